From an optimization exercise on the open Yosys and OpenROAD flow, aimed at small area and a short achievable clock period; shortcuts taken in it are not production practice. RTL that was checked went through simulation tests only; none was proved equivalent to the original. Order is by start time. A run may have started before the one above it ended, and the first run may already hold edits. The series may have gaps, and a smaller design here may also do less where the tests do not look. No functional check of the RTL was part of runs 3 to 16, 19, 25, 27 and 38. The clock cells of runs 16 to 40 come from the design's own scripts or RTL, not from TritonCTS. The clock port is modelled as an ideal driver, which makes a skipped or thinned clock tree look cheaper than it is; a real chip needs a root buffer or a tree. Power is estimated from default activity; no workload was simulated.

==> design.v <==
module xspi_top (
    input  wire        clk,       
    input  wire        rst_n,     
    input  wire        start,     
    input  wire [7:0]  command,   
    input  wire [47:0] address,   
    input  wire [63:0] wr_data,   
    output wire [63:0] rd_data,   
    output wire        done,      
    output wire        ready,     
    output wire        xspi_cs_n,  
    output wire [7:0]  xspi_io     
);
    wire        cs_n;            
    wire        sck;             
    wire [7:0]  master_io_out;   
    wire [7:0]  slave_io_out;    
    wire        master_io_oe;    
    wire        slave_io_oe;     
    wire [7:0]  io_bus;          
    assign io_bus = master_io_oe ? master_io_out : 
                    slave_io_oe  ? slave_io_out  : 8'h00;
    assign xspi_cs_n = cs_n;
    assign xspi_io   = io_bus;
    xspi_sopi_controller master (
        .clk(clk),
        .rst_n(rst_n),
        .cs_n(cs_n),
        .sck(sck),
        .io_out(master_io_out),
        .io_in(io_bus),
        .io_oe(master_io_oe),
        .start(start),
        .command(command),
        .address(address),
        .wr_data(wr_data),
        .rd_data(rd_data),
        .done(done)
    );
    xspi_sopi_slave slave (
        .clk(clk),
        .rst_n(rst_n),
        .cs_n(cs_n),
        .sck(sck),
        .io_out(slave_io_out),
        .io_in(io_bus),
        .io_oe(slave_io_oe),
        .ready(ready)
    );
endmodule
module xspi_sopi_controller (
    input  wire        clk,       
    input  wire        rst_n,     
    output reg         cs_n,      
    output reg         sck,       
    output reg [7:0]   io_out,    
    input  wire [7:0]  io_in,     
    output reg         io_oe,     
    input  wire        start,     
    input  wire [7:0]  command,   
    input  wire [47:0] address,   
    input  wire [63:0] wr_data,   
    output reg [63:0]  rd_data,   
    output reg         done       
);
    reg [2:0] state;          
    reg [2:0] next_state;     
    localparam STATE_IDLE      = 3'd0;  
    localparam STATE_CMD       = 3'd1;  
    localparam STATE_ADDR      = 3'd2;  
    localparam STATE_WR_DATA   = 3'd3;  
    localparam STATE_RD_DATA   = 3'd4;  
    localparam STATE_FINISH    = 3'd5;  
    reg [3:0] byte_cnt;       
    reg [63:0] rdata_buf;     
    always @(posedge clk or negedge rst_n) begin
        if (!rst_n)
            state <= STATE_IDLE;
        else
            state <= next_state;
    end
    always @(*) begin
        next_state = state;
        case (state)
            STATE_IDLE:
                if (start)
                    next_state = STATE_CMD;
            STATE_CMD:
                    next_state = STATE_ADDR;
            STATE_ADDR:
              if (byte_cnt == 6) 
                next_state = (command == 8'hFF) ? STATE_RD_DATA : (command == 8'hA5) ? STATE_WR_DATA : STATE_FINISH; 
            STATE_WR_DATA:
              if (byte_cnt == 14)
                    next_state = STATE_FINISH;
            STATE_RD_DATA:
              if (byte_cnt == 15)
                    next_state = STATE_FINISH;
            STATE_FINISH:
                next_state = STATE_IDLE;
            default:
                next_state = STATE_IDLE;
        endcase
    end
    always @(posedge clk or negedge rst_n) begin
        if (!rst_n) begin
            cs_n     <= 1'b1;
            sck      <= 1'b0;
            io_out   <= 8'h00;
            io_oe    <= 1'b0;
            done     <= 1'b0;
            rd_data  <= 64'h0;
            rdata_buf <= 64'h0;
            byte_cnt <= 4'd0;
        end else begin
            case (state)
                STATE_IDLE: begin
                    cs_n     <= 1'b1;
                    sck      <= 1'b0;
                    io_oe    <= 1'b0;
                    done     <= 1'b0;
                    byte_cnt <= 4'd0;
                end
                STATE_CMD: begin
                    cs_n     <= 1'b0;
                    io_oe    <= 1'b1;
                    io_out   <= command;
                    byte_cnt <= byte_cnt + 1;
                end
                STATE_ADDR: begin
                  io_oe    <= 1'b1;
                  case (byte_cnt)
                        1: io_out <= address[47:40];
                        2: io_out <= address[39:32];
                        3: io_out <= address[31:24];
                        4: io_out <= address[23:16];
                        5: io_out <= address[15:8];
                        6: io_out <= address[7:0];
                  endcase
                    byte_cnt <= byte_cnt + 1;
                end
                STATE_WR_DATA: begin
                  io_oe    <= 1'b1;
                  case (byte_cnt)
                    7: io_out <= wr_data[63:56];
                        8: io_out <= wr_data[55:48];
                        9: io_out <= wr_data[47:40];
                        10: io_out <= wr_data[39:32];
                       11: io_out <= wr_data[31:24];
                       12: io_out <= wr_data[23:16];
                       13: io_out <= wr_data[15:8];
                       14: io_out <= wr_data[7:0];
                  endcase
                    byte_cnt <= byte_cnt + 1;
                end
                STATE_RD_DATA: begin
                    io_oe <= 1'b0;
                  case (byte_cnt)
                        8: rdata_buf[63:56] <= io_in;
                        9: rdata_buf[55:48] <= io_in;
                        10: rdata_buf[47:40] <= io_in;
                        11: rdata_buf[39:32] <= io_in;
                        12: rdata_buf[31:24] <= io_in;
                        13: rdata_buf[23:16] <= io_in;
                        14: rdata_buf[15:8]  <= io_in;
                        15: rdata_buf[7:0]   <= io_in;
                  endcase
                    byte_cnt <= byte_cnt + 1;
                end
                STATE_FINISH: begin
                    cs_n    <= 1'b1;
                    io_oe   <= 1'b0;
                    done    <= 1'b1;
                    rd_data <= rdata_buf;
                end
            endcase
        end
    end
endmodule
module xspi_sopi_slave (
    input  wire        clk,       
    input  wire        rst_n,     
    input  wire        cs_n,      
    input  wire        sck,       
    output reg [7:0]   io_out,    
    input  wire [7:0]  io_in,     
    output reg         io_oe,     
    output reg         ready      
);
    reg [2:0] state;          
    localparam STATE_IDLE      = 3'd0;  
    localparam STATE_CMD       = 3'd1;  
    localparam STATE_ADDR      = 3'd2;  
    localparam STATE_WR_DATA   = 3'd3;  
    localparam STATE_RD_DATA   = 3'd4;  
    localparam STATE_DONE      = 3'd5;  
    reg [3:0] byte_cnt;       
    reg [7:0]  command_reg;   
    reg [47:0] addr_reg;      
    reg [63:0] data_reg;      
    reg [63:0] mem ;    
  always @(negedge clk or negedge rst_n) begin
        if (!rst_n) begin
            state      <= STATE_IDLE;
            io_out     <= 8'h00;
            io_oe      <= 1'b0;
            byte_cnt   <= 4'd0;
            ready      <= 1'b0;
            command_reg <= 8'h00;
            addr_reg   <= 48'h0;
            data_reg   <= 64'h0;
        end else begin
            if (cs_n) begin
                state    <= STATE_CMD;
                io_oe    <= 1'b0;
                byte_cnt <= 0;
                ready    <= 1'b0;
            end else begin
                case (state)
                    STATE_IDLE: begin
                        byte_cnt <= 0;
                        state    <= STATE_CMD;
                    end
                    STATE_CMD: begin
                        command_reg <= io_in;
                        byte_cnt    <= 1;
                        state       <= STATE_ADDR;
                    end
                    STATE_ADDR: begin
                        case (byte_cnt)
                            1: addr_reg[47:40] <= io_in;
                            2: addr_reg[39:32] <= io_in;
                            3: addr_reg[31:24] <= io_in;
                            4: addr_reg[23:16] <= io_in;
                            5: addr_reg[15:8]  <= io_in;
                            6: addr_reg[7:0]   <= io_in;
                        endcase
                        byte_cnt <= byte_cnt + 1;
                        if (byte_cnt == 6)
                            state <= (command_reg == 8'hFF) ? STATE_RD_DATA :
                                     (command_reg == 8'hA5) ? STATE_WR_DATA : STATE_DONE;
                    end
                    STATE_WR_DATA: begin
                        case (byte_cnt)
                            7: data_reg[63:56] <= io_in;
                            8: data_reg[55:48] <= io_in;
                            9: data_reg[47:40] <= io_in;
                           10: data_reg[39:32] <= io_in;
                           11: data_reg[31:24] <= io_in;
                           12: data_reg[23:16] <= io_in;
                           13: data_reg[15:8]  <= io_in;
                           14: data_reg[7:0]   <= io_in;
                        endcase
                        byte_cnt <= byte_cnt + 1;
                      if (byte_cnt == 14) begin
                            mem <= {io_in, data_reg[55:0]};  
                            state <= STATE_DONE;
                        end
                    end
                    STATE_RD_DATA: begin
                      if (byte_cnt == 6)
                        data_reg <= mem;
                        io_oe  <= 1'b1;
                        case (byte_cnt)
                            7: io_out <= data_reg[63:56];
                            8: io_out <= data_reg[55:48];
                            9: io_out <= data_reg[47:40];
                           10: io_out <= data_reg[39:32];
                           11: io_out <= data_reg[31:24];
                           12: io_out <= data_reg[23:16];
                           13: io_out <= data_reg[15:8];
                           14: io_out <= data_reg[7:0];
                        endcase
                        byte_cnt <= byte_cnt + 1;
                      if (byte_cnt == 14)
                            state <= STATE_DONE;
                    end
                    STATE_DONE: begin
                        io_oe <= 1'b0;
                        ready <= 1'b1;
                    end
                    default: state <= STATE_IDLE;
                endcase
            end
        end
    end
endmodule
==> run.sh <==
#!/bin/bash
# synth_recipe.tcl (not shown) runs the flow's synth.tcl, then flattens the netlist and writes it again
# the make line also repeats each setting of config.mk as NAME=value (left out here)
make -C /OpenROAD-flow-scripts/flow DESIGN_CONFIG=/design/flow/config.mk WORK_HOME=/design/flow/orfs CLKGATE_MAP_FILE= SYNTH_SCRIPT=/design/flow/synth_recipe.tcl finish
==> config.mk <==
export PLATFORM = sky130hd
export DESIGN_NAME = xspi_top
export DESIGN_NICKNAME = xspi_top
export VERILOG_FILES = /design/flow/design.v
export SDC_FILE = /design/flow/constraint.sdc
export NUM_CORES = 4
export LEC_CHECK = 0
export CAP_MARGIN = 20
export CORE_MARGIN = 2
export CORE_UTILIZATION = 40
export SLEW_MARGIN = 20
==> constraint.sdc <==
create_clock -name core_clock -period 7.0 [get_ports {clk}]
set_input_delay 1.4000 -clock core_clock [delete_from_list [all_inputs] [get_ports {clk}]]
set_output_delay 1.4000 -clock core_clock [all_outputs]
set_load 0.01 [all_outputs]
==> reports/metrics.cfg, run 1 <==
[status]
status=no timing/DRC/antenna violations

[logic_synthesis]
synth.area.mux_share_pct=8.85
synth_adder_area_share_pct=0.872
yosysWarnings=2
yosysSeqAreaShare_pct=60.4
synth_top_area_share_pct=28.1
synthArstFlopShare_pct=78.6
synth_simple_gate_area_share_pct=9.16
ys_ff_latch=299
synth-edff-count=64
avgSynthCellArea_um2=11.1
synthTopCellsByArea=dfrtp_1 (28%), dfrtn_1 (17%), edfxtp_1 (15%)
synth_compound_area_share_pct=16.9
synth_top_family_by_area=compound AO/OA/AOI/OAI gates
yosys.area.top_type=dfrtp_1
synth_area_mm2=0.0129
synth.distinct_cells=58
synth_xor_area_share_pct=0.136
syn_nets=1300
netlist_instances=1168
synth_flop_cell=dfrtp_1

[sta]
setup_viol=0
clock_skew_ns=0.0705
relSlewSlack_pct=36.4
worst_pin_slew_ns=0.954
hold_violations=0
rsz0062_at_grt=false
slew_violations=0
setup-tns-final_ns=0

[grt]
antenna_found_initial=0
grt_pass1_wl_mm=57.3
grt_max_degree=168
grtUsageTotal_pct=22.0
grt_overflow_total=0
grt_pass1_vias=9815

[worst_setup_path]
crit_cells=5
cp_num_buf_inv=3
cp_slowest_cell=clkdlybuf4s50_1
crit_type=register to output port
worstPathArrival_ns=5.51
crit_required_ns=5.60
crit_path_max_incr_delay_ns=0.53
crit_path_start_kind=register
rr_startpoint=master.io_oe$_DFFE_PN0P_
cp-end-kind=output port
path_max_fanout=3
critical-path-top-delay-family=buffers and inverters
crit_chain=nor2b_2, buf_4, a22oi_2, inv_2, clkdlybuf4s50_1
reg2regPathDepth=7
timing.critical_path.from=slave.io_oe$_DFFE_NN0P_

[cells_and_area]
utilization_pct=52.1
diodes=0
stdcell_count=1831
final_cell_area_mm2=0.0165
layout.cells.most_common=clkdlybuf4s50_1
areaGrowthSynthToFinish_pct=28.0
nNetsFinal=1539
final_cell_mix=clkdlybuf4s50_1 (190), nand2_1 (169), dfrtp_1 (145), o21ai_1 (106), inv_1 (103)
layout-drive-gt1-share_pct=9.31

[clocking]
htree_levels=1
clock_sinks=299
numCtsBuffers=30
cts_tree=yes
clk_pin_slew_ns=0.05
cts_root_buffer=clkbuf_16
worstSkewPairLatency_ns=0.61
ctsLongestPathBuffers=3

[die]
ios=198
die_w_um=184
core_area_mm2=0.0317
initial_core_util_pct=40.7
dieArea_mm2=0.0337
die_y_um=184
num_rows=65

[place]
io_buffers=197
gp_congestion=0.808
place_area_mm2=0.0153
placedCellCount=1714
dpl.hpwl_mm=24.3

[worst_hold_path]
hp-start=slave.io_out[7]$_DFFE_NN0P_
holdPathStages=2
hold_class=register to register

[flow_run]
cap_violations=0

[route]
drt_iter0_drc=757
num_vias=10042
wirelength_mm=37.3
dr.pass1.iters=5
routed_via_density=5.48
drc=0
wl_per_cell_um=20.4
antenna_left=0

[power]
powerDensity_mw_per_mm2=350
ir_worst_vdd_uv=237
p_leak_uw=0.00727

final cells by class:
type                            count  area, um2
Clock buffer                       38        842
Fill cell                        2895      15200
Multi-Input combinational cell    751       4660
Timing Repair Buffer              221       2210
Inverter                           40        150
Sequential cell                   299       7800
Clock inverter                     80        367
Tap cell                          402        503
layer usage:
| metal | part of all wire, % | wire length (um) | GRT usage [%] |
|---|---|---|---|
| met5 | 0 | 0 | 0 |
| met4 | 2.7 | 1010 | 7.04 |
| met3 | 5.8 | 2160 | 3.03 |
| met2 | 46 | 17000 | 34.6 |
| met1 | 46 | 17100 | 31.5 |
cells by family (layout without fill, tap and decap cells):
group | count (synthesis) | in the layout
AOI/OAI and AO/OA | 360 | 360
DFF | 299 | 299
and+or+nand+nor | 275 | 275
buffers and inverters | 118 | 379
muxes | 105 | 105
adders and majority gates | 9 | 9
xor gates and xnor gates | 2 | 2
final timing paths:
| kind | to | slack, ns |
|---|---|---|
| min in group asynchronous | master.io_out[0]$_DFFE_PN0P_ | 1.08 |
| max in group asynchronous | slave.data_reg[60]$_DFFE_NN0P_ | 1.90 |
| worst max register to register | slave.data_reg[9]$_DFFE_NN0P_ | 1.35 |
| worst min-delay path | slave.io_out[7]$_DFFE_NN0P_ | 0.44 |
| worst max-delay path | xspi_io[2] | 0.09 |
| worst min register to register | slave.io_out[7]$_DFFE_NN0P_ | 0.44 |
worst reg2reg max path, delay by kind of cell, from the launching register on:
family | cells | cell delay [ns]
and+or+nand+nor | 2 | 0.38
buffers and inverters | 2 | 0.47
AOI/OAI and AO/OA | 3 | 0.45
DFF | 1 | 0.68
through the flow:
step | hold WS, ns | setup slack (ns) | power [uW]
floorplan | 0.403 | 0.126 | 3440
detailed placement | 0.414 | 0.521 | 4150
global placement | 0.406 | 0.551 | 4120
global route | 0.463 | 0.0141 | 6140
finish | 0.441 | 0.0882 | 5790
CTS | 0.444 | 0.00139 | 5830
cells in the mapped netlist (all sizes together), types with 7 or more instances:
| cell | count |
|---|---|
| buf | 21 |
| nand3 | 9 |
| mux2 | 74 |
| a222oi | 13 |
| a22oi | 39 |
| edfxtp | 64 |
| ha | 9 |
| clkbuf | 56 |
| a311oi | 7 |
| nor3 | 13 |
| nor2 | 43 |
| mux2i | 31 |
| a221oi | 13 |
| a21oi | 58 |
| dfrtn | 89 |
| nand2 | 171 |
| inv | 41 |
| nor2b | 9 |
| dfrtp | 145 |
| a22o | 7 |
| o21ai | 190 |
repair_timing:
item,CTS,global route
hold buffers,0,0
endpoints found under the setup margin,4,6
setup buffers,0,0
gates resized for setup,3,6
power by group:
| part | total [uW] | internal, uW | switching (uW) |
|---|---|---|---|
| Sequential | 2350 | 2070 | 273 |
| Combinational | 1730 | 665 | 1070 |
| Clock | 1710 | 950 | 762 |
==> inputs of run 2 (changes only) <==
==> design.v (replaced) <==
module xspi_top (
    input  wire        clk,
    input  wire        rst_n,
    input  wire        start,
    input  wire [7:0]  command,
    input  wire [47:0] address,
    input  wire [63:0] wr_data,
    output reg  [63:0] rd_data,
    output reg         done,
    output reg         ready,
    output reg         xspi_cs_n,
    output reg  [7:0]  xspi_io
);
    reg  [4:0]  cyc;
    reg         is_wr;       
    reg         is_rd;       
    reg         clr_pend;    
    reg  [63:0] mem;         
    wire is_oth = ~is_wr & ~is_rd;
    wire c0  = (cyc == 5'd0);
    wire c1  = (cyc == 5'd1);
    wire c8  = (cyc == 5'd8);
    wire c16 = (cyc == 5'd16);
    wire c17 = (cyc == 5'd17);
    wire c1_7  = (cyc >= 5'd1) & (cyc <= 5'd7);
    wire c9_15 = (cyc >= 5'd9) & (cyc <= 5'd15);
    reg [4:0] cyc_nx;
    always @(*) begin
        if (c0)
            cyc_nx = start ? 5'd1 : 5'd0;
        else if ((c8 & is_oth) | (c16 & is_wr) | c17)
            cyc_nx = 5'd0;
        else
            cyc_nx = cyc + 5'd1;
    end
    always @(posedge clk or negedge rst_n) begin
        if (!rst_n)
            cyc <= 5'd0;
        else
            cyc <= cyc_nx;
    end
    always @(posedge clk or negedge rst_n) begin
        if (!rst_n)
            clr_pend <= 1'b1;
        else if (c8)
            clr_pend <= 1'b0;
    end
    always @(posedge clk) begin
        if (c1) begin
            is_wr <= (command == 8'hA5);
            is_rd <= (command == 8'hFF);
        end
    end
    wire data_nx = (c8 & ~is_oth) | c9_15;
    wire [7:0] data_byte =
          ({8{is_wr & (cyc == 5'd8)}}  & wr_data[63:56])
        | ({8{is_wr & (cyc == 5'd9)}}  & wr_data[55:48])
        | ({8{is_wr & (cyc == 5'd10)}} & wr_data[47:40])
        | ({8{is_wr & (cyc == 5'd11)}} & wr_data[39:32])
        | ({8{is_wr & (cyc == 5'd12)}} & wr_data[31:24])
        | ({8{is_wr & (cyc == 5'd13)}} & wr_data[23:16])
        | ({8{is_wr & (cyc == 5'd14)}} & wr_data[15:8])
        | ({8{is_wr & (cyc == 5'd15)}} & wr_data[7:0])
        | ({8{is_rd & data_nx}}        & mem[63:56]);
    wire [7:0] io_nx =
          ({8{c1}}              & command)
        | ({8{cyc == 5'd2}}     & address[47:40])
        | ({8{cyc == 5'd3}}     & address[39:32])
        | ({8{cyc == 5'd4}}     & address[31:24])
        | ({8{cyc == 5'd5}}     & address[23:16])
        | ({8{cyc == 5'd6}}     & address[15:8])
        | ({8{cyc == 5'd7}}     & address[7:0])
        | data_byte;
    always @(posedge clk) begin
        xspi_io   <= io_nx;
        xspi_cs_n <= ~(c1_7 | (c8 & ~is_oth) | c9_15 | (c16 & is_rd));
        done      <= (c8 & is_oth) | (c16 & is_wr) | c17;
        ready     <= c16 & is_rd;
    end
    wire mem_wr  = is_wr & ((cyc >= 5'd9) & (cyc <= 5'd16));
    wire mem_rot = is_rd & (c8 | c9_15);
    wire [7:0] mem_in = (is_wr ? xspi_io : mem[63:56]) & {8{~clr_pend}};
    always @(posedge clk) begin
        if (clr_pend | mem_wr | mem_rot)
            mem <= {mem[55:0], mem_in};
    end
    wire rd_sh = is_rd & ((cyc >= 5'd9) & (cyc <= 5'd16));
    always @(posedge clk) begin
        if (clr_pend | rd_sh)
            rd_data <= {rd_data[55:0], xspi_io & {8{~clr_pend}}};
    end
endmodule
==> run 2 against run 1 <==
  * Hold slack worse by 0.025 ns
  * Design area fell by 47%
  * Flip-flop and latch count decreased by 152
  * Die area decreased by 53%
==> reports/metrics.cfg, run 2 <==
[clocking]
htree_levels=4  ; +3
worstSkewPairLatency_ns=0.40  ; -0.21 ns
cts_root_buffer=clkbuf_16
ctsLongestPathBuffers=2  ; -1
postCtsResizedCells=0  ; -3
numCtsBuffers=17  ; -43%
clock_sinks=147  ; -51%
clk_pin_slew_ns=0.06  ; about the same
post_cts_buffers=0  ; unchanged
cts_hold_buf=0  ; unchanged
cts_tree=yes

[logic_synthesis]
synth_top_area_share_pct=65.4  ; +37 points
synth-edff-count=130  ; +100%
synth.distinct_cells=61  ; +5.2%
synthArstFlopShare_pct=4.08  ; -75 points
synth_flop_cell=edfxtp_1
synthTopCellsByCount=edfxtp_1 (130), nor2_1 (29), mux2i_1 (25)
yosys.area.top_type=edfxtp_1
yosysSeqAreaShare_pct=71.6  ; +11 points
synth_most_common_cell=edfxtp_1
netlist_instances=384  ; -67%
synthTopCellsByArea=edfxtp_1 (65%), mux2i_1 (4.2%), dfxtp_1 (3.7%)
synth_area_mm2=0.00597  ; -54%
ys_ff_latch=147  ; -51%
yosysWarnings=1  ; -1
avgSynthCellArea_um2=15.6  ; +41%
syn_nets=512  ; -61%

[cells_and_area]
diodes=0  ; unchanged
layout.cells.most_common=clkdlybuf4s50_1
reg_top3=mem x64, rd_data x64, xspi_io x8
layout-drive-gt1-share_pct=8.11  ; -1.2 points
final_cell_mix=clkdlybuf4s50_1 (197), edfxtp_1 (130), nor2_1 (29), mux2i_1 (25), clkbuf_16 (19)
areaGrowthSynthToFinish_pct=45.9
stdcell_count=776  ; -58%
nNetsFinal=707  ; -54%

[power]
clockPowerShare_pct=24.9  ; -4.7 points
netSwitchingPower_uw=1180  ; -44%
ir_worst_vdd_uv=274  ; +16%
combPwrFrac_pct=31.2  ; +1.3 points
p_seq_share_pct=43.9  ; +3.4 points
powerDensity_mw_per_mm2=438  ; +25%
internal_power_uw=2640  ; -29%
p_leak_uw=0.00305  ; -58%
switching_share_pct=31.0  ; -5.3 points
total_power_uw=3820  ; -34%

[sta]
setup-tns-final_ns=0  ; unchanged
fin_crit_ns=3.15
fmax_mhz=318
rsz0062_at_grt=false
slew_violations=0  ; unchanged
hold_violations=0  ; unchanged
worst_pin_slew_ns=0.970  ; +0.0160 ns
setup_viol=0  ; unchanged
hold_ws_ns=0.416  ; -0.0250 ns
relSlewSlack_pct=35.3  ; -1.1 points
clock_skew_ns=0.00613  ; -0.0644 ns
fin_crit_sh_pct=45.0

[worst_setup_path]
crit_path_max_incr_delay_ns=0.73  ; +0.20 ns
path_max_fanout=64  ; +61
crit_chain=inv_1, ha_1, nand2_1, o32ai_1, a21oi_1, o21ai_4, buf_4
rr_startpoint=cyc[0]$_DFF_PN0_
cp_slowest_cell=ha_1
reg2regPathDepth=7  ; unchanged
r2r_slack_ns=3.85  ; +2.50 ns
crit_required_ns=7.03  ; +1.43 ns
timing.rr.end=mem[55]$_DFFE_PP_
cp-end-kind=register
crit_path_start_kind=register
crit_type=register to register
worstPathArrival_ns=3.18  ; -2.33 ns

[route]
wl_per_cell_um=21.1  ; +3.6%
antenna_left=0  ; unchanged
dr.pass1.iters=6  ; +1
drt_iter0_drc=330  ; -56%
drc=0  ; unchanged
wirelength_mm=16.4  ; -56%
routed_via_density=5.38  ; -1.9%
num_vias=4174  ; -58%

[grt]
antenna_found_initial=0  ; unchanged
grtUsageMet2_pct=33.0  ; -1.6 points
grtUsageTotal_pct=20.7  ; -1.3 points
grt_pass1_vias=4317  ; -56%
grtUsageMet3_pct=4.63  ; +1.6 points
grt_max_degree=65  ; -61%
met1_usage_pct=28.1  ; -3.4 points
grt_overflow_total=0  ; unchanged
grt_pass1_wl_mm=24.9  ; -56%
grt-busiest-layer=met2

[worst_hold_path]
hold_class=register to register
holdPathStages=0  ; -2
hp-start=mem[46]$_DFFE_PP_
hold_end=mem[54]$_DFFE_PP_

[place]
placedCellCount=744  ; -57%
io_buffers=197  ; unchanged
gp_congestion=0.886  ; +9.7%
dpl.hpwl_mm=12.0  ; -51%

[die]
dieArea_mm2=0.0159  ; -53%
die_y_um=126  ; -31%
core_area_mm2=0.0145  ; -54%
initial_core_util_pct=41.1  ; +0.36 points
ios=198  ; unchanged
die_w_um=126  ; -31%
num_rows=44  ; -32%

[flow_run]
cap_violations=0  ; unchanged

[status]
status=no timing/DRC/antenna violations

## run 2: changes by cell type after synthesis, moves of 55 or more
cell / delta
dfrtp_1: -140
nand2_1: -156
edfxtp_1: +66
a21oi_1: -55
dfrtn_1: -89
o21ai_1: -106
o21ai_0: -81
## run 2: layout make-up
type	count	area, um2
Tap cell	184	230
Clock buffer	24	524
Multi-Input combinational cell	206	1540
Fill cell	1169	5820
Inverter	7	26.3
Clock inverter	8	120
Timing Repair Buffer	200	1990
Sequential cell	147	4280
## run 2: worst max path at each step
stage                          start            endpoint  cells after the start
floorplan           cyc[0]$_DFF_PN0_    mem[0]$_DFFE_PP_                      7
global placement         wr_data[26]  xspi_io[2]$_DFF_P_                      5
detailed placement       wr_data[26]  xspi_io[2]$_DFF_P_                      5
CTS                 cyc[0]$_DFF_PN0_   mem[53]$_DFFE_PP_                      7
global route        cyc[0]$_DFF_PN0_   mem[55]$_DFFE_PP_                      7
finish              cyc[0]$_DFF_PN0_   mem[55]$_DFFE_PP_                      7
## run 2: cells by family (layout without fill, tap and decap cells)
group | after synthesis | after routing | synth area share (%)
muxes | 28 | 28 | 4.82
adders and majority gates | 5 | 5 | 1.05
AOI/OAI and AO/OA | 75 | 75 | 10.2
DFF | 147 | 147 | 71.6
buffers and inverters | 31 | 239 | 2.83
and+or+nand+nor | 96 | 96 | 9.20
xor gates and xnor gates | 2 | 2 | 0.293
## run 2: through the flow
step                      instance area (um2)  utilization (%)  worst slack [ns]
after floorplan                          5970                -             0.397
after global placement                   8070             55.5              3.75
after detailed placement                 8070             55.5              3.77
after CTS                                8710             59.9              3.88
after global routing                     8710             59.9              3.68
final                                    8710             59.9              3.85
## run 2: power groups by stage
stage | Clock, uW | Combinational, uW | Sequential [uW]
finish | 952 | 1190 | 1680
global route | 1010 | 1290 | 1720
CTS | 971 | 1200 | 1680
detailed placement | 0 | 1190 | 1690
global placement | 0 | 1180 | 1670
floorplan | 0 | 669 | 1710
## run 2: worst max-delay path: cells and delay by family, from the launching register on
family	cells	cell delay, ns
compound gates	3	0.61
fa+ha+maj	1	0.73
buf+inv	2	0.75
flops	1	0.44
simple gates	1	0.20
## run 2: routing by layer
layer,vias to the layer above,share of wire [%]
met1,2076,44
met5,-,0
met2,156,49
met4,0,2.0
li1,1915,-
met3,27,5.3
==> inputs of run 3 (changes only) <==
--- a/design.v
+++ b/design.v
@@ -77,14 +77,19 @@
         done      <= (c8 & is_oth) | (c16 & is_wr) | c17;
         ready     <= c16 & is_rd;
     end
-    wire mem_wr  = is_wr & ((cyc >= 5'd9) & (cyc <= 5'd16));
-    wire mem_rot = is_rd & (c8 | c9_15);
+    reg mem_wr;      
+    reg mem_rot;     
+    reg rd_sh;       
+    always @(posedge clk) begin
+        mem_wr  <= is_wr & (cyc >= 5'd8) & (cyc <= 5'd15);
+        mem_rot <= is_rd & (cyc >= 5'd7) & (cyc <= 5'd14);
+        rd_sh   <= is_rd & (cyc >= 5'd8) & (cyc <= 5'd15);
+    end
     wire [7:0] mem_in = (is_wr ? xspi_io : mem[63:56]) & {8{~clr_pend}};
     always @(posedge clk) begin
         if (clr_pend | mem_wr | mem_rot)
             mem <= {mem[55:0], mem_in};
     end
-    wire rd_sh = is_rd & ((cyc >= 5'd9) & (cyc <= 5'd16));
     always @(posedge clk) begin
         if (clr_pend | rd_sh)
             rd_data <= {rd_data[55:0], xspi_io & {8{~clr_pend}}};
--- a/config.mk
+++ b/config.mk
@@ -5,7 +5,9 @@
 export SDC_FILE = /design/flow/constraint.sdc
 export NUM_CORES = 4
 export LEC_CHECK = 0
+export ABC_CLOCK_PERIOD_IN_PS = 2300
 export CAP_MARGIN = 20
 export CORE_MARGIN = 2
 export CORE_UTILIZATION = 40
+export SETUP_SLACK_MARGIN = 4.6
 export SLEW_MARGIN = 20
==> run 3 against run 2 <==
  * Flip-flop and latch count up 3
  * Via count up 1.6%
  * Sequential share of layout area up 0.68 points
  * Power down 14%
  * Highest routed layer is now met5
  * Clock skew up 0.0015 ns
  * Die area down 0.70%
  * Sequential power down 13%
  * Final cell count up 5.7%
==> reports/metrics.cfg, run 3 <==
[status]
status=no timing/DRC/antenna violations

[cells_and_area]
final_cell_area_mm2=0.00874  ; +0.39%
final_cell_mix=edfxtp_1 (130), clkdlybuf4s50_1 (122), buf_2 (70), buf_4 (47), mux2i_1 (30)
diodes=0  ; unchanged
stdcell_count=820  ; +5.7%
nNetsFinal=751  ; +6.2%
layout.cells.most_common=edfxtp_1
areaGrowthSynthToFinish_pct=47.5
layout-drive-gt1-share_pct=29.9  ; +22 points
utilization_pct=60.2  ; +0.23 points
reg_top3=mem x64, rd_data x64, xspi_io x8

[sta]
hold_violations=0  ; unchanged
fin_crit_ns=2.39  ; -0.755 ns
clock_skew_ns=0.00763  ; +0.00150 ns
rsz0062_at_grt=true
fin_crit_sh_pct=34.2  ; -11 points
fmax_mhz=418  ; +32%
worst_pin_slew_ns=0.800  ; -0.171 ns
setup-tns-final_ns=0  ; unchanged
setup_viol=0  ; unchanged
slew_violations=0  ; unchanged
relSlewSlack_pct=46.7  ; +11 points

[power]
combPwrFrac_pct=28.0  ; -3.2 points
switching_share_pct=29.9  ; -1.1 points
p_seq_share_pct=44.7  ; +0.8 points
clockPowerShare_pct=27.3  ; +2.4 points
ir_worst_vdd_uv=231  ; -16%
netSwitchingPower_uw=979  ; -17%
internal_power_uw=2290  ; -13%
powerDensity_mw_per_mm2=374  ; -15%
p_leak_uw=0.00328  ; +7.8%
total_power_uw=3270  ; -14%

[clocking]
htree_levels=4  ; unchanged
ctsLongestPathBuffers=2  ; unchanged
cts_hold_buf=0  ; unchanged
clock_sinks=150  ; +2.0%
numCtsBuffers=17  ; unchanged
worstSkewPairLatency_ns=0.41  ; about the same
cts_tree=yes
cts_root_buffer=clkbuf_16
clk_pin_slew_ns=0.06  ; about the same

[logic_synthesis]
syn_nets=510  ; -0.39%
synthTopCellsByCount=edfxtp_1 (130), mux2i_1 (30), nor2_1 (27)
netlist_instances=382  ; -0.52%
synth.distinct_cells=56  ; -8.2%
synth-edff-count=130  ; unchanged
ys_ff_latch=150  ; +2.0%
synthTopCellsByArea=edfxtp_1 (66%), mux2i_1 (5.1%), dfxtp_1 (4.7%)
synth_area_mm2=0.00593  ; -0.71%
yosys.area.top_type=edfxtp_1
synthArstFlopShare_pct=4.00  ; -0.082 points
synth_most_common_cell=edfxtp_1
synth_flop_cell=edfxtp_1
yosysWarnings=1  ; unchanged
avgSynthCellArea_um2=15.5  ; -0.19%
yosysSeqAreaShare_pct=73.1  ; +1.5 points
synth_top_area_share_pct=65.8  ; +0.47 points

[die]
die_w_um=126  ; -0.35%
die_y_um=126  ; -0.35%
num_rows=44  ; unchanged
core_area_mm2=0.0145  ; unchanged
dieArea_mm2=0.0158  ; -0.70%
ios=198  ; unchanged
initial_core_util_pct=40.8  ; -0.29 points

[route]
dr.pass1.iters=4  ; -2
drt_iter0_drc=278  ; -16%
antenna_left=0  ; unchanged
drc=0  ; unchanged
wirelength_mm=16.2  ; -1.2%
wl_per_cell_um=19.7  ; -6.5%
routed_via_density=5.17  ; -3.8%
num_vias=4242  ; +1.6%

[grt]
grt_pass1_vias=4301  ; -0.37%
grt_max_degree=65  ; unchanged
grt_pass1_wl_mm=24.7  ; -1.0%
antenna_found_initial=1  ; +1
grt_overflow_total=0  ; unchanged
grtUsageTotal_pct=20.7  ; about the same

[worst_setup_path]
crit_path_start_kind=input port
reg2regPathDepth=7  ; unchanged
crit_type=input port to register
worstPathArrival_ns=2.66  ; -0.52 ns
cp-end-kind=register
crit_required_ns=7.27  ; +0.24 ns
path_max_fanout=1  ; -98%

[place]
placedCellCount=744  ; unchanged
gp_congestion=0.871  ; -1.8%
dpl.hpwl_mm=11.4  ; -4.8%
io_buffers=197  ; unchanged
place_area_mm2=0.00807  ; about the same

[worst_hold_path]
hold_class=register to register
holdPathStages=0  ; unchanged

[flow_run]
cap_violations=0  ; unchanged

run 3: cell types whose count changed in the layout (fill, tap and decap cells not counted), moves of 5 or more:
cell	change
nand2_1	-5
a311oi_1	-6
buf_4	+44
clkdlybuf4s50_1	-75
dfxtp_2	+6
buf_6	+6
a222oi_1	-7
a221oi_1	+7
o211ai_1	-8
dfxtp_1	-5
buf_2	+70
mux2i_1	+5
run 3: worst max-delay path, cell delays in order:
cell and delay (ns):
clkdlybuf4s50_1 0.41, a221oi_1 0.27, a211oi_1 0.11, nor3_1 0.36, nand3_1 0.12
run 3: cells by family after synthesis:
| group | Yosys count | synth area share [%] |
|---|---|---|
| buffers and inverters | 30 | 2.11 |
| flip-flops | 150 | 73.1 |
| AND/OR/NAND/NOR | 97 | 9.12 |
| AO/OA/AOI/OAI | 66 | 8.86 |
| XOR/XNOR | 2 | 0.295 |
| adder cells (fa/ha/maj) | 5 | 1.06 |
| multiplexers | 32 | 5.44 |
run 3: final timing paths:
| path | startpoint | end | slack [ns] |
|---|---|---|---|
| hold / removal | mem[17]$_DFFE_PP_ | mem[25]$_DFFE_PP_ | 0.42 |
| max in group asynchronous | rst_n | clr_pend$_DFFE_PN1N_ | 5.47 |
| setup / recovery | wr_data[42] | xspi_io[2]$_DFF_P_ | 4.61 |
| setup reg to reg | cyc[0]$_DFF_PN0_ | xspi_io[7]$_DFF_P_ | 4.74 |
| min in group asynchronous | rst_n | cyc[3]$_DFF_PN0_ | 1.24 |
| hold reg to reg | mem[17]$_DFFE_PP_ | mem[25]$_DFFE_PP_ | 0.42 |
run 3: metal layers:
metal,routed length (um),up-vias,GRT usage (%)
met5,13,-,0
met4,195,2,5.49
met3,1050,15,7.05
met2,8040,158,33.9
met1,6880,2088,26.7
li1,-,1979,-
run 3: area by class of cell:
type	instances	area (um2)
clock buffers	22	507
clock inverters	10	90.1
fillers	1203	5790
inverters	7	26.3
multi-input cells	202	1550
flip-flops and latches	150	4350
well taps	184	230
repair buffers	245	1990
run 3: timing repair:
item,in CTS,in global routing
hold endpoints to repair,0,0
pin swaps,2,1
gates resized for setup,311,22
endpoints found under the setup margin,83,48
buffers inserted,30,14
run 3: per-stage QoR:
step / hold WS (ns) / setup WS, ns
final: 0.416 / 4.61
after global routing: 0.429 / 4.55
after CTS: 0.419 / 4.55
after detailed placement: 0.405 / 4.03
after global placement: 0.406 / 4.02
after floorplan: 0.400 / 4.61
run 3: power groups by stage:
| stage | logic [uW] | clock network [uW] | registers [uW] |
|---|---|---|---|
| final | 915 | 893 | 1460 |
| after detailed placement | 877 | 0 | 1490 |
| after global routing | 994 | 955 | 1490 |
| after global placement | 863 | 0 | 1480 |
| after floorplan | 475 | 0 | 1460 |
| after CTS | 873 | 910 | 1480 |
==> inputs of run 4 (changes only) <==
--- a/config.mk
+++ b/config.mk
@@ -5,9 +5,7 @@
 export SDC_FILE = /design/flow/constraint.sdc
 export NUM_CORES = 4
 export LEC_CHECK = 0
-export ABC_CLOCK_PERIOD_IN_PS = 2300
 export CAP_MARGIN = 20
 export CORE_MARGIN = 2
 export CORE_UTILIZATION = 40
-export SETUP_SLACK_MARGIN = 4.6
 export SLEW_MARGIN = 20
==> run 4 against run 3 <==
  * Sequential share of layout area rose by 0.36 points
  * Combinational power decreased by 4.3%
  * Largest cell class unchanged
  * Core utilization fell by 0.64 points
  * Via count shrank 3.7%
  * Critical endpoint is now xspi_io[5]
  * Largest power group unchanged
  * Final cell count down 5.4%
==> reports/metrics.cfg, run 4 <==
[worst_hold_path]
hp-start=mem[41]$_DFFE_PP_
holdPathStages=0  ; unchanged
hold_class=register to register

[clocking]
numCtsBuffers=17  ; unchanged
ctsLongestPathBuffers=2  ; unchanged
cts_hold_buf=0  ; unchanged
clock_sinks=150  ; unchanged
postCtsResizedCells=0  ; -100%
post_cts_buffers=0  ; -100%
htree_levels=4  ; unchanged
clk_pin_slew_ns=0.06  ; about the same
cts_tree=yes
worstSkewPairLatency_ns=0.41  ; about the same
cts_root_buffer=clkbuf_16

[sta]
relSlewSlack_pct=45.1  ; -1.6 points
rsz0062_at_grt=false
fin_crit_ns=2.84  ; +0.442 ns
setup_viol=0  ; unchanged
hold_violations=0  ; unchanged
fin_crit_sh_pct=40.5  ; +6.3 points
fmax_mhz=353  ; -16%
clock_skew_ns=0.00776  ; +0.000128 ns
fin_ws_ns=4.16  ; -0.442 ns
slew_violations=0  ; unchanged
worst_pin_slew_ns=0.824  ; +0.0247 ns
setup-tns-final_ns=0  ; unchanged

[grt]
grt_pass1_wl_mm=23.6  ; -4.4%
grt_overflow_total=0  ; unchanged
grt_max_degree=65  ; unchanged
grt_pass1_vias=4136  ; -3.8%
grtUsageTotal_pct=19.8  ; -0.96 points
antenna_found_initial=1  ; unchanged

[place]
dpl.hpwl_mm=11.3  ; -0.73%
pre_cts_slack_ns=4.04  ; +0.0105 ns
place_area_mm2=0.00807  ; unchanged
io_buffers=197  ; unchanged
gp_congestion=0.869  ; -0.21%

[route]
drt_iter0_drc=348  ; +25%
num_vias=4087  ; -3.7%
antenna_left=0  ; unchanged
wirelength_mm=15.5  ; -4.1%
wl_per_cell_um=20.0  ; +1.3%
drc=0  ; unchanged
dr.pass1.iters=5  ; +1
routed_via_density=5.27  ; +1.8%

[worst_setup_path]
cp_slowest_cell=clkdlybuf4s50_1
worstPathArrival_ns=1.44  ; -1.22 ns
path_max_fanout=3  ; +2
crit_chain=clkdlybuf4s50_1
crit_type=register to output port
critical-path-top-delay-family=buffers and inverters
r2r_slack_ns=4.31  ; -0.43 ns
crit_required_ns=5.60  ; -1.67 ns
crit_end=xspi_io[5]
cp-end-kind=output port
cp_num_buf_inv=1  ; unchanged
timing.rr.end=xspi_io[7]$_DFF_P_
reg2regPathDepth=7  ; unchanged
crit_path_start_kind=register
crit_cells=1  ; -4
rr_startpoint=cyc[1]$_DFF_PN0_
crit_path_max_incr_delay_ns=0.60  ; +0.19 ns
timing.critical_path.from=xspi_io[5]$_DFF_P_

[logic_synthesis]
syn_nets=510  ; unchanged
synthArstFlopShare_pct=4.00  ; unchanged
synth_most_common_cell=edfxtp_1
synth-edff-count=130  ; unchanged
synthTopCellsByCount=edfxtp_1 (130), mux2i_1 (30), nor2_1 (27)
yosysWarnings=1  ; unchanged
yosysSeqAreaShare_pct=73.1  ; unchanged
synthTopCellsByArea=edfxtp_1 (66%), mux2i_1 (5.1%), dfxtp_1 (4.7%)
synth_flop_cell=edfxtp_1
synth_area_mm2=0.00593  ; unchanged
netlist_instances=382  ; unchanged
synth.distinct_cells=56  ; unchanged
synth_top_area_share_pct=65.8  ; unchanged
avgSynthCellArea_um2=15.5  ; unchanged
ys_ff_latch=150  ; unchanged
yosys.area.top_type=edfxtp_1

[cells_and_area]
nNetsFinal=707  ; -5.9%
final_cell_mix=clkdlybuf4s50_1 (197), edfxtp_1 (130), mux2i_1 (30), nor2_1 (27), clkbuf_16 (17)
reg_top3=mem x64, rd_data x64, xspi_io x8
areaGrowthSynthToFinish_pct=45.9
layout.cells.most_common=clkdlybuf4s50_1
layout-drive-gt1-share_pct=8.45  ; -21 points
fill_cells=1184  ; -1.6%
diodes=0  ; unchanged
final_cell_area_mm2=0.00865  ; -1.1%

[die]
dieArea_mm2=0.0158  ; unchanged
core_area_mm2=0.0145  ; unchanged
initial_core_util_pct=40.8  ; unchanged
die_w_um=126  ; unchanged
die_y_um=126  ; unchanged
ios=198  ; unchanged
num_rows=44  ; unchanged

[flow_run]
cap_violations=0  ; unchanged

[power]
ir_worst_vdd_uv=268  ; +16%
p_leak_uw=0.00302  ; -7.9%
total_power_uw=3240  ; -0.88%
powerDensity_mw_per_mm2=375  ; +0.18%

[status]
status=no timing/DRC/antenna violations

run 4: report_power, final:
part,switching [uW],internal [uW],total [uW],leakage [uW]
registers,142,1330,1470,0.00138
logic,464,412,876,0.00135
clock network,341,558,899,0.000291
run 4: logic make-up after synthesis:
logic type / after synthesis / share of synthesized area (%)
compound gates: 66 / 8.86
fa+ha+maj: 5 / 1.06
xor+xnor: 2 / 0.295
simple gates: 97 / 9.12
mux: 32 / 5.44
flops: 150 / 73.1
buf+inv: 30 / 2.11
run 4: cell type report:
class | count | area [um2] | area share [%]
well taps | 184 | 230 | 2.66
clock buffers | 18 | 429 | 4.96
multi-input cells | 202 | 1470 | 17.0
repair buffers | 201 | 2000 | 23.1
flip-flops and latches | 150 | 4340 | 50.1
inverters | 7 | 26.3 | 0.304
clock inverters | 14 | 158 | 1.82
run 4: how the worst min path moves through the flow:
stage,endpoint,slack (ns)
finish,mem[49]$_DFFE_PP_,0.42
global route,mem[44]$_DFFE_PP_,0.43
detailed placement,mem[50]$_DFFE_PP_,0.40
CTS,mem[31]$_DFFE_PP_,0.42
floorplan,mem[10]$_DFFE_PP_,0.40
global placement,mem[11]$_DFFE_PP_,0.40
run 4: metal layers:
layer	global-route usage, %	vias up	part of all wire (%)
met2	32.3	168	49
met1	25.6	2010	43
li1	-	1894	-
met3	6.24	15	7.2
met5	0	-	0
met4	5.62	0	0.94
run 4: per-stage QoR:
| stage | hold slack (ns) | util [%] | cells |
|---|---|---|---|
| floorplan | 0.400 | - | 382 |
| global placement | 0.404 | 55.5 | 744 |
| detailed placement | 0.405 | 55.5 | 744 |
| CTS | 0.417 | 59.5 | 776 |
| global route | 0.430 | 59.5 | 776 |
| finish | 0.415 | 59.5 | 776 |
==> inputs of run 5 (changes only) <==
==> flow/run.sh (new file) <==
#!/bin/bash
# Standard ORFS layout, with plain buf_1 cells as the port buffers.
set -euo pipefail
export BUFFER_PORTS_ARGS="-buffer_cell sky130_fd_sc_hd__buf_1"
bash standard.sh "BUFFER_PORTS_ARGS=$BUFFER_PORTS_ARGS" finish > standard_flow.log 2>&1
==> standard.sh (new file) <==
#!/bin/bash
# synth_recipe.tcl (not shown) runs the flow's synth.tcl, then flattens the netlist and writes it again
# the make line also repeats each setting of config.mk as NAME=value (left out here)
make -C /OpenROAD-flow-scripts/flow DESIGN_CONFIG=/design/flow/config.mk WORK_HOME=/design/flow/orfs CLKGATE_MAP_FILE= SYNTH_SCRIPT=/design/flow/synth_recipe.tcl "${@:-finish}"
--- a/config.mk
+++ b/config.mk
@@ -5,7 +5,11 @@
 export SDC_FILE = /design/flow/constraint.sdc
 export NUM_CORES = 4
 export LEC_CHECK = 0
+export ABC_CLOCK_PERIOD_IN_PS = 2200
 export CAP_MARGIN = 20
 export CORE_MARGIN = 2
 export CORE_UTILIZATION = 40
+export CTS_BUF_LIST = sky130_fd_sc_hd__clkbuf_8
+export CTS_CLUSTER_SIZE = 30
+export SETUP_SLACK_MARGIN = 4.8
 export SLEW_MARGIN = 20
removed: run.sh
==> run 5 against run 4 <==
  * Critical endpoint is now rd_data[25]
  * Clock power fell by 31%
  * Synthesized area did not move
  * Die area did not move
  * First-iteration DRC count is 4.9% higher
  * Flip-flop and latch count did not move
  * Non-clock buffer count rose by 62
  * Highest routed layer unchanged
  * Setup slack better by 0.43 ns
  * Fmax up 18%
  * Hold slack about the same
  * Still clean on timing, DRC and antenna
  * Clock-buffer cell count is 1 lower
==> reports/metrics.cfg, run 5 <==
[worst_hold_path]
hold_class=register to register
holdPathStages=0  ; unchanged

[sta]
slew_violations=0  ; unchanged
relSlewSlack_pct=42.4  ; -2.7 points
hold_violations=0  ; unchanged
fmax_mhz=416  ; +18%
setup_viol=0  ; unchanged
fin_crit_sh_pct=34.3  ; -6.2 points
worst_pin_slew_ns=0.864  ; +0.0402 ns
clock_skew_ns=0.00945  ; +0.00169 ns
setup-tns-final_ns=0  ; unchanged
fin_crit_ns=2.40  ; -0.434 ns
rsz0062_at_grt=true

[logic_synthesis]
synth_flop_cell=edfxtp_1
avgSynthCellArea_um2=15.5  ; unchanged
synthTopCellsByCount=edfxtp_1 (130), mux2i_1 (30), nor2_1 (27)
yosys.area.top_type=edfxtp_1
yosysSeqAreaShare_pct=73.1  ; unchanged
synthArstFlopShare_pct=4.00  ; unchanged
synth_top_area_share_pct=65.8  ; unchanged
syn_nets=510  ; unchanged
synth-edff-count=130  ; unchanged
yosysWarnings=1  ; unchanged
synth_area_mm2=0.00593  ; unchanged
synth_most_common_cell=edfxtp_1
netlist_instances=382  ; unchanged
synthTopCellsByArea=edfxtp_1 (66%), mux2i_1 (5.1%), dfxtp_1 (4.7%)
synth.distinct_cells=56  ; unchanged
ys_ff_latch=150  ; unchanged

[route]
dr.pass1.iters=4  ; -1
wl_per_cell_um=18.8  ; -5.8%
num_vias=4320  ; +5.7%
drc=0  ; unchanged
antenna_left=0  ; unchanged
routed_via_density=5.16  ; -2.1%
drt_iter0_drc=365  ; +4.9%
wirelength_mm=15.8  ; +1.7%

[cells_and_area]
final_cell_mix=buf_1 (132), edfxtp_1 (130), buf_4 (64), clkbuf_2 (46), mux2i_1 (30)
areaGrowthSynthToFinish_pct=34.0
layout.cells.most_common=buf_1
nNetsFinal=769  ; +8.8%
reg_top3=mem x64, rd_data x64, xspi_io x8
diodes=0  ; unchanged
utilization_pct=54.7  ; -4.9 points
layout-drive-gt1-share_pct=30.6  ; +22 points

[power]
netSwitchingPower_uw=971  ; +2.5%
ir_worst_vdd_uv=169  ; -37%
p_leak_uw=0.00290  ; -4.0%
p_seq_share_pct=48.0  ; +2.7 points
combPwrFrac_pct=31.6  ; +4.6 points
clockPowerShare_pct=20.4  ; -7.3 points
powerDensity_mw_per_mm2=384  ; +2.5%
switching_share_pct=31.8  ; +2.6 points
internal_power_uw=2080  ; -9.3%

[clocking]
clock_sinks=150  ; unchanged
clk_pin_slew_ns=0.08  ; +0.02 ns
numCtsBuffers=17  ; unchanged
ctsLongestPathBuffers=2  ; unchanged
cts_root_buffer=clkbuf_8
htree_levels=4  ; unchanged
cts_tree=yes
worstSkewPairLatency_ns=0.43  ; +0.02 ns

[place]
gp_congestion=0.984  ; +13%
io_buffers=197  ; unchanged
dpl.hpwl_mm=11.0  ; -3.1%

[flow_run]
cap_violations=0  ; unchanged

[worst_setup_path]
crit_cells=1  ; unchanged
cp_slowest_cell=edfxtp_1
reg2regPathDepth=6  ; -1
critical-path-top-delay-family=flip-flops
worstPathArrival_ns=1.00  ; -0.44 ns
crit_path_max_incr_delay_ns=0.42  ; -0.18 ns
crit_chain=clkbuf_2
crit_path_start_kind=register
cp-end-kind=output port
cp_num_buf_inv=1  ; unchanged
path_max_fanout=2  ; -1
crit_type=register to output port
crit_required_ns=5.60  ; about the same

[die]
initial_core_util_pct=40.8  ; unchanged
num_rows=44  ; unchanged
core_area_mm2=0.0145  ; unchanged
ios=198  ; unchanged
die_y_um=126  ; unchanged
dieArea_mm2=0.0158  ; unchanged
die_w_um=126  ; unchanged

[grt]
grt_pass1_vias=4296  ; +3.9%
grt_overflow_total=0  ; unchanged
grtUsageTotal_pct=19.8  ; +0.028 points
grt_pass1_wl_mm=23.8  ; +0.70%
grt_max_degree=65  ; unchanged
antenna_found_initial=0  ; -1

[status]
status=no timing/DRC/antenna violations

run 5: cell counts after synthesis:
No cell type changed its count.
run 5: cells by family after synthesis:
| group | after synthesis | share of synthesized area, % |
|---|---|---|
| AOI/OAI and AO/OA | 66 | 8.86 |
| buffers and inverters | 30 | 2.11 |
| DFF | 150 | 73.1 |
| adders and majority gates | 5 | 1.06 |
| and+or+nand+nor | 97 | 9.12 |
| muxes | 32 | 5.44 |
| xor gates and xnor gates | 2 | 0.295 |
run 5: final cells by class:
class                   count  area (um2)
clock buffers              17         234
clock inverters            15         139
fillers                  1239        6590
inverters                   7        26.3
multi-input cells         202        1550
flip-flops and latches    150        4370
well taps                 184         230
repair buffers            263        1400
run 5: final timing paths:
path / to / from / slack, ns
worst max-delay path: rd_data[25] / rd_data[25]$_DFFE_PP_ / 4.60
worst min-delay path: mem[25]$_DFFE_PP_ / mem[17]$_DFFE_PP_ / 0.42
worst max register to register: xspi_io[1]$_DFF_P_ / cyc[1]$_DFF_PN0_ / 4.89
worst min register to register: mem[25]$_DFFE_PP_ / mem[17]$_DFFE_PP_ / 0.42
max in group asynchronous: clr_pend$_DFFE_PN1N_ / rst_n / 5.86
min in group asynchronous: cyc[1]$_DFF_PN0_ / rst_n / 0.84
run 5: power by group through the flow:
stage	Combinational, uW	Sequential (uW)	Clock [uW]
after floorplan	485	1460	0
after global placement	732	1480	0
after detailed placement	743	1490	0
after CTS	880	1470	639
after global routing	1050	1490	675
final	964	1470	623
run 5: timing repair:
action | in CTS | in global routing
pin swaps | 0 | 3
setup endpoints to repair | 83 | 83
hold endpoints to repair | 0 | 0
setup buffers | 36 | 27
gates cloned | 0 | 0
gates resized for setup | 46 | 68
hold buffers | 0 | 0
run 5: through the flow:
stage / worst slack [ns] / cell area [um2] / cells / total power (uW) / hold slack [ns]
2_1_floorplan: 4.75 / 5950 / 382 / 1940 / 0.400
3_3_place_gp: 4.39 / 6840 / 743 / 2210 / 0.401
3_5_place_dp: 4.40 / 6840 / 743 / 2230 / 0.405
4_1_cts: 4.56 / 7620 / 811 / 2990 / 0.419
5_1_grt: 4.53 / 7950 / 838 / 3210 / 0.422
6_report: 4.60 / 7950 / 838 / 3050 / 0.416
run 5: metal layers:
metal	global-route usage (%)	up-vias	part of all wire [%]
met4	5.82	0	1.6
met5	0	-	0
met2	31.2	161	47
met3	5.27	22	5.9
li1	-	2016	-
met1	27.2	2121	45
==> inputs of run 6 (changes only) <==
--- a/config.mk
+++ b/config.mk
@@ -9,7 +9,5 @@
 export CAP_MARGIN = 20
 export CORE_MARGIN = 2
 export CORE_UTILIZATION = 40
-export CTS_BUF_LIST = sky130_fd_sc_hd__clkbuf_8
-export CTS_CLUSTER_SIZE = 30
 export SETUP_SLACK_MARGIN = 4.8
 export SLEW_MARGIN = 20
==> run 6 against run 5 <==
  * Still clean
  * Final cell count is 0.60% lower
  * Hold slack worse by 0.0071 ns
  * Die area stayed put
  * Clock-buffer cell count stayed put
  * Fmax is 0.59% higher
==> reports/metrics.cfg, run 6 <==
[status]
status=no timing/DRC/antenna violations

[clocking]
cts_root_buffer=clkbuf_16
cts_tree=yes
ctsLongestPathBuffers=2  ; unchanged
clock_sinks=150  ; unchanged
cts_hold_buf=0  ; unchanged
htree_levels=4  ; unchanged
numCtsBuffers=17  ; unchanged
clk_pin_slew_ns=0.06  ; -0.02 ns
worstSkewPairLatency_ns=0.41  ; -0.02 ns

[die]
die_y_um=126  ; unchanged
core_area_mm2=0.0145  ; unchanged
initial_core_util_pct=40.8  ; unchanged
dieArea_mm2=0.0158  ; unchanged
num_rows=44  ; unchanged
die_w_um=126  ; unchanged
ios=198  ; unchanged

[place]
gp_congestion=0.984  ; unchanged
place_area_mm2=0.00684  ; unchanged
dpl.hpwl_mm=11.0  ; unchanged
io_buffers=197  ; unchanged

[route]
num_vias=4338  ; +0.42%
antenna_left=0  ; unchanged
drt_iter0_drc=363  ; -0.55%
routed_via_density=5.21  ; +1.0%
drc=0  ; unchanged
dr.pass1.iters=4  ; unchanged
wirelength_mm=15.9  ; +0.70%
wl_per_cell_um=19.1  ; +1.3%

[sta]
relSlewSlack_pct=43.3  ; +0.94 points
setup_viol=0  ; unchanged
setup-tns-final_ns=0  ; unchanged
slew_violations=0  ; unchanged
hold_ws_ns=0.409  ; -0.00712 ns
rsz0062_at_grt=true
worst_pin_slew_ns=0.850  ; -0.0141 ns
fmax_mhz=419  ; +0.59%
fin_crit_ns=2.39  ; -0.0141 ns
fin_crit_sh_pct=34.1  ; -0.20 points
hold_violations=0  ; unchanged
clock_skew_ns=0.0123  ; +0.00288 ns

[logic_synthesis]
synthTopCellsByArea=edfxtp_1 (66%), mux2i_1 (5.1%), dfxtp_1 (4.7%)
synth.distinct_cells=56  ; unchanged
synthArstFlopShare_pct=4.00  ; unchanged
yosys.area.top_type=edfxtp_1
yosysSeqAreaShare_pct=73.1  ; unchanged
syn_nets=510  ; unchanged
yosysWarnings=1  ; unchanged
ys_ff_latch=150  ; unchanged
synth_area_mm2=0.00593  ; unchanged
synth_most_common_cell=edfxtp_1
synth-edff-count=130  ; unchanged
avgSynthCellArea_um2=15.5  ; unchanged
netlist_instances=382  ; unchanged
synth_flop_cell=edfxtp_1
synthTopCellsByCount=edfxtp_1 (130), mux2i_1 (30), nor2_1 (27)
synth_top_area_share_pct=65.8  ; unchanged

[worst_hold_path]
hp-start=mem[21]$_DFFE_PP_
hold_class=register to register
holdPathStages=0  ; unchanged

[cells_and_area]
final_cell_area_mm2=0.00811  ; +2.1%
layout-drive-gt1-share_pct=30.0  ; -0.53 points
areaGrowthSynthToFinish_pct=36.8
fill_cells=1220  ; -1.5%
layout.cells.most_common=buf_1
final_cell_mix=buf_1 (132), edfxtp_1 (130), buf_4 (59), clkbuf_2 (39), mux2i_1 (30)
multi_input_area_mm2=0.00155  ; +0.16%
diodes=0  ; unchanged
ff_latch_area_mm2=0.00437  ; about the same
nNetsFinal=764  ; -0.65%
reg_top3=mem x64, rd_data x64, xspi_io x8

[worst_setup_path]
crit_path_max_incr_delay_ns=0.43  ; about the same
timing.critical_path.from=rd_data[18]$_DFFE_PP_
rr_startpoint=cyc[1]$_DFF_PN0_
worstPathArrival_ns=0.99  ; about the same
cp_slowest_cell=edfxtp_1
cp-end-kind=output port
crit_chain=buf_6
crit_type=register to output port
crit_path_start_kind=register
cp_num_buf_inv=1  ; unchanged
crit_cells=1  ; unchanged
path_max_fanout=2  ; unchanged
r2r_slack_ns=4.88  ; about the same
critical-path-top-delay-family=flip-flops
reg2regPathDepth=6  ; unchanged
crit_required_ns=5.60  ; about the same

[grt]
grt_overflow_total=0  ; unchanged
antenna_found_initial=0  ; unchanged
grt_pass1_wl_mm=24.0  ; +0.87%
grt_max_degree=65  ; unchanged
grt_pass1_vias=4241  ; -1.3%
grtUsageTotal_pct=19.9  ; +0.14 points

[power]
powerDensity_mw_per_mm2=404  ; +5.2%
ir_worst_vdd_uv=227  ; +34%
p_leak_uw=0.00297  ; +2.3%

[flow_run]
cap_violations=0  ; unchanged

## run 6: power by group
part           leakage [uW]  switching (uW)  internal, uW
Combinational       0.00132             521           422
Sequential          0.00138             138          1340
Clock              0.000270             342           519
## run 6: layout make-up
cell class                 count  area share [%]
clock buffer                  17            5.24
sequential                   150            53.8
tap                          184            2.84
clock inverter                15            1.71
multi-input combinational    202            19.1
timing repair buffer         258            17.0
inverter                       7           0.324
## run 6: final timing paths
kind                                   endpoint
max                                 rd_data[18]
min                           mem[29]$_DFFE_PP_
max reg2reg                  xspi_io[7]$_DFF_P_
min reg2reg                   mem[29]$_DFFE_PP_
max in group asynchronous  clr_pend$_DFFE_PN1N_
min in group asynchronous      cyc[1]$_DFF_PN0_
## run 6: stage by stage
| step | total power (uW) | std cells | utilization [%] | setup WS, ns |
|---|---|---|---|---|
| 2_1_floorplan | 1940 | 382 | - | 4.75 |
| 3_3_place_gp | 2210 | 743 | 47.1 | 4.39 |
| 3_5_place_dp | 2230 | 743 | 47.1 | 4.40 |
| 4_1_cts | 3220 | 809 | 53.6 | 4.58 |
| 5_1_grt | 3450 | 833 | 55.8 | 4.57 |
| 6_report | 3280 | 833 | 55.8 | 4.61 |
## run 6: metal layers
metal | GRT usage [%] | part of all wire, % | routed length, um | vias to the layer above
met5 | 0 | 0 | 0 | -
met4 | 5.17 | 0.82 | 131 | 0
met3 | 5.48 | 5.3 | 839 | 10
met2 | 31.3 | 48 | 7640 | 163
met1 | 27.7 | 46 | 7280 | 2154
li1 | - | - | - | 2011
## run 6: what timing repair did
| action | in CTS | in global routing |
|---|---|---|
| gates resized for setup | 52 | 63 |
| setup endpoints to repair | 83 | 83 |
| buffers inserted | 34 | 24 |
| pin swaps | 0 | 2 |
## run 6: logic make-up (layout without fill, tap and decap cells)
group / Yosys count / after routing / share of synthesized area (%)
DFF: 150 / 150 / 73.1
and+or+nand+nor: 97 / 97 / 9.12
AOI/OAI and AO/OA: 66 / 66 / 8.86
muxes: 32 / 32 / 5.44
buffers and inverters: 30 / 297 / 2.11
adders and majority gates: 5 / 5 / 1.06
xor gates and xnor gates: 2 / 2 / 0.295
## run 6: worst reg2reg max path, stage by stage, from the launching register on
cell,delay [ns]
dfrtp_2,0.48
inv_1,0.11
ha_2,0.34
or3b_2,0.62
o22ai_1,0.30
a2111oi_4,0.09
nand4_1,0.11
==> inputs of run 7 (changes only) <==
==> flow/run.sh (replaced) <==
#!/bin/bash
# Standard ORFS layout, with plain buf_1 cells as the port buffers and a
# shallow clock tree.
set -euo pipefail
export BUFFER_PORTS_ARGS="-buffer_cell sky130_fd_sc_hd__buf_1"
export CTS_ARGS="-sink_clustering_enable -repair_clock_nets -buf_list sky130_fd_sc_hd__clkbuf_8 -root_buf sky130_fd_sc_hd__clkbuf_16 -sink_clustering_size 40 -sink_clustering_max_diameter 150 -dont_use_dummy_load"
bash standard.sh "BUFFER_PORTS_ARGS=$BUFFER_PORTS_ARGS" "CTS_ARGS=$CTS_ARGS" finish > standard_flow.log 2>&1
==> run 7 against run 6 <==
  * Non-clock buffer count rose by 4
  * Hold slack got worse by 0.0026 ns
  * Sequential share of layout area rose by 2.0 points
  * Wire length fell by 0.34%
  * Die area did not move
  * Clock power fell by 44%
  * Synthesized cell count did not move
  * Largest cell class unchanged
==> reports/metrics.cfg, run 7 <==
[sta]
fin_crit_ns=2.32  ; -0.0638 ns
fmax_mhz=430  ; +2.7%
worst_pin_slew_ns=0.856  ; +0.00597 ns
fin_ws_ns=4.68  ; +0.0638 ns
relSlewSlack_pct=42.9  ; -0.40 points
setup-tns-final_ns=0  ; unchanged
fin_crit_sh_pct=33.2  ; -0.91 points
hold_violations=0  ; unchanged
slew_violations=0  ; unchanged
rsz0062_at_grt=true
setup_viol=0  ; unchanged
clock_skew_ns=0.0218  ; +0.00950 ns

[power]
ir_worst_vdd_uv=181  ; -20%
p_leak_uw=0.00284  ; -4.2%
total_power_uw=2920  ; -11%
powerDensity_mw_per_mm2=373  ; -7.7%

[worst_setup_path]
cp-end-kind=output port
crit_type=register to output port
path_max_fanout=2  ; unchanged
cp_slowest_cell=edfxtp_1
worstPathArrival_ns=0.92  ; -0.07 ns
crit_path_max_incr_delay_ns=0.42  ; about the same
crit_required_ns=5.60  ; about the same
cp_num_buf_inv=1  ; unchanged
critical-path-top-delay-family=flip-flops
rr_startpoint=cyc[1]$_DFF_PN0_
crit_chain=clkbuf_2
timing.critical_path.from=rd_data[43]$_DFFE_PP_
crit_path_start_kind=register

[cells_and_area]
stdcell_count=822  ; -1.3%
final_cell_mix=buf_1 (133), edfxtp_1 (130), buf_4 (64), clkbuf_2 (43), mux2i_1 (30)
layout-drive-gt1-share_pct=29.9  ; -0.11 points
diodes=0  ; unchanged
layout.cells.most_common=buf_1
reg_top3=mem x64, rd_data x64, xspi_io x8
areaGrowthSynthToFinish_pct=31.9
utilization_pct=53.8  ; -2.0 points
nNetsFinal=768  ; +0.52%

[logic_synthesis]
synth_flop_cell=edfxtp_1
ys_ff_latch=150  ; unchanged
avgSynthCellArea_um2=15.5  ; unchanged
synth-edff-count=130  ; unchanged
synthTopCellsByArea=edfxtp_1 (66%), mux2i_1 (5.1%), dfxtp_1 (4.7%)
yosys.area.top_type=edfxtp_1
synth_top_area_share_pct=65.8  ; unchanged
synth_most_common_cell=edfxtp_1
yosysSeqAreaShare_pct=73.1  ; unchanged
synth.distinct_cells=56  ; unchanged
synthArstFlopShare_pct=4.00  ; unchanged
syn_nets=510  ; unchanged
synthTopCellsByCount=edfxtp_1 (130), mux2i_1 (30), nor2_1 (27)
yosysWarnings=1  ; unchanged
netlist_instances=382  ; unchanged
synth_area_mm2=0.00593  ; unchanged

[place]
pre_cts_slack_ns=4.40  ; unchanged
dpl.hpwl_mm=11.0  ; unchanged
gp_congestion=0.984  ; unchanged
placedCellCount=743  ; unchanged
io_buffers=197  ; unchanged

[route]
drc=0  ; unchanged
highest_layer=met4
antenna_left=0  ; unchanged
routed_via_density=5.23  ; +0.50%
dr.pass1.iters=4  ; unchanged
wl_per_cell_um=19.3  ; +0.99%
drt-met1-wl_mm=7.10  ; -2.6%
wl_met3_um=903  ; +7.6%
dr_wl_met2_mm=7.64  ; about the same
drt_iter0_drc=358  ; -1.4%
num_vias=4302  ; -0.83%
wirelength_mm=15.8  ; -0.34%

[die]
dieArea_mm2=0.0158  ; unchanged
die_y_um=126  ; unchanged
num_rows=44  ; unchanged
ios=198  ; unchanged
core_area_mm2=0.0145  ; unchanged
initial_core_util_pct=40.8  ; unchanged
die_w_um=126  ; unchanged

[clocking]
numCtsBuffers=17  ; unchanged
worstSkewPairLatency_ns=0.36  ; -0.05 ns
clock_sinks=150  ; unchanged
clk_pin_slew_ns=0.08  ; +0.02 ns
cts_tree=yes
htree_levels=4  ; unchanged
cts_root_buffer=clkbuf_16
ctsLongestPathBuffers=2  ; unchanged

[grt]
grt_pass1_wl_mm=23.6  ; -1.4%
antenna_found_initial=0  ; unchanged
grt_pass1_vias=4273  ; +0.75%
grtUsageTotal_pct=19.7  ; -0.18 points
grt_overflow_total=0  ; unchanged
grt_max_degree=65  ; unchanged

[worst_hold_path]
hp-start=mem[21]$_DFFE_PP_
hold_class=register to register

[status]
status=no timing/DRC/antenna violations

[flow_run]
cap_violations=0  ; unchanged

-- run 7: logic make-up after synthesis --
| logic type | synth area share (%) |
|---|---|
| flops | 73.1 |
| simple gates | 9.12 |
| compound gates | 8.86 |
| mux | 5.44 |
| buf+inv | 2.11 |
| fa+ha+maj | 1.06 |
| xor+xnor | 0.295 |
-- run 7: area by class of cell --
cell class / count / area, um2
clock buffers: 17 / 245
fillers: 1253 / 6710
inverters: 7 / 26.3
multi-input cells: 202 / 1560
flip-flops and latches: 150 / 4360
well taps: 184 / 230
repair buffers: 262 / 1400
-- run 7: per-stage QoR --
stage	hold slack (ns)	instance area [um2]
2_1_floorplan	0.400	5950
6_report	0.406	7820
4_1_cts	0.404	7520
3_3_place_gp	0.401	6840
3_5_place_dp	0.405	6840
5_1_grt	0.408	7820
-- run 7: repair_timing --
action | in CTS | in global routing
resized for setup | 53 | 64
setup endpoints to repair | 83 | 83
pin swaps | 1 | 2
hold buffers | 0 | 0
buffers inserted | 37 | 25
-- run 7: final timing paths --
kind | to | slack [ns] | depth (start not counted)
setup / recovery | rd_data[43] | 4.68 | 1
hold / removal | mem[29]$_DFFE_PP_ | 0.41 | 0
setup reg to reg | xspi_io[7]$_DFF_P_ | 4.91 | 6
hold reg to reg | mem[29]$_DFFE_PP_ | 0.41 | 0
max in group asynchronous | clr_pend$_DFFE_PN1N_ | 5.77 | 1
min in group asynchronous | cyc[0]$_DFF_PN0_ | 0.92 | 1
-- run 7: metal layers --
| metal | track usage, % | up-vias |
|---|---|---|
| met5 | 0 | - |
| met4 | 6.21 | 0 |
| met3 | 5.14 | 16 |
| met2 | 31.2 | 161 |
| met1 | 27.0 | 2125 |
| li1 | - | 2000 |
-- run 7: report_power, final --
part	internal, uW	leakage (uW)	switching (uW)
sequential	1340	0.00137	130
clock	229	0.000127	257
combinational	432	0.00134	532
total	2000	0.00284	920
==> inputs of run 8 (changes only) <==
==> flow/run.sh (replaced) <==
#!/bin/bash
# Standard ORFS layout, with plain buf_1 cells as the port buffers and a
# shallow clock tree.
set -euo pipefail
export BUFFER_PORTS_ARGS="-buffer_cell sky130_fd_sc_hd__buf_1"
export CTS_ARGS="-sink_clustering_enable -repair_clock_nets -buf_list sky130_fd_sc_hd__clkbuf_16 -root_buf sky130_fd_sc_hd__clkbuf_16 -sink_clustering_size 80 -sink_clustering_max_diameter 200 -dont_use_dummy_load"
bash standard.sh "BUFFER_PORTS_ARGS=$BUFFER_PORTS_ARGS" "CTS_ARGS=$CTS_ARGS" finish > standard_flow.log 2>&1
==> run 8 against run 7 <==
  * Core utilization grew 0.94 points
  * Die area did not move
  * Via count increased by 0.21%
  * Non-clock buffer count down 6
  * Largest power group unchanged
  * Still clean on timing, DRC and antenna
  * Flip-flop and latch count stayed put
  * Sequential power barely moved
  * Fmax decreased by 1.9%
  * Power is 7.0% higher
  * Design area grew 1.7%
==> reports/metrics.cfg, run 8 <==
[route]
antenna_left=0  ; unchanged
routed_via_density=5.28  ; +0.95%
drc=0  ; unchanged
dr.pass1.iters=4  ; unchanged
num_vias=4311  ; +0.21%
wirelength_mm=15.8  ; -0.50%
wl_per_cell_um=19.3  ; +0.23%
drt_iter0_drc=351  ; -2.0%

[clocking]
ctsLongestPathBuffers=2  ; unchanged
cts_root_buffer=clkbuf_16
cts_tree=yes
numCtsBuffers=17  ; unchanged
clock_sinks=150  ; unchanged
htree_levels=4  ; unchanged
cts_hold_buf=0  ; unchanged
clk_pin_slew_ns=0.06  ; -0.02 ns
worstSkewPairLatency_ns=0.40  ; +0.04 ns

[logic_synthesis]
synth_flop_cell=edfxtp_1
synth_area_mm2=0.00593  ; unchanged
synth-edff-count=130  ; unchanged
avgSynthCellArea_um2=15.5  ; unchanged
synth_adder_area_share_pct=1.06  ; unchanged
synth_top_family_by_area=simple AND/OR/NAND/NOR gates
yosysWarnings=1  ; unchanged
synthArstFlopShare_pct=4.00  ; unchanged
synth_top_area_share_pct=65.8  ; unchanged
synth_simple_gate_area_share_pct=9.12  ; unchanged
synthTopCellsByArea=edfxtp_1 (66%), mux2i_1 (5.1%), dfxtp_1 (4.7%)
synth.distinct_cells=56  ; unchanged
yosys.area.top_type=edfxtp_1
netlist_instances=382  ; unchanged
syn_nets=510  ; unchanged
yosysSeqAreaShare_pct=73.1  ; unchanged
synth_compound_area_share_pct=8.86  ; unchanged
synth.area.mux_share_pct=5.44  ; unchanged
synth_xor_area_share_pct=0.295  ; unchanged
ys_ff_latch=150  ; unchanged
synth_most_common_cell=edfxtp_1
synthTopCellsByCount=edfxtp_1 (130), mux2i_1 (30), nor2_1 (27)

[worst_setup_path]
path_max_fanout=2  ; unchanged
crit_path_max_incr_delay_ns=0.41  ; about the same
crit_chain=clkbuf_2
cp-end-kind=output port
cp_num_buf_inv=1  ; unchanged
worstPathArrival_ns=0.97  ; +0.05 ns
cp_slowest_cell=edfxtp_1
critical-path-top-delay-family=flip-flops
rr_startpoint=cyc[0]$_DFF_PN0_
timing.critical_path.from=rd_data[43]$_DFFE_PP_
crit_type=register to output port
crit_path_start_kind=register
crit_required_ns=5.60  ; about the same

[grt]
antenna_found_initial=0  ; unchanged
grt_overflow_total=0  ; unchanged
grt_max_degree=65  ; unchanged
grt_pass1_vias=4210  ; -1.5%
grtUsageTotal_pct=19.8  ; +0.068 points
grt_pass1_wl_mm=23.7  ; +0.41%

[sta]
setup-tns-final_ns=0  ; unchanged
relSlewSlack_pct=43.3  ; +0.41 points
worst_pin_slew_ns=0.850  ; -0.00614 ns
fin_ws_ns=4.63  ; -0.0452 ns
slew_violations=0  ; unchanged
fmax_mhz=422  ; -1.9%
fin_crit_sh_pct=33.8  ; +0.65 points
setup_viol=0  ; unchanged
hold_violations=0  ; unchanged
rsz0062_at_grt=true
clock_skew_ns=0.0154  ; -0.00644 ns
fin_crit_ns=2.37  ; +0.0452 ns

[die]
die_w_um=126  ; unchanged
core_area_mm2=0.0145  ; unchanged
ios=198  ; unchanged
dieArea_mm2=0.0158  ; unchanged
die_y_um=126  ; unchanged
initial_core_util_pct=40.8  ; unchanged
num_rows=44  ; unchanged

[cells_and_area]
multi_input_area_mm2=0.00155  ; -0.96%
areaGrowthSynthToFinish_pct=34.2
nNetsFinal=762  ; -0.78%
layout-drive-gt1-share_pct=29.0  ; -0.98 points
layout.cells.most_common=buf_1
fill_cells=1232  ; -1.7%
ff_latch_area_mm2=0.00437  ; about the same
final_cell_mix=buf_1 (132), edfxtp_1 (130), buf_4 (57), clkbuf_2 (38), mux2i_1 (30)
reg_top3=mem x64, rd_data x64, xspi_io x8
diodes=0  ; unchanged

[power]
ir_worst_vdd_uv=224  ; +23%
internal_power_uw=2180  ; +9.0%
powerDensity_mw_per_mm2=392  ; +5.2%
clockPowerShare_pct=22.7  ; +6.0 points
p_seq_share_pct=47.3  ; -3.0 points
combPwrFrac_pct=30.0  ; -3.0 points
netSwitchingPower_uw=945  ; +2.8%
switching_share_pct=30.3  ; -1.2 points
p_leak_uw=0.00290  ; +1.9%

[place]
dpl.hpwl_mm=11.0  ; unchanged
io_buffers=197  ; unchanged
pre_cts_slack_ns=4.40  ; unchanged
gp_congestion=0.984  ; unchanged

[status]
status=no timing/DRC/antenna violations

[worst_hold_path]
hp-start=mem[17]$_DFFE_PP_
hold_class=register to register

[flow_run]
cap_violations=0  ; unchanged

==> run 8: cell counts after synthesis <==
No cell type changed its count.
==> run 8: power by group through the flow <==
| stage | clock (uW) | combinational (uW) | sequential (uW) |
|---|---|---|---|
| global route | 762 | 1020 | 1510 |
| finish | 709 | 936 | 1480 |
| CTS | 725 | 866 | 1470 |
| global placement | 0 | 732 | 1480 |
| detailed placement | 0 | 743 | 1490 |
| floorplan | 0 | 485 | 1460 |
==> run 8: layout make-up <==
| cell class | count | area share [%] |
|---|---|---|
| Clock buffer | 17 | 5.34 |
| Sequential cell | 150 | 54.8 |
| Multi-Input combinational cell | 202 | 19.4 |
| Tap cell | 184 | 2.89 |
| Inverter | 7 | 0.330 |
| Timing Repair Buffer | 256 | 17.1 |
==> run 8: per-stage QoR <==
step | std cells | power, uW | cell area (um2) | util [%] | hold slack (ns)
floorplan | 382 | 1940 | 5950 | - | 0.400
detailed placement | 743 | 2230 | 6840 | 47.1 | 0.405
CTS | 794 | 3060 | 7650 | 52.6 | 0.406
global placement | 743 | 2210 | 6840 | 47.1 | 0.401
finish | 816 | 3120 | 7960 | 54.8 | 0.407
global route | 816 | 3280 | 7960 | 54.8 | 0.410
==> run 8: path summary, 6_finish.rpt <==
kind,endpoint,depth (start not counted),slack (ns)
worst max-delay path,rd_data[43],1,4.63
worst min-delay path,mem[25]$_DFFE_PP_,0,0.41
worst max register to register,xspi_io[1]$_DFF_P_,6,4.89
worst min register to register,mem[25]$_DFFE_PP_,0,0.41
max in group asynchronous,clr_pend$_DFFE_PN1N_,1,5.82
min in group asynchronous,cyc[0]$_DFF_PN0_,1,0.87
==> run 8: layer usage <==
metal,global-route usage (%),wire length (um),up-vias
li1,-,-,1988
met1,27.1,7010,2117
met2,31.4,7580,191
met3,5.73,1010,15
met4,5.17,173,0
met5,0,0,-
==> run 8: cell families (layout without fill, tap and decap cells) <==
logic type,after synthesis,after routing
xor+xnor,2,2
buf+inv,30,280
fa+ha+maj,5,5
mux,32,32
flops,150,150
compound gates,66,66
simple gates,97,97
==> run 8: worst register-to-register path, cell delays in order, from the launching register on <==
cell	delay, ns
dfrtp_2	0.45
inv_1	0.11
ha_2	0.30
and4b_2	0.37
and3_1	0.29
a2111oi_2	0.33
nand4_1	0.13
==> run 8: what timing repair did <==
item,4_1_cts,5_1_grt
setup buffers,34,22
endpoints found under the hold margin,0,0
pin swaps,0,2
gates resized for setup,50,66
setup endpoints to repair,83,83
cloned,0,0
==> inputs of run 9 (changes only) <==
--- a/design.v
+++ b/design.v
@@ -77,21 +77,20 @@
         done      <= (c8 & is_oth) | (c16 & is_wr) | c17;
         ready     <= c16 & is_rd;
     end
-    reg mem_wr;      
-    reg mem_rot;     
-    reg rd_sh;       
+    reg mem_sh;      
+    reg rd_ld;       
     always @(posedge clk) begin
-        mem_wr  <= is_wr & (cyc >= 5'd8) & (cyc <= 5'd15);
-        mem_rot <= is_rd & (cyc >= 5'd7) & (cyc <= 5'd14);
-        rd_sh   <= is_rd & (cyc >= 5'd8) & (cyc <= 5'd15);
+        mem_sh <= (is_wr & (cyc >= 5'd8) & (cyc <= 5'd15))
+                | (is_rd & (cyc >= 5'd7) & (cyc <= 5'd14));
+        rd_ld  <= is_rd & (cyc == 5'd15);
     end
     wire [7:0] mem_in = (is_wr ? xspi_io : mem[63:56]) & {8{~clr_pend}};
     always @(posedge clk) begin
-        if (clr_pend | mem_wr | mem_rot)
+        if (clr_pend | mem_sh)
             mem <= {mem[55:0], mem_in};
     end
     always @(posedge clk) begin
-        if (clr_pend | rd_sh)
-            rd_data <= {rd_data[55:0], xspi_io & {8{~clr_pend}}};
+        if (clr_pend | rd_ld)
+            rd_data <= mem;
     end
 endmodule
==> flow/run.sh (replaced) <==
#!/bin/bash
# Standard ORFS layout, with plain buf_1 cells as the port buffers and a
# shallow clock tree.
set -euo pipefail
export BUFFER_PORTS_ARGS="-buffer_cell sky130_fd_sc_hd__buf_1"
export CTS_ARGS="-sink_clustering_enable -repair_clock_nets -buf_list sky130_fd_sc_hd__clkbuf_8 -root_buf sky130_fd_sc_hd__clkbuf_16 -sink_clustering_size 40 -sink_clustering_max_diameter 150 -dont_use_dummy_load"
export RECOVER_POWER=100
bash standard.sh "BUFFER_PORTS_ARGS=$BUFFER_PORTS_ARGS" "CTS_ARGS=$CTS_ARGS" finish > standard_flow.log 2>&1
--- a/config.mk
+++ b/config.mk
@@ -9,5 +9,5 @@
 export CAP_MARGIN = 20
 export CORE_MARGIN = 2
 export CORE_UTILIZATION = 40
-export SETUP_SLACK_MARGIN = 4.8
+export SETUP_SLACK_MARGIN = 4.6
 export SLEW_MARGIN = 20
==> run 9 against run 8 <==
  * Now fails the layout checks on capacitance limit, slew limit
  * Largest power group unchanged
  * Register-to-register slack lost 1.8 ns
  * Critical endpoint is now rd_data[4]$_DFFE_PP_
  * Sequential power is essentially flat
  * Largest cell class unchanged
  * Setup slack lost 1.5 ns
==> reports/metrics.cfg, run 9 <==
[logic_synthesis]
synthTopCellsByArea=edfxtp_1 (64%), mux2i_1 (5.4%), dfxtp_1 (4.3%)
netlist_instances=398  ; +4.2%
synth-edff-count=130  ; unchanged
synthTopCellsByCount=edfxtp_1 (130), mux2i_1 (33), nor2_1 (22)
synth.distinct_cells=58  ; +3.6%
synthArstFlopShare_pct=4.03  ; +0.027 points
synth_most_common_cell=edfxtp_1
syn_nets=526  ; +3.1%
yosysWarnings=1  ; unchanged
synth_top_area_share_pct=64.1  ; -1.8 points
ys_ff_latch=149  ; -0.67%
synth_flop_cell=edfxtp_1
avgSynthCellArea_um2=15.3  ; -1.4%
yosysSeqAreaShare_pct=70.8  ; -2.3 points
synth_area_mm2=0.00609  ; +2.8%
yosys.area.top_type=edfxtp_1

[die]
initial_core_util_pct=40.5  ; -0.26 points
core_area_mm2=0.0150  ; +3.4%
die_y_um=127  ; +1.3%
die_w_um=127  ; +1.3%
ios=198  ; unchanged
num_rows=45  ; +2.3%
dieArea_mm2=0.0162  ; +2.7%

[cells_and_area]
diodes=0  ; unchanged
nNetsFinal=722  ; -5.2%
final_cell_mix=buf_1 (196), edfxtp_1 (130), mux2i_1 (33), nor2_1 (23), nand2_1 (20)
layout.cells.most_common=buf_1
fill_cells=1414  ; +15%
reg_top3=mem x64, rd_data x64, xspi_io x8
layout-drive-gt1-share_pct=6.08  ; -23 points
areaGrowthSynthToFinish_pct=17.2

[route]
num_vias=4112  ; -4.6%
drt_iter0_drc=308  ; -12%
wirelength_mm=15.7  ; -0.27%
routed_via_density=5.27  ; -0.21%
dr.pass1.iters=4  ; unchanged
wl_per_cell_um=20.2  ; +4.3%
drc=0  ; unchanged
antenna_left=0  ; unchanged

[grt]
grt_pass1_wl_mm=23.1  ; -2.5%
grtUsageMet2_pct=33.4  ; +2.1 points
grtUsageTotal_pct=19.4  ; -0.40 points
grt_overflow_total=0  ; unchanged
met1_usage_pct=23.4  ; -3.7 points
antenna_found_initial=0  ; unchanged
grt-busiest-layer=met2
grt_pass1_vias=4164  ; -1.1%
grt_max_degree=65  ; unchanged
grtUsageMet3_pct=5.32  ; -0.42 points

[clocking]
ctsLongestPathBuffers=2  ; unchanged
worstSkewPairLatency_ns=0.36  ; -0.04 ns
htree_levels=4  ; unchanged
cts_tree=yes
clock_sinks=149  ; -0.67%
post_cts_buffers=0  ; -100%
clk_pin_slew_ns=0.06  ; about the same
cts_root_buffer=clkbuf_16
numCtsBuffers=17  ; unchanged

[sta]
fin_crit_sh_pct=55.3  ; +21 points
rsz0062_at_grt=false
hold_violations=0  ; unchanged
setup-tns-final_ns=0  ; unchanged
worst_pin_slew_ns=3.52  ; +2.67 ns
setup_viol=0  ; unchanged
slew_violations=65  ; +65
fin_crit_ns=3.87  ; +1.50 ns
relSlewSlack_pct=-135  ; -180 points
clock_skew_ns=0.0217  ; +0.00631 ns
fmax_mhz=258  ; -39%

[worst_hold_path]
hold_class=register to register

[power]
p_leak_uw=0.00233  ; -19%
total_power_uw=2720  ; -13%
powerDensity_mw_per_mm2=381  ; -2.9%
ir_worst_vdd_uv=133  ; -40%

[place]
dpl.hpwl_mm=11.7  ; +7.0%
gp_congestion=0.876  ; -11%
io_buffers=197  ; unchanged

[flow_run]
cap_violations=1  ; +1

[status]
status=complete, but fails checks
failed_checks=capacitance limit, slew limit

[worst_setup_path]
crit_path_start_kind=register
crit_required_ns=6.88  ; +1.28 ns
crit_type=register to register
cp-end-kind=register
path_max_fanout=64  ; +62
worstPathArrival_ns=3.75  ; +2.78 ns

-- run 9: cell count changes in the layout (fill, tap and decap cells not counted), moves of 10 or more --
cell | before | now
buf_1 | 132 | 196
buf_2 | 14 | 0
buf_4 | 57 | 1
buf_6 | 13 | 0
clkbuf_16 | 17 | 1
clkbuf_2 | 38 | 0
clkbuf_8 | 0 | 16
nand2_1 | 10 | 20
-- run 9: worst max-delay path, cell delays in order (launching register included) --
cell and delay [ns]:
dfstp_1 0.72, or2_2 0.18, clkbuf_1 2.46
-- run 9: through the flow --
stage,hold WS (ns),std cells,cell area [um2],util (%),worst slack [ns]
finish,0.429,780,7140,47.5,3.13
global route,0.448,780,7140,47.5,2.71
CTS,0.434,780,7190,47.8,4.67
detailed placement,0.430,763,6940,46.1,4.46
global placement,0.425,763,6940,46.1,4.48
floorplan,0.421,398,6090,-,4.82
-- run 9: area by class of cell --
class / count / area [um2] / share of cell area, %
flip-flops and latches: 149 / 4320 / 60.5
inverters: 16 / 60.1 / 0.841
clock buffers: 17 / 245 / 3.43
well taps: 188 / 235 / 3.29
repair buffers: 200 / 754 / 10.6
multi-input cells: 210 / 1530 / 21.4
-- run 9: repair_timing --
item | in CTS | in global routing
setup endpoints to repair | 8 | 8
resized for setup | 2 | 3
pin swaps | 0 | 0
hold buffers | 0 | 0
-- run 9: path summary, 6_finish.rpt --
kind,from,end,slack [ns],cells after the start
setup / recovery,clr_pend$_DFFE_PN1N_,rd_data[4]$_DFFE_PP_,3.13,2
hold / removal,mem[18]$_DFFE_PP_,rd_data[18]$_DFFE_PP_,0.43,0
min in group asynchronous,rst_n,cyc[1]$_DFF_PN0_,0.93,1
setup reg to reg,clr_pend$_DFFE_PN1N_,rd_data[4]$_DFFE_PP_,3.13,2
max in group asynchronous,rst_n,clr_pend$_DFFE_PN1N_,5.73,1
hold reg to reg,mem[18]$_DFFE_PP_,rd_data[18]$_DFFE_PP_,0.43,0
-- run 9: cell families (layout without fill, tap and decap cells) --
group / Yosys count / after routing / synth area share [%]
flip-flops: 149 / 149 / 70.8
AND/OR/NAND/NOR: 96 / 96 / 8.89
multiplexers: 33 / 33 / 5.42
buffers and inverters: 39 / 233 / 3.57
AO/OA/AOI/OAI: 73 / 73 / 9.84
adder cells (fa/ha/maj): 5 / 5 / 1.03
XOR/XNOR: 3 / 3 / 0.431
-- run 9: layer usage --
metal	up-vias	routed length [um]
met5	-	0
met4	0	369
met3	22	1240
met2	220	7850
met1	1951	6270
li1	1919	-
-- run 9: where the power goes --
| part | total, uW | internal (uW) | leakage (uW) | switching (uW) |
|---|---|---|---|---|
| registers | 1500 | 1300 | 0.00138 | 204 |
| logic | 731 | 292 | 0.000825 | 440 |
| clock network | 483 | 229 | 0.000127 | 255 |
| total | 2720 | 1820 | 0.00233 | 898 |
==> inputs of run 10 (changes only) <==
--- a/flow/run.sh
+++ b/flow/run.sh
@@ -4,5 +4,5 @@
 set -euo pipefail
 export BUFFER_PORTS_ARGS="-buffer_cell sky130_fd_sc_hd__buf_1"
 export CTS_ARGS="-sink_clustering_enable -repair_clock_nets -buf_list sky130_fd_sc_hd__clkbuf_8 -root_buf sky130_fd_sc_hd__clkbuf_16 -sink_clustering_size 40 -sink_clustering_max_diameter 150 -dont_use_dummy_load"
-export RECOVER_POWER=100
+
 bash standard.sh "BUFFER_PORTS_ARGS=$BUFFER_PORTS_ARGS" "CTS_ARGS=$CTS_ARGS" finish > standard_flow.log 2>&1
--- a/config.mk
+++ b/config.mk
@@ -9,5 +9,5 @@
 export CAP_MARGIN = 20
 export CORE_MARGIN = 2
 export CORE_UTILIZATION = 40
-export SETUP_SLACK_MARGIN = 4.6
+export SETUP_SLACK_MARGIN = 4.8
 export SLEW_MARGIN = 20
==> run 10 against run 9 <==
  * The run now finishes clean
  * Critical path depth fell by 1
  * Core utilization rose by 1.8 points
  * Via count rose by 0.75%
  * Clock skew fell by 0.0024 ns
  * Die area did not move
  * Wire length rose by 0.95%
  * Power rose by 4.2%
  * Critical endpoint is now rd_data[7]
  * Highest routed layer unchanged
==> reports/metrics.cfg, run 10 <==
[cells_and_area]
reg_top3=mem x64, rd_data x64, xspi_io x8
layout.cells.most_common=buf_1
diodes=0  ; unchanged
final_cell_mix=buf_1 (133), edfxtp_1 (130), clkbuf_2 (53), mux2i_1 (33), nor2_1 (22)
nNetsFinal=723  ; +0.14%
layout-drive-gt1-share_pct=21.2  ; +15 points
areaGrowthSynthToFinish_pct=21.6

[route]
num_vias=4143  ; +0.75%
wl_per_cell_um=20.3  ; +0.82%
wirelength_mm=15.9  ; +0.95%
drt_iter0_drc=312  ; +1.3%
routed_via_density=5.30  ; +0.62%
antenna_left=0  ; unchanged
dr.pass1.iters=4  ; unchanged
drc=0  ; unchanged

[worst_setup_path]
cp-end-kind=output port
rr_startpoint=cyc[1]$_DFF_PN0_
critical-path-top-delay-family=flip-flops
crit_path_max_incr_delay_ns=0.41  ; -2.05 ns
cp_slowest_cell=edfxtp_1
cp_num_buf_inv=1  ; unchanged
crit_path_start_kind=register
crit_chain=clkbuf_2
path_max_fanout=1  ; -98%
crit_type=register to output port
crit_required_ns=5.60  ; -1.28 ns
r2r_slack_ns=4.89  ; +1.76 ns
worstPathArrival_ns=0.90  ; -2.85 ns
reg2regPathDepth=6  ; +4
timing.rr.end=xspi_io[1]$_DFF_P_

[flow_run]
cap_violations=0  ; -1

[logic_synthesis]
synth_xor_area_share_pct=0.431  ; unchanged
synth_area_mm2=0.00609  ; unchanged
synth_most_common_cell=edfxtp_1
yosysWarnings=1  ; unchanged
synth_simple_gate_area_share_pct=8.89  ; unchanged
synth.distinct_cells=58  ; unchanged
synth_adder_area_share_pct=1.03  ; unchanged
synth_top_area_share_pct=64.1  ; unchanged
ys_ff_latch=149  ; unchanged
yosys.area.top_type=edfxtp_1
synthArstFlopShare_pct=4.03  ; unchanged
yosysSeqAreaShare_pct=70.8  ; unchanged
synth_compound_area_share_pct=9.84  ; unchanged
synth_top_family_by_area=compound AO/OA/AOI/OAI gates
avgSynthCellArea_um2=15.3  ; unchanged
synthTopCellsByArea=edfxtp_1 (64%), mux2i_1 (5.4%), dfxtp_1 (4.3%)
synthTopCellsByCount=edfxtp_1 (130), mux2i_1 (33), nor2_1 (22)
synth.area.mux_share_pct=5.42  ; unchanged
synth_flop_cell=edfxtp_1
syn_nets=526  ; unchanged
synth-edff-count=130  ; unchanged
netlist_instances=398  ; unchanged

[grt]
grtUsageTotal_pct=19.4  ; -0.027 points
grt_overflow_total=0  ; unchanged
grt_pass1_vias=4172  ; +0.19%
grt_pass1_wl_mm=23.1  ; about the same
grt_max_degree=65  ; unchanged
antenna_found_initial=0  ; unchanged

[sta]
clock_skew_ns=0.0193  ; -0.00242 ns
fin_crit_sh_pct=32.8  ; -23 points
worst_pin_slew_ns=0.903  ; -2.62 ns
fin_ws_ns=4.70  ; +1.58 ns
hold_violations=0  ; unchanged
relSlewSlack_pct=39.8  ; +170 points
setup-tns-final_ns=0  ; unchanged
fin_crit_ns=2.30  ; -1.58 ns
fmax_mhz=436  ; +69%
rsz0062_at_grt=true
slew_violations=0  ; -100%
hold_ws_ns=0.434  ; +0.00441 ns
setup_viol=0  ; unchanged

[clocking]
cts_tree=yes
clk_pin_slew_ns=0.06  ; about the same
worstSkewPairLatency_ns=0.36  ; about the same
clock_sinks=149  ; unchanged
cts_root_buffer=clkbuf_16
htree_levels=4  ; unchanged
numCtsBuffers=17  ; unchanged
ctsLongestPathBuffers=2  ; unchanged

[place]
gp_congestion=0.876  ; unchanged
dpl.hpwl_mm=11.7  ; unchanged
io_buffers=197  ; unchanged
pre_cts_slack_ns=4.46  ; unchanged

[die]
die_y_um=127  ; unchanged
num_rows=45  ; unchanged
ios=198  ; unchanged
initial_core_util_pct=40.5  ; unchanged
core_area_mm2=0.0150  ; unchanged
dieArea_mm2=0.0162  ; unchanged
die_w_um=127  ; unchanged

[power]
p_leak_uw=0.00258  ; +11%
ir_worst_vdd_uv=137  ; +2.9%
powerDensity_mw_per_mm2=382  ; +0.43%

[status]
status=no timing/DRC/antenna violations

[worst_hold_path]
hp-start=mem[18]$_DFFE_PP_
hold_class=register to register
holdPathStages=0  ; unchanged
hold_end=rd_data[18]$_DFFE_PP_

[run 10: timing repair]
action | 4_1_cts | 5_1_grt
gates resized for setup | 37 | 60
hold buffers | 0 | 0
setup buffers | 0 | 1
endpoints found under the setup margin | 84 | 84
[run 10: kinds of logic (layout without fill, tap and decap cells)]
group,after synthesis,count (layout)
AO/OA/AOI/OAI,73,73
XOR/XNOR,3,3
adder cells (fa/ha/maj),5,5
buffers and inverters,39,234
flip-flops,149,149
multiplexers,33,33
AND/OR/NAND/NOR,96,96
[run 10: cell type report]
| class | count | area [um2] |
|---|---|---|
| flip-flops and latches | 149 | 4340 |
| repair buffers | 201 | 926 |
| clock buffers | 17 | 245 |
| multi-input cells | 210 | 1610 |
| inverters | 16 | 60.1 |
| fillers | 1369 | 7630 |
| well taps | 188 | 235 |
[run 10: where the power goes]
part	switching (uW)	total, uW	internal (uW)
Sequential	196	1500	1310
Clock	256	484	229
Combinational	478	846	368
Total	930	2830	1900
[run 10: metal layers]
layer	wire (um)	GRT usage (%)	up-vias
li1	-	-	1925
met1	6380	23.3	1974
met2	7900	33.4	219
met3	1210	5.32	25
met4	378	7.11	0
met5	0	0	-
[run 10: worst max path at each step]
stage	slack (ns)	cells after the start	from	to
after detailed placement	4.46	5	wr_data[47]	xspi_io[7]$_DFF_P_
after floorplan	4.82	4	address[15]	xspi_io[7]$_DFF_P_
after global routing	4.67	1	rd_data[12]$_DFFE_PP_	rd_data[12]
after global placement	4.48	5	wr_data[47]	xspi_io[7]$_DFF_P_
after CTS	4.69	1	rd_data[23]$_DFFE_PP_	rd_data[23]
final	4.70	1	rd_data[7]$_DFFE_PP_	rd_data[7]
[run 10: through the flow]
| stage | power [uW] | util (%) | std cells | instance area [um2] |
|---|---|---|---|---|
| detailed placement | 2280 | 46.1 | 763 | 6940 |
| global route | 2980 | 49.3 | 781 | 7410 |
| floorplan | 2030 | - | 398 | 6090 |
| global placement | 2250 | 46.1 | 763 | 6940 |
| finish | 2830 | 49.3 | 781 | 7410 |
| CTS | 2820 | 48.5 | 780 | 7290 |
==> inputs of run 11 (changes only) <==
==> flow/run.sh (replaced) <==
#!/bin/bash
# Standard ORFS layout, with plain buf_1 cells as the port buffers and a
# shallow clock tree.
set -euo pipefail
export BUFFER_PORTS_ARGS="-buffer_cell sky130_fd_sc_hd__buf_1"
export CTS_ARGS="-sink_clustering_enable -repair_clock_nets -buf_list sky130_fd_sc_hd__clkbuf_16 -root_buf sky130_fd_sc_hd__clkbuf_16 -sink_clustering_size 80 -sink_clustering_max_diameter 500 -sink_clustering_levels 1 -dont_use_dummy_load"

bash standard.sh "BUFFER_PORTS_ARGS=$BUFFER_PORTS_ARGS" "CTS_ARGS=$CTS_ARGS" finish > standard_flow.log 2>&1
==> run 11 against run 10 <==
  * Still clean on timing, DRC and antenna
  * Non-clock buffer count unchanged
  * Synthesized area is the same
  * Setup slack lost 0.048 ns
  * Hold slack worse by 0.0039 ns
  * Fmax decreased by 2.1%
  * Sequential power about the same
  * Sequential share of layout area decreased by 1.3 points
  * Clock-buffer cell count unchanged
  * Flip-flop and latch count is the same
  * Via count grew 0.36%
  * Clock power grew 45%
  * Critical path type unchanged
  * Largest cell class unchanged
==> reports/metrics.cfg, run 11 <==
[route]
routed_via_density=5.32  ; +0.36%
wl_per_cell_um=20.4  ; +0.21%
num_vias=4158  ; +0.36%
drt_iter0_drc=349  ; +12%
dr.pass1.iters=5  ; +1
antenna_left=0  ; unchanged
wirelength_mm=15.9  ; +0.21%
drc=0  ; unchanged

[sta]
fin_crit_sh_pct=33.5  ; +0.69 points
relSlewSlack_pct=39.4  ; -0.36 points
fin_crit_ns=2.34  ; +0.0483 ns
rsz0062_at_grt=true
fmax_mhz=427  ; -2.1%
worst_pin_slew_ns=0.908  ; +0.00534 ns
slew_violations=0  ; unchanged
clock_skew_ns=0.0172  ; -0.00208 ns
setup_viol=0  ; unchanged
hold_ws_ns=0.430  ; -0.00389 ns
setup-tns-final_ns=0  ; unchanged
hold_violations=0  ; unchanged

[cells_and_area]
layout-drive-gt1-share_pct=21.2  ; unchanged
diodes=0  ; unchanged
areaGrowthSynthToFinish_pct=24.3
layout.cells.most_common=buf_1
final_cell_mix=buf_1 (133), edfxtp_1 (130), clkbuf_2 (53), mux2i_1 (33), nor2_1 (22)
reg_top3=mem x64, rd_data x64, xspi_io x8
utilization_pct=50.4  ; +1.1 points
nNetsFinal=723  ; unchanged

[worst_setup_path]
crit_chain=clkbuf_2
crit_type=register to output port
crit_path_start_kind=register
path_max_fanout=1  ; unchanged
cp_num_buf_inv=1  ; unchanged
crit_required_ns=5.60  ; about the same
critical-path-top-delay-family=flip-flops
worstPathArrival_ns=0.94  ; +0.04 ns
crit_path_max_incr_delay_ns=0.40  ; about the same
cp-end-kind=output port
cp_slowest_cell=edfxtp_1

[power]
p_leak_uw=0.00266  ; +3.1%
ir_worst_vdd_uv=208  ; +52%
powerDensity_mw_per_mm2=402  ; +5.3%
total_power_uw=3050  ; +7.6%

[clocking]
htree_levels=4  ; unchanged
ctsLongestPathBuffers=2  ; unchanged
cts_root_buffer=clkbuf_16
numCtsBuffers=17  ; unchanged
worstSkewPairLatency_ns=0.41  ; +0.05 ns
clk_pin_slew_ns=0.05  ; about the same
cts_tree=yes
clock_sinks=149  ; unchanged

[grt]
antenna_found_initial=0  ; unchanged
grtUsageTotal_pct=19.5  ; +0.14 points
grt_pass1_wl_mm=23.2  ; +0.33%
grt_overflow_total=0  ; unchanged
grt_max_degree=65  ; unchanged
grt_pass1_vias=4201  ; +0.70%

[logic_synthesis]
synth-edff-count=130  ; unchanged
syn_nets=526  ; unchanged
synthArstFlopShare_pct=4.03  ; unchanged
synthTopCellsByArea=edfxtp_1 (64%), mux2i_1 (5.4%), dfxtp_1 (4.3%)
synth.distinct_cells=58  ; unchanged
yosysWarnings=1  ; unchanged
ys_ff_latch=149  ; unchanged
synthTopCellsByCount=edfxtp_1 (130), mux2i_1 (33), nor2_1 (22)
netlist_instances=398  ; unchanged
synth_flop_cell=edfxtp_1
synth_area_mm2=0.00609  ; unchanged
yosysSeqAreaShare_pct=70.8  ; unchanged
avgSynthCellArea_um2=15.3  ; unchanged
yosys.area.top_type=edfxtp_1
synth_top_area_share_pct=64.1  ; unchanged
synth_most_common_cell=edfxtp_1

[status]
status=no timing/DRC/antenna violations

[die]
initial_core_util_pct=40.5  ; unchanged
core_area_mm2=0.0150  ; unchanged
ios=198  ; unchanged
die_y_um=127  ; unchanged
die_w_um=127  ; unchanged
num_rows=45  ; unchanged
dieArea_mm2=0.0162  ; unchanged

[place]
dpl.hpwl_mm=11.7  ; unchanged
io_buffers=197  ; unchanged
gp_congestion=0.876  ; unchanged

[worst_hold_path]
hold_class=register to register

[flow_run]
cap_violations=0  ; unchanged

## run 11: cell counts after synthesis
Identical to the previous run, type by type.
## run 11: worst paths after layout
kind / from / to / slack, ns / depth (start not counted)
setup reg to reg: cyc[1]$_DFF_PN0_ / xspi_io[1]$_DFF_P_ / 4.90 / 6
max in group asynchronous: rst_n / clr_pend$_DFFE_PN1N_ / 5.77 / 1
setup / recovery: rd_data[7]$_DFFE_PP_ / rd_data[7] / 4.66 / 1
min in group asynchronous: rst_n / cyc[3]$_DFF_PN0_ / 0.89 / 1
hold / removal: mem[18]$_DFFE_PP_ / rd_data[18]$_DFFE_PP_ / 0.43 / 0
hold reg to reg: mem[18]$_DFFE_PP_ / rd_data[18]$_DFFE_PP_ / 0.43 / 0
## run 11: through the flow
| stage | std cells | worst slack, ns | instance area [um2] |
|---|---|---|---|
| after floorplan | 398 | 4.82 | 6090 |
| after global placement | 763 | 4.48 | 6940 |
| after detailed placement | 763 | 4.46 | 6940 |
| after CTS | 780 | 4.64 | 7470 |
| after global routing | 781 | 4.62 | 7570 |
| final | 781 | 4.66 | 7570 |
## run 11: final cells by class
cell class                 instances  area (um2)
fill                            1350        7460
tap                              188         235
sequential                       149        4340
timing repair buffer             201         926
clock buffer                      17         425
inverter                          16        60.1
multi-input combinational        210        1590
## run 11: worst reg2reg max path, delay by kind of cell, from the launching register on
family          cells  cell delay [ns]
simple gates        1             0.49
fa+ha+maj           1             0.48
compound gates      3             0.47
flops               1             0.46
buf+inv             1             0.11
## run 11: metal layers
layer / global-route usage (%) / up-vias / routed length, um
met2: 33.4 / 234 / 8040
met4: 7.89 / 0 / 292
li1: - / 1926 / -
met5: 0 / - / 0
met3: 5.32 / 21 / 1250
met1: 23.4 / 1977 / 6330
## run 11: cell families (layout without fill, tap and decap cells)
kind of cell	after synthesis	after routing	share of synthesized area, %
DFF	149	149	70.8
and+or+nand+nor	96	96	8.89
AOI/OAI and AO/OA	73	73	9.84
buffers and inverters	39	234	3.57
muxes	33	33	5.42
adders and majority gates	5	5	1.03
xor gates and xnor gates	3	3	0.431
## run 11: power breakdown
part           internal (uW)  total [uW]  switching (uW)
combinational            364         840             475
sequential              1310        1500             197
clock                    419         704             285
total                   2090        3050             957
## run 11: what timing repair did
action,CTS,global route
hold buffers,0,0
gates cloned,0,0
setup buffers,0,1
endpoints found under the setup margin,84,84
resized for setup,37,59
pin swaps,0,1
==> inputs of run 12 (changes only) <==
==> flow/run.sh (replaced) <==
#!/bin/bash
# Standard ORFS layout, with plain buf_1 cells as the port buffers and a
# shallow clock tree.
set -euo pipefail
export BUFFER_PORTS_ARGS="-buffer_cell sky130_fd_sc_hd__buf_1"
export CTS_ARGS="-sink_clustering_enable -repair_clock_nets -buf_list sky130_fd_sc_hd__clkbuf_16 -root_buf sky130_fd_sc_hd__clkbuf_16 -sink_clustering_size 50 -sink_clustering_max_diameter 500 -dont_use_dummy_load"

bash standard.sh "BUFFER_PORTS_ARGS=$BUFFER_PORTS_ARGS" "CTS_ARGS=$CTS_ARGS" finish > standard_flow.log 2>&1
==> run 12 against run 11 <==
  * Clock-buffer cell count unchanged
  * Via count unchanged
  * Design area unchanged
  * Flip-flop and latch count unchanged
  * Power unchanged
  * Fmax unchanged
  * Core utilization unchanged
  * Critical endpoint unchanged
  * Sequential share of layout area unchanged
==> reports/metrics.cfg, run 12 <==
[sta]
fmax_mhz=427  ; unchanged
relSlewSlack_pct=39.4  ; unchanged
rsz0062_at_grt=true
setup_viol=0  ; unchanged
hold_violations=0  ; unchanged
worst_pin_slew_ns=0.908  ; unchanged
setup-tns-final_ns=0  ; unchanged
fin_crit_ns=2.34  ; unchanged
fin_crit_sh_pct=33.5  ; unchanged
slew_violations=0  ; unchanged
clock_skew_ns=0.0172  ; unchanged

[logic_synthesis]
yosysSeqAreaShare_pct=70.8  ; unchanged
yosysWarnings=1  ; unchanged
synth_top_area_share_pct=64.1  ; unchanged
syn_nets=526  ; unchanged
yosys.area.top_type=edfxtp_1
synth_most_common_cell=edfxtp_1
synthArstFlopShare_pct=4.03  ; unchanged
synth_area_mm2=0.00609  ; unchanged
synthTopCellsByArea=edfxtp_1 (64%), mux2i_1 (5.4%), dfxtp_1 (4.3%)
synth-edff-count=130  ; unchanged
netlist_instances=398  ; unchanged
avgSynthCellArea_um2=15.3  ; unchanged
synth.distinct_cells=58  ; unchanged
synthTopCellsByCount=edfxtp_1 (130), mux2i_1 (33), nor2_1 (22)
ys_ff_latch=149  ; unchanged
synth_flop_cell=edfxtp_1

[die]
num_rows=45  ; unchanged
dieArea_mm2=0.0162  ; unchanged
die_y_um=127  ; unchanged
initial_core_util_pct=40.5  ; unchanged
ios=198  ; unchanged
core_area_mm2=0.0150  ; unchanged
die_w_um=127  ; unchanged

[route]
antenna_left=0  ; unchanged
drt_iter0_drc=349  ; unchanged
wirelength_mm=15.9  ; unchanged
dr.pass1.iters=5  ; unchanged
num_vias=4158  ; unchanged
drc=0  ; unchanged
wl_per_cell_um=20.4  ; unchanged
routed_via_density=5.32  ; unchanged

[cells_and_area]
layout.cells.most_common=buf_1
fill_cells=1350  ; unchanged
multi_input_area_mm2=0.00159  ; unchanged
areaGrowthSynthToFinish_pct=24.3  ; unchanged
stdcell_count=781  ; unchanged
diodes=0  ; unchanged
layout-drive-gt1-share_pct=21.2  ; unchanged
final_cell_mix=buf_1 (133), edfxtp_1 (130), clkbuf_2 (53), mux2i_1 (33), nor2_1 (22)
ff_latch_area_mm2=0.00434  ; unchanged
reg_top3=mem x64, rd_data x64, xspi_io x8
nNetsFinal=723  ; unchanged

[status]
status=no timing/DRC/antenna violations

[clocking]
numCtsBuffers=17  ; unchanged
clock_sinks=149  ; unchanged
cts_tree=yes
htree_levels=4  ; unchanged
clk_pin_slew_ns=0.05  ; about the same
worstSkewPairLatency_ns=0.41  ; about the same
cts_root_buffer=clkbuf_16
ctsLongestPathBuffers=2  ; unchanged

[worst_setup_path]
path_max_fanout=1  ; unchanged
cp_slowest_cell=edfxtp_1
worstPathArrival_ns=0.94  ; about the same
crit_chain=clkbuf_2
cp-end-kind=output port
crit_type=register to output port
crit_path_start_kind=register
cp_num_buf_inv=1  ; unchanged
critical-path-top-delay-family=flip-flops
crit_path_max_incr_delay_ns=0.40  ; about the same
crit_required_ns=5.60  ; about the same

[place]
placedCellCount=763  ; unchanged
io_buffers=197  ; unchanged
gp_congestion=0.876  ; unchanged
dpl.hpwl_mm=11.7  ; unchanged

[grt]
grtUsageTotal_pct=19.5  ; unchanged
grt_pass1_vias=4201  ; unchanged
antenna_found_initial=0  ; unchanged
grt_max_degree=65  ; unchanged
grt_pass1_wl_mm=23.2  ; unchanged
grt_overflow_total=0  ; unchanged

[worst_hold_path]
hold_class=register to register

[power]
total_power_uw=3050  ; unchanged
clockPowerShare_pct=23.1  ; about the same
ir_worst_vdd_uv=208  ; unchanged
switching_share_pct=31.4  ; unchanged
netSwitchingPower_uw=957  ; unchanged
p_leak_uw=0.00266  ; unchanged
p_seq_share_pct=49.4  ; about the same
combPwrFrac_pct=27.6  ; about the same
powerDensity_mw_per_mm2=402  ; unchanged
internal_power_uw=2090  ; unchanged

[flow_run]
cap_violations=0  ; unchanged

run 12: final cells by class:
| cell class | instances | share of cell area (%) |
|---|---|---|
| Multi-Input combinational cell | 210 | 21.0 |
| Sequential cell | 149 | 57.2 |
| Inverter | 16 | 0.793 |
| Timing Repair Buffer | 201 | 12.2 |
| Tap cell | 188 | 3.11 |
| Clock buffer | 17 | 5.62 |
run 12: logic make-up (layout without fill, tap and decap cells):
group                    after synthesis  after routing  synth area share [%]
multiplexers                          33             33                  5.42
AND/OR/NAND/NOR                       96             96                  8.89
buffers and inverters                 39            234                  3.57
AO/OA/AOI/OAI                         73             73                  9.84
adder cells (fa/ha/maj)                5              5                  1.03
XOR/XNOR                               3              3                 0.431
flip-flops                           149            149                  70.8
run 12: power by group through the flow:
stage / Clock (uW) / Sequential, uW / Combinational (uW)
finish: 704 / 1500 / 840
global route: 757 / 1540 / 909
CTS: 728 / 1520 / 800
detailed placement: 0 / 1520 / 755
global placement: 0 / 1500 / 743
floorplan: 0 / 1410 / 620
run 12: worst paths after layout:
check,start,endpoint,slack (ns),cells past startpoint
setup / recovery,rd_data[7]$_DFFE_PP_,rd_data[7],4.66,1
hold / removal,mem[18]$_DFFE_PP_,rd_data[18]$_DFFE_PP_,0.43,0
setup reg to reg,cyc[1]$_DFF_PN0_,xspi_io[1]$_DFF_P_,4.90,6
hold reg to reg,mem[18]$_DFFE_PP_,rd_data[18]$_DFFE_PP_,0.43,0
max in group asynchronous,rst_n,clr_pend$_DFFE_PN1N_,5.77,1
min in group asynchronous,rst_n,cyc[3]$_DFF_PN0_,0.89,1
run 12: worst reg2reg max path, delay by kind of cell (launching register included):
family / cells / cell delay, ns
buffers and inverters: 1 / 0.11
flip-flops: 1 / 0.46
adder cells (fa/ha/maj): 1 / 0.48
AO/OA/AOI/OAI: 3 / 0.47
AND/OR/NAND/NOR: 1 / 0.49
run 12: through the flow:
stage	hold slack, ns	utilization [%]	worst slack (ns)	cell area (um2)
floorplan	0.421	-	4.82	6090
global placement	0.425	46.1	4.48	6940
detailed placement	0.430	46.1	4.46	6940
CTS	0.433	49.7	4.64	7470
global route	0.448	50.4	4.62	7570
finish	0.430	50.4	4.66	7570
run 12: metal layers:
metal / up-vias / GRT usage, % / wire length (um)
li1: 1926 / - / -
met3: 21 / 5.32 / 1250
met4: 0 / 7.89 / 292
met5: - / 0 / 0
met1: 1977 / 23.4 / 6330
met2: 234 / 33.4 / 8040
run 12: what timing repair did:
item                                    CTS  global route
hold buffers                              0             0
pin swaps                                 0             1
endpoints found under the setup margin   84            84
setup buffers                             0             1
gates resized for setup                  37            59
cloned                                    0             0
==> inputs of run 13 (changes only) <==
==> flow/run.sh (replaced) <==
#!/bin/bash
# Standard ORFS layout, with plain buf_1 cells as the port buffers and a
# shallow clock tree.
set -euo pipefail
export BUFFER_PORTS_ARGS="-buffer_cell sky130_fd_sc_hd__buf_1"
export CTS_ARGS="-sink_clustering_enable -repair_clock_nets -buf_list sky130_fd_sc_hd__clkbuf_8 -root_buf sky130_fd_sc_hd__clkbuf_16 -sink_clustering_size 40 -sink_clustering_max_diameter 150 -dont_use_dummy_load"

bash standard.sh "BUFFER_PORTS_ARGS=$BUFFER_PORTS_ARGS" "CTS_ARGS=$CTS_ARGS" finish > standard_flow.log 2>&1
--- a/config.mk
+++ b/config.mk
@@ -5,9 +5,9 @@
 export SDC_FILE = /design/flow/constraint.sdc
 export NUM_CORES = 4
 export LEC_CHECK = 0
-export ABC_CLOCK_PERIOD_IN_PS = 2200
+export ABC_AREA = 1
 export CAP_MARGIN = 20
 export CORE_MARGIN = 2
 export CORE_UTILIZATION = 40
-export SETUP_SLACK_MARGIN = 4.8
+export SETUP_SLACK_MARGIN = 4.7
 export SLEW_MARGIN = 20
==> run 13 against run 12 <==
  * Still clean on timing, DRC and antenna
  * Die area increased by 1.2%
  * Core utilization down 1.3 points
  * Combinational power decreased by 13%
  * Flip-flop and latch count unchanged
  * Setup slack improved by 0.028 ns
  * Critical endpoint is now rd_data[2]
  * Largest cell class unchanged
  * Largest power group unchanged
  * Highest routed layer unchanged
==> reports/metrics.cfg, run 13 <==
[status]
status=no timing/DRC/antenna violations

[worst_setup_path]
crit_path_start_kind=register
crit_required_ns=5.60  ; about the same
crit_chain=buf_1
cp_num_buf_inv=1  ; unchanged
critical-path-top-delay-family=flip-flops
worstPathArrival_ns=0.92  ; -0.02 ns
path_max_fanout=1  ; unchanged
cp-end-kind=output port
cp_slowest_cell=edfxtp_1
crit_path_max_incr_delay_ns=0.41  ; about the same
crit_type=register to output port

[place]
gp_congestion=0.898  ; +2.5%
pre_cts_slack_ns=4.71  ; +0.249 ns
dpl.hpwl_mm=12.5  ; +6.8%
io_buffers=197  ; unchanged
place_area_mm2=0.00707  ; +1.9%

[logic_synthesis]
synth-edff-count=130  ; unchanged
synthTopCellsByArea=edfxtp_1 (63%), nand2_1 (7.7%), nor2_1 (5.4%)
avgSynthCellArea_um2=11.0  ; -28%
syn_nets=687  ; +31%
synth_area_mm2=0.00617  ; +1.2%
synth.distinct_cells=33  ; -43%
synth_flop_cell=edfxtp_1
yosys.area.top_type=edfxtp_1
ys_ff_latch=149  ; unchanged
synth_top_area_share_pct=63.3  ; -0.78 points
synthArstFlopShare_pct=4.03  ; unchanged
yosysSeqAreaShare_pct=70.0  ; -0.86 points
netlist_instances=559  ; +40%
yosysWarnings=1  ; unchanged
synthTopCellsByCount=edfxtp_1 (130), nand2_1 (126), nor2_1 (89)
synth_most_common_cell=edfxtp_1

[die]
ios=198  ; unchanged
initial_core_util_pct=40.7  ; +0.19 points
dieArea_mm2=0.0164  ; +1.2%
die_w_um=128  ; +0.59%
num_rows=45  ; unchanged
core_area_mm2=0.0151  ; +0.75%
die_y_um=128  ; +0.59%

[power]
combPwrFrac_pct=27.4  ; -0.2 points
netSwitchingPower_uw=923  ; -3.6%
internal_power_uw=1740  ; -17%
ir_worst_vdd_uv=156  ; -25%
switching_share_pct=34.6  ; +3.2 points
powerDensity_mw_per_mm2=359  ; -11%
p_seq_share_pct=54.6  ; +5.2 points
clockPowerShare_pct=18.0  ; -5.1 points
p_leak_uw=0.00302  ; +14%

[route]
wl_per_cell_um=17.3  ; -15%
wirelength_mm=16.6  ; +4.2%
antenna_left=0  ; unchanged
routed_via_density=4.99  ; -6.3%
drc=0  ; unchanged
drt_iter0_drc=374  ; +7.2%
dr.pass1.iters=5  ; unchanged
num_vias=4763  ; +15%

[clocking]
numCtsBuffers=17  ; unchanged
cts_root_buffer=clkbuf_16
clk_pin_slew_ns=0.07  ; +0.02 ns
clock_sinks=149  ; unchanged
ctsLongestPathBuffers=2  ; unchanged
htree_levels=4  ; unchanged
cts_hold_buf=0  ; unchanged
worstSkewPairLatency_ns=0.36  ; -0.05 ns
cts_tree=yes

[cells_and_area]
layout.cells.most_common=buf_1
reg_top3=mem x64, rd_data x64, xspi_io x8
nNetsFinal=897  ; +24%
diodes=0  ; unchanged
fill_cells=1441  ; +6.7%
areaGrowthSynthToFinish_pct=20.5
final_cell_area_mm2=0.00743  ; -1.9%
final_cell_mix=buf_1 (146), edfxtp_1 (130), nand2_1 (126), nor2_1 (89), nand3_1 (58)
layout-drive-gt1-share_pct=12.6  ; -8.6 points

[sta]
slew_violations=0  ; unchanged
fin_crit_ns=2.32  ; -0.0282 ns
fmax_mhz=432  ; +1.2%
rsz0062_at_grt=true
relSlewSlack_pct=39.8  ; +0.41 points
setup-tns-final_ns=0  ; unchanged
setup_viol=0  ; unchanged
worst_pin_slew_ns=0.899  ; -0.00948 ns
fin_ws_ns=4.68  ; +0.0282 ns
hold_violations=0  ; unchanged
clock_skew_ns=0.0129  ; -0.00427 ns
fin_crit_sh_pct=33.1  ; -0.40 points

[grt]
grt_pass1_vias=4830  ; +15%
grt_pass1_wl_mm=25.0  ; +7.6%
grtUsageTotal_pct=20.7  ; +1.2 points
grt_max_degree=65  ; unchanged
antenna_found_initial=0  ; unchanged
grt_overflow_total=0  ; unchanged

[flow_run]
cap_violations=0  ; unchanged

[worst_hold_path]
hold_class=register to register

run 13: changes by cell type after synthesis, sizes merged, moves of 8 or more:
cell / before / now
nand2: 21 / 132
nor2: 25 / 96
nand3: 9 / 59
inv: 16 / 55
mux2i: 33 / 0
a2111oi: 9 / 0
buf: 19 / 10
a22oi: 8 / 0
run 13: final timing paths:
check                           cells past startpoint                 start                   end  slack (ns)
worst min-delay path                                0      mem[8]$_DFFE_PP_  rd_data[8]$_DFFE_PP_        0.43
min in group asynchronous                           1                 rst_n      cyc[1]$_DFF_PN0_        0.97
max in group asynchronous                           1                 rst_n  clr_pend$_DFFE_PN1N_        5.70
worst max register to register                     12      cyc[0]$_DFF_PN0_    xspi_io[6]$_DFF_P_        4.86
worst max-delay path                                1  rd_data[2]$_DFFE_PP_            rd_data[2]        4.68
worst min register to register                      0      mem[8]$_DFFE_PP_  rd_data[8]$_DFFE_PP_        0.43
run 13: power by group through the flow:
| stage | registers (uW) | logic [uW] | clock network (uW) |
|---|---|---|---|
| floorplan | 1410 | 488 | 0 |
| global placement | 1460 | 694 | 0 |
| detailed placement | 1470 | 708 | 0 |
| CTS | 1460 | 712 | 501 |
| global route | 1480 | 819 | 535 |
| finish | 1460 | 729 | 481 |
run 13: area by class of cell:
type / count / area (um2) / area share (%)
sequential: 149 / 4320 / 58.1
multi-input combinational: 343 / 1570 / 21.1
timing repair buffer: 203 / 853 / 11.5
clock buffer: 17 / 245 / 3.30
tap: 188 / 235 / 3.16
inverter: 55 / 214 / 2.88
run 13: worst register-to-register path: cells and delay by family (launching register included):
kind                     cells  cell delay (ns)
adder cells (fa/ha/maj)      2             0.50
buffers and inverters        2             0.26
AND/OR/NAND/NOR              8             0.82
flip-flops                   1             0.45
run 13: kinds of logic (layout without fill, tap and decap cells):
family | Yosys count | after routing | share of synthesized area [%]
buffers and inverters | 67 | 275 | 4.87
AND/OR/NAND/NOR | 312 | 312 | 21.7
adder cells (fa/ha/maj) | 5 | 5 | 1.01
AO/OA/AOI/OAI | 26 | 26 | 2.43
flip-flops | 149 | 149 | 70.0
run 13: per-stage QoR:
step,util (%),hold WS [ns],power (uW),instances
6_report,49.1,0.427,2670,955
5_1_grt,49.1,0.451,2840,955
4_1_cts,48.3,0.430,2670,950
3_5_place_dp,46.7,0.429,2180,933
3_3_place_gp,46.7,0.424,2150,933
2_1_floorplan,-,0.421,1900,559
run 13: what timing repair did:
item                                   CTS  global route
setup endpoints to repair               23            63
pin swaps                                0             0
resized for setup                        5            52
endpoints found under the hold margin    0             0
buffers inserted                         0             5
run 13: routing by layer:
metal	up-vias	part of all wire [%]	track usage [%]
met1	2181	41	24.8
met2	246	47	34.0
met4	0	4.3	11.8
met3	48	7.3	5.13
met5	-	0	0
li1	2288	-	-
==> inputs of run 14 (changes only) <==
--- a/config.mk
+++ b/config.mk
@@ -9,5 +9,5 @@
 export CAP_MARGIN = 20
 export CORE_MARGIN = 2
 export CORE_UTILIZATION = 40
-export SETUP_SLACK_MARGIN = 4.7
+export SETUP_SLACK_MARGIN = 4.8
 export SLEW_MARGIN = 20
==> run 14 against run 13 <==
  * Flip-flop and latch count unchanged
  * Sequential power about the same
  * Power up 1.6%
  * Critical path depth did not move
  * Clock skew about the same
  * Largest power group unchanged
  * Via count is 0.17% higher
  * Synthesized cell count did not move
  * Fmax barely moved
  * Hold slack improved by 0.0028 ns
  * Non-clock buffer count down 1
  * Still clean on timing, DRC and antenna
  * Wire length grew 1.0%
==> reports/metrics.cfg, run 14 <==
[power]
switching_share_pct=34.5  ; -0.091 points
internal_power_uw=1770  ; +1.8%
clockPowerShare_pct=17.8  ; -0.2 points
p_seq_share_pct=54.0  ; -0.6 points
powerDensity_mw_per_mm2=360  ; +0.50%
combPwrFrac_pct=28.2  ; +0.8 points
netSwitchingPower_uw=935  ; +1.4%
p_leak_uw=0.00309  ; +2.1%
ir_worst_vdd_uv=158  ; +0.72%

[cells_and_area]
nNetsFinal=896  ; -0.11%
reg_top3=mem x64, rd_data x64, xspi_io x8
layout.cells.most_common=edfxtp_1
multi_input_area_mm2=0.00158  ; +0.48%
utilization_pct=49.6  ; +0.55 points
diodes=0  ; unchanged
stdcell_count=954  ; -0.10%
ff_latch_area_mm2=0.00433  ; +0.23%
final_cell_mix=edfxtp_1 (130), buf_1 (128), nand2_1 (126), nor2_1 (88), nand3_1 (58)
areaGrowthSynthToFinish_pct=21.9
layout-drive-gt1-share_pct=16.2  ; +3.5 points
fill_cells=1435  ; -0.42%

[logic_synthesis]
synth_area_mm2=0.00617  ; unchanged
ys_ff_latch=149  ; unchanged
synth-edff-count=130  ; unchanged
yosysSeqAreaShare_pct=70.0  ; unchanged
syn_nets=687  ; unchanged
synth.distinct_cells=33  ; unchanged
synthTopCellsByCount=edfxtp_1 (130), nand2_1 (126), nor2_1 (89)
avgSynthCellArea_um2=11.0  ; unchanged
synthTopCellsByArea=edfxtp_1 (63%), nand2_1 (7.7%), nor2_1 (5.4%)
yosys.area.top_type=edfxtp_1
synth_top_area_share_pct=63.3  ; unchanged
synth_flop_cell=edfxtp_1
synthArstFlopShare_pct=4.03  ; unchanged
synth_most_common_cell=edfxtp_1
netlist_instances=559  ; unchanged
yosysWarnings=1  ; unchanged

[die]
die_w_um=128  ; unchanged
num_rows=45  ; unchanged
ios=198  ; unchanged
die_y_um=128  ; unchanged
core_area_mm2=0.0151  ; unchanged
dieArea_mm2=0.0164  ; unchanged
initial_core_util_pct=40.7  ; unchanged

[place]
gp_congestion=0.898  ; unchanged
dpl.hpwl_mm=12.5  ; unchanged
io_buffers=197  ; unchanged
placedCellCount=933  ; unchanged

[worst_setup_path]
reg2regPathDepth=10  ; -2
crit_cells=1  ; unchanged
crit_chain=buf_1
cp-end-kind=output port
timing.critical_path.from=rd_data[2]$_DFFE_PP_
timing.rr.end=xspi_io[5]$_DFF_P_
worstPathArrival_ns=0.92  ; about the same
path_max_fanout=1  ; unchanged
critical-path-top-delay-family=flip-flops
crit_path_start_kind=register
cp_num_buf_inv=1  ; unchanged
crit_end=rd_data[2]
crit_type=register to output port
crit_path_max_incr_delay_ns=0.41  ; about the same
crit_required_ns=5.60  ; about the same
r2r_slack_ns=4.94  ; +0.08 ns
rr_startpoint=cyc[0]$_DFF_PN0_
cp_slowest_cell=edfxtp_1

[sta]
hold_ws_ns=0.430  ; +0.00283 ns
rsz0062_at_grt=true
setup_viol=0  ; unchanged
hold_violations=0  ; unchanged
clock_skew_ns=0.0126  ; -0.000327 ns
fin_crit_sh_pct=33.1  ; about the same
setup-tns-final_ns=0  ; unchanged
slew_violations=0  ; unchanged
worst_pin_slew_ns=0.889  ; -0.00968 ns
fmax_mhz=431  ; about the same
fin_crit_ns=2.32  ; +0.00197 ns
relSlewSlack_pct=40.5  ; +0.65 points

[clocking]
clock_sinks=149  ; unchanged
cts_root_buffer=clkbuf_16
clk_pin_slew_ns=0.07  ; about the same
ctsLongestPathBuffers=2  ; unchanged
cts_hold_buf=0  ; unchanged
cts_tree=yes
htree_levels=4  ; unchanged
worstSkewPairLatency_ns=0.36  ; about the same
numCtsBuffers=17  ; unchanged

[grt]
antenna_found_initial=0  ; unchanged
grt_pass1_wl_mm=25.2  ; +0.77%
grtUsageTotal_pct=20.8  ; +0.17 points
grt_pass1_vias=4897  ; +1.4%
grt_overflow_total=0  ; unchanged
grt_max_degree=65  ; unchanged

[route]
num_vias=4771  ; +0.17%
wirelength_mm=16.7  ; +1.0%
antenna_left=0  ; unchanged
drc=0  ; unchanged
wl_per_cell_um=17.5  ; +1.1%
drt_iter0_drc=372  ; -0.53%
dr.pass1.iters=5  ; unchanged
routed_via_density=5.00  ; +0.27%

[flow_run]
cap_violations=0  ; unchanged

[status]
status=no timing/DRC/antenna violations

[worst_hold_path]
hold_class=register to register

-- run 14: cell counts after synthesis --
Identical to the previous run, type by type.
-- run 14: power by group through the flow --
| stage | logic [uW] | clock network, uW | registers (uW) |
|---|---|---|---|
| 2_1_floorplan | 488 | 0 | 1410 |
| 5_1_grt | 852 | 535 | 1490 |
| 6_report | 763 | 483 | 1460 |
| 3_5_place_dp | 708 | 0 | 1470 |
| 4_1_cts | 756 | 501 | 1460 |
| 3_3_place_gp | 694 | 0 | 1460 |
-- run 14: per-stage QoR --
step | total power, uW | setup slack (ns) | cell area (um2)
6_report | 2710 | 4.68 | 7520
5_1_grt | 2880 | 4.65 | 7520
4_1_cts | 2720 | 4.66 | 7420
3_5_place_dp | 2180 | 4.71 | 7070
3_3_place_gp | 2150 | 4.74 | 7070
2_1_floorplan | 1900 | 5.10 | 6170
-- run 14: worst min-delay path by stage --
stage | start | endpoint | slack, ns | cells after the start
finish | mem[8]$_DFFE_PP_ | rd_data[8]$_DFFE_PP_ | 0.43 | 0
global route | mem[8]$_DFFE_PP_ | rd_data[8]$_DFFE_PP_ | 0.45 | 0
CTS | mem[8]$_DFFE_PP_ | rd_data[8]$_DFFE_PP_ | 0.43 | 0
detailed placement | mem[8]$_DFFE_PP_ | rd_data[8]$_DFFE_PP_ | 0.43 | 0
global placement | mem[54]$_DFFE_PP_ | rd_data[54]$_DFFE_PP_ | 0.42 | 0
floorplan | mem[2]$_DFFE_PP_ | mem[10]$_DFFE_PP_ | 0.42 | 0
-- run 14: area by class of cell --
cell class                 count  share of cell area (%)
clock buffer                  17                    3.26
multi-input combinational    343                    21.0
timing repair buffer         202                    12.2
sequential                   149                    57.6
inverter                      55                    2.85
tap                          188                    3.13
-- run 14: repair_timing --
| action | in CTS | in global routing |
|---|---|---|
| setup endpoints to repair | 80 | 81 |
| buffers inserted | 4 | 0 |
| gates resized for setup | 30 | 66 |
| gates cloned | 0 | 0 |
-- run 14: cells by family (layout without fill, tap and decap cells) --
| kind of cell | after synthesis | after routing | share of synthesized area [%] |
|---|---|---|---|
| flip-flops | 149 | 149 | 70.0 |
| AND/OR/NAND/NOR | 312 | 312 | 21.7 |
| buffers and inverters | 67 | 274 | 4.87 |
| AO/OA/AOI/OAI | 26 | 26 | 2.43 |
| adder cells (fa/ha/maj) | 5 | 5 | 1.01 |
-- run 14: per-layer routing --
layer | vias to the layer above | share of wire [%] | track usage (%)
li1 | 2285 | - | -
met1 | 2172 | 40 | 24.8
met2 | 263 | 47 | 34.1
met3 | 51 | 8.0 | 5.18
met4 | 0 | 4.9 | 12.9
met5 | - | 0 | 0
==> inputs of run 15 (changes only) <==
--- a/design.v
+++ b/design.v
@@ -52,25 +52,29 @@
         end
     end
     wire data_nx = (c8 & ~is_oth) | c9_15;
-    wire [7:0] data_byte =
-          ({8{is_wr & (cyc == 5'd8)}}  & wr_data[63:56])
-        | ({8{is_wr & (cyc == 5'd9)}}  & wr_data[55:48])
-        | ({8{is_wr & (cyc == 5'd10)}} & wr_data[47:40])
-        | ({8{is_wr & (cyc == 5'd11)}} & wr_data[39:32])
-        | ({8{is_wr & (cyc == 5'd12)}} & wr_data[31:24])
-        | ({8{is_wr & (cyc == 5'd13)}} & wr_data[23:16])
-        | ({8{is_wr & (cyc == 5'd14)}} & wr_data[15:8])
-        | ({8{is_wr & (cyc == 5'd15)}} & wr_data[7:0])
-        | ({8{is_rd & data_nx}}        & mem[63:56]);
-    wire [7:0] io_nx =
-          ({8{c1}}              & command)
-        | ({8{cyc == 5'd2}}     & address[47:40])
-        | ({8{cyc == 5'd3}}     & address[39:32])
-        | ({8{cyc == 5'd4}}     & address[31:24])
-        | ({8{cyc == 5'd5}}     & address[23:16])
-        | ({8{cyc == 5'd6}}     & address[15:8])
-        | ({8{cyc == 5'd7}}     & address[7:0])
-        | data_byte;
+    wire [15:0] io_sel;
+    assign io_sel[0]  = c1;                         
+    assign io_sel[1]  = (cyc == 5'd7);             
+    assign io_sel[2]  = (cyc == 5'd6);             
+    assign io_sel[3]  = (cyc == 5'd5);             
+    assign io_sel[4]  = (cyc == 5'd4);             
+    assign io_sel[5]  = (cyc == 5'd3);             
+    assign io_sel[6]  = (cyc == 5'd2);             
+    assign io_sel[7]  = is_wr & (cyc == 5'd15);    
+    assign io_sel[8]  = is_wr & (cyc == 5'd14);    
+    assign io_sel[9]  = is_wr & (cyc == 5'd13);    
+    assign io_sel[10] = is_wr & (cyc == 5'd12);    
+    assign io_sel[11] = is_wr & (cyc == 5'd11);    
+    assign io_sel[12] = is_wr & (cyc == 5'd10);    
+    assign io_sel[13] = is_wr & (cyc == 5'd9);     
+    assign io_sel[14] = is_wr & (cyc == 5'd8);     
+    assign io_sel[15] = is_rd & data_nx;            
+    wire [7:0] io_nx;
+    xspi_bytesel io_mux (
+        .sel(io_sel),
+        .src({mem[63:56], wr_data, address, command}),
+        .y(io_nx)
+    );
     always @(posedge clk) begin
         xspi_io   <= io_nx;
         xspi_cs_n <= ~(c1_7 | (c8 & ~is_oth) | c9_15 | (c16 & is_rd));
@@ -94,3 +98,20 @@
             rd_data <= mem;
     end
 endmodule
+module xspi_bytesel (
+    input  wire [15:0]  sel,
+    input  wire [127:0] src,
+    output wire [7:0]   y
+);
+    genvar b;
+    generate
+        for (b = 0; b < 8; b = b + 1) begin : g_bit
+            wire [15:0] bits;
+            genvar k;
+            for (k = 0; k < 16; k = k + 1) begin : g_src
+                assign bits[k] = sel[k] & src[8 * k + b];
+            end
+            assign y[b] = |bits;
+        end
+    endgenerate
+endmodule
--- a/config.mk
+++ b/config.mk
@@ -5,9 +5,11 @@
 export SDC_FILE = /design/flow/constraint.sdc
 export NUM_CORES = 4
 export LEC_CHECK = 0
-export ABC_AREA = 1
+export ABC_CLOCK_PERIOD_IN_PS = 2200
 export CAP_MARGIN = 20
 export CORE_MARGIN = 2
 export CORE_UTILIZATION = 40
 export SETUP_SLACK_MARGIN = 4.8
 export SLEW_MARGIN = 20
+export SYNTH_HIERARCHICAL = 1
+export SYNTH_MINIMUM_KEEP_SIZE = 0
==> run 15 against run 14 <==
  * Register-to-register slack worse by 0.21 ns
  * Fmax down 0.24%
  * Global-route usage down 0.56 points
  * Non-clock buffer count up 20
  * Combinational power up 0.8%
  * Largest power group unchanged
  * Highest routed layer unchanged
==> reports/metrics.cfg, run 15 <==
[grt]
grt_overflow_total=0  ; unchanged
grt_pass1_vias=3980  ; -19%
grtUsageTotal_pct=20.3  ; -0.56 points
grt_max_degree=65  ; unchanged
grt_pass1_wl_mm=21.9  ; -13%
antenna_found_initial=0  ; unchanged

[cells_and_area]
areaGrowthSynthToFinish_pct=27.6
multi_input_area_mm2=0.00138  ; -13%
fill_cells=1205  ; -16%
nNetsFinal=687  ; -23%
ff_latch_area_mm2=0.00434  ; +0.23%
layout-drive-gt1-share_pct=29.3  ; +13 points
diodes=0  ; unchanged
final_cell_mix=edfxtp_1 (130), buf_1 (124), clkbuf_2 (59), a22o_1 (31), buf_4 (24)
final_cell_area_mm2=0.00729  ; -3.0%
layout.cells.most_common=edfxtp_1
reg_top3=mem x64, rd_data x64, xspi_io x8

[logic_synthesis]
yosys.area.top_type=edfxtp_1
avgSynthCellArea_um2=16.8  ; +52%
yosysWarnings=7  ; +6
synthTopCellsByCount=edfxtp_1 (130), a22o_1 (31), a221oi_1 (27)
synthTopCellsByArea=edfxtp_1 (68%), a22o_1 (4.8%), dfxtp_1 (4.6%)
synthArstFlopShare_pct=4.03  ; unchanged
synth.distinct_cells=43  ; +30%
syn_nets=469  ; -32%
synth-edff-count=130  ; unchanged
netlist_instances=341  ; -39%
synth_flop_cell=edfxtp_1
synth_top_area_share_pct=68.3  ; +5.0 points
yosysSeqAreaShare_pct=75.5  ; +5.6 points
synth_area_mm2=0.00571  ; -7.4%
ys_ff_latch=149  ; unchanged
synth_most_common_cell=edfxtp_1

[route]
routed_via_density=5.34  ; +6.7%
num_vias=3933  ; -18%
dr.pass1.iters=4  ; -1
wirelength_mm=15.2  ; -9.0%
drc=0  ; unchanged
wl_per_cell_um=20.7  ; +18%
antenna_left=0  ; unchanged
drt_iter0_drc=256  ; -31%

[power]
ir_worst_vdd_uv=181  ; +15%
p_leak_uw=0.00260  ; -16%
powerDensity_mw_per_mm2=371  ; +2.9%

[sta]
worst_pin_slew_ns=0.887  ; -0.00239 ns
setup-tns-final_ns=0  ; unchanged
setup_viol=0  ; unchanged
hold_violations=0  ; unchanged
slew_violations=0  ; unchanged
relSlewSlack_pct=40.9  ; +0.38 points
fmax_mhz=430  ; -0.24%
clock_skew_ns=0.0175  ; +0.00494 ns
fin_crit_sh_pct=33.2  ; +0.080 points
fin_crit_ns=2.32  ; +0.00560 ns
rsz0062_at_grt=true

[worst_setup_path]
path_max_fanout=1  ; unchanged
worstPathArrival_ns=0.92  ; about the same
crit_path_start_kind=register
crit_type=register to output port
r2r_slack_ns=4.73  ; -0.21 ns
cp-end-kind=output port
cp_num_buf_inv=1  ; unchanged
critical-path-top-delay-family=flip-flops
crit_path_max_incr_delay_ns=0.42  ; about the same
cp_slowest_cell=edfxtp_1
crit_chain=clkbuf_2
crit_required_ns=5.60  ; about the same

[place]
io_buffers=197  ; unchanged
gp_congestion=0.916  ; +1.9%
dpl.hpwl_mm=11.3  ; -9.8%
place_area_mm2=0.00658  ; -6.9%

[die]
core_area_mm2=0.0139  ; -8.0%
die_y_um=124  ; -3.6%
dieArea_mm2=0.0153  ; -7.2%
die_w_um=124  ; -3.6%
initial_core_util_pct=41.0  ; +0.27 points
ios=198  ; unchanged
num_rows=43  ; -4.4%

[clocking]
cts_tree=yes
numCtsBuffers=17  ; unchanged
worstSkewPairLatency_ns=0.36  ; about the same
clk_pin_slew_ns=0.06  ; about the same
ctsLongestPathBuffers=2  ; unchanged
htree_levels=4  ; unchanged
cts_hold_buf=0  ; unchanged
clock_sinks=149  ; unchanged
cts_root_buffer=clkbuf_16

[worst_hold_path]
hold_class=register to register

[flow_run]
cap_violations=0  ; unchanged

[status]
status=no timing/DRC/antenna violations

-- run 15: power by group --
| part | internal, uW | leakage [uW] | switching, uW | total, uW |
|---|---|---|---|---|
| combinational | 339 | 0.00109 | 430 | 769 |
| clock | 229 | 0.000127 | 248 | 477 |
| sequential | 1310 | 0.00138 | 152 | 1460 |
-- run 15: stage by stage --
step / power (uW) / setup slack [ns] / utilization [%] / cells / hold WS, ns
finish: 2710 / 4.68 / 52.3 / 737 / 0.433
global route: 2850 / 4.63 / 52.3 / 737 / 0.441
CTS: 2640 / 4.64 / 50.5 / 726 / 0.437
detailed placement: 2060 / 4.51 / 47.2 / 700 / 0.430
global placement: 2030 / 4.46 / 47.1 / 700 / 0.425
floorplan: 1840 / 4.83 / - / 341 / 0.421
-- run 15: cell type report --
| cell class | count | share of cell area [%] |
|---|---|---|
| tap | 180 | 3.09 |
| clock buffer | 17 | 3.36 |
| timing repair buffer | 222 | 14.9 |
| multi-input combinational | 164 | 18.9 |
| inverter | 5 | 0.292 |
| sequential | 149 | 59.5 |
-- run 15: logic make-up (layout without fill, tap and decap cells) --
logic type	after synthesis	in the layout	share of synthesized area, %
adder cells (fa/ha/maj)	5	5	1.10
AND/OR/NAND/NOR	70	70	6.46
AO/OA/AOI/OAI	79	79	12.0
buffers and inverters	28	244	3.15
multiplexers	8	8	1.40
flip-flops	149	149	75.5
XOR/XNOR	2	2	0.307
-- run 15: timing repair --
| action | CTS | global route |
|---|---|---|
| setup endpoints to repair | 83 | 83 |
| setup buffers | 9 | 11 |
| gates resized for setup | 48 | 79 |
| pin swaps | 7 | 12 |
-- run 15: final timing paths --
path                                      start                    end  cells after the start
min reg2reg                   mem[13]$_DFFE_PP_  rd_data[13]$_DFFE_PP_                      0
max                        rd_data[0]$_DFFE_PP_             rd_data[0]                      1
min                           mem[13]$_DFFE_PP_  rd_data[13]$_DFFE_PP_                      0
max reg2reg                    cyc[0]$_DFF_PN0_     xspi_io[2]$_DFF_P_                      8
max in group asynchronous                 rst_n   clr_pend$_DFFE_PN1N_                      1
min in group asynchronous                 rst_n       cyc[4]$_DFF_PN0_                      1
-- run 15: Yosys stat by module, one instance, submodules excluded --
module | flip-flops and latches | cells
xspi_top | 149 | 253
xspi_bytesel | 0 | 88
-- run 15: routing by layer --
layer | share of wire (%) | up-vias | track usage (%) | wire length, um
li1 | - | 1812 | - | -
met1 | 41 | 1898 | 24.5 | 6200
met2 | 50 | 195 | 33.2 | 7600
met3 | 6.4 | 28 | 7.15 | 976
met4 | 3.0 | 0 | 8.10 | 456
met5 | 0 | - | 0 | 0
==> inputs of run 16 (changes only) <==
==> design.v (replaced) <==
module xspi_top (
    input  wire        clk,
    input  wire        rst_n,
    input  wire        start,
    input  wire [7:0]  command,
    input  wire [47:0] address,
    input  wire [63:0] wr_data,
    output reg  [63:0] rd_data,
    output reg         done,
    output reg         ready,
    output reg         xspi_cs_n,
    output reg  [7:0]  xspi_io
);
    reg  [8:0]  jc;
    reg         is_wr;       
    reg         is_rd;       
    reg         clr_pend;    
    reg  [63:0] mem;         
    wire is_oth = ~is_wr & ~is_rd;
    wire [17:0] st;          
    assign st[0] = ~jc[0] & ~jc[8];
    genvar n;
    generate
        for (n = 1; n <= 8; n = n + 1) begin : g_up
            assign st[n] = jc[n - 1] & ~jc[n];
        end
        for (n = 10; n <= 17; n = n + 1) begin : g_down
            assign st[n] = ~jc[n - 10] & jc[n - 9];
        end
    endgenerate
    assign st[9] = jc[0] & jc[8];
    wire up_1_8  = jc[0] & ~jc[8];   
    wire st_9_15 = jc[8] & jc[6];    
    wire fin = (st[8] & is_oth) | (st[16] & is_wr) | st[17];
    always @(posedge clk or negedge rst_n) begin
        if (!rst_n)
            jc <= 9'd0;
        else if (fin)
            jc <= 9'd0;
        else
            jc <= {jc[7:0], ~jc[8] & (jc[0] | start)};
    end
    always @(posedge clk or negedge rst_n) begin
        if (!rst_n)
            clr_pend <= 1'b1;
        else if (st[8])
            clr_pend <= 1'b0;
    end
    always @(posedge clk) begin
        if (st[1]) begin
            is_wr <= (command == 8'hA5);
            is_rd <= (command == 8'hFF);
        end
    end
    wire [15:0] io_sel;
    assign io_sel[0]  = st[1];                      
    assign io_sel[1]  = st[7];                      
    assign io_sel[2]  = st[6];                      
    assign io_sel[3]  = st[5];                      
    assign io_sel[4]  = st[4];                      
    assign io_sel[5]  = st[3];                      
    assign io_sel[6]  = st[2];                      
    assign io_sel[7]  = is_wr & st[15];             
    assign io_sel[8]  = is_wr & st[14];             
    assign io_sel[9]  = is_wr & st[13];             
    assign io_sel[10] = is_wr & st[12];             
    assign io_sel[11] = is_wr & st[11];             
    assign io_sel[12] = is_wr & st[10];             
    assign io_sel[13] = is_wr & st[9];              
    assign io_sel[14] = is_wr & st[8];              
    assign io_sel[15] = is_rd & (st[8] | st_9_15);  
    wire [7:0] io_nx;
    xspi_bytesel io_mux (
        .sel(io_sel),
        .src({mem[63:56], wr_data, address, command}),
        .y(io_nx)
    );
    always @(posedge clk) begin
        xspi_io   <= io_nx;
        xspi_cs_n <= ~((up_1_8 & ~(st[8] & is_oth)) | st_9_15
                       | (st[16] & is_rd));
        done      <= fin;
        ready     <= st[16] & is_rd;
    end
    reg mem_sh;      
    reg rd_ld;       
    always @(posedge clk) begin
        mem_sh <= (is_wr & (st[8] | st_9_15))
                | (is_rd & (st[7] | st[8] | st[9] | st[10] | st[11]
                            | st[12] | st[13] | st[14]));
        rd_ld  <= is_rd & st[15];
    end
    wire [7:0] mem_in = (is_wr ? xspi_io : mem[63:56]) & {8{~clr_pend}};
    always @(posedge clk) begin
        if (clr_pend | mem_sh)
            mem <= {mem[55:0], mem_in};
    end
    always @(posedge clk) begin
        if (clr_pend | rd_ld)
            rd_data <= mem;
    end
endmodule
module xspi_bytesel (
    input  wire [15:0]  sel,
    input  wire [127:0] src,
    output wire [7:0]   y
);
    genvar b, p;
    generate
        for (b = 0; b < 8; b = b + 1) begin : g_bit
            wire [7:0] pair_n;   
            for (p = 0; p < 8; p = p + 1) begin : g_pair
                xspi_aoi22 u_aoi (
                    .a1(sel[2 * p]),     .a2(src[16 * p + b]),
                    .b1(sel[2 * p + 1]), .b2(src[16 * p + 8 + b]),
                    .y(pair_n[p])
                );
            end
            wire lo, hi;
            xspi_nand4 u_lo (.a(pair_n[3:0]), .y(lo));
            xspi_nand4 u_hi (.a(pair_n[7:4]), .y(hi));
            xspi_or2 u_or (.a(lo), .b(hi), .y(y[b]));
        end
    endgenerate
endmodule
module xspi_aoi22 (
    input  wire a1, a2, b1, b2,
    output wire y
);
    assign y = ~((a1 & a2) | (b1 & b2));
endmodule
module xspi_nand4 (
    input  wire [3:0] a,
    output wire       y
);
    assign y = ~&a;
endmodule
module xspi_or2 (
    input  wire a, b,
    output wire y
);
    assign y = a | b;
endmodule
==> flow/run.sh (replaced) <==
#!/bin/bash
# Layout flow: the standard ORFS flow (standard.sh), with these changes.
#  - The port buffers are plain buf_1 cells.
#  - flow/mycts.tcl replaces ORFS's CTS step. The clock port drives one
#    clock inverter, which drives CTS_NBUF clock inverters, each driving one
#    cluster of flip-flops. Then timing repair aims at CTS_MARGIN ns of setup
#    slack, and an area recovery pass gives each cell the smallest size that
#    keeps the worst slack that repair reached.
set -euo pipefail
export BUFFER_PORTS_ARGS="-buffer_cell sky130_fd_sc_hd__buf_1"
RES=$PWD/orfs/results/$FLOW_PLATFORM/xspi_top/base

bash standard.sh "BUFFER_PORTS_ARGS=$BUFFER_PORTS_ARGS" place > flow_1_to_3_place.log 2>&1

PLATFORM_DIR=$FLOW_HOME/platforms/$FLOW_PLATFORM RES=$RES CLK_PORT=clk \
  CTS_ROOT=sky130_fd_sc_hd__clkinv_16 CTS_NBUF=6 CTS_BUFCELL=sky130_fd_sc_hd__clkinv_8 \
  SETUP_SLACK_MARGIN=4.85 AREA_RECOVER=1 AR_MAX_SLEW=0.4 AR_EPS=0.003 \
  openroad -no_init -exit flow/mycts.tcl > flow_4_cts.log 2>&1
cp $RES/4_1_cts.odb $RES/4_cts.odb
touch $RES/4_cts.sdc

bash standard.sh "BUFFER_PORTS_ARGS=$BUFFER_PORTS_ARGS" finish > flow_5_to_6_finish.log 2>&1
==> flow/mycts.tcl (new file) <==
# Clock tree by hand: the clock port drives NBUF clock buffers, each of which
# drives one cluster of the clock sinks (k-means on their placed positions).
# Then timing repair and legal placement as ORFS's CTS step does.
set plat $::env(PLATFORM_DIR)
set res $::env(RES)
set nbuf $::env(CTS_NBUF)
set bufcell $::env(CTS_BUFCELL)
read_liberty $plat/lib/sky130_fd_sc_hd__tt_025C_1v80.lib
read_db $res/3_place.odb
read_sdc $res/3_place.sdc
source $plat/setRC.tcl
set_dont_use [concat [get_lib_cells *probe*] [get_lib_cells *lpflow*]]

set db [ord::get_db]
set block [ord::get_db_block]
# Move each flip-flop that drives an output port buffer next to that buffer,
# so that the flip-flop's output net is short.
proc driver_of {net} {
  if {$net eq "NULL"} { return "" }
  foreach it [$net getITerms] {
    if {[$it isOutputSignal]} { return [$it getInst] }
  }
  return ""
}
set moved 0
if {[info exists ::env(PULL_OUT_FLOPS)] && $::env(PULL_OUT_FLOPS)} {
  foreach bt [$block getBTerms] {
    if {[$bt getIoType] ne "OUTPUT"} continue
    set buf [driver_of [$bt getNet]]
    if {$buf eq ""} continue
    set bin ""
    foreach it [$buf getITerms] { if {[$it isInputSignal]} { set bin $it } }
    if {$bin eq ""} continue
    set ff [driver_of [$bin getNet]]
    if {$ff eq "" || ![string match "*df*" [[$ff getMaster] getName]]} continue
    lassign [$buf getLocation] bx by
    $ff setLocation $bx $by
    incr moved
  }
  puts "moved $moved flip-flops next to their output buffers"
  detailed_placement
}
set clknet [$block findNet $::env(CLK_PORT)]
set sinks {}
foreach it [$clknet getITerms] {
  lappend sinks $it
}
puts "clock sinks: [llength $sinks]"
# positions
set px {}; set py {}
foreach it $sinks {
  set b [[$it getInst] getBBox]
  lappend px [expr {([$b xMin] + [$b xMax]) / 2.0}]
  lappend py [expr {([$b yMin] + [$b yMax]) / 2.0}]
}
set n [llength $sinks]
# k-means, seeded by sorting on angle around the centroid
set cx 0; set cy 0
foreach x $px y $py { set cx [expr {$cx + $x}]; set cy [expr {$cy + $y}] }
set cx [expr {$cx / $n}]; set cy [expr {$cy / $n}]
set cent {}
for {set k 0} {$k < $nbuf} {incr k} {
  set a [expr {2 * 3.14159265 * ($k + 0.5) / $nbuf}]
  lappend cent [list [expr {$cx + 20000 * cos($a)}] [expr {$cy + 20000 * sin($a)}]]
}
set cap [expr {int(ceil(double($n) / $nbuf)) + 2}]
for {set iter 0} {$iter < 50} {incr iter} {
  # balanced assignment: greedy by distance with a size cap
  set pairs {}
  for {set i 0} {$i < $n} {incr i} {
    for {set k 0} {$k < $nbuf} {incr k} {
      lassign [lindex $cent $k] ux uy
      set d [expr {abs([lindex $px $i] - $ux) + abs([lindex $py $i] - $uy)}]
      lappend pairs [list $d $i $k]
    }
  }
  set pairs [lsort -real -index 0 $pairs]
  set asg [lrepeat $n -1]
  set cnt [lrepeat $nbuf 0]
  foreach p $pairs {
    lassign $p d i k
    if {[lindex $asg $i] >= 0} continue
    if {[lindex $cnt $k] >= $cap} continue
    lset asg $i $k
    lset cnt $k [expr {[lindex $cnt $k] + 1}]
  }
  set newc {}
  for {set k 0} {$k < $nbuf} {incr k} {
    set sx 0; set sy 0; set m 0
    for {set i 0} {$i < $n} {incr i} {
      if {[lindex $asg $i] == $k} {
        set sx [expr {$sx + [lindex $px $i]}]; set sy [expr {$sy + [lindex $py $i]}]; incr m
      }
    }
    if {$m > 0} { lappend newc [list [expr {$sx / $m}] [expr {$sy / $m}]] } else { lappend newc [lindex $cent $k] }
  }
  set cent $newc
}
puts "cluster sizes: $cnt"
proc out_iterm {inst} {
  foreach it [$inst getITerms] {
    if {[$it isOutputSignal]} { return $it }
  }
  error "no output on [$inst getName]"
}
proc in_iterm {inst} {
  foreach it [$inst getITerms] {
    if {[$it isInputSignal]} { return $it }
  }
  error "no input on [$inst getName]"
}
# Optional root cell between the clock port and the cluster drivers.
set leafsrc $clknet
if {[info exists ::env(CTS_ROOT)] && $::env(CTS_ROOT) ne ""} {
  set rm [$db findMaster $::env(CTS_ROOT)]
  set root [odb::dbInst_create $block $rm "cts_root"]
  set leafsrc [odb::dbNet_create $block "cts_root_net"]
  $leafsrc setSigType CLOCK
  [in_iterm $root] connect $clknet
  [out_iterm $root] connect $leafsrc
  set sx 0; set sy 0
  foreach c $cent { set sx [expr {$sx + [lindex $c 0]}]; set sy [expr {$sy + [lindex $c 1]}] }
  $root setLocation [expr {int($sx / $nbuf)}] [expr {int($sy / $nbuf)}]
  $root setPlacementStatus PLACED
}
set master [$db findMaster $bufcell]
for {set k 0} {$k < $nbuf} {incr k} {
  set inst [odb::dbInst_create $block $master "cts_buf_$k"]
  set net [odb::dbNet_create $block "cts_net_$k"]
  $net setSigType CLOCK
  [in_iterm $inst] connect $leafsrc
  [out_iterm $inst] connect $net
  lassign [lindex $cent $k] ux uy
  $inst setLocation [expr {int($ux) - [$master getWidth] / 2}] [expr {int($uy)}]
  $inst setPlacementStatus PLACED
  for {set i 0} {$i < $n} {incr i} {
    if {[lindex $asg $i] == $k} {
      set it [lindex $sinks $i]
      $it disconnect
      $it connect $net
    }
  }
}
$clknet setSigType CLOCK
detailed_placement
set_propagated_clock [all_clocks]
estimate_parasitics -placement
report_clock_min_period
report_clock_latency
report_check_types -max_slew -max_capacitance -violators
foreach p [get_pins -of_objects [get_nets cts_net_*] -filter "direction==input"] { set sl [get_property $p slew_max] ; if {$sl > 0.09} { puts "slew $sl [get_full_name $p]" } }
report_checks -path_delay max -format end -group_path_count 3
set rt_args {-verbose}
if {[info exists ::env(SETUP_SLACK_MARGIN)]} { lappend rt_args -setup_margin $::env(SETUP_SLACK_MARGIN) }
repair_timing {*}$rt_args
detailed_placement
estimate_parasitics -placement

# Area recovery: give each cell the smallest size of its kind that keeps the
# worst setup slack (as repair_timing left it), keeps the slew on the cell's
# outputs under AR_MAX_SLEW ns and adds no slew or capacitance violation.
proc cell_kind {name} {
  if {[regexp {^(.*)_([0-9]+)$} $name -> base size]} { return [list $base $size] }
  return [list $name -1]
}
proc out_slew {inst} {
  set w 0
  foreach p [get_pins -of_objects $inst -filter "direction==output"] {
    set s [get_property $p slew_max]
    if {$s > $w} { set w $s }
  }
  return $w
}
if {[info exists ::env(AREA_RECOVER)] && $::env(AREA_RECOVER)} {
  set maxslew $::env(AR_MAX_SLEW)
  set floor [expr {[sta::worst_slack_cmd max] - $::env(AR_EPS) * 1e-9}]
  set nslew [sta::max_slew_violation_count]
  set ncap [sta::max_capacitance_violation_count]
  puts "area recovery: slack floor $floor"
  set todo {}
  foreach inst [get_cells *] {
    set iname [get_full_name $inst]
    if {[string match "cts_*" $iname]} continue
    set ref [get_property $inst ref_name]
    if {[string match "*tap*" $ref] || [string match "*fill*" $ref] || [string match "*decap*" $ref]} continue
    lassign [cell_kind $ref] base size
    if {$size < 0} continue
    set kinds [list $base]
    if {$base eq "sky130_fd_sc_hd__clkbuf" || $base eq "sky130_fd_sc_hd__buf"} {
      set kinds {sky130_fd_sc_hd__buf sky130_fd_sc_hd__clkbuf}
    }
    set area [get_property [get_lib_cells */$ref] area]
    set cands {}
    foreach k $kinds {
      foreach lc [get_lib_cells */${k}_*] {
        set ln [get_name $lc]
        lassign [cell_kind $ln] b2 s2
        if {$b2 ne $k} continue
        if {[get_property $lc is_buffer] != [get_property [get_lib_cells */$ref] is_buffer]} continue
        if {[get_property $lc dont_use]} continue
        set a2 [get_property $lc area]
        if {$a2 < $area - 0.01} { lappend cands [list $a2 $ln] }
      }
    }
    if {[llength $cands] == 0} continue
    set cands [lsort -real -index 0 $cands]
    lappend todo [list [expr {$area - [lindex $cands 0 0]}] $iname $ref $cands]
  }
  set todo [lsort -real -decreasing -index 0 $todo]
  set saved 0.0
  foreach t $todo {
    lassign $t gain iname ref cands
    set inst [get_cells $iname]
    set oldarea [get_property [get_lib_cells */$ref] area]
    foreach c $cands {
      lassign $c a2 ln
      replace_cell $inst [get_lib_cells */$ln]
      estimate_parasitics -placement
      set ok 1
      if {[sta::worst_slack_cmd max] < $floor} { set ok 0 }
      if {$ok && [out_slew $inst] > $maxslew} { set ok 0 }
      if {$ok && [sta::max_slew_violation_count] > $nslew} { set ok 0 }
      if {$ok && [sta::max_capacitance_violation_count] > $ncap} { set ok 0 }
      if {$ok} {
        set saved [expr {$saved + $oldarea - $a2}]
        break
      }
      replace_cell $inst [get_lib_cells */$ref]
      estimate_parasitics -placement
    }
  }
  puts "area recovery: saved $saved um2, worst slack [sta::worst_slack_cmd max]"
  detailed_placement
  estimate_parasitics -placement
}
check_placement -verbose
report_checks -path_delay max -format end -group_path_count 5
report_checks -path_delay max
write_db $res/4_1_cts.odb
write_sdc -no_timestamp $res/4_cts.sdc
--- a/config.mk
+++ b/config.mk
@@ -5,11 +5,10 @@
 export SDC_FILE = /design/flow/constraint.sdc
 export NUM_CORES = 4
 export LEC_CHECK = 0
-export ABC_CLOCK_PERIOD_IN_PS = 2200
+export ABC_CLOCK_PERIOD_IN_PS = 2100
 export CAP_MARGIN = 20
 export CORE_MARGIN = 2
 export CORE_UTILIZATION = 40
-export SETUP_SLACK_MARGIN = 4.8
 export SLEW_MARGIN = 20
 export SYNTH_HIERARCHICAL = 1
 export SYNTH_MINIMUM_KEEP_SIZE = 0
==> run 16 against run 15 <==
  * Still clean on timing, DRC and antenna
  * Global-route usage is 3.5 points lower
  * Hold slack better by 0.014 ns
  * Flip-flop and latch count is 4 higher
  * Core utilization is 6.3 points lower
  * Design area is 8.9% lower
  * Sequential power is 13% higher
  * Synthesized area is 3.0% higher
  * Combinational power is 15% lower
  * Die area is 2.9% higher
  * Critical path type unchanged
  * Critical endpoint is now rd_data[6]
  * Largest cell class unchanged
==> reports/metrics.cfg, run 16 <==
[status]
status=no timing/DRC/antenna violations

[grt]
grt_pass1_vias=3657  ; -8.1%
grt_overflow_total=0  ; unchanged
grt_pass1_wl_mm=20.8  ; -4.8%
grtUsageTotal_pct=16.8  ; -3.5 points
antenna_found_initial=0  ; unchanged
grt_max_degree=65  ; unchanged

[sta]
setup-tns-final_ns=0  ; unchanged
setup_viol=0  ; unchanged
fmax_mhz=455  ; +5.8%
hold_violations=0  ; unchanged
slew_violations=0  ; unchanged
clock_skew_ns=0.0143  ; -0.00321 ns
fin_crit_sh_pct=31.4  ; -1.8 points
fin_crit_ns=2.20  ; -0.126 ns
rsz0062_at_grt=false
worst_pin_slew_ns=0.939  ; +0.0525 ns
relSlewSlack_pct=37.4  ; -3.5 points

[worst_hold_path]
hold_class=register to register
holdPathStages=0  ; unchanged

[die]
initial_core_util_pct=40.8  ; -0.21 points
dieArea_mm2=0.0157  ; +2.9%
die_y_um=125  ; +1.4%
die_w_um=125  ; +1.4%
core_area_mm2=0.0144  ; +3.5%
num_rows=44  ; +2.3%
ios=198  ; unchanged

[logic_synthesis]
synth.distinct_cells=32  ; -26%
synthArstFlopShare_pct=6.54  ; +2.5 points
yosys.area.top_type=edfxtp_1
synth_compound_area_share_pct=14.9  ; +2.8 points
synth-edff-count=130  ; unchanged
syn_nets=442  ; -5.8%
synth_simple_gate_area_share_pct=8.32  ; +1.9 points
synth_area_mm2=0.00588  ; +3.0%
avgSynthCellArea_um2=18.4  ; +10%
synth_most_common_cell=edfxtp_1
synthTopCellsByCount=edfxtp_1 (130), a22oi_2 (64), nand4_1 (18)
yosysSeqAreaShare_pct=75.1  ; -0.48 points
synth.area.mux_share_pct=1.36  ; -0.041 points
synth_xor_area_share_pct=0  ; -0.31 points
synth_adder_area_share_pct=0  ; -1.1 points
synth_top_area_share_pct=66.4  ; -2.0 points
yosysWarnings=7  ; unchanged
synth_top_family_by_area=compound AO/OA/AOI/OAI gates
netlist_instances=319  ; -6.5%
ys_ff_latch=153  ; +2.7%
synth_flop_cell=edfxtp_1
synthTopCellsByArea=edfxtp_1 (66%), a22oi_2 (14%), dfxtp_1 (4.4%)

[route]
routed_via_density=5.17  ; -3.2%
wl_per_cell_um=19.5  ; -5.8%
drc=0  ; unchanged
num_vias=3653  ; -7.1%
drt_iter0_drc=258  ; +0.78%
antenna_left=0  ; unchanged
dr.pass1.iters=5  ; +1
wirelength_mm=13.8  ; -9.7%

[power]
ir_worst_vdd_uv=152  ; -16%
internal_power_uw=1740  ; -7.2%
netSwitchingPower_uw=900  ; +8.3%
switching_share_pct=34.1  ; +3.4 points
powerDensity_mw_per_mm2=397  ; +7.1%
combPwrFrac_pct=24.9  ; -3.5 points
p_leak_uw=0.00211  ; -19%
p_seq_share_pct=62.4  ; +8.5 points
clockPowerShare_pct=12.7  ; -4.9 points

[place]
io_buffers=197  ; unchanged
placedCellCount=698  ; -0.29%
dpl.hpwl_mm=9.94  ; -12%
gp_congestion=0.815  ; -11%

[worst_setup_path]
crit_required_ns=5.60  ; about the same
path_max_fanout=1  ; unchanged
critical-path-top-delay-family=flip-flops
crit_type=register to output port
cp_slowest_cell=edfxtp_1
crit_chain=buf_1
worstPathArrival_ns=0.80  ; -0.12 ns
cp_num_buf_inv=1  ; unchanged
cp-end-kind=output port
crit_path_max_incr_delay_ns=0.43  ; about the same
crit_cells=1  ; unchanged
reg2regPathDepth=6  ; -2
crit_path_start_kind=register

[cells_and_area]
nNetsFinal=648  ; -5.7%
diodes=0  ; unchanged
layout.cells.most_common=buf_1
layout-drive-gt1-share_pct=3.82  ; -25 points
areaGrowthSynthToFinish_pct=13.0
stdcell_count=707  ; -4.1%
reg_top3=mem x64, rd_data x64, jc x9
final_cell_mix=buf_1 (197), edfxtp_1 (130), a22oi_1 (64), nor2b_1 (19), nand4_1 (18)

[clocking]
worstSkewPairLatency_ns=0.21  ; -0.15 ns
clk_pin_slew_ns=0.10  ; +0.04 ns

[flow_run]
cap_violations=0  ; unchanged

==> run 16: cell types whose count changed after synthesis, sizes merged, moves of 9 or more <==
cell	before	now
a221oi	32	1
or2	2	11
nor2b	2	20
a22oi	0	64
a22o	32	0
buf	16	1
==> run 16: modules after synthesis (local to each module, per instance), excerpt <==
module      cell area [um2]  cells inside  flip-flops and latches
xspi_or2               6.26             1                       0
xspi_top               4930           231                     153
xspi_nand4             6.26             1                       0
xspi_aoi22             12.5             1                       0
==> run 16: power groups by stage <==
stage	sequential, uW	clock, uW	combinational (uW)
global route	1690	378	729
finish	1650	335	657
floorplan	1640	0	477
detailed placement	1680	0	763
global placement	1670	0	755
==> run 16: kinds of logic (layout without fill, tap and decap cells) <==
kind of cell,count (synthesis),count (layout)
and+or+nand+nor,82,82
DFF,153,153
buffers and inverters,4,208
muxes,8,8
AOI/OAI and AO/OA,72,72
==> run 16: per-layer routing <==
layer | global-route usage, % | part of all wire [%] | up-vias | wire, um
met5 | 0 | 0 | - | 0
met4 | 2.09 | 1.5 | 0 | 212
met3 | 2.35 | 6.6 | 17 | 902
met2 | 29.8 | 50 | 144 | 6840
met1 | 22.7 | 42 | 1794 | 5800
li1 | - | - | 1698 | -
==> run 16: final cells by class <==
class,count,area (um2)
multi-input cells,162,1110
flip-flops and latches,153,4420
inverters,8,131
fillers,1391,7780
well taps,184,230
repair buffers,200,754
==> run 16: per-stage QoR <==
step,setup slack [ns],hold slack (ns),power (uW),area [um2],utilization [%]
after floorplan,4.88,0.421,2120,5880,-
after global placement,4.60,0.427,2420,6850,47.5
after detailed placement,4.53,0.430,2440,6850,47.5
after global routing,4.74,0.458,2800,6650,46.1
final,4.80,0.447,2640,6650,46.1
==> run 16: path summary, 6_finish.rpt <==
check	startpoint	end	slack, ns
setup / recovery	rd_data[6]$_DFFE_PP_	rd_data[6]	4.80
hold / removal	mem[11]$_DFFE_PP_	mem[19]$_DFFE_PP_	0.45
setup reg to reg	jc[7]$_DFF_PN0_	xspi_io[0]$_DFF_P_	5.06
hold reg to reg	mem[11]$_DFFE_PP_	mem[19]$_DFFE_PP_	0.45
max in group asynchronous	rst_n	jc[5]$_DFF_PN0_	5.44
min in group asynchronous	rst_n	jc[2]$_DFF_PN0_	1.16
==> inputs of run 17 (changes only) <==
--- a/design.v
+++ b/design.v
@@ -105,39 +105,15 @@
     input  wire [127:0] src,
     output wire [7:0]   y
 );
-    genvar b, p;
+    genvar b;
     generate
         for (b = 0; b < 8; b = b + 1) begin : g_bit
-            wire [7:0] pair_n;   
-            for (p = 0; p < 8; p = p + 1) begin : g_pair
-                xspi_aoi22 u_aoi (
-                    .a1(sel[2 * p]),     .a2(src[16 * p + b]),
-                    .b1(sel[2 * p + 1]), .b2(src[16 * p + 8 + b]),
-                    .y(pair_n[p])
-                );
+            wire [15:0] bits;
+            genvar k;
+            for (k = 0; k < 16; k = k + 1) begin : g_src
+                assign bits[k] = sel[k] & src[8 * k + b];
             end
-            wire lo, hi;
-            xspi_nand4 u_lo (.a(pair_n[3:0]), .y(lo));
-            xspi_nand4 u_hi (.a(pair_n[7:4]), .y(hi));
-            xspi_or2 u_or (.a(lo), .b(hi), .y(y[b]));
+            assign y[b] = |bits;
         end
     endgenerate
 endmodule
-module xspi_aoi22 (
-    input  wire a1, a2, b1, b2,
-    output wire y
-);
-    assign y = ~((a1 & a2) | (b1 & b2));
-endmodule
-module xspi_nand4 (
-    input  wire [3:0] a,
-    output wire       y
-);
-    assign y = ~&a;
-endmodule
-module xspi_or2 (
-    input  wire a, b,
-    output wire y
-);
-    assign y = a | b;
-endmodule
--- a/config.mk
+++ b/config.mk
@@ -8,7 +8,7 @@
 export ABC_CLOCK_PERIOD_IN_PS = 2100
 export CAP_MARGIN = 20
 export CORE_MARGIN = 2
-export CORE_UTILIZATION = 40
+export CORE_UTILIZATION = 60
 export SLEW_MARGIN = 20
 export SYNTH_HIERARCHICAL = 1
 export SYNTH_MINIMUM_KEEP_SIZE = 0
==> run 17 against run 16 <==
  * Global-route usage up 8.1 points
  * Synthesized cell count unchanged
  * Hold slack got worse by 0.0097 ns
  * Sequential share of layout area up 0.97 points
  * Die area decreased by 34%
  * Largest power group unchanged
==> reports/metrics.cfg, run 17 <==
[logic_synthesis]
yosysWarnings=7  ; unchanged
synth_flop_cell=edfxtp_1
yosysSeqAreaShare_pct=77.4  ; +2.4 points
avgSynthCellArea_um2=17.9  ; -3.1%
synthTopCellsByArea=edfxtp_1 (68%), a22o_1 (4.8%), dfxtp_1 (4.6%)
synth_xor_area_share_pct=0  ; unchanged
synth_adder_area_share_pct=0  ; unchanged
synth_top_area_share_pct=68.5  ; +2.1 points
synth.distinct_cells=37  ; +16%
ys_ff_latch=153  ; unchanged
synth-edff-count=130  ; unchanged
synth.area.mux_share_pct=1.40  ; +0.043 points
synth_compound_area_share_pct=11.7  ; -3.2 points
yosys.area.top_type=edfxtp_1
synthArstFlopShare_pct=6.54  ; unchanged
synth_area_mm2=0.00570  ; -3.1%
synthTopCellsByCount=edfxtp_1 (130), a22o_1 (31), a221oi_1 (28)
synth_top_family_by_area=compound AO/OA/AOI/OAI gates
synth_most_common_cell=edfxtp_1
syn_nets=442  ; unchanged
synth_simple_gate_area_share_pct=6.82  ; -1.5 points
netlist_instances=319  ; unchanged

[sta]
worst_pin_slew_ns=0.842  ; -0.0979 ns
setup_viol=0  ; unchanged
fmax_mhz=459  ; +0.78%
setup-tns-final_ns=0  ; unchanged
rsz0062_at_grt=false
clock_skew_ns=0.0205  ; +0.00615 ns
fin_crit_sh_pct=31.1  ; -0.24 points
fin_crit_ns=2.18  ; -0.0170 ns
slew_violations=0  ; unchanged
hold_violations=0  ; unchanged
relSlewSlack_pct=43.9  ; +6.5 points

[flow_run]
cap_violations=0  ; unchanged

[die]
initial_core_util_pct=61.7  ; +21 points
die_y_um=101  ; -19%
die_w_um=101  ; -19%
ios=198  ; unchanged
core_area_mm2=0.00924  ; -36%
dieArea_mm2=0.0103  ; -34%
num_rows=35  ; -20%

[worst_setup_path]
worstPathArrival_ns=2.26  ; +1.46 ns
path_max_fanout=3  ; +2
crit_required_ns=7.08  ; +1.48 ns
crit_path_max_incr_delay_ns=0.33  ; -0.10 ns
cp_num_buf_inv=1  ; unchanged
crit_chain=buf_1, a22o_1, a221oi_1, nand4_1
crit_type=input port to register
critical-path-top-delay-family=compound AO/OA/AOI/OAI gates
cp_slowest_cell=a221oi_1
crit_path_start_kind=input port
cp-end-kind=register

[grt]
grtUsageMet3_pct=5.24  ; +2.9 points
grt_pass1_vias=3529  ; -3.5%
grtUsageTotal_pct=24.8  ; +8.1 points
grt_pass1_wl_mm=19.1  ; -8.0%
grt_max_degree=65  ; unchanged
grt-busiest-layer=met2
antenna_found_initial=0  ; unchanged
grt_overflow_total=0  ; unchanged
grtUsageMet2_pct=42.4  ; +13 points
met1_usage_pct=31.7  ; +9.1 points

[route]
routed_via_density=5.74  ; +11%
drt_iter0_drc=199  ; -23%
antenna_left=0  ; unchanged
dr.pass1.iters=4  ; -1
num_vias=3645  ; -0.22%
drc=0  ; unchanged
wirelength_mm=13.1  ; -5.0%
wl_per_cell_um=20.6  ; +5.8%

[cells_and_area]
final_cell_area_mm2=0.00655  ; -1.5%
reg_top3=mem x64, rd_data x64, jc x9
utilization_pct=70.9  ; +25 points
final_cell_mix=buf_1 (195), edfxtp_1 (130), a221oi_1 (33), a22o_1 (32), nor2b_1 (20)
layout-drive-gt1-share_pct=3.36  ; -0.46 points
areaGrowthSynthToFinish_pct=14.8
layout.cells.most_common=buf_1
nNetsFinal=631  ; -2.6%
diodes=0  ; unchanged

[worst_hold_path]
hold_class=register to register

[place]
gp_congestion=0.968  ; +19%
dpl.hpwl_mm=9.84  ; -0.97%
io_buffers=197  ; unchanged
place_area_mm2=0.00647  ; -5.5%

[clocking]
worstSkewPairLatency_ns=0.21  ; about the same
clk_pin_slew_ns=0.10  ; about the same

[status]
status=no timing/DRC/antenna violations

[power]
ir_worst_vdd_uv=167  ; +9.8%
powerDensity_mw_per_mm2=401  ; +0.97%
p_leak_uw=0.00213  ; +1.2%

run 17: cell types whose count changed after synthesis:
cell | previous run | this run
a221oi_1 | 1 | 28
a221oi_2 | 0 | 5
a22o_1 | 0 | 31
a22o_2 | 0 | 1
a22oi_2 | 64 | 0
buf_1 | 0 | 1
buf_2 | 0 | 1
buf_4 | 0 | 1
buf_6 | 1 | 9
clkbuf_1 | 2 | 6
clkbuf_2 | 0 | 1
nand4_1 | 18 | 10
or2_1 | 8 | 0
run 17: through the flow:
stage / std cells / power, uW / setup slack, ns / hold slack (ns)
2_1_floorplan: 319 / 2100 / 4.88 / 0.421
5_1_grt: 635 / 2770 / 4.78 / 0.434
3_5_place_dp: 628 / 2350 / 4.61 / 0.429
6_report: 635 / 2630 / 4.82 / 0.437
3_3_place_gp: 628 / 2320 / 4.66 / 0.422
run 17: final timing paths:
kind	start	end	slack, ns	cells past startpoint
max in group asynchronous	rst_n	clr_pend$_DFFE_PN1P_	5.48	1
hold reg to reg	mem[7]$_DFFE_PP_	mem[15]$_DFFE_PP_	0.44	0
setup reg to reg	is_wr$_DFFE_PP_	xspi_io[0]$_DFF_P_	4.97	5
setup / recovery	command[4]	xspi_io[4]$_DFF_P_	4.82	4
hold / removal	mem[7]$_DFFE_PP_	mem[15]$_DFFE_PP_	0.44	0
min in group asynchronous	rst_n	jc[4]$_DFF_PN0_	1.14	1
run 17: kinds of logic (layout without fill, tap and decap cells):
| logic type | count (synthesis) | in the layout |
|---|---|---|
| muxes | 8 | 8 |
| DFF | 153 | 153 |
| buffers and inverters | 20 | 207 |
| AOI/OAI and AO/OA | 72 | 72 |
| and+or+nand+nor | 66 | 66 |
run 17: power by group:
group	leakage, uW	switching, uW	total [uW]	internal (uW)
combinational	0.000627	402	646	244
clock	0.0000528	277	325	48.5
sequential	0.00145	194	1650	1460
run 17: per-layer routing:
metal	part of all wire (%)	vias to the layer above
li1	-	1660
met1	38	1762
met2	50	182
met3	7.9	41
met4	4.4	0
met5	0	-
run 17: Yosys stat by module (local to each module, per instance):
| module | copies in the design | cells inside | area (um2) |
|---|---|---|---|
| xspi_bytesel | 1 | 88 | 769 |
| xspi_top | 1 | 231 | 4930 |
run 17: cell type report:
type	count	area, um2
fillers	659	2690
inverters	8	131
multi-input cells	146	1080
flip-flops and latches	153	4420
well taps	129	161
repair buffers	199	757
==> inputs of run 18 (changes only) <==
--- a/config.mk
+++ b/config.mk
@@ -8,7 +8,7 @@
 export ABC_CLOCK_PERIOD_IN_PS = 2100
 export CAP_MARGIN = 20
 export CORE_MARGIN = 2
-export CORE_UTILIZATION = 60
+export CORE_UTILIZATION = 75
 export SLEW_MARGIN = 20
 export SYNTH_HIERARCHICAL = 1
 export SYNTH_MINIMUM_KEEP_SIZE = 0
==> run 18 against run 17 <==
  * Design area is essentially flat
  * Die area down 19%
  * Critical path depth stayed put
  * Synthesized area unchanged
  * Global-route usage up 22 points
  * Still clean on timing, DRC and antenna
  * Combinational power is 22% higher
  * First-iteration DRC count rose to 4.0 times the previous value
  * Via count rose by 24%
==> reports/metrics.cfg, run 18 <==
[status]
status=no timing/DRC/antenna violations

[worst_setup_path]
crit_required_ns=7.05  ; -0.03 ns
r2r_slack_ns=4.76  ; -0.21 ns
crit_type=input port to register
reg2regPathDepth=6  ; +1
cp-end-kind=register
rr_startpoint=jc[7]$_DFF_PN0_
worstPathArrival_ns=2.40  ; +0.14 ns
crit_path_start_kind=input port
path_max_fanout=3  ; unchanged
timing.rr.end=xspi_io[6]$_DFF_P_

[route]
wirelength_mm=19.1  ; +46%
drt_iter0_drc=800  ; +300%
drc=0  ; unchanged
dr.pass1.iters=9  ; +5
routed_via_density=7.42  ; +29%
antenna_left=0  ; unchanged
num_vias=4526  ; +24%
wl_per_cell_um=31.2  ; +52%

[place]
gp_congestion=0.999  ; +3.2%
pre_cts_slack_ns=4.39  ; -0.223 ns
dpl.hpwl_mm=11.1  ; +13%
io_buffers=197  ; unchanged
placedCellCount=598  ; -4.8%
place_area_mm2=0.00643  ; -0.58%

[sta]
worst_pin_slew_ns=1.03  ; +0.188 ns
slew_violations=0  ; unchanged
clock_skew_ns=0.0208  ; +0.000339 ns
fin_ws_ns=4.65  ; -0.171 ns
fin_crit_ns=2.35  ; +0.171 ns
relSlewSlack_pct=31.2  ; -13 points
fin_crit_sh_pct=33.6  ; +2.4 points
rsz0062_at_grt=false
fmax_mhz=425  ; -7.3%
setup_viol=0  ; unchanged
setup-tns-final_ns=0  ; unchanged
hold_violations=0  ; unchanged

[worst_hold_path]
holdPathStages=0  ; unchanged
hp-start=mem[7]$_DFFE_PP_
hold_end=mem[15]$_DFFE_PP_
hold_class=register to register

[logic_synthesis]
yosys.area.top_type=edfxtp_1
synth.distinct_cells=37  ; unchanged
synthTopCellsByCount=edfxtp_1 (130), a22o_1 (31), a221oi_1 (28)
ys_ff_latch=153  ; unchanged
synthArstFlopShare_pct=6.54  ; unchanged
synthTopCellsByArea=edfxtp_1 (68%), a22o_1 (4.8%), dfxtp_1 (4.6%)
synth_flop_cell=edfxtp_1
syn_nets=442  ; unchanged
avgSynthCellArea_um2=17.9  ; unchanged
synth-edff-count=130  ; unchanged
netlist_instances=319  ; unchanged
yosysWarnings=7  ; unchanged
synth_most_common_cell=edfxtp_1
yosysSeqAreaShare_pct=77.4  ; unchanged
synth_top_area_share_pct=68.5  ; unchanged
synth_area_mm2=0.00570  ; unchanged

[cells_and_area]
final_cell_area_mm2=0.00654  ; about the same
layout.cells.most_common=buf_1
areaGrowthSynthToFinish_pct=14.8  ; about the same
reg_top3=mem x64, rd_data x64, jc x9
fill_cells=273  ; -59%
ff_latch_area_mm2=0.00442  ; unchanged
final_cell_mix=buf_1 (199), edfxtp_1 (130), a22o_1 (32), a221oi_1 (31), nor2b_1 (19)
layout-drive-gt1-share_pct=3.73  ; +0.37 points
stdcell_count=610  ; -3.9%
utilization_pct=89.7  ; +19 points
multi_input_area_mm2=0.00110  ; +1.4%
nNetsFinal=634  ; +0.48%

[die]
core_area_mm2=0.00729  ; -21%
ios=198  ; unchanged
dieArea_mm2=0.00832  ; -19%
die_y_um=91.2  ; -10%
die_w_um=91.2  ; -10%
initial_core_util_pct=78.2  ; +16 points
num_rows=31  ; -11%

[flow_run]
cap_violations=0  ; unchanged

[grt]
antenna_found_initial=2  ; +2
grt_overflow_total=0  ; unchanged
grt_pass1_vias=4503  ; +28%
grtUsageTotal_pct=46.4  ; +22 points
grt_max_degree=65  ; unchanged
grt_pass1_wl_mm=27.8  ; +45%

[clocking]
clk_pin_slew_ns=0.10  ; about the same
worstSkewPairLatency_ns=0.22  ; about the same

[power]
powerDensity_mw_per_mm2=435  ; +8.5%
ir_worst_vdd_uv=296  ; +78%
p_leak_uw=0.00214  ; +0.36%

run 18: how the worst max path moves through the flow:
stage / slack, ns / cells after the start / to / from
after floorplan: 4.88 / 2 / is_wr$_DFFE_PP_ / command[1]
after global placement: 4.67 / 4 / xspi_io[2]$_DFF_P_ / address[26]
after detailed placement: 4.39 / 4 / xspi_io[6]$_DFF_P_ / is_wr$_DFFE_PP_
after global routing: 4.62 / 4 / xspi_io[6]$_DFF_P_ / command[6]
final: 4.65 / 4 / xspi_io[6]$_DFF_P_ / command[6]
run 18: stage by stage:
stage	power [uW]	hold WS, ns
after floorplan	2100	0.421
after global placement	2290	0.425
after detailed placement	2380	0.431
after global routing	2910	0.473
final	2850	0.456
run 18: modules after synthesis (local to each module, per instance):
module,flip-flops and latches,times used
xspi_top,153,1
xspi_bytesel,0,1
run 18: area by class of cell:
| type | instances | area share [%] |
|---|---|---|
| diodes | 2 | 0.0765 |
| flip-flops and latches | 153 | 67.5 |
| well taps | 99 | 1.89 |
| inverters | 8 | 2.01 |
| repair buffers | 202 | 11.8 |
| multi-input cells | 146 | 16.8 |
run 18: kinds of logic after synthesis:
| logic type | count (synthesis) | share of synthesized area, % |
|---|---|---|
| flops | 153 | 77.4 |
| compound gates | 72 | 11.7 |
| simple gates | 66 | 6.82 |
| buf+inv | 20 | 2.61 |
| mux | 8 | 1.40 |
run 18: power by group:
group	total (uW)	internal, uW	switching, uW	leakage [uW]
clock	337	48.5	288	0.0000528
sequential	1720	1460	258	0.00145
combinational	788	251	536	0.000635
run 18: layer usage:
metal	share of wire, %	track usage [%]	vias up	routed length (um)
met2	45	74.5	666	8640
met1	28	52.3	1973	5270
li1	-	-	1676	-
met3	16	15.6	211	3020
met5	0	0	-	0
met4	11	32.8	0	2110
run 18: critical path, stage by stage:
cell	delay (ns)
buf_1	0.11
a22o_1	0.26
a221oi_1	0.41
nand4_1	0.22
==> inputs of run 19 (changes only) <==
--- a/design.v
+++ b/design.v
@@ -82,17 +82,18 @@
         done      <= fin;
         ready     <= st[16] & is_rd;
     end
-    reg mem_sh;      
+    reg mem_wsh;     
+    reg mem_rot;     
     reg rd_ld;       
     always @(posedge clk) begin
-        mem_sh <= (is_wr & (st[8] | st_9_15))
-                | (is_rd & (st[7] | st[8] | st[9] | st[10] | st[11]
-                            | st[12] | st[13] | st[14]));
-        rd_ld  <= is_rd & st[15];
+        mem_wsh <= is_wr & (st[8] | st_9_15);
+        mem_rot <= is_rd & (st[7] | st[8] | st[9] | st[10] | st[11]
+                            | st[12] | st[13] | st[14]);
+        rd_ld   <= is_rd & st[15];
     end
-    wire [7:0] mem_in = (is_wr ? xspi_io : mem[63:56]) & {8{~clr_pend}};
+    wire [7:0] mem_in = (mem_wsh ? xspi_io : mem[63:56]) & {8{~clr_pend}};
     always @(posedge clk) begin
-        if (clr_pend | mem_sh)
+        if (clr_pend | mem_wsh | mem_rot)
             mem <= {mem[55:0], mem_in};
     end
     always @(posedge clk) begin
--- a/config.mk
+++ b/config.mk
@@ -8,7 +8,7 @@
 export ABC_CLOCK_PERIOD_IN_PS = 2100
 export CAP_MARGIN = 20
 export CORE_MARGIN = 2
-export CORE_UTILIZATION = 75
+export CORE_UTILIZATION = 40
 export SLEW_MARGIN = 20
 export SYNTH_HIERARCHICAL = 1
 export SYNTH_MINIMUM_KEEP_SIZE = 0
==> run 19 against run 18 <==
  * Synthesized area increased by 0.46%
  * Largest power group unchanged
  * Critical path type is now register to output port
  * Via count decreased by 20%
  * Flip-flop and latch count increased by 1
  * Final cell count increased by 13%
  * Design area increased by 1.4%
  * Register-to-register slack improved by 0.20 ns
  * Hold slack got worse by 0.015 ns
  * Clock power about the same
  * Fmax increased by 8.3%
  * Synthesized cell count increased by 0.63%
  * Die area increased by 84%
  * Sequential power about the same
==> reports/metrics.cfg, run 19 <==
[worst_setup_path]
crit_path_max_incr_delay_ns=0.39  ; -0.02 ns
worstPathArrival_ns=0.77  ; -1.63 ns
crit_chain=buf_1
cp_slowest_cell=dfxtp_1
reg2regPathDepth=6  ; unchanged
crit_type=register to output port
r2r_slack_ns=4.96  ; +0.20 ns
crit_cells=1  ; -3
cp_num_buf_inv=1  ; unchanged
timing.rr.end=xspi_io[7]$_DFF_P_
cp-end-kind=output port
crit_path_start_kind=register
rr_startpoint=jc[7]$_DFF_PN0_
critical-path-top-delay-family=flip-flops
crit_required_ns=5.60  ; -1.45 ns
path_max_fanout=2  ; -1

[logic_synthesis]
synth_most_common_cell=edfxtp_1
yosysWarnings=7  ; unchanged
yosysSeqAreaShare_pct=77.4  ; about the same
synth.distinct_cells=39  ; +5.4%
synthTopCellsByCount=edfxtp_1 (130), a22o_1 (31), a221oi_1 (27)
synth_top_area_share_pct=68.2  ; -0.31 points
yosys.area.top_type=edfxtp_1
ys_ff_latch=154  ; +0.65%
synthTopCellsByArea=edfxtp_1 (68%), dfxtp_1 (4.9%), a22o_1 (4.7%)
synth_area_mm2=0.00573  ; +0.46%
synth_flop_cell=edfxtp_1
synth-edff-count=130  ; unchanged
syn_nets=444  ; +0.45%
avgSynthCellArea_um2=17.8  ; -0.17%
netlist_instances=321  ; +0.63%
synthArstFlopShare_pct=6.49  ; -0.042 points

[cells_and_area]
final_cell_area_mm2=0.00663  ; +1.4%
final_cell_mix=buf_1 (195), edfxtp_1 (130), a22o_1 (32), a221oi_1 (32), nor2b_1 (19)
reg_top3=mem x64, rd_data x64, jc x9
diodes=0  ; -2
layout-drive-gt1-share_pct=3.73  ; unchanged
areaGrowthSynthToFinish_pct=15.8
stdcell_count=689  ; +13%
nNetsFinal=634  ; unchanged
layout.cells.most_common=buf_1
fill_cells=1319  ; +380%

[die]
die_y_um=124  ; +36%
num_rows=43  ; +39%
die_w_um=124  ; +36%
dieArea_mm2=0.0153  ; +84%
ios=198  ; unchanged
initial_core_util_pct=41.1  ; -37 points
core_area_mm2=0.0139  ; +91%

[sta]
fmax_mhz=461  ; +8.3%
slew_violations=0  ; unchanged
setup-tns-final_ns=0  ; unchanged
fin_crit_sh_pct=31.0  ; -2.6 points
setup_viol=0  ; unchanged
clock_skew_ns=0.0168  ; -0.00405 ns
rsz0062_at_grt=false
fin_crit_ns=2.17  ; -0.180 ns
relSlewSlack_pct=41.1  ; +9.8 points
hold_violations=0  ; unchanged
worst_pin_slew_ns=0.882  ; -0.147 ns

[clocking]
clk_pin_slew_ns=0.10  ; about the same
worstSkewPairLatency_ns=0.22  ; about the same

[grt]
grt_pass1_vias=3771  ; -16%
grt_pass1_wl_mm=20.8  ; -25%
antenna_found_initial=0  ; -2
grtUsageTotal_pct=18.0  ; -28 points
grt_max_degree=65  ; unchanged
grt_overflow_total=0  ; unchanged

[route]
dr.pass1.iters=4  ; -5
drt_iter0_drc=240  ; -70%
num_vias=3623  ; -20%
drc=0  ; unchanged
routed_via_density=5.26  ; -29%
wl_per_cell_um=20.6  ; -34%
antenna_left=0  ; unchanged
wirelength_mm=14.2  ; -25%

[power]
switching_share_pct=33.9  ; -4.1 points
combPwrFrac_pct=24.7  ; -3.0 points
powerDensity_mw_per_mm2=412  ; -5.4%
ir_worst_vdd_uv=202  ; -32%
total_power_uw=2730  ; -4.1%
internal_power_uw=1800  ; +2.2%
netSwitchingPower_uw=926  ; -14%
clockPowerShare_pct=12.3  ; +0.5 points
p_leak_uw=0.00213  ; -0.55%
p_seq_share_pct=63.0  ; +2.5 points

[place]
place_area_mm2=0.00657  ; +2.1%
io_buffers=197  ; unchanged
gp_congestion=0.859  ; -14%
dpl.hpwl_mm=10.8  ; -2.9%
placedCellCount=682  ; +14%

[worst_hold_path]
hp-start=mem[2]$_DFFE_PP_
holdPathStages=0  ; unchanged
hold_end=rd_data[2]$_DFFE_PP_
hold_class=register to register

[status]
status=no timing/DRC/antenna violations

[flow_run]
cap_violations=0  ; unchanged

## run 19: cells by family after synthesis
family | after synthesis | share of synthesized area (%)
AO/OA/AOI/OAI | 73 | 11.6
buffers and inverters | 20 | 2.62
flip-flops | 154 | 77.4
multiplexers | 8 | 1.40
AND/OR/NAND/NOR | 66 | 6.92
## run 19: how the worst max path moves through the flow
stage	from	end	slack [ns]
6_report	xspi_io[7]$_DFF_P_	xspi_io[7]	4.83
5_1_grt	xspi_io[7]$_DFF_P_	xspi_io[7]	4.77
3_5_place_dp	address[30]	xspi_io[6]$_DFF_P_	4.62
3_3_place_gp	address[30]	xspi_io[6]$_DFF_P_	4.63
2_1_floorplan	mem_wsh$_DFF_P_	mem[0]$_DFFE_PP_	4.61
## run 19: power groups by stage
| stage | sequential, uW | combinational, uW | clock [uW] |
|---|---|---|---|
| global route | 1770 | 749 | 382 |
| finish | 1720 | 674 | 335 |
| detailed placement | 1740 | 711 | 0 |
| floorplan | 1700 | 477 | 0 |
| global placement | 1730 | 696 | 0 |
## run 19: metrics by stage
stage / hold WS (ns) / utilization, % / setup WS, ns
after floorplan: 0.421 / - / 4.61
after global placement: 0.425 / 47.1 / 4.63
after detailed placement: 0.430 / 47.1 / 4.62
after global routing: 0.453 / 47.6 / 4.77
final: 0.442 / 47.6 / 4.83
## run 19: modules after synthesis (local to each module, per instance)
module        copies in the design  flip-flops and latches  cells
xspi_top                         1                     154    233
xspi_bytesel                     1                       0     88
## run 19: routing by layer
metal / vias up / share of wire (%) / track usage (%)
met5: - / 0 / 0
met4: 0 / 3.4 / 5.68
met3: 28 / 7.2 / 2.20
met2: 201 / 49 / 30.9
met1: 1721 / 40 / 23.8
li1: 1673 / - / -
## run 19: cell type report
class	instances	area, um2	share of cell area (%)
inverters	8	131	1.98
multi-input cells	147	1080	16.3
flip-flops and latches	154	4440	66.9
well taps	180	225	3.39
repair buffers	200	762	11.5
==> inputs of run 20 (changes only) <==
--- a/design.v
+++ b/design.v
@@ -82,18 +82,17 @@
         done      <= fin;
         ready     <= st[16] & is_rd;
     end
-    reg mem_wsh;     
-    reg mem_rot;     
+    reg mem_sh;      
     reg rd_ld;       
     always @(posedge clk) begin
-        mem_wsh <= is_wr & (st[8] | st_9_15);
-        mem_rot <= is_rd & (st[7] | st[8] | st[9] | st[10] | st[11]
-                            | st[12] | st[13] | st[14]);
-        rd_ld   <= is_rd & st[15];
+        mem_sh <= (is_wr & (st[8] | st_9_15))
+                | (is_rd & (st[7] | st[8] | st[9] | st[10] | st[11]
+                            | st[12] | st[13] | st[14]));
+        rd_ld  <= is_rd & st[15];
     end
-    wire [7:0] mem_in = (mem_wsh ? xspi_io : mem[63:56]) & {8{~clr_pend}};
+    wire [7:0] mem_in = (is_wr ? xspi_io : mem[63:56]) & {8{~clr_pend}};
     always @(posedge clk) begin
-        if (clr_pend | mem_wsh | mem_rot)
+        if (clr_pend | mem_sh)
             mem <= {mem[55:0], mem_in};
     end
     always @(posedge clk) begin
==> run 20 against run 19 <==
  * Clock skew fell by 0.0019 ns
  * Flip-flop and latch count down 1
  * Clock power increased by 1%
  * Setup slack got worse by 0.00095 ns
  * Highest routed layer unchanged
  * Largest power group unchanged
  * Die area is 0.44% lower
  * Hold slack barely moved
  * Wire length grew 3.0%
  * Sequential power decreased by 3%
  * Still clean on timing, DRC and antenna
  * Sequential share of layout area about the same
==> reports/metrics.cfg, run 20 <==
[status]
status=no timing/DRC/antenna violations

[die]
core_area_mm2=0.0139  ; -0.39%
dieArea_mm2=0.0152  ; -0.44%
die_w_um=123  ; -0.22%
die_y_um=123  ; -0.22%
ios=198  ; unchanged
initial_core_util_pct=41.1  ; about the same
num_rows=43  ; unchanged

[place]
gp_congestion=0.908  ; +5.7%
place_area_mm2=0.00653  ; -0.59%
dpl.hpwl_mm=11.2  ; +3.7%
placedCellCount=678  ; -0.59%
io_buffers=197  ; unchanged

[worst_setup_path]
path_max_fanout=2  ; unchanged
cp_num_buf_inv=1  ; unchanged
cp-end-kind=output port
cp_slowest_cell=dfxtp_1
worstPathArrival_ns=0.77  ; about the same
rr_startpoint=is_wr$_DFFE_PP_
crit_path_max_incr_delay_ns=0.38  ; about the same
crit_type=register to output port
crit_chain=clkbuf_2
timing.critical_path.from=xspi_io[1]$_DFF_P_
critical-path-top-delay-family=flip-flops
crit_path_start_kind=register
crit_required_ns=5.60  ; about the same

[cells_and_area]
final_cell_area_mm2=0.00661  ; -0.43%
final_cell_mix=buf_1 (194), edfxtp_1 (130), a221oi_1 (33), a22o_1 (32), nor2b_1 (20)
layout-drive-gt1-share_pct=3.17  ; -0.56 points
nNetsFinal=630  ; -0.63%
stdcell_count=686  ; -0.44%
layout.cells.most_common=buf_1
fill_cells=1301  ; -1.4%
reg_top3=mem x64, rd_data x64, jc x9
areaGrowthSynthToFinish_pct=15.8  ; about the same

[sta]
clock_skew_ns=0.0148  ; -0.00193 ns
rsz0062_at_grt=false
relSlewSlack_pct=39.6  ; -1.5 points
slew_violations=0  ; unchanged
setup_viol=0  ; unchanged
fin_crit_sh_pct=31.0  ; about the same
setup-tns-final_ns=0  ; unchanged
hold_violations=0  ; unchanged
fin_crit_ns=2.17  ; +0.000950 ns
fmax_mhz=460  ; about the same
worst_pin_slew_ns=0.907  ; +0.0244 ns

[worst_hold_path]
hp-start=mem[28]$_DFFE_PP_
hold_class=register to register

[logic_synthesis]
synth_most_common_cell=edfxtp_1
netlist_instances=319  ; -0.62%
synth_area_mm2=0.00570  ; -0.46%
synth_flop_cell=edfxtp_1
synthArstFlopShare_pct=6.54  ; +0.042 points
synth-edff-count=130  ; unchanged
yosysSeqAreaShare_pct=77.4  ; about the same
syn_nets=442  ; -0.45%
synthTopCellsByCount=edfxtp_1 (130), a22o_1 (31), a221oi_1 (28)
ys_ff_latch=153  ; -0.65%
synthTopCellsByArea=edfxtp_1 (68%), a22o_1 (4.8%), dfxtp_1 (4.6%)
synth_top_area_share_pct=68.5  ; +0.31 points
avgSynthCellArea_um2=17.9  ; +0.17%
yosys.area.top_type=edfxtp_1
yosysWarnings=7  ; unchanged
synth.distinct_cells=37  ; -5.1%

[route]
routed_via_density=5.34  ; +1.5%
wirelength_mm=14.7  ; +3.0%
wl_per_cell_um=21.4  ; +3.5%
drc=0  ; unchanged
dr.pass1.iters=4  ; unchanged
drt_iter0_drc=421  ; +75%
antenna_left=0  ; unchanged
num_vias=3662  ; +1.1%

[grt]
grt_overflow_total=0  ; unchanged
grt_pass1_vias=3702  ; -1.8%
antenna_found_initial=0  ; unchanged
grtUsageTotal_pct=18.5  ; +0.57 points
grt_pass1_wl_mm=21.0  ; +0.66%
grt_max_degree=65  ; unchanged

[power]
p_leak_uw=0.00212  ; -0.11%
ir_worst_vdd_uv=144  ; -29%
powerDensity_mw_per_mm2=401  ; -2.5%

[clocking]
clk_pin_slew_ns=0.10  ; about the same
worstSkewPairLatency_ns=0.22  ; about the same

[flow_run]
cap_violations=0  ; unchanged

[run 20: cell count changes after synthesis, moves of 2 or more]
cell and delta:
and2_1 +3, and2_2 -3, a21oi_1 -2, and3_1 +2
and3_2 -2
[run 20: layer usage]
| layer | share of wire, % | routed length [um] | vias to the layer above | global-route usage [%] |
|---|---|---|---|---|
| met5 | 0 | 0 | - | 0 |
| met4 | 2.6 | 380 | 0 | 4.26 |
| met3 | 7.1 | 1040 | 24 | 2.58 |
| met2 | 49 | 7230 | 200 | 32.2 |
| met1 | 41 | 6000 | 1771 | 24.7 |
| li1 | - | - | 1667 | - |
[run 20: power by group]
| group | internal, uW | total, uW | leakage (uW) | switching, uW |
|---|---|---|---|---|
| registers | 1460 | 1660 | 0.00145 | 202 |
| logic | 243 | 645 | 0.000621 | 402 |
| clock network | 48.7 | 340 | 0.0000528 | 292 |
| total | 1750 | 2650 | 0.00212 | 896 |
[run 20: kinds of logic after synthesis]
| logic type | count (synthesis) | synth area share, % |
|---|---|---|
| AO/OA/AOI/OAI | 72 | 11.7 |
| buffers and inverters | 20 | 2.61 |
| flip-flops | 153 | 77.4 |
| multiplexers | 8 | 1.40 |
| AND/OR/NAND/NOR | 66 | 6.82 |
[run 20: worst paths after layout]
kind / slack [ns] / cells past startpoint / to
setup / recovery: 4.83 / 1 / xspi_io[1]
hold / removal: 0.44 / 0 / rd_data[28]$_DFFE_PP_
setup reg to reg: 4.87 / 5 / xspi_io[7]$_DFF_P_
hold reg to reg: 0.44 / 0 / rd_data[28]$_DFFE_PP_
max in group asynchronous: 5.47 / 1 / jc[7]$_DFF_PN0_
min in group asynchronous: 1.15 / 1 / jc[2]$_DFF_PN0_
[run 20: area by class of cell]
class                      instances  area, um2  area share (%)
inverter                           8        131            1.99
multi-input combinational        146       1080            16.4
timing repair buffer             198        748            11.3
sequential                       153       4420            66.8
antenna                            1       2.50          0.0379
tap                              180        225            3.41
[run 20: stage by stage]
stage          hold slack, ns  util [%]  worst slack [ns]  power, uW
3_5_place_dp            0.430      47.1              4.68       2360
6_report                0.442      47.6              4.83       2650
2_1_floorplan           0.421         -              4.88       2100
5_1_grt                 0.448      47.6              4.67       2800
3_3_place_gp            0.425      47.0              4.64       2340
[run 20: modules after synthesis (local to each module, per instance)]
module,cells inside,flops+latches,times used
xspi_top,231,153,1
xspi_bytesel,88,0,1
==> inputs of run 21 (changes only) <==
--- a/flow/run.sh
+++ b/flow/run.sh
@@ -12,7 +12,7 @@
 
 bash standard.sh "BUFFER_PORTS_ARGS=$BUFFER_PORTS_ARGS" place > flow_1_to_3_place.log 2>&1
 
-PLATFORM_DIR=$FLOW_HOME/platforms/$FLOW_PLATFORM RES=$RES CLK_PORT=clk \
+PLATFORM_DIR=$FLOW_HOME/platforms/$FLOW_PLATFORM RES=$RES CLK_PORT=clk PULL_OUT_FLOPS=1 PULL_OUT_BUFS=1 \
   CTS_ROOT=sky130_fd_sc_hd__clkinv_16 CTS_NBUF=6 CTS_BUFCELL=sky130_fd_sc_hd__clkinv_8 \
   SETUP_SLACK_MARGIN=4.85 AREA_RECOVER=1 AR_MAX_SLEW=0.4 AR_EPS=0.003 \
   openroad -no_init -exit flow/mycts.tcl > flow_4_cts.log 2>&1
--- a/flow/mycts.tcl
+++ b/flow/mycts.tcl
@@ -33,8 +33,13 @@
     if {$bin eq ""} continue
     set ff [driver_of [$bin getNet]]
     if {$ff eq "" || ![string match "*df*" [[$ff getMaster] getName]]} continue
-    lassign [$buf getLocation] bx by
-    $ff setLocation $bx $by
+    if {[info exists ::env(PULL_OUT_BUFS)] && $::env(PULL_OUT_BUFS)} {
+      lassign [$ff getLocation] fx fy
+      $buf setLocation [expr {$fx + [[$ff getMaster] getWidth]}] $fy
+    } else {
+      lassign [$buf getLocation] bx by
+      $ff setLocation $bx $by
+    }
     incr moved
   }
   puts "moved $moved flip-flops next to their output buffers"
==> run 21 against run 20 <==
  * Largest power group unchanged
  * Clock skew up 0.0030 ns
  * Clock power about the same
  * Still clean
  * Hold slack worse by 0.0026 ns
  * Sequential share of layout area about the same
  * Highest routed layer unchanged
==> reports/metrics.cfg, run 21 <==
[worst_hold_path]
hp-start=mem[28]$_DFFE_PP_
hold_class=register to register
hold_end=rd_data[28]$_DFFE_PP_
holdPathStages=0  ; unchanged

[sta]
fin_crit_sh_pct=31.1  ; +0.050 points
rsz0062_at_grt=false
slew_violations=0  ; unchanged
fin_crit_ns=2.18  ; +0.00348 ns
worst_pin_slew_ns=0.893  ; -0.0136 ns
fmax_mhz=460  ; -0.16%
relSlewSlack_pct=40.5  ; +0.91 points
setup-tns-final_ns=0  ; unchanged
clock_skew_ns=0.0178  ; +0.00295 ns
fin_ws_ns=4.82  ; -0.00348 ns
hold_violations=0  ; unchanged
setup_viol=0  ; unchanged

[logic_synthesis]
synth_top_area_share_pct=68.5  ; unchanged
synth_area_mm2=0.00570  ; unchanged
ys_ff_latch=153  ; unchanged
avgSynthCellArea_um2=17.9  ; unchanged
synth-edff-count=130  ; unchanged
synthTopCellsByArea=edfxtp_1 (68%), a22o_1 (4.8%), dfxtp_1 (4.6%)
synth.distinct_cells=37  ; unchanged
synth_most_common_cell=edfxtp_1
syn_nets=442  ; unchanged
yosysSeqAreaShare_pct=77.4  ; unchanged
netlist_instances=319  ; unchanged
synthArstFlopShare_pct=6.54  ; unchanged
synth_flop_cell=edfxtp_1
synthTopCellsByCount=edfxtp_1 (130), a22o_1 (31), a221oi_1 (28)
yosys.area.top_type=edfxtp_1
yosysWarnings=7  ; unchanged

[worst_setup_path]
cp-end-kind=output port
crit_path_start_kind=register
crit_path_max_incr_delay_ns=0.37  ; about the same
crit_chain=buf_2
worstPathArrival_ns=0.78  ; about the same
path_max_fanout=2  ; unchanged
crit_required_ns=5.60  ; about the same
reg2regPathDepth=5  ; unchanged
timing.rr.end=xspi_io[7]$_DFF_P_
critical-path-top-delay-family=flip-flops
crit_type=register to output port
r2r_slack_ns=4.87  ; about the same
rr_startpoint=is_wr$_DFFE_PP_
cp_num_buf_inv=1  ; unchanged
cp_slowest_cell=dfxtp_1

[power]
combPwrFrac_pct=24.9  ; +0.5 points
internal_power_uw=1750  ; about the same
p_leak_uw=0.00212  ; about the same
clockPowerShare_pct=12.8  ; about the same
netSwitchingPower_uw=901  ; +0.51%
powerDensity_mw_per_mm2=402  ; +0.15%
switching_share_pct=33.9  ; +0.11 points
total_power_uw=2650  ; +0.17%
ir_worst_vdd_uv=148  ; +2.7%
p_seq_share_pct=62.2  ; -0.6 points

[place]
io_buffers=197  ; unchanged
dpl.hpwl_mm=11.2  ; unchanged
pre_cts_slack_ns=4.68  ; unchanged
gp_congestion=0.908  ; unchanged

[route]
routed_via_density=5.19  ; -2.9%
dr.pass1.iters=4  ; unchanged
drt_iter0_drc=434  ; +3.1%
antenna_left=0  ; unchanged
wl_per_cell_um=21.6  ; +1.3%
drc=0  ; unchanged
wirelength_mm=14.9  ; +1.3%
num_vias=3557  ; -2.9%

[die]
dieArea_mm2=0.0152  ; unchanged
initial_core_util_pct=41.1  ; unchanged
die_w_um=123  ; unchanged
core_area_mm2=0.0139  ; unchanged
num_rows=43  ; unchanged
ios=198  ; unchanged
die_y_um=123  ; unchanged

[cells_and_area]
final_cell_mix=buf_1 (193), edfxtp_1 (130), a221oi_1 (33), a22o_1 (32), nor2b_1 (20)
nNetsFinal=630  ; unchanged
fill_cells=1236  ; -5.0%
areaGrowthSynthToFinish_pct=15.9  ; about the same
reg_top3=mem x64, rd_data x64, jc x9
utilization_pct=47.6  ; about the same
multi_input_area_mm2=0.00108  ; unchanged
ff_latch_area_mm2=0.00442  ; unchanged
layout-drive-gt1-share_pct=3.37  ; +0.20 points
layout.cells.most_common=buf_1

[clocking]
worstSkewPairLatency_ns=0.22  ; about the same
clk_pin_slew_ns=0.11  ; about the same

[status]
status=no timing/DRC/antenna violations

[grt]
grt_pass1_wl_mm=21.4  ; +2.2%
grtUsageTotal_pct=19.0  ; +0.46 points
grt_pass1_vias=3592  ; -3.0%
grt_overflow_total=0  ; unchanged
antenna_found_initial=0  ; unchanged
grt_max_degree=65  ; unchanged

[flow_run]
cap_violations=0  ; unchanged

[run 21: kinds of logic (layout without fill, tap and decap cells)]
family / Yosys count / count (layout) / share of synthesized area, %
AO/OA/AOI/OAI: 72 / 72 / 11.7
buffers and inverters: 20 / 206 / 2.61
flip-flops: 153 / 153 / 77.4
multiplexers: 8 / 8 / 1.40
other: 0 / 1 / 0
AND/OR/NAND/NOR: 66 / 66 / 6.82
[run 21: worst max path at each step]
stage / cells after the start / endpoint / from
after floorplan: 2 / is_wr$_DFFE_PP_ / command[1]
after global placement: 4 / xspi_io[1]$_DFF_P_ / is_wr$_DFFE_PP_
after detailed placement: 4 / xspi_io[7]$_DFF_P_ / command[7]
after global routing: 5 / xspi_io[7]$_DFF_P_ / is_wr$_DFFE_PP_
final: 1 / xspi_io[1] / xspi_io[1]$_DFF_P_
[run 21: Yosys stat by module, one instance, submodules excluded]
module / cells inside / area (um2)
xspi_bytesel: 88 / 769
xspi_top: 231 / 4930
[run 21: power groups by stage]
stage / Sequential, uW / Combinational (uW) / Clock (uW)
finish: 1650 / 662 / 341
global placement: 1670 / 670 / 0
global route: 1690 / 736 / 379
floorplan: 1630 / 465 / 0
detailed placement: 1690 / 677 / 0
[run 21: per-layer routing]
metal  share of wire (%)  wire length, um  global-route usage, %  up-vias
met3                 8.3             1230                   3.14       23
met5                   0                0                      0        -
met4                 2.5              371                   4.62        0
met2                  49             7290                   32.6      192
met1                  40             5960                   25.3     1679
li1                    -                -                      -     1663
[run 21: final cells by class]
cell class,count,area share [%]
sequential,153,66.8
inverter,8,1.99
timing repair buffer,198,11.3
tap,180,3.41
multi-input combinational,146,16.4
antenna,1,0.0379
[run 21: per-stage QoR]
stage	hold slack, ns	cells	instance area, um2
final	0.440	686	6610
after global routing	0.445	685	6600
after detailed placement	0.430	678	6530
after global placement	0.425	677	6530
after floorplan	0.421	319	5700
==> inputs of run 22 (changes only) <==
--- a/flow/run.sh
+++ b/flow/run.sh
@@ -12,9 +12,9 @@
 
 bash standard.sh "BUFFER_PORTS_ARGS=$BUFFER_PORTS_ARGS" place > flow_1_to_3_place.log 2>&1
 
-PLATFORM_DIR=$FLOW_HOME/platforms/$FLOW_PLATFORM RES=$RES CLK_PORT=clk PULL_OUT_FLOPS=1 PULL_OUT_BUFS=1 \
+PLATFORM_DIR=$FLOW_HOME/platforms/$FLOW_PLATFORM RES=$RES CLK_PORT=clk \
   CTS_ROOT=sky130_fd_sc_hd__clkinv_16 CTS_NBUF=6 CTS_BUFCELL=sky130_fd_sc_hd__clkinv_8 \
-  SETUP_SLACK_MARGIN=4.85 AREA_RECOVER=1 AR_MAX_SLEW=0.4 AR_EPS=0.003 \
+  SETUP_SLACK_MARGIN=4.95 AREA_RECOVER=1 AR_MAX_SLEW=0.4 AR_EPS=0.003 AR_GUARD=0.03 \
   openroad -no_init -exit flow/mycts.tcl > flow_4_cts.log 2>&1
 cp $RES/4_1_cts.odb $RES/4_cts.odb
 touch $RES/4_cts.sdc
--- a/flow/mycts.tcl
+++ b/flow/mycts.tcl
@@ -181,7 +181,10 @@
   set floor [expr {[sta::worst_slack_cmd max] - $::env(AR_EPS) * 1e-9}]
   set nslew [sta::max_slew_violation_count]
   set ncap [sta::max_capacitance_violation_count]
-  puts "area recovery: slack floor $floor"
+  set guard 0
+  if {[info exists ::env(AR_GUARD)]} { set guard $::env(AR_GUARD) }
+  set gfloor [expr {$floor * 1e9 + $guard}]
+  puts "area recovery: slack floor $floor, guard floor $gfloor ns"
   set todo {}
   foreach inst [get_cells *] {
     set iname [get_full_name $inst]
@@ -224,6 +227,12 @@
       set ok 1
       if {[sta::worst_slack_cmd max] < $floor} { set ok 0 }
       if {$ok && [out_slew $inst] > $maxslew} { set ok 0 }
+      if {$ok && $guard > 0} {
+        foreach p [get_pins -of_objects $inst -filter "direction==output"] {
+          set ps [get_property $p slack_max]
+          if {$ps ne "INF" && $ps < $gfloor} { set ok 0 }
+        }
+      }
       if {$ok && [sta::max_slew_violation_count] > $nslew} { set ok 0 }
       if {$ok && [sta::max_capacitance_violation_count] > $ncap} { set ok 0 }
       if {$ok} {
==> run 22 against run 21 <==
  * Combinational power about the same
  * Via count grew 3.4%
  * Synthesized area unchanged
  * Design area up 0.45%
  * Core utilization grew 0.22 points
  * Largest power group unchanged
  * Wire length about the same
  * Still clean on timing, DRC and antenna
  * Power is 0.37% higher
  * Register-to-register slack improved by 0.21 ns
==> reports/metrics.cfg, run 22 <==
[worst_setup_path]
crit_chain=clkbuf_2
crit_path_max_incr_delay_ns=0.41  ; +0.04 ns
path_max_fanout=1  ; -1
cp_slowest_cell=edfxtp_1
worstPathArrival_ns=0.77  ; about the same
cp_num_buf_inv=1  ; unchanged
cp-end-kind=output port
crit_path_start_kind=register
crit_type=register to output port
critical-path-top-delay-family=flip-flops
crit_required_ns=5.60  ; about the same

[power]
ir_worst_vdd_uv=142  ; -3.7%
p_leak_uw=0.00215  ; +1.2%
switching_share_pct=33.9  ; -0.066 points
p_seq_share_pct=62.3  ; about the same
powerDensity_mw_per_mm2=401  ; about the same
internal_power_uw=1760  ; +0.47%
netSwitchingPower_uw=902  ; +0.18%
combPwrFrac_pct=25.0  ; about the same
clockPowerShare_pct=12.8  ; about the same

[cells_and_area]
multi_input_area_mm2=0.00108  ; unchanged
layout.cells.most_common=buf_1
final_cell_area_mm2=0.00664  ; +0.45%
areaGrowthSynthToFinish_pct=16.4
reg_top3=mem x64, rd_data x64, jc x9
ff_latch_area_mm2=0.00442  ; +0.14%
fill_cells=1306  ; +5.7%
nNetsFinal=634  ; +0.63%
final_cell_mix=buf_1 (190), edfxtp_1 (130), a221oi_1 (33), a22o_1 (32), nor2b_1 (20)
stdcell_count=690  ; +0.58%
layout-drive-gt1-share_pct=5.70  ; +2.3 points

[logic_synthesis]
synth_area_mm2=0.00570  ; unchanged
synth_flop_cell=edfxtp_1
synth_top_area_share_pct=68.5  ; unchanged
avgSynthCellArea_um2=17.9  ; unchanged
synth-edff-count=130  ; unchanged
yosys.area.top_type=edfxtp_1
synthTopCellsByCount=edfxtp_1 (130), a22o_1 (31), a221oi_1 (28)
syn_nets=442  ; unchanged
synthArstFlopShare_pct=6.54  ; unchanged
synth.distinct_cells=37  ; unchanged
yosysSeqAreaShare_pct=77.4  ; unchanged
synthTopCellsByArea=edfxtp_1 (68%), a22o_1 (4.8%), dfxtp_1 (4.6%)
yosysWarnings=7  ; unchanged
ys_ff_latch=153  ; unchanged
synth_most_common_cell=edfxtp_1
netlist_instances=319  ; unchanged

[sta]
fin_crit_ns=2.17  ; -0.00159 ns
worst_pin_slew_ns=0.898  ; +0.00482 ns
clock_skew_ns=0.0164  ; -0.00140 ns
hold_violations=0  ; unchanged
fin_ws_ns=4.83  ; +0.00159 ns
fin_crit_sh_pct=31.1  ; about the same
relSlewSlack_pct=40.1  ; -0.32 points
setup_viol=0  ; unchanged
hold_ws_ns=0.442  ; +0.00212 ns
fmax_mhz=460  ; about the same
rsz0062_at_grt=false
setup-tns-final_ns=0  ; unchanged
slew_violations=0  ; unchanged

[flow_run]
cap_violations=0  ; unchanged

[route]
wirelength_mm=14.9  ; about the same
drt_iter0_drc=424  ; -2.3%
routed_via_density=5.33  ; +2.8%
antenna_left=0  ; unchanged
drc=0  ; unchanged
wl_per_cell_um=21.5  ; -0.53%
dr.pass1.iters=5  ; +1
num_vias=3679  ; +3.4%

[grt]
grtUsageTotal_pct=18.8  ; -0.23 points
grt_overflow_total=0  ; unchanged
grt_pass1_wl_mm=21.2  ; -0.93%
grt_max_degree=65  ; unchanged
antenna_found_initial=0  ; unchanged
grt_pass1_vias=3741  ; +4.1%

[place]
pre_cts_slack_ns=4.68  ; unchanged
place_area_mm2=0.00653  ; unchanged
placedCellCount=678  ; unchanged
dpl.hpwl_mm=11.2  ; unchanged
gp_congestion=0.908  ; unchanged
io_buffers=197  ; unchanged

[die]
core_area_mm2=0.0139  ; unchanged
num_rows=43  ; unchanged
die_w_um=123  ; unchanged
dieArea_mm2=0.0152  ; unchanged
ios=198  ; unchanged
die_y_um=123  ; unchanged
initial_core_util_pct=41.1  ; unchanged

[worst_hold_path]
hold_class=register to register

[clocking]
worstSkewPairLatency_ns=0.22  ; about the same
clk_pin_slew_ns=0.10  ; about the same

[status]
status=no timing/DRC/antenna violations

==> run 22: cell counts after synthesis <==
No cell type changed its count.
==> run 22: final timing paths <==
kind | from | endpoint | slack [ns] | cells after the start
max in group asynchronous | rst_n | jc[7]$_DFF_PN0_ | 5.47 | 1
min in group asynchronous | rst_n | jc[2]$_DFF_PN0_ | 1.15 | 1
worst min-delay path | mem[28]$_DFFE_PP_ | mem[36]$_DFFE_PP_ | 0.44 | 0
worst max-delay path | rd_data[0]$_DFFE_PP_ | rd_data[0] | 4.83 | 1
worst max register to register | jc[7]$_DFF_PN0_ | xspi_io[2]$_DFF_P_ | 5.08 | 6
worst min register to register | mem[28]$_DFFE_PP_ | mem[36]$_DFFE_PP_ | 0.44 | 0
==> run 22: area by class of cell <==
class / count / area share (%)
diodes: 1 / 0.0377
inverters: 8 / 1.98
multi-input cells: 146 / 16.3
flip-flops and latches: 153 / 66.6
well taps: 180 / 3.39
repair buffers: 202 / 11.7
==> run 22: metrics by stage <==
| stage | util, % | power [uW] |
|---|---|---|
| 2_1_floorplan | - | 2100 |
| 3_3_place_gp | 47.0 | 2340 |
| 3_5_place_dp | 47.1 | 2360 |
| 5_1_grt | 47.8 | 2820 |
| 6_report | 47.8 | 2660 |
==> run 22: power by group through the flow <==
| stage | sequential [uW] | combinational, uW | clock (uW) |
|---|---|---|---|
| floorplan | 1630 | 465 | 0 |
| global placement | 1670 | 670 | 0 |
| detailed placement | 1690 | 677 | 0 |
| global route | 1700 | 739 | 379 |
| finish | 1660 | 665 | 340 |
==> run 22: logic make-up (layout without fill, tap and decap cells) <==
family | count (synthesis) | count (layout) | share of synthesized area (%)
flip-flops | 153 | 153 | 77.4
buffers and inverters | 20 | 210 | 2.61
multiplexers | 8 | 8 | 1.40
AO/OA/AOI/OAI | 72 | 72 | 11.7
other | 0 | 1 | 0
AND/OR/NAND/NOR | 66 | 66 | 6.82
==> run 22: metal layers <==
layer	track usage, %	wire length, um	share of wire [%]
met1	24.7	6110	41
met2	32.6	7310	49
met3	2.72	1020	6.8
met4	4.90	418	2.8
met5	0	0	0
==> run 22: modules after synthesis (local to each module, per instance) <==
| module | flip-flops and latches | cells inside |
|---|---|---|
| xspi_top | 153 | 231 |
| xspi_bytesel | 0 | 88 |
==> inputs of run 23 (changes only) <==
--- a/flow/run.sh
+++ b/flow/run.sh
@@ -14,7 +14,7 @@
 
 PLATFORM_DIR=$FLOW_HOME/platforms/$FLOW_PLATFORM RES=$RES CLK_PORT=clk \
   CTS_ROOT=sky130_fd_sc_hd__clkinv_16 CTS_NBUF=6 CTS_BUFCELL=sky130_fd_sc_hd__clkinv_8 \
-  SETUP_SLACK_MARGIN=4.95 AREA_RECOVER=1 AR_MAX_SLEW=0.4 AR_EPS=0.003 AR_GUARD=0.03 \
+  SETUP_SLACK_MARGIN=4.85 AREA_RECOVER=1 AR_MAX_SLEW=0.4 AR_EPS=0.003 AR_GUARD=0.03 \
   openroad -no_init -exit flow/mycts.tcl > flow_4_cts.log 2>&1
 cp $RES/4_1_cts.odb $RES/4_cts.odb
 touch $RES/4_cts.sdc
==> run 23 against run 22 <==
  * Die area is the same
  * Combinational power shrank 2%
  * Power shrank 0.34%
  * Largest cell class unchanged
  * Clock skew shrank 0.0013 ns
  * Register-to-register slack lost 0.21 ns
  * Global-route usage shrank 0.22 points
  * Critical path depth is the same
  * Clock power is essentially flat
  * Largest power group unchanged
  * Sequential share of layout area grew 0.094 points
  * Via count shrank 0.41%
  * Flip-flop and latch count is the same
  * Hold slack is essentially flat
==> reports/metrics.cfg, run 23 <==
[status]
status=no timing/DRC/antenna violations

[die]
initial_core_util_pct=41.1  ; unchanged
dieArea_mm2=0.0152  ; unchanged
die_w_um=123  ; unchanged
die_y_um=123  ; unchanged
ios=198  ; unchanged
num_rows=43  ; unchanged
core_area_mm2=0.0139  ; unchanged

[logic_synthesis]
synthArstFlopShare_pct=6.54  ; unchanged
synth_top_area_share_pct=68.5  ; unchanged
ys_ff_latch=153  ; unchanged
netlist_instances=319  ; unchanged
avgSynthCellArea_um2=17.9  ; unchanged
synthTopCellsByCount=edfxtp_1 (130), a22o_1 (31), a221oi_1 (28)
synthTopCellsByArea=edfxtp_1 (68%), a22o_1 (4.8%), dfxtp_1 (4.6%)
syn_nets=442  ; unchanged
synth_compound_area_share_pct=11.7  ; unchanged
yosysSeqAreaShare_pct=77.4  ; unchanged
yosysWarnings=7  ; unchanged
synth_simple_gate_area_share_pct=6.82  ; unchanged
synth-edff-count=130  ; unchanged
synth_area_mm2=0.00570  ; unchanged
synth.area.mux_share_pct=1.40  ; unchanged
synth_adder_area_share_pct=0  ; unchanged
synth.distinct_cells=37  ; unchanged
synth_top_family_by_area=compound AO/OA/AOI/OAI gates
synth_most_common_cell=edfxtp_1
synth_flop_cell=edfxtp_1
synth_xor_area_share_pct=0  ; unchanged
yosys.area.top_type=edfxtp_1

[cells_and_area]
multi_input_area_mm2=0.00108  ; unchanged
layout.cells.most_common=buf_1
fill_cells=1297  ; -0.69%
final_cell_mix=buf_1 (183), edfxtp_1 (130), a221oi_1 (33), a22o_1 (32), nor2b_1 (20)
areaGrowthSynthToFinish_pct=16.1
nNetsFinal=630  ; -0.63%
layout-drive-gt1-share_pct=5.74  ; +0.045 points
ff_latch_area_mm2=0.00442  ; about the same
reg_top3=mem x64, rd_data x64, jc x9
final_cell_area_mm2=0.00662  ; -0.23%

[sta]
setup_viol=0  ; unchanged
slew_violations=0  ; unchanged
fmax_mhz=460  ; about the same
setup-tns-final_ns=0  ; unchanged
hold_violations=0  ; unchanged
fin_ws_ns=4.83  ; -0.0000700 ns
fin_crit_ns=2.17  ; +0.0000700 ns
hold_ws_ns=0.442  ; -0.0000380 ns
relSlewSlack_pct=40.0  ; -0.16 points
clock_skew_ns=0.0151  ; -0.00127 ns
rsz0062_at_grt=false
fin_crit_sh_pct=31.1  ; about the same
worst_pin_slew_ns=0.900  ; +0.00236 ns

[place]
dpl.hpwl_mm=11.2  ; unchanged
place_area_mm2=0.00653  ; unchanged
gp_congestion=0.908  ; unchanged
pre_cts_slack_ns=4.68  ; unchanged
io_buffers=197  ; unchanged

[power]
total_power_uw=2660  ; -0.34%
powerDensity_mw_per_mm2=401  ; -0.11%
p_leak_uw=0.00216  ; +0.28%
ir_worst_vdd_uv=142  ; about the same

[grt]
grtUsageTotal_pct=18.5  ; -0.22 points
grt_overflow_total=0  ; unchanged
antenna_found_initial=0  ; unchanged
grt_pass1_vias=3701  ; -1.1%
grt_max_degree=65  ; unchanged
grt_pass1_wl_mm=21.0  ; -1.2%

[worst_setup_path]
cp_slowest_cell=edfxtp_1
critical-path-top-delay-family=flip-flops
crit_required_ns=5.60  ; about the same
cp-end-kind=output port
crit_path_max_incr_delay_ns=0.41  ; about the same
crit_chain=clkbuf_2
cp_num_buf_inv=1  ; unchanged
path_max_fanout=1  ; unchanged
crit_path_start_kind=register
rr_startpoint=is_wr$_DFFE_PP_
worstPathArrival_ns=0.77  ; about the same
timing.critical_path.from=rd_data[0]$_DFFE_PP_
crit_type=register to output port

[route]
antenna_left=0  ; unchanged
wirelength_mm=14.7  ; -1.3%
drt_iter0_drc=423  ; -0.24%
drc=0  ; unchanged
num_vias=3664  ; -0.41%
dr.pass1.iters=4  ; -1
wl_per_cell_um=21.4  ; -0.71%
routed_via_density=5.34  ; +0.17%

[flow_run]
cap_violations=0  ; unchanged

[worst_hold_path]
hp-start=mem[28]$_DFFE_PP_
hold_class=register to register

[clocking]
clk_pin_slew_ns=0.10  ; about the same
worstSkewPairLatency_ns=0.22  ; about the same

-- run 23: cell count changes in the layout (fill, tap and decap cells not counted), sizes merged --
| cell | previous run | this run |
|---|---|---|
| buf | 195 | 184 |
| clkbuf | 7 | 14 |
-- run 23: cells by family after synthesis --
| kind of cell | after synthesis |
|---|---|
| DFF | 153 |
| buffers and inverters | 20 |
| and+or+nand+nor | 66 |
| AOI/OAI and AO/OA | 72 |
| muxes | 8 |
-- run 23: stage by stage --
stage               cells  utilization (%)
floorplan             319                -
global placement      677             47.0
detailed placement    678             47.1
global route          685             47.7
finish                686             47.7
-- run 23: final cells by class --
type	count	area share, %
antenna	1	0.0378
inverter	8	1.98
multi-input combinational	146	16.3
sequential	153	66.7
tap	180	3.40
timing repair buffer	198	11.5
-- run 23: final timing paths --
kind                                       to  slack (ns)  cells after the start
max                                rd_data[0]        4.83                      1
min                         mem[36]$_DFFE_PP_        0.44                      0
max reg2reg                xspi_io[7]$_DFF_P_        4.87                      5
min reg2reg                 mem[36]$_DFFE_PP_        0.44                      0
max in group asynchronous     jc[7]$_DFF_PN0_        5.47                      1
min in group asynchronous     jc[2]$_DFF_PN0_        1.16                      1
-- run 23: layer usage --
layer / share of wire (%) / vias to the layer above / track usage, %
li1: - / 1667 / -
met1: 41 / 1781 / 24.7
met2: 50 / 196 / 32.2
met3: 6.9 / 20 / 2.58
met4: 2.3 / 0 / 4.26
met5: 0 / - / 0
-- run 23: per-module statistics from Yosys (local to each module, per instance) --
| module | area (um2) | cells inside | flip-flops and latches | times used |
|---|---|---|---|---|
| xspi_top | 4930 | 231 | 153 | 1 |
| xspi_bytesel | 769 | 88 | 0 | 1 |
-- run 23: power breakdown --
group          internal, uW  leakage (uW)  switching [uW]
registers              1460       0.00145             203
clock network          48.8     0.0000528             291
logic                   247      0.000653             402
total                  1760       0.00216             896
==> inputs of run 24 (changes only) <==
--- a/flow/run.sh
+++ b/flow/run.sh
@@ -12,9 +12,9 @@
 
 bash standard.sh "BUFFER_PORTS_ARGS=$BUFFER_PORTS_ARGS" place > flow_1_to_3_place.log 2>&1
 
-PLATFORM_DIR=$FLOW_HOME/platforms/$FLOW_PLATFORM RES=$RES CLK_PORT=clk \
+PLATFORM_DIR=$FLOW_HOME/platforms/$FLOW_PLATFORM RES=$RES CLK_PORT=clk PULL_OUT_FLOPS=1 PULL_OUT_BUFS=1 PULL_MATCH=*edfxtp* \
   CTS_ROOT=sky130_fd_sc_hd__clkinv_16 CTS_NBUF=6 CTS_BUFCELL=sky130_fd_sc_hd__clkinv_8 \
-  SETUP_SLACK_MARGIN=4.85 AREA_RECOVER=1 AR_MAX_SLEW=0.4 AR_EPS=0.003 AR_GUARD=0.03 \
+  SETUP_SLACK_MARGIN=4.95 AREA_RECOVER=1 AR_MAX_SLEW=0.4 AR_EPS=0.003 AR_GUARD=0.03 \
   openroad -no_init -exit flow/mycts.tcl > flow_4_cts.log 2>&1
 cp $RES/4_1_cts.odb $RES/4_cts.odb
 touch $RES/4_cts.sdc
--- a/flow/mycts.tcl
+++ b/flow/mycts.tcl
@@ -32,7 +32,9 @@
     foreach it [$buf getITerms] { if {[$it isInputSignal]} { set bin $it } }
     if {$bin eq ""} continue
     set ff [driver_of [$bin getNet]]
-    if {$ff eq "" || ![string match "*df*" [[$ff getMaster] getName]]} continue
+    set pm "*df*"
+    if {[info exists ::env(PULL_MATCH)]} { set pm $::env(PULL_MATCH) }
+    if {$ff eq "" || ![string match $pm [[$ff getMaster] getName]]} continue
     if {[info exists ::env(PULL_OUT_BUFS)] && $::env(PULL_OUT_BUFS)} {
       lassign [$ff getLocation] fx fy
       $buf setLocation [expr {$fx + [[$ff getMaster] getWidth]}] $fy
==> run 24 against run 23 <==
  * Sequential power about the same
  * Die area unchanged
  * Still clean
  * Setup slack improved by 0.035 ns
  * Wire length increased by 0.84%
  * Sequential share of layout area decreased by 0.64 points
  * Power increased by 0.88%
  * First-iteration DRC count decreased by 6.1%
  * Synthesized cell count unchanged
  * Largest cell class unchanged
  * Design area increased by 1.1%
  * Core utilization increased by 0.54 points
  * Fmax increased by 1.6%
  * Clock power about the same
==> reports/metrics.cfg, run 24 <==
[die]
num_rows=43  ; unchanged
dieArea_mm2=0.0152  ; unchanged
core_area_mm2=0.0139  ; unchanged
ios=198  ; unchanged
initial_core_util_pct=41.1  ; unchanged
die_y_um=123  ; unchanged
die_w_um=123  ; unchanged

[grt]
grt_max_degree=65  ; unchanged
antenna_found_initial=0  ; unchanged
grt_pass1_wl_mm=21.4  ; +2.2%
grt_overflow_total=0  ; unchanged
grt_pass1_vias=3636  ; -1.8%
grtUsageTotal_pct=18.9  ; +0.37 points

[logic_synthesis]
synthArstFlopShare_pct=6.54  ; unchanged
yosysWarnings=7  ; unchanged
synth-edff-count=130  ; unchanged
synthTopCellsByCount=edfxtp_1 (130), a22o_1 (31), a221oi_1 (28)
synth.distinct_cells=37  ; unchanged
syn_nets=442  ; unchanged
synth_flop_cell=edfxtp_1
yosys.area.top_type=edfxtp_1
synth_area_mm2=0.00570  ; unchanged
synth_top_area_share_pct=68.5  ; unchanged
avgSynthCellArea_um2=17.9  ; unchanged
ys_ff_latch=153  ; unchanged
synthTopCellsByArea=edfxtp_1 (68%), a22o_1 (4.8%), dfxtp_1 (4.6%)
synth_most_common_cell=edfxtp_1
netlist_instances=319  ; unchanged
yosysSeqAreaShare_pct=77.4  ; unchanged

[cells_and_area]
reg_top3=mem x64, rd_data x64, jc x9
layout.cells.most_common=buf_1
nNetsFinal=634  ; +0.63%
layout-drive-gt1-share_pct=13.0  ; +7.2 points
fill_cells=1243  ; -4.2%
areaGrowthSynthToFinish_pct=17.4
final_cell_mix=buf_1 (156), edfxtp_1 (130), clkbuf_2 (35), a221oi_1 (33), a22o_1 (32)

[worst_setup_path]
path_max_fanout=1  ; unchanged
cp-end-kind=output port
crit_end=rd_data[35]
crit_path_max_incr_delay_ns=0.38  ; -0.03 ns
worstPathArrival_ns=0.74  ; -0.03 ns
crit_required_ns=5.60  ; about the same
reg2regPathDepth=6  ; +1
r2r_slack_ns=5.09  ; +0.22 ns
crit_type=register to output port
timing.critical_path.from=rd_data[35]$_DFFE_PP_
rr_startpoint=jc[7]$_DFF_PN0_
crit_cells=1  ; unchanged
cp_slowest_cell=edfxtp_1
crit_chain=buf_1
critical-path-top-delay-family=flip-flops
cp_num_buf_inv=1  ; unchanged
timing.rr.end=xspi_io[2]$_DFF_P_
crit_path_start_kind=register

[place]
dpl.hpwl_mm=11.2  ; unchanged
io_buffers=197  ; unchanged
gp_congestion=0.908  ; unchanged

[sta]
fmax_mhz=467  ; +1.6%
relSlewSlack_pct=40.4  ; +0.44 points
fin_crit_sh_pct=30.6  ; -0.50 points
rsz0062_at_grt=false
hold_violations=0  ; unchanged
fin_crit_ns=2.14  ; -0.0350 ns
setup_viol=0  ; unchanged
clock_skew_ns=0.0169  ; +0.00178 ns
setup-tns-final_ns=0  ; unchanged
slew_violations=0  ; unchanged
worst_pin_slew_ns=0.893  ; -0.00667 ns

[power]
ir_worst_vdd_uv=143  ; +0.54%
p_leak_uw=0.00225  ; +4.5%
powerDensity_mw_per_mm2=400  ; -0.25%
total_power_uw=2680  ; +0.88%

[clocking]
worstSkewPairLatency_ns=0.22  ; about the same
clk_pin_slew_ns=0.11  ; about the same

[route]
dr.pass1.iters=4  ; unchanged
routed_via_density=5.17  ; -3.2%
drt_iter0_drc=397  ; -6.1%
num_vias=3566  ; -2.7%
antenna_left=0  ; unchanged
wl_per_cell_um=21.4  ; +0.25%
wirelength_mm=14.8  ; +0.84%
drc=0  ; unchanged

[status]
status=no timing/DRC/antenna violations

[flow_run]
cap_violations=0  ; unchanged

[worst_hold_path]
hold_class=register to register

run 24: cell counts after synthesis:
Identical to the previous run, type by type.
run 24: Yosys stat by module, one instance, submodules excluded:
module / times used / area [um2]
xspi_top: 1 / 4930
xspi_bytesel: 1 / 769
run 24: power by group:
part	switching (uW)	internal, uW
combinational	421	265
clock	292	48.7
sequential	187	1470
total	900	1780
run 24: cells by family after synthesis:
family	synth area share, %
compound gates	11.7
buf+inv	2.61
flops	77.4
mux	1.40
simple gates	6.82
run 24: worst min-delay path by stage:
stage                            from                    end  slack, ns  depth (start not counted)
floorplan            mem[2]$_DFFE_PP_      mem[10]$_DFFE_PP_       0.42                          0
finish              mem[28]$_DFFE_PP_  rd_data[28]$_DFFE_PP_       0.44                          0
global placement     mem[1]$_DFFE_PP_       mem[9]$_DFFE_PP_       0.42                          0
global route        mem[28]$_DFFE_PP_      mem[36]$_DFFE_PP_       0.44                          0
detailed placement  mem[33]$_DFFE_PP_  rd_data[33]$_DFFE_PP_       0.43                          0
run 24: final cells by class:
cell class,count,area (um2),share of cell area [%]
multi-input combinational,146,1080,16.2
antenna,1,2.50,0.0374
sequential,153,4430,66.1
inverter,8,131,1.96
tap,180,225,3.36
timing repair buffer,202,830,12.4
run 24: metal layers:
layer / up-vias / global-route usage, % / share of wire (%)
li1: 1670 / - / -
met1: 1690 / 24.7 / 40
met2: 181 / 32.8 / 49
met3: 25 / 3.18 / 7.9
met4: 0 / 4.76 / 3.1
met5: - / 0 / 0
run 24: stage by stage:
stage,instances,area (um2),setup slack [ns],utilization [%],hold WS (ns)
3_5_place_dp,678,6530,4.68,47.1,0.430
2_1_floorplan,319,5700,4.88,-,0.421
5_1_grt,689,6690,4.82,48.2,0.445
6_report,690,6700,4.86,48.2,0.439
3_3_place_gp,677,6530,4.64,47.0,0.425
==> inputs of run 25 (changes only) <==
--- a/design.v
+++ b/design.v
@@ -15,6 +15,7 @@
     reg         is_wr;       
     reg         is_rd;       
     reg         clr_pend;    
+    reg  [2:0]  ph;          
     reg  [63:0] mem;         
     wire is_oth = ~is_wr & ~is_rd;
     wire [17:0] st;          
@@ -30,7 +31,9 @@
     endgenerate
     assign st[9] = jc[0] & jc[8];
     wire up_1_8  = jc[0] & ~jc[8];   
+    wire up_1_7  = jc[0] & ~jc[7];   
     wire st_9_15 = jc[8] & jc[6];    
+    wire go = st[0] & start;         
     wire fin = (st[8] & is_oth) | (st[16] & is_wr) | st[17];
     always @(posedge clk or negedge rst_n) begin
         if (!rst_n)
@@ -47,12 +50,21 @@
             clr_pend <= 1'b0;
     end
     always @(posedge clk) begin
-        if (st[1]) begin
+        if (go) begin
             is_wr <= (command == 8'hA5);
             is_rd <= (command == 8'hFF);
         end
     end
-    wire [15:0] io_sel;
+    always @(posedge clk or negedge rst_n) begin
+        if (!rst_n)
+            ph <= 3'd0;
+        else if (st[8] & is_wr)
+            ph <= 3'd0;
+        else
+            ph <= ph + 3'd1;
+    end
+    wire ph0 = (ph == 3'd0);
+    wire [23:0] io_sel;
     assign io_sel[0]  = st[1];                      
     assign io_sel[1]  = st[7];                      
     assign io_sel[2]  = st[6];                      
@@ -68,11 +80,19 @@
     assign io_sel[12] = is_wr & st[10];             
     assign io_sel[13] = is_wr & st[9];              
     assign io_sel[14] = is_wr & st[8];              
-    assign io_sel[15] = is_rd & (st[8] | st_9_15);  
+    assign io_sel[15] = is_rd & st[15];             
+    assign io_sel[16] = is_rd & st[14];             
+    assign io_sel[17] = is_rd & st[13];             
+    assign io_sel[18] = is_rd & st[12];             
+    assign io_sel[19] = is_rd & st[11];             
+    assign io_sel[20] = is_rd & st[10];             
+    assign io_sel[21] = is_rd & st[9];              
+    assign io_sel[22] = is_rd & st[8] & ~ph0;       
+    assign io_sel[23] = is_rd & st[8] & ph0;        
     wire [7:0] io_nx;
     xspi_bytesel io_mux (
         .sel(io_sel),
-        .src({mem[63:56], wr_data, address, command}),
+        .src({mem[63:56], rd_data, wr_data, address, command}),
         .y(io_nx)
     );
     always @(posedge clk) begin
@@ -82,35 +102,32 @@
         done      <= fin;
         ready     <= st[16] & is_rd;
     end
-    reg mem_sh;      
+    reg mem_wsh;     
     reg rd_ld;       
     always @(posedge clk) begin
-        mem_sh <= (is_wr & (st[8] | st_9_15))
-                | (is_rd & (st[7] | st[8] | st[9] | st[10] | st[11]
-                            | st[12] | st[13] | st[14]));
-        rd_ld  <= is_rd & st[15];
+        mem_wsh <= is_wr & (st[8] | st_9_15);
+        rd_ld   <= (ph == 3'd7)
+                 & ((go & (command == 8'hFF)) | (is_rd & up_1_7));
     end
-    wire [7:0] mem_in = (is_wr ? xspi_io : mem[63:56]) & {8{~clr_pend}};
-    always @(posedge clk) begin
-        if (clr_pend | mem_sh)
-            mem <= {mem[55:0], mem_in};
-    end
+    wire [7:0] mem_in = (mem_wsh ? xspi_io : mem[63:56]) & {8{~clr_pend}};
+    always @(posedge clk)
+        mem <= {mem[55:0], mem_in};
     always @(posedge clk) begin
         if (clr_pend | rd_ld)
             rd_data <= mem;
     end
 endmodule
 module xspi_bytesel (
-    input  wire [15:0]  sel,
-    input  wire [127:0] src,
+    input  wire [23:0]  sel,
+    input  wire [191:0] src,
     output wire [7:0]   y
 );
     genvar b;
     generate
         for (b = 0; b < 8; b = b + 1) begin : g_bit
-            wire [15:0] bits;
+            wire [23:0] bits;
             genvar k;
-            for (k = 0; k < 16; k = k + 1) begin : g_src
+            for (k = 0; k < 24; k = k + 1) begin : g_src
                 assign bits[k] = sel[k] & src[8 * k + b];
             end
             assign y[b] = |bits;
--- a/flow/run.sh
+++ b/flow/run.sh
@@ -12,9 +12,9 @@
 
 bash standard.sh "BUFFER_PORTS_ARGS=$BUFFER_PORTS_ARGS" place > flow_1_to_3_place.log 2>&1
 
-PLATFORM_DIR=$FLOW_HOME/platforms/$FLOW_PLATFORM RES=$RES CLK_PORT=clk PULL_OUT_FLOPS=1 PULL_OUT_BUFS=1 PULL_MATCH=*edfxtp* \
+PLATFORM_DIR=$FLOW_HOME/platforms/$FLOW_PLATFORM RES=$RES CLK_PORT=clk \
   CTS_ROOT=sky130_fd_sc_hd__clkinv_16 CTS_NBUF=6 CTS_BUFCELL=sky130_fd_sc_hd__clkinv_8 \
-  SETUP_SLACK_MARGIN=4.95 AREA_RECOVER=1 AR_MAX_SLEW=0.4 AR_EPS=0.003 AR_GUARD=0.03 \
+  SETUP_SLACK_MARGIN=4.85 AREA_RECOVER=1 AR_MAX_SLEW=0.4 AR_EPS=0.003 \
   openroad -no_init -exit flow/mycts.tcl > flow_4_cts.log 2>&1
 cp $RES/4_1_cts.odb $RES/4_cts.odb
 touch $RES/4_cts.sdc
--- a/flow/mycts.tcl
+++ b/flow/mycts.tcl
@@ -32,16 +32,9 @@
     foreach it [$buf getITerms] { if {[$it isInputSignal]} { set bin $it } }
     if {$bin eq ""} continue
     set ff [driver_of [$bin getNet]]
-    set pm "*df*"
-    if {[info exists ::env(PULL_MATCH)]} { set pm $::env(PULL_MATCH) }
-    if {$ff eq "" || ![string match $pm [[$ff getMaster] getName]]} continue
-    if {[info exists ::env(PULL_OUT_BUFS)] && $::env(PULL_OUT_BUFS)} {
-      lassign [$ff getLocation] fx fy
-      $buf setLocation [expr {$fx + [[$ff getMaster] getWidth]}] $fy
-    } else {
-      lassign [$buf getLocation] bx by
-      $ff setLocation $bx $by
-    }
+    if {$ff eq "" || ![string match "*df*" [[$ff getMaster] getName]]} continue
+    lassign [$buf getLocation] bx by
+    $ff setLocation $bx $by
     incr moved
   }
   puts "moved $moved flip-flops next to their output buffers"
@@ -183,10 +176,7 @@
   set floor [expr {[sta::worst_slack_cmd max] - $::env(AR_EPS) * 1e-9}]
   set nslew [sta::max_slew_violation_count]
   set ncap [sta::max_capacitance_violation_count]
-  set guard 0
-  if {[info exists ::env(AR_GUARD)]} { set guard $::env(AR_GUARD) }
-  set gfloor [expr {$floor * 1e9 + $guard}]
-  puts "area recovery: slack floor $floor, guard floor $gfloor ns"
+  puts "area recovery: slack floor $floor"
   set todo {}
   foreach inst [get_cells *] {
     set iname [get_full_name $inst]
@@ -229,12 +219,6 @@
       set ok 1
       if {[sta::worst_slack_cmd max] < $floor} { set ok 0 }
       if {$ok && [out_slew $inst] > $maxslew} { set ok 0 }
-      if {$ok && $guard > 0} {
-        foreach p [get_pins -of_objects $inst -filter "direction==output"] {
-          set ps [get_property $p slack_max]
-          if {$ps ne "INF" && $ps < $gfloor} { set ok 0 }
-        }
-      }
       if {$ok && [sta::max_slew_violation_count] > $nslew} { set ok 0 }
       if {$ok && [sta::max_capacitance_violation_count] > $ncap} { set ok 0 }
       if {$ok} {
==> run 25 against run 24 <==
  * Register-to-register slack worse by 0.24 ns
  * Critical path type unchanged
  * Largest power group unchanged
  * Flip-flop and latch count increased by 3
  * Still clean on timing, DRC and antenna
  * Fmax decreased by 4.0%
  * Largest cell class unchanged
  * Global-route usage is 6.3 points higher
==> reports/metrics.cfg, run 25 <==
[die]
die_y_um=123  ; -0.51%
dieArea_mm2=0.0151  ; -1.0%
initial_core_util_pct=40.8  ; -0.27 points
core_area_mm2=0.0138  ; -0.39%
num_rows=43  ; unchanged
die_w_um=123  ; -0.51%
ios=198  ; unchanged

[logic_synthesis]
synthArstFlopShare_pct=8.33  ; +1.8 points
synth.distinct_cells=38  ; +2.7%
synth_area_mm2=0.00564  ; -1.1%
syn_nets=524  ; +19%
yosysWarnings=7  ; unchanged
synthTopCellsByCount=a22oi_1 (91), dfxtp_1 (77), edfxtp_1 (66)
synth_most_common_cell=a22oi_1
synth-edff-count=66  ; -49%
netlist_instances=398  ; +25%
avgSynthCellArea_um2=14.2  ; -21%
synthTopCellsByArea=edfxtp_1 (35%), dfxtp_1 (27%), a22oi_1 (12%)
yosys.area.top_type=edfxtp_1
yosysSeqAreaShare_pct=68.2  ; -9.2 points
ys_ff_latch=156  ; +2.0%
synth_flop_cell=dfxtp_1
synth_top_area_share_pct=35.1  ; -33 points

[sta]
worst_pin_slew_ns=1.32  ; +0.428 ns
relSlewSlack_pct=11.7  ; -29 points
fmax_mhz=449  ; -4.0%
slew_violations=0  ; unchanged
rsz0062_at_grt=false
clock_skew_ns=0.0109  ; -0.00595 ns
fin_crit_ns=2.23  ; +0.0881 ns
fin_crit_sh_pct=31.8  ; +1.3 points
setup-tns-final_ns=0  ; unchanged
hold_violations=0  ; unchanged
fin_ws_ns=4.77  ; -0.0881 ns
setup_viol=0  ; unchanged

[cells_and_area]
diodes=0  ; -1
areaGrowthSynthToFinish_pct=16.7
stdcell_count=784  ; +14%
final_cell_mix=buf_1 (224), a22oi_1 (96), dfxtp_1 (77), edfxtp_1 (66), nand4_1 (26)
layout.cells.most_common=buf_1
reg_top3=mem x64, rd_data x64, jc x9
layout-drive-gt1-share_pct=3.15  ; -9.8 points
nNetsFinal=732  ; +15%

[clocking]
worstSkewPairLatency_ns=0.22  ; about the same
clk_pin_slew_ns=0.10  ; about the same

[power]
p_leak_uw=0.00225  ; -0.12%
switching_share_pct=36.3  ; +2.7 points
powerDensity_mw_per_mm2=372  ; -7.0%
netSwitchingPower_uw=891  ; -1.0%
combPwrFrac_pct=27.2  ; +1.6 points
clockPowerShare_pct=13.8  ; +1.1 points
internal_power_uw=1560  ; -12%
p_seq_share_pct=59.0  ; -2.7 points
ir_worst_vdd_uv=152  ; +6.0%

[grt]
grt_max_degree=38  ; -42%
grt_overflow_total=0  ; unchanged
grt_pass1_wl_mm=27.3  ; +27%
antenna_found_initial=0  ; unchanged
grtUsageTotal_pct=25.2  ; +6.3 points
grt_pass1_vias=4371  ; +20%

[worst_setup_path]
crit_path_start_kind=register
crit_path_max_incr_delay_ns=0.45  ; +0.07 ns
crit_chain=buf_1
worstPathArrival_ns=0.83  ; +0.09 ns
path_max_fanout=2  ; +1
crit_required_ns=5.60  ; about the same
cp-end-kind=output port
critical-path-top-delay-family=flip-flops
cp_slowest_cell=edfxtp_1
crit_cells=1  ; unchanged
cp_num_buf_inv=1  ; unchanged
crit_type=register to output port
reg2regPathDepth=7  ; +1

[route]
drt_iter0_drc=435  ; +9.6%
num_vias=4434  ; +24%
routed_via_density=5.66  ; +9.4%
wirelength_mm=19.6  ; +33%
dr.pass1.iters=5  ; +1
wl_per_cell_um=25.0  ; +17%
antenna_left=0  ; unchanged
drc=0  ; unchanged

[place]
dpl.hpwl_mm=14.0  ; +25%
pre_cts_slack_ns=4.53  ; -0.155 ns
io_buffers=197  ; unchanged
gp_congestion=0.926  ; +2.0%
placedCellCount=752  ; +11%

[worst_hold_path]
hold_class=register to register
holdPathStages=0  ; unchanged

[flow_run]
cap_violations=0  ; unchanged

[status]
status=no timing/DRC/antenna violations

==> run 25: cell count changes after synthesis, moves of 4 or more <==
cell,change
a22oi_2,+5
a221oi_2,-5
and3b_1,+11
edfxtp_1,-64
nand4_1,+16
dfxtp_1,+64
buf_2,+10
or3_1,+8
a22oi_1,+91
a221oi_1,-28
buf_6,+4
a22o_1,-31
nor2b_1,-4
==> run 25: area by class of cell <==
type	instances	area [um2]
Multi-Input combinational cell	208	1500
Timing Repair Buffer	229	868
Fill cell	1374	7240
Inverter	11	143
Sequential cell	156	3850
Tap cell	180	225
==> run 25: cells by family after synthesis <==
family,after synthesis,synth area share (%)
flip-flops,156,68.2
AO/OA/AOI/OAI,103,14.3
AND/OR/NAND/NOR,94,11.0
buffers and inverters,34,4.37
multiplexers,8,1.42
adder cells (fa/ha/maj),3,0.665
==> run 25: power by group through the flow <==
stage / registers [uW] / clock network [uW] / logic [uW]
after detailed placement: 1460 / 0 / 671
after floorplan: 1410 / 0 / 450
after global placement: 1450 / 0 / 662
after global routing: 1480 / 380 / 711
final: 1440 / 339 / 667
==> run 25: per-module statistics from Yosys, one instance, submodules excluded <==
module,area (um2),cells inside,copies in the design
xspi_bytesel,1150,152,1
xspi_top,4500,246,1
==> run 25: worst paths after layout <==
path	startpoint	endpoint	slack, ns
worst min-delay path	mem[42]$_DFF_P_	mem[50]$_DFF_P_	0.35
max in group asynchronous	rst_n	jc[0]$_DFF_PN0_	5.25
worst max register to register	jc[8]$_DFF_PN0_	xspi_io[4]$_DFF_P_	4.85
worst min register to register	mem[42]$_DFF_P_	mem[50]$_DFF_P_	0.35
min in group asynchronous	rst_n	ph[1]$_DFF_PN0_	1.24
worst max-delay path	rd_data[52]$_DFFE_PP_	rd_data[52]	4.77
==> run 25: per-stage QoR <==
step	utilization, %	hold WS (ns)	total power (uW)	instance area, um2
2_1_floorplan	-	0.327	1860	5640
3_3_place_gp	46.5	0.329	2110	6430
3_5_place_dp	46.5	0.333	2130	6430
5_1_grt	47.6	0.356	2570	6590
6_report	47.6	0.350	2450	6590
==> run 25: routing by layer <==
metal	share of wire (%)	vias up	track usage, %
met1	39	2107	35.9
met3	13	46	4.32
li1	-	1949	-
met4	2.9	0	6.82
met2	44	332	39.8
met5	0	-	0
==> inputs of run 26 (changes only) <==
==> design.v: back to that of run 17 <==
--- a/flow/run.sh
+++ b/flow/run.sh
@@ -12,9 +12,9 @@
 
 bash standard.sh "BUFFER_PORTS_ARGS=$BUFFER_PORTS_ARGS" place > flow_1_to_3_place.log 2>&1
 
-PLATFORM_DIR=$FLOW_HOME/platforms/$FLOW_PLATFORM RES=$RES CLK_PORT=clk \
+PLATFORM_DIR=$FLOW_HOME/platforms/$FLOW_PLATFORM RES=$RES CLK_PORT=clk PULL_OUT_FLOPS=1 PULL_OUT_BUFS=1 PULL_MATCH=*edfxtp* \
   CTS_ROOT=sky130_fd_sc_hd__clkinv_16 CTS_NBUF=6 CTS_BUFCELL=sky130_fd_sc_hd__clkinv_8 \
-  SETUP_SLACK_MARGIN=4.85 AREA_RECOVER=1 AR_MAX_SLEW=0.4 AR_EPS=0.003 \
+  SETUP_SLACK_MARGIN=5.0 AREA_RECOVER=1 AR_MAX_SLEW=0.4 AR_EPS=0.003 AR_GUARD=0.03 \
   openroad -no_init -exit flow/mycts.tcl > flow_4_cts.log 2>&1
 cp $RES/4_1_cts.odb $RES/4_cts.odb
 touch $RES/4_cts.sdc
--- a/flow/mycts.tcl
+++ b/flow/mycts.tcl
@@ -32,9 +32,16 @@
     foreach it [$buf getITerms] { if {[$it isInputSignal]} { set bin $it } }
     if {$bin eq ""} continue
     set ff [driver_of [$bin getNet]]
-    if {$ff eq "" || ![string match "*df*" [[$ff getMaster] getName]]} continue
-    lassign [$buf getLocation] bx by
-    $ff setLocation $bx $by
+    set pm "*df*"
+    if {[info exists ::env(PULL_MATCH)]} { set pm $::env(PULL_MATCH) }
+    if {$ff eq "" || ![string match $pm [[$ff getMaster] getName]]} continue
+    if {[info exists ::env(PULL_OUT_BUFS)] && $::env(PULL_OUT_BUFS)} {
+      lassign [$ff getLocation] fx fy
+      $buf setLocation [expr {$fx + [[$ff getMaster] getWidth]}] $fy
+    } else {
+      lassign [$buf getLocation] bx by
+      $ff setLocation $bx $by
+    }
     incr moved
   }
   puts "moved $moved flip-flops next to their output buffers"
@@ -176,7 +183,10 @@
   set floor [expr {[sta::worst_slack_cmd max] - $::env(AR_EPS) * 1e-9}]
   set nslew [sta::max_slew_violation_count]
   set ncap [sta::max_capacitance_violation_count]
-  puts "area recovery: slack floor $floor"
+  set guard 0
+  if {[info exists ::env(AR_GUARD)]} { set guard $::env(AR_GUARD) }
+  set gfloor [expr {$floor * 1e9 + $guard}]
+  puts "area recovery: slack floor $floor, guard floor $gfloor ns"
   set todo {}
   foreach inst [get_cells *] {
     set iname [get_full_name $inst]
@@ -219,6 +229,12 @@
       set ok 1
       if {[sta::worst_slack_cmd max] < $floor} { set ok 0 }
       if {$ok && [out_slew $inst] > $maxslew} { set ok 0 }
+      if {$ok && $guard > 0} {
+        foreach p [get_pins -of_objects $inst -filter "direction==output"] {
+          set ps [get_property $p slack_max]
+          if {$ps ne "INF" && $ps < $gfloor} { set ok 0 }
+        }
+      }
       if {$ok && [sta::max_slew_violation_count] > $nslew} { set ok 0 }
       if {$ok && [sta::max_capacitance_violation_count] > $ncap} { set ok 0 }
       if {$ok} {
==> run 26 against run 25 <==
  * Still clean on timing, DRC and antenna
  * Critical path depth unchanged
  * Clock skew is 0.0019 ns higher
  * Die area rose by 1.0%
  * Fmax is 4.3% higher
  * Sequential power increased by 15%
  * Hold slack better by 0.089 ns
  * Wire length shrank 24%
  * Setup slack better by 0.093 ns
  * Critical endpoint is now rd_data[35]
  * Largest cell class unchanged
==> reports/metrics.cfg, run 26 <==
[status]
status=no timing/DRC/antenna violations

[place]
gp_congestion=0.908  ; -2.0%
place_area_mm2=0.00653  ; +1.6%
dpl.hpwl_mm=11.2  ; -20%
placedCellCount=678  ; -9.8%
pre_cts_slack_ns=4.68  ; +0.155 ns
io_buffers=197  ; unchanged

[sta]
rsz0062_at_grt=false
clock_skew_ns=0.0128  ; +0.00186 ns
relSlewSlack_pct=39.5  ; +28 points
hold_ws_ns=0.439  ; +0.0892 ns
fin_ws_ns=4.87  ; +0.0926 ns
hold_violations=0  ; unchanged
setup_viol=0  ; unchanged
setup-tns-final_ns=0  ; unchanged
slew_violations=0  ; unchanged
fin_crit_ns=2.13  ; -0.0926 ns
fmax_mhz=468  ; +4.3%
fin_crit_sh_pct=30.5  ; -1.3 points
worst_pin_slew_ns=0.907  ; -0.414 ns

[die]
initial_core_util_pct=41.1  ; +0.27 points
core_area_mm2=0.0139  ; +0.39%
num_rows=43  ; unchanged
ios=198  ; unchanged
dieArea_mm2=0.0152  ; +1.0%
die_y_um=123  ; +0.51%
die_w_um=123  ; +0.51%

[logic_synthesis]
synth_top_family_by_area=compound AO/OA/AOI/OAI gates
ys_ff_latch=153  ; -1.9%
synthArstFlopShare_pct=6.54  ; -1.8 points
synth.area.mux_share_pct=1.40  ; -0.015 points
synthTopCellsByCount=edfxtp_1 (130), a22o_1 (31), a221oi_1 (28)
synth_simple_gate_area_share_pct=6.82  ; -4.1 points
synth_compound_area_share_pct=11.7  ; -2.6 points
synth_flop_cell=edfxtp_1
synth_most_common_cell=edfxtp_1
synthTopCellsByArea=edfxtp_1 (68%), a22o_1 (4.8%), dfxtp_1 (4.6%)
synth-edff-count=130  ; +97%
synth.distinct_cells=37  ; -2.6%
syn_nets=442  ; -16%
yosys.area.top_type=edfxtp_1
avgSynthCellArea_um2=17.9  ; +26%
yosysWarnings=7  ; unchanged
synth_xor_area_share_pct=0  ; unchanged
synth_top_area_share_pct=68.5  ; +33 points
synth_adder_area_share_pct=0  ; -0.67 points
netlist_instances=319  ; -20%
synth_area_mm2=0.00570  ; +1.1%
yosysSeqAreaShare_pct=77.4  ; +9.2 points

[power]
powerDensity_mw_per_mm2=400  ; +7.6%
ir_worst_vdd_uv=144  ; -4.9%
p_leak_uw=0.00225  ; +0.12%

[route]
drt_iter0_drc=424  ; -2.5%
wl_per_cell_um=21.6  ; -14%
dr.pass1.iters=4  ; -1
antenna_left=0  ; unchanged
wirelength_mm=14.9  ; -24%
num_vias=3591  ; -19%
drc=0  ; unchanged
routed_via_density=5.20  ; -8.0%

[grt]
grt_pass1_vias=3625  ; -17%
grt_max_degree=65  ; +71%
grt_pass1_wl_mm=21.5  ; -21%
grtUsageTotal_pct=19.0  ; -6.2 points
antenna_found_initial=0  ; unchanged
grt_overflow_total=0  ; unchanged

[clocking]
clk_pin_slew_ns=0.10  ; about the same
worstSkewPairLatency_ns=0.21  ; about the same

[cells_and_area]
layout.cells.most_common=buf_1
stdcell_count=690  ; -12%
nNetsFinal=634  ; -13%
final_cell_mix=buf_1 (156), edfxtp_1 (130), clkbuf_2 (35), a221oi_1 (33), a22o_1 (32)
areaGrowthSynthToFinish_pct=17.4
reg_top3=mem x64, rd_data x64, jc x9
final_cell_area_mm2=0.00670  ; +1.7%
layout-drive-gt1-share_pct=13.0  ; +9.8 points

[worst_setup_path]
cp-end-kind=output port
crit_required_ns=5.60  ; about the same
critical-path-top-delay-family=flip-flops
crit_chain=buf_1
crit_type=register to output port
worstPathArrival_ns=0.73  ; -0.10 ns
crit_path_start_kind=register
crit_path_max_incr_delay_ns=0.38  ; -0.07 ns
path_max_fanout=1  ; -1
cp_num_buf_inv=1  ; unchanged
cp_slowest_cell=edfxtp_1

[worst_hold_path]
hold_class=register to register

[flow_run]
cap_violations=0  ; unchanged

[run 26: final timing paths]
path	startpoint	endpoint	slack, ns	cells after the start
worst max register to register	jc[7]$_DFF_PN0_	xspi_io[6]$_DFF_P_	5.10	6
worst min-delay path	mem[28]$_DFFE_PP_	rd_data[28]$_DFFE_PP_	0.44	0
worst min register to register	mem[28]$_DFFE_PP_	rd_data[28]$_DFFE_PP_	0.44	0
max in group asynchronous	rst_n	jc[7]$_DFF_PN0_	5.47	1
min in group asynchronous	rst_n	jc[2]$_DFF_PN0_	1.15	1
worst max-delay path	rd_data[35]$_DFFE_PP_	rd_data[35]	4.87	1
[run 26: Yosys stat by module (local to each module, per instance)]
module / cells / copies in the design / flops+latches
xspi_top: 231 / 1 / 153
xspi_bytesel: 88 / 1 / 0
[run 26: cells by family after synthesis]
| group | after synthesis |
|---|---|
| compound gates | 72 |
| buf+inv | 20 |
| flops | 153 |
| mux | 8 |
| simple gates | 66 |
[run 26: layout make-up]
class	count	area, um2
fill	1243	7180
inverter	8	131
timing repair buffer	202	830
antenna	1	2.50
tap	180	225
sequential	153	4430
multi-input combinational	146	1080
[run 26: metal layers]
layer	routed length, um	vias up	global-route usage [%]
li1	-	1672	-
met1	5880	1704	24.9
met2	7380	194	33.1
met3	1270	21	3.14
met4	380	0	4.33
met5	0	-	0
[run 26: power by group]
part | internal, uW | leakage (uW) | total [uW] | switching (uW)
sequential | 1470 | 0.00145 | 1650 | 188
clock | 48.7 | 0.0000528 | 339 | 291
combinational | 265 | 0.000751 | 689 | 424
[run 26: stage by stage]
stage / utilization (%) / total power [uW]
2_1_floorplan: - / 2100
3_3_place_gp: 47.0 / 2340
3_5_place_dp: 47.1 / 2360
5_1_grt: 48.2 / 2840
6_report: 48.2 / 2680
==> inputs of run 27 (changes only) <==
--- a/design.v
+++ b/design.v
@@ -82,17 +82,18 @@
         done      <= fin;
         ready     <= st[16] & is_rd;
     end
-    reg mem_sh;      
+    reg mem_wsh;     
+    reg mem_rot;     
     reg rd_ld;       
     always @(posedge clk) begin
-        mem_sh <= (is_wr & (st[8] | st_9_15))
-                | (is_rd & (st[7] | st[8] | st[9] | st[10] | st[11]
-                            | st[12] | st[13] | st[14]));
-        rd_ld  <= is_rd & st[15];
+        mem_wsh <= is_wr & (st[8] | st_9_15);
+        mem_rot <= is_rd & (st[7] | st[8] | st[9] | st[10] | st[11]
+                            | st[12] | st[13] | st[14]);
+        rd_ld   <= is_rd & st[15];
     end
-    wire [7:0] mem_in = (is_wr ? xspi_io : mem[63:56]) & {8{~clr_pend}};
+    wire [7:0] mem_in = (mem_wsh ? xspi_io : mem[63:56]) & {8{~clr_pend}};
     always @(posedge clk) begin
-        if (clr_pend | mem_sh)
+        if (clr_pend | mem_wsh | mem_rot)
             mem <= {mem[55:0], mem_in};
     end
     always @(posedge clk) begin
--- a/flow/run.sh
+++ b/flow/run.sh
@@ -14,7 +14,7 @@
 
 PLATFORM_DIR=$FLOW_HOME/platforms/$FLOW_PLATFORM RES=$RES CLK_PORT=clk PULL_OUT_FLOPS=1 PULL_OUT_BUFS=1 PULL_MATCH=*edfxtp* \
   CTS_ROOT=sky130_fd_sc_hd__clkinv_16 CTS_NBUF=6 CTS_BUFCELL=sky130_fd_sc_hd__clkinv_8 \
-  SETUP_SLACK_MARGIN=5.0 AREA_RECOVER=1 AR_MAX_SLEW=0.4 AR_EPS=0.003 AR_GUARD=0.03 \
+  SETUP_SLACK_MARGIN=4.95 AREA_RECOVER=1 AR_MAX_SLEW=0.4 AR_EPS=0.003 AR_GUARD=0.03 \
   openroad -no_init -exit flow/mycts.tcl > flow_4_cts.log 2>&1
 cp $RES/4_1_cts.odb $RES/4_cts.odb
 touch $RES/4_cts.sdc
==> run 27 against run 26 <==
  * Fmax decreased by 0.37%
  * Largest power group unchanged
  * Final cell count increased by 0.29%
  * Sequential share of layout area decreased by 0.059 points
  * Synthesized area increased by 0.46%
  * Register-to-register slack about the same
  * Power increased by 2.9%
  * Synthesized cell count increased by 0.63%
  * Design area increased by 0.54%
==> reports/metrics.cfg, run 27 <==
[flow_run]
cap_violations=0  ; unchanged

[power]
ir_worst_vdd_uv=182  ; +26%
p_leak_uw=0.00226  ; +0.31%
powerDensity_mw_per_mm2=410  ; +2.3%

[grt]
grt_max_degree=65  ; unchanged
grt_overflow_total=0  ; unchanged
grt_pass1_vias=3698  ; +2.0%
grt_pass1_wl_mm=21.0  ; -2.3%
antenna_found_initial=0  ; unchanged
grtUsageTotal_pct=18.2  ; -0.84 points

[worst_setup_path]
crit_type=input port to register
cp-end-kind=register
worstPathArrival_ns=2.23  ; +1.50 ns
crit_required_ns=7.09  ; +1.49 ns
path_max_fanout=2  ; +1
crit_path_start_kind=input port

[sta]
hold_violations=0  ; unchanged
setup-tns-final_ns=0  ; unchanged
fmax_mhz=467  ; -0.37%
worst_pin_slew_ns=0.876  ; -0.0315 ns
clock_skew_ns=0.0290  ; +0.0162 ns
relSlewSlack_pct=41.5  ; +2.0 points
fin_crit_ns=2.14  ; +0.00787 ns
rsz0062_at_grt=false
hold_ws_ns=0.422  ; -0.0167 ns
slew_violations=0  ; unchanged
fin_crit_sh_pct=30.6  ; +0.11 points
setup_viol=0  ; unchanged

[status]
status=no timing/DRC/antenna violations

[place]
gp_congestion=0.859  ; -5.4%
io_buffers=197  ; unchanged
placedCellCount=682  ; +0.59%
place_area_mm2=0.00657  ; +0.59%
dpl.hpwl_mm=10.8  ; -3.5%

[cells_and_area]
final_cell_mix=buf_1 (155), edfxtp_1 (130), clkbuf_2 (36), a22o_1 (32), a221oi_1 (30)
reg_top3=mem x64, rd_data x64, jc x9
multi_input_area_mm2=0.00109  ; +1.2%
areaGrowthSynthToFinish_pct=17.5  ; about the same
layout-drive-gt1-share_pct=14.3  ; +1.3 points
ff_latch_area_mm2=0.00445  ; +0.45%
final_cell_area_mm2=0.00673  ; +0.54%
nNetsFinal=637  ; +0.47%
diodes=0  ; -1
fill_cells=1252  ; +0.72%
stdcell_count=692  ; +0.29%
layout.cells.most_common=buf_1

[die]
initial_core_util_pct=41.1  ; about the same
num_rows=43  ; unchanged
dieArea_mm2=0.0153  ; +0.45%
ios=198  ; unchanged
die_y_um=124  ; +0.22%
core_area_mm2=0.0139  ; +0.39%
die_w_um=124  ; +0.22%

[logic_synthesis]
synth.distinct_cells=39  ; +5.4%
synth_top_area_share_pct=68.2  ; -0.31 points
yosysWarnings=7  ; unchanged
synthTopCellsByArea=edfxtp_1 (68%), dfxtp_1 (4.9%), a22o_1 (4.7%)
yosys.area.top_type=edfxtp_1
ys_ff_latch=154  ; +0.65%
synthArstFlopShare_pct=6.49  ; -0.042 points
avgSynthCellArea_um2=17.8  ; -0.17%
syn_nets=444  ; +0.45%
netlist_instances=321  ; +0.63%
synth_area_mm2=0.00573  ; +0.46%
synthTopCellsByCount=edfxtp_1 (130), a22o_1 (31), a221oi_1 (27)
synth_most_common_cell=edfxtp_1
yosysSeqAreaShare_pct=77.4  ; about the same
synth-edff-count=130  ; unchanged
synth_flop_cell=edfxtp_1

[route]
antenna_left=0  ; unchanged
wirelength_mm=14.3  ; -4.1%
drc=0  ; unchanged
routed_via_density=5.15  ; -1.1%
wl_per_cell_um=20.7  ; -4.3%
dr.pass1.iters=4  ; unchanged
num_vias=3561  ; -0.84%
drt_iter0_drc=306  ; -28%

[clocking]
worstSkewPairLatency_ns=0.22  ; about the same
clk_pin_slew_ns=0.10  ; about the same

[worst_hold_path]
hold_class=register to register

==> run 27: modules after synthesis (local to each module, per instance) <==
module / flip-flops and latches / cells
xspi_top: 154 / 233
xspi_bytesel: 0 / 88
==> run 27: kinds of logic after synthesis <==
| logic type | Yosys count | synth area share [%] |
|---|---|---|
| buffers and inverters | 20 | 2.62 |
| multiplexers | 8 | 1.40 |
| AO/OA/AOI/OAI | 73 | 11.6 |
| AND/OR/NAND/NOR | 66 | 6.92 |
| flip-flops | 154 | 77.4 |
==> run 27: worst max-delay path: stages <==
cell and delay, ns:
buf_1 0.12, a22o_1 0.26, a221oi_1 0.31, nand4_1 0.14
==> run 27: power by group <==
group          internal (uW)  switching (uW)  leakage, uW
registers               1520             202      0.00146
logic                    266             445     0.000747
clock network           48.6             282    0.0000528
==> run 27: area by class of cell <==
class                   instances  share of cell area [%]
repair buffers                203                    12.4
flip-flops and latches        154                    66.0
inverters                       8                    1.95
multi-input cells             147                    16.3
well taps                     180                    3.35
==> run 27: worst paths after layout <==
kind,start,endpoint,slack [ns],cells after the start
min reg2reg,mem[20]$_DFFE_PP_,rd_data[20]$_DFFE_PP_,0.42,0
max reg2reg,mem_wsh$_DFF_P_,mem[6]$_DFFE_PP_,5.09,2
max in group asynchronous,rst_n,jc[6]$_DFF_PN0_,5.43,1
min,mem[20]$_DFFE_PP_,rd_data[20]$_DFFE_PP_,0.42,0
max,command[7],xspi_io[7]$_DFF_P_,4.86,4
min in group asynchronous,rst_n,jc[7]$_DFF_PN0_,1.16,1
==> run 27: through the flow <==
step	setup slack (ns)	power, uW	util [%]
2_1_floorplan	4.61	2180	-
3_3_place_gp	4.63	2420	47.1
3_5_place_dp	4.62	2460	47.1
5_1_grt	4.80	2920	48.3
6_report	4.86	2760	48.3
==> run 27: layer usage <==
metal	global-route usage [%]	share of wire [%]	up-vias
met2	30.8	49	194
li1	-	-	1677
met1	24.2	39	1661
met5	0	0	-
met3	2.52	8.3	29
met4	5.89	3.6	0
==> inputs of run 28 (changes only) <==
--- a/design.v
+++ b/design.v
@@ -82,18 +82,17 @@
         done      <= fin;
         ready     <= st[16] & is_rd;
     end
-    reg mem_wsh;     
-    reg mem_rot;     
+    reg mem_sh;      
     reg rd_ld;       
     always @(posedge clk) begin
-        mem_wsh <= is_wr & (st[8] | st_9_15);
-        mem_rot <= is_rd & (st[7] | st[8] | st[9] | st[10] | st[11]
-                            | st[12] | st[13] | st[14]);
-        rd_ld   <= is_rd & st[15];
+        mem_sh <= (is_wr & (st[8] | st_9_15))
+                | (is_rd & (st[7] | st[8] | st[9] | st[10] | st[11]
+                            | st[12] | st[13] | st[14]));
+        rd_ld  <= is_rd & st[15];
     end
-    wire [7:0] mem_in = (mem_wsh ? xspi_io : mem[63:56]) & {8{~clr_pend}};
+    wire [7:0] mem_in = (is_wr ? xspi_io : mem[63:56]) & {8{~clr_pend}};
     always @(posedge clk) begin
-        if (clr_pend | mem_wsh | mem_rot)
+        if (clr_pend | mem_sh)
             mem <= {mem[55:0], mem_in};
     end
     always @(posedge clk) begin
==> flow/run.sh (replaced) <==
#!/bin/bash
# Layout flow: the standard ORFS flow (standard.sh), with these changes.
#  - The port buffers are plain buf_1 cells.
#  - flow/mycts.tcl replaces ORFS's CTS step. It first moves each output
#    port buffer that an enable flip-flop drives next to that flip-flop.
#    Then it builds the clock tree: the clock port drives one clock
#    inverter, which drives CTS_NBUF clock inverters, each driving one
#    cluster of flip-flops. Then timing repair aims at SETUP_SLACK_MARGIN ns
#    of setup slack, and an area recovery pass gives each cell the smallest
#    size that keeps the worst slack that repair reached (and keeps AR_GUARD
#    ns more on the paths through the cell).
set -euo pipefail
export BUFFER_PORTS_ARGS="-buffer_cell sky130_fd_sc_hd__buf_1"
RES=$PWD/orfs/results/$FLOW_PLATFORM/xspi_top/base

bash standard.sh "BUFFER_PORTS_ARGS=$BUFFER_PORTS_ARGS" place > flow_1_to_3_place.log 2>&1

PLATFORM_DIR=$FLOW_HOME/platforms/$FLOW_PLATFORM RES=$RES CLK_PORT=clk \
  PULL_OUT_FLOPS=1 PULL_OUT_BUFS=1 PULL_MATCH='*edfxtp*' \
  CTS_ROOT=sky130_fd_sc_hd__clkinv_16 CTS_NBUF=6 CTS_BUFCELL=sky130_fd_sc_hd__clkinv_8 \
  SETUP_SLACK_MARGIN=4.95 AREA_RECOVER=1 AR_MAX_SLEW=0.4 AR_EPS=0.003 AR_GUARD=0.03 \
  openroad -no_init -exit flow/mycts.tcl > flow_4_cts.log 2>&1
cp $RES/4_1_cts.odb $RES/4_cts.odb
touch $RES/4_cts.sdc

bash standard.sh "BUFFER_PORTS_ARGS=$BUFFER_PORTS_ARGS" finish > flow_5_to_6_finish.log 2>&1
--- a/flow/mycts.tcl
+++ b/flow/mycts.tcl
@@ -1,6 +1,16 @@
-# Clock tree by hand: the clock port drives NBUF clock buffers, each of which
-# drives one cluster of the clock sinks (k-means on their placed positions).
-# Then timing repair and legal placement as ORFS's CTS step does.
+# Clock tree step, run in place of ORFS's CTS step on 3_place.odb; writes
+# 4_1_cts.odb and 4_cts.sdc.
+#  1. PULL_OUT_FLOPS: each output port buffer driven by a flip-flop whose cell
+#     matches PULL_MATCH is moved next to that flip-flop (PULL_OUT_BUFS), or
+#     the flip-flop next to the buffer; then legal placement.
+#  2. Clock tree by hand: the clock port drives CTS_ROOT (if set), which
+#     drives CTS_NBUF cells CTS_BUFCELL, each driving one cluster of the clock
+#     sinks (balanced k-means on their placed positions).
+#  3. repair_timing towards SETUP_SLACK_MARGIN, then (AREA_RECOVER) area
+#     recovery: each cell gets the smallest size of its kind that keeps the
+#     worst setup slack, keeps AR_GUARD ns more on the paths through the
+#     cell, keeps its output slew under AR_MAX_SLEW and adds no slew or
+#     capacitance violation.
 set plat $::env(PLATFORM_DIR)
 set res $::env(RES)
 set nbuf $::env(CTS_NBUF)
==> run 28 against run 27 <==
  * Clock skew fell by 0.012 ns
  * Wire length rose by 3.4%
  * Critical endpoint is now rd_data[35]
  * Final cell count fell by 0.29%
  * Global-route usage rose by 0.76 points
  * First-iteration DRC count rose by 30%
  * Register-to-register slack barely moved
  * Largest power group unchanged
  * Clock power rose by 3%
  * Still clean
  * Die area fell by 0.44%
  * Core utilization fell by 0.074 points
==> reports/metrics.cfg, run 28 <==
[sta]
hold_ws_ns=0.439  ; +0.0162 ns
worst_pin_slew_ns=0.893  ; +0.0175 ns
rsz0062_at_grt=false
slew_violations=0  ; unchanged
setup-tns-final_ns=0  ; unchanged
fin_crit_sh_pct=30.6  ; -0.049 points
relSlewSlack_pct=40.4  ; -1.0 points
fin_crit_ns=2.14  ; -0.00340 ns
clock_skew_ns=0.0169  ; -0.0121 ns
setup_viol=0  ; unchanged
hold_violations=0  ; unchanged
fmax_mhz=467  ; +0.16%
fin_ws_ns=4.86  ; +0.00340 ns

[grt]
grtUsageTotal_pct=18.9  ; +0.76 points
antenna_found_initial=0  ; unchanged
grt_overflow_total=0  ; unchanged
grt_max_degree=65  ; unchanged
grt_pass1_wl_mm=21.4  ; +1.9%
grt_pass1_vias=3636  ; -1.7%

[die]
ios=198  ; unchanged
num_rows=43  ; unchanged
initial_core_util_pct=41.1  ; about the same
dieArea_mm2=0.0152  ; -0.44%
die_w_um=123  ; -0.22%
die_y_um=123  ; -0.22%
core_area_mm2=0.0139  ; -0.39%

[place]
dpl.hpwl_mm=11.2  ; +3.7%
io_buffers=197  ; unchanged
pre_cts_slack_ns=4.68  ; +0.0576 ns
placedCellCount=678  ; -0.59%
gp_congestion=0.908  ; +5.7%

[logic_synthesis]
synth.distinct_cells=37  ; -5.1%
yosysWarnings=7  ; unchanged
synth-edff-count=130  ; unchanged
synth_top_area_share_pct=68.5  ; +0.31 points
synth_most_common_cell=edfxtp_1
netlist_instances=319  ; -0.62%
ys_ff_latch=153  ; -0.65%
synth_flop_cell=edfxtp_1
yosysSeqAreaShare_pct=77.4  ; about the same
yosys.area.top_type=edfxtp_1
synth_area_mm2=0.00570  ; -0.46%
synthTopCellsByCount=edfxtp_1 (130), a22o_1 (31), a221oi_1 (28)
avgSynthCellArea_um2=17.9  ; +0.17%
synthArstFlopShare_pct=6.54  ; +0.042 points
syn_nets=442  ; -0.45%
synthTopCellsByArea=edfxtp_1 (68%), a22o_1 (4.8%), dfxtp_1 (4.6%)

[worst_setup_path]
cp_num_buf_inv=1  ; unchanged
crit_type=register to output port
cp-end-kind=output port
crit_path_start_kind=register
path_max_fanout=1  ; -1
worstPathArrival_ns=0.74  ; -1.49 ns
critical-path-top-delay-family=flip-flops
crit_chain=buf_1
crit_path_max_incr_delay_ns=0.38  ; +0.07 ns
crit_required_ns=5.60  ; -1.49 ns
cp_slowest_cell=edfxtp_1

[power]
p_leak_uw=0.00225  ; -0.31%
ir_worst_vdd_uv=143  ; -21%
powerDensity_mw_per_mm2=400  ; -2.4%

[cells_and_area]
layout-drive-gt1-share_pct=13.0  ; -1.3 points
reg_top3=mem x64, rd_data x64, jc x9
areaGrowthSynthToFinish_pct=17.4  ; about the same
nNetsFinal=634  ; -0.47%
layout.cells.most_common=buf_1
stdcell_count=690  ; -0.29%
ff_latch_area_mm2=0.00443  ; -0.45%
final_cell_mix=buf_1 (156), edfxtp_1 (130), clkbuf_2 (35), a221oi_1 (33), a22o_1 (32)
multi_input_area_mm2=0.00108  ; -1.1%
fill_cells=1243  ; -0.72%

[worst_hold_path]
hold_class=register to register

[clocking]
worstSkewPairLatency_ns=0.22  ; about the same
clk_pin_slew_ns=0.11  ; about the same

[status]
status=no timing/DRC/antenna violations

[route]
num_vias=3566  ; +0.14%
drc=0  ; unchanged
routed_via_density=5.17  ; +0.43%
wl_per_cell_um=21.4  ; +3.7%
drt_iter0_drc=397  ; +30%
dr.pass1.iters=4  ; unchanged
antenna_left=0  ; unchanged
wirelength_mm=14.8  ; +3.4%

[flow_run]
cap_violations=0  ; unchanged

run 28: cell type report:
type                            count  share of cell area (%)
Inverter                            8                    1.96
Antenna cell                        1                  0.0374
Tap cell                          180                    3.36
Multi-Input combinational cell    146                    16.2
Timing Repair Buffer              202                    12.4
Sequential cell                   153                    66.1
run 28: Yosys stat by module (local to each module, per instance):
module        times used  cells inside  flops+latches
xspi_bytesel           1            88              0
xspi_top               1           231            153
run 28: metal layers:
layer | vias up | share of wire, % | global-route usage, % | routed length (um)
li1 | 1670 | - | - | -
met1 | 1690 | 40 | 24.7 | 5900
met2 | 181 | 49 | 32.8 | 7260
met3 | 25 | 7.9 | 3.18 | 1170
met4 | 0 | 3.1 | 4.76 | 458
met5 | - | 0 | 0 | 0
run 28: kinds of logic (layout without fill, tap and decap cells):
kind of cell | after synthesis | after routing | share of synthesized area [%]
AOI/OAI and AO/OA | 72 | 72 | 11.7
buffers and inverters | 20 | 210 | 2.61
DFF | 153 | 153 | 77.4
muxes | 8 | 8 | 1.40
other | 0 | 1 | 0
and+or+nand+nor | 66 | 66 | 6.82
run 28: final timing paths:
path,startpoint,endpoint,slack [ns],cells past startpoint
worst min-delay path,mem[28]$_DFFE_PP_,rd_data[28]$_DFFE_PP_,0.44,0
min in group asynchronous,rst_n,jc[2]$_DFF_PN0_,1.15,1
worst max-delay path,rd_data[35]$_DFFE_PP_,rd_data[35],4.86,1
max in group asynchronous,rst_n,jc[7]$_DFF_PN0_,5.47,1
worst max register to register,jc[7]$_DFF_PN0_,xspi_io[2]$_DFF_P_,5.09,6
worst min register to register,mem[28]$_DFFE_PP_,rd_data[28]$_DFFE_PP_,0.44,0
run 28: through the flow:
| stage | total power, uW | util, % | instance area (um2) |
|---|---|---|---|
| global route | 2830 | 48.2 | 6690 |
| floorplan | 2100 | - | 5700 |
| finish | 2680 | 48.2 | 6700 |
| detailed placement | 2360 | 47.1 | 6530 |
| global placement | 2340 | 47.0 | 6530 |
run 28: where the power goes:
part	leakage (uW)	switching (uW)	total, uW	internal [uW]
combinational	0.000751	421	686	265
sequential	0.00145	187	1650	1470
clock	0.0000528	292	340	48.7
==> inputs of run 29 (changes only) <==
--- a/flow/run.sh
+++ b/flow/run.sh
@@ -18,7 +18,7 @@
 PLATFORM_DIR=$FLOW_HOME/platforms/$FLOW_PLATFORM RES=$RES CLK_PORT=clk \
   PULL_OUT_FLOPS=1 PULL_OUT_BUFS=1 PULL_MATCH='*edfxtp*' \
   CTS_ROOT=sky130_fd_sc_hd__clkinv_16 CTS_NBUF=6 CTS_BUFCELL=sky130_fd_sc_hd__clkinv_8 \
-  SETUP_SLACK_MARGIN=4.95 AREA_RECOVER=1 AR_MAX_SLEW=0.4 AR_EPS=0.003 AR_GUARD=0.03 \
+  SETUP_SLACK_MARGIN=4.95 AREA_RECOVER=1 AR_MAX_SLEW=0.4 AR_EPS=0.003 AR_GUARD=0.05 \
   openroad -no_init -exit flow/mycts.tcl > flow_4_cts.log 2>&1
 cp $RES/4_1_cts.odb $RES/4_cts.odb
 touch $RES/4_cts.sdc
==> run 29 against run 28 <==
  * Power grew 0.89%
  * Die area is the same
  * Register-to-register slack lost 0.02 ns
  * Critical path depth is the same
  * Setup slack gained 0.0033 ns
  * Global-route usage is essentially flat
  * Critical endpoint unchanged
  * Largest cell class unchanged
  * Largest power group unchanged
==> reports/metrics.cfg, run 29 <==
[cells_and_area]
reg_top3=mem x64, rd_data x64, jc x9
areaGrowthSynthToFinish_pct=18.3
nNetsFinal=634  ; unchanged
final_cell_mix=buf_1 (149), edfxtp_1 (130), clkbuf_2 (42), a221oi_1 (32), a22o_1 (32)
layout-drive-gt1-share_pct=14.5  ; +1.6 points
layout.cells.most_common=buf_1

[grt]
grt_max_degree=65  ; unchanged
grt_overflow_total=0  ; unchanged
grt_pass1_wl_mm=21.5  ; +0.26%
antenna_found_initial=0  ; unchanged
grt_pass1_vias=3647  ; +0.30%
grtUsageTotal_pct=19.0  ; +0.050 points

[flow_run]
cap_violations=0  ; unchanged

[power]
clockPowerShare_pct=12.6  ; about the same
p_seq_share_pct=61.3  ; -0.4 points
switching_share_pct=33.5  ; -0.067 points
netSwitchingPower_uw=906  ; +0.69%
p_leak_uw=0.00229  ; +1.6%
ir_worst_vdd_uv=143  ; -0.20%
combPwrFrac_pct=26.1  ; +0.5 points
powerDensity_mw_per_mm2=401  ; +0.18%
internal_power_uw=1800  ; +0.99%

[logic_synthesis]
yosysWarnings=7  ; unchanged
ys_ff_latch=153  ; unchanged
avgSynthCellArea_um2=17.9  ; unchanged
yosysSeqAreaShare_pct=77.4  ; unchanged
synthTopCellsByArea=edfxtp_1 (68%), a22o_1 (4.8%), dfxtp_1 (4.6%)
syn_nets=442  ; unchanged
synth_most_common_cell=edfxtp_1
netlist_instances=319  ; unchanged
synth_area_mm2=0.00570  ; unchanged
synth.distinct_cells=37  ; unchanged
synth-edff-count=130  ; unchanged
synthTopCellsByCount=edfxtp_1 (130), a22o_1 (31), a221oi_1 (28)
synth_top_area_share_pct=68.5  ; unchanged
synthArstFlopShare_pct=6.54  ; unchanged
yosys.area.top_type=edfxtp_1
synth_flop_cell=edfxtp_1

[sta]
hold_violations=0  ; unchanged
fin_crit_sh_pct=30.5  ; -0.048 points
slew_violations=0  ; unchanged
fin_ws_ns=4.86  ; +0.00334 ns
relSlewSlack_pct=40.3  ; -0.18 points
hold_ws_ns=0.438  ; -0.000482 ns
setup-tns-final_ns=0  ; unchanged
worst_pin_slew_ns=0.896  ; +0.00267 ns
rsz0062_at_grt=false
fmax_mhz=468  ; +0.16%
clock_skew_ns=0.0171  ; +0.000243 ns
fin_crit_ns=2.14  ; -0.00334 ns
setup_viol=0  ; unchanged

[place]
pre_cts_slack_ns=4.68  ; unchanged
dpl.hpwl_mm=11.2  ; unchanged
gp_congestion=0.908  ; unchanged
io_buffers=197  ; unchanged

[route]
wl_per_cell_um=21.6  ; +0.57%
dr.pass1.iters=5  ; +1
routed_via_density=5.22  ; +0.93%
antenna_left=0  ; unchanged
wirelength_mm=14.9  ; +0.57%
drt_iter0_drc=415  ; +4.5%
num_vias=3599  ; +0.93%
drc=0  ; unchanged

[worst_setup_path]
crit_path_start_kind=register
cp-end-kind=output port
path_max_fanout=1  ; unchanged
cp_num_buf_inv=1  ; unchanged
crit_chain=buf_1
reg2regPathDepth=6  ; unchanged
cp_slowest_cell=edfxtp_1
crit_type=register to output port
timing.rr.end=xspi_io[2]$_DFF_P_
worstPathArrival_ns=0.74  ; about the same
crit_required_ns=5.60  ; about the same
r2r_slack_ns=5.07  ; -0.02 ns
crit_path_max_incr_delay_ns=0.38  ; about the same
critical-path-top-delay-family=flip-flops
rr_startpoint=jc[7]$_DFF_PN0_

[worst_hold_path]
hold_end=rd_data[28]$_DFFE_PP_
hold_class=register to register
hp-start=mem[28]$_DFFE_PP_
holdPathStages=0  ; unchanged

[die]
die_y_um=123  ; unchanged
ios=198  ; unchanged
num_rows=43  ; unchanged
core_area_mm2=0.0139  ; unchanged
die_w_um=123  ; unchanged
dieArea_mm2=0.0152  ; unchanged
initial_core_util_pct=41.1  ; unchanged

[clocking]
clk_pin_slew_ns=0.11  ; about the same
worstSkewPairLatency_ns=0.22  ; about the same

[status]
status=no timing/DRC/antenna violations

-- run 29: cell counts after synthesis --
Identical to the previous run, type by type.
-- run 29: kinds of logic after synthesis --
| group | Yosys count | synth area share (%) |
|---|---|---|
| compound gates | 72 | 11.7 |
| buf+inv | 20 | 2.61 |
| flops | 153 | 77.4 |
| simple gates | 66 | 6.82 |
| mux | 8 | 1.40 |
-- run 29: how the worst max path moves through the flow --
stage,start,end,slack [ns],cells past startpoint
6_report,rd_data[35]$_DFFE_PP_,rd_data[35],4.86,1
5_1_grt,rd_data[58]$_DFFE_PP_,rd_data[58],4.82,1
3_5_place_dp,command[7],xspi_io[7]$_DFF_P_,4.68,4
3_3_place_gp,is_wr$_DFFE_PP_,xspi_io[1]$_DFF_P_,4.64,4
2_1_floorplan,command[1],is_wr$_DFFE_PP_,4.88,2
-- run 29: per-module statistics from Yosys (local to each module, per instance) --
module	times used	area, um2
xspi_top	1	4930
xspi_bytesel	1	769
-- run 29: cell type report --
| type | instances | area (um2) |
|---|---|---|
| tap | 180 | 225 |
| timing repair buffer | 202 | 871 |
| multi-input combinational | 146 | 1090 |
| fill | 1241 | 7140 |
| inverter | 8 | 131 |
| antenna | 1 | 2.50 |
| sequential | 153 | 4430 |
-- run 29: stage by stage --
step	cells	utilization, %	power [uW]	instance area, um2
finish	690	48.6	2700	6740
global placement	677	47.0	2340	6530
floorplan	319	-	2100	5700
global route	689	48.6	2860	6740
detailed placement	678	47.1	2360	6530
-- run 29: power groups by stage --
stage	Sequential, uW	Combinational, uW	Clock, uW
global route	1700	780	380
detailed placement	1690	677	0
global placement	1670	670	0
floorplan	1630	465	0
finish	1660	705	340
-- run 29: routing by layer --
| layer | GRT usage, % | vias up | part of all wire [%] |
|---|---|---|---|
| met1 | 24.8 | 1720 | 40 |
| met3 | 3.23 | 21 | 8.0 |
| met5 | 0 | - | 0 |
| li1 | - | 1670 | - |
| met2 | 33.0 | 188 | 50 |
| met4 | 4.47 | 0 | 2.5 |
==> inputs of run 30 (changes only) <==
--- a/flow/run.sh
+++ b/flow/run.sh
@@ -18,7 +18,7 @@
 PLATFORM_DIR=$FLOW_HOME/platforms/$FLOW_PLATFORM RES=$RES CLK_PORT=clk \
   PULL_OUT_FLOPS=1 PULL_OUT_BUFS=1 PULL_MATCH='*edfxtp*' \
   CTS_ROOT=sky130_fd_sc_hd__clkinv_16 CTS_NBUF=6 CTS_BUFCELL=sky130_fd_sc_hd__clkinv_8 \
-  SETUP_SLACK_MARGIN=4.95 AREA_RECOVER=1 AR_MAX_SLEW=0.4 AR_EPS=0.003 AR_GUARD=0.05 \
+  SETUP_SLACK_MARGIN=5.05 AREA_RECOVER=1 AR_MAX_SLEW=0.4 AR_EPS=0.003 AR_GUARD=0.03 \
   openroad -no_init -exit flow/mycts.tcl > flow_4_cts.log 2>&1
 cp $RES/4_1_cts.odb $RES/4_cts.odb
 touch $RES/4_cts.sdc
==> run 30 against run 29 <==
  * Largest cell class unchanged
  * Critical path depth is the same
  * Final cell count unchanged
  * Wire length down 0.47%
  * Sequential power hardly changed
  * Combinational power is 3% lower
  * Power decreased by 0.88%
  * Sequential share of layout area grew 0.47 points
==> reports/metrics.cfg, run 30 <==
[status]
status=no timing/DRC/antenna violations

[cells_and_area]
final_cell_mix=buf_1 (156), edfxtp_1 (130), clkbuf_2 (35), a221oi_1 (33), a22o_1 (32)
utilization_pct=48.2  ; -0.34 points
areaGrowthSynthToFinish_pct=17.4
fill_cells=1249  ; +0.64%
reg_top3=mem x64, rd_data x64, jc x9
nNetsFinal=634  ; unchanged
layout-drive-gt1-share_pct=13.0  ; -1.6 points
layout.cells.most_common=buf_1

[route]
num_vias=3582  ; -0.47%
routed_via_density=5.19  ; -0.47%
wirelength_mm=14.8  ; -0.47%
dr.pass1.iters=4  ; -1
wl_per_cell_um=21.5  ; -0.47%
drc=0  ; unchanged
drt_iter0_drc=427  ; +2.9%
antenna_left=0  ; unchanged

[place]
dpl.hpwl_mm=11.2  ; unchanged
io_buffers=197  ; unchanged
gp_congestion=0.908  ; unchanged

[die]
dieArea_mm2=0.0152  ; unchanged
die_w_um=123  ; unchanged
ios=198  ; unchanged
num_rows=43  ; unchanged
die_y_um=123  ; unchanged
core_area_mm2=0.0139  ; unchanged
initial_core_util_pct=41.1  ; unchanged

[worst_setup_path]
critical-path-top-delay-family=flip-flops
cp_slowest_cell=edfxtp_1
crit_path_max_incr_delay_ns=0.38  ; about the same
crit_type=register to output port
cp_num_buf_inv=1  ; unchanged
crit_required_ns=5.60  ; about the same
crit_path_start_kind=register
crit_chain=buf_1
cp-end-kind=output port
path_max_fanout=1  ; unchanged
worstPathArrival_ns=0.74  ; about the same

[clocking]
clk_pin_slew_ns=0.11  ; about the same
worstSkewPairLatency_ns=0.22  ; about the same

[sta]
fin_crit_sh_pct=30.5  ; about the same
setup-tns-final_ns=0  ; unchanged
setup_viol=0  ; unchanged
fmax_mhz=468  ; about the same
hold_violations=0  ; unchanged
worst_pin_slew_ns=0.890  ; -0.00636 ns
rsz0062_at_grt=false
clock_skew_ns=0.0178  ; +0.000650 ns
relSlewSlack_pct=40.7  ; +0.42 points
fin_crit_ns=2.14  ; +0.00179 ns
slew_violations=0  ; unchanged

[grt]
met1_usage_pct=24.7  ; -0.15 points
grtUsageMet2_pct=33.5  ; +0.52 points
grt_overflow_total=0  ; unchanged
grtUsageTotal_pct=19.0  ; unchanged
grtUsageMet3_pct=3.14  ; -0.092 points
grt_pass1_wl_mm=21.5  ; +0.13%
antenna_found_initial=0  ; unchanged
grt-busiest-layer=met2
grt_pass1_vias=3655  ; +0.22%
grt_max_degree=65  ; unchanged

[logic_synthesis]
synth_flop_cell=edfxtp_1
avgSynthCellArea_um2=17.9  ; unchanged
synthTopCellsByArea=edfxtp_1 (68%), a22o_1 (4.8%), dfxtp_1 (4.6%)
synth_top_area_share_pct=68.5  ; unchanged
yosys.area.top_type=edfxtp_1
ys_ff_latch=153  ; unchanged
netlist_instances=319  ; unchanged
synthTopCellsByCount=edfxtp_1 (130), a22o_1 (31), a221oi_1 (28)
synth_area_mm2=0.00570  ; unchanged
synth-edff-count=130  ; unchanged
synthArstFlopShare_pct=6.54  ; unchanged
yosysSeqAreaShare_pct=77.4  ; unchanged
synth.distinct_cells=37  ; unchanged
syn_nets=442  ; unchanged
yosysWarnings=7  ; unchanged
synth_most_common_cell=edfxtp_1

[power]
clockPowerShare_pct=12.6  ; about the same
p_leak_uw=0.00225  ; -1.6%
netSwitchingPower_uw=900  ; -0.69%
switching_share_pct=33.6  ; +0.063 points
combPwrFrac_pct=25.7  ; -0.4 points
powerDensity_mw_per_mm2=400  ; -0.18%
ir_worst_vdd_uv=142  ; -0.49%
p_seq_share_pct=61.7  ; +0.4 points
internal_power_uw=1780  ; -0.97%

[worst_hold_path]
hold_class=register to register

[flow_run]
cap_violations=0  ; unchanged

## run 30: worst paths after layout
check | start | endpoint | slack, ns | cells after the start
worst max-delay path | rd_data[35]$_DFFE_PP_ | rd_data[35] | 4.86 | 1
worst min register to register | mem[28]$_DFFE_PP_ | rd_data[28]$_DFFE_PP_ | 0.44 | 0
worst max register to register | jc[7]$_DFF_PN0_ | xspi_io[7]$_DFF_P_ | 5.09 | 6
min in group asynchronous | rst_n | jc[2]$_DFF_PN0_ | 1.16 | 1
worst min-delay path | mem[28]$_DFFE_PP_ | rd_data[28]$_DFFE_PP_ | 0.44 | 0
max in group asynchronous | rst_n | jc[7]$_DFF_PN0_ | 5.47 | 1
## run 30: routing by layer
metal / share of wire [%] / up-vias
li1: - / 1671
met1: 40 / 1706
met2: 50 / 186
met3: 7.9 / 19
met4: 2.3 / 0
met5: 0 / -
## run 30: cell type report
class / instances / area [um2] / area share (%)
sequential: 153 / 4430 / 66.1
multi-input combinational: 146 / 1080 / 16.2
timing repair buffer: 202 / 830 / 12.4
tap: 180 / 225 / 3.36
inverter: 8 / 131 / 1.96
antenna: 1 / 2.50 / 0.0374
## run 30: logic make-up (layout without fill, tap and decap cells)
family | count (synthesis) | count (layout) | share of synthesized area [%]
AOI/OAI and AO/OA | 72 | 72 | 11.7
buffers and inverters | 20 | 210 | 2.61
and+or+nand+nor | 66 | 66 | 6.82
DFF | 153 | 153 | 77.4
muxes | 8 | 8 | 1.40
other | 0 | 1 | 0
## run 30: per-module statistics from Yosys, one instance, submodules excluded
module	flops+latches	times used	cell area, um2	cells inside
xspi_bytesel	0	1	769	88
xspi_top	153	1	4930	231
## run 30: power groups by stage
stage | combinational, uW | sequential (uW) | clock [uW]
floorplan | 465 | 1630 | 0
global placement | 670 | 1670 | 0
detailed placement | 677 | 1690 | 0
global route | 761 | 1690 | 380
finish | 687 | 1650 | 338
## run 30: stage by stage
| step | setup slack (ns) | cells | hold slack, ns | total power [uW] | cell area [um2] |
|---|---|---|---|---|---|
| floorplan | 4.88 | 319 | 0.421 | 2100 | 5700 |
| global placement | 4.64 | 677 | 0.425 | 2340 | 6530 |
| detailed placement | 4.68 | 678 | 0.430 | 2360 | 6530 |
| global route | 4.82 | 689 | 0.445 | 2840 | 6690 |
| finish | 4.86 | 690 | 0.438 | 2680 | 6700 |
## run 30: worst register-to-register path: stages, from the launching register on
cell and delay, ns:
dfrtp_1 0.52, nor2b_1 0.34, a21oi_1 0.10, nor2b_1 0.47, a22o_1 0.22, a221oi_1 0.06, nand4_1 0.14
==> inputs of run 31 (changes only) <==
--- a/design.v
+++ b/design.v
@@ -47,10 +47,8 @@
             clr_pend <= 1'b0;
     end
     always @(posedge clk) begin
-        if (st[1]) begin
-            is_wr <= (command == 8'hA5);
-            is_rd <= (command == 8'hFF);
-        end
+        is_wr <= (command == 8'hA5);
+        is_rd <= (command == 8'hFF);
     end
     wire [15:0] io_sel;
     assign io_sel[0]  = st[1];                      
@@ -82,14 +80,9 @@
         done      <= fin;
         ready     <= st[16] & is_rd;
     end
-    reg mem_sh;      
-    reg rd_ld;       
-    always @(posedge clk) begin
-        mem_sh <= (is_wr & (st[8] | st_9_15))
-                | (is_rd & (st[7] | st[8] | st[9] | st[10] | st[11]
-                            | st[12] | st[13] | st[14]));
-        rd_ld  <= is_rd & st[15];
-    end
+    wire mem_sh = (is_wr & jc[8] & jc[7])                   
+                | (is_rd & ((jc[7] & ~jc[8]) | st_9_15));   
+    wire rd_ld  = is_rd & st[16];
     wire [7:0] mem_in = (is_wr ? xspi_io : mem[63:56]) & {8{~clr_pend}};
     always @(posedge clk) begin
         if (clr_pend | mem_sh)
--- a/flow/run.sh
+++ b/flow/run.sh
@@ -18,7 +18,7 @@
 PLATFORM_DIR=$FLOW_HOME/platforms/$FLOW_PLATFORM RES=$RES CLK_PORT=clk \
   PULL_OUT_FLOPS=1 PULL_OUT_BUFS=1 PULL_MATCH='*edfxtp*' \
   CTS_ROOT=sky130_fd_sc_hd__clkinv_16 CTS_NBUF=6 CTS_BUFCELL=sky130_fd_sc_hd__clkinv_8 \
-  SETUP_SLACK_MARGIN=5.05 AREA_RECOVER=1 AR_MAX_SLEW=0.4 AR_EPS=0.003 AR_GUARD=0.03 \
+  SETUP_SLACK_MARGIN=4.95 AREA_RECOVER=1 AR_MAX_SLEW=0.4 AR_EPS=0.003 AR_GUARD=0.03 \
   openroad -no_init -exit flow/mycts.tcl > flow_4_cts.log 2>&1
 cp $RES/4_1_cts.odb $RES/4_cts.odb
 touch $RES/4_cts.sdc
==> run 31 against run 30 <==
  * Still clean on timing, DRC and antenna
  * Wire length decreased by 5.6%
  * Register-to-register slack got worse by 0.10 ns
  * Fmax decreased by 0.42%
  * Critical path type is now input port to register
  * Critical endpoint is now xspi_io[2]$_DFF_P_
  * Largest power group unchanged
==> reports/metrics.cfg, run 31 <==
[worst_setup_path]
crit_chain=buf_1, a22o_1, a221oi_1, nand4_1
rr_startpoint=is_wr$_DFF_P_
critical-path-top-delay-family=compound AO/OA/AOI/OAI gates
crit_path_max_incr_delay_ns=0.30  ; -0.08 ns
crit_type=input port to register
r2r_slack_ns=4.99  ; -0.10 ns
crit_required_ns=7.06  ; +1.46 ns
crit_path_start_kind=input port
cp-end-kind=register
worstPathArrival_ns=2.21  ; +1.47 ns
path_max_fanout=2  ; +1
cp_slowest_cell=a221oi_1
reg2regPathDepth=5  ; -1
cp_num_buf_inv=1  ; unchanged
timing.rr.end=xspi_io[5]$_DFF_P_

[die]
core_area_mm2=0.0139  ; unchanged
dieArea_mm2=0.0151  ; -0.53%
die_w_um=123  ; -0.26%
initial_core_util_pct=40.9  ; -0.23 points
num_rows=43  ; unchanged
ios=198  ; unchanged
die_y_um=123  ; -0.26%

[cells_and_area]
layout-drive-gt1-share_pct=11.4  ; -1.5 points
reg_top3=mem x64, rd_data x64, jc x9
stdcell_count=688  ; -0.29%
fill_cells=1253  ; +0.32%
layout.cells.most_common=buf_1
nNetsFinal=632  ; -0.32%
areaGrowthSynthToFinish_pct=16.9
final_cell_area_mm2=0.00663  ; -1.0%
utilization_pct=47.8  ; -0.49 points
final_cell_mix=buf_1 (165), edfxtp_1 (128), a221oi_1 (32), a22o_1 (32), clkbuf_2 (30)

[logic_synthesis]
synth_most_common_cell=edfxtp_1
yosysSeqAreaShare_pct=76.8  ; -0.63 points
synth.distinct_cells=39  ; +5.4%
netlist_instances=318  ; -0.31%
synthTopCellsByCount=edfxtp_1 (128), a22o_1 (31), a221oi_1 (28)
synthTopCellsByArea=edfxtp_1 (68%), a22o_1 (4.8%), dfxtp_1 (4.6%)
synthArstFlopShare_pct=6.62  ; +0.087 points
syn_nets=441  ; -0.23%
synth_flop_cell=edfxtp_1
synth_area_mm2=0.00567  ; -0.55%
synth-edff-count=128  ; -1.5%
synth_top_area_share_pct=67.8  ; -0.68 points
yosysWarnings=7  ; unchanged
yosys.area.top_type=edfxtp_1
avgSynthCellArea_um2=17.8  ; -0.24%
ys_ff_latch=151  ; -1.3%

[power]
internal_power_uw=1230  ; -31%
netSwitchingPower_uw=509  ; -43%
p_seq_share_pct=61.4  ; -0.3 points
combPwrFrac_pct=20.4  ; -5.3 points
powerDensity_mw_per_mm2=263  ; -34%
p_leak_uw=0.00212  ; -5.9%
switching_share_pct=29.2  ; -4.4 points
ir_worst_vdd_uv=126  ; -11%
clockPowerShare_pct=18.3  ; +5.7 points

[flow_run]
cap_violations=0  ; unchanged

[route]
antenna_left=0  ; unchanged
wl_per_cell_um=20.3  ; -5.4%
drt_iter0_drc=258  ; -40%
drc=0  ; unchanged
num_vias=3563  ; -0.53%
routed_via_density=5.18  ; -0.24%
wirelength_mm=14.0  ; -5.6%
dr.pass1.iters=5  ; +1

[place]
dpl.hpwl_mm=10.7  ; -3.9%
pre_cts_slack_ns=4.63  ; -0.0546 ns
placedCellCount=674  ; -0.59%
io_buffers=197  ; unchanged
place_area_mm2=0.00647  ; -0.86%
gp_congestion=0.975  ; +7.3%

[worst_hold_path]
hp-start=mem[0]$_DFFE_PP_
hold_end=mem[8]$_DFFE_PP_
holdPathStages=0  ; unchanged
hold_class=register to register

[sta]
clock_skew_ns=0.0129  ; -0.00488 ns
slew_violations=0  ; unchanged
hold_violations=0  ; unchanged
fmax_mhz=466  ; -0.42%
fin_ws_ns=4.85  ; -0.00906 ns
fin_crit_sh_pct=30.7  ; +0.13 points
setup-tns-final_ns=0  ; unchanged
setup_viol=0  ; unchanged
worst_pin_slew_ns=0.927  ; +0.0371 ns
fin_crit_ns=2.15  ; +0.00906 ns
relSlewSlack_pct=38.0  ; -2.7 points
rsz0062_at_grt=false

[grt]
grt_max_degree=65  ; unchanged
grtUsageTotal_pct=17.6  ; -1.4 points
grt_pass1_wl_mm=20.1  ; -6.8%
grt_overflow_total=0  ; unchanged
antenna_found_initial=1  ; +1
grt_pass1_vias=3525  ; -3.6%

[clocking]
clk_pin_slew_ns=0.09  ; -0.02 ns
worstSkewPairLatency_ns=0.21  ; about the same

[status]
status=no timing/DRC/antenna violations

## run 31: layout make-up
cell class / instances / area, um2 / area share [%]
Sequential cell: 151 / 4360 / 65.8
Tap cell: 180 / 225 / 3.40
Antenna cell: 1 / 2.50 / 0.0378
Multi-Input combinational cell: 142 / 1070 / 16.2
Timing Repair Buffer: 205 / 827 / 12.5
Inverter: 9 / 135 / 2.04
## run 31: logic make-up (layout without fill, tap and decap cells)
| group | Yosys count | in the layout | synth area share [%] |
|---|---|---|---|
| buf+inv | 25 | 214 | 3.42 |
| mux | 9 | 9 | 1.59 |
| other cells | 0 | 1 | 0 |
| flops | 151 | 151 | 76.8 |
| simple gates | 62 | 62 | 6.82 |
| compound gates | 71 | 71 | 11.4 |
## run 31: worst max path at each step
| stage | start | end | slack [ns] | cells past startpoint |
|---|---|---|---|---|
| floorplan | jc[8]$_DFF_PN0_ | mem[0]$_DFFE_PP_ | 1.30 | 3 |
| finish | command[2] | xspi_io[2]$_DFF_P_ | 4.85 | 4 |
| global route | rd_data[14]$_DFFE_PP_ | rd_data[14] | 4.81 | 1 |
| global placement | command[2] | xspi_io[2]$_DFF_P_ | 4.65 | 4 |
| detailed placement | is_wr$_DFF_P_ | mem[48]$_DFFE_PP_ | 4.63 | 3 |
## run 31: power by group through the flow
stage / sequential, uW / combinational, uW / clock [uW]
2_1_floorplan: 1080 / 258 / 0
3_3_place_gp: 1090 / 350 / 0
3_5_place_dp: 1090 / 352 / 0
5_1_grt: 1080 / 390 / 367
6_report: 1070 / 355 / 318
## run 31: layer usage
layer	wire length, um	GRT usage, %	vias to the layer above
li1	-	-	1664
met1	5400	22.3	1664
met2	6780	31.1	197
met3	1240	3.18	38
met4	553	4.83	0
met5	0	0	-
## run 31: per-module statistics from Yosys (local to each module, per instance)
module	area, um2	times used
xspi_bytesel	769	1
xspi_top	4900	1
## run 31: per-stage QoR
stage	hold slack, ns	total power, uW
floorplan	0.421	1340
global placement	0.426	1440
detailed placement	0.430	1450
global route	0.450	1840
finish	0.437	1740
==> inputs of run 32 (changes only) <==
--- a/config.mk
+++ b/config.mk
@@ -8,7 +8,7 @@
 export ABC_CLOCK_PERIOD_IN_PS = 2100
 export CAP_MARGIN = 20
 export CORE_MARGIN = 2
-export CORE_UTILIZATION = 40
+export CORE_UTILIZATION = 50
 export SLEW_MARGIN = 20
 export SYNTH_HIERARCHICAL = 1
 export SYNTH_MINIMUM_KEEP_SIZE = 0
==> run 32 against run 31 <==
  * Critical path depth fell by 3
  * Clock power up 2%
  * Still clean on timing, DRC and antenna
  * Core utilization grew 12 points
  * Critical path type is now register to output port
  * Largest cell class unchanged
  * Hold slack better by 0.0065 ns
  * Sequential power hardly changed
  * Clock skew up 0.015 ns
  * Die area shrank 19%
  * Power grew 0.13%
  * Via count grew 2.3%
==> reports/metrics.cfg, run 32 <==
[logic_synthesis]
synth_xor_area_share_pct=0  ; unchanged
synth-edff-count=128  ; unchanged
synth_top_family_by_area=compound AO/OA/AOI/OAI gates
avgSynthCellArea_um2=17.8  ; unchanged
synth_area_mm2=0.00567  ; unchanged
yosys.area.top_type=edfxtp_1
synth.distinct_cells=39  ; unchanged
synth_compound_area_share_pct=11.4  ; unchanged
netlist_instances=318  ; unchanged
yosysSeqAreaShare_pct=76.8  ; unchanged
synthTopCellsByCount=edfxtp_1 (128), a22o_1 (31), a221oi_1 (28)
synth_flop_cell=edfxtp_1
synthArstFlopShare_pct=6.62  ; unchanged
synth_most_common_cell=edfxtp_1
synth_simple_gate_area_share_pct=6.82  ; unchanged
syn_nets=441  ; unchanged
synth_adder_area_share_pct=0  ; unchanged
yosysWarnings=7  ; unchanged
synth_top_area_share_pct=67.8  ; unchanged
synth.area.mux_share_pct=1.59  ; unchanged
ys_ff_latch=151  ; unchanged
synthTopCellsByArea=edfxtp_1 (68%), a22o_1 (4.8%), dfxtp_1 (4.6%)

[worst_hold_path]
holdPathStages=0  ; unchanged
hold_class=register to register
hold_end=mem[37]$_DFFE_PP_
hp-start=mem[29]$_DFFE_PP_

[grt]
grtUsageTotal_pct=21.5  ; +3.9 points
grt_pass1_wl_mm=20.6  ; +2.5%
grt_overflow_total=0  ; unchanged
antenna_found_initial=0  ; -1
grt_pass1_vias=3662  ; +3.9%
grt_max_degree=65  ; unchanged

[cells_and_area]
layout.cells.most_common=buf_1
areaGrowthSynthToFinish_pct=15.9
nNetsFinal=631  ; -0.16%
layout-drive-gt1-share_pct=10.1  ; -1.4 points
final_cell_mix=buf_1 (170), edfxtp_1 (128), a22o_1 (32), a221oi_1 (30), clkbuf_2 (24)
fill_cells=882  ; -30%
reg_top3=mem x64, rd_data x64, jc x9
diodes=0  ; -1

[power]
netSwitchingPower_uw=513  ; +0.80%
ir_worst_vdd_uv=153  ; +21%
p_leak_uw=0.00210  ; -0.88%
switching_share_pct=29.4  ; +0.20 points
clockPowerShare_pct=18.5  ; +0.2 points
powerDensity_mw_per_mm2=266  ; +1.0%
internal_power_uw=1230  ; -0.15%
p_seq_share_pct=61.4  ; about the same
combPwrFrac_pct=20.1  ; -0.3 points

[sta]
fin_ws_ns=4.85  ; -0.00224 ns
worst_pin_slew_ns=0.835  ; -0.0917 ns
rsz0062_at_grt=false
fin_crit_ns=2.15  ; +0.00224 ns
slew_violations=0  ; unchanged
fin_crit_sh_pct=30.7  ; +0.032 points
setup-tns-final_ns=0  ; unchanged
clock_skew_ns=0.0282  ; +0.0153 ns
relSlewSlack_pct=44.2  ; +6.2 points
hold_violations=0  ; unchanged
setup_viol=0  ; unchanged
fmax_mhz=465  ; -0.10%

[worst_setup_path]
crit_required_ns=5.60  ; -1.46 ns
cp_num_buf_inv=1  ; unchanged
crit_path_max_incr_delay_ns=0.37  ; +0.07 ns
critical-path-top-delay-family=flip-flops
path_max_fanout=1  ; -1
r2r_slack_ns=5.06  ; +0.07 ns
crit_type=register to output port
worstPathArrival_ns=0.75  ; -1.46 ns
cp-end-kind=output port
crit_path_start_kind=register
reg2regPathDepth=3  ; -2
crit_chain=buf_2
rr_startpoint=jc[7]$_DFF_PN0_
crit_cells=1  ; -3
cp_slowest_cell=edfxtp_1
timing.rr.end=rd_data[33]$_DFFE_PP_

[place]
pre_cts_slack_ns=4.58  ; -0.0501 ns
dpl.hpwl_mm=10.4  ; -3.0%
io_buffers=197  ; unchanged
gp_congestion=0.931  ; -4.5%

[die]
initial_core_util_pct=51.9  ; +11 points
dieArea_mm2=0.0122  ; -19%
die_w_um=110  ; -10%
core_area_mm2=0.0109  ; -21%
die_y_um=110  ; -10%
ios=198  ; unchanged
num_rows=38  ; -12%

[status]
status=no timing/DRC/antenna violations

[clocking]
worstSkewPairLatency_ns=0.21  ; about the same
clk_pin_slew_ns=0.10  ; about the same

[route]
routed_via_density=5.64  ; +9.0%
num_vias=3646  ; +2.3%
drc=0  ; unchanged
wl_per_cell_um=21.3  ; +4.8%
wirelength_mm=13.8  ; -1.6%
antenna_left=0  ; unchanged
drt_iter0_drc=230  ; -11%
dr.pass1.iters=5  ; unchanged

[flow_run]
cap_violations=0  ; unchanged

run 32: metal layers:
metal,global-route usage (%),up-vias,wire length (um)
li1,-,1660,-
met1,26.8,1753,5350
met2,38.8,208,6870
met3,3.79,25,1140
met4,5.25,0,402
met5,0,-,0
run 32: area by class of cell:
class,count,area [um2],share of cell area [%]
Multi-Input combinational cell,142,1090,16.5
Inverter,9,135,2.06
Tap cell,140,175,2.67
Timing Repair Buffer,204,812,12.4
Sequential cell,151,4360,66.4
run 32: through the flow:
step | cell area (um2) | hold slack, ns | utilization (%) | total power, uW | std cells
detailed placement | 6420 | 0.429 | 58.8 | 1440 | 634
floorplan | 5670 | 0.421 | - | 1340 | 318
global route | 6570 | 0.459 | 60.1 | 1820 | 646
global placement | 6420 | 0.424 | 58.8 | 1440 | 634
finish | 6570 | 0.444 | 60.1 | 1750 | 646
run 32: Yosys stat by module, one instance, submodules excluded:
module / flip-flops and latches / area [um2] / cells inside / times used
xspi_bytesel: 0 / 769 / 88 / 1
xspi_top: 151 / 4900 / 230 / 1
run 32: logic make-up after synthesis:
family / count (synthesis)
AO/OA/AOI/OAI: 71
buffers and inverters: 25
flip-flops: 151
multiplexers: 9
AND/OR/NAND/NOR: 62
run 32: worst max path at each step:
| stage | startpoint | to |
|---|---|---|
| 2_1_floorplan | jc[8]$_DFF_PN0_ | mem[0]$_DFFE_PP_ |
| 6_report | rd_data[3]$_DFFE_PP_ | rd_data[3] |
| 3_3_place_gp | command[5] | xspi_io[5]$_DFF_P_ |
| 5_1_grt | rd_data[3]$_DFFE_PP_ | rd_data[3] |
| 3_5_place_dp | command[5] | xspi_io[5]$_DFF_P_ |
run 32: power by group through the flow:
stage                     sequential (uW)  clock [uW]  combinational, uW
after floorplan                      1080           0                258
after global placement               1090           0                344
after detailed placement             1090           0                346
after global routing                 1080         366                379
final                                1070         323                350
==> inputs of run 33 (changes only) <==
--- a/flow/run.sh
+++ b/flow/run.sh
@@ -17,7 +17,7 @@
 
 PLATFORM_DIR=$FLOW_HOME/platforms/$FLOW_PLATFORM RES=$RES CLK_PORT=clk \
   PULL_OUT_FLOPS=1 PULL_OUT_BUFS=1 PULL_MATCH='*edfxtp*' \
-  CTS_ROOT=sky130_fd_sc_hd__clkinv_16 CTS_NBUF=6 CTS_BUFCELL=sky130_fd_sc_hd__clkinv_8 \
+  CTS_ROOT=sky130_fd_sc_hd__clkinv_16 CTS_NBUF=4 CTS_BUFCELL=sky130_fd_sc_hd__clkinv_16 \
   SETUP_SLACK_MARGIN=4.95 AREA_RECOVER=1 AR_MAX_SLEW=0.4 AR_EPS=0.003 AR_GUARD=0.03 \
   openroad -no_init -exit flow/mycts.tcl > flow_4_cts.log 2>&1
 cp $RES/4_1_cts.odb $RES/4_cts.odb
--- a/config.mk
+++ b/config.mk
@@ -8,7 +8,7 @@
 export ABC_CLOCK_PERIOD_IN_PS = 2100
 export CAP_MARGIN = 20
 export CORE_MARGIN = 2
-export CORE_UTILIZATION = 50
+export CORE_UTILIZATION = 40
 export SLEW_MARGIN = 20
 export SYNTH_HIERARCHICAL = 1
 export SYNTH_MINIMUM_KEEP_SIZE = 0
==> run 33 against run 32 <==
  * Setup slack gained 0.0094 ns
  * Critical path depth is the same
  * Via count shrank 3.0%
  * First-iteration DRC count grew 14%
  * Clock power grew 6.5%
==> reports/metrics.cfg, run 33 <==
[status]
status=no timing/DRC/antenna violations

[worst_hold_path]
hold_class=register to register

[worst_setup_path]
critical-path-top-delay-family=flip-flops
crit_path_start_kind=register
crit_required_ns=5.60  ; about the same
path_max_fanout=1  ; unchanged
cp-end-kind=output port
cp_slowest_cell=edfxtp_1
crit_type=register to output port
crit_path_max_incr_delay_ns=0.36  ; about the same
crit_chain=buf_2
worstPathArrival_ns=0.74  ; about the same
cp_num_buf_inv=1  ; unchanged

[logic_synthesis]
synth_flop_cell=edfxtp_1
netlist_instances=318  ; unchanged
synth_area_mm2=0.00567  ; unchanged
syn_nets=441  ; unchanged
synth-edff-count=128  ; unchanged
synthTopCellsByArea=edfxtp_1 (68%), a22o_1 (4.8%), dfxtp_1 (4.6%)
synth.distinct_cells=39  ; unchanged
yosys.area.top_type=edfxtp_1
synthArstFlopShare_pct=6.62  ; unchanged
ys_ff_latch=151  ; unchanged
yosysWarnings=7  ; unchanged
synthTopCellsByCount=edfxtp_1 (128), a22o_1 (31), a221oi_1 (28)
avgSynthCellArea_um2=17.8  ; unchanged
synth_top_area_share_pct=67.8  ; unchanged
synth_most_common_cell=edfxtp_1
yosysSeqAreaShare_pct=76.8  ; unchanged

[power]
powerDensity_mw_per_mm2=266  ; +0.15%
ir_worst_vdd_uv=132  ; -13%
p_leak_uw=0.00216  ; +2.9%
total_power_uw=1770  ; +1.6%

[cells_and_area]
fill_cells=1250  ; +42%
layout.cells.most_common=buf_1
nNetsFinal=630  ; -0.16%
reg_top3=mem x64, rd_data x64, jc x9
layout-drive-gt1-share_pct=13.9  ; +3.8 points
final_cell_mix=buf_1 (152), edfxtp_1 (128), clkbuf_2 (40), a221oi_1 (32), a22o_1 (32)
areaGrowthSynthToFinish_pct=17.6
final_cell_area_mm2=0.00667  ; +1.5%

[grt]
grt_pass1_wl_mm=20.0  ; -2.6%
grt_max_degree=65  ; unchanged
grt_overflow_total=0  ; unchanged
antenna_found_initial=1  ; +1
grt_pass1_vias=3511  ; -4.1%
grtUsageTotal_pct=17.6  ; -3.9 points

[route]
wirelength_mm=14.0  ; +2.0%
drc=0  ; unchanged
antenna_left=0  ; unchanged
dr.pass1.iters=4  ; -1
routed_via_density=5.16  ; -8.6%
wl_per_cell_um=20.4  ; -3.9%
num_vias=3538  ; -3.0%
drt_iter0_drc=263  ; +14%

[die]
ios=198  ; unchanged
die_w_um=123  ; +11%
num_rows=43  ; +13%
initial_core_util_pct=40.9  ; -11 points
dieArea_mm2=0.0151  ; +24%
core_area_mm2=0.0139  ; +27%
die_y_um=123  ; +11%

[sta]
setup-tns-final_ns=0  ; unchanged
setup_viol=0  ; unchanged
fin_ws_ns=4.86  ; +0.00935 ns
hold_ws_ns=0.446  ; +0.00197 ns
clock_skew_ns=0.00862  ; -0.0196 ns
fin_crit_ns=2.14  ; -0.00935 ns
hold_violations=0  ; unchanged
slew_violations=0  ; unchanged
relSlewSlack_pct=39.8  ; -4.4 points
fmax_mhz=467  ; +0.44%
rsz0062_at_grt=false
worst_pin_slew_ns=0.899  ; +0.0641 ns
fin_crit_sh_pct=30.6  ; -0.13 points

[clocking]
worstSkewPairLatency_ns=0.22  ; about the same
clk_pin_slew_ns=0.09  ; about the same

[flow_run]
cap_violations=0  ; unchanged

[place]
place_area_mm2=0.00647  ; +0.78%
dpl.hpwl_mm=10.7  ; +3.1%
io_buffers=197  ; unchanged
gp_congestion=0.975  ; +4.7%
pre_cts_slack_ns=4.63  ; +0.0501 ns

run 33: cell count changes in the layout (fill, tap and decap cells not counted), sizes merged:
cell,change
clkinv,-2
diode,+1
buf,-14
clkbuf,+15
run 33: worst paths after layout:
path | startpoint | end | slack [ns] | cells after the start
max in group asynchronous | rst_n | jc[0]$_DFF_PN0_ | 5.43 | 1
min in group asynchronous | rst_n | jc[6]$_DFF_PN0_ | 1.17 | 1
worst max-delay path | rd_data[14]$_DFFE_PP_ | rd_data[14] | 4.86 | 1
worst min register to register | mem[16]$_DFFE_PP_ | mem[24]$_DFFE_PP_ | 0.45 | 0
worst min-delay path | mem[16]$_DFFE_PP_ | mem[24]$_DFFE_PP_ | 0.45 | 0
worst max register to register | is_wr$_DFF_P_ | xspi_io[5]$_DFF_P_ | 5.01 | 5
run 33: where the power goes:
part / leakage [uW] / internal [uW] / switching [uW] / total (uW)
clock: 0.0000571 / 56.5 / 287 / 344
sequential: 0.00138 / 1020 / 50.9 / 1070
combinational: 0.000724 / 169 / 191 / 360
run 33: layout make-up:
| cell class | instances | area [um2] | share of cell area (%) |
|---|---|---|---|
| antenna | 1 | 2.50 | 0.0375 |
| inverter | 7 | 158 | 2.36 |
| multi-input combinational | 142 | 1070 | 16.1 |
| sequential | 151 | 4370 | 65.5 |
| tap | 180 | 225 | 3.38 |
| timing repair buffer | 205 | 843 | 12.6 |
run 33: cell families after synthesis:
group                  after synthesis  share of synthesized area, %
AOI/OAI and AO/OA                   71                          11.4
buffers and inverters               25                          3.42
muxes                                9                          1.59
and+or+nand+nor                     62                          6.82
DFF                                151                          76.8
run 33: layer usage:
layer,routed length (um),vias to the layer above,track usage (%)
li1,-,1655,-
met1,5530,1683,22.6
met2,7000,179,30.9
met3,1130,21,2.72
met4,364,0,4.97
met5,0,-,0
run 33: Yosys stat by module, one instance, submodules excluded:
module	flops+latches	area (um2)
xspi_top	151	4900
xspi_bytesel	0	769
run 33: per-stage QoR:
stage          utilization, %  instances
2_1_floorplan               -        318
3_3_place_gp             46.6        674
6_report                 48.0        686
3_5_place_dp             46.6        674
5_1_grt                  48.0        686
==> inputs of run 34 (changes only) <==
--- a/flow/run.sh
+++ b/flow/run.sh
@@ -17,7 +17,7 @@
 
 PLATFORM_DIR=$FLOW_HOME/platforms/$FLOW_PLATFORM RES=$RES CLK_PORT=clk \
   PULL_OUT_FLOPS=1 PULL_OUT_BUFS=1 PULL_MATCH='*edfxtp*' \
-  CTS_ROOT=sky130_fd_sc_hd__clkinv_16 CTS_NBUF=4 CTS_BUFCELL=sky130_fd_sc_hd__clkinv_16 \
+  CTS_ROOT=sky130_fd_sc_hd__clkinv_16 CTS_NBUF=5 CTS_BUFCELL=sky130_fd_sc_hd__clkinv_8 \
   SETUP_SLACK_MARGIN=4.95 AREA_RECOVER=1 AR_MAX_SLEW=0.4 AR_EPS=0.003 AR_GUARD=0.03 \
   openroad -no_init -exit flow/mycts.tcl > flow_4_cts.log 2>&1
 cp $RES/4_1_cts.odb $RES/4_cts.odb
==> run 34 against run 33 <==
  * Highest routed layer unchanged
  * Setup slack improved by 0.015 ns
  * Flip-flop and latch count stayed put
  * Still clean
  * Sequential power hardly changed
  * Power decreased by 1.6%
  * Critical path depth stayed put
  * Die area stayed put
  * Largest power group unchanged
  * Fmax is 0.72% higher
  * Register-to-register slack worse by 0.07 ns
  * Clock skew increased by 0.0049 ns
  * Design area fell by 0.41%
  * Global-route usage is essentially flat
  * Wire length up 0.63%
==> reports/metrics.cfg, run 34 <==
[status]
status=no timing/DRC/antenna violations

[sta]
fin_crit_ns=2.12  ; -0.0152 ns
relSlewSlack_pct=36.7  ; -3.2 points
setup-tns-final_ns=0  ; unchanged
worst_pin_slew_ns=0.946  ; +0.0471 ns
fin_ws_ns=4.88  ; +0.0152 ns
hold_violations=0  ; unchanged
setup_viol=0  ; unchanged
clock_skew_ns=0.0135  ; +0.00488 ns
hold_ws_ns=0.453  ; +0.00670 ns
fmax_mhz=471  ; +0.72%
fin_crit_sh_pct=30.3  ; -0.22 points
rsz0062_at_grt=false
slew_violations=0  ; unchanged

[logic_synthesis]
yosysSeqAreaShare_pct=76.8  ; unchanged
synth_top_area_share_pct=67.8  ; unchanged
synth_most_common_cell=edfxtp_1
synthArstFlopShare_pct=6.62  ; unchanged
synthTopCellsByCount=edfxtp_1 (128), a22o_1 (31), a221oi_1 (28)
synth-edff-count=128  ; unchanged
ys_ff_latch=151  ; unchanged
yosys.area.top_type=edfxtp_1
synthTopCellsByArea=edfxtp_1 (68%), a22o_1 (4.8%), dfxtp_1 (4.6%)
avgSynthCellArea_um2=17.8  ; unchanged
synth_area_mm2=0.00567  ; unchanged
synth_flop_cell=edfxtp_1
syn_nets=441  ; unchanged
yosysWarnings=7  ; unchanged
synth.distinct_cells=39  ; unchanged
netlist_instances=318  ; unchanged

[worst_setup_path]
crit_path_start_kind=register
crit_type=register to output port
critical-path-top-delay-family=flip-flops
cp_num_buf_inv=1  ; unchanged
cp_slowest_cell=edfxtp_1
cp-end-kind=output port
crit_path_max_incr_delay_ns=0.38  ; +0.02 ns
crit_required_ns=5.60  ; about the same
worstPathArrival_ns=0.72  ; -0.02 ns
crit_chain=clkbuf_2
path_max_fanout=1  ; unchanged

[cells_and_area]
layout-drive-gt1-share_pct=14.4  ; +0.57 points
reg_top3=mem x64, rd_data x64, jc x9
areaGrowthSynthToFinish_pct=17.1
layout.cells.most_common=buf_1
nNetsFinal=631  ; +0.16%
stdcell_count=687  ; +0.15%
utilization_pct=47.8  ; -0.20 points
final_cell_mix=buf_1 (152), edfxtp_1 (128), clkbuf_2 (40), a22o_1 (32), a221oi_1 (31)

[power]
combPwrFrac_pct=20.8  ; +0.5 points
switching_share_pct=29.1  ; -0.66 points
p_leak_uw=0.00215  ; -0.35%
ir_worst_vdd_uv=109  ; -18%
netSwitchingPower_uw=508  ; -3.8%
p_seq_share_pct=61.4  ; +1.1 points
clockPowerShare_pct=17.8  ; -1.6 points
powerDensity_mw_per_mm2=263  ; -1.2%
internal_power_uw=1240  ; -0.71%

[die]
core_area_mm2=0.0139  ; unchanged
die_y_um=123  ; unchanged
die_w_um=123  ; unchanged
num_rows=43  ; unchanged
dieArea_mm2=0.0151  ; unchanged
initial_core_util_pct=40.9  ; unchanged
ios=198  ; unchanged

[route]
drt_iter0_drc=269  ; +2.3%
wl_per_cell_um=20.5  ; +0.49%
num_vias=3557  ; +0.54%
routed_via_density=5.18  ; +0.39%
wirelength_mm=14.1  ; +0.63%
dr.pass1.iters=5  ; +1
antenna_left=0  ; unchanged
drc=0  ; unchanged

[clocking]
worstSkewPairLatency_ns=0.21  ; about the same
clk_pin_slew_ns=0.11  ; +0.02 ns

[grt]
grt_max_degree=65  ; unchanged
grt_overflow_total=0  ; unchanged
grt_pass1_wl_mm=20.1  ; +0.14%
grt_pass1_vias=3550  ; +1.1%
antenna_found_initial=1  ; unchanged
grtUsageTotal_pct=17.6  ; about the same

[flow_run]
cap_violations=0  ; unchanged

[place]
pre_cts_slack_ns=4.63  ; unchanged
io_buffers=197  ; unchanged
gp_congestion=0.975  ; unchanged
dpl.hpwl_mm=10.7  ; unchanged
placedCellCount=674  ; unchanged

[worst_hold_path]
hold_class=register to register

-- run 34: cell counts after synthesis --
No cell type changed its count.
-- run 34: layout make-up --
cell class,count,area (um2)
inverter,8,119
timing repair buffer,205,847
tap,180,225
fill,1254,7240
sequential,151,4370
multi-input combinational,142,1080
antenna,1,2.50
-- run 34: power by group through the flow --
stage | logic (uW) | registers, uW | clock network [uW]
after floorplan | 258 | 1080 | 0
final | 363 | 1070 | 310
after global routing | 395 | 1080 | 355
after global placement | 350 | 1090 | 0
after detailed placement | 352 | 1090 | 0
-- run 34: path summary, 6_finish.rpt --
path / startpoint / end / slack, ns / cells after the start
setup / recovery: rd_data[1]$_DFFE_PP_ / rd_data[1] / 4.88 / 1
hold / removal: mem[13]$_DFFE_PP_ / rd_data[13]$_DFFE_PP_ / 0.45 / 0
setup reg to reg: is_wr$_DFF_P_ / xspi_io[5]$_DFF_P_ / 4.94 / 5
hold reg to reg: mem[13]$_DFFE_PP_ / rd_data[13]$_DFFE_PP_ / 0.45 / 0
max in group asynchronous: rst_n / jc[0]$_DFF_PN0_ / 5.42 / 1
min in group asynchronous: rst_n / jc[4]$_DFF_PN0_ / 1.17 / 1
-- run 34: Yosys stat by module, one instance, submodules excluded --
| module | flip-flops and latches | cell area, um2 | cells inside |
|---|---|---|---|
| xspi_top | 151 | 4900 | 230 |
| xspi_bytesel | 0 | 769 | 88 |
-- run 34: through the flow --
step | cell area [um2] | total power, uW
finish | 6640 | 1740
global route | 6640 | 1830
detailed placement | 6470 | 1450
global placement | 6470 | 1440
floorplan | 5670 | 1340
-- run 34: per-layer routing --
layer  vias up  GRT usage, %  routed length [um]
met3        24          2.91                1210
met1      1689          22.3                5490
li1       1661             -                   -
met4         0          5.33                 339
met2       183          30.9                7080
met5         -             0                   0
-- run 34: cell families (layout without fill, tap and decap cells) --
logic type,count (synthesis),in the layout,synth area share (%)
AND/OR/NAND/NOR,62,62,6.82
AO/OA/AOI/OAI,71,71,11.4
multiplexers,9,9,1.59
flip-flops,151,151,76.8
buffers and inverters,25,213,3.42
other,0,1,0
==> inputs of run 35 (changes only) <==
--- a/design.v
+++ b/design.v
@@ -47,8 +47,10 @@
             clr_pend <= 1'b0;
     end
     always @(posedge clk) begin
-        is_wr <= (command == 8'hA5);
-        is_rd <= (command == 8'hFF);
+        if (st[1]) begin
+            is_wr <= (command == 8'hA5);
+            is_rd <= (command == 8'hFF);
+        end
     end
     wire [15:0] io_sel;
     assign io_sel[0]  = st[1];                      
@@ -80,9 +82,14 @@
         done      <= fin;
         ready     <= st[16] & is_rd;
     end
-    wire mem_sh = (is_wr & jc[8] & jc[7])                   
-                | (is_rd & ((jc[7] & ~jc[8]) | st_9_15));   
-    wire rd_ld  = is_rd & st[16];
+    reg mem_sh;      
+    reg rd_ld;       
+    always @(posedge clk) begin
+        mem_sh <= (is_wr & (st[8] | st_9_15))
+                | (is_rd & (st[7] | st[8] | st[9] | st[10] | st[11]
+                            | st[12] | st[13] | st[14]));
+        rd_ld  <= is_rd & st[15];
+    end
     wire [7:0] mem_in = (is_wr ? xspi_io : mem[63:56]) & {8{~clr_pend}};
     always @(posedge clk) begin
         if (clr_pend | mem_sh)
==> run 35 against run 34 <==
  * Still clean on timing, DRC and antenna
  * Die area grew 0.53%
  * Wire length grew 3.8%
  * Global-route usage grew 1.2 points
  * Sequential share of layout area grew 0.70 points
  * Setup slack lost 0.011 ns
  * Flip-flop and latch count grew 2
  * Synthesized cell count grew 0.31%
  * Critical path depth is the same
  * Register-to-register slack lost 0.02 ns
  * Via count grew 0.31%
  * Combinational power grew 83%
  * Critical endpoint is now rd_data[35]
  * Highest routed layer unchanged
==> reports/metrics.cfg, run 35 <==
[status]
status=no timing/DRC/antenna violations

[sta]
slew_violations=0  ; unchanged
setup_viol=0  ; unchanged
fin_crit_ns=2.14  ; +0.0114 ns
fmax_mhz=468  ; -0.54%
worst_pin_slew_ns=0.897  ; -0.0493 ns
fin_crit_sh_pct=30.5  ; +0.16 points
hold_violations=0  ; unchanged
setup-tns-final_ns=0  ; unchanged
rsz0062_at_grt=false
fin_ws_ns=4.86  ; -0.0114 ns
clock_skew_ns=0.0326  ; +0.0191 ns
relSlewSlack_pct=40.2  ; +3.5 points

[worst_setup_path]
cp_num_buf_inv=1  ; unchanged
cp-end-kind=output port
crit_chain=buf_1
worstPathArrival_ns=0.74  ; +0.02 ns
crit_required_ns=5.60  ; about the same
cp_slowest_cell=edfxtp_1
crit_path_max_incr_delay_ns=0.38  ; about the same
crit_type=register to output port
path_max_fanout=1  ; unchanged
critical-path-top-delay-family=flip-flops
crit_path_start_kind=register

[power]
netSwitchingPower_uw=879  ; +73%
powerDensity_mw_per_mm2=397  ; +51%
combPwrFrac_pct=25.1  ; +4.3 points
clockPowerShare_pct=12.2  ; -5.6 points
switching_share_pct=33.2  ; +4.1 points
p_leak_uw=0.00225  ; +4.6%
p_seq_share_pct=62.7  ; +1.3 points
internal_power_uw=1770  ; +43%
ir_worst_vdd_uv=142  ; +31%

[logic_synthesis]
yosysWarnings=7  ; unchanged
yosysSeqAreaShare_pct=77.4  ; +0.63 points
avgSynthCellArea_um2=17.9  ; +0.24%
synthTopCellsByArea=edfxtp_1 (68%), a22o_1 (4.8%), dfxtp_1 (4.6%)
synth_area_mm2=0.00570  ; +0.55%
synth-edff-count=130  ; +1.6%
syn_nets=442  ; +0.23%
ys_ff_latch=153  ; +1.3%
synthTopCellsByCount=edfxtp_1 (130), a22o_1 (31), a221oi_1 (28)
synth_top_area_share_pct=68.5  ; +0.68 points
yosys.area.top_type=edfxtp_1
synth_flop_cell=edfxtp_1
synth_most_common_cell=edfxtp_1
synth.distinct_cells=37  ; -5.1%
synthArstFlopShare_pct=6.54  ; -0.087 points
netlist_instances=319  ; +0.31%

[flow_run]
cap_violations=0  ; unchanged

[cells_and_area]
final_cell_mix=buf_1 (147), edfxtp_1 (130), clkbuf_2 (42), a221oi_1 (33), a22o_1 (32)
multi_input_area_mm2=0.00108  ; +0.12%
areaGrowthSynthToFinish_pct=16.8
fill_cells=1243  ; -0.88%
ff_latch_area_mm2=0.00443  ; +1.3%
layout-drive-gt1-share_pct=13.9  ; -0.54 points
layout.cells.most_common=buf_1
reg_top3=mem x64, rd_data x64, jc x9
nNetsFinal=629  ; -0.32%

[route]
wl_per_cell_um=21.4  ; +4.1%
antenna_left=0  ; unchanged
drt_iter0_drc=371  ; +38%
num_vias=3568  ; +0.31%
wirelength_mm=14.7  ; +3.8%
routed_via_density=5.21  ; +0.60%
dr.pass1.iters=4  ; -1
drc=0  ; unchanged

[grt]
grt_pass1_wl_mm=21.3  ; +5.9%
grtUsageTotal_pct=18.7  ; +1.2 points
grt_overflow_total=0  ; unchanged
grt_max_degree=65  ; unchanged
grt_pass1_vias=3590  ; +1.1%
antenna_found_initial=0  ; -1

[place]
pre_cts_slack_ns=4.68  ; +0.0546 ns
dpl.hpwl_mm=11.2  ; +4.0%
gp_congestion=0.908  ; -6.8%
io_buffers=197  ; unchanged

[die]
dieArea_mm2=0.0152  ; +0.53%
ios=198  ; unchanged
die_w_um=123  ; +0.26%
initial_core_util_pct=41.1  ; +0.23 points
core_area_mm2=0.0139  ; unchanged
num_rows=43  ; unchanged
die_y_um=123  ; +0.26%

[worst_hold_path]
hold_class=register to register

[clocking]
worstSkewPairLatency_ns=0.22  ; about the same
clk_pin_slew_ns=0.12  ; about the same

## run 35: worst paths after layout
path,startpoint,endpoint,slack (ns),depth (start not counted)
max,rd_data[35]$_DFFE_PP_,rd_data[35],4.86,1
min,mem[6]$_DFFE_PP_,rd_data[6]$_DFFE_PP_,0.43,0
max reg2reg,is_wr$_DFFE_PP_,xspi_io[0]$_DFF_P_,4.92,5
min reg2reg,mem[6]$_DFFE_PP_,rd_data[6]$_DFFE_PP_,0.43,0
max in group asynchronous,rst_n,jc[7]$_DFF_PN0_,5.49,1
min in group asynchronous,rst_n,jc[3]$_DFF_PN0_,1.13,1
## run 35: cells by family (layout without fill, tap and decap cells)
group,Yosys count,after routing,share of synthesized area [%]
buf+inv,20,205,2.61
compound gates,72,72,11.7
other cells,0,1,0
simple gates,66,66,6.82
mux,8,8,1.40
flops,153,153,77.4
## run 35: power groups by stage
| stage | Sequential, uW | Clock [uW] | Combinational [uW] |
|---|---|---|---|
| after detailed placement | 1690 | 0 | 677 |
| after global routing | 1700 | 363 | 739 |
| after floorplan | 1630 | 0 | 465 |
| after global placement | 1670 | 0 | 670 |
| final | 1660 | 322 | 665 |
## run 35: final cells by class
cell class	instances	share of cell area, %
multi-input cells	146	16.3
repair buffers	198	12.2
inverters	7	1.73
flip-flops and latches	153	66.4
well taps	180	3.38
diodes	1	0.0376
## run 35: per-layer routing
| metal | routed length, um | global-route usage, % |
|---|---|---|
| met3 | 1190 | 2.49 |
| met5 | 0 | 0 |
| met2 | 7280 | 32.0 |
| met4 | 441 | 5.04 |
| met1 | 5750 | 25.2 |
## run 35: stage by stage
step	std cells	instance area, um2	utilization, %	hold WS [ns]	power [uW]
finish	685	6660	48.0	0.435	2640
global placement	677	6530	47.0	0.425	2340
floorplan	319	5700	-	0.421	2100
detailed placement	678	6530	47.1	0.430	2360
global route	684	6660	48.0	0.444	2800
## run 35: modules after synthesis, one instance, submodules excluded
module	times used	cells	flip-flops and latches
xspi_bytesel	1	88	0
xspi_top	1	231	153
==> inputs of run 36 (changes only) <==
--- a/design.v
+++ b/design.v
@@ -47,10 +47,8 @@
             clr_pend <= 1'b0;
     end
     always @(posedge clk) begin
-        if (st[1]) begin
-            is_wr <= (command == 8'hA5);
-            is_rd <= (command == 8'hFF);
-        end
+        is_wr <= (command == 8'hA5);
+        is_rd <= (command == 8'hFF);
     end
     wire [15:0] io_sel;
     assign io_sel[0]  = st[1];                      
@@ -82,14 +80,9 @@
         done      <= fin;
         ready     <= st[16] & is_rd;
     end
-    reg mem_sh;      
-    reg rd_ld;       
-    always @(posedge clk) begin
-        mem_sh <= (is_wr & (st[8] | st_9_15))
-                | (is_rd & (st[7] | st[8] | st[9] | st[10] | st[11]
-                            | st[12] | st[13] | st[14]));
-        rd_ld  <= is_rd & st[15];
-    end
+    wire mem_sh = (is_wr & jc[8] & jc[7])                   
+                | (is_rd & ((jc[7] & ~jc[8]) | st_9_15));   
+    wire rd_ld  = is_rd & st[16];
     wire [7:0] mem_in = (is_wr ? xspi_io : mem[63:56]) & {8{~clr_pend}};
     always @(posedge clk) begin
         if (clr_pend | mem_sh)
--- a/flow/run.sh
+++ b/flow/run.sh
@@ -17,7 +17,7 @@
 
 PLATFORM_DIR=$FLOW_HOME/platforms/$FLOW_PLATFORM RES=$RES CLK_PORT=clk \
   PULL_OUT_FLOPS=1 PULL_OUT_BUFS=1 PULL_MATCH='*edfxtp*' \
-  CTS_ROOT=sky130_fd_sc_hd__clkinv_16 CTS_NBUF=5 CTS_BUFCELL=sky130_fd_sc_hd__clkinv_8 \
+  CTS_NROOT=4 CTS_ROOT=sky130_fd_sc_hd__clkinv_8 CTS_NBUF=4 CTS_BUFCELL=sky130_fd_sc_hd__clkinv_16 \
   SETUP_SLACK_MARGIN=4.95 AREA_RECOVER=1 AR_MAX_SLEW=0.4 AR_EPS=0.003 AR_GUARD=0.03 \
   openroad -no_init -exit flow/mycts.tcl > flow_4_cts.log 2>&1
 cp $RES/4_1_cts.odb $RES/4_cts.odb
--- a/flow/mycts.tcl
+++ b/flow/mycts.tcl
@@ -126,26 +126,50 @@
   }
   error "no input on [$inst getName]"
 }
-# Optional root cell between the clock port and the cluster drivers.
-set leafsrc $clknet
+# Optional root cells between the clock port and the cluster drivers:
+# CTS_NROOT of them (default 1), each driving the cluster drivers of one
+# sector of the die (clusters taken in order of angle around the centre).
+set nroot 1
+if {[info exists ::env(CTS_NROOT)]} { set nroot $::env(CTS_NROOT) }
+set leafsrc {}
 if {[info exists ::env(CTS_ROOT)] && $::env(CTS_ROOT) ne ""} {
   set rm [$db findMaster $::env(CTS_ROOT)]
-  set root [odb::dbInst_create $block $rm "cts_root"]
-  set leafsrc [odb::dbNet_create $block "cts_root_net"]
-  $leafsrc setSigType CLOCK
-  [in_iterm $root] connect $clknet
-  [out_iterm $root] connect $leafsrc
-  set sx 0; set sy 0
-  foreach c $cent { set sx [expr {$sx + [lindex $c 0]}]; set sy [expr {$sy + [lindex $c 1]}] }
-  $root setLocation [expr {int($sx / $nbuf)}] [expr {int($sy / $nbuf)}]
-  $root setPlacementStatus PLACED
+  set order {}
+  for {set k 0} {$k < $nbuf} {incr k} {
+    lassign [lindex $cent $k] ux uy
+    lappend order [list [expr {atan2($uy - $cy, $ux - $cx)}] $k]
+  }
+  set order [lsort -real -index 0 $order]
+  set rootof [lrepeat $nbuf 0]
+  for {set r 0} {$r < $nroot} {incr r} {
+    set root [odb::dbInst_create $block $rm "cts_root_$r"]
+    set rnet [odb::dbNet_create $block "cts_root_net_$r"]
+    $rnet setSigType CLOCK
+    [in_iterm $root] connect $clknet
+    [out_iterm $root] connect $rnet
+    set sx 0; set sy 0; set m 0
+    for {set i 0} {$i < $nbuf} {incr i} {
+      if {$i * $nroot / $nbuf == $r} {
+        set k [lindex $order $i 1]
+        lset rootof $k $r
+        lassign [lindex $cent $k] ux uy
+        set sx [expr {$sx + $ux}]; set sy [expr {$sy + $uy}]; incr m
+      }
+    }
+    $root setLocation [expr {int($sx / $m)}] [expr {int($sy / $m)}]
+    $root setPlacementStatus PLACED
+    lappend leafsrc $rnet
+  }
+} else {
+  set rootof [lrepeat $nbuf 0]
+  set leafsrc [list $clknet]
 }
 set master [$db findMaster $bufcell]
 for {set k 0} {$k < $nbuf} {incr k} {
   set inst [odb::dbInst_create $block $master "cts_buf_$k"]
   set net [odb::dbNet_create $block "cts_net_$k"]
   $net setSigType CLOCK
-  [in_iterm $inst] connect $leafsrc
+  [in_iterm $inst] connect [lindex $leafsrc [lindex $rootof $k]]
   [out_iterm $inst] connect $net
   lassign [lindex $cent $k] ux uy
   $inst setLocation [expr {int($ux) - [$master getWidth] / 2}] [expr {int($uy)}]
==> run 36 against run 35 <==
  * Largest power group unchanged
  * Setup slack improved by 0.037 ns
  * Flip-flop and latch count decreased by 2
  * First-iteration DRC count decreased by 29%
  * Via count increased by 0.31%
  * Global-route usage decreased by 1.0 points
  * Critical path type is now input port to register
  * Critical endpoint is now xspi_io[4]$_DFF_P_
  * Critical path depth increased by 3
  * Largest cell class unchanged
  * Register-to-register slack improved by 0.04 ns
  * Wire length decreased by 4.5%
  * Power decreased by 32%
==> reports/metrics.cfg, run 36 <==
[sta]
fin_crit_sh_pct=30.0  ; -0.54 points
setup_viol=0  ; unchanged
rsz0062_at_grt=false
fin_crit_ns=2.10  ; -0.0375 ns
relSlewSlack_pct=33.9  ; -6.3 points
slew_violations=0  ; unchanged
setup-tns-final_ns=0  ; unchanged
clock_skew_ns=0.00840  ; -0.0242 ns
worst_pin_slew_ns=0.990  ; +0.0928 ns
hold_violations=0  ; unchanged
fin_ws_ns=4.90  ; +0.0375 ns
fmax_mhz=477  ; +1.8%

[logic_synthesis]
yosysWarnings=7  ; unchanged
synth_flop_cell=edfxtp_1
synth-edff-count=128  ; -1.5%
yosys.area.top_type=edfxtp_1
synth_top_area_share_pct=67.8  ; -0.68 points
synth.distinct_cells=39  ; +5.4%
yosysSeqAreaShare_pct=76.8  ; -0.63 points
syn_nets=441  ; -0.23%
ys_ff_latch=151  ; -1.3%
netlist_instances=318  ; -0.31%
synth_most_common_cell=edfxtp_1
avgSynthCellArea_um2=17.8  ; -0.24%
synth_area_mm2=0.00567  ; -0.55%
synthTopCellsByArea=edfxtp_1 (68%), a22o_1 (4.8%), dfxtp_1 (4.6%)
synthArstFlopShare_pct=6.62  ; +0.087 points
synthTopCellsByCount=edfxtp_1 (128), a22o_1 (31), a221oi_1 (28)

[grt]
grt_pass1_wl_mm=20.2  ; -5.0%
grt_pass1_vias=3550  ; -1.1%
antenna_found_initial=0  ; unchanged
grt_overflow_total=0  ; unchanged
grt_max_degree=65  ; unchanged
grtUsageTotal_pct=17.7  ; -1.0 points

[worst_hold_path]
hold_class=register to register

[cells_and_area]
areaGrowthSynthToFinish_pct=19.4
ff_latch_area_mm2=0.00437  ; -1.3%
layout.cells.most_common=buf_1
final_cell_area_mm2=0.00677  ; +1.7%
diodes=0  ; -1
layout-drive-gt1-share_pct=11.7  ; -2.2 points
nNetsFinal=629  ; unchanged
reg_top3=mem x64, rd_data x64, jc x9
final_cell_mix=buf_1 (180), edfxtp_1 (128), a22o_1 (32), nor2_1 (19), a221oi_2 (18)
multi_input_area_mm2=0.00118  ; +9.1%
fill_cells=1242  ; -0.080%

[route]
wirelength_mm=14.0  ; -4.5%
antenna_left=0  ; unchanged
routed_via_density=5.23  ; +0.45%
dr.pass1.iters=5  ; +1
num_vias=3579  ; +0.31%
wl_per_cell_um=20.5  ; -4.3%
drc=0  ; unchanged
drt_iter0_drc=265  ; -29%

[worst_setup_path]
crit_path_max_incr_delay_ns=0.26  ; -0.12 ns
crit_type=input port to register
crit_path_start_kind=input port
cp_slowest_cell=a221oi_1
crit_required_ns=7.01  ; +1.41 ns
worstPathArrival_ns=2.11  ; +1.37 ns
cp-end-kind=register
cp_num_buf_inv=1  ; unchanged
critical-path-top-delay-family=compound AO/OA/AOI/OAI gates
path_max_fanout=1  ; unchanged
crit_chain=buf_1, a22o_1, a221oi_1, nand4_1

[clocking]
worstSkewPairLatency_ns=0.14  ; -0.08 ns
clk_pin_slew_ns=0.08  ; -0.04 ns

[die]
dieArea_mm2=0.0151  ; -0.53%
ios=198  ; unchanged
core_area_mm2=0.0139  ; unchanged
initial_core_util_pct=40.9  ; -0.23 points
num_rows=43  ; unchanged
die_y_um=123  ; -0.26%
die_w_um=123  ; -0.26%

[place]
dpl.hpwl_mm=10.7  ; -3.9%
gp_congestion=0.975  ; +7.3%
place_area_mm2=0.00647  ; -0.86%
pre_cts_slack_ns=4.63  ; -0.0546 ns
io_buffers=197  ; unchanged

[status]
status=no timing/DRC/antenna violations

[power]
ir_worst_vdd_uv=122  ; -14%
p_leak_uw=0.00213  ; -5.6%
powerDensity_mw_per_mm2=266  ; -33%

[flow_run]
cap_violations=0  ; unchanged

==> run 36: cell types whose count changed after synthesis, moves of 3 or more <==
cell	previous run	this run
nor2b_2	7	0
buf_4	1	4
nor4b_2	0	3
nor4b_1	0	3
nor2b_1	13	8
nor2_1	16	19
==> run 36: cells by family (layout without fill, tap and decap cells) <==
| family | count (synthesis) | in the layout | synth area share (%) |
|---|---|---|---|
| muxes | 9 | 9 | 1.59 |
| AOI/OAI and AO/OA | 71 | 71 | 11.4 |
| buffers and inverters | 25 | 211 | 3.42 |
| DFF | 151 | 151 | 76.8 |
| and+or+nand+nor | 62 | 62 | 6.82 |
==> run 36: modules after synthesis (local to each module, per instance) <==
module	times used	flops+latches
xspi_top	1	151
xspi_bytesel	1	0
==> run 36: path summary, 6_finish.rpt <==
check | cells after the start | start | end | slack, ns
worst max-delay path | 4 | address[12] | xspi_io[4]$_DFF_P_ | 4.90
worst min-delay path | 0 | mem[13]$_DFFE_PP_ | rd_data[13]$_DFFE_PP_ | 0.45
worst max register to register | 5 | is_wr$_DFF_P_ | xspi_io[5]$_DFF_P_ | 4.96
worst min register to register | 0 | mem[13]$_DFFE_PP_ | rd_data[13]$_DFFE_PP_ | 0.45
max in group asynchronous | 1 | rst_n | jc[0]$_DFF_PN0_ | 5.35
min in group asynchronous | 1 | rst_n | jc[6]$_DFF_PN0_ | 1.25
==> run 36: per-stage QoR <==
step           total power (uW)  hold slack (ns)  cells  util, %
6_report                   1800            0.447    684     48.8
5_1_grt                    1890            0.453    684     48.8
3_5_place_dp               1450            0.430    674     46.6
3_3_place_gp               1440            0.426    674     46.6
2_1_floorplan              1340            0.421    318        -
==> run 36: layer usage <==
| metal | vias to the layer above | share of wire (%) | GRT usage [%] | wire [um] |
|---|---|---|---|---|
| li1 | 1657 | - | - | - |
| met1 | 1693 | 38 | 23.0 | 5340 |
| met2 | 207 | 50 | 31.1 | 7010 |
| met3 | 22 | 9.2 | 2.72 | 1290 |
| met4 | 0 | 2.6 | 4.76 | 358 |
| met5 | - | 0 | 0 | 0 |
==> run 36: power breakdown <==
part	internal, uW	leakage (uW)	switching (uW)
Sequential	1020	0.00138	55.3
Combinational	175	0.000673	195
Clock	76.1	0.0000732	278
==> run 36: cell type report <==
class                      count  area share, %
sequential                   151           64.5
inverter                      10           2.85
timing repair buffer         201           11.9
multi-input combinational    142           17.4
tap                          180           3.33
==> run 36: worst register-to-register path, delay by kind of cell (launching register included) <==
| family | cells | cell delay (ns) |
|---|---|---|
| flip-flops | 1 | 0.66 |
| buffers and inverters | 1 | 0.09 |
| AO/OA/AOI/OAI | 2 | 0.32 |
| AND/OR/NAND/NOR | 2 | 0.89 |
==> inputs of run 37 (changes only) <==
--- a/flow/run.sh
+++ b/flow/run.sh
@@ -17,7 +17,7 @@
 
 PLATFORM_DIR=$FLOW_HOME/platforms/$FLOW_PLATFORM RES=$RES CLK_PORT=clk \
   PULL_OUT_FLOPS=1 PULL_OUT_BUFS=1 PULL_MATCH='*edfxtp*' \
-  CTS_NROOT=4 CTS_ROOT=sky130_fd_sc_hd__clkinv_8 CTS_NBUF=4 CTS_BUFCELL=sky130_fd_sc_hd__clkinv_16 \
+  CTS_NROOT=4 CTS_ROOT=sky130_fd_sc_hd__clkinv_8 CTS_NBUF=8 CTS_BUFCELL=sky130_fd_sc_hd__clkinv_8 \
   SETUP_SLACK_MARGIN=4.95 AREA_RECOVER=1 AR_MAX_SLEW=0.4 AR_EPS=0.003 AR_GUARD=0.03 \
   openroad -no_init -exit flow/mycts.tcl > flow_4_cts.log 2>&1
 cp $RES/4_1_cts.odb $RES/4_cts.odb
==> run 37 against run 36 <==
  * Die area stayed put
  * Design area is 0.17% higher
  * Via count is 1.1% higher
  * Clock skew is 0.00086 ns lower
  * Synthesized cell count stayed put
  * Register-to-register slack better by 0.03 ns
  * Fmax is 1.3% higher
  * Critical path depth stayed put
  * Highest routed layer unchanged
  * Sequential power hardly changed
  * Wire length is 0.70% higher
  * Global-route usage is 0.051 points higher
  * Core utilization is 0.081 points higher
==> reports/metrics.cfg, run 37 <==
[power]
ir_worst_vdd_uv=108  ; -11%
internal_power_uw=1270  ; +0.21%
powerDensity_mw_per_mm2=268  ; +0.83%
p_seq_share_pct=59.2  ; -0.6 points
combPwrFrac_pct=20.6  ; about the same
switching_share_pct=29.9  ; +0.55 points
clockPowerShare_pct=20.2  ; +0.5 points
p_leak_uw=0.00212  ; -0.32%
netSwitchingPower_uw=544  ; +2.9%

[logic_synthesis]
synth_area_mm2=0.00567  ; unchanged
yosysSeqAreaShare_pct=76.8  ; unchanged
yosys.area.top_type=edfxtp_1
synthTopCellsByCount=edfxtp_1 (128), a22o_1 (31), a221oi_1 (28)
synth-edff-count=128  ; unchanged
synth_adder_area_share_pct=0  ; unchanged
synth.distinct_cells=39  ; unchanged
yosysWarnings=7  ; unchanged
ys_ff_latch=151  ; unchanged
synth_flop_cell=edfxtp_1
synth_xor_area_share_pct=0  ; unchanged
avgSynthCellArea_um2=17.8  ; unchanged
synth_most_common_cell=edfxtp_1
synth_top_family_by_area=compound AO/OA/AOI/OAI gates
synthArstFlopShare_pct=6.62  ; unchanged
synth_simple_gate_area_share_pct=6.82  ; unchanged
synthTopCellsByArea=edfxtp_1 (68%), a22o_1 (4.8%), dfxtp_1 (4.6%)
netlist_instances=318  ; unchanged
synth.area.mux_share_pct=1.59  ; unchanged
synth_compound_area_share_pct=11.4  ; unchanged
syn_nets=441  ; unchanged
synth_top_area_share_pct=67.8  ; unchanged

[cells_and_area]
diodes=0  ; unchanged
utilization_pct=48.9  ; +0.081 points
areaGrowthSynthToFinish_pct=19.6
layout.cells.most_common=buf_1
final_cell_mix=buf_1 (188), edfxtp_1 (128), a22o_1 (32), a221oi_2 (20), nor2_1 (19)
layout-drive-gt1-share_pct=10.6  ; -1.1 points
fill_cells=1243  ; +0.081%
stdcell_count=688  ; +0.58%
nNetsFinal=633  ; +0.64%
reg_top3=mem x64, rd_data x64, jc x9

[clocking]
clk_pin_slew_ns=0.07  ; about the same
worstSkewPairLatency_ns=0.13  ; about the same

[sta]
setup-tns-final_ns=0  ; unchanged
fin_crit_sh_pct=29.6  ; -0.39 points
hold_violations=0  ; unchanged
setup_viol=0  ; unchanged
slew_violations=0  ; unchanged
clock_skew_ns=0.00754  ; -0.000864 ns
worst_pin_slew_ns=1.01  ; +0.0202 ns
fin_crit_ns=2.07  ; -0.0275 ns
relSlewSlack_pct=32.4  ; -1.5 points
rsz0062_at_grt=false
fmax_mhz=483  ; +1.3%

[die]
num_rows=43  ; unchanged
ios=198  ; unchanged
die_y_um=123  ; unchanged
die_w_um=123  ; unchanged
core_area_mm2=0.0139  ; unchanged
dieArea_mm2=0.0151  ; unchanged
initial_core_util_pct=40.9  ; unchanged

[place]
placedCellCount=674  ; unchanged
gp_congestion=0.975  ; unchanged
dpl.hpwl_mm=10.7  ; unchanged
io_buffers=197  ; unchanged

[flow_run]
cap_violations=0  ; unchanged

[worst_setup_path]
r2r_slack_ns=4.99  ; +0.03 ns
rr_startpoint=is_wr$_DFF_P_
crit_path_start_kind=input port
worstPathArrival_ns=2.07  ; -0.04 ns
timing.rr.end=xspi_io[3]$_DFF_P_
crit_type=input port to register
path_max_fanout=1  ; unchanged
reg2regPathDepth=4  ; -1
crit_required_ns=7.00  ; about the same
cp-end-kind=register

[route]
wl_per_cell_um=20.5  ; +0.11%
antenna_left=0  ; unchanged
num_vias=3618  ; +1.1%
dr.pass1.iters=4  ; -1
drt_iter0_drc=241  ; -9.1%
wirelength_mm=14.1  ; +0.70%
drc=0  ; unchanged
routed_via_density=5.26  ; +0.50%

[grt]
grt_pass1_wl_mm=20.3  ; +0.48%
grtUsageMet2_pct=31.5  ; +0.45 points
antenna_found_initial=0  ; unchanged
grt_pass1_vias=3583  ; +0.93%
grt-busiest-layer=met2
grtUsageTotal_pct=17.8  ; +0.051 points
grtUsageMet3_pct=2.91  ; +0.18 points
grt_max_degree=65  ; unchanged
grt_overflow_total=0  ; unchanged
met1_usage_pct=22.5  ; -0.47 points

[status]
status=no timing/DRC/antenna violations

[worst_hold_path]
holdPathStages=0  ; unchanged
hold_end=rd_data[13]$_DFFE_PP_
hp-start=mem[13]$_DFFE_PP_
hold_class=register to register

## run 37: cell types whose count changed in the layout (fill, tap and decap cells not counted), sizes merged
| cell | before | now |
|---|---|---|
| buf | 189 | 194 |
| clkbuf | 12 | 7 |
| clkinv | 8 | 12 |
## run 37: area by class of cell
| type | instances | area [um2] | share of cell area [%] |
|---|---|---|---|
| tap | 180 | 225 | 3.32 |
| inverter | 14 | 203 | 2.99 |
| sequential | 151 | 4360 | 64.3 |
| timing repair buffer | 201 | 797 | 11.8 |
| multi-input combinational | 142 | 1190 | 17.6 |
## run 37: worst max-delay path by stage
stage                    start            endpoint  depth (start not counted)
2_1_floorplan  jc[8]$_DFF_PN0_    mem[0]$_DFFE_PP_                          3
3_3_place_gp        command[2]  xspi_io[2]$_DFF_P_                          4
3_5_place_dp     is_wr$_DFF_P_   mem[48]$_DFFE_PP_                          3
5_1_grt             address[8]  xspi_io[0]$_DFF_P_                          4
6_report           address[12]  xspi_io[4]$_DFF_P_                          4
## run 37: kinds of logic (layout without fill, tap and decap cells)
family          after synthesis  after routing
flops                       151            151
compound gates               71             71
simple gates                 62             62
buf+inv                      25            215
mux                           9              9
## run 37: per-module statistics from Yosys, one instance, submodules excluded
module        cell area, um2  flops+latches  times used
xspi_top                4900            151           1
xspi_bytesel             769              0           1
## run 37: power groups by stage
stage                     combinational, uW  clock, uW  sequential [uW]
final                                   376        367             1080
after detailed placement                352          0             1090
after floorplan                         258          0             1080
after global routing                    406        417             1080
after global placement                  350          0             1090
## run 37: worst max-delay path, stage by stage
cell and delay (ns):
buf_1 0.10, a22o_1 0.23, a221oi_1 0.22, nand4_1 0.12
## run 37: routing by layer
| layer | part of all wire, % | up-vias |
|---|---|---|
| li1 | - | 1673 |
| met1 | 39 | 1721 |
| met2 | 50 | 190 |
| met5 | 0 | - |
| met3 | 8.3 | 34 |
| met4 | 2.8 | 0 |
## run 37: through the flow
step	power (uW)	setup WS, ns	instance area (um2)	hold WS, ns
floorplan	1340	1.30	5670	0.421
global placement	1440	4.65	6470	0.426
detailed placement	1450	4.63	6470	0.430
global route	1910	4.81	6780	0.455
finish	1820	4.93	6780	0.446
==> inputs of run 38 (changes only) <==
--- a/design.v
+++ b/design.v
@@ -98,15 +98,39 @@
     input  wire [127:0] src,
     output wire [7:0]   y
 );
-    genvar b;
+    genvar b, p;
     generate
         for (b = 0; b < 8; b = b + 1) begin : g_bit
-            wire [15:0] bits;
-            genvar k;
-            for (k = 0; k < 16; k = k + 1) begin : g_src
-                assign bits[k] = sel[k] & src[8 * k + b];
+            wire [7:0] pair_n;   
+            for (p = 0; p < 8; p = p + 1) begin : g_pair
+                xspi_aoi22 u_aoi (
+                    .a1(sel[2 * p]),     .a2(src[16 * p + b]),
+                    .b1(sel[2 * p + 1]), .b2(src[16 * p + 8 + b]),
+                    .y(pair_n[p])
+                );
             end
-            assign y[b] = |bits;
+            wire lo, hi;
+            xspi_nand4 u_lo (.a(pair_n[3:0]), .y(lo));
+            xspi_nand4 u_hi (.a(pair_n[7:4]), .y(hi));
+            xspi_or2 u_or (.a(lo), .b(hi), .y(y[b]));
         end
     endgenerate
 endmodule
+module xspi_aoi22 (
+    input  wire a1, a2, b1, b2,
+    output wire y
+);
+    assign y = ~((a1 & a2) | (b1 & b2));
+endmodule
+module xspi_nand4 (
+    input  wire [3:0] a,
+    output wire       y
+);
+    assign y = ~&a;
+endmodule
+module xspi_or2 (
+    input  wire a, b,
+    output wire y
+);
+    assign y = a | b;
+endmodule
==> run 38 against run 37 <==
  * Sequential power about the same
  * Clock skew up 0.017 ns
  * Synthesized cell count unchanged
  * Flip-flop and latch count unchanged
  * Synthesized area up 3.2%
  * Still clean
  * Critical path depth unchanged
  * Final cell count up 2.6%
  * Die area up 3.1%
==> reports/metrics.cfg, run 38 <==
[worst_setup_path]
cp_slowest_cell=or2_1
path_max_fanout=3  ; +2
crit_required_ns=7.03  ; +0.03 ns
crit_chain=buf_6, a22oi_2, nand4_1, or2_1
critical-path-top-delay-family=simple AND/OR/NAND/NOR gates
cp-end-kind=register
crit_type=input port to register
crit_path_start_kind=input port
cp_num_buf_inv=1  ; unchanged
crit_path_max_incr_delay_ns=0.24  ; about the same
worstPathArrival_ns=2.15  ; +0.08 ns

[sta]
setup_viol=0  ; unchanged
relSlewSlack_pct=44.6  ; +12 points
worst_pin_slew_ns=0.831  ; -0.179 ns
setup-tns-final_ns=0  ; unchanged
fin_ws_ns=4.87  ; -0.0545 ns
clock_skew_ns=0.0241  ; +0.0166 ns
fin_crit_ns=2.13  ; +0.0545 ns
hold_violations=0  ; unchanged
fin_crit_sh_pct=30.4  ; +0.78 points
rsz0062_at_grt=false
slew_violations=0  ; unchanged
fmax_mhz=471  ; -2.6%

[grt]
grt_pass1_vias=3814  ; +6.4%
antenna_found_initial=0  ; unchanged
grt_pass1_wl_mm=21.6  ; +6.5%
grt_max_degree=65  ; unchanged
grt_overflow_total=0  ; unchanged
grtUsageTotal_pct=17.7  ; -0.084 points

[die]
dieArea_mm2=0.0156  ; +3.1%
die_y_um=125  ; +1.5%
ios=198  ; unchanged
core_area_mm2=0.0144  ; +3.9%
initial_core_util_pct=40.6  ; -0.28 points
num_rows=44  ; +2.3%
die_w_um=125  ; +1.5%

[route]
routed_via_density=5.17  ; -1.7%
wirelength_mm=14.4  ; +2.4%
dr.pass1.iters=4  ; unchanged
antenna_left=0  ; unchanged
drc=0  ; unchanged
num_vias=3650  ; +0.88%
drt_iter0_drc=257  ; +6.6%
wl_per_cell_um=20.5  ; -0.23%

[cells_and_area]
reg_top3=mem x64, rd_data x64, jc x9
diodes=0  ; unchanged
nNetsFinal=647  ; +2.2%
layout.cells.most_common=buf_1
final_cell_area_mm2=0.00667  ; -1.7%
areaGrowthSynthToFinish_pct=13.9
final_cell_mix=buf_1 (196), edfxtp_1 (128), a22oi_1 (61), nand4_1 (18), nor2_1 (16)
layout-drive-gt1-share_pct=4.79  ; -5.8 points

[power]
netSwitchingPower_uw=541  ; -0.63%
internal_power_uw=1230  ; -3.5%
p_seq_share_pct=60.8  ; +1.6 points
clockPowerShare_pct=21.0  ; +0.8 points
switching_share_pct=30.5  ; +0.62 points
combPwrFrac_pct=18.1  ; -2.5 points
powerDensity_mw_per_mm2=266  ; -0.98%
p_leak_uw=0.00202  ; -4.6%
ir_worst_vdd_uv=101  ; -6.8%

[status]
status=no timing/DRC/antenna violations

[place]
pre_cts_slack_ns=4.48  ; -0.143 ns
place_area_mm2=0.00679  ; +4.8%
dpl.hpwl_mm=10.9  ; +1.1%
gp_congestion=0.934  ; -4.2%
io_buffers=197  ; unchanged

[logic_synthesis]
ys_ff_latch=151  ; unchanged
synthTopCellsByCount=edfxtp_1 (128), a22oi_2 (64), nor2_1 (19)
synth_most_common_cell=edfxtp_1
netlist_instances=318  ; unchanged
synth_flop_cell=edfxtp_1
synth.distinct_cells=35  ; -10%
yosys.area.top_type=edfxtp_1
yosysWarnings=7  ; unchanged
synth-edff-count=128  ; unchanged
synth_top_area_share_pct=65.7  ; -2.1 points
syn_nets=441  ; unchanged
synthTopCellsByArea=edfxtp_1 (66%), a22oi_2 (14%), dfxtp_1 (4.4%)
avgSynthCellArea_um2=18.4  ; +3.2%
synth_area_mm2=0.00585  ; +3.2%
synthArstFlopShare_pct=6.62  ; unchanged
yosysSeqAreaShare_pct=74.4  ; -2.4 points

[flow_run]
cap_violations=0  ; unchanged

[clocking]
worstSkewPairLatency_ns=0.15  ; +0.02 ns
clk_pin_slew_ns=0.07  ; about the same

[worst_hold_path]
hold_class=register to register

## run 38: changes by cell type after synthesis, moves of 8 or more
cell | previous run | this run
nand4_1 | 10 | 18
buf_6 | 11 | 3
or2_1 | 0 | 8
a221oi_1 | 28 | 1
a22o_1 | 31 | 0
a22oi_2 | 0 | 64
## run 38: logic make-up (layout without fill, tap and decap cells)
family                 after synthesis  after routing  share of synthesized area, %
AOI/OAI and AO/OA                   71             71                          14.6
and+or+nand+nor                     78             78                          8.32
muxes                                9              9                          1.54
buffers and inverters                9            213                          1.15
DFF                                151            151                          74.4
## run 38: path summary, 6_finish.rpt
| kind | from | slack (ns) | depth (start not counted) | to |
|---|---|---|---|---|
| max reg2reg | jc[7]$_DFF_PN0_ | 4.98 | 3 | rd_data[38]$_DFFE_PP_ |
| max | command[4] | 4.87 | 4 | xspi_io[4]$_DFF_P_ |
| min in group asynchronous | rst_n | 1.22 | 1 | jc[7]$_DFF_PN0_ |
| min reg2reg | mem[34]$_DFFE_PP_ | 0.44 | 0 | rd_data[34]$_DFFE_PP_ |
| max in group asynchronous | rst_n | 5.37 | 1 | jc[5]$_DFF_PN0_ |
| min | mem[34]$_DFFE_PP_ | 0.44 | 0 | rd_data[34]$_DFFE_PP_ |
## run 38: modules after synthesis, one instance, submodules excluded, a selection
module / times used / area (um2)
xspi_nand4: 16 / 6.26
xspi_top: 1 / 4900
xspi_or2: 8 / 6.26
xspi_aoi22: 64 / 12.5
## run 38: metrics by stage
step,std cells,hold WS (ns),util (%),total power (uW)
floorplan,318,0.421,-,1330
global placement,694,0.427,47.1,1470
detailed placement,694,0.430,47.1,1480
global route,706,0.460,46.2,1860
finish,706,0.443,46.2,1770
## run 38: power groups by stage
stage	logic [uW]	registers, uW	clock network [uW]
3_5_place_dp	386	1100	0
2_1_floorplan	250	1080	0
3_3_place_gp	378	1100	0
5_1_grt	351	1080	422
6_report	321	1080	373
## run 38: layout make-up
cell class / count / area, um2
Fill cell: 1316 / 7760
Sequential cell: 151 / 4360
Multi-Input combinational cell: 158 / 1110
Timing Repair Buffer: 199 / 766
Tap cell: 184 / 230
Inverter: 14 / 203
## run 38: per-layer routing
metal	up-vias	track usage [%]	part of all wire, %
met5	-	0	0
met4	0	6.73	4.2
met3	29	2.78	7.3
met2	183	31.6	49
met1	1739	21.7	39
li1	1699	-	-
==> inputs of run 39 (changes only) <==
--- a/design.v
+++ b/design.v
@@ -98,39 +98,15 @@
     input  wire [127:0] src,
     output wire [7:0]   y
 );
-    genvar b, p;
+    genvar b;
     generate
         for (b = 0; b < 8; b = b + 1) begin : g_bit
-            wire [7:0] pair_n;   
-            for (p = 0; p < 8; p = p + 1) begin : g_pair
-                xspi_aoi22 u_aoi (
-                    .a1(sel[2 * p]),     .a2(src[16 * p + b]),
-                    .b1(sel[2 * p + 1]), .b2(src[16 * p + 8 + b]),
-                    .y(pair_n[p])
-                );
+            wire [15:0] bits;
+            genvar k;
+            for (k = 0; k < 16; k = k + 1) begin : g_src
+                assign bits[k] = sel[k] & src[8 * k + b];
             end
-            wire lo, hi;
-            xspi_nand4 u_lo (.a(pair_n[3:0]), .y(lo));
-            xspi_nand4 u_hi (.a(pair_n[7:4]), .y(hi));
-            xspi_or2 u_or (.a(lo), .b(hi), .y(y[b]));
+            assign y[b] = |bits;
         end
     endgenerate
 endmodule
-module xspi_aoi22 (
-    input  wire a1, a2, b1, b2,
-    output wire y
-);
-    assign y = ~((a1 & a2) | (b1 & b2));
-endmodule
-module xspi_nand4 (
-    input  wire [3:0] a,
-    output wire       y
-);
-    assign y = ~&a;
-endmodule
-module xspi_or2 (
-    input  wire a, b,
-    output wire y
-);
-    assign y = a | b;
-endmodule
--- a/flow/run.sh
+++ b/flow/run.sh
@@ -17,7 +17,7 @@
 
 PLATFORM_DIR=$FLOW_HOME/platforms/$FLOW_PLATFORM RES=$RES CLK_PORT=clk \
   PULL_OUT_FLOPS=1 PULL_OUT_BUFS=1 PULL_MATCH='*edfxtp*' \
-  CTS_NROOT=4 CTS_ROOT=sky130_fd_sc_hd__clkinv_8 CTS_NBUF=8 CTS_BUFCELL=sky130_fd_sc_hd__clkinv_8 \
+  CTS_NROOT=2 CTS_ROOT=sky130_fd_sc_hd__clkinv_8 CTS_NBUF=6 CTS_BUFCELL=sky130_fd_sc_hd__clkinv_8 \
   SETUP_SLACK_MARGIN=4.95 AREA_RECOVER=1 AR_MAX_SLEW=0.4 AR_EPS=0.003 AR_GUARD=0.03 \
   openroad -no_init -exit flow/mycts.tcl > flow_4_cts.log 2>&1
 cp $RES/4_1_cts.odb $RES/4_cts.odb
==> run 39 against run 38 <==
  * Core utilization up 1.6 points
  * Highest routed layer unchanged
  * Power shrank 1.4%
  * Critical endpoint is now rd_data[14]
  * Design area fell by 0.43%
  * Via count is 1.9% lower
==> reports/metrics.cfg, run 39 <==
[power]
p_seq_share_pct=61.3  ; +0.5 points
combPwrFrac_pct=20.5  ; +2.4 points
ir_worst_vdd_uv=136  ; +34%
p_leak_uw=0.00211  ; +4.6%
internal_power_uw=1240  ; +0.69%
switching_share_pct=29.1  ; -1.4 points
powerDensity_mw_per_mm2=263  ; -0.94%
netSwitchingPower_uw=508  ; -6.0%
clockPowerShare_pct=18.2  ; -2.8 points

[cells_and_area]
nNetsFinal=631  ; -2.5%
reg_top3=mem x64, rd_data x64, jc x9
ff_latch_area_mm2=0.00436  ; +0.11%
fill_cells=1262  ; -4.1%
areaGrowthSynthToFinish_pct=17.1
multi_input_area_mm2=0.00109  ; -1.6%
final_cell_mix=buf_1 (167), edfxtp_1 (128), a22o_1 (32), a221oi_1 (29), clkbuf_2 (26)
layout.cells.most_common=buf_1
layout-drive-gt1-share_pct=11.1  ; +6.3 points

[worst_hold_path]
hold_class=register to register
holdPathStages=0  ; unchanged
hp-start=mem[0]$_DFFE_PP_

[die]
die_w_um=123  ; -1.5%
ios=198  ; unchanged
dieArea_mm2=0.0151  ; -3.0%
die_y_um=123  ; -1.5%
core_area_mm2=0.0139  ; -3.8%
num_rows=43  ; -2.3%
initial_core_util_pct=40.9  ; +0.28 points

[worst_setup_path]
crit_type=register to output port
crit_path_start_kind=register
cp_slowest_cell=edfxtp_1
crit_required_ns=5.60  ; -1.43 ns
cp-end-kind=output port
crit_chain=buf_2
cp_num_buf_inv=1  ; unchanged
crit_cells=1  ; -3
path_max_fanout=1  ; -2
crit_path_max_incr_delay_ns=0.37  ; +0.13 ns
worstPathArrival_ns=0.71  ; -1.44 ns
reg2regPathDepth=5  ; +2
critical-path-top-delay-family=flip-flops
rr_startpoint=is_wr$_DFF_P_
timing.critical_path.from=rd_data[14]$_DFFE_PP_

[logic_synthesis]
synth_top_area_share_pct=67.8  ; +2.1 points
yosysWarnings=7  ; unchanged
avgSynthCellArea_um2=17.8  ; -3.1%
ys_ff_latch=151  ; unchanged
syn_nets=441  ; unchanged
synth_adder_area_share_pct=0  ; unchanged
synth_most_common_cell=edfxtp_1
synthTopCellsByCount=edfxtp_1 (128), a22o_1 (31), a221oi_1 (28)
yosys.area.top_type=edfxtp_1
synth.area.mux_share_pct=1.59  ; +0.049 points
netlist_instances=318  ; unchanged
synth_simple_gate_area_share_pct=6.82  ; -1.5 points
synth_area_mm2=0.00567  ; -3.1%
synth_xor_area_share_pct=0  ; unchanged
synth_top_family_by_area=compound AO/OA/AOI/OAI gates
synth_compound_area_share_pct=11.4  ; -3.2 points
synth_flop_cell=edfxtp_1
synth.distinct_cells=39  ; +11%
yosysSeqAreaShare_pct=76.8  ; +2.4 points
synthTopCellsByArea=edfxtp_1 (68%), a22o_1 (4.8%), dfxtp_1 (4.6%)
synth-edff-count=128  ; unchanged
synthArstFlopShare_pct=6.62  ; unchanged

[sta]
worst_pin_slew_ns=0.922  ; +0.0910 ns
rsz0062_at_grt=false
clock_skew_ns=0.0189  ; -0.00521 ns
hold_ws_ns=0.440  ; -0.00307 ns
slew_violations=0  ; unchanged
setup-tns-final_ns=0  ; unchanged
fin_ws_ns=4.89  ; +0.0178 ns
hold_violations=0  ; unchanged
setup_viol=0  ; unchanged
fin_crit_sh_pct=30.1  ; -0.25 points
relSlewSlack_pct=38.3  ; -6.3 points
fin_crit_ns=2.11  ; -0.0178 ns
fmax_mhz=475  ; +0.85%

[route]
dr.pass1.iters=4  ; unchanged
num_vias=3582  ; -1.9%
drc=0  ; unchanged
wl_per_cell_um=20.3  ; -0.84%
routed_via_density=5.21  ; +0.70%
drt_iter0_drc=295  ; +15%
wirelength_mm=14.0  ; -3.4%
antenna_left=0  ; unchanged

[flow_run]
cap_violations=0  ; unchanged

[place]
pre_cts_slack_ns=4.63  ; +0.143 ns
io_buffers=197  ; unchanged
dpl.hpwl_mm=10.7  ; -1.1%
gp_congestion=0.975  ; +4.4%

[grt]
grt_max_degree=65  ; unchanged
grt_pass1_vias=3566  ; -6.5%
grt_pass1_wl_mm=20.0  ; -7.6%
grt_overflow_total=0  ; unchanged
grtUsageTotal_pct=17.5  ; -0.19 points
antenna_found_initial=1  ; +1

[status]
status=no timing/DRC/antenna violations

[clocking]
worstSkewPairLatency_ns=0.18  ; +0.03 ns
clk_pin_slew_ns=0.10  ; +0.03 ns

run 39: cell types whose count changed after synthesis, moves of 4 or more:
cell      delta
a22oi_2     -64
a22o_1      +31
a221oi_1    +27
buf_6        +8
nand4_1      -8
or2_1        -8
a221oi_2     +5
clkbuf_1     +4
run 39: final timing paths:
kind                       slack, ns            endpoint
setup / recovery                4.89         rd_data[14]
hold / removal                  0.44    mem[8]$_DFFE_PP_
setup reg to reg                4.97  xspi_io[5]$_DFF_P_
hold reg to reg                 0.44    mem[8]$_DFFE_PP_
max in group asynchronous       5.39     jc[8]$_DFF_PN0_
min in group asynchronous       1.21     jc[6]$_DFF_PN0_
run 39: stage by stage:
step | utilization (%) | std cells | total power (uW) | area, um2
3_3_place_gp | 46.6 | 674 | 1440 | 6470
3_5_place_dp | 46.6 | 674 | 1450 | 6470
2_1_floorplan | - | 318 | 1340 | 5670
6_report | 47.8 | 688 | 1750 | 6640
5_1_grt | 47.8 | 687 | 1840 | 6640
run 39: cell type report:
cell class	instances	area share (%)
repair buffers	203	12.3
multi-input cells	142	16.5
well taps	180	3.39
diodes	2	0.0754
flip-flops and latches	151	65.7
inverters	10	2.07
run 39: logic make-up after synthesis:
logic type             after synthesis
flip-flops                         151
AO/OA/AOI/OAI                       71
AND/OR/NAND/NOR                     62
buffers and inverters               25
multiplexers                         9
run 39: layer usage:
metal  track usage [%]  wire length, um  up-vias
met1              21.8             5340     1687
met2              30.7             6940      202
met3              3.41             1280       26
li1                  -                -     1667
met5                 0                0        -
met4              5.61              396        0
run 39: modules after synthesis, one instance, submodules excluded:
module / cell area, um2 / cells / flip-flops and latches / copies in the design
xspi_bytesel: 769 / 88 / 0 / 1
xspi_top: 4900 / 230 / 151 / 1
run 39: power by group through the flow:
stage	combinational [uW]	sequential, uW	clock, uW
6_report	359	1070	318
3_5_place_dp	352	1090	0
3_3_place_gp	350	1090	0
2_1_floorplan	258	1080	0
5_1_grt	392	1080	367
==> inputs of run 40 (changes only) <==
--- a/flow/run.sh
+++ b/flow/run.sh
@@ -3,9 +3,9 @@
 #  - The port buffers are plain buf_1 cells.
 #  - flow/mycts.tcl replaces ORFS's CTS step. It first moves each output
 #    port buffer that an enable flip-flop drives next to that flip-flop.
-#    Then it builds the clock tree: the clock port drives one clock
-#    inverter, which drives CTS_NBUF clock inverters, each driving one
-#    cluster of flip-flops. Then timing repair aims at SETUP_SLACK_MARGIN ns
+#    Then it builds the clock tree: the clock port drives CTS_NROOT clock
+#    inverters, which drive CTS_NBUF clock inverters (each root those of one
+#    sector of the die), each driving one cluster of flip-flops. Then timing repair aims at SETUP_SLACK_MARGIN ns
 #    of setup slack, and an area recovery pass gives each cell the smallest
 #    size that keeps the worst slack that repair reached (and keeps AR_GUARD
 #    ns more on the paths through the cell).
--- a/flow/mycts.tcl
+++ b/flow/mycts.tcl
@@ -3,9 +3,9 @@
 #  1. PULL_OUT_FLOPS: each output port buffer driven by a flip-flop whose cell
 #     matches PULL_MATCH is moved next to that flip-flop (PULL_OUT_BUFS), or
 #     the flip-flop next to the buffer; then legal placement.
-#  2. Clock tree by hand: the clock port drives CTS_ROOT (if set), which
-#     drives CTS_NBUF cells CTS_BUFCELL, each driving one cluster of the clock
-#     sinks (balanced k-means on their placed positions).
+#  2. Clock tree by hand: the clock port drives CTS_NROOT cells CTS_ROOT (if
+#     set), which drive CTS_NBUF cells CTS_BUFCELL, each driving one cluster
+#     of the clock sinks (balanced k-means on their placed positions).
 #  3. repair_timing towards SETUP_SLACK_MARGIN, then (AREA_RECOVER) area
 #     recovery: each cell gets the smallest size of its kind that keeps the
 #     worst setup slack, keeps AR_GUARD ns more on the paths through the
==> run 40 against run 39 <==
  * Flip-flop and latch count unchanged
  * Largest cell class unchanged
  * Clock power about the same
  * Via count unchanged
  * Critical path depth unchanged
  * Wire length unchanged
  * Highest routed layer unchanged
  * Still clean
  * Fmax unchanged
==> reports/metrics.cfg, run 40 <==
[status]
status=no timing/DRC/antenna violations

[logic_synthesis]
synth-edff-count=128  ; unchanged
synth_flop_cell=edfxtp_1
synthTopCellsByArea=edfxtp_1 (68%), a22o_1 (4.8%), dfxtp_1 (4.6%)
synth_top_area_share_pct=67.8  ; unchanged
synth_area_mm2=0.00567  ; unchanged
synth.distinct_cells=39  ; unchanged
avgSynthCellArea_um2=17.8  ; unchanged
yosysWarnings=7  ; unchanged
netlist_instances=318  ; unchanged
syn_nets=441  ; unchanged
synthTopCellsByCount=edfxtp_1 (128), a22o_1 (31), a221oi_1 (28)
ys_ff_latch=151  ; unchanged
synth_most_common_cell=edfxtp_1
yosysSeqAreaShare_pct=76.8  ; unchanged
yosys.area.top_type=edfxtp_1
synthArstFlopShare_pct=6.62  ; unchanged

[cells_and_area]
utilization_pct=47.8  ; unchanged
layout-drive-gt1-share_pct=11.1  ; unchanged
stdcell_count=688  ; unchanged
final_cell_mix=buf_1 (167), edfxtp_1 (128), a22o_1 (32), a221oi_1 (29), clkbuf_2 (26)
layout.cells.most_common=buf_1
multi_input_area_mm2=0.00109  ; unchanged
nNetsFinal=631  ; unchanged
reg_top3=mem x64, rd_data x64, jc x9
areaGrowthSynthToFinish_pct=17.1  ; unchanged
fill_cells=1262  ; unchanged
ff_latch_area_mm2=0.00436  ; unchanged

[place]
io_buffers=197  ; unchanged
dpl.hpwl_mm=10.7  ; unchanged
placedCellCount=674  ; unchanged
pre_cts_slack_ns=4.63  ; unchanged
gp_congestion=0.975  ; unchanged

[sta]
slew_violations=0  ; unchanged
fin_crit_sh_pct=30.1  ; unchanged
clock_skew_ns=0.0189  ; unchanged
rsz0062_at_grt=false
setup_viol=0  ; unchanged
relSlewSlack_pct=38.3  ; unchanged
fin_crit_ns=2.11  ; unchanged
setup-tns-final_ns=0  ; unchanged
fmax_mhz=475  ; unchanged
worst_pin_slew_ns=0.922  ; unchanged
hold_violations=0  ; unchanged
fin_ws_ns=4.89  ; unchanged

[route]
drt_iter0_drc=295  ; unchanged
routed_via_density=5.21  ; unchanged
wl_per_cell_um=20.3  ; unchanged
drc=0  ; unchanged
wirelength_mm=14.0  ; unchanged
dr.pass1.iters=4  ; unchanged
num_vias=3582  ; unchanged
antenna_left=0  ; unchanged

[flow_run]
cap_violations=0  ; unchanged

[worst_hold_path]
hold_class=register to register
hp-start=mem[0]$_DFFE_PP_
holdPathStages=0  ; unchanged
hold_end=mem[8]$_DFFE_PP_

[worst_setup_path]
path_max_fanout=1  ; unchanged
cp_num_buf_inv=1  ; unchanged
crit_required_ns=5.60  ; about the same
crit_chain=buf_2
crit_path_start_kind=register
crit_cells=1  ; unchanged
cp_slowest_cell=edfxtp_1
crit_type=register to output port
crit_path_max_incr_delay_ns=0.37  ; about the same
worstPathArrival_ns=0.71  ; about the same
r2r_slack_ns=4.97  ; about the same
rr_startpoint=is_wr$_DFF_P_
cp-end-kind=output port
critical-path-top-delay-family=flip-flops
timing.rr.end=xspi_io[5]$_DFF_P_
reg2regPathDepth=5  ; unchanged

[power]
total_power_uw=1750  ; unchanged
powerDensity_mw_per_mm2=263  ; unchanged
ir_worst_vdd_uv=136  ; unchanged
p_leak_uw=0.00211  ; unchanged

[grt]
grt_max_degree=65  ; unchanged
antenna_found_initial=1  ; unchanged
grt_pass1_wl_mm=20.0  ; unchanged
grtUsageTotal_pct=17.5  ; unchanged
grt_pass1_vias=3566  ; unchanged
grt_overflow_total=0  ; unchanged

[die]
initial_core_util_pct=40.9  ; unchanged
core_area_mm2=0.0139  ; unchanged
num_rows=43  ; unchanged
die_y_um=123  ; unchanged
ios=198  ; unchanged
die_w_um=123  ; unchanged
dieArea_mm2=0.0151  ; unchanged

[clocking]
clk_pin_slew_ns=0.10  ; about the same
worstSkewPairLatency_ns=0.18  ; about the same

run 40: cell counts after synthesis:
Identical to the previous run, type by type.
run 40: stage by stage:
step,instance area [um2],hold slack [ns]
after floorplan,5670,0.421
after global placement,6470,0.426
after detailed placement,6470,0.430
after global routing,6640,0.449
final,6640,0.440
run 40: power breakdown:
part | internal, uW | total [uW] | switching [uW]
combinational | 170 | 359 | 189
clock | 50.3 | 318 | 268
sequential | 1020 | 1070 | 52.0
run 40: worst max-delay path by stage:
stage,startpoint,to,slack (ns)
final,rd_data[14]$_DFFE_PP_,rd_data[14],4.89
after floorplan,jc[8]$_DFF_PN0_,mem[0]$_DFFE_PP_,1.30
after detailed placement,is_wr$_DFF_P_,mem[48]$_DFFE_PP_,4.63
after global routing,is_wr$_DFF_P_,mem[19]$_DFFE_PP_,4.82
after global placement,command[2],xspi_io[2]$_DFF_P_,4.65
run 40: final cells by class:
class	instances	area share (%)
flip-flops and latches	151	65.7
multi-input cells	142	16.5
repair buffers	203	12.3
well taps	180	3.39
inverters	10	2.07
diodes	2	0.0754
run 40: modules after synthesis, one instance, submodules excluded:
module	flip-flops and latches	copies in the design
xspi_top	151	1
xspi_bytesel	0	1
run 40: kinds of logic after synthesis:
kind of cell	synth area share (%)
AND/OR/NAND/NOR	6.82
AO/OA/AOI/OAI	11.4
multiplexers	1.59
buffers and inverters	3.42
flip-flops	76.8
run 40: metal layers:
metal | global-route usage (%) | up-vias | wire length, um
met5 | 0 | - | 0
met4 | 5.61 | 0 | 396
met3 | 3.41 | 26 | 1280
met2 | 30.7 | 202 | 6940
met1 | 21.8 | 1687 | 5340
li1 | - | 1667 | -

## separate check: timing with driven ports
How much do the figures lean on ideal ports? The routed layouts below were timed once more, with nothing changed but the port constraints.
Step 1: set_driving_cell puts a clkbuf_16 on clk and a buf_2 on each other input, an assumption about the parent block.
Step 2 moves the port delays by t, midway between the first and last clock arrival at a register: inputs arrive t later, outputs are due t later. That takes back most of the time a late clock gives input paths.
a / b / c = ideal / step 1 / step 2; a / b = the first two.
run | t, ns | slack for setup (ns) | worst setup path at the end | worst slew at a driven data input, ns | pins driven straight from the clock port
run 2 | 0.437 | 3.851 / 3.851 / 3.724 | input to register | 0.07 | 1
run 3 | 0.446 | 4.606 / 4.587 / 4.178 | input to register | 0.07 | 1
run 4 | 0.443 | 4.164 / 4.126 / 4.067 | input to register | 0.07 | 1
run 5 | 0.460 | 4.598 / 4.565 / 4.478 | input to register | 0.06 | 1
run 6 | 0.442 | 4.612 / 4.574 / 4.478 | input to register | 0.06 | 1
run 7 | 0.385 | 4.676 / 4.638 / 4.478 | input to register | 0.06 | 1
run 8 | 0.436 | 4.631 / 4.591 / 4.441 | input to register | 0.06 | 1
run 9 | 0.392 | 3.129 / 3.129 / 3.129 | register to register | 0.06 | 1
run 10 | 0.393 | 4.704 / 4.661 / 4.446 | input to register | 0.06 | 1
run 11 | 0.441 | 4.656 / 4.614 / 4.475 | input to register | 0.06 | 1
run 12 | 0.441 | 4.656 / 4.614 / 4.475 | input to register | 0.06 | 1
run 13 | 0.391 | 4.684 / 4.649 / 4.705 | input to register | 0.06 | 1
run 14 | 0.395 | 4.682 / 4.646 / 4.714 | input to register | 0.06 | 1
run 15 | 0.395 | 4.677 / 4.636 / 4.650 | input to register | 0.04 | 1
run 16 | 0.278 | 4.803 / 4.731 / 4.575 | input to register | 0.07 | 1
run 17 | 0.275 | 4.820 / 4.763 / 4.573 | input to register | 0.07 | 1
run 18 | 0.282 | 4.649 / 4.653 / 4.390 | input to register | 0.16 | 1
run 19 | 0.282 | 4.829 / 4.754 / 4.642 | input to register | 0.07 | 1
run 20 | 0.285 | 4.828 / 4.753 / 4.653 | input to register | 0.09 | 1
run 21 | 0.283 | 4.824 / 4.750 / 4.601 | input to register | 0.08 | 1
run 22 | 0.284 | 4.826 / 4.751 / 4.655 | input to register | 0.08 | 1
run 23 | 0.284 | 4.826 / 4.751 / 4.657 | input to register | 0.08 | 1
run 24 | 0.284 | 4.861 / 4.786 / 4.658 | input to register | 0.09 | 1
run 25 | 0.284 | 4.773 / 4.700 / 4.538 | input to register | 0.06 | 1
run 26 | 0.284 | 4.865 / 4.790 / 4.639 | input to register | 0.08 | 1
run 27 | 0.276 | 4.858 / 4.798 / 4.629 | input to register | 0.07 | 1
run 28 | 0.284 | 4.861 / 4.786 / 4.658 | input to register | 0.09 | 1
run 29 | 0.283 | 4.864 / 4.789 / 4.654 | input to register | 0.09 | 1
run 30 | 0.283 | 4.862 / 4.787 / 4.667 | input to register | 0.08 | 1
run 31 | 0.278 | 4.853 / 4.790 / 4.622 | input to register | 0.09 | 1
run 32 | 0.272 | 4.851 / 4.777 / 4.624 | input to register | 0.05 | 1
run 33 | 0.294 | 4.860 / 4.784 / 4.644 | input to register | 0.09 | 1
run 34 | 0.273 | 4.876 / 4.802 / 4.689 | input to register | 0.09 | 1
run 35 | 0.278 | 4.864 / 4.790 / 4.642 | input to register | 0.09 | 1
run 36 | 0.277 | 4.902 / 4.800 / 4.737 | input to register | 0.08 | 4
run 37 | 0.271 | 4.929 / 4.810 / 4.764 | input to register | 0.08 | 4
run 38 | 0.271 | 4.875 / 4.773 / 4.704 | input to register | 0.09 | 4
run 39 | 0.258 | 4.893 / 4.807 / 4.708 | input to register | 0.10 | 2
run 40 | 0.258 | 4.893 / 4.807 / 4.708 | input to register | 0.10 | 2
The setup slack of run 3, which loses most, moves by -0.019 ns with the drivers and by -0.428 ns with both steps.
